What follows belongs to an exercise in optimizing a design on an open flow for small area; a production flow would make more cautious choices. At most, simulation tests tie the RTL to the original design; equivalence was not proved. Runs are listed by start time; runs that overlapped did not see each other's results, and the first one shown may already differ from the original design. The series may have gaps, and a smaller design here may also do less where the tests do not look. The RTL of run 1 was laid out without a check of its function.

File: design/flow/design.v
module fme(
	clock,
	reset,
	enable,
	best_sad_ime,
	in_0,
	in_1,
	in_2,
	in_3,
	in_4,
	in_5,
	in_6,
	in_7,
	in_8,
	in_9,
	in_10,
	in_11,
	in_12,
	in_13,
	in_14,
	in_15,
	original_0,
	original_1,
	original_2,
	original_3,
	original_4,
	original_5,
	original_6,
	original_7,
	lambda_r_SAD_0,
	lambda_r_SAD_1,
	lambda_r_SAD_2,
	lambda_r_SAD_3,
	lambda_r_SAD_4,
	lambda_r_SAD_5,
	address_best_sad,
	best_sad
	);
parameter DATAWIDTH = 8;
input clock, reset, enable;
input [DATAWIDTH+8:0] best_sad_ime;
input [DATAWIDTH-1:0] in_0, in_1, in_2, in_3, in_4, in_5, in_6, in_7, in_8, in_9, in_10, in_11, in_12, in_13, in_14, in_15,original_0,original_1,original_2,original_3,original_4,original_5,original_6,original_7;
input [DATAWIDTH+7:0] lambda_r_SAD_0,lambda_r_SAD_1,lambda_r_SAD_2,lambda_r_SAD_3,lambda_r_SAD_4,lambda_r_SAD_5;
output [5:0] address_best_sad;
output [DATAWIDTH+8:0] best_sad;
wire [DATAWIDTH-1:0] a0,a1,a2,a3,a4,a5,a6,a7,a8,b0,b1,b2,b3,b4,b5,b6,b7,b8,c0,c1,c2,c3,c4,c5,c6,c7,c8;
reg enable_search;
reg [2:0] counter_enable_search;
interpolation #(DATAWIDTH) interpolation_cell (clock,reset,enable,in_0,in_1,in_2,in_3,in_4,in_5,in_6,in_7,in_8,in_9,in_10,in_11,in_12,in_13,in_14,in_15,a0,a1,a2,a3,a4,a5,a6,a7,a8,b0,b1,b2,b3,b4,b5,b6,b7,b8,c0,c1,c2,c3,c4,c5,c6,c7,c8);
search #(DATAWIDTH) search_cell (clock,reset,enable_search,best_sad_ime,original_0,original_1,original_2,original_3,original_4,original_5,original_6,original_7,a0,a1,a2,a3,a4,a5,a6,a7,a8,b0,b1,b2,b3,b4,b5,b6,b7,b8,c0,c1,c2,c3,c4,c5,c6,c7,c8,lambda_r_SAD_0,lambda_r_SAD_1,lambda_r_SAD_2,lambda_r_SAD_3,lambda_r_SAD_4,lambda_r_SAD_5,address_best_sad,best_sad); 
always @ (posedge reset or posedge clock)
    if (reset) begin
        enable_search <= 0;
        counter_enable_search <= 2;
    end else if (enable) begin
    	counter_enable_search <= counter_enable_search +1;
        	if (counter_enable_search > 4) begin  
            enable_search <= 1;
            end
    end 
    else begin
        counter_enable_search <= counter_enable_search -1;
            if (counter_enable_search < 5) begin  
            enable_search <= 0;
            end
    end 
endmodule
module interpolation(
	clock,
	reset,
	enable,
	in_0,
	in_1,
	in_2,
	in_3,
	in_4,
	in_5,
	in_6,
	in_7,
	in_8,
	in_9,
	in_10,
	in_11,
	in_12,
	in_13,
	in_14,
	in_15,
	out_0,
	out_1,
	out_2,
	out_3,
	out_4,
	out_5,
	out_6,
	out_7,
	out_8,
	out_9,
	out_10,
	out_11,
	out_12,
	out_13,
	out_14,
	out_15,
	out_16,
	out_17,
	out_18,
	out_19,
	out_20,
	out_21,
	out_22,
	out_23,
	out_24,
	out_25,
	out_26
	);
parameter DATAWIDTH = 8;
input clock, reset, enable;
input [DATAWIDTH-1:0] in_0, in_1, in_2, in_3, in_4, in_5, in_6, in_7, in_8, in_9, in_10, in_11, in_12, in_13, in_14, in_15;
output [DATAWIDTH-1:0] out_0,out_1,out_2,out_3,out_4,out_5,out_6,out_7,out_8,out_9,out_10,out_11,out_12,out_13,out_14,out_15,out_16,out_17,out_18,out_19,out_20,out_21,out_22,out_23,out_24,out_25,out_26;
wire enable_reg_int, enable_TB_int, enable_TB_PH, direction_int, direction_PH, mux_c0, mux_c1, enable_clip, PH_INTERPOLATION_finished, PVPO_INTERPOLATION_finished, PVSO_INTERPOLATION_finished;
interpolation_operative #(DATAWIDTH) interpolation_op (clock, reset,enable,enable_reg_int,enable_TB_int,enable_TB_PH,direction_int,direction_PH,mux_c0,mux_c1,enable_clip,in_0,in_1,in_2,in_3,in_4,in_5,in_6,in_7,in_8,in_9,in_10,in_11,in_12,in_13,in_14,in_15,PH_INTERPOLATION_finished,PVPO_INTERPOLATION_finished,PVSO_INTERPOLATION_finished,out_0,out_1,out_2,out_3,out_4,out_5,out_6,out_7,out_8,out_9,out_10,out_11,out_12,out_13,out_14,out_15,out_16,out_17,out_18,out_19,out_20,out_21,out_22,out_23,out_24,out_25,out_26);
interpolation_control #(DATAWIDTH) interpolation_con(clock,reset,enable,PH_INTERPOLATION_finished,PVPO_INTERPOLATION_finished,PVSO_INTERPOLATION_finished,enable_reg_int,enable_TB_int,enable_TB_PH,direction_int,direction_PH,mux_c0,mux_c1,enable_clip);
endmodule
module interpolation_control(
	clock,
	reset,
	enable,
	PH_INTERPOLATION_finished,
	PVPO_INTERPOLATION_finished,
	PVSO_INTERPOLATION_finished,
	enable_reg_int,
	enable_TB_int,
	enable_TB_PH,
	direction_int, 
	direction_PH,
	mux_c0,
	mux_c1,
	enable_clip
	);
parameter DATAWIDTH = 8;
input clock, reset, enable, PH_INTERPOLATION_finished, PVPO_INTERPOLATION_finished, PVSO_INTERPOLATION_finished;
output reg enable_reg_int,enable_TB_int,enable_TB_PH,direction_int,direction_PH,mux_c0,mux_c1,enable_clip;
reg [2:0] state;
parameter
IDLE = 0,
BEGINNING = 1,
PH_INTERPOLATION = 2,
PVPO_INTERPOLATION_SETUP = 3,
PVPO_INTERPOLATION = 4,
PVSO_INTERPOLATION = 5;
always @ (state) begin
	case (state)
		IDLE:begin  
			enable_reg_int = 1'b0;
			enable_TB_int = 1'b0;
			enable_TB_PH = 1'b0;
			direction_int = 1'b0;
			direction_PH = 1'b0;
			mux_c0 = 1'b0;
			mux_c1 = 1'b0;
			enable_clip = 1'b0;
		end
		BEGINNING:begin  
			enable_reg_int = 1'b1;
			enable_TB_int = 1'b1;
			enable_TB_PH = 1'b0;
			direction_int = 1'b0; 
			direction_PH = 1'b0;
			mux_c0 = 1'b0;
			mux_c1 = 1'b0;
			enable_clip = 1'b0;
		end
		PH_INTERPOLATION:begin  
			enable_reg_int = 1'b1;
			enable_TB_int = 1'b1;
			enable_TB_PH = 1'b1;
			direction_int = 1'b0;
			direction_PH = 1'b0;
			mux_c0 = 1'b0;
			mux_c1 = 1'b0;
			enable_clip = 1'b1;
		end
		PVPO_INTERPOLATION_SETUP:begin  
			enable_reg_int = 1'b1;
			enable_TB_int = 1'b1;
			enable_TB_PH = 1'b1;
			direction_int = 1'b0;
			direction_PH = 1'b0;
			mux_c0 = 1'b0;
			mux_c1 = 1'b0;
			enable_clip = 1'b1;
		end
		PVPO_INTERPOLATION:begin  
			enable_reg_int = 1'b0;
			enable_TB_int = 1'b1;
			enable_TB_PH = 1'b0;
			direction_int = 1'b1;
			direction_PH = 1'b1;
			mux_c0 = 1'b0;
			mux_c1 = 1'b1;
			enable_clip = 1'b1;
		end
		PVSO_INTERPOLATION:begin  
			enable_reg_int = 1'b0;
			enable_TB_int = 1'b0;
			enable_TB_PH = 1'b1;
			direction_int = 1'b1;
			direction_PH = 1'b1;
			mux_c0 = 1'b1;
			mux_c1 = 1'b1;
			enable_clip = 1'b1;
		end
		default:begin 
			enable_reg_int = 1'b0;
			enable_TB_int = 1'b0;
			enable_TB_PH = 1'b0;
			direction_int = 1'b0;
			direction_PH = 1'b0;
			mux_c0 = 1'b0;
			mux_c1 = 1'b0;
			enable_clip = 1'b0;
		end
	endcase
end
always @ (posedge clock or posedge reset) begin
	if (reset)
		state <= IDLE;
	else
	case (state)
		IDLE: if(enable)
				state <= BEGINNING;
		BEGINNING: state <= PH_INTERPOLATION;
		PH_INTERPOLATION: if (PH_INTERPOLATION_finished)
				state <= PVPO_INTERPOLATION_SETUP;
		PVPO_INTERPOLATION_SETUP: state <= PVPO_INTERPOLATION;
		PVPO_INTERPOLATION: if (PVPO_INTERPOLATION_finished)
			state <= PVSO_INTERPOLATION;
		PVSO_INTERPOLATION: if (PVSO_INTERPOLATION_finished)
			state <= IDLE;
	endcase
end
endmodule
module interpolation_operative(
	clock, 
	reset,
	enable,
	enable_reg_int,
	enable_TB_int,
	enable_TB_PH,
	direction_int,
	direction_PH,
	mux_c0,
	mux_c1,
	enable_clip,
	in_0,
	in_1,
	in_2,
	in_3,
	in_4,
	in_5,
	in_6,
	in_7,
	in_8,
	in_9,
	in_10,
	in_11,
	in_12,
	in_13,
	in_14,
	in_15,
	PH_INTERPOLATION_finished,
	PVPO_INTERPOLATION_finished,
	PVSO_INTERPOLATION_finished,
	out_0,
	out_1,
	out_2,
	out_3,
	out_4,
	out_5,
	out_6,
	out_7,
	out_8,
	out_9,
	out_10,
	out_11,
	out_12,
	out_13,
	out_14,
	out_15,
	out_16,
	out_17,
	out_18,
	out_19,
	out_20,
	out_21,
	out_22,
	out_23,
	out_24,
	out_25,
	out_26
	);
parameter DATAWIDTH = 8;
input clock, reset, enable, enable_reg_int, enable_TB_int, direction_int, enable_TB_PH, direction_PH, mux_c0, mux_c1, enable_clip;
input [DATAWIDTH-1:0] in_0, in_1, in_2, in_3, in_4, in_5, in_6, in_7, in_8, in_9, in_10, in_11, in_12, in_13, in_14, in_15;
output reg PH_INTERPOLATION_finished, PVPO_INTERPOLATION_finished, PVSO_INTERPOLATION_finished;
output [DATAWIDTH-1:0] out_0,out_1,out_2,out_3,out_4,out_5,out_6,out_7,out_8,out_9,out_10,out_11,out_12,out_13,out_14,out_15,out_16,out_17,out_18,out_19,out_20,out_21,out_22,out_23,out_24,out_25,out_26;
wire [DATAWIDTH-1:0] out_reg_barrier_0,out_reg_barrier_1,out_reg_barrier_2,out_reg_barrier_3,out_reg_barrier_4,out_reg_barrier_5,out_reg_barrier_6,out_reg_barrier_7,out_reg_barrier_8,out_reg_barrier_9,out_reg_barrier_10,out_reg_barrier_11,out_reg_barrier_12,out_reg_barrier_13,out_reg_barrier_14,out_reg_barrier_15,out_TB_int_0,out_TB_int_1,out_TB_int_2,out_TB_int_3,out_TB_int_4,out_TB_int_5,out_TB_int_6,out_TB_int_7,out_TB_int_8,out_TB_int_9,out_TB_int_10,out_TB_int_11,out_TB_int_12,out_TB_int_13,out_TB_int_14,out_TB_int_15;
wire [DATAWIDTH+1:0] A0,A1,A2,A3,A4,A5,A6,A7,A8,A9,A10,A11,A12,A13,A14,A15;  
wire signed [DATAWIDTH+1:0] a3,a4,a5,a6,a7,a8,a9,a10,a11,c3,c4,c5,c6,c7,c8,c9,c10,c11, PH_0,PH_1,PH_2,PH_3,PH_4,PH_5,PH_6,PH_7,PH_8,PH_9,PH_10,PH_11,PH_12,PH_13,PH_14,PH_15;
wire signed [DATAWIDTH+2:0] b3,b4,b5,b6,b7,b8,b9,b10,b11;
wire [DATAWIDTH-1:0] out_clip_0, out_clip_1, out_clip_2, out_clip_3, out_clip_4, out_clip_5, out_clip_6, out_clip_7, out_clip_8, out_clip_9, out_clip_10, out_clip_11, out_clip_12, out_clip_13, out_clip_14, out_clip_15, out_clip_16, out_clip_17, out_clip_18, out_clip_19, out_clip_20, out_clip_21, out_clip_22, out_clip_23, out_clip_24, out_clip_25, out_clip_26;
reg [5:0] counter_operative;
reg_int #(DATAWIDTH) reg_int_cell(clock,reset,enable_reg_int,in_0, in_1, in_2, in_3, in_4, in_5, in_6, in_7, in_8, in_9, in_10, in_11, in_12, in_13, in_14, in_15,out_reg_barrier_0,out_reg_barrier_1,out_reg_barrier_2,out_reg_barrier_3,out_reg_barrier_4,out_reg_barrier_5,out_reg_barrier_6,out_reg_barrier_7,out_reg_barrier_8,out_reg_barrier_9,out_reg_barrier_10,out_reg_barrier_11,out_reg_barrier_12,out_reg_barrier_13,out_reg_barrier_14,out_reg_barrier_15);
TB_int #(DATAWIDTH) TB_int_cell (clock,reset,enable_TB_int,direction_int,out_reg_barrier_4,out_reg_barrier_5,out_reg_barrier_6,out_reg_barrier_7,out_reg_barrier_8,out_reg_barrier_9,out_reg_barrier_10,out_reg_barrier_11,out_TB_int_0,out_TB_int_1,out_TB_int_2,out_TB_int_3,out_TB_int_4,out_TB_int_5,out_TB_int_6,out_TB_int_7,out_TB_int_8,out_TB_int_9,out_TB_int_10,out_TB_int_11,out_TB_int_12,out_TB_int_13,out_TB_int_14,out_TB_int_15);
TB_PH #(DATAWIDTH) TB_PH_cell (clock,reset,enable_TB_PH,direction_PH,a3,a4,a5,a6,a7,a8,a9,a10,a11,b3[9:0],b4[9:0],b5[9:0],b6[9:0],b7[9:0],b8[9:0],b9[9:0],b10[9:0],b11[9:0],c3,c4,c5,c6,c7,c8,c9,c10,c11,PH_0,PH_1,PH_2,PH_3,PH_4,PH_5,PH_6,PH_7,PH_8,PH_9,PH_10,PH_11,PH_12,PH_13,PH_14,PH_15);
mux3x1_48inputs #(DATAWIDTH) mux_cell (mux_c0,mux_c1,{2'b00, out_reg_barrier_0},{2'b00, out_reg_barrier_1},{2'b00, out_reg_barrier_2},{2'b00, out_reg_barrier_3},{2'b00, out_reg_barrier_4},{2'b00, out_reg_barrier_5},{2'b00, out_reg_barrier_6},{2'b00, out_reg_barrier_7},{2'b00, out_reg_barrier_8},{2'b00, out_reg_barrier_9},{2'b00, out_reg_barrier_10},{2'b00, out_reg_barrier_11},{2'b00, out_reg_barrier_12},{2'b00, out_reg_barrier_13},{2'b00, out_reg_barrier_14},{2'b00, out_reg_barrier_15}, {2'b00, out_TB_int_0},{2'b00, out_TB_int_1},{2'b00, out_TB_int_2},{2'b00, out_TB_int_3},{2'b00, out_TB_int_4},{2'b00, out_TB_int_5},{2'b00, out_TB_int_6},{2'b00, out_TB_int_7},{2'b00, out_TB_int_8},{2'b00, out_TB_int_9},{2'b00, out_TB_int_10},{2'b00, out_TB_int_11},{2'b00, out_TB_int_12},{2'b00, out_TB_int_13},{2'b00, out_TB_int_14},{2'b00, out_TB_int_15},PH_0,PH_1,PH_2,PH_3,PH_4,PH_5,PH_6,PH_7,PH_8,PH_9,PH_10,PH_11,PH_12,PH_13,PH_14,PH_15, A0,A1,A2,A3,A4,A5,A6,A7,A8,A9,A10,A11,A12,A13,A14,A15);
arithmetic #(DATAWIDTH) arithmetic_cell(A0,A1,A2,A3,A4,A5,A6,A7,A8,A9,A10,A11,A12,A13,A14,A15,a3,a4,a5,a6,a7,a8,a9,a10,a11,b3,b4,b5,b6,b7,b8,b9,b10,b11,c3,c4,c5,c6,c7,c8,c9,c10,c11);
clipper #(DATAWIDTH) clipper_cell (clock,enable_clip,a3,a4,a5,a6,a7,a8,a9,a10,a11,b3,b4,b5,b6,b7,b8,b9,b10,b11,c3,c4,c5,c6,c7,c8,c9,c10,c11,out_clip_0, out_clip_1, out_clip_2, out_clip_3, out_clip_4, out_clip_5, out_clip_6, out_clip_7, out_clip_8, out_clip_9, out_clip_10, out_clip_11, out_clip_12, out_clip_13, out_clip_14, out_clip_15, out_clip_16, out_clip_17, out_clip_18, out_clip_19, out_clip_20, out_clip_21, out_clip_22, out_clip_23, out_clip_24, out_clip_25, out_clip_26);
assign out_0  = out_clip_0;
assign out_1  = out_clip_1;
assign out_2  = out_clip_2;
assign out_3  = out_clip_3;
assign out_4  = out_clip_4;
assign out_5  = out_clip_5;
assign out_6  = out_clip_6;
assign out_7  = out_clip_7;
assign out_8  = out_clip_8;
assign out_9  = out_clip_9;
assign out_10 = out_clip_10;
assign out_11 = out_clip_11;
assign out_12 = out_clip_12;
assign out_13 = out_clip_13;
assign out_14 = out_clip_14;
assign out_15 = out_clip_15;
assign out_16 = out_clip_16;
assign out_17 = out_clip_17;
assign out_18 = out_clip_18;
assign out_19 = out_clip_19;
assign out_20 = out_clip_20;
assign out_21 = out_clip_21;
assign out_22 = out_clip_22;
assign out_23 = out_clip_23;
assign out_24 = out_clip_24;
assign out_25 = out_clip_25;
assign out_26 = out_clip_26;
always @ (posedge clock) begin
	if (reset) begin
	PH_INTERPOLATION_finished <= 0;
	PVPO_INTERPOLATION_finished <= 0;
	PVSO_INTERPOLATION_finished <= 0;
	counter_operative <= 6'b0;
	end
 	else if (enable) begin
 		counter_operative <= counter_operative + 1;
 		if (counter_operative == 15) begin
 			PH_INTERPOLATION_finished <= 1;
 		end
 		else if (counter_operative == 24) begin
 			PVPO_INTERPOLATION_finished  <= 1;
 		end
 		else if (counter_operative == 51) begin
 			PVSO_INTERPOLATION_finished <= 1;
 		end
 	end
end
endmodule
module reg_int(
	clock,
	reset,
	enable,
	in_0,
	in_1,
	in_2,
	in_3,
	in_4,
	in_5,
	in_6,
	in_7,
	in_8,
	in_9,
	in_10,
	in_11,
	in_12,
	in_13,
	in_14,
	in_15,
	out_0,
	out_1,
	out_2,
	out_3,
	out_4,
	out_5,
	out_6,
	out_7,
	out_8,
	out_9,
	out_10,
	out_11,
	out_12,
	out_13,
	out_14,
	out_15
	);
	parameter DATAWIDTH = 8;
	input clock, reset, enable;
	input [DATAWIDTH-1:0] in_0, in_1, in_2, in_3, in_4, in_5, in_6, in_7, in_8, in_9, in_10, in_11, in_12, in_13, in_14, in_15;
	output [DATAWIDTH-1:0] out_0,out_1,out_2,out_3,out_4,out_5,out_6,out_7,out_8,out_9,out_10,out_11,out_12,out_13,out_14,out_15;
register #(DATAWIDTH) reg_0(clock,reset,enable,in_0,out_0);
register #(DATAWIDTH) reg_1(clock,reset,enable,in_1,out_1);
register #(DATAWIDTH) reg_2(clock,reset,enable,in_2,out_2);
register #(DATAWIDTH) reg_3(clock,reset,enable,in_3,out_3);
register #(DATAWIDTH) reg_4(clock,reset,enable,in_4,out_4);
register #(DATAWIDTH) reg_5(clock,reset,enable,in_5,out_5);
register #(DATAWIDTH) reg_6(clock,reset,enable,in_6,out_6);
register #(DATAWIDTH) reg_7(clock,reset,enable,in_7,out_7);
register #(DATAWIDTH) reg_8(clock,reset,enable,in_8,out_8);
register #(DATAWIDTH) reg_9(clock,reset,enable,in_9,out_9);
register #(DATAWIDTH) reg_10(clock,reset,enable,in_10,out_10);
register #(DATAWIDTH) reg_11(clock,reset,enable,in_11,out_11);
register #(DATAWIDTH) reg_12(clock,reset,enable,in_12,out_12);
register #(DATAWIDTH) reg_13(clock,reset,enable,in_13,out_13);
register #(DATAWIDTH) reg_14(clock,reset,enable,in_14,out_14);
register #(DATAWIDTH) reg_15(clock,reset,enable,in_15,out_15);
endmodule
module register(
	clock,
	reset,
	enable,
	in,
	out
	);
	parameter DATAWIDTH = 8;
	input clock, enable, reset;
	input  [DATAWIDTH-1:0] in;
	output reg [DATAWIDTH-1:0] out;
	always @ (posedge clock or posedge reset)
	if (reset) begin
 		out <= 8'b0;
	end else if (enable) begin
  		out <= in;
	end 
endmodule
module TB_int(
	clock, 
	reset,
	enable,
	direction,
	in_0,
	in_1,
	in_2,
	in_3,
	in_4,
	in_5,
	in_6,
	in_7,
	out_0,
	out_1,
	out_2,
	out_3,
	out_4,
	out_5,
	out_6,
	out_7,
	out_8,
	out_9,
	out_10,
	out_11,
	out_12,
	out_13,
	out_14,
	out_15
);
parameter DATAWIDTH = 8;
input clock, reset, enable, direction;
input [DATAWIDTH-1:0] in_0, in_1, in_2, in_3, in_4, in_5, in_6, in_7;
output [DATAWIDTH-1:0] out_0, out_1, out_2, out_3, out_4, out_5, out_6, out_7, out_8, out_9, out_10, out_11, out_12, out_13, out_14, out_15;
wire [DATAWIDTH-1:0] out_of_0_0, out_of_0_1, out_of_0_2, out_of_0_3, out_of_0_4, out_of_0_5, out_of_0_6, out_of_0_7,out_of_1_0, out_of_1_1, out_of_1_2, out_of_1_3, out_of_1_4, out_of_1_5, out_of_1_6, out_of_1_7,out_of_2_0, out_of_2_1, out_of_2_2, out_of_2_3, out_of_2_4, out_of_2_5, out_of_2_6, out_of_2_7, out_of_3_0, out_of_3_1, out_of_3_2, out_of_3_3, out_of_3_4, out_of_3_5, out_of_3_6, out_of_3_7,out_of_4_0, out_of_4_1, out_of_4_2, out_of_4_3, out_of_4_4, out_of_4_5, out_of_4_6, out_of_4_7, out_of_5_0, out_of_5_1, out_of_5_2, out_of_5_3, out_of_5_4, out_of_5_5, out_of_5_6, out_of_5_7,  out_of_6_0, out_of_6_1, out_of_6_2, out_of_6_3, out_of_6_4, out_of_6_5, out_of_6_6, out_of_6_7, out_of_7_0, out_of_7_1, out_of_7_2, out_of_7_3, out_of_7_4, out_of_7_5, out_of_7_6, out_of_7_7,  out_of_8_0, out_of_8_1, out_of_8_2, out_of_8_3, out_of_8_4, out_of_8_5, out_of_8_6, out_of_8_7, out_of_9_0, out_of_9_1, out_of_9_2, out_of_9_3, out_of_9_4, out_of_9_5, out_of_9_6, out_of_9_7,   out_of_10_0, out_of_10_1, out_of_10_2, out_of_10_3, out_of_10_4, out_of_10_5, out_of_10_6, out_of_10_7, out_of_11_0, out_of_11_1, out_of_11_2, out_of_11_3, out_of_11_4, out_of_11_5, out_of_11_6, out_of_11_7,out_of_12_0, out_of_12_1, out_of_12_2, out_of_12_3, out_of_12_4, out_of_12_5, out_of_12_6, out_of_12_7,out_of_13_0, out_of_13_1, out_of_13_2, out_of_13_3, out_of_13_4, out_of_13_5, out_of_13_6, out_of_13_7, out_of_14_0, out_of_14_1, out_of_14_2, out_of_14_3, out_of_14_4, out_of_14_5, out_of_14_6, out_of_14_7, out_of_15_0, out_of_15_1, out_of_15_2, out_of_15_3, out_of_15_4, out_of_15_5, out_of_15_6, out_of_15_7;
transpose_buffer_cell #(DATAWIDTH) tb_cell_0_0(clock, reset, enable, direction, in_7, in_0, out_of_0_0);
transpose_buffer_cell #(DATAWIDTH) tb_cell_0_1(clock, reset, enable, direction, in_6, out_of_0_0, out_of_0_1);
transpose_buffer_cell #(DATAWIDTH) tb_cell_0_2(clock, reset, enable, direction, in_5, out_of_0_1, out_of_0_2);
transpose_buffer_cell #(DATAWIDTH) tb_cell_0_3(clock, reset, enable, direction, in_4, out_of_0_2, out_of_0_3);
transpose_buffer_cell #(DATAWIDTH) tb_cell_0_4(clock, reset, enable, direction, in_3, out_of_0_3, out_of_0_4);
transpose_buffer_cell #(DATAWIDTH) tb_cell_0_5(clock, reset, enable, direction, in_2, out_of_0_4, out_of_0_5);
transpose_buffer_cell #(DATAWIDTH) tb_cell_0_6(clock, reset, enable, direction, in_1, out_of_0_5, out_of_0_6);
transpose_buffer_cell #(DATAWIDTH) tb_cell_0_7(clock, reset, enable, direction, in_0, out_of_0_6, out_of_0_7);
transpose_buffer_cell #(DATAWIDTH) tb_cell_1_0(clock, reset, enable, direction, out_of_0_0, in_1, out_of_1_0);
transpose_buffer_cell #(DATAWIDTH) tb_cell_1_1(clock, reset, enable, direction, out_of_0_1, out_of_1_0, out_of_1_1);
transpose_buffer_cell #(DATAWIDTH) tb_cell_1_2(clock, reset, enable, direction, out_of_0_2, out_of_1_1, out_of_1_2);
transpose_buffer_cell #(DATAWIDTH) tb_cell_1_3(clock, reset, enable, direction, out_of_0_3, out_of_1_2, out_of_1_3);
transpose_buffer_cell #(DATAWIDTH) tb_cell_1_4(clock, reset, enable, direction, out_of_0_4, out_of_1_3, out_of_1_4);
transpose_buffer_cell #(DATAWIDTH) tb_cell_1_5(clock, reset, enable, direction, out_of_0_5, out_of_1_4, out_of_1_5);
transpose_buffer_cell #(DATAWIDTH) tb_cell_1_6(clock, reset, enable, direction, out_of_0_6, out_of_1_5, out_of_1_6);
transpose_buffer_cell #(DATAWIDTH) tb_cell_1_7(clock, reset, enable, direction, out_of_0_7, out_of_1_6, out_of_1_7);
transpose_buffer_cell #(DATAWIDTH) tb_cell_2_0(clock, reset, enable, direction, out_of_1_0, in_2, out_of_2_0);
transpose_buffer_cell #(DATAWIDTH) tb_cell_2_1(clock, reset, enable, direction, out_of_1_1, out_of_2_0, out_of_2_1);
transpose_buffer_cell #(DATAWIDTH) tb_cell_2_2(clock, reset, enable, direction, out_of_1_2, out_of_2_1, out_of_2_2);
transpose_buffer_cell #(DATAWIDTH) tb_cell_2_3(clock, reset, enable, direction, out_of_1_3, out_of_2_2, out_of_2_3);
transpose_buffer_cell #(DATAWIDTH) tb_cell_2_4(clock, reset, enable, direction, out_of_1_4, out_of_2_3, out_of_2_4);
transpose_buffer_cell #(DATAWIDTH) tb_cell_2_5(clock, reset, enable, direction, out_of_1_5, out_of_2_4, out_of_2_5);
transpose_buffer_cell #(DATAWIDTH) tb_cell_2_6(clock, reset, enable, direction, out_of_1_6, out_of_2_5, out_of_2_6);
transpose_buffer_cell #(DATAWIDTH) tb_cell_2_7(clock, reset, enable, direction, out_of_1_7, out_of_2_6, out_of_2_7);
transpose_buffer_cell #(DATAWIDTH) tb_cell_3_0(clock, reset, enable, direction, out_of_2_0, in_3, out_of_3_0);
transpose_buffer_cell #(DATAWIDTH) tb_cell_3_1(clock, reset, enable, direction, out_of_2_1, out_of_3_0, out_of_3_1);
transpose_buffer_cell #(DATAWIDTH) tb_cell_3_2(clock, reset, enable, direction, out_of_2_2, out_of_3_1, out_of_3_2);
transpose_buffer_cell #(DATAWIDTH) tb_cell_3_3(clock, reset, enable, direction, out_of_2_3, out_of_3_2, out_of_3_3);
transpose_buffer_cell #(DATAWIDTH) tb_cell_3_4(clock, reset, enable, direction, out_of_2_4, out_of_3_3, out_of_3_4);
transpose_buffer_cell #(DATAWIDTH) tb_cell_3_5(clock, reset, enable, direction, out_of_2_5, out_of_3_4, out_of_3_5);
transpose_buffer_cell #(DATAWIDTH) tb_cell_3_6(clock, reset, enable, direction, out_of_2_6, out_of_3_5, out_of_3_6);
transpose_buffer_cell #(DATAWIDTH) tb_cell_3_7(clock, reset, enable, direction, out_of_2_7, out_of_3_6, out_of_3_7);
transpose_buffer_cell #(DATAWIDTH) tb_cell_4_0(clock, reset, enable, direction, out_of_3_0, in_4, out_of_4_0);
transpose_buffer_cell #(DATAWIDTH) tb_cell_4_1(clock, reset, enable, direction, out_of_3_1, out_of_4_0, out_of_4_1);
transpose_buffer_cell #(DATAWIDTH) tb_cell_4_2(clock, reset, enable, direction, out_of_3_2, out_of_4_1, out_of_4_2);
transpose_buffer_cell #(DATAWIDTH) tb_cell_4_3(clock, reset, enable, direction, out_of_3_3, out_of_4_2, out_of_4_3);
transpose_buffer_cell #(DATAWIDTH) tb_cell_4_4(clock, reset, enable, direction, out_of_3_4, out_of_4_3, out_of_4_4);
transpose_buffer_cell #(DATAWIDTH) tb_cell_4_5(clock, reset, enable, direction, out_of_3_5, out_of_4_4, out_of_4_5);
transpose_buffer_cell #(DATAWIDTH) tb_cell_4_6(clock, reset, enable, direction, out_of_3_6, out_of_4_5, out_of_4_6);
transpose_buffer_cell #(DATAWIDTH) tb_cell_4_7(clock, reset, enable, direction, out_of_3_7, out_of_4_6, out_of_4_7);
transpose_buffer_cell #(DATAWIDTH) tb_cell_5_0(clock, reset, enable, direction, out_of_4_0, in_5, out_of_5_0);
transpose_buffer_cell #(DATAWIDTH) tb_cell_5_1(clock, reset, enable, direction, out_of_4_1, out_of_5_0, out_of_5_1);
transpose_buffer_cell #(DATAWIDTH) tb_cell_5_2(clock, reset, enable, direction, out_of_4_2, out_of_5_1, out_of_5_2);
transpose_buffer_cell #(DATAWIDTH) tb_cell_5_3(clock, reset, enable, direction, out_of_4_3, out_of_5_2, out_of_5_3);
transpose_buffer_cell #(DATAWIDTH) tb_cell_5_4(clock, reset, enable, direction, out_of_4_4, out_of_5_3, out_of_5_4);
transpose_buffer_cell #(DATAWIDTH) tb_cell_5_5(clock, reset, enable, direction, out_of_4_5, out_of_5_4, out_of_5_5);
transpose_buffer_cell #(DATAWIDTH) tb_cell_5_6(clock, reset, enable, direction, out_of_4_6, out_of_5_5, out_of_5_6);
transpose_buffer_cell #(DATAWIDTH) tb_cell_5_7(clock, reset, enable, direction, out_of_4_7, out_of_5_6, out_of_5_7);
transpose_buffer_cell #(DATAWIDTH) tb_cell_6_0(clock, reset, enable, direction, out_of_5_0, in_6, out_of_6_0);
transpose_buffer_cell #(DATAWIDTH) tb_cell_6_1(clock, reset, enable, direction, out_of_5_1, out_of_6_0, out_of_6_1);
transpose_buffer_cell #(DATAWIDTH) tb_cell_6_2(clock, reset, enable, direction, out_of_5_2, out_of_6_1, out_of_6_2);
transpose_buffer_cell #(DATAWIDTH) tb_cell_6_3(clock, reset, enable, direction, out_of_5_3, out_of_6_2, out_of_6_3);
transpose_buffer_cell #(DATAWIDTH) tb_cell_6_4(clock, reset, enable, direction, out_of_5_4, out_of_6_3, out_of_6_4);
transpose_buffer_cell #(DATAWIDTH) tb_cell_6_5(clock, reset, enable, direction, out_of_5_5, out_of_6_4, out_of_6_5);
transpose_buffer_cell #(DATAWIDTH) tb_cell_6_6(clock, reset, enable, direction, out_of_5_6, out_of_6_5, out_of_6_6);
transpose_buffer_cell #(DATAWIDTH) tb_cell_6_7(clock, reset, enable, direction, out_of_5_7, out_of_6_6, out_of_6_7);
transpose_buffer_cell #(DATAWIDTH) tb_cell_7_0(clock, reset, enable, direction, out_of_6_0, in_7, out_of_7_0);
transpose_buffer_cell #(DATAWIDTH) tb_cell_7_1(clock, reset, enable, direction, out_of_6_1, out_of_7_0, out_of_7_1);
transpose_buffer_cell #(DATAWIDTH) tb_cell_7_2(clock, reset, enable, direction, out_of_6_2, out_of_7_1, out_of_7_2);
transpose_buffer_cell #(DATAWIDTH) tb_cell_7_3(clock, reset, enable, direction, out_of_6_3, out_of_7_2, out_of_7_3);
transpose_buffer_cell #(DATAWIDTH) tb_cell_7_4(clock, reset, enable, direction, out_of_6_4, out_of_7_3, out_of_7_4);
transpose_buffer_cell #(DATAWIDTH) tb_cell_7_5(clock, reset, enable, direction, out_of_6_5, out_of_7_4, out_of_7_5);
transpose_buffer_cell #(DATAWIDTH) tb_cell_7_6(clock, reset, enable, direction, out_of_6_6, out_of_7_5, out_of_7_6);
transpose_buffer_cell #(DATAWIDTH) tb_cell_7_7(clock, reset, enable, direction, out_of_6_7, out_of_7_6, out_of_7_7);
transpose_buffer_cell #(DATAWIDTH) tb_cell_8_0(clock, reset, enable, direction, out_of_7_0, in_7, out_of_8_0);
transpose_buffer_cell #(DATAWIDTH) tb_cell_8_1(clock, reset, enable, direction, out_of_7_1, out_of_8_0, out_of_8_1);
transpose_buffer_cell #(DATAWIDTH) tb_cell_8_2(clock, reset, enable, direction, out_of_7_2, out_of_8_1, out_of_8_2);
transpose_buffer_cell #(DATAWIDTH) tb_cell_8_3(clock, reset, enable, direction, out_of_7_3, out_of_8_2, out_of_8_3);
transpose_buffer_cell #(DATAWIDTH) tb_cell_8_4(clock, reset, enable, direction, out_of_7_4, out_of_8_3, out_of_8_4);
transpose_buffer_cell #(DATAWIDTH) tb_cell_8_5(clock, reset, enable, direction, out_of_7_5, out_of_8_4, out_of_8_5);
transpose_buffer_cell #(DATAWIDTH) tb_cell_8_6(clock, reset, enable, direction, out_of_7_6, out_of_8_5, out_of_8_6);
transpose_buffer_cell #(DATAWIDTH) tb_cell_8_7(clock, reset, enable, direction, out_of_7_7, out_of_8_6, out_of_8_7);
transpose_buffer_cell #(DATAWIDTH) tb_cell_9_0(clock, reset, enable, direction, out_of_8_0, in_7, out_of_9_0);
transpose_buffer_cell #(DATAWIDTH) tb_cell_9_1(clock, reset, enable, direction, out_of_8_1, out_of_9_0, out_of_9_1);
transpose_buffer_cell #(DATAWIDTH) tb_cell_9_2(clock, reset, enable, direction, out_of_8_2, out_of_9_1, out_of_9_2);
transpose_buffer_cell #(DATAWIDTH) tb_cell_9_3(clock, reset, enable, direction, out_of_8_3, out_of_9_2, out_of_9_3);
transpose_buffer_cell #(DATAWIDTH) tb_cell_9_4(clock, reset, enable, direction, out_of_8_4, out_of_9_3, out_of_9_4);
transpose_buffer_cell #(DATAWIDTH) tb_cell_9_5(clock, reset, enable, direction, out_of_8_5, out_of_9_4, out_of_9_5);
transpose_buffer_cell #(DATAWIDTH) tb_cell_9_6(clock, reset, enable, direction, out_of_8_6, out_of_9_5, out_of_9_6);
transpose_buffer_cell #(DATAWIDTH) tb_cell_9_7(clock, reset, enable, direction, out_of_8_7, out_of_9_6, out_of_9_7);
transpose_buffer_cell #(DATAWIDTH) tb_cell_10_0(clock, reset, enable, direction, out_of_9_0, in_7, out_of_10_0);
transpose_buffer_cell #(DATAWIDTH) tb_cell_10_1(clock, reset, enable, direction, out_of_9_1, out_of_10_0, out_of_10_1);
transpose_buffer_cell #(DATAWIDTH) tb_cell_10_2(clock, reset, enable, direction, out_of_9_2, out_of_10_1, out_of_10_2);
transpose_buffer_cell #(DATAWIDTH) tb_cell_10_3(clock, reset, enable, direction, out_of_9_3, out_of_10_2, out_of_10_3);
transpose_buffer_cell #(DATAWIDTH) tb_cell_10_4(clock, reset, enable, direction, out_of_9_4, out_of_10_3, out_of_10_4);
transpose_buffer_cell #(DATAWIDTH) tb_cell_10_5(clock, reset, enable, direction, out_of_9_5, out_of_10_4, out_of_10_5);
transpose_buffer_cell #(DATAWIDTH) tb_cell_10_6(clock, reset, enable, direction, out_of_9_6, out_of_10_5, out_of_10_6);
transpose_buffer_cell #(DATAWIDTH) tb_cell_10_7(clock, reset, enable, direction, out_of_9_7, out_of_10_6, out_of_10_7);
transpose_buffer_cell #(DATAWIDTH) tb_cell_11_0(clock, reset, enable, direction, out_of_10_0, in_7, out_of_11_0);
transpose_buffer_cell #(DATAWIDTH) tb_cell_11_1(clock, reset, enable, direction, out_of_10_1, out_of_11_0, out_of_11_1);
transpose_buffer_cell #(DATAWIDTH) tb_cell_11_2(clock, reset, enable, direction, out_of_10_2, out_of_11_1, out_of_11_2);
transpose_buffer_cell #(DATAWIDTH) tb_cell_11_3(clock, reset, enable, direction, out_of_10_3, out_of_11_2, out_of_11_3);
transpose_buffer_cell #(DATAWIDTH) tb_cell_11_4(clock, reset, enable, direction, out_of_10_4, out_of_11_3, out_of_11_4);
transpose_buffer_cell #(DATAWIDTH) tb_cell_11_5(clock, reset, enable, direction, out_of_10_5, out_of_11_4, out_of_11_5);
transpose_buffer_cell #(DATAWIDTH) tb_cell_11_6(clock, reset, enable, direction, out_of_10_6, out_of_11_5, out_of_11_6);
transpose_buffer_cell #(DATAWIDTH) tb_cell_11_7(clock, reset, enable, direction, out_of_10_7, out_of_11_6, out_of_11_7);
transpose_buffer_cell #(DATAWIDTH) tb_cell_12_0(clock, reset, enable, direction, out_of_11_0, in_7, out_of_12_0);
transpose_buffer_cell #(DATAWIDTH) tb_cell_12_1(clock, reset, enable, direction, out_of_11_1, out_of_12_0, out_of_12_1);
transpose_buffer_cell #(DATAWIDTH) tb_cell_12_2(clock, reset, enable, direction, out_of_11_2, out_of_12_1, out_of_12_2);
transpose_buffer_cell #(DATAWIDTH) tb_cell_12_3(clock, reset, enable, direction, out_of_11_3, out_of_12_2, out_of_12_3);
transpose_buffer_cell #(DATAWIDTH) tb_cell_12_4(clock, reset, enable, direction, out_of_11_4, out_of_12_3, out_of_12_4);
transpose_buffer_cell #(DATAWIDTH) tb_cell_12_5(clock, reset, enable, direction, out_of_11_5, out_of_12_4, out_of_12_5);
transpose_buffer_cell #(DATAWIDTH) tb_cell_12_6(clock, reset, enable, direction, out_of_11_6, out_of_12_5, out_of_12_6);
transpose_buffer_cell #(DATAWIDTH) tb_cell_12_7(clock, reset, enable, direction, out_of_11_7, out_of_12_6, out_of_12_7);
transpose_buffer_cell #(DATAWIDTH) tb_cell_13_0(clock, reset, enable, direction, out_of_12_0, in_7, out_of_13_0);
transpose_buffer_cell #(DATAWIDTH) tb_cell_13_1(clock, reset, enable, direction, out_of_12_1, out_of_13_0, out_of_13_1);
transpose_buffer_cell #(DATAWIDTH) tb_cell_13_2(clock, reset, enable, direction, out_of_12_2, out_of_13_1, out_of_13_2);
transpose_buffer_cell #(DATAWIDTH) tb_cell_13_3(clock, reset, enable, direction, out_of_12_3, out_of_13_2, out_of_13_3);
transpose_buffer_cell #(DATAWIDTH) tb_cell_13_4(clock, reset, enable, direction, out_of_12_4, out_of_13_3, out_of_13_4);
transpose_buffer_cell #(DATAWIDTH) tb_cell_13_5(clock, reset, enable, direction, out_of_12_5, out_of_13_4, out_of_13_5);
transpose_buffer_cell #(DATAWIDTH) tb_cell_13_6(clock, reset, enable, direction, out_of_12_6, out_of_13_5, out_of_13_6);
transpose_buffer_cell #(DATAWIDTH) tb_cell_13_7(clock, reset, enable, direction, out_of_12_7, out_of_13_6, out_of_13_7);
transpose_buffer_cell #(DATAWIDTH) tb_cell_14_0(clock, reset, enable, direction, out_of_13_0, in_7, out_of_14_0);
transpose_buffer_cell #(DATAWIDTH) tb_cell_14_1(clock, reset, enable, direction, out_of_13_1, out_of_14_0, out_of_14_1);
transpose_buffer_cell #(DATAWIDTH) tb_cell_14_2(clock, reset, enable, direction, out_of_13_2, out_of_14_1, out_of_14_2);
transpose_buffer_cell #(DATAWIDTH) tb_cell_14_3(clock, reset, enable, direction, out_of_13_3, out_of_14_2, out_of_14_3);
transpose_buffer_cell #(DATAWIDTH) tb_cell_14_4(clock, reset, enable, direction, out_of_13_4, out_of_14_3, out_of_14_4);
transpose_buffer_cell #(DATAWIDTH) tb_cell_14_5(clock, reset, enable, direction, out_of_13_5, out_of_14_4, out_of_14_5);
transpose_buffer_cell #(DATAWIDTH) tb_cell_14_6(clock, reset, enable, direction, out_of_13_6, out_of_14_5, out_of_14_6);
transpose_buffer_cell #(DATAWIDTH) tb_cell_14_7(clock, reset, enable, direction, out_of_13_7, out_of_14_6, out_of_14_7);
transpose_buffer_cell #(DATAWIDTH) tb_cell_15_0(clock, reset, enable, direction, out_of_14_0, in_7, out_of_15_0);
transpose_buffer_cell #(DATAWIDTH) tb_cell_15_1(clock, reset, enable, direction, out_of_14_1, out_of_15_0, out_of_15_1);
transpose_buffer_cell #(DATAWIDTH) tb_cell_15_2(clock, reset, enable, direction, out_of_14_2, out_of_15_1, out_of_15_2);
transpose_buffer_cell #(DATAWIDTH) tb_cell_15_3(clock, reset, enable, direction, out_of_14_3, out_of_15_2, out_of_15_3);
transpose_buffer_cell #(DATAWIDTH) tb_cell_15_4(clock, reset, enable, direction, out_of_14_4, out_of_15_3, out_of_15_4);
transpose_buffer_cell #(DATAWIDTH) tb_cell_15_5(clock, reset, enable, direction, out_of_14_5, out_of_15_4, out_of_15_5);
transpose_buffer_cell #(DATAWIDTH) tb_cell_15_6(clock, reset, enable, direction, out_of_14_6, out_of_15_5, out_of_15_6);
transpose_buffer_cell #(DATAWIDTH) tb_cell_15_7(clock, reset, enable, direction, out_of_14_7, out_of_15_6, out_of_15_7);
assign out_0 = (direction) ? out_of_0_7 : {8'b0}; 
assign out_1 = (direction) ? out_of_1_7 : {8'b0}; 
assign out_2 = (direction) ? out_of_2_7 : {8'b0}; 
assign out_3 = (direction) ? out_of_3_7 : {8'b0}; 
assign out_4 = (direction) ? out_of_4_7 : {8'b0}; 
assign out_5 = (direction) ? out_of_5_7 : {8'b0}; 
assign out_6 = (direction) ? out_of_6_7 : {8'b0}; 
assign out_7 = (direction) ? out_of_7_7 : {8'b0}; 
assign out_8 = (direction) ? out_of_8_7 : {8'b0}; 
assign out_9 = (direction) ? out_of_9_7 : {8'b0}; 
assign out_10 = (direction) ? out_of_10_7 : {8'b0}; 
assign out_11 = (direction) ? out_of_11_7 : {8'b0}; 
assign out_12 = (direction) ? out_of_12_7 : {8'b0}; 
assign out_13 = (direction) ? out_of_13_7 : {8'b0}; 
assign out_14 = (direction) ? out_of_14_7 : {8'b0}; 
assign out_15 = (direction) ? out_of_15_7 : {8'b0}; 
endmodule
module TB_PH(
	clock, 
	reset,
	enable,
	direction,
	in_0,
	in_1,
	in_2,
	in_3,
	in_4,
	in_5,
	in_6,
	in_7,
	in_8,
	in_9,
	in_10,
	in_11,
	in_12,
	in_13,
	in_14,
	in_15,
	in_16,
	in_17,
	in_18,
	in_19,
	in_20,
	in_21,
	in_22,
	in_23,
	in_24,
	in_25,
	in_26,
	out_0,
	out_1,
	out_2,
	out_3,
	out_4,
	out_5,
	out_6,
	out_7,
	out_8,
	out_9,
	out_10,
	out_11,
	out_12,
	out_13,
	out_14,
	out_15
);
parameter DATAWIDTH = 8;
input clock, reset, enable, direction;
input signed [DATAWIDTH+1:0] in_0, in_1, in_2, in_3, in_4, in_5, in_6, in_7, in_8, in_9, in_10, in_11, in_12, in_13, in_14, in_15, in_16,in_17,in_18,in_19,in_20,in_21,in_22,in_23,in_24,in_25,in_26;
output signed [DATAWIDTH+1:0] out_0, out_1, out_2, out_3, out_4, out_5, out_6, out_7, out_8, out_9, out_10, out_11, out_12, out_13, out_14, out_15;
wire signed [DATAWIDTH+1:0] out_of_0_0,out_of_0_1,out_of_0_2,out_of_0_3,out_of_0_4,out_of_0_5,out_of_0_6,out_of_0_7,out_of_0_8,out_of_0_9,out_of_0_10,out_of_0_11,out_of_0_12,out_of_0_13,out_of_0_14,out_of_0_15,out_of_0_16,out_of_0_17,out_of_0_18,out_of_0_19,out_of_0_20,out_of_0_21,out_of_0_22,out_of_0_23,out_of_0_24,out_of_0_25,out_of_0_26,out_of_1_0,out_of_1_1,out_of_1_2,out_of_1_3,out_of_1_4,out_of_1_5,out_of_1_6,out_of_1_7,out_of_1_8,out_of_1_9,out_of_1_10,out_of_1_11,out_of_1_12,out_of_1_13,out_of_1_14,out_of_1_15,out_of_1_16,out_of_1_17,out_of_1_18,out_of_1_19,out_of_1_20,out_of_1_21,out_of_1_22,out_of_1_23,out_of_1_24,out_of_1_25,out_of_1_26,out_of_2_0,out_of_2_1,out_of_2_2,out_of_2_3,out_of_2_4,out_of_2_5,out_of_2_6,out_of_2_7,out_of_2_8,out_of_2_9,out_of_2_10,out_of_2_11,out_of_2_12,out_of_2_13,out_of_2_14,out_of_2_15,out_of_2_16,out_of_2_17,out_of_2_18,out_of_2_19,out_of_2_20,out_of_2_21,out_of_2_22,out_of_2_23,out_of_2_24,out_of_2_25,out_of_2_26,out_of_3_0,out_of_3_1,out_of_3_2,out_of_3_3,out_of_3_4,out_of_3_5,out_of_3_6,out_of_3_7,out_of_3_8,out_of_3_9,out_of_3_10,out_of_3_11,out_of_3_12,out_of_3_13,out_of_3_14,out_of_3_15,out_of_3_16,out_of_3_17,out_of_3_18,out_of_3_19,out_of_3_20,out_of_3_21,out_of_3_22,out_of_3_23,out_of_3_24,out_of_3_25,out_of_3_26,out_of_4_0,out_of_4_1,out_of_4_2,out_of_4_3,out_of_4_4,out_of_4_5,out_of_4_6,out_of_4_7,out_of_4_8,out_of_4_9,out_of_4_10,out_of_4_11,out_of_4_12,out_of_4_13,out_of_4_14,out_of_4_15,out_of_4_16,out_of_4_17,out_of_4_18,out_of_4_19,out_of_4_20,out_of_4_21,out_of_4_22,out_of_4_23,out_of_4_24,out_of_4_25,out_of_4_26,out_of_5_0,out_of_5_1,out_of_5_2,out_of_5_3,out_of_5_4,out_of_5_5,out_of_5_6,out_of_5_7,out_of_5_8,out_of_5_9,out_of_5_10,out_of_5_11,out_of_5_12,out_of_5_13,out_of_5_14,out_of_5_15,out_of_5_16,out_of_5_17,out_of_5_18,out_of_5_19,out_of_5_20,out_of_5_21,out_of_5_22,out_of_5_23,out_of_5_24,out_of_5_25,out_of_5_26,out_of_6_0,out_of_6_1,out_of_6_2,out_of_6_3,out_of_6_4,out_of_6_5,out_of_6_6,out_of_6_7,out_of_6_8,out_of_6_9,out_of_6_10,out_of_6_11,out_of_6_12,out_of_6_13,out_of_6_14,out_of_6_15,out_of_6_16,out_of_6_17,out_of_6_18,out_of_6_19,out_of_6_20,out_of_6_21,out_of_6_22,out_of_6_23,out_of_6_24,out_of_6_25,out_of_6_26,out_of_7_0,out_of_7_1,out_of_7_2,out_of_7_3,out_of_7_4,out_of_7_5,out_of_7_6,out_of_7_7,out_of_7_8,out_of_7_9,out_of_7_10,out_of_7_11,out_of_7_12,out_of_7_13,out_of_7_14,out_of_7_15,out_of_7_16,out_of_7_17,out_of_7_18,out_of_7_19,out_of_7_20,out_of_7_21,out_of_7_22,out_of_7_23,out_of_7_24,out_of_7_25,out_of_7_26,out_of_8_0,out_of_8_1,out_of_8_2,out_of_8_3,out_of_8_4,out_of_8_5,out_of_8_6,out_of_8_7,out_of_8_8,out_of_8_9,out_of_8_10,out_of_8_11,out_of_8_12,out_of_8_13,out_of_8_14,out_of_8_15,out_of_8_16,out_of_8_17,out_of_8_18,out_of_8_19,out_of_8_20,out_of_8_21,out_of_8_22,out_of_8_23,out_of_8_24,out_of_8_25,out_of_8_26,out_of_9_0,out_of_9_1,out_of_9_2,out_of_9_3,out_of_9_4,out_of_9_5,out_of_9_6,out_of_9_7,out_of_9_8,out_of_9_9,out_of_9_10,out_of_9_11,out_of_9_12,out_of_9_13,out_of_9_14,out_of_9_15,out_of_9_16,out_of_9_17,out_of_9_18,out_of_9_19,out_of_9_20,out_of_9_21,out_of_9_22,out_of_9_23,out_of_9_24,out_of_9_25,out_of_9_26,out_of_10_0,out_of_10_1,out_of_10_2,out_of_10_3,out_of_10_4,out_of_10_5,out_of_10_6,out_of_10_7,out_of_10_8,out_of_10_9,out_of_10_10,out_of_10_11,out_of_10_12,out_of_10_13,out_of_10_14,out_of_10_15,out_of_10_16,out_of_10_17,out_of_10_18,out_of_10_19,out_of_10_20,out_of_10_21,out_of_10_22,out_of_10_23,out_of_10_24,out_of_10_25,out_of_10_26,out_of_11_0,out_of_11_1,out_of_11_2,out_of_11_3,out_of_11_4,out_of_11_5,out_of_11_6,out_of_11_7,out_of_11_8,out_of_11_9,out_of_11_10,out_of_11_11,out_of_11_12,out_of_11_13,out_of_11_14,out_of_11_15,out_of_11_16,out_of_11_17,out_of_11_18,out_of_11_19,out_of_11_20,out_of_11_21,out_of_11_22,out_of_11_23,out_of_11_24,out_of_11_25,out_of_11_26,out_of_12_0,out_of_12_1,out_of_12_2,out_of_12_3,out_of_12_4,out_of_12_5,out_of_12_6,out_of_12_7,out_of_12_8,out_of_12_9,out_of_12_10,out_of_12_11,out_of_12_12,out_of_12_13,out_of_12_14,out_of_12_15,out_of_12_16,out_of_12_17,out_of_12_18,out_of_12_19,out_of_12_20,out_of_12_21,out_of_12_22,out_of_12_23,out_of_12_24,out_of_12_25,out_of_12_26,out_of_13_0,out_of_13_1,out_of_13_2,out_of_13_3,out_of_13_4,out_of_13_5,out_of_13_6,out_of_13_7,out_of_13_8,out_of_13_9,out_of_13_10,out_of_13_11,out_of_13_12,out_of_13_13,out_of_13_14,out_of_13_15,out_of_13_16,out_of_13_17,out_of_13_18,out_of_13_19,out_of_13_20,out_of_13_21,out_of_13_22,out_of_13_23,out_of_13_24,out_of_13_25,out_of_13_26,out_of_14_0,out_of_14_1,out_of_14_2,out_of_14_3,out_of_14_4,out_of_14_5,out_of_14_6,out_of_14_7,out_of_14_8,out_of_14_9,out_of_14_10,out_of_14_11,out_of_14_12,out_of_14_13,out_of_14_14,out_of_14_15,out_of_14_16,out_of_14_17,out_of_14_18,out_of_14_19,out_of_14_20,out_of_14_21,out_of_14_22,out_of_14_23,out_of_14_24,out_of_14_25,out_of_14_26,out_of_15_0,out_of_15_1,out_of_15_2,out_of_15_3,out_of_15_4,out_of_15_5,out_of_15_6,out_of_15_7,out_of_15_8,out_of_15_9,out_of_15_10,out_of_15_11,out_of_15_12,out_of_15_13,out_of_15_14,out_of_15_15,out_of_15_16,out_of_15_17,out_of_15_18,out_of_15_19,out_of_15_20,out_of_15_21,out_of_15_22,out_of_15_23,out_of_15_24,out_of_15_25,out_of_15_26;
transpose_buffer_cell #(DATAWIDTH+2) tb_cell_0_0(clock, reset, enable, direction, in_26, in_0, out_of_0_0);
transpose_buffer_cell #(DATAWIDTH+2) tb_cell_0_1(clock, reset, enable, direction, in_25, out_of_0_0, out_of_0_1);
transpose_buffer_cell #(DATAWIDTH+2) tb_cell_0_2(clock, reset, enable, direction, in_24, out_of_0_1, out_of_0_2);
transpose_buffer_cell #(DATAWIDTH+2) tb_cell_0_3(clock, reset, enable, direction, in_23, out_of_0_2, out_of_0_3);
transpose_buffer_cell #(DATAWIDTH+2) tb_cell_0_4(clock, reset, enable, direction, in_22, out_of_0_3, out_of_0_4);
transpose_buffer_cell #(DATAWIDTH+2) tb_cell_0_5(clock, reset, enable, direction, in_21, out_of_0_4, out_of_0_5);
transpose_buffer_cell #(DATAWIDTH+2) tb_cell_0_6(clock, reset, enable, direction, in_20, out_of_0_5, out_of_0_6);
transpose_buffer_cell #(DATAWIDTH+2) tb_cell_0_7(clock, reset, enable, direction, in_19, out_of_0_6, out_of_0_7);
transpose_buffer_cell #(DATAWIDTH+2) tb_cell_0_8(clock, reset, enable, direction, in_18, out_of_0_7, out_of_0_8);
transpose_buffer_cell #(DATAWIDTH+2) tb_cell_0_9(clock, reset, enable, direction, in_17, out_of_0_8, out_of_0_9);
transpose_buffer_cell #(DATAWIDTH+2) tb_cell_0_10(clock, reset, enable, direction, in_16, out_of_0_9, out_of_0_10);
transpose_buffer_cell #(DATAWIDTH+2) tb_cell_0_11(clock, reset, enable, direction, in_15, out_of_0_10, out_of_0_11);
transpose_buffer_cell #(DATAWIDTH+2) tb_cell_0_12(clock, reset, enable, direction, in_14, out_of_0_11, out_of_0_12);
transpose_buffer_cell #(DATAWIDTH+2) tb_cell_0_13(clock, reset, enable, direction, in_13, out_of_0_12, out_of_0_13);
transpose_buffer_cell #(DATAWIDTH+2) tb_cell_0_14(clock, reset, enable, direction, in_12, out_of_0_13, out_of_0_14);
transpose_buffer_cell #(DATAWIDTH+2) tb_cell_0_15(clock, reset, enable, direction, in_11, out_of_0_14, out_of_0_15);
transpose_buffer_cell #(DATAWIDTH+2) tb_cell_0_16(clock, reset, enable, direction, in_10, out_of_0_15, out_of_0_16);
transpose_buffer_cell #(DATAWIDTH+2) tb_cell_0_17(clock, reset, enable, direction, in_9, out_of_0_16, out_of_0_17);
transpose_buffer_cell #(DATAWIDTH+2) tb_cell_0_18(clock, reset, enable, direction, in_8, out_of_0_17, out_of_0_18);
transpose_buffer_cell #(DATAWIDTH+2) tb_cell_0_19(clock, reset, enable, direction, in_7, out_of_0_18, out_of_0_19);
transpose_buffer_cell #(DATAWIDTH+2) tb_cell_0_20(clock, reset, enable, direction, in_6, out_of_0_19, out_of_0_20);
transpose_buffer_cell #(DATAWIDTH+2) tb_cell_0_21(clock, reset, enable, direction, in_5, out_of_0_20, out_of_0_21);
transpose_buffer_cell #(DATAWIDTH+2) tb_cell_0_22(clock, reset, enable, direction, in_4, out_of_0_21, out_of_0_22);
transpose_buffer_cell #(DATAWIDTH+2) tb_cell_0_23(clock, reset, enable, direction, in_3, out_of_0_22, out_of_0_23);
transpose_buffer_cell #(DATAWIDTH+2) tb_cell_0_24(clock, reset, enable, direction, in_2, out_of_0_23, out_of_0_24);
transpose_buffer_cell #(DATAWIDTH+2) tb_cell_0_25(clock, reset, enable, direction, in_1, out_of_0_24, out_of_0_25);
transpose_buffer_cell #(DATAWIDTH+2) tb_cell_0_26(clock, reset, enable, direction, in_0, out_of_0_25, out_of_0_26);
transpose_buffer_cell #(DATAWIDTH+2) tb_cell_1_0(clock, reset, enable, direction,  out_of_0_0,      in_1,    out_of_1_0);
transpose_buffer_cell #(DATAWIDTH+2) tb_cell_1_1(clock, reset, enable, direction,  out_of_0_1,  out_of_1_0,  out_of_1_1);
transpose_buffer_cell #(DATAWIDTH+2) tb_cell_1_2(clock, reset, enable, direction,  out_of_0_2,  out_of_1_1,  out_of_1_2);
transpose_buffer_cell #(DATAWIDTH+2) tb_cell_1_3(clock, reset, enable, direction,  out_of_0_3,  out_of_1_2,  out_of_1_3);
transpose_buffer_cell #(DATAWIDTH+2) tb_cell_1_4(clock, reset, enable, direction,  out_of_0_4,  out_of_1_3,  out_of_1_4);
transpose_buffer_cell #(DATAWIDTH+2) tb_cell_1_5(clock, reset, enable, direction,  out_of_0_5,  out_of_1_4,  out_of_1_5);
transpose_buffer_cell #(DATAWIDTH+2) tb_cell_1_6(clock, reset, enable, direction,  out_of_0_6,  out_of_1_5,  out_of_1_6);
transpose_buffer_cell #(DATAWIDTH+2) tb_cell_1_7(clock, reset, enable, direction,  out_of_0_7,  out_of_1_6,  out_of_1_7);
transpose_buffer_cell #(DATAWIDTH+2) tb_cell_1_8(clock, reset, enable, direction,  out_of_0_8,  out_of_1_7,  out_of_1_8);
transpose_buffer_cell #(DATAWIDTH+2) tb_cell_1_9(clock, reset, enable, direction,  out_of_0_9,  out_of_1_8,  out_of_1_9);
transpose_buffer_cell #(DATAWIDTH+2) tb_cell_1_10(clock, reset, enable, direction, out_of_0_10, out_of_1_9,  out_of_1_10);
transpose_buffer_cell #(DATAWIDTH+2) tb_cell_1_11(clock, reset, enable, direction, out_of_0_11, out_of_1_10, out_of_1_11);
transpose_buffer_cell #(DATAWIDTH+2) tb_cell_1_12(clock, reset, enable, direction, out_of_0_12, out_of_1_11, out_of_1_12);
transpose_buffer_cell #(DATAWIDTH+2) tb_cell_1_13(clock, reset, enable, direction, out_of_0_13, out_of_1_12, out_of_1_13);
transpose_buffer_cell #(DATAWIDTH+2) tb_cell_1_14(clock, reset, enable, direction, out_of_0_14, out_of_1_13, out_of_1_14);
transpose_buffer_cell #(DATAWIDTH+2) tb_cell_1_15(clock, reset, enable, direction, out_of_0_15, out_of_1_14, out_of_1_15);
transpose_buffer_cell #(DATAWIDTH+2) tb_cell_1_16(clock, reset, enable, direction, out_of_0_16, out_of_1_15, out_of_1_16);
transpose_buffer_cell #(DATAWIDTH+2) tb_cell_1_17(clock, reset, enable, direction, out_of_0_17, out_of_1_16, out_of_1_17);
transpose_buffer_cell #(DATAWIDTH+2) tb_cell_1_18(clock, reset, enable, direction, out_of_0_18, out_of_1_17, out_of_1_18);
transpose_buffer_cell #(DATAWIDTH+2) tb_cell_1_19(clock, reset, enable, direction, out_of_0_19, out_of_1_18, out_of_1_19);
transpose_buffer_cell #(DATAWIDTH+2) tb_cell_1_20(clock, reset, enable, direction, out_of_0_20, out_of_1_19, out_of_1_20);
transpose_buffer_cell #(DATAWIDTH+2) tb_cell_1_21(clock, reset, enable, direction, out_of_0_21, out_of_1_20, out_of_1_21);
transpose_buffer_cell #(DATAWIDTH+2) tb_cell_1_22(clock, reset, enable, direction, out_of_0_22, out_of_1_21, out_of_1_22);
transpose_buffer_cell #(DATAWIDTH+2) tb_cell_1_23(clock, reset, enable, direction, out_of_0_23, out_of_1_22, out_of_1_23);
transpose_buffer_cell #(DATAWIDTH+2) tb_cell_1_24(clock, reset, enable, direction, out_of_0_24, out_of_1_23, out_of_1_24);
transpose_buffer_cell #(DATAWIDTH+2) tb_cell_1_25(clock, reset, enable, direction, out_of_0_25, out_of_1_24, out_of_1_25);
transpose_buffer_cell #(DATAWIDTH+2) tb_cell_1_26(clock, reset, enable, direction, out_of_0_26, out_of_1_25, out_of_1_26);
transpose_buffer_cell #(DATAWIDTH+2) tb_cell_2_0(clock, reset, enable, direction,  out_of_1_0,      in_2,    out_of_2_0);
transpose_buffer_cell #(DATAWIDTH+2) tb_cell_2_1(clock, reset, enable, direction,  out_of_1_1,  out_of_2_0,  out_of_2_1);
transpose_buffer_cell #(DATAWIDTH+2) tb_cell_2_2(clock, reset, enable, direction,  out_of_1_2,  out_of_2_1,  out_of_2_2);
transpose_buffer_cell #(DATAWIDTH+2) tb_cell_2_3(clock, reset, enable, direction,  out_of_1_3,  out_of_2_2,  out_of_2_3);
transpose_buffer_cell #(DATAWIDTH+2) tb_cell_2_4(clock, reset, enable, direction,  out_of_1_4,  out_of_2_3,  out_of_2_4);
transpose_buffer_cell #(DATAWIDTH+2) tb_cell_2_5(clock, reset, enable, direction,  out_of_1_5,  out_of_2_4,  out_of_2_5);
transpose_buffer_cell #(DATAWIDTH+2) tb_cell_2_6(clock, reset, enable, direction,  out_of_1_6,  out_of_2_5,  out_of_2_6);
transpose_buffer_cell #(DATAWIDTH+2) tb_cell_2_7(clock, reset, enable, direction,  out_of_1_7,  out_of_2_6,  out_of_2_7);
transpose_buffer_cell #(DATAWIDTH+2) tb_cell_2_8(clock, reset, enable, direction,  out_of_1_8,  out_of_2_7,  out_of_2_8);
transpose_buffer_cell #(DATAWIDTH+2) tb_cell_2_9(clock, reset, enable, direction,  out_of_1_9,  out_of_2_8,  out_of_2_9);
transpose_buffer_cell #(DATAWIDTH+2) tb_cell_2_10(clock, reset, enable, direction, out_of_1_10, out_of_2_9,  out_of_2_10);
transpose_buffer_cell #(DATAWIDTH+2) tb_cell_2_11(clock, reset, enable, direction, out_of_1_11, out_of_2_10, out_of_2_11);
transpose_buffer_cell #(DATAWIDTH+2) tb_cell_2_12(clock, reset, enable, direction, out_of_1_12, out_of_2_11, out_of_2_12);
transpose_buffer_cell #(DATAWIDTH+2) tb_cell_2_13(clock, reset, enable, direction, out_of_1_13, out_of_2_12, out_of_2_13);
transpose_buffer_cell #(DATAWIDTH+2) tb_cell_2_14(clock, reset, enable, direction, out_of_1_14, out_of_2_13, out_of_2_14);
transpose_buffer_cell #(DATAWIDTH+2) tb_cell_2_15(clock, reset, enable, direction, out_of_1_15, out_of_2_14, out_of_2_15);
transpose_buffer_cell #(DATAWIDTH+2) tb_cell_2_16(clock, reset, enable, direction, out_of_1_16, out_of_2_15, out_of_2_16);
transpose_buffer_cell #(DATAWIDTH+2) tb_cell_2_17(clock, reset, enable, direction, out_of_1_17, out_of_2_16, out_of_2_17);
transpose_buffer_cell #(DATAWIDTH+2) tb_cell_2_18(clock, reset, enable, direction, out_of_1_18, out_of_2_17, out_of_2_18);
transpose_buffer_cell #(DATAWIDTH+2) tb_cell_2_19(clock, reset, enable, direction, out_of_1_19, out_of_2_18, out_of_2_19);
transpose_buffer_cell #(DATAWIDTH+2) tb_cell_2_20(clock, reset, enable, direction, out_of_1_20, out_of_2_19, out_of_2_20);
transpose_buffer_cell #(DATAWIDTH+2) tb_cell_2_21(clock, reset, enable, direction, out_of_1_21, out_of_2_20, out_of_2_21);
transpose_buffer_cell #(DATAWIDTH+2) tb_cell_2_22(clock, reset, enable, direction, out_of_1_22, out_of_2_21, out_of_2_22);
transpose_buffer_cell #(DATAWIDTH+2) tb_cell_2_23(clock, reset, enable, direction, out_of_1_23, out_of_2_22, out_of_2_23);
transpose_buffer_cell #(DATAWIDTH+2) tb_cell_2_24(clock, reset, enable, direction, out_of_1_24, out_of_2_23, out_of_2_24);
transpose_buffer_cell #(DATAWIDTH+2) tb_cell_2_25(clock, reset, enable, direction, out_of_1_25, out_of_2_24, out_of_2_25);
transpose_buffer_cell #(DATAWIDTH+2) tb_cell_2_26(clock, reset, enable, direction, out_of_1_26, out_of_2_25, out_of_2_26);
transpose_buffer_cell #(DATAWIDTH+2) tb_cell_3_0(clock, reset, enable, direction,  out_of_2_0,      in_3,    out_of_3_0);
transpose_buffer_cell #(DATAWIDTH+2) tb_cell_3_1(clock, reset, enable, direction,  out_of_2_1,  out_of_3_0,  out_of_3_1);
transpose_buffer_cell #(DATAWIDTH+2) tb_cell_3_2(clock, reset, enable, direction,  out_of_2_2,  out_of_3_1,  out_of_3_2);
transpose_buffer_cell #(DATAWIDTH+2) tb_cell_3_3(clock, reset, enable, direction,  out_of_2_3,  out_of_3_2,  out_of_3_3);
transpose_buffer_cell #(DATAWIDTH+2) tb_cell_3_4(clock, reset, enable, direction,  out_of_2_4,  out_of_3_3,  out_of_3_4);
transpose_buffer_cell #(DATAWIDTH+2) tb_cell_3_5(clock, reset, enable, direction,  out_of_2_5,  out_of_3_4,  out_of_3_5);
transpose_buffer_cell #(DATAWIDTH+2) tb_cell_3_6(clock, reset, enable, direction,  out_of_2_6,  out_of_3_5,  out_of_3_6);
transpose_buffer_cell #(DATAWIDTH+2) tb_cell_3_7(clock, reset, enable, direction,  out_of_2_7,  out_of_3_6,  out_of_3_7);
transpose_buffer_cell #(DATAWIDTH+2) tb_cell_3_8(clock, reset, enable, direction,  out_of_2_8,  out_of_3_7,  out_of_3_8);
transpose_buffer_cell #(DATAWIDTH+2) tb_cell_3_9(clock, reset, enable, direction,  out_of_2_9,  out_of_3_8,  out_of_3_9);
transpose_buffer_cell #(DATAWIDTH+2) tb_cell_3_10(clock, reset, enable, direction, out_of_2_10, out_of_3_9,  out_of_3_10);
transpose_buffer_cell #(DATAWIDTH+2) tb_cell_3_11(clock, reset, enable, direction, out_of_2_11, out_of_3_10, out_of_3_11);
transpose_buffer_cell #(DATAWIDTH+2) tb_cell_3_12(clock, reset, enable, direction, out_of_2_12, out_of_3_11, out_of_3_12);
transpose_buffer_cell #(DATAWIDTH+2) tb_cell_3_13(clock, reset, enable, direction, out_of_2_13, out_of_3_12, out_of_3_13);
transpose_buffer_cell #(DATAWIDTH+2) tb_cell_3_14(clock, reset, enable, direction, out_of_2_14, out_of_3_13, out_of_3_14);
transpose_buffer_cell #(DATAWIDTH+2) tb_cell_3_15(clock, reset, enable, direction, out_of_2_15, out_of_3_14, out_of_3_15);
transpose_buffer_cell #(DATAWIDTH+2) tb_cell_3_16(clock, reset, enable, direction, out_of_2_16, out_of_3_15, out_of_3_16);
transpose_buffer_cell #(DATAWIDTH+2) tb_cell_3_17(clock, reset, enable, direction, out_of_2_17, out_of_3_16, out_of_3_17);
transpose_buffer_cell #(DATAWIDTH+2) tb_cell_3_18(clock, reset, enable, direction, out_of_2_18, out_of_3_17, out_of_3_18);
transpose_buffer_cell #(DATAWIDTH+2) tb_cell_3_19(clock, reset, enable, direction, out_of_2_19, out_of_3_18, out_of_3_19);
transpose_buffer_cell #(DATAWIDTH+2) tb_cell_3_20(clock, reset, enable, direction, out_of_2_20, out_of_3_19, out_of_3_20);
transpose_buffer_cell #(DATAWIDTH+2) tb_cell_3_21(clock, reset, enable, direction, out_of_2_21, out_of_3_20, out_of_3_21);
transpose_buffer_cell #(DATAWIDTH+2) tb_cell_3_22(clock, reset, enable, direction, out_of_2_22, out_of_3_21, out_of_3_22);
transpose_buffer_cell #(DATAWIDTH+2) tb_cell_3_23(clock, reset, enable, direction, out_of_2_23, out_of_3_22, out_of_3_23);
transpose_buffer_cell #(DATAWIDTH+2) tb_cell_3_24(clock, reset, enable, direction, out_of_2_24, out_of_3_23, out_of_3_24);
transpose_buffer_cell #(DATAWIDTH+2) tb_cell_3_25(clock, reset, enable, direction, out_of_2_25, out_of_3_24, out_of_3_25);
transpose_buffer_cell #(DATAWIDTH+2) tb_cell_3_26(clock, reset, enable, direction, out_of_2_26, out_of_3_25, out_of_3_26);
transpose_buffer_cell #(DATAWIDTH+2) tb_cell_4_0(clock, reset, enable, direction,  out_of_3_0,      in_4,    out_of_4_0);
transpose_buffer_cell #(DATAWIDTH+2) tb_cell_4_1(clock, reset, enable, direction,  out_of_3_1,  out_of_4_0,  out_of_4_1);
transpose_buffer_cell #(DATAWIDTH+2) tb_cell_4_2(clock, reset, enable, direction,  out_of_3_2,  out_of_4_1,  out_of_4_2);
transpose_buffer_cell #(DATAWIDTH+2) tb_cell_4_3(clock, reset, enable, direction,  out_of_3_3,  out_of_4_2,  out_of_4_3);
transpose_buffer_cell #(DATAWIDTH+2) tb_cell_4_4(clock, reset, enable, direction,  out_of_3_4,  out_of_4_3,  out_of_4_4);
transpose_buffer_cell #(DATAWIDTH+2) tb_cell_4_5(clock, reset, enable, direction,  out_of_3_5,  out_of_4_4,  out_of_4_5);
transpose_buffer_cell #(DATAWIDTH+2) tb_cell_4_6(clock, reset, enable, direction,  out_of_3_6,  out_of_4_5,  out_of_4_6);
transpose_buffer_cell #(DATAWIDTH+2) tb_cell_4_7(clock, reset, enable, direction,  out_of_3_7,  out_of_4_6,  out_of_4_7);
transpose_buffer_cell #(DATAWIDTH+2) tb_cell_4_8(clock, reset, enable, direction,  out_of_3_8,  out_of_4_7,  out_of_4_8);
transpose_buffer_cell #(DATAWIDTH+2) tb_cell_4_9(clock, reset, enable, direction,  out_of_3_9,  out_of_4_8,  out_of_4_9);
transpose_buffer_cell #(DATAWIDTH+2) tb_cell_4_10(clock, reset, enable, direction, out_of_3_10, out_of_4_9,  out_of_4_10);
transpose_buffer_cell #(DATAWIDTH+2) tb_cell_4_11(clock, reset, enable, direction, out_of_3_11, out_of_4_10, out_of_4_11);
transpose_buffer_cell #(DATAWIDTH+2) tb_cell_4_12(clock, reset, enable, direction, out_of_3_12, out_of_4_11, out_of_4_12);
transpose_buffer_cell #(DATAWIDTH+2) tb_cell_4_13(clock, reset, enable, direction, out_of_3_13, out_of_4_12, out_of_4_13);
transpose_buffer_cell #(DATAWIDTH+2) tb_cell_4_14(clock, reset, enable, direction, out_of_3_14, out_of_4_13, out_of_4_14);
transpose_buffer_cell #(DATAWIDTH+2) tb_cell_4_15(clock, reset, enable, direction, out_of_3_15, out_of_4_14, out_of_4_15);
transpose_buffer_cell #(DATAWIDTH+2) tb_cell_4_16(clock, reset, enable, direction, out_of_3_16, out_of_4_15, out_of_4_16);
transpose_buffer_cell #(DATAWIDTH+2) tb_cell_4_17(clock, reset, enable, direction, out_of_3_17, out_of_4_16, out_of_4_17);
transpose_buffer_cell #(DATAWIDTH+2) tb_cell_4_18(clock, reset, enable, direction, out_of_3_18, out_of_4_17, out_of_4_18);
transpose_buffer_cell #(DATAWIDTH+2) tb_cell_4_19(clock, reset, enable, direction, out_of_3_19, out_of_4_18, out_of_4_19);
transpose_buffer_cell #(DATAWIDTH+2) tb_cell_4_20(clock, reset, enable, direction, out_of_3_20, out_of_4_19, out_of_4_20);
transpose_buffer_cell #(DATAWIDTH+2) tb_cell_4_21(clock, reset, enable, direction, out_of_3_21, out_of_4_20, out_of_4_21);
transpose_buffer_cell #(DATAWIDTH+2) tb_cell_4_22(clock, reset, enable, direction, out_of_3_22, out_of_4_21, out_of_4_22);
transpose_buffer_cell #(DATAWIDTH+2) tb_cell_4_23(clock, reset, enable, direction, out_of_3_23, out_of_4_22, out_of_4_23);
transpose_buffer_cell #(DATAWIDTH+2) tb_cell_4_24(clock, reset, enable, direction, out_of_3_24, out_of_4_23, out_of_4_24);
transpose_buffer_cell #(DATAWIDTH+2) tb_cell_4_25(clock, reset, enable, direction, out_of_3_25, out_of_4_24, out_of_4_25);
transpose_buffer_cell #(DATAWIDTH+2) tb_cell_4_26(clock, reset, enable, direction, out_of_3_26, out_of_4_25, out_of_4_26);
transpose_buffer_cell #(DATAWIDTH+2) tb_cell_5_0(clock, reset, enable, direction,  out_of_4_0,      in_5,    out_of_5_0);
transpose_buffer_cell #(DATAWIDTH+2) tb_cell_5_1(clock, reset, enable, direction,  out_of_4_1,  out_of_5_0,  out_of_5_1);
transpose_buffer_cell #(DATAWIDTH+2) tb_cell_5_2(clock, reset, enable, direction,  out_of_4_2,  out_of_5_1,  out_of_5_2);
transpose_buffer_cell #(DATAWIDTH+2) tb_cell_5_3(clock, reset, enable, direction,  out_of_4_3,  out_of_5_2,  out_of_5_3);
transpose_buffer_cell #(DATAWIDTH+2) tb_cell_5_4(clock, reset, enable, direction,  out_of_4_4,  out_of_5_3,  out_of_5_4);
transpose_buffer_cell #(DATAWIDTH+2) tb_cell_5_5(clock, reset, enable, direction,  out_of_4_5,  out_of_5_4,  out_of_5_5);
transpose_buffer_cell #(DATAWIDTH+2) tb_cell_5_6(clock, reset, enable, direction,  out_of_4_6,  out_of_5_5,  out_of_5_6);
transpose_buffer_cell #(DATAWIDTH+2) tb_cell_5_7(clock, reset, enable, direction,  out_of_4_7,  out_of_5_6,  out_of_5_7);
transpose_buffer_cell #(DATAWIDTH+2) tb_cell_5_8(clock, reset, enable, direction,  out_of_4_8,  out_of_5_7,  out_of_5_8);
transpose_buffer_cell #(DATAWIDTH+2) tb_cell_5_9(clock, reset, enable, direction,  out_of_4_9,  out_of_5_8,  out_of_5_9);
transpose_buffer_cell #(DATAWIDTH+2) tb_cell_5_10(clock, reset, enable, direction, out_of_4_10, out_of_5_9,  out_of_5_10);
transpose_buffer_cell #(DATAWIDTH+2) tb_cell_5_11(clock, reset, enable, direction, out_of_4_11, out_of_5_10, out_of_5_11);
transpose_buffer_cell #(DATAWIDTH+2) tb_cell_5_12(clock, reset, enable, direction, out_of_4_12, out_of_5_11, out_of_5_12);
transpose_buffer_cell #(DATAWIDTH+2) tb_cell_5_13(clock, reset, enable, direction, out_of_4_13, out_of_5_12, out_of_5_13);
transpose_buffer_cell #(DATAWIDTH+2) tb_cell_5_14(clock, reset, enable, direction, out_of_4_14, out_of_5_13, out_of_5_14);
transpose_buffer_cell #(DATAWIDTH+2) tb_cell_5_15(clock, reset, enable, direction, out_of_4_15, out_of_5_14, out_of_5_15);
transpose_buffer_cell #(DATAWIDTH+2) tb_cell_5_16(clock, reset, enable, direction, out_of_4_16, out_of_5_15, out_of_5_16);
transpose_buffer_cell #(DATAWIDTH+2) tb_cell_5_17(clock, reset, enable, direction, out_of_4_17, out_of_5_16, out_of_5_17);
transpose_buffer_cell #(DATAWIDTH+2) tb_cell_5_18(clock, reset, enable, direction, out_of_4_18, out_of_5_17, out_of_5_18);
transpose_buffer_cell #(DATAWIDTH+2) tb_cell_5_19(clock, reset, enable, direction, out_of_4_19, out_of_5_18, out_of_5_19);
transpose_buffer_cell #(DATAWIDTH+2) tb_cell_5_20(clock, reset, enable, direction, out_of_4_20, out_of_5_19, out_of_5_20);
transpose_buffer_cell #(DATAWIDTH+2) tb_cell_5_21(clock, reset, enable, direction, out_of_4_21, out_of_5_20, out_of_5_21);
transpose_buffer_cell #(DATAWIDTH+2) tb_cell_5_22(clock, reset, enable, direction, out_of_4_22, out_of_5_21, out_of_5_22);
transpose_buffer_cell #(DATAWIDTH+2) tb_cell_5_23(clock, reset, enable, direction, out_of_4_23, out_of_5_22, out_of_5_23);
transpose_buffer_cell #(DATAWIDTH+2) tb_cell_5_24(clock, reset, enable, direction, out_of_4_24, out_of_5_23, out_of_5_24);
transpose_buffer_cell #(DATAWIDTH+2) tb_cell_5_25(clock, reset, enable, direction, out_of_4_25, out_of_5_24, out_of_5_25);
transpose_buffer_cell #(DATAWIDTH+2) tb_cell_5_26(clock, reset, enable, direction, out_of_4_26, out_of_5_25, out_of_5_26);
transpose_buffer_cell #(DATAWIDTH+2) tb_cell_6_0(clock, reset, enable, direction,  out_of_5_0,      in_6,    out_of_6_0);
transpose_buffer_cell #(DATAWIDTH+2) tb_cell_6_1(clock, reset, enable, direction,  out_of_5_1,  out_of_6_0,  out_of_6_1);
transpose_buffer_cell #(DATAWIDTH+2) tb_cell_6_2(clock, reset, enable, direction,  out_of_5_2,  out_of_6_1,  out_of_6_2);
transpose_buffer_cell #(DATAWIDTH+2) tb_cell_6_3(clock, reset, enable, direction,  out_of_5_3,  out_of_6_2,  out_of_6_3);
transpose_buffer_cell #(DATAWIDTH+2) tb_cell_6_4(clock, reset, enable, direction,  out_of_5_4,  out_of_6_3,  out_of_6_4);
transpose_buffer_cell #(DATAWIDTH+2) tb_cell_6_5(clock, reset, enable, direction,  out_of_5_5,  out_of_6_4,  out_of_6_5);
transpose_buffer_cell #(DATAWIDTH+2) tb_cell_6_6(clock, reset, enable, direction,  out_of_5_6,  out_of_6_5,  out_of_6_6);
transpose_buffer_cell #(DATAWIDTH+2) tb_cell_6_7(clock, reset, enable, direction,  out_of_5_7,  out_of_6_6,  out_of_6_7);
transpose_buffer_cell #(DATAWIDTH+2) tb_cell_6_8(clock, reset, enable, direction,  out_of_5_8,  out_of_6_7,  out_of_6_8);
transpose_buffer_cell #(DATAWIDTH+2) tb_cell_6_9(clock, reset, enable, direction,  out_of_5_9,  out_of_6_8,  out_of_6_9);
transpose_buffer_cell #(DATAWIDTH+2) tb_cell_6_10(clock, reset, enable, direction, out_of_5_10, out_of_6_9,  out_of_6_10);
transpose_buffer_cell #(DATAWIDTH+2) tb_cell_6_11(clock, reset, enable, direction, out_of_5_11, out_of_6_10, out_of_6_11);
transpose_buffer_cell #(DATAWIDTH+2) tb_cell_6_12(clock, reset, enable, direction, out_of_5_12, out_of_6_11, out_of_6_12);
transpose_buffer_cell #(DATAWIDTH+2) tb_cell_6_13(clock, reset, enable, direction, out_of_5_13, out_of_6_12, out_of_6_13);
transpose_buffer_cell #(DATAWIDTH+2) tb_cell_6_14(clock, reset, enable, direction, out_of_5_14, out_of_6_13, out_of_6_14);
transpose_buffer_cell #(DATAWIDTH+2) tb_cell_6_15(clock, reset, enable, direction, out_of_5_15, out_of_6_14, out_of_6_15);
transpose_buffer_cell #(DATAWIDTH+2) tb_cell_6_16(clock, reset, enable, direction, out_of_5_16, out_of_6_15, out_of_6_16);
transpose_buffer_cell #(DATAWIDTH+2) tb_cell_6_17(clock, reset, enable, direction, out_of_5_17, out_of_6_16, out_of_6_17);
transpose_buffer_cell #(DATAWIDTH+2) tb_cell_6_18(clock, reset, enable, direction, out_of_5_18, out_of_6_17, out_of_6_18);
transpose_buffer_cell #(DATAWIDTH+2) tb_cell_6_19(clock, reset, enable, direction, out_of_5_19, out_of_6_18, out_of_6_19);
transpose_buffer_cell #(DATAWIDTH+2) tb_cell_6_20(clock, reset, enable, direction, out_of_5_20, out_of_6_19, out_of_6_20);
transpose_buffer_cell #(DATAWIDTH+2) tb_cell_6_21(clock, reset, enable, direction, out_of_5_21, out_of_6_20, out_of_6_21);
transpose_buffer_cell #(DATAWIDTH+2) tb_cell_6_22(clock, reset, enable, direction, out_of_5_22, out_of_6_21, out_of_6_22);
transpose_buffer_cell #(DATAWIDTH+2) tb_cell_6_23(clock, reset, enable, direction, out_of_5_23, out_of_6_22, out_of_6_23);
transpose_buffer_cell #(DATAWIDTH+2) tb_cell_6_24(clock, reset, enable, direction, out_of_5_24, out_of_6_23, out_of_6_24);
transpose_buffer_cell #(DATAWIDTH+2) tb_cell_6_25(clock, reset, enable, direction, out_of_5_25, out_of_6_24, out_of_6_25);
transpose_buffer_cell #(DATAWIDTH+2) tb_cell_6_26(clock, reset, enable, direction, out_of_5_26, out_of_6_25, out_of_6_26);
transpose_buffer_cell #(DATAWIDTH+2) tb_cell_7_0(clock, reset, enable, direction,  out_of_6_0,      in_7,    out_of_7_0);
transpose_buffer_cell #(DATAWIDTH+2) tb_cell_7_1(clock, reset, enable, direction,  out_of_6_1,  out_of_7_0,  out_of_7_1);
transpose_buffer_cell #(DATAWIDTH+2) tb_cell_7_2(clock, reset, enable, direction,  out_of_6_2,  out_of_7_1,  out_of_7_2);
transpose_buffer_cell #(DATAWIDTH+2) tb_cell_7_3(clock, reset, enable, direction,  out_of_6_3,  out_of_7_2,  out_of_7_3);
transpose_buffer_cell #(DATAWIDTH+2) tb_cell_7_4(clock, reset, enable, direction,  out_of_6_4,  out_of_7_3,  out_of_7_4);
transpose_buffer_cell #(DATAWIDTH+2) tb_cell_7_5(clock, reset, enable, direction,  out_of_6_5,  out_of_7_4,  out_of_7_5);
transpose_buffer_cell #(DATAWIDTH+2) tb_cell_7_6(clock, reset, enable, direction,  out_of_6_6,  out_of_7_5,  out_of_7_6);
transpose_buffer_cell #(DATAWIDTH+2) tb_cell_7_7(clock, reset, enable, direction,  out_of_6_7,  out_of_7_6,  out_of_7_7);
transpose_buffer_cell #(DATAWIDTH+2) tb_cell_7_8(clock, reset, enable, direction,  out_of_6_8,  out_of_7_7,  out_of_7_8);
transpose_buffer_cell #(DATAWIDTH+2) tb_cell_7_9(clock, reset, enable, direction,  out_of_6_9,  out_of_7_8,  out_of_7_9);
transpose_buffer_cell #(DATAWIDTH+2) tb_cell_7_10(clock, reset, enable, direction, out_of_6_10, out_of_7_9,  out_of_7_10);
transpose_buffer_cell #(DATAWIDTH+2) tb_cell_7_11(clock, reset, enable, direction, out_of_6_11, out_of_7_10, out_of_7_11);
transpose_buffer_cell #(DATAWIDTH+2) tb_cell_7_12(clock, reset, enable, direction, out_of_6_12, out_of_7_11, out_of_7_12);
transpose_buffer_cell #(DATAWIDTH+2) tb_cell_7_13(clock, reset, enable, direction, out_of_6_13, out_of_7_12, out_of_7_13);
transpose_buffer_cell #(DATAWIDTH+2) tb_cell_7_14(clock, reset, enable, direction, out_of_6_14, out_of_7_13, out_of_7_14);
transpose_buffer_cell #(DATAWIDTH+2) tb_cell_7_15(clock, reset, enable, direction, out_of_6_15, out_of_7_14, out_of_7_15);
transpose_buffer_cell #(DATAWIDTH+2) tb_cell_7_16(clock, reset, enable, direction, out_of_6_16, out_of_7_15, out_of_7_16);
transpose_buffer_cell #(DATAWIDTH+2) tb_cell_7_17(clock, reset, enable, direction, out_of_6_17, out_of_7_16, out_of_7_17);
transpose_buffer_cell #(DATAWIDTH+2) tb_cell_7_18(clock, reset, enable, direction, out_of_6_18, out_of_7_17, out_of_7_18);
transpose_buffer_cell #(DATAWIDTH+2) tb_cell_7_19(clock, reset, enable, direction, out_of_6_19, out_of_7_18, out_of_7_19);
transpose_buffer_cell #(DATAWIDTH+2) tb_cell_7_20(clock, reset, enable, direction, out_of_6_20, out_of_7_19, out_of_7_20);
transpose_buffer_cell #(DATAWIDTH+2) tb_cell_7_21(clock, reset, enable, direction, out_of_6_21, out_of_7_20, out_of_7_21);
transpose_buffer_cell #(DATAWIDTH+2) tb_cell_7_22(clock, reset, enable, direction, out_of_6_22, out_of_7_21, out_of_7_22);
transpose_buffer_cell #(DATAWIDTH+2) tb_cell_7_23(clock, reset, enable, direction, out_of_6_23, out_of_7_22, out_of_7_23);
transpose_buffer_cell #(DATAWIDTH+2) tb_cell_7_24(clock, reset, enable, direction, out_of_6_24, out_of_7_23, out_of_7_24);
transpose_buffer_cell #(DATAWIDTH+2) tb_cell_7_25(clock, reset, enable, direction, out_of_6_25, out_of_7_24, out_of_7_25);
transpose_buffer_cell #(DATAWIDTH+2) tb_cell_7_26(clock, reset, enable, direction, out_of_6_26, out_of_7_25, out_of_7_26);
transpose_buffer_cell #(DATAWIDTH+2) tb_cell_8_0(clock, reset, enable, direction,  out_of_7_0,      in_8,    out_of_8_0);
transpose_buffer_cell #(DATAWIDTH+2) tb_cell_8_1(clock, reset, enable, direction,  out_of_7_1,  out_of_8_0,  out_of_8_1);
transpose_buffer_cell #(DATAWIDTH+2) tb_cell_8_2(clock, reset, enable, direction,  out_of_7_2,  out_of_8_1,  out_of_8_2);
transpose_buffer_cell #(DATAWIDTH+2) tb_cell_8_3(clock, reset, enable, direction,  out_of_7_3,  out_of_8_2,  out_of_8_3);
transpose_buffer_cell #(DATAWIDTH+2) tb_cell_8_4(clock, reset, enable, direction,  out_of_7_4,  out_of_8_3,  out_of_8_4);
transpose_buffer_cell #(DATAWIDTH+2) tb_cell_8_5(clock, reset, enable, direction,  out_of_7_5,  out_of_8_4,  out_of_8_5);
transpose_buffer_cell #(DATAWIDTH+2) tb_cell_8_6(clock, reset, enable, direction,  out_of_7_6,  out_of_8_5,  out_of_8_6);
transpose_buffer_cell #(DATAWIDTH+2) tb_cell_8_7(clock, reset, enable, direction,  out_of_7_7,  out_of_8_6,  out_of_8_7);
transpose_buffer_cell #(DATAWIDTH+2) tb_cell_8_8(clock, reset, enable, direction,  out_of_7_8,  out_of_8_7,  out_of_8_8);
transpose_buffer_cell #(DATAWIDTH+2) tb_cell_8_9(clock, reset, enable, direction,  out_of_7_9,  out_of_8_8,  out_of_8_9);
transpose_buffer_cell #(DATAWIDTH+2) tb_cell_8_10(clock, reset, enable, direction, out_of_7_10, out_of_8_9,  out_of_8_10);
transpose_buffer_cell #(DATAWIDTH+2) tb_cell_8_11(clock, reset, enable, direction, out_of_7_11, out_of_8_10, out_of_8_11);
transpose_buffer_cell #(DATAWIDTH+2) tb_cell_8_12(clock, reset, enable, direction, out_of_7_12, out_of_8_11, out_of_8_12);
transpose_buffer_cell #(DATAWIDTH+2) tb_cell_8_13(clock, reset, enable, direction, out_of_7_13, out_of_8_12, out_of_8_13);
transpose_buffer_cell #(DATAWIDTH+2) tb_cell_8_14(clock, reset, enable, direction, out_of_7_14, out_of_8_13, out_of_8_14);
transpose_buffer_cell #(DATAWIDTH+2) tb_cell_8_15(clock, reset, enable, direction, out_of_7_15, out_of_8_14, out_of_8_15);
transpose_buffer_cell #(DATAWIDTH+2) tb_cell_8_16(clock, reset, enable, direction, out_of_7_16, out_of_8_15, out_of_8_16);
transpose_buffer_cell #(DATAWIDTH+2) tb_cell_8_17(clock, reset, enable, direction, out_of_7_17, out_of_8_16, out_of_8_17);
transpose_buffer_cell #(DATAWIDTH+2) tb_cell_8_18(clock, reset, enable, direction, out_of_7_18, out_of_8_17, out_of_8_18);
transpose_buffer_cell #(DATAWIDTH+2) tb_cell_8_19(clock, reset, enable, direction, out_of_7_19, out_of_8_18, out_of_8_19);
transpose_buffer_cell #(DATAWIDTH+2) tb_cell_8_20(clock, reset, enable, direction, out_of_7_20, out_of_8_19, out_of_8_20);
transpose_buffer_cell #(DATAWIDTH+2) tb_cell_8_21(clock, reset, enable, direction, out_of_7_21, out_of_8_20, out_of_8_21);
transpose_buffer_cell #(DATAWIDTH+2) tb_cell_8_22(clock, reset, enable, direction, out_of_7_22, out_of_8_21, out_of_8_22);
transpose_buffer_cell #(DATAWIDTH+2) tb_cell_8_23(clock, reset, enable, direction, out_of_7_23, out_of_8_22, out_of_8_23);
transpose_buffer_cell #(DATAWIDTH+2) tb_cell_8_24(clock, reset, enable, direction, out_of_7_24, out_of_8_23, out_of_8_24);
transpose_buffer_cell #(DATAWIDTH+2) tb_cell_8_25(clock, reset, enable, direction, out_of_7_25, out_of_8_24, out_of_8_25);
transpose_buffer_cell #(DATAWIDTH+2) tb_cell_8_26(clock, reset, enable, direction, out_of_7_26, out_of_8_25, out_of_8_26);
transpose_buffer_cell #(DATAWIDTH+2) tb_cell_9_0(clock, reset, enable, direction,  out_of_8_0,      in_9,    out_of_9_0);
transpose_buffer_cell #(DATAWIDTH+2) tb_cell_9_1(clock, reset, enable, direction,  out_of_8_1,  out_of_9_0,  out_of_9_1);
transpose_buffer_cell #(DATAWIDTH+2) tb_cell_9_2(clock, reset, enable, direction,  out_of_8_2,  out_of_9_1,  out_of_9_2);
transpose_buffer_cell #(DATAWIDTH+2) tb_cell_9_3(clock, reset, enable, direction,  out_of_8_3,  out_of_9_2,  out_of_9_3);
transpose_buffer_cell #(DATAWIDTH+2) tb_cell_9_4(clock, reset, enable, direction,  out_of_8_4,  out_of_9_3,  out_of_9_4);
transpose_buffer_cell #(DATAWIDTH+2) tb_cell_9_5(clock, reset, enable, direction,  out_of_8_5,  out_of_9_4,  out_of_9_5);
transpose_buffer_cell #(DATAWIDTH+2) tb_cell_9_6(clock, reset, enable, direction,  out_of_8_6,  out_of_9_5,  out_of_9_6);
transpose_buffer_cell #(DATAWIDTH+2) tb_cell_9_7(clock, reset, enable, direction,  out_of_8_7,  out_of_9_6,  out_of_9_7);
transpose_buffer_cell #(DATAWIDTH+2) tb_cell_9_8(clock, reset, enable, direction,  out_of_8_8,  out_of_9_7,  out_of_9_8);
transpose_buffer_cell #(DATAWIDTH+2) tb_cell_9_9(clock, reset, enable, direction,  out_of_8_9,  out_of_9_8,  out_of_9_9);
transpose_buffer_cell #(DATAWIDTH+2) tb_cell_9_10(clock, reset, enable, direction, out_of_8_10, out_of_9_9,  out_of_9_10);
transpose_buffer_cell #(DATAWIDTH+2) tb_cell_9_11(clock, reset, enable, direction, out_of_8_11, out_of_9_10, out_of_9_11);
transpose_buffer_cell #(DATAWIDTH+2) tb_cell_9_12(clock, reset, enable, direction, out_of_8_12, out_of_9_11, out_of_9_12);
transpose_buffer_cell #(DATAWIDTH+2) tb_cell_9_13(clock, reset, enable, direction, out_of_8_13, out_of_9_12, out_of_9_13);
transpose_buffer_cell #(DATAWIDTH+2) tb_cell_9_14(clock, reset, enable, direction, out_of_8_14, out_of_9_13, out_of_9_14);
transpose_buffer_cell #(DATAWIDTH+2) tb_cell_9_15(clock, reset, enable, direction, out_of_8_15, out_of_9_14, out_of_9_15);
transpose_buffer_cell #(DATAWIDTH+2) tb_cell_9_16(clock, reset, enable, direction, out_of_8_16, out_of_9_15, out_of_9_16);
transpose_buffer_cell #(DATAWIDTH+2) tb_cell_9_17(clock, reset, enable, direction, out_of_8_17, out_of_9_16, out_of_9_17);
transpose_buffer_cell #(DATAWIDTH+2) tb_cell_9_18(clock, reset, enable, direction, out_of_8_18, out_of_9_17, out_of_9_18);
transpose_buffer_cell #(DATAWIDTH+2) tb_cell_9_19(clock, reset, enable, direction, out_of_8_19, out_of_9_18, out_of_9_19);
transpose_buffer_cell #(DATAWIDTH+2) tb_cell_9_20(clock, reset, enable, direction, out_of_8_20, out_of_9_19, out_of_9_20);
transpose_buffer_cell #(DATAWIDTH+2) tb_cell_9_21(clock, reset, enable, direction, out_of_8_21, out_of_9_20, out_of_9_21);
transpose_buffer_cell #(DATAWIDTH+2) tb_cell_9_22(clock, reset, enable, direction, out_of_8_22, out_of_9_21, out_of_9_22);
transpose_buffer_cell #(DATAWIDTH+2) tb_cell_9_23(clock, reset, enable, direction, out_of_8_23, out_of_9_22, out_of_9_23);
transpose_buffer_cell #(DATAWIDTH+2) tb_cell_9_24(clock, reset, enable, direction, out_of_8_24, out_of_9_23, out_of_9_24);
transpose_buffer_cell #(DATAWIDTH+2) tb_cell_9_25(clock, reset, enable, direction, out_of_8_25, out_of_9_24, out_of_9_25);
transpose_buffer_cell #(DATAWIDTH+2) tb_cell_9_26(clock, reset, enable, direction, out_of_8_26, out_of_9_25, out_of_9_26);
transpose_buffer_cell #(DATAWIDTH+2) tb_cell_10_0(clock, reset, enable, direction,  out_of_9_0,      in_10,    out_of_10_0);
transpose_buffer_cell #(DATAWIDTH+2) tb_cell_10_1(clock, reset, enable, direction,  out_of_9_1,  out_of_10_0,  out_of_10_1);
transpose_buffer_cell #(DATAWIDTH+2) tb_cell_10_2(clock, reset, enable, direction,  out_of_9_2,  out_of_10_1,  out_of_10_2);
transpose_buffer_cell #(DATAWIDTH+2) tb_cell_10_3(clock, reset, enable, direction,  out_of_9_3,  out_of_10_2,  out_of_10_3);
transpose_buffer_cell #(DATAWIDTH+2) tb_cell_10_4(clock, reset, enable, direction,  out_of_9_4,  out_of_10_3,  out_of_10_4);
transpose_buffer_cell #(DATAWIDTH+2) tb_cell_10_5(clock, reset, enable, direction,  out_of_9_5,  out_of_10_4,  out_of_10_5);
transpose_buffer_cell #(DATAWIDTH+2) tb_cell_10_6(clock, reset, enable, direction,  out_of_9_6,  out_of_10_5,  out_of_10_6);
transpose_buffer_cell #(DATAWIDTH+2) tb_cell_10_7(clock, reset, enable, direction,  out_of_9_7,  out_of_10_6,  out_of_10_7);
transpose_buffer_cell #(DATAWIDTH+2) tb_cell_10_8(clock, reset, enable, direction,  out_of_9_8,  out_of_10_7,  out_of_10_8);
transpose_buffer_cell #(DATAWIDTH+2) tb_cell_10_9(clock, reset, enable, direction,  out_of_9_9,  out_of_10_8,  out_of_10_9);
transpose_buffer_cell #(DATAWIDTH+2) tb_cell_10_10(clock, reset, enable, direction, out_of_9_10, out_of_10_9,  out_of_10_10);
transpose_buffer_cell #(DATAWIDTH+2) tb_cell_10_11(clock, reset, enable, direction, out_of_9_11, out_of_10_10, out_of_10_11);
transpose_buffer_cell #(DATAWIDTH+2) tb_cell_10_12(clock, reset, enable, direction, out_of_9_12, out_of_10_11, out_of_10_12);
transpose_buffer_cell #(DATAWIDTH+2) tb_cell_10_13(clock, reset, enable, direction, out_of_9_13, out_of_10_12, out_of_10_13);
transpose_buffer_cell #(DATAWIDTH+2) tb_cell_10_14(clock, reset, enable, direction, out_of_9_14, out_of_10_13, out_of_10_14);
transpose_buffer_cell #(DATAWIDTH+2) tb_cell_10_15(clock, reset, enable, direction, out_of_9_15, out_of_10_14, out_of_10_15);
transpose_buffer_cell #(DATAWIDTH+2) tb_cell_10_16(clock, reset, enable, direction, out_of_9_16, out_of_10_15, out_of_10_16);
transpose_buffer_cell #(DATAWIDTH+2) tb_cell_10_17(clock, reset, enable, direction, out_of_9_17, out_of_10_16, out_of_10_17);
transpose_buffer_cell #(DATAWIDTH+2) tb_cell_10_18(clock, reset, enable, direction, out_of_9_18, out_of_10_17, out_of_10_18);
transpose_buffer_cell #(DATAWIDTH+2) tb_cell_10_19(clock, reset, enable, direction, out_of_9_19, out_of_10_18, out_of_10_19);
transpose_buffer_cell #(DATAWIDTH+2) tb_cell_10_20(clock, reset, enable, direction, out_of_9_20, out_of_10_19, out_of_10_20);
transpose_buffer_cell #(DATAWIDTH+2) tb_cell_10_21(clock, reset, enable, direction, out_of_9_21, out_of_10_20, out_of_10_21);
transpose_buffer_cell #(DATAWIDTH+2) tb_cell_10_22(clock, reset, enable, direction, out_of_9_22, out_of_10_21, out_of_10_22);
transpose_buffer_cell #(DATAWIDTH+2) tb_cell_10_23(clock, reset, enable, direction, out_of_9_23, out_of_10_22, out_of_10_23);
transpose_buffer_cell #(DATAWIDTH+2) tb_cell_10_24(clock, reset, enable, direction, out_of_9_24, out_of_10_23, out_of_10_24);
transpose_buffer_cell #(DATAWIDTH+2) tb_cell_10_25(clock, reset, enable, direction, out_of_9_25, out_of_10_24, out_of_10_25);
transpose_buffer_cell #(DATAWIDTH+2) tb_cell_10_26(clock, reset, enable, direction, out_of_9_26, out_of_10_25, out_of_10_26);
transpose_buffer_cell #(DATAWIDTH+2) tb_cell_11_0(clock, reset, enable, direction,  out_of_10_0,      in_11,    out_of_11_0);
transpose_buffer_cell #(DATAWIDTH+2) tb_cell_11_1(clock, reset, enable, direction,  out_of_10_1,  out_of_11_0,  out_of_11_1);
transpose_buffer_cell #(DATAWIDTH+2) tb_cell_11_2(clock, reset, enable, direction,  out_of_10_2,  out_of_11_1,  out_of_11_2);
transpose_buffer_cell #(DATAWIDTH+2) tb_cell_11_3(clock, reset, enable, direction,  out_of_10_3,  out_of_11_2,  out_of_11_3);
transpose_buffer_cell #(DATAWIDTH+2) tb_cell_11_4(clock, reset, enable, direction,  out_of_10_4,  out_of_11_3,  out_of_11_4);
transpose_buffer_cell #(DATAWIDTH+2) tb_cell_11_5(clock, reset, enable, direction,  out_of_10_5,  out_of_11_4,  out_of_11_5);
transpose_buffer_cell #(DATAWIDTH+2) tb_cell_11_6(clock, reset, enable, direction,  out_of_10_6,  out_of_11_5,  out_of_11_6);
transpose_buffer_cell #(DATAWIDTH+2) tb_cell_11_7(clock, reset, enable, direction,  out_of_10_7,  out_of_11_6,  out_of_11_7);
transpose_buffer_cell #(DATAWIDTH+2) tb_cell_11_8(clock, reset, enable, direction,  out_of_10_8,  out_of_11_7,  out_of_11_8);
transpose_buffer_cell #(DATAWIDTH+2) tb_cell_11_9(clock, reset, enable, direction,  out_of_10_9,  out_of_11_8,  out_of_11_9);
transpose_buffer_cell #(DATAWIDTH+2) tb_cell_11_10(clock, reset, enable, direction, out_of_10_10, out_of_11_9,  out_of_11_10);
transpose_buffer_cell #(DATAWIDTH+2) tb_cell_11_11(clock, reset, enable, direction, out_of_10_11, out_of_11_10, out_of_11_11);
transpose_buffer_cell #(DATAWIDTH+2) tb_cell_11_12(clock, reset, enable, direction, out_of_10_12, out_of_11_11, out_of_11_12);
transpose_buffer_cell #(DATAWIDTH+2) tb_cell_11_13(clock, reset, enable, direction, out_of_10_13, out_of_11_12, out_of_11_13);
transpose_buffer_cell #(DATAWIDTH+2) tb_cell_11_14(clock, reset, enable, direction, out_of_10_14, out_of_11_13, out_of_11_14);
transpose_buffer_cell #(DATAWIDTH+2) tb_cell_11_15(clock, reset, enable, direction, out_of_10_15, out_of_11_14, out_of_11_15);
transpose_buffer_cell #(DATAWIDTH+2) tb_cell_11_16(clock, reset, enable, direction, out_of_10_16, out_of_11_15, out_of_11_16);
transpose_buffer_cell #(DATAWIDTH+2) tb_cell_11_17(clock, reset, enable, direction, out_of_10_17, out_of_11_16, out_of_11_17);
transpose_buffer_cell #(DATAWIDTH+2) tb_cell_11_18(clock, reset, enable, direction, out_of_10_18, out_of_11_17, out_of_11_18);
transpose_buffer_cell #(DATAWIDTH+2) tb_cell_11_19(clock, reset, enable, direction, out_of_10_19, out_of_11_18, out_of_11_19);
transpose_buffer_cell #(DATAWIDTH+2) tb_cell_11_20(clock, reset, enable, direction, out_of_10_20, out_of_11_19, out_of_11_20);
transpose_buffer_cell #(DATAWIDTH+2) tb_cell_11_21(clock, reset, enable, direction, out_of_10_21, out_of_11_20, out_of_11_21);
transpose_buffer_cell #(DATAWIDTH+2) tb_cell_11_22(clock, reset, enable, direction, out_of_10_22, out_of_11_21, out_of_11_22);
transpose_buffer_cell #(DATAWIDTH+2) tb_cell_11_23(clock, reset, enable, direction, out_of_10_23, out_of_11_22, out_of_11_23);
transpose_buffer_cell #(DATAWIDTH+2) tb_cell_11_24(clock, reset, enable, direction, out_of_10_24, out_of_11_23, out_of_11_24);
transpose_buffer_cell #(DATAWIDTH+2) tb_cell_11_25(clock, reset, enable, direction, out_of_10_25, out_of_11_24, out_of_11_25);
transpose_buffer_cell #(DATAWIDTH+2) tb_cell_11_26(clock, reset, enable, direction, out_of_10_26, out_of_11_25, out_of_11_26);
transpose_buffer_cell #(DATAWIDTH+2) tb_cell_12_0(clock, reset, enable, direction,  out_of_11_0,      in_12,    out_of_12_0);
transpose_buffer_cell #(DATAWIDTH+2) tb_cell_12_1(clock, reset, enable, direction,  out_of_11_1,  out_of_12_0,  out_of_12_1);
transpose_buffer_cell #(DATAWIDTH+2) tb_cell_12_2(clock, reset, enable, direction,  out_of_11_2,  out_of_12_1,  out_of_12_2);
transpose_buffer_cell #(DATAWIDTH+2) tb_cell_12_3(clock, reset, enable, direction,  out_of_11_3,  out_of_12_2,  out_of_12_3);
transpose_buffer_cell #(DATAWIDTH+2) tb_cell_12_4(clock, reset, enable, direction,  out_of_11_4,  out_of_12_3,  out_of_12_4);
transpose_buffer_cell #(DATAWIDTH+2) tb_cell_12_5(clock, reset, enable, direction,  out_of_11_5,  out_of_12_4,  out_of_12_5);
transpose_buffer_cell #(DATAWIDTH+2) tb_cell_12_6(clock, reset, enable, direction,  out_of_11_6,  out_of_12_5,  out_of_12_6);
transpose_buffer_cell #(DATAWIDTH+2) tb_cell_12_7(clock, reset, enable, direction,  out_of_11_7,  out_of_12_6,  out_of_12_7);
transpose_buffer_cell #(DATAWIDTH+2) tb_cell_12_8(clock, reset, enable, direction,  out_of_11_8,  out_of_12_7,  out_of_12_8);
transpose_buffer_cell #(DATAWIDTH+2) tb_cell_12_9(clock, reset, enable, direction,  out_of_11_9,  out_of_12_8,  out_of_12_9);
transpose_buffer_cell #(DATAWIDTH+2) tb_cell_12_10(clock, reset, enable, direction, out_of_11_10, out_of_12_9,  out_of_12_10);
transpose_buffer_cell #(DATAWIDTH+2) tb_cell_12_11(clock, reset, enable, direction, out_of_11_11, out_of_12_10, out_of_12_11);
transpose_buffer_cell #(DATAWIDTH+2) tb_cell_12_12(clock, reset, enable, direction, out_of_11_12, out_of_12_11, out_of_12_12);
transpose_buffer_cell #(DATAWIDTH+2) tb_cell_12_13(clock, reset, enable, direction, out_of_11_13, out_of_12_12, out_of_12_13);
transpose_buffer_cell #(DATAWIDTH+2) tb_cell_12_14(clock, reset, enable, direction, out_of_11_14, out_of_12_13, out_of_12_14);
transpose_buffer_cell #(DATAWIDTH+2) tb_cell_12_15(clock, reset, enable, direction, out_of_11_15, out_of_12_14, out_of_12_15);
transpose_buffer_cell #(DATAWIDTH+2) tb_cell_12_16(clock, reset, enable, direction, out_of_11_16, out_of_12_15, out_of_12_16);
transpose_buffer_cell #(DATAWIDTH+2) tb_cell_12_17(clock, reset, enable, direction, out_of_11_17, out_of_12_16, out_of_12_17);
transpose_buffer_cell #(DATAWIDTH+2) tb_cell_12_18(clock, reset, enable, direction, out_of_11_18, out_of_12_17, out_of_12_18);
transpose_buffer_cell #(DATAWIDTH+2) tb_cell_12_19(clock, reset, enable, direction, out_of_11_19, out_of_12_18, out_of_12_19);
transpose_buffer_cell #(DATAWIDTH+2) tb_cell_12_20(clock, reset, enable, direction, out_of_11_20, out_of_12_19, out_of_12_20);
transpose_buffer_cell #(DATAWIDTH+2) tb_cell_12_21(clock, reset, enable, direction, out_of_11_21, out_of_12_20, out_of_12_21);
transpose_buffer_cell #(DATAWIDTH+2) tb_cell_12_22(clock, reset, enable, direction, out_of_11_22, out_of_12_21, out_of_12_22);
transpose_buffer_cell #(DATAWIDTH+2) tb_cell_12_23(clock, reset, enable, direction, out_of_11_23, out_of_12_22, out_of_12_23);
transpose_buffer_cell #(DATAWIDTH+2) tb_cell_12_24(clock, reset, enable, direction, out_of_11_24, out_of_12_23, out_of_12_24);
transpose_buffer_cell #(DATAWIDTH+2) tb_cell_12_25(clock, reset, enable, direction, out_of_11_25, out_of_12_24, out_of_12_25);
transpose_buffer_cell #(DATAWIDTH+2) tb_cell_12_26(clock, reset, enable, direction, out_of_11_26, out_of_12_25, out_of_12_26);
transpose_buffer_cell #(DATAWIDTH+2) tb_cell_13_0(clock, reset, enable, direction,  out_of_12_0,      in_13,    out_of_13_0);
transpose_buffer_cell #(DATAWIDTH+2) tb_cell_13_1(clock, reset, enable, direction,  out_of_12_1,  out_of_13_0,  out_of_13_1);
transpose_buffer_cell #(DATAWIDTH+2) tb_cell_13_2(clock, reset, enable, direction,  out_of_12_2,  out_of_13_1,  out_of_13_2);
transpose_buffer_cell #(DATAWIDTH+2) tb_cell_13_3(clock, reset, enable, direction,  out_of_12_3,  out_of_13_2,  out_of_13_3);
transpose_buffer_cell #(DATAWIDTH+2) tb_cell_13_4(clock, reset, enable, direction,  out_of_12_4,  out_of_13_3,  out_of_13_4);
transpose_buffer_cell #(DATAWIDTH+2) tb_cell_13_5(clock, reset, enable, direction,  out_of_12_5,  out_of_13_4,  out_of_13_5);
transpose_buffer_cell #(DATAWIDTH+2) tb_cell_13_6(clock, reset, enable, direction,  out_of_12_6,  out_of_13_5,  out_of_13_6);
transpose_buffer_cell #(DATAWIDTH+2) tb_cell_13_7(clock, reset, enable, direction,  out_of_12_7,  out_of_13_6,  out_of_13_7);
transpose_buffer_cell #(DATAWIDTH+2) tb_cell_13_8(clock, reset, enable, direction,  out_of_12_8,  out_of_13_7,  out_of_13_8);
transpose_buffer_cell #(DATAWIDTH+2) tb_cell_13_9(clock, reset, enable, direction,  out_of_12_9,  out_of_13_8,  out_of_13_9);
transpose_buffer_cell #(DATAWIDTH+2) tb_cell_13_10(clock, reset, enable, direction, out_of_12_10, out_of_13_9,  out_of_13_10);
transpose_buffer_cell #(DATAWIDTH+2) tb_cell_13_11(clock, reset, enable, direction, out_of_12_11, out_of_13_10, out_of_13_11);
transpose_buffer_cell #(DATAWIDTH+2) tb_cell_13_12(clock, reset, enable, direction, out_of_12_12, out_of_13_11, out_of_13_12);
transpose_buffer_cell #(DATAWIDTH+2) tb_cell_13_13(clock, reset, enable, direction, out_of_12_13, out_of_13_12, out_of_13_13);
transpose_buffer_cell #(DATAWIDTH+2) tb_cell_13_14(clock, reset, enable, direction, out_of_12_14, out_of_13_13, out_of_13_14);
transpose_buffer_cell #(DATAWIDTH+2) tb_cell_13_15(clock, reset, enable, direction, out_of_12_15, out_of_13_14, out_of_13_15);
transpose_buffer_cell #(DATAWIDTH+2) tb_cell_13_16(clock, reset, enable, direction, out_of_12_16, out_of_13_15, out_of_13_16);
transpose_buffer_cell #(DATAWIDTH+2) tb_cell_13_17(clock, reset, enable, direction, out_of_12_17, out_of_13_16, out_of_13_17);
transpose_buffer_cell #(DATAWIDTH+2) tb_cell_13_18(clock, reset, enable, direction, out_of_12_18, out_of_13_17, out_of_13_18);
transpose_buffer_cell #(DATAWIDTH+2) tb_cell_13_19(clock, reset, enable, direction, out_of_12_19, out_of_13_18, out_of_13_19);
transpose_buffer_cell #(DATAWIDTH+2) tb_cell_13_20(clock, reset, enable, direction, out_of_12_20, out_of_13_19, out_of_13_20);
transpose_buffer_cell #(DATAWIDTH+2) tb_cell_13_21(clock, reset, enable, direction, out_of_12_21, out_of_13_20, out_of_13_21);
transpose_buffer_cell #(DATAWIDTH+2) tb_cell_13_22(clock, reset, enable, direction, out_of_12_22, out_of_13_21, out_of_13_22);
transpose_buffer_cell #(DATAWIDTH+2) tb_cell_13_23(clock, reset, enable, direction, out_of_12_23, out_of_13_22, out_of_13_23);
transpose_buffer_cell #(DATAWIDTH+2) tb_cell_13_24(clock, reset, enable, direction, out_of_12_24, out_of_13_23, out_of_13_24);
transpose_buffer_cell #(DATAWIDTH+2) tb_cell_13_25(clock, reset, enable, direction, out_of_12_25, out_of_13_24, out_of_13_25);
transpose_buffer_cell #(DATAWIDTH+2) tb_cell_13_26(clock, reset, enable, direction, out_of_12_26, out_of_13_25, out_of_13_26);
transpose_buffer_cell #(DATAWIDTH+2) tb_cell_14_0(clock, reset, enable, direction,  out_of_13_0,      in_14,    out_of_14_0);
transpose_buffer_cell #(DATAWIDTH+2) tb_cell_14_1(clock, reset, enable, direction,  out_of_13_1,  out_of_14_0,  out_of_14_1);
transpose_buffer_cell #(DATAWIDTH+2) tb_cell_14_2(clock, reset, enable, direction,  out_of_13_2,  out_of_14_1,  out_of_14_2);
transpose_buffer_cell #(DATAWIDTH+2) tb_cell_14_3(clock, reset, enable, direction,  out_of_13_3,  out_of_14_2,  out_of_14_3);
transpose_buffer_cell #(DATAWIDTH+2) tb_cell_14_4(clock, reset, enable, direction,  out_of_13_4,  out_of_14_3,  out_of_14_4);
transpose_buffer_cell #(DATAWIDTH+2) tb_cell_14_5(clock, reset, enable, direction,  out_of_13_5,  out_of_14_4,  out_of_14_5);
transpose_buffer_cell #(DATAWIDTH+2) tb_cell_14_6(clock, reset, enable, direction,  out_of_13_6,  out_of_14_5,  out_of_14_6);
transpose_buffer_cell #(DATAWIDTH+2) tb_cell_14_7(clock, reset, enable, direction,  out_of_13_7,  out_of_14_6,  out_of_14_7);
transpose_buffer_cell #(DATAWIDTH+2) tb_cell_14_8(clock, reset, enable, direction,  out_of_13_8,  out_of_14_7,  out_of_14_8);
transpose_buffer_cell #(DATAWIDTH+2) tb_cell_14_9(clock, reset, enable, direction,  out_of_13_9,  out_of_14_8,  out_of_14_9);
transpose_buffer_cell #(DATAWIDTH+2) tb_cell_14_10(clock, reset, enable, direction, out_of_13_10, out_of_14_9,  out_of_14_10);
transpose_buffer_cell #(DATAWIDTH+2) tb_cell_14_11(clock, reset, enable, direction, out_of_13_11, out_of_14_10, out_of_14_11);
transpose_buffer_cell #(DATAWIDTH+2) tb_cell_14_12(clock, reset, enable, direction, out_of_13_12, out_of_14_11, out_of_14_12);
transpose_buffer_cell #(DATAWIDTH+2) tb_cell_14_13(clock, reset, enable, direction, out_of_13_13, out_of_14_12, out_of_14_13);
transpose_buffer_cell #(DATAWIDTH+2) tb_cell_14_14(clock, reset, enable, direction, out_of_13_14, out_of_14_13, out_of_14_14);
transpose_buffer_cell #(DATAWIDTH+2) tb_cell_14_15(clock, reset, enable, direction, out_of_13_15, out_of_14_14, out_of_14_15);
transpose_buffer_cell #(DATAWIDTH+2) tb_cell_14_16(clock, reset, enable, direction, out_of_13_16, out_of_14_15, out_of_14_16);
transpose_buffer_cell #(DATAWIDTH+2) tb_cell_14_17(clock, reset, enable, direction, out_of_13_17, out_of_14_16, out_of_14_17);
transpose_buffer_cell #(DATAWIDTH+2) tb_cell_14_18(clock, reset, enable, direction, out_of_13_18, out_of_14_17, out_of_14_18);
transpose_buffer_cell #(DATAWIDTH+2) tb_cell_14_19(clock, reset, enable, direction, out_of_13_19, out_of_14_18, out_of_14_19);
transpose_buffer_cell #(DATAWIDTH+2) tb_cell_14_20(clock, reset, enable, direction, out_of_13_20, out_of_14_19, out_of_14_20);
transpose_buffer_cell #(DATAWIDTH+2) tb_cell_14_21(clock, reset, enable, direction, out_of_13_21, out_of_14_20, out_of_14_21);
transpose_buffer_cell #(DATAWIDTH+2) tb_cell_14_22(clock, reset, enable, direction, out_of_13_22, out_of_14_21, out_of_14_22);
transpose_buffer_cell #(DATAWIDTH+2) tb_cell_14_23(clock, reset, enable, direction, out_of_13_23, out_of_14_22, out_of_14_23);
transpose_buffer_cell #(DATAWIDTH+2) tb_cell_14_24(clock, reset, enable, direction, out_of_13_24, out_of_14_23, out_of_14_24);
transpose_buffer_cell #(DATAWIDTH+2) tb_cell_14_25(clock, reset, enable, direction, out_of_13_25, out_of_14_24, out_of_14_25);
transpose_buffer_cell #(DATAWIDTH+2) tb_cell_14_26(clock, reset, enable, direction, out_of_13_26, out_of_14_25, out_of_14_26);
transpose_buffer_cell #(DATAWIDTH+2) tb_cell_15_0(clock, reset, enable, direction,  out_of_14_0,      in_15,    out_of_15_0);
transpose_buffer_cell #(DATAWIDTH+2) tb_cell_15_1(clock, reset, enable, direction,  out_of_14_1,  out_of_15_0,  out_of_15_1);
transpose_buffer_cell #(DATAWIDTH+2) tb_cell_15_2(clock, reset, enable, direction,  out_of_14_2,  out_of_15_1,  out_of_15_2);
transpose_buffer_cell #(DATAWIDTH+2) tb_cell_15_3(clock, reset, enable, direction,  out_of_14_3,  out_of_15_2,  out_of_15_3);
transpose_buffer_cell #(DATAWIDTH+2) tb_cell_15_4(clock, reset, enable, direction,  out_of_14_4,  out_of_15_3,  out_of_15_4);
transpose_buffer_cell #(DATAWIDTH+2) tb_cell_15_5(clock, reset, enable, direction,  out_of_14_5,  out_of_15_4,  out_of_15_5);
transpose_buffer_cell #(DATAWIDTH+2) tb_cell_15_6(clock, reset, enable, direction,  out_of_14_6,  out_of_15_5,  out_of_15_6);
transpose_buffer_cell #(DATAWIDTH+2) tb_cell_15_7(clock, reset, enable, direction,  out_of_14_7,  out_of_15_6,  out_of_15_7);
transpose_buffer_cell #(DATAWIDTH+2) tb_cell_15_8(clock, reset, enable, direction,  out_of_14_8,  out_of_15_7,  out_of_15_8);
transpose_buffer_cell #(DATAWIDTH+2) tb_cell_15_9(clock, reset, enable, direction,  out_of_14_9,  out_of_15_8,  out_of_15_9);
transpose_buffer_cell #(DATAWIDTH+2) tb_cell_15_10(clock, reset, enable, direction, out_of_14_10, out_of_15_9,  out_of_15_10);
transpose_buffer_cell #(DATAWIDTH+2) tb_cell_15_11(clock, reset, enable, direction, out_of_14_11, out_of_15_10, out_of_15_11);
transpose_buffer_cell #(DATAWIDTH+2) tb_cell_15_12(clock, reset, enable, direction, out_of_14_12, out_of_15_11, out_of_15_12);
transpose_buffer_cell #(DATAWIDTH+2) tb_cell_15_13(clock, reset, enable, direction, out_of_14_13, out_of_15_12, out_of_15_13);
transpose_buffer_cell #(DATAWIDTH+2) tb_cell_15_14(clock, reset, enable, direction, out_of_14_14, out_of_15_13, out_of_15_14);
transpose_buffer_cell #(DATAWIDTH+2) tb_cell_15_15(clock, reset, enable, direction, out_of_14_15, out_of_15_14, out_of_15_15);
transpose_buffer_cell #(DATAWIDTH+2) tb_cell_15_16(clock, reset, enable, direction, out_of_14_16, out_of_15_15, out_of_15_16);
transpose_buffer_cell #(DATAWIDTH+2) tb_cell_15_17(clock, reset, enable, direction, out_of_14_17, out_of_15_16, out_of_15_17);
transpose_buffer_cell #(DATAWIDTH+2) tb_cell_15_18(clock, reset, enable, direction, out_of_14_18, out_of_15_17, out_of_15_18);
transpose_buffer_cell #(DATAWIDTH+2) tb_cell_15_19(clock, reset, enable, direction, out_of_14_19, out_of_15_18, out_of_15_19);
transpose_buffer_cell #(DATAWIDTH+2) tb_cell_15_20(clock, reset, enable, direction, out_of_14_20, out_of_15_19, out_of_15_20);
transpose_buffer_cell #(DATAWIDTH+2) tb_cell_15_21(clock, reset, enable, direction, out_of_14_21, out_of_15_20, out_of_15_21);
transpose_buffer_cell #(DATAWIDTH+2) tb_cell_15_22(clock, reset, enable, direction, out_of_14_22, out_of_15_21, out_of_15_22);
transpose_buffer_cell #(DATAWIDTH+2) tb_cell_15_23(clock, reset, enable, direction, out_of_14_23, out_of_15_22, out_of_15_23);
transpose_buffer_cell #(DATAWIDTH+2) tb_cell_15_24(clock, reset, enable, direction, out_of_14_24, out_of_15_23, out_of_15_24);
transpose_buffer_cell #(DATAWIDTH+2) tb_cell_15_25(clock, reset, enable, direction, out_of_14_25, out_of_15_24, out_of_15_25);
transpose_buffer_cell #(DATAWIDTH+2) tb_cell_15_26(clock, reset, enable, direction, out_of_14_26, out_of_15_25, out_of_15_26);
assign out_0 = (direction) ? out_of_0_26 : {10'b0}; 
assign out_1 = (direction) ? out_of_1_26 : {10'b0}; 
assign out_2 = (direction) ? out_of_2_26 : {10'b0}; 
assign out_3 = (direction) ? out_of_3_26 : {10'b0}; 
assign out_4 = (direction) ? out_of_4_26 : {10'b0}; 
assign out_5 = (direction) ? out_of_5_26 : {10'b0}; 
assign out_6 = (direction) ? out_of_6_26 : {10'b0}; 
assign out_7 = (direction) ? out_of_7_26 : {10'b0}; 
assign out_8 = (direction) ? out_of_8_26 : {10'b0}; 
assign out_9 = (direction) ? out_of_9_26 : {10'b0}; 
assign out_10 = (direction) ? out_of_10_26 : {10'b0}; 
assign out_11 = (direction) ? out_of_11_26 : {10'b0}; 
assign out_12 = (direction) ? out_of_12_26 : {10'b0}; 
assign out_13 = (direction) ? out_of_13_26 : {10'b0}; 
assign out_14 = (direction) ? out_of_14_26 : {10'b0}; 
assign out_15 = (direction) ? out_of_15_26 : {10'b0}; 
endmodule
module transpose_buffer_cell (
	clock, 
	reset,
	enable,
	direction,
	in_0,
	in_1,
	out
);
parameter DATA_WIDTH = 8;
input clock, reset, enable, direction;
input signed[DATA_WIDTH-1:0] in_0, in_1;
output signed[DATA_WIDTH-1:0] out;
reg signed[DATA_WIDTH-1:0] out;
always @ (posedge clock or posedge reset)
if (reset) begin
 out <= 0;
end else if (enable && !direction) begin  
  out <= in_0;
end else if (enable && direction) begin
  out <= in_1;
end
endmodule
module mux3x1_48inputs(
	c0,
   c1, 
   in_0,
   in_1,
   in_2,
   in_3,
   in_4,
   in_5,
   in_6,
   in_7,
   in_8,
   in_9,
   in_10,
   in_11,
   in_12,
   in_13,
   in_14,
   in_15,
   in_16,
   in_17,
   in_18,
   in_19,
   in_20,
   in_21,
   in_22,
   in_23,
   in_24,
   in_25,
   in_26,
   in_27,
   in_28,
   in_29,
   in_30,
   in_31,
   in_32,
   in_33,
   in_34,
   in_35,
   in_36,
   in_37,
   in_38,
   in_39,
   in_40,
   in_41,
   in_42,
   in_43,
   in_44,
   in_45,
   in_46,
   in_47,
	out_0,
   out_1,
   out_2,
   out_3,
   out_4,
   out_5,
   out_6,
   out_7,
   out_8,
   out_9,
   out_10,
   out_11,
   out_12,
   out_13,
   out_14,
   out_15
);
parameter DATA_WIDTH = 8;
input c0,c1;
input signed [DATA_WIDTH+1:0] in_0, in_1, in_2, in_3, in_4, in_5, in_6, in_7, in_8, in_9, in_10, in_11, in_12, in_13, in_14, in_15, in_16,in_17,in_18,in_19,in_20,in_21,in_22,in_23,in_24,in_25,in_26,in_27,in_28,in_29,in_30,in_31,in_32,in_33,in_34,in_35,in_36,in_37,in_38,in_39,in_40,in_41,in_42,in_43,in_44,in_45,in_46,in_47;
output signed [DATA_WIDTH+1:0] out_0,out_1,out_2,out_3,out_4,out_5,out_6,out_7,out_8,out_9,out_10,out_11,out_12,out_13,out_14,out_15;
assign out_0  = (c1) ? ((c0) ? in_32  :in_16) :in_0 ;  
assign out_1  = (c1) ? ((c0) ? in_33  :in_17) :in_1 ;
assign out_2  = (c1) ? ((c0) ? in_34  :in_18) :in_2 ; 
assign out_3  = (c1) ? ((c0) ? in_35  :in_19) :in_3 ; 
assign out_4  = (c1) ? ((c0) ? in_36  :in_20) :in_4 ; 
assign out_5  = (c1) ? ((c0) ? in_37  :in_21) :in_5 ;
assign out_6  = (c1) ? ((c0) ? in_38  :in_22) :in_6 ;
assign out_7  = (c1) ? ((c0) ? in_39  :in_23) :in_7 ;
assign out_8  = (c1) ? ((c0) ? in_40  :in_24) :in_8 ;
assign out_9  = (c1) ? ((c0) ? in_41  :in_25) :in_9 ;
assign out_10 = (c1) ? ((c0) ? in_42  :in_26) :in_10;
assign out_11 = (c1) ? ((c0) ? in_43  :in_27) :in_11;
assign out_12 = (c1) ? ((c0) ? in_44  :in_28) :in_12;
assign out_13 = (c1) ? ((c0) ? in_45  :in_29) :in_13;
assign out_14 = (c1) ? ((c0) ? in_46  :in_30) :in_14;
assign out_15 = (c1) ? ((c0) ? in_47  :in_31) :in_15;  
endmodule
module arithmetic(
	A0,
	A1,
	A2,
	A3,
	A4,
	A5,
	A6,
	A7,
	A8,
	A9,
	A10,
	A11,
	A12,
	A13,
	A14,
	A15,
	a3,
	a4,
	a5,
	a6,
	a7,
	a8,
	a9,
	a10,
	a11,
	b3,
	b4,
	b5,
	b6,
	b7,
	b8,
	b9,
	b10,
	b11,
	c3,
	c4,
	c5,
	c6,
	c7,
	c8,
	c9,
	c10,
	c11
	);
	parameter DATAWIDTH = 8;
	input signed [DATAWIDTH+1:0] A0, A1, A2, A3, A4, A5, A6, A7, A8, A9, A10, A11, A12, A13, A14, A15; 
	output signed [DATAWIDTH+1:0] a3, a4, a5, a6, a7, a8, a9, a10, a11, c3, c4, c5, c6, c7, c8, c9, c10, c11;  
	output signed [DATAWIDTH+2:0] b3, b4, b5, b6, b7, b8, b9, b10, b11;  
	wire signed [DATAWIDTH+10:0]
	A0_,A1_,A1_4,
	A2_,A2_4,A2_5,A2_10,A2_11,
	A3_,A3_4,A3_5,A3_10,A3_11,A3_17,A3_40,A3_58,
	A4_,A4_4,A4_5,A4_10,A4_11,A4_17,A4_40,A4_58,
	A5_,A5_4,A5_5,A5_10,A5_11,A5_17,A5_40,A5_58,
	A6_,A6_4,A6_5,A6_10,A6_11,A6_17,A6_40,A6_58,
	A7_,A7_4,A7_5,A7_10,A7_11,A7_17,A7_40,A7_58,
	A8_,A8_4,A8_5,A8_10,A8_11,A8_17,A8_40,A8_58,
	A9_,A9_4,A9_5,A9_10,A9_11,A9_17,A9_40,A9_58,
	A10_,A10_4,A10_5,A10_10,A10_11,A10_17,A10_40,A10_58,
	A11_,A11_4,A11_5,A11_10,A11_11,A11_17,A11_40,A11_58,
	A12_,A12_4,A12_5,A12_10,A12_11,A12_17,A12_40,A12_58,
	A13_,A13_4,A13_5,A13_10,A13_11,
	A14_,A14_4,A15_,
	p_a3, p_a4, p_a5, p_a6, p_a7, p_a8, p_a9, p_a10, p_a11, p_b3, p_b4, p_b5, p_b6, p_b7, p_b8, p_b9, p_b10, p_b11, p_c3, p_c4, p_c5, p_c6, p_c7, p_c8, p_c9, p_c10, p_c11;
	datapath1 #(DATAWIDTH) dp1_0(A0,A0_);
	datapath2 #(DATAWIDTH) dp2_0(A1,A1_,A1_4);
	datapath5 #(DATAWIDTH) dp5_0(A2,A2_,A2_4,A2_5,A2_10,A2_11);
	datapath8 #(DATAWIDTH) dp8_0(A3,A3_,A3_4,A3_5,A3_10,A3_11,A3_17,A3_40,A3_58);
	datapath8 #(DATAWIDTH) dp8_1(A4,A4_,A4_4,A4_5,A4_10,A4_11,A4_17,A4_40,A4_58);
	datapath8 #(DATAWIDTH) dp8_2(A5,A5_,A5_4,A5_5,A5_10,A5_11,A5_17,A5_40,A5_58);
	datapath8 #(DATAWIDTH) dp8_3(A6,A6_,A6_4,A6_5,A6_10,A6_11,A6_17,A6_40,A6_58);
	datapath8 #(DATAWIDTH) dp8_4(A7,A7_,A7_4,A7_5,A7_10,A7_11,A7_17,A7_40,A7_58);
	datapath8 #(DATAWIDTH) dp8_5(A8,A8_,A8_4,A8_5,A8_10,A8_11,A8_17,A8_40,A8_58);
	datapath8 #(DATAWIDTH) dp8_6(A9,A9_,A9_4,A9_5,A9_10,A9_11,A9_17,A9_40,A9_58);
	datapath8 #(DATAWIDTH) dp8_7(A10,A10_,A10_4,A10_5,A10_10,A10_11,A10_17,A10_40,A10_58);
	datapath8 #(DATAWIDTH) dp8_8(A11,A11_,A11_4,A11_5,A11_10,A11_11,A11_17,A11_40,A11_58);
	datapath8 #(DATAWIDTH) dp8_9(A12,A12_,A12_4,A12_5,A12_10,A12_11,A12_17,A12_40,A12_58);
	datapath5 #(DATAWIDTH) dp5_1(A13,A13_,A13_4,A13_5,A13_10,A13_11);
	datapath2 #(DATAWIDTH) dp2_1(A14,A14_,A14_4);
	datapath1 #(DATAWIDTH) dp1_1(A15,A15_);
	assign p_a3 = A0_ + A1_4 + A2_10 + A3_58 + A4_17 + A5_5 + A6;  
	assign p_a4 = A1_ + A2_4 + A3_10 + A4_58 + A5_17 + A6_5 + A7;
	assign p_a5 = A2_ + A3_4 + A4_10 + A5_58 + A6_17 + A7_5 + A8;
	assign p_a6 = A3_ + A4_4 + A5_10 + A6_58 + A7_17 + A8_5 + A9;
	assign p_a7 = A4_ + A5_4 + A6_10 + A7_58 + A8_17 + A9_5 + A10;
	assign p_a8 = A5_ + A6_4 + A7_10 + A8_58 + A9_17 + A10_5 + A11;
	assign p_a9 = A6_ + A7_4 + A8_10 + A9_58 + A10_17 + A11_5 + A12;
	assign p_a10 = A7_ + A8_4 + A9_10 + A10_58 + A11_17 + A12_5 + A13;
	assign p_a11 = A8_ + A9_4 + A10_10 + A11_58 + A12_17 + A13_5 + A14;
	assign p_b3 = A0_ + A1_4 + A2_11 + A3_40 + A4_40 + A5_11 + A6_4 + A7_;
	assign p_b4 = A1_ + A2_4 + A3_11 + A4_40 + A5_40 + A6_11 + A7_4 + A8_;
	assign p_b5 = A2_ + A3_4 + A4_11 + A5_40 + A6_40 + A7_11 + A8_4 + A9_;
	assign p_b6 = A3_ + A4_4 + A5_11 + A6_40 + A7_40 + A8_11 + A9_4 + A10_;
	assign p_b7 = A4_ + A5_4 + A6_11 + A7_40 + A8_40 + A9_11 + A10_4 + A11_;
	assign p_b8 = A5_ + A6_4 + A7_11 + A8_40 + A9_40 + A10_11 + A11_4 + A12_;
	assign p_b9 = A6_ + A7_4 + A8_11 + A9_40 + A10_40 + A11_11 + A12_4 + A13_;
	assign p_b10 = A7_ + A8_4 + A9_11 + A10_40 + A11_40 + A12_11 + A13_4 + A14_;
	assign p_b11 = A8_ + A9_4 + A10_11 + A11_40 + A12_40 + A13_11 + A14_4 + A15_;
	assign p_c3 = A1 + A2_5 + A3_17 + A4_58 + A5_10 + A6_4 + A7_;
	assign p_c4 = A2 + A3_5 + A4_17 + A5_58 + A6_10 + A7_4 + A8_;
	assign p_c5 = A3 + A4_5 + A5_17 + A6_58 + A7_10 + A8_4 + A9_;
	assign p_c6 = A4 + A5_5 + A6_17 + A7_58 + A8_10 + A9_4 + A10_;
	assign p_c7 = A5 + A6_5 + A7_17 + A8_58 + A9_10 + A10_4 + A11_;
	assign p_c8 = A6 + A7_5 + A8_17 + A9_58 + A10_10 + A11_4 + A12_;
	assign p_c9 = A7 + A8_5 + A9_17 + A10_58 + A11_10 + A12_4 + A13_;
	assign p_c10 = A8 + A9_5 + A10_17 + A11_58 + A12_10 + A13_4 + A14_;
	assign p_c11 = A9 + A10_5 + A11_17 + A12_58 + A13_10 + A14_4 + A15_;
	assign a3 = p_a3 >> 6;
	assign a4 = p_a4 >> 6;
	assign a5 = p_a5 >> 6;
	assign a6 = p_a6 >> 6;
	assign a7 = p_a7 >> 6;
	assign a8 = p_a8 >> 6;
	assign a9 = p_a9 >> 6;
	assign a10 = p_a10 >> 6;
	assign a11 = p_a11 >> 6;
	assign b3 = p_b3 >> 6;
	assign b4 = p_b4 >> 6;
	assign b5 = p_b5 >> 6;
	assign b6 = p_b6 >> 6;
	assign b7 = p_b7 >> 6;
	assign b8 = p_b8 >> 6;
	assign b9 = p_b9 >> 6;
	assign b10 = p_b10 >> 6;
	assign b11 = p_b11 >> 6;
	assign c3 = p_c3 >> 6;
	assign c4 = p_c4 >> 6;
	assign c5 = p_c5 >> 6;
	assign c6 = p_c6 >> 6;
	assign c7 = p_c7 >> 6;
	assign c8 = p_c8 >> 6;
	assign c9 = p_c9 >> 6;
	assign c10 = p_c10 >> 6;
	assign c11 = p_c11 >> 6;
endmodule
module datapath1 (
    X,
    Y
);
parameter DATAWIDTH = 8;
  input  signed  [DATAWIDTH+1:0] X;
  output signed  [DATAWIDTH+10:0] Y;
  wire signed [DATAWIDTH+10:0]
    w1,
    w1_;
  assign w1 = X;
  assign w1_ = -1 * w1;
  assign Y = w1_;
endmodule 
module datapath2 (
    X,
    Y1,
    Y2
);
parameter DATAWIDTH = 8;
  input  signed  [DATAWIDTH+1:0] X;
  output signed  [DATAWIDTH+10:0]
    Y1, 
    Y2;
  wire signed [DATAWIDTH+10:0] Y [0:1];
  assign Y1 = Y[0];
  assign Y2 = Y[1];
  wire signed [DATAWIDTH+10:0]
    w1,
    w1_,
    w4;
  assign w1 = X;
  assign w1_ = -1 * w1;
  assign w4 = w1 << 2;
  assign Y[0] = w1_;
  assign Y[1] = w4;
endmodule 
module datapath5 (
    X,
    Y1,
    Y2,
    Y3,
    Y4,
    Y5
);
parameter DATAWIDTH = 8;
  input  signed  [DATAWIDTH+1:0] X;
  output signed  [DATAWIDTH+10:0]
    Y1,
    Y2,
    Y3,
    Y4,
    Y5;
  wire signed [DATAWIDTH+10:0] Y [0:4];
  assign Y1 = Y[0];
  assign Y2 = Y[1];
  assign Y3 = Y[2];
  assign Y4 = Y[3];
  assign Y5 = Y[4];
  wire signed [DATAWIDTH+10:0]
    w1,
    w4,
    w5,
    w16,
    w11,
    w1_,
    w5_,
    w10,
    w10_,
    w11_;
  assign w1 = X;
  assign w4 = w1 << 2;
  assign w5 = w1 + w4;
  assign w16 = w1 << 4;
  assign w11 = w16 - w5;
  assign w1_ = -1 * w1;
  assign w5_ = -1 * w5;
  assign w10 = w5 << 1;
  assign w10_ = -1 * w10;
  assign w11_ = -1 * w11;
  assign Y[0] = w1_;
  assign Y[1] = w4;
  assign Y[2] = w5_;
  assign Y[3] = w10_;
  assign Y[4] = w11_;
endmodule
module datapath8 (
    X,
    Y1,
    Y2,
    Y3,
    Y4,
    Y5,
    Y6,
    Y7,
    Y8
);
parameter DATAWIDTH = 8;
  input  signed  [DATAWIDTH+1:0] X;
  output signed  [DATAWIDTH+10:0]
    Y1,
    Y2,
    Y3,
    Y4,
    Y5,
    Y6,
    Y7,
    Y8;
  wire signed [DATAWIDTH+10:0] Y [0:7];
  assign Y1 = Y[0];
  assign Y2 = Y[1];
  assign Y3 = Y[2];
  assign Y4 = Y[3];
  assign Y5 = Y[4];
  assign Y6 = Y[5];
  assign Y7 = Y[6];
  assign Y8 = Y[7];
  wire signed [DATAWIDTH+10:0]
    w1,
    w4,
    w5,
    w16,
    w17,
    w11,
    w34,
    w29,
    w1_,
    w5_,
    w10,
    w10_,
    w11_,
    w40,
    w58;
  assign w1 = X;
  assign w4 = w1 << 2;
  assign w5 = w1 + w4;
  assign w16 = w1 << 4;
  assign w17 = w1 + w16;
  assign w11 = w16 - w5;
  assign w34 = w17 << 1;
  assign w29 = w34 - w5;
  assign w1_ = -1 * w1;
  assign w5_ = -1 * w5;
  assign w10 = w5 << 1;
  assign w10_ = -1 * w10;
  assign w11_ = -1 * w11;
  assign w40 = w5 << 3;
  assign w58 = w29 << 1;
  assign Y[0] = w1_;
  assign Y[1] = w4;
  assign Y[2] = w5_;
  assign Y[3] = w10_;
  assign Y[4] = w11_;
  assign Y[5] = w17;
  assign Y[6] = w40;
  assign Y[7] = w58;
endmodule
module clipper(
	clock,
	enable,
	in_0,
	in_1,
	in_2,
	in_3,
	in_4,
	in_5,
	in_6,
	in_7,
	in_8,
	in_9,
	in_10,
	in_11,
	in_12,
	in_13,
	in_14,
	in_15,
	in_16,
	in_17,
	in_18,
	in_19,
	in_20,
	in_21,
	in_22,
	in_23,
	in_24,
	in_25,
	in_26,
	out_0,
	out_1,
	out_2,
	out_3,
	out_4,
	out_5,
	out_6,
	out_7,
	out_8,
	out_9,
	out_10,
	out_11,
	out_12,
	out_13,
	out_14,
	out_15,
	out_16,
	out_17,
	out_18,
	out_19,
	out_20,
	out_21,
	out_22,
	out_23,
	out_24,
	out_25,
	out_26
	);
parameter DATAWIDTH = 8;
input clock, enable;
input signed [DATAWIDTH+1:0] in_0,in_1,in_2,in_3,in_4,in_5,in_6,in_7,in_8,in_18,in_19,in_20,in_21,in_22,in_23,in_24,in_25,in_26;
input signed [DATAWIDTH+2:0] in_9,in_10,in_11,in_12,in_13,in_14,in_15,in_16,in_17;
output [DATAWIDTH-1:0] out_0,out_1,out_2,out_3,out_4,out_5,out_6,out_7,out_8,out_9,out_10,out_11,out_12,out_13,out_14,out_15,out_16,out_17,out_18,out_19,out_20,out_21,out_22,out_23,out_24,out_25,out_26;
clip10 #(DATAWIDTH) cell_00(clock,enable,in_0,out_0);
clip10 #(DATAWIDTH) cell_01(clock,enable,in_1,out_1);
clip10 #(DATAWIDTH) cell_02(clock,enable,in_2,out_2);
clip10 #(DATAWIDTH) cell_03(clock,enable,in_3,out_3);
clip10 #(DATAWIDTH) cell_04(clock,enable,in_4,out_4);
clip10 #(DATAWIDTH) cell_05(clock,enable,in_5,out_5);
clip10 #(DATAWIDTH) cell_06(clock,enable,in_6,out_6);
clip10 #(DATAWIDTH) cell_07(clock,enable,in_7,out_7);
clip10 #(DATAWIDTH) cell_08(clock,enable,in_8,out_8);
clip11 #(DATAWIDTH) cell_09(clock,enable,in_9,out_9);
clip11 #(DATAWIDTH) cell_10(clock,enable,in_10,out_10);
clip11 #(DATAWIDTH) cell_11(clock,enable,in_11,out_11);
clip11 #(DATAWIDTH) cell_12(clock,enable,in_12,out_12);
clip11 #(DATAWIDTH) cell_13(clock,enable,in_13,out_13);
clip11 #(DATAWIDTH) cell_14(clock,enable,in_14,out_14);
clip11 #(DATAWIDTH) cell_15(clock,enable,in_15,out_15);
clip11 #(DATAWIDTH) cell_16(clock,enable,in_16,out_16);
clip11 #(DATAWIDTH) cell_17(clock,enable,in_17,out_17);
clip10 #(DATAWIDTH) cell_18(clock,enable,in_18,out_18);
clip10 #(DATAWIDTH) cell_19(clock,enable,in_19,out_19);
clip10 #(DATAWIDTH) cell_20(clock,enable,in_20,out_20);
clip10 #(DATAWIDTH) cell_21(clock,enable,in_21,out_21);
clip10 #(DATAWIDTH) cell_22(clock,enable,in_22,out_22);
clip10 #(DATAWIDTH) cell_23(clock,enable,in_23,out_23);
clip10 #(DATAWIDTH) cell_24(clock,enable,in_24,out_24);
clip10 #(DATAWIDTH) cell_25(clock,enable,in_25,out_25);
clip10 #(DATAWIDTH) cell_26(clock,enable,in_26,out_26);
endmodule
module clip10(
	clock,
	enable,
	in,
	out
	);
parameter DATAWIDTH = 8;
input clock, enable;
input signed [DATAWIDTH+1:0] in;
output [DATAWIDTH-1:0] out;
reg [DATAWIDTH-1:0] in_8bits;
always @ (posedge clock) begin
	if (enable) begin
		if (in[9] == 1'b1 ) begin
			in_8bits <= 8'b0;
		end else if (in[8] == 1'b1) begin
	  		in_8bits <= 8'b11111111;
	  	end else begin
			in_8bits <= in[7:0];
	  	end
	end
end
assign out = in_8bits;
endmodule
module clip11(
	clock,
	enable,
	in,
	out
	);
parameter DATAWIDTH = 8;
input clock, enable;
input signed [DATAWIDTH+2:0] in;
output [DATAWIDTH-1:0] out;
reg [DATAWIDTH-1:0] in_8bits;
always @ (posedge clock) begin
	if (enable) begin
		if (in[10] == 1'b1 ) begin
		in_8bits <= 8'b0;
		end else if (in[8] == 1'b1) begin
	  	in_8bits <= 8'b11111111;
	  	end else begin
		in_8bits <= in[7:0];
	  	end
	end
end
assign out = in_8bits;
endmodule
module search(
	clock,
	reset,
	enable,
	best_sad_ime,
	original_0,
	original_1,
	original_2,
	original_3,
	original_4,
	original_5,
	original_6,
	original_7,
	a0,
	a1,
	a2,
	a3,
	a4,
	a5,
	a6,
	a7,
	a8,
	b0,
	b1,
	b2,
	b3,
	b4,
	b5,
	b6,
	b7,
	b8,
	c0,
	c1,
	c2,
	c3,
	c4,
	c5,
	c6,
	c7,
	c8,
	lambda_r_SAD_0,
	lambda_r_SAD_1,
	lambda_r_SAD_2,
	lambda_r_SAD_3,
	lambda_r_SAD_4,
	lambda_r_SAD_5,
	address_best_sad,
	best_sad
	);
parameter DATAWIDTH = 8;
input clock, reset, enable;
input [DATAWIDTH-1:0] original_0,original_1,original_2,original_3,original_4,original_5,original_6,original_7,a0,a1,a2,a3,a4,a5,a6,a7,a8,b0,b1,b2,b3,b4,b5,b6,b7,b8,c0,c1,c2,c3,c4,c5,c6,c7,c8;
input [DATAWIDTH+7:0] lambda_r_SAD_0,lambda_r_SAD_1,lambda_r_SAD_2,lambda_r_SAD_3,lambda_r_SAD_4,lambda_r_SAD_5;
input [DATAWIDTH+8:0] best_sad_ime;
output [5:0] address_best_sad;
output [DATAWIDTH+8:0] best_sad;
wire reset_right_sads,enable_reg_ori,enable_tb_ori,direction_tb_ori,enable_left_side,enable_right_side,enable_out_sad_tree,sel_sad,enable_finder,enable_out_finder,left_or_right;
search_control #(DATAWIDTH) SC_block (clock,reset,reset_right_sads,enable,enable_reg_ori,enable_tb_ori,direction_tb_ori,enable_left_side,enable_right_side,enable_out_sad_tree,sel_sad,enable_finder,enable_out_finder,left_or_right);
search_operative #(DATAWIDTH) SO_block (clock,reset,enable,reset_right_sads,enable_reg_ori,enable_tb_ori,direction_tb_ori,enable_left_side,enable_right_side,enable_out_sad_tree,sel_sad,enable_finder,enable_out_finder,left_or_right,best_sad_ime,original_0,original_1,original_2,original_3,original_4,original_5,original_6,original_7,a0,a1,a2,a3,a4,a5,a6,a7,a8,b0,b1,b2,b3,b4,b5,b6,b7,b8,c0,c1,c2,c3,c4,c5,c6,c7,c8,lambda_r_SAD_0,lambda_r_SAD_1,lambda_r_SAD_2,lambda_r_SAD_3,lambda_r_SAD_4,lambda_r_SAD_5,address_best_sad,best_sad);
endmodule
module search_control(
	clock,
	reset,
	reset_right_sads,
	enable,
	enable_reg_ori,
	enable_tb_ori,
	direction_tb_ori,
	enable_left_side,
	enable_right_side,
	enable_out_sad_tree,
	sel_sad,
	enable_finder,
	enable_out_finder,
	left_or_right
	);
parameter DATAWIDTH = 8;
input clock, reset, enable;
output reg reset_right_sads,enable_reg_ori,enable_tb_ori,direction_tb_ori,enable_left_side,enable_right_side,enable_out_sad_tree,sel_sad,enable_finder,enable_out_finder,left_or_right;
reg [5:0] state;
parameter
IDLE = 0,
LOAD_NEW_INPUTS = 1,
LOAD_NEW_INPUTS_0  = 2,
SAD_CALCULATION_RIGHT_OFF_0 = 3, 
SAD_CALCULATION_RIGHT_OFF_1 = 4,
SAD_CALCULATION_RIGHT_OFF_2 = 5,
SAD_CALCULATION_RIGHT_OFF_3 = 6,
SAD_CALCULATION_RIGHT_OFF_4 = 7,
SAD_CALCULATION_RIGHT_OFF_5 = 8,
SAD_CALCULATION_RIGHT_OFF_6 = 9,
LOAD_NEW_INPUTS_1 = 10,
SAD_CALCULATION_RIGHT_OFF_8 = 11,
SAD_CALCULATION_RIGHT_OFF_9 = 12,
SAD_CALCULATION_RIGHT_OFF_10 = 13,
SAD_CALCULATION_RIGHT_OFF_11 = 14,
SAD_CALCULATION_RIGHT_OFF_12 = 15,
SAD_CALCULATION_RIGHT_OFF_13 = 16,
SAD_CALCULATION_RIGHT_OFF_14 = 17,
LOAD_NEW_INPUTS_2 = 18,
SAD_CALCULATION_RIGHT_ON_0 = 19,
SAD_CALCULATION_RIGHT_ON_1 = 20,
SAD_CALCULATION_RIGHT_ON_2 = 21,
SAD_CALCULATION_RIGHT_ON_3 = 22,
SAD_CALCULATION_RIGHT_ON_4 = 23,
SAD_CALCULATION_RIGHT_ON_5 = 24,
SAD_CALCULATION_RIGHT_ON_6 = 25,
SAD_CALCULATION_RIGHT_ON_7 = 26,
LOAD_NEW_INPUTS_3 = 27,
SAD_CALCULATION_RIGHT_ON_9 = 28,
SAD_CALCULATION_RIGHT_ON_10 = 29,
SAD_CALCULATION_RIGHT_ON_11 = 30,
SAD_CALCULATION_RIGHT_ON_12 = 31,
SAD_CALCULATION_RIGHT_ON_13 = 32,
SAD_CALCULATION_RIGHT_ON_14 = 33,
SAD_CALCULATION_RIGHT_ON_15 = 34,
SAD_CALCULATION_RIGHT_ON_16 = 35,
LOAD_NEW_INPUTS_4 = 36,
SAD_CALCULATION_RIGHT_ON_18 = 37,
SAD_CALCULATION_RIGHT_ON_19 = 38,
SAD_CALCULATION_RIGHT_ON_20 = 39,
SAD_CALCULATION_RIGHT_ON_21 = 40,
SAD_CALCULATION_RIGHT_ON_22 = 41,
SAD_CALCULATION_RIGHT_ON_23 = 42,
SAD_CALCULATION_RIGHT_ON_24 = 43,
SAD_CALCULATION_RIGHT_ON_25 = 44,
LAST_PART_0 = 45,
LAST_PART_1 = 46,
LAST_PART_2 = 47,
STALL_0 = 48,
STALL_1 = 49,
STALL_2 = 50,
STALL_3 = 51;
always @ (state) begin
	case (state)
		IDLE:begin 
			enable_left_side = 1'b0;
			enable_right_side = 1'b0;
			enable_out_sad_tree = 1'b0;
			sel_sad = 1'b0;
			enable_finder = 1'b0;
			enable_out_finder = 1'b0;
			left_or_right = 1'b0;
			enable_reg_ori = 1'b0;
			enable_tb_ori = 1'b0;
			direction_tb_ori = 1'b0;
			reset_right_sads  = 1'b0;
		end
		LOAD_NEW_INPUTS:begin  
			enable_left_side = 1'b1;
			enable_right_side = 1'b0;
			enable_out_sad_tree = 1'b0;
			sel_sad = 1'b0;
			enable_finder = 1'b0;
			enable_out_finder = 1'b0;
			left_or_right = 1'b0;
			enable_reg_ori = 1'b1;
			enable_tb_ori = 1'b1;
			direction_tb_ori = 1'b0;
			reset_right_sads  = 1'b1;
		end
		LOAD_NEW_INPUTS_0:begin 
			enable_left_side = 1'b1;
			enable_right_side = 1'b0;
			enable_out_sad_tree = 1'b0;
			sel_sad = 1'b0;  
			enable_finder = 1'b0;
			enable_out_finder = 1'b0;
			left_or_right = 1'b0;
			enable_reg_ori = 1'b1;
			enable_tb_ori = 1'b1;
			direction_tb_ori = 1'b0;
			reset_right_sads  = 1'b0;
		end
		SAD_CALCULATION_RIGHT_OFF_0:begin 
			enable_left_side = 1'b1;
			enable_right_side = 1'b0;
			enable_out_sad_tree = 1'b0;
			sel_sad = 1'b1;
			enable_finder = 1'b0;
			enable_out_finder = 1'b0;
			left_or_right = 1'b0;
			enable_reg_ori = 1'b1;
			enable_tb_ori = 1'b1;
			direction_tb_ori = 1'b0;
			reset_right_sads  = 1'b0;
		end
		SAD_CALCULATION_RIGHT_OFF_1:begin 
			enable_left_side = 1'b1;
			enable_right_side = 1'b0;
			enable_out_sad_tree = 1'b0;
			sel_sad = 1'b1;
			enable_finder = 1'b0;
			enable_out_finder = 1'b0;
			left_or_right = 1'b0;
			enable_reg_ori = 1'b1;
			enable_tb_ori = 1'b1;
			direction_tb_ori = 1'b0;
			reset_right_sads  = 1'b0;
		end
		SAD_CALCULATION_RIGHT_OFF_2:begin 
			enable_left_side = 1'b1;
			enable_right_side = 1'b0;
			enable_out_sad_tree = 1'b0;
			sel_sad = 1'b1;
			enable_finder = 1'b0;
			enable_out_finder = 1'b0;
			left_or_right = 1'b0;
			enable_reg_ori = 1'b1;
			enable_tb_ori = 1'b1;
			direction_tb_ori = 1'b0;
			reset_right_sads  = 1'b0;
		end
		SAD_CALCULATION_RIGHT_OFF_3:begin 
			enable_left_side = 1'b1;
			enable_right_side = 1'b0;
			enable_out_sad_tree = 1'b0;
			sel_sad = 1'b1;
			enable_finder = 1'b0;
			enable_out_finder = 1'b0;
			left_or_right = 1'b0;
			enable_reg_ori = 1'b1;
			enable_tb_ori = 1'b1;
			direction_tb_ori = 1'b0;
			reset_right_sads  = 1'b0;
		end
		SAD_CALCULATION_RIGHT_OFF_4:begin 
			enable_left_side = 1'b1;
			enable_right_side = 1'b0;
			enable_out_sad_tree = 1'b0;
			sel_sad = 1'b1;
			enable_finder = 1'b0;
			enable_out_finder = 1'b0;
			left_or_right = 1'b0;
			enable_reg_ori = 1'b1;
			enable_tb_ori = 1'b1;
			direction_tb_ori = 1'b0;
			reset_right_sads  = 1'b0;
		end
		SAD_CALCULATION_RIGHT_OFF_5:begin 
			enable_left_side = 1'b1;
			enable_right_side = 1'b0;
			enable_out_sad_tree = 1'b0;
			sel_sad = 1'b1;
			enable_finder = 1'b0;
			enable_out_finder = 1'b0;
			left_or_right = 1'b0;
			enable_reg_ori = 1'b1;
			enable_tb_ori = 1'b1;
			direction_tb_ori = 1'b0;
			reset_right_sads  = 1'b0;
		end
		SAD_CALCULATION_RIGHT_OFF_6:begin 
			enable_left_side = 1'b1;
			enable_right_side = 1'b0;
			enable_out_sad_tree = 1'b0;
			sel_sad = 1'b1;
			enable_finder = 1'b0;
			enable_out_finder = 1'b0;
			left_or_right = 1'b0;
			enable_reg_ori = 1'b1;
			enable_tb_ori = 1'b1;
			direction_tb_ori = 1'b0;
			reset_right_sads  = 1'b0;
		end
		LOAD_NEW_INPUTS_1:begin  
			enable_left_side = 1'b1;
			enable_right_side = 1'b0;
			enable_out_sad_tree = 1'b1;
			sel_sad = 1'b0;
			enable_finder = 1'b0;
			enable_out_finder = 1'b0;
			left_or_right = 1'b0;
			enable_reg_ori = 1'b0;
			enable_tb_ori = 1'b0;
			direction_tb_ori = 1'b1;
			reset_right_sads  = 1'b0;
		end
		STALL_0:begin 
			enable_left_side = 1'b1;
			enable_right_side = 1'b0;
			enable_out_sad_tree = 1'b0;
			sel_sad = 1'b0;
			enable_finder = 1'b0;
			enable_out_finder = 1'b0;
			left_or_right = 1'b0;
			enable_reg_ori = 1'b0;
			enable_tb_ori = 1'b0;
			direction_tb_ori = 1'b1;
			reset_right_sads  = 1'b0;
		end
		STALL_1:begin 
			enable_left_side = 1'b1;
			enable_right_side = 1'b0;
			enable_out_sad_tree = 1'b0;
			sel_sad = 1'b0;
			enable_finder = 1'b1;
			enable_out_finder = 1'b0;
			left_or_right = 1'b0;
			enable_reg_ori = 1'b0;
			enable_tb_ori = 1'b0;
			direction_tb_ori = 1'b1;
			reset_right_sads  = 1'b0;
		end
		STALL_2:begin
			enable_left_side = 1'b1;
			enable_right_side = 1'b0;
			enable_out_sad_tree = 1'b0;
			sel_sad = 1'b0;
			enable_finder = 1'b1;
			enable_out_finder = 1'b0;
			left_or_right = 1'b0;
			enable_reg_ori = 1'b0;
			enable_tb_ori = 1'b0;
			direction_tb_ori = 1'b1;
			reset_right_sads  = 1'b0;
		end
		STALL_3:begin
			enable_left_side = 1'b1;
			enable_right_side = 1'b0;
			enable_out_sad_tree = 1'b0;
			sel_sad = 1'b0;
			enable_finder = 1'b1;
			enable_out_finder = 1'b0;
			left_or_right = 1'b0;
			enable_reg_ori = 1'b0;
			enable_tb_ori = 1'b1;
			direction_tb_ori = 1'b1;
			reset_right_sads  = 1'b0;
		end
		SAD_CALCULATION_RIGHT_OFF_8:begin 
			enable_left_side = 1'b1;
			enable_right_side = 1'b0;
			enable_out_sad_tree = 1'b0;
			sel_sad = 1'b1;
			enable_finder = 1'b1;
			enable_out_finder = 1'b0;
			left_or_right = 1'b0;
			enable_reg_ori = 1'b0;
			enable_tb_ori = 1'b1;
			direction_tb_ori = 1'b1;
			reset_right_sads  = 1'b0;
		end
		SAD_CALCULATION_RIGHT_OFF_9:begin 
			enable_left_side = 1'b1;
			enable_right_side = 1'b0;
			enable_out_sad_tree = 1'b0;
			sel_sad = 1'b1;
			enable_finder = 1'b1;
			enable_out_finder = 1'b0;
			left_or_right = 1'b0;
			enable_reg_ori = 1'b0;
			enable_tb_ori = 1'b1;
			direction_tb_ori = 1'b1;
			reset_right_sads  = 1'b0;
		end
		SAD_CALCULATION_RIGHT_OFF_10:begin 
			enable_left_side = 1'b1;
			enable_right_side = 1'b0;
			enable_out_sad_tree = 1'b0;
			sel_sad = 1'b1;
			enable_finder = 1'b1;
			enable_out_finder = 1'b0;
			left_or_right = 1'b0;
			enable_reg_ori = 1'b0;
			enable_tb_ori = 1'b1;
			direction_tb_ori = 1'b1;
			reset_right_sads  = 1'b0;
		end
		SAD_CALCULATION_RIGHT_OFF_11:begin 
			enable_left_side = 1'b1;
			enable_right_side = 1'b0;
			enable_out_sad_tree = 1'b0;
			sel_sad = 1'b1;
			enable_finder = 1'b1;
			enable_out_finder = 1'b0;
			left_or_right = 1'b0;
			enable_reg_ori = 1'b0;
			enable_tb_ori = 1'b1;
			direction_tb_ori = 1'b1;
			reset_right_sads  = 1'b0;
		end
		SAD_CALCULATION_RIGHT_OFF_12:begin 
			enable_left_side = 1'b1;
			enable_right_side = 1'b0;
			enable_out_sad_tree = 1'b0;
			sel_sad = 1'b1;
			enable_finder = 1'b1;
			enable_out_finder = 1'b0;
			left_or_right = 1'b0;
			enable_reg_ori = 1'b0;
			enable_tb_ori = 1'b1;
			direction_tb_ori = 1'b1;
			reset_right_sads  = 1'b0;
		end
		SAD_CALCULATION_RIGHT_OFF_13:begin 
			enable_left_side = 1'b1;
			enable_right_side = 1'b0;
			enable_out_sad_tree = 1'b0;
			sel_sad = 1'b1;
			enable_finder = 1'b1;
			enable_out_finder = 1'b0;
			left_or_right = 1'b0;
			enable_reg_ori = 1'b0;
			enable_tb_ori = 1'b1;
			direction_tb_ori = 1'b1;
			reset_right_sads  = 1'b0;
		end
		SAD_CALCULATION_RIGHT_OFF_14:begin 
			enable_left_side = 1'b1;
			enable_right_side = 1'b0;
			enable_out_sad_tree = 1'b0;
			sel_sad = 1'b1;
			enable_finder = 1'b1;
			enable_out_finder = 1'b0;
			left_or_right = 1'b0;
			enable_reg_ori = 1'b0;
			enable_tb_ori = 1'b1;
			direction_tb_ori = 1'b1;
			reset_right_sads  = 1'b0;
		end
		LOAD_NEW_INPUTS_2:begin 
			enable_left_side = 1'b1;
			enable_right_side = 1'b1;
			enable_out_sad_tree = 1'b1;
			sel_sad = 1'b0;
			enable_finder = 1'b1;
			enable_out_finder = 1'b0;
			left_or_right = 1'b0;
			enable_reg_ori = 1'b0;
			enable_tb_ori = 1'b1;
			direction_tb_ori = 1'b1;
			reset_right_sads  = 1'b0;
		end
		SAD_CALCULATION_RIGHT_ON_0:begin 
			enable_left_side = 1'b1;
			enable_right_side = 1'b1;
			enable_out_sad_tree = 1'b0;
			sel_sad = 1'b1;
			enable_finder = 1'b1;
			enable_out_finder = 1'b0;
			left_or_right = 1'b0;
			enable_reg_ori = 1'b0;
			enable_tb_ori = 1'b1;
			direction_tb_ori = 1'b1;
			reset_right_sads  = 1'b0;
		end
		SAD_CALCULATION_RIGHT_ON_1:begin 
			enable_left_side = 1'b1;
			enable_right_side = 1'b1;
			enable_out_sad_tree = 1'b0;
			sel_sad = 1'b1;
			enable_finder = 1'b1;
			enable_out_finder = 1'b0;
			left_or_right = 1'b0;
			enable_reg_ori = 1'b0;
			enable_tb_ori = 1'b1;
			direction_tb_ori = 1'b1;
			reset_right_sads  = 1'b0;
		end
		SAD_CALCULATION_RIGHT_ON_2:begin 
			enable_left_side = 1'b1;
			enable_right_side = 1'b1;
			enable_out_sad_tree = 1'b0;
			sel_sad = 1'b1;
			enable_finder = 1'b1;
			enable_out_finder = 1'b0;
			left_or_right = 1'b0;
			enable_reg_ori = 1'b0;
			enable_tb_ori = 1'b1;
			direction_tb_ori = 1'b1;
			reset_right_sads  = 1'b0;
		end
		SAD_CALCULATION_RIGHT_ON_3:begin 
			enable_left_side = 1'b1;
			enable_right_side = 1'b1;
			enable_out_sad_tree = 1'b0;
			sel_sad = 1'b1;
			enable_finder = 1'b1;
			enable_out_finder = 1'b0;
			left_or_right = 1'b0;
			enable_reg_ori = 1'b0;
			enable_tb_ori = 1'b1;
			direction_tb_ori = 1'b1;
			reset_right_sads  = 1'b0;
		end
		SAD_CALCULATION_RIGHT_ON_4:begin 
			enable_left_side = 1'b1;
			enable_right_side = 1'b1;
			enable_out_sad_tree = 1'b0;
			sel_sad = 1'b1;
			enable_finder = 1'b1;
			enable_out_finder = 1'b0;
			left_or_right = 1'b0;
			enable_reg_ori = 1'b0;
			enable_tb_ori = 1'b1;
			direction_tb_ori = 1'b1;
			reset_right_sads  = 1'b0;
		end
		SAD_CALCULATION_RIGHT_ON_5:begin 
			enable_left_side = 1'b1;
			enable_right_side = 1'b1;
			enable_out_sad_tree = 1'b0;
			sel_sad = 1'b1;
			enable_finder = 1'b1;
			enable_out_finder = 1'b0;
			left_or_right = 1'b0;
			enable_reg_ori = 1'b0;
			enable_tb_ori = 1'b1;
			direction_tb_ori = 1'b1;
			reset_right_sads  = 1'b0;
		end
		SAD_CALCULATION_RIGHT_ON_6:begin 
			enable_left_side = 1'b1;
			enable_right_side = 1'b1;
			enable_out_sad_tree = 1'b0;
			sel_sad = 1'b1;
			enable_finder = 1'b1;
			enable_out_finder = 1'b0;
			left_or_right = 1'b0;
			enable_reg_ori = 1'b0;
			enable_tb_ori = 1'b1;
			direction_tb_ori = 1'b1;
			reset_right_sads  = 1'b0;
		end
		SAD_CALCULATION_RIGHT_ON_7:begin 
			enable_left_side = 1'b1;
			enable_right_side = 1'b1;
			enable_out_sad_tree = 1'b1;
			sel_sad = 1'b0;
			enable_finder = 1'b1;
			enable_out_finder = 1'b0;
			left_or_right = 1'b0;
			enable_reg_ori = 1'b0;
			enable_tb_ori = 1'b0;
			direction_tb_ori = 1'b1;
			reset_right_sads  = 1'b0;
		end
		LOAD_NEW_INPUTS_3:begin 
			enable_left_side = 1'b1;
			enable_right_side = 1'b1;
			enable_out_sad_tree = 1'b0;
			sel_sad = 1'b0;
			enable_finder = 1'b1;
			enable_out_finder = 1'b0;
			left_or_right = 1'b0;
			enable_reg_ori = 1'b0;
			enable_tb_ori = 1'b1;
			direction_tb_ori = 1'b1;
			reset_right_sads  = 1'b0;
		end
		SAD_CALCULATION_RIGHT_ON_9:begin 
			enable_left_side = 1'b1;
			enable_right_side = 1'b1;
			enable_out_sad_tree = 1'b0;
			sel_sad = 1'b1;
			enable_finder = 1'b1;
			enable_out_finder = 1'b0;
			left_or_right = 1'b1;
			enable_reg_ori = 1'b0;
			enable_tb_ori = 1'b1;
			direction_tb_ori = 1'b1;
			reset_right_sads  = 1'b0;
		end
		SAD_CALCULATION_RIGHT_ON_10:begin 
			enable_left_side = 1'b1;
			enable_right_side = 1'b1;
			enable_out_sad_tree = 1'b0;
			sel_sad = 1'b1;
			enable_finder = 1'b1;
			enable_out_finder = 1'b0;
			left_or_right = 1'b1;
			enable_reg_ori = 1'b0;
			enable_tb_ori = 1'b1;
			direction_tb_ori = 1'b1;
			reset_right_sads  = 1'b0;
		end
		SAD_CALCULATION_RIGHT_ON_11:begin 
			enable_left_side = 1'b1;
			enable_right_side = 1'b1;
			enable_out_sad_tree = 1'b0;
			sel_sad = 1'b1;
			enable_finder = 1'b1;
			enable_out_finder = 1'b0;
			left_or_right = 1'b1;
			enable_reg_ori = 1'b0;
			enable_tb_ori = 1'b1;
			direction_tb_ori = 1'b1;
			reset_right_sads  = 1'b0;
		end
		SAD_CALCULATION_RIGHT_ON_12:begin 
			enable_left_side = 1'b1;
			enable_right_side = 1'b1;
			enable_out_sad_tree = 1'b0;
			sel_sad = 1'b1;
			enable_finder = 1'b1;
			enable_out_finder = 1'b0;
			left_or_right = 1'b1;
			enable_reg_ori = 1'b0;
			enable_tb_ori = 1'b1;
			direction_tb_ori = 1'b1;
			reset_right_sads  = 1'b0;
		end
		SAD_CALCULATION_RIGHT_ON_13:begin 
			enable_left_side = 1'b1;
			enable_right_side = 1'b1;
			enable_out_sad_tree = 1'b0;
			sel_sad = 1'b1;
			enable_finder = 1'b1;
			enable_out_finder = 1'b0;
			left_or_right = 1'b1;
			enable_reg_ori = 1'b0;
			enable_tb_ori = 1'b1;
			direction_tb_ori = 1'b1;
			reset_right_sads  = 1'b0;
		end
		SAD_CALCULATION_RIGHT_ON_14:begin 
			enable_left_side = 1'b1;
			enable_right_side = 1'b1;
			enable_out_sad_tree = 1'b0;
			sel_sad = 1'b1;
			enable_finder = 1'b1;
			enable_out_finder = 1'b0;
			left_or_right = 1'b1;
			enable_reg_ori = 1'b0;
			enable_tb_ori = 1'b1;
			direction_tb_ori = 1'b1;
			reset_right_sads  = 1'b0;
		end
		SAD_CALCULATION_RIGHT_ON_15:begin 
			enable_left_side = 1'b1;
			enable_right_side = 1'b1;
			enable_out_sad_tree = 1'b0;
			sel_sad = 1'b1;
			enable_finder = 1'b1;
			enable_out_finder = 1'b0;
			left_or_right = 1'b1;
			enable_reg_ori = 1'b0;
			enable_tb_ori = 1'b1;
			direction_tb_ori = 1'b1;
			reset_right_sads  = 1'b0;
		end
		SAD_CALCULATION_RIGHT_ON_16:begin 
			enable_left_side = 1'b1;
			enable_right_side = 1'b1;
			enable_out_sad_tree = 1'b1;
			sel_sad = 1'b0;
			enable_finder = 1'b1;
			enable_out_finder = 1'b0;
			left_or_right = 1'b1;
			enable_reg_ori = 1'b0;
			enable_tb_ori = 1'b0;
			direction_tb_ori = 1'b1;
			reset_right_sads  = 1'b0;
		end
		LOAD_NEW_INPUTS_4:begin 
			enable_left_side = 1'b1;
			enable_right_side = 1'b1;
			enable_out_sad_tree = 1'b0;
			sel_sad = 1'b0;
			enable_finder = 1'b1;
			enable_out_finder = 1'b0;
			left_or_right = 1'b0;
			enable_reg_ori = 1'b0;
			enable_tb_ori = 1'b1;
			direction_tb_ori = 1'b1;
			reset_right_sads  = 1'b0;
		end
		SAD_CALCULATION_RIGHT_ON_18:begin 
			enable_left_side = 1'b1;
			enable_right_side = 1'b1;
			enable_out_sad_tree = 1'b0;
			sel_sad = 1'b1;
			enable_finder = 1'b1;
			enable_out_finder = 1'b0;
			left_or_right = 1'b1;
			enable_reg_ori = 1'b0;
			enable_tb_ori = 1'b1;
			direction_tb_ori = 1'b1;
			reset_right_sads  = 1'b0;
		end
		SAD_CALCULATION_RIGHT_ON_19:begin 
			enable_left_side = 1'b1;
			enable_right_side = 1'b1;
			enable_out_sad_tree = 1'b0;
			sel_sad = 1'b1;
			enable_finder = 1'b1;
			enable_out_finder = 1'b0;
			left_or_right = 1'b1;
			enable_reg_ori = 1'b0;
			enable_tb_ori = 1'b1;
			direction_tb_ori = 1'b1;
			reset_right_sads  = 1'b0;
		end
		SAD_CALCULATION_RIGHT_ON_20:begin 
			enable_left_side = 1'b1;
			enable_right_side = 1'b1;
			enable_out_sad_tree = 1'b0;
			sel_sad = 1'b1;
			enable_finder = 1'b1;
			enable_out_finder = 1'b0;
			left_or_right = 1'b1;
			enable_reg_ori = 1'b0;
			enable_tb_ori = 1'b1;
			direction_tb_ori = 1'b1;
			reset_right_sads  = 1'b0;
		end
		SAD_CALCULATION_RIGHT_ON_21:begin 
			enable_left_side = 1'b1;
			enable_right_side = 1'b1;
			enable_out_sad_tree = 1'b0;
			sel_sad = 1'b1;
			enable_finder = 1'b1;
			enable_out_finder = 1'b0;
			left_or_right = 1'b1;
			enable_reg_ori = 1'b0;
			enable_tb_ori = 1'b1;
			direction_tb_ori = 1'b1;
			reset_right_sads  = 1'b0;
		end
		SAD_CALCULATION_RIGHT_ON_22:begin 
			enable_left_side = 1'b1;
			enable_right_side = 1'b1;
			enable_out_sad_tree = 1'b0;
			sel_sad = 1'b1;
			enable_finder = 1'b1;
			enable_out_finder = 1'b0;
			left_or_right = 1'b1;
			enable_reg_ori = 1'b0;
			enable_tb_ori = 1'b1;
			direction_tb_ori = 1'b1;
			reset_right_sads  = 1'b0;
		end
		SAD_CALCULATION_RIGHT_ON_23:begin 
			enable_left_side = 1'b1;
			enable_right_side = 1'b1;
			enable_out_sad_tree = 1'b0;
			sel_sad = 1'b1;
			enable_finder = 1'b1;
			enable_out_finder = 1'b0;
			left_or_right = 1'b1;
			enable_reg_ori = 1'b0;
			enable_tb_ori = 1'b1;
			direction_tb_ori = 1'b1;
			reset_right_sads  = 1'b0;
		end
		SAD_CALCULATION_RIGHT_ON_24:begin 
			enable_left_side = 1'b1;
			enable_right_side = 1'b1;
			enable_out_sad_tree = 1'b0;
			sel_sad = 1'b1;
			enable_finder = 1'b1;
			enable_out_finder = 1'b0;
			left_or_right = 1'b1;
			enable_reg_ori = 1'b0;
			enable_tb_ori = 1'b1;
			direction_tb_ori = 1'b1;
			reset_right_sads  = 1'b0;
		end
		SAD_CALCULATION_RIGHT_ON_25:begin 
			enable_left_side = 1'b1;
			enable_right_side = 1'b1;
			enable_out_sad_tree = 1'b1;
			sel_sad = 1'b0;
			enable_finder = 1'b1;
			enable_out_finder = 1'b0;
			left_or_right = 1'b1;
			enable_reg_ori = 1'b0;
			enable_tb_ori = 1'b0;
			direction_tb_ori = 1'b1;
			reset_right_sads  = 1'b0;
		end
		LAST_PART_0:begin 
			enable_left_side = 1'b0;
			enable_right_side = 1'b0;
			enable_out_sad_tree = 1'b0;
			sel_sad = 1'b0;
			enable_finder = 1'b1;
			enable_out_finder = 1'b0;
			left_or_right = 1'b0;
			enable_reg_ori = 1'b0;
			enable_tb_ori = 1'b0;
			direction_tb_ori = 1'b1;
			reset_right_sads  = 1'b0;
		end
		LAST_PART_1:begin 
			enable_left_side = 1'b1;
			enable_right_side = 1'b0;
			enable_out_sad_tree = 1'b0;
			sel_sad = 1'b0;
			enable_finder = 1'b1;
			enable_out_finder = 1'b1;
			left_or_right = 1'b1;
			enable_reg_ori = 1'b0;
			enable_tb_ori = 1'b0;
			direction_tb_ori = 1'b1;
			reset_right_sads  = 1'b0;
		end
		LAST_PART_2:begin 
			enable_left_side = 1'b1;
			enable_right_side = 1'b0;
			enable_out_sad_tree = 1'b0;
			sel_sad = 1'b1;
			enable_finder = 1'b1;
			enable_out_finder = 1'b0;
			left_or_right = 1'b1;
			enable_reg_ori = 1'b1;
			enable_tb_ori = 1'b1;
			direction_tb_ori = 1'b0;
			reset_right_sads  = 1'b0;
		end
		default:begin 
			enable_left_side = 1'b0;
			enable_right_side = 1'b0;
			enable_out_sad_tree = 1'b0;
			sel_sad = 1'b0;
			enable_finder = 1'b0;
			enable_out_finder = 1'b0;
			left_or_right = 1'b0;
			enable_reg_ori = 1'b0;
			enable_tb_ori = 1'b0;
			direction_tb_ori = 1'b0;		
			reset_right_sads  = 1'b0;
		end
	endcase
end
always @ (posedge clock or posedge reset) begin
	if (reset)
		state <= IDLE;
	else
	case (state)
		IDLE: if(enable)
				state <=  LOAD_NEW_INPUTS;
		LOAD_NEW_INPUTS: if (enable)  state <=  LOAD_NEW_INPUTS_0;
		LOAD_NEW_INPUTS_0: if (enable)  state <=  SAD_CALCULATION_RIGHT_OFF_0;
		SAD_CALCULATION_RIGHT_OFF_0: if (enable) state <= SAD_CALCULATION_RIGHT_OFF_1;  
		SAD_CALCULATION_RIGHT_OFF_1: if (enable) state <= SAD_CALCULATION_RIGHT_OFF_2;
		SAD_CALCULATION_RIGHT_OFF_2: if (enable) state <= SAD_CALCULATION_RIGHT_OFF_3;
		SAD_CALCULATION_RIGHT_OFF_3: if (enable) state <= SAD_CALCULATION_RIGHT_OFF_4;
		SAD_CALCULATION_RIGHT_OFF_4: if (enable) state <= SAD_CALCULATION_RIGHT_OFF_5;
		SAD_CALCULATION_RIGHT_OFF_5: if (enable) state <= SAD_CALCULATION_RIGHT_OFF_6;
		SAD_CALCULATION_RIGHT_OFF_6: if (enable) state <= LOAD_NEW_INPUTS_1;
		LOAD_NEW_INPUTS_1: state <= STALL_0;
		STALL_0:  state <= STALL_1;
		STALL_1:  state <= STALL_2;
		STALL_2:  state <= STALL_3;
		STALL_3:  state <= SAD_CALCULATION_RIGHT_OFF_8;
		SAD_CALCULATION_RIGHT_OFF_8: if (enable) state <= SAD_CALCULATION_RIGHT_OFF_9;
		SAD_CALCULATION_RIGHT_OFF_9: if (enable)  state <= SAD_CALCULATION_RIGHT_OFF_10;
		SAD_CALCULATION_RIGHT_OFF_10: if (enable) state <= SAD_CALCULATION_RIGHT_OFF_11;
		SAD_CALCULATION_RIGHT_OFF_11: if (enable) state <= SAD_CALCULATION_RIGHT_OFF_12;
		SAD_CALCULATION_RIGHT_OFF_12: if (enable) state <= SAD_CALCULATION_RIGHT_OFF_13;
		SAD_CALCULATION_RIGHT_OFF_13: if (enable) state <= SAD_CALCULATION_RIGHT_OFF_14;
		SAD_CALCULATION_RIGHT_OFF_14: if (enable) state <= LOAD_NEW_INPUTS_2;
		LOAD_NEW_INPUTS_2: if (enable)  state <= SAD_CALCULATION_RIGHT_ON_0;
		SAD_CALCULATION_RIGHT_ON_0: if (enable) state <= SAD_CALCULATION_RIGHT_ON_1;
		SAD_CALCULATION_RIGHT_ON_1: if (enable) state <= SAD_CALCULATION_RIGHT_ON_2;
		SAD_CALCULATION_RIGHT_ON_2: if (enable) state <= SAD_CALCULATION_RIGHT_ON_3;
		SAD_CALCULATION_RIGHT_ON_3: if (enable) state <= SAD_CALCULATION_RIGHT_ON_4;
		SAD_CALCULATION_RIGHT_ON_4: if (enable) state <= SAD_CALCULATION_RIGHT_ON_5;
		SAD_CALCULATION_RIGHT_ON_5: if (enable) state <= SAD_CALCULATION_RIGHT_ON_6;
		SAD_CALCULATION_RIGHT_ON_6: if (enable) state <= SAD_CALCULATION_RIGHT_ON_7;
		SAD_CALCULATION_RIGHT_ON_7: if (enable) state <= LOAD_NEW_INPUTS_3;
		LOAD_NEW_INPUTS_3: if (enable)  state <= SAD_CALCULATION_RIGHT_ON_9;
		SAD_CALCULATION_RIGHT_ON_9: if (enable) state <= SAD_CALCULATION_RIGHT_ON_10;
		SAD_CALCULATION_RIGHT_ON_10: if (enable) state <= SAD_CALCULATION_RIGHT_ON_11;
		SAD_CALCULATION_RIGHT_ON_11: if (enable) state <= SAD_CALCULATION_RIGHT_ON_12;
		SAD_CALCULATION_RIGHT_ON_12: if (enable) state <= SAD_CALCULATION_RIGHT_ON_13;
		SAD_CALCULATION_RIGHT_ON_13: if (enable) state <= SAD_CALCULATION_RIGHT_ON_14;
		SAD_CALCULATION_RIGHT_ON_14: if (enable) state <= SAD_CALCULATION_RIGHT_ON_15;
		SAD_CALCULATION_RIGHT_ON_15: if (enable) state <= SAD_CALCULATION_RIGHT_ON_16;
		SAD_CALCULATION_RIGHT_ON_16: if (enable) state <= LOAD_NEW_INPUTS_4;
		LOAD_NEW_INPUTS_4: if (enable)  state <= SAD_CALCULATION_RIGHT_ON_18;
		SAD_CALCULATION_RIGHT_ON_18: if (enable) state <= SAD_CALCULATION_RIGHT_ON_19;
		SAD_CALCULATION_RIGHT_ON_19: if (enable) state <= SAD_CALCULATION_RIGHT_ON_20;
		SAD_CALCULATION_RIGHT_ON_20: if (enable) state <= SAD_CALCULATION_RIGHT_ON_21;
		SAD_CALCULATION_RIGHT_ON_21: if (enable) state <= SAD_CALCULATION_RIGHT_ON_22;
		SAD_CALCULATION_RIGHT_ON_22: if (enable) state <= SAD_CALCULATION_RIGHT_ON_23;
		SAD_CALCULATION_RIGHT_ON_23: if (enable) state <= SAD_CALCULATION_RIGHT_ON_24;
		SAD_CALCULATION_RIGHT_ON_24: if (enable) state <= SAD_CALCULATION_RIGHT_ON_25;
		SAD_CALCULATION_RIGHT_ON_25: if (enable) state <= LAST_PART_0;
		LAST_PART_0: state <= LAST_PART_1;
		LAST_PART_1: state <= LAST_PART_2;
	endcase
end
endmodule
module search_operative (
	clock,
	reset,
	enable,
	reset_right_sads,
	enable_reg_ori,
	enable_tb_ori,
	direction_tb_ori,
	enable_left_side,
	enable_right_side,
	enable_out_sad_tree,
	sel_sad,
	enable_finder,
	enable_out_finder,
	left_or_right,
	best_sad_ime,
	original_0,
	original_1,
	original_2,
	original_3,
	original_4,
	original_5,
	original_6,
	original_7,
	a0,
	a1,
	a2,
	a3,
	a4,
	a5,
	a6,
	a7,
	a8,
	b0,
	b1,
	b2,
	b3,
	b4,
	b5,
	b6,
	b7,
	b8,
	c0,
	c1,
	c2,
	c3,
	c4,
	c5,
	c6,
	c7,
	c8,
	lambda_r_SAD_0,
	lambda_r_SAD_1,
	lambda_r_SAD_2,
	lambda_r_SAD_3,
	lambda_r_SAD_4,
	lambda_r_SAD_5,
	address_best_sad,
	best_sad
	);
parameter DATAWIDTH = 8;
input clock,reset,enable,reset_right_sads,enable_reg_ori,enable_tb_ori,direction_tb_ori,enable_left_side,enable_right_side,enable_out_sad_tree,sel_sad,enable_finder,enable_out_finder,left_or_right;
input [DATAWIDTH-1:0] original_0,original_1,original_2,original_3,original_4,original_5,original_6,original_7,a0,a1,a2,a3,a4,a5,a6,a7,a8,b0,b1,b2,b3,b4,b5,b6,b7,b8,c0,c1,c2,c3,c4,c5,c6,c7,c8;
input [DATAWIDTH+7:0] lambda_r_SAD_0,lambda_r_SAD_1,lambda_r_SAD_2,lambda_r_SAD_3,lambda_r_SAD_4,lambda_r_SAD_5;
input [DATAWIDTH+8:0] best_sad_ime;
output [DATAWIDTH+8:0] best_sad;
output [5:0] address_best_sad;
wire msb_lr;
wire [2:0] address_best_of_6;
wire [DATAWIDTH+8:0] sad_0,sad_1,sad_2,sad_3,sad_4,sad_5,sad_6,sad_7,sad_8,sad_9,sad_10,sad_11;
wire [DATAWIDTH-1:0] reg_ori_out_0,reg_ori_out_1,reg_ori_out_2,reg_ori_out_3,reg_ori_out_4,reg_ori_out_5,reg_ori_out_6,reg_ori_out_7,tb_out_0,tb_out_1,tb_out_2,tb_out_3,tb_out_4,tb_out_5,tb_out_6,tb_out_7,tb_out_8,tb_out_9,tb_out_10,tb_out_11,tb_out_12,tb_out_13,tb_out_14,tb_out_15;
wire [DATAWIDTH-1:0] sad_tree_input_0, sad_tree_input_1, sad_tree_input_2, sad_tree_input_3, sad_tree_input_4, sad_tree_input_5, sad_tree_input_6, sad_tree_input_7;
 reg_barrier #(DATAWIDTH) reg_original_block(clock,reset,enable_reg_ori,original_0,original_1,original_2,original_3,original_4,original_5,original_6,original_7,reg_ori_out_0,reg_ori_out_1,reg_ori_out_2,reg_ori_out_3,reg_ori_out_4,reg_ori_out_5,reg_ori_out_6,reg_ori_out_7);
 TB_original #(DATAWIDTH) TB_original_block(clock,reset,enable_tb_ori,direction_tb_ori,reg_ori_out_0,reg_ori_out_1,reg_ori_out_2,reg_ori_out_3,reg_ori_out_4,reg_ori_out_5,reg_ori_out_6,reg_ori_out_7,tb_out_0,tb_out_1,tb_out_2,tb_out_3,tb_out_4,tb_out_5,tb_out_6,tb_out_7,tb_out_8,tb_out_9,tb_out_10,tb_out_11,tb_out_12,tb_out_13,tb_out_14,tb_out_15);
 SAD_tree #(DATAWIDTH) SAD_tree_block(clock,reset,reset_right_sads,enable_left_side,enable_right_side,enable_out_sad_tree,sel_sad,sad_tree_input_0,sad_tree_input_1,sad_tree_input_2,sad_tree_input_3,sad_tree_input_4,sad_tree_input_5,sad_tree_input_6,sad_tree_input_7,tb_out_8,tb_out_9,tb_out_10,tb_out_11,tb_out_12,tb_out_13,tb_out_14,tb_out_15,a0,a1,a2,a3,a4,a5,a6,a7,a8,b0,b1,b2,b3,b4,b5,b6,b7,b8,c0,c1,c2,c3,c4,c5,c6,c7,c8,lambda_r_SAD_0,lambda_r_SAD_1,lambda_r_SAD_2,lambda_r_SAD_3,lambda_r_SAD_4,lambda_r_SAD_5,sad_0,sad_1,sad_2,sad_3,sad_4,sad_5,sad_6,sad_7,sad_8,sad_9,sad_10,sad_11);
 finder #(DATAWIDTH) finder_block(clock,reset,enable_finder,enable_out_finder,left_or_right,best_sad_ime,sad_0,sad_1,sad_2,sad_3,sad_4,sad_5,sad_6,sad_7,sad_8,sad_9,sad_10,sad_11,address_best_of_6,msb_lr,best_sad,address_best_sad);
 assign sad_tree_input_0 = (enable_reg_ori) ? reg_ori_out_0 : tb_out_0;
 assign sad_tree_input_1 = (enable_reg_ori) ? reg_ori_out_1 : tb_out_1;
 assign sad_tree_input_2 = (enable_reg_ori) ? reg_ori_out_2 : tb_out_2;
 assign sad_tree_input_3 = (enable_reg_ori) ? reg_ori_out_3 : tb_out_3;
 assign sad_tree_input_4 = (enable_reg_ori) ? reg_ori_out_4 : tb_out_4;
 assign sad_tree_input_5 = (enable_reg_ori) ? reg_ori_out_5 : tb_out_5;
 assign sad_tree_input_6 = (enable_reg_ori) ? reg_ori_out_6 : tb_out_6;
 assign sad_tree_input_7 = (enable_reg_ori) ? reg_ori_out_7 : tb_out_7;
endmodule
module reg_barrier(
	clock,
	reset,
	enable,
	in_0,
	in_1,
	in_2,
	in_3,
	in_4,
	in_5,
	in_6,
	in_7,
	out_0,
	out_1,
	out_2,
	out_3,
	out_4,
	out_5,
	out_6,
	out_7
	);
	parameter DATAWIDTH = 8;
	input clock, reset,enable;
	input [DATAWIDTH-1:0] in_0, in_1, in_2, in_3, in_4, in_5, in_6, in_7;
	output [DATAWIDTH-1:0] out_0,out_1,out_2,out_3,out_4,out_5,out_6,out_7;
	register #(DATAWIDTH) reg_0(clock,reset,enable,in_0,out_0);
	register #(DATAWIDTH) reg_1(clock,reset,enable,in_1,out_1);
	register #(DATAWIDTH) reg_2(clock,reset,enable,in_2,out_2);
	register #(DATAWIDTH) reg_3(clock,reset,enable,in_3,out_3);
	register #(DATAWIDTH) reg_4(clock,reset,enable,in_4,out_4);
	register #(DATAWIDTH) reg_5(clock,reset,enable,in_5,out_5);
	register #(DATAWIDTH) reg_6(clock,reset,enable,in_6,out_6);
	register #(DATAWIDTH) reg_7(clock,reset,enable,in_7,out_7);
endmodule
module TB_original(
	clock, 
	reset,
	enable,
	direction,
	in_0,
	in_1,
	in_2,
	in_3,
	in_4,
	in_5,
	in_6,
	in_7,
	out_0,
	out_1,
	out_2,
	out_3,
	out_4,
	out_5,
	out_6,
	out_7,
	out_8,
	out_9,
	out_10,
	out_11,
	out_12,
	out_13,
	out_14,
	out_15
);
parameter DATAWIDTH = 8;
input clock, reset, enable, direction;
input [DATAWIDTH-1:0] in_0, in_1, in_2, in_3, in_4, in_5, in_6, in_7;
output [DATAWIDTH-1:0] out_0, out_1, out_2, out_3, out_4, out_5, out_6, out_7, out_8, out_9, out_10, out_11, out_12, out_13, out_14, out_15;
wire [DATAWIDTH-1:0] out_of_0_0, out_of_0_1, out_of_0_2, out_of_0_3, out_of_0_4, out_of_0_5, out_of_0_6, out_of_0_7,out_of_1_0, out_of_1_1, out_of_1_2, out_of_1_3, out_of_1_4, out_of_1_5, out_of_1_6, out_of_1_7,out_of_2_0, out_of_2_1, out_of_2_2, out_of_2_3, out_of_2_4, out_of_2_5, out_of_2_6, out_of_2_7, out_of_3_0, out_of_3_1, out_of_3_2, out_of_3_3, out_of_3_4, out_of_3_5, out_of_3_6, out_of_3_7,out_of_4_0, out_of_4_1, out_of_4_2, out_of_4_3, out_of_4_4, out_of_4_5, out_of_4_6, out_of_4_7, out_of_5_0, out_of_5_1, out_of_5_2, out_of_5_3, out_of_5_4, out_of_5_5, out_of_5_6, out_of_5_7,  out_of_6_0, out_of_6_1, out_of_6_2, out_of_6_3, out_of_6_4, out_of_6_5, out_of_6_6, out_of_6_7, out_of_7_0, out_of_7_1, out_of_7_2, out_of_7_3, out_of_7_4, out_of_7_5, out_of_7_6, out_of_7_7;
transpose_buffer_cell #(DATAWIDTH) tb_cell_0_0(clock, reset, enable, direction, in_7, out_of_0_7, out_of_0_0);
transpose_buffer_cell #(DATAWIDTH) tb_cell_0_1(clock, reset, enable, direction, in_6, out_of_0_0, out_of_0_1);
transpose_buffer_cell #(DATAWIDTH) tb_cell_0_2(clock, reset, enable, direction, in_5, out_of_0_1, out_of_0_2);
transpose_buffer_cell #(DATAWIDTH) tb_cell_0_3(clock, reset, enable, direction, in_4, out_of_0_2, out_of_0_3);
transpose_buffer_cell #(DATAWIDTH) tb_cell_0_4(clock, reset, enable, direction, in_3, out_of_0_3, out_of_0_4);
transpose_buffer_cell #(DATAWIDTH) tb_cell_0_5(clock, reset, enable, direction, in_2, out_of_0_4, out_of_0_5);
transpose_buffer_cell #(DATAWIDTH) tb_cell_0_6(clock, reset, enable, direction, in_1, out_of_0_5, out_of_0_6);
transpose_buffer_cell #(DATAWIDTH) tb_cell_0_7(clock, reset, enable, direction, in_0, out_of_0_6, out_of_0_7);
transpose_buffer_cell #(DATAWIDTH) tb_cell_1_0(clock, reset, enable, direction, out_of_0_0, out_of_1_7, out_of_1_0);
transpose_buffer_cell #(DATAWIDTH) tb_cell_1_1(clock, reset, enable, direction, out_of_0_1, out_of_1_0, out_of_1_1);
transpose_buffer_cell #(DATAWIDTH) tb_cell_1_2(clock, reset, enable, direction, out_of_0_2, out_of_1_1, out_of_1_2);
transpose_buffer_cell #(DATAWIDTH) tb_cell_1_3(clock, reset, enable, direction, out_of_0_3, out_of_1_2, out_of_1_3);
transpose_buffer_cell #(DATAWIDTH) tb_cell_1_4(clock, reset, enable, direction, out_of_0_4, out_of_1_3, out_of_1_4);
transpose_buffer_cell #(DATAWIDTH) tb_cell_1_5(clock, reset, enable, direction, out_of_0_5, out_of_1_4, out_of_1_5);
transpose_buffer_cell #(DATAWIDTH) tb_cell_1_6(clock, reset, enable, direction, out_of_0_6, out_of_1_5, out_of_1_6);
transpose_buffer_cell #(DATAWIDTH) tb_cell_1_7(clock, reset, enable, direction, out_of_0_7, out_of_1_6, out_of_1_7);
transpose_buffer_cell #(DATAWIDTH) tb_cell_2_0(clock, reset, enable, direction, out_of_1_0, out_of_2_7, out_of_2_0);
transpose_buffer_cell #(DATAWIDTH) tb_cell_2_1(clock, reset, enable, direction, out_of_1_1, out_of_2_0, out_of_2_1);
transpose_buffer_cell #(DATAWIDTH) tb_cell_2_2(clock, reset, enable, direction, out_of_1_2, out_of_2_1, out_of_2_2);
transpose_buffer_cell #(DATAWIDTH) tb_cell_2_3(clock, reset, enable, direction, out_of_1_3, out_of_2_2, out_of_2_3);
transpose_buffer_cell #(DATAWIDTH) tb_cell_2_4(clock, reset, enable, direction, out_of_1_4, out_of_2_3, out_of_2_4);
transpose_buffer_cell #(DATAWIDTH) tb_cell_2_5(clock, reset, enable, direction, out_of_1_5, out_of_2_4, out_of_2_5);
transpose_buffer_cell #(DATAWIDTH) tb_cell_2_6(clock, reset, enable, direction, out_of_1_6, out_of_2_5, out_of_2_6);
transpose_buffer_cell #(DATAWIDTH) tb_cell_2_7(clock, reset, enable, direction, out_of_1_7, out_of_2_6, out_of_2_7);
transpose_buffer_cell #(DATAWIDTH) tb_cell_3_0(clock, reset, enable, direction, out_of_2_0, out_of_3_7, out_of_3_0);
transpose_buffer_cell #(DATAWIDTH) tb_cell_3_1(clock, reset, enable, direction, out_of_2_1, out_of_3_0, out_of_3_1);
transpose_buffer_cell #(DATAWIDTH) tb_cell_3_2(clock, reset, enable, direction, out_of_2_2, out_of_3_1, out_of_3_2);
transpose_buffer_cell #(DATAWIDTH) tb_cell_3_3(clock, reset, enable, direction, out_of_2_3, out_of_3_2, out_of_3_3);
transpose_buffer_cell #(DATAWIDTH) tb_cell_3_4(clock, reset, enable, direction, out_of_2_4, out_of_3_3, out_of_3_4);
transpose_buffer_cell #(DATAWIDTH) tb_cell_3_5(clock, reset, enable, direction, out_of_2_5, out_of_3_4, out_of_3_5);
transpose_buffer_cell #(DATAWIDTH) tb_cell_3_6(clock, reset, enable, direction, out_of_2_6, out_of_3_5, out_of_3_6);
transpose_buffer_cell #(DATAWIDTH) tb_cell_3_7(clock, reset, enable, direction, out_of_2_7, out_of_3_6, out_of_3_7);
transpose_buffer_cell #(DATAWIDTH) tb_cell_4_0(clock, reset, enable, direction, out_of_3_0, out_of_4_7, out_of_4_0);
transpose_buffer_cell #(DATAWIDTH) tb_cell_4_1(clock, reset, enable, direction, out_of_3_1, out_of_4_0, out_of_4_1);
transpose_buffer_cell #(DATAWIDTH) tb_cell_4_2(clock, reset, enable, direction, out_of_3_2, out_of_4_1, out_of_4_2);
transpose_buffer_cell #(DATAWIDTH) tb_cell_4_3(clock, reset, enable, direction, out_of_3_3, out_of_4_2, out_of_4_3);
transpose_buffer_cell #(DATAWIDTH) tb_cell_4_4(clock, reset, enable, direction, out_of_3_4, out_of_4_3, out_of_4_4);
transpose_buffer_cell #(DATAWIDTH) tb_cell_4_5(clock, reset, enable, direction, out_of_3_5, out_of_4_4, out_of_4_5);
transpose_buffer_cell #(DATAWIDTH) tb_cell_4_6(clock, reset, enable, direction, out_of_3_6, out_of_4_5, out_of_4_6);
transpose_buffer_cell #(DATAWIDTH) tb_cell_4_7(clock, reset, enable, direction, out_of_3_7, out_of_4_6, out_of_4_7);
transpose_buffer_cell #(DATAWIDTH) tb_cell_5_0(clock, reset, enable, direction, out_of_4_0, out_of_5_7, out_of_5_0);
transpose_buffer_cell #(DATAWIDTH) tb_cell_5_1(clock, reset, enable, direction, out_of_4_1, out_of_5_0, out_of_5_1);
transpose_buffer_cell #(DATAWIDTH) tb_cell_5_2(clock, reset, enable, direction, out_of_4_2, out_of_5_1, out_of_5_2);
transpose_buffer_cell #(DATAWIDTH) tb_cell_5_3(clock, reset, enable, direction, out_of_4_3, out_of_5_2, out_of_5_3);
transpose_buffer_cell #(DATAWIDTH) tb_cell_5_4(clock, reset, enable, direction, out_of_4_4, out_of_5_3, out_of_5_4);
transpose_buffer_cell #(DATAWIDTH) tb_cell_5_5(clock, reset, enable, direction, out_of_4_5, out_of_5_4, out_of_5_5);
transpose_buffer_cell #(DATAWIDTH) tb_cell_5_6(clock, reset, enable, direction, out_of_4_6, out_of_5_5, out_of_5_6);
transpose_buffer_cell #(DATAWIDTH) tb_cell_5_7(clock, reset, enable, direction, out_of_4_7, out_of_5_6, out_of_5_7);
transpose_buffer_cell #(DATAWIDTH) tb_cell_6_0(clock, reset, enable, direction, out_of_5_0, out_of_6_7, out_of_6_0);
transpose_buffer_cell #(DATAWIDTH) tb_cell_6_1(clock, reset, enable, direction, out_of_5_1, out_of_6_0, out_of_6_1);
transpose_buffer_cell #(DATAWIDTH) tb_cell_6_2(clock, reset, enable, direction, out_of_5_2, out_of_6_1, out_of_6_2);
transpose_buffer_cell #(DATAWIDTH) tb_cell_6_3(clock, reset, enable, direction, out_of_5_3, out_of_6_2, out_of_6_3);
transpose_buffer_cell #(DATAWIDTH) tb_cell_6_4(clock, reset, enable, direction, out_of_5_4, out_of_6_3, out_of_6_4);
transpose_buffer_cell #(DATAWIDTH) tb_cell_6_5(clock, reset, enable, direction, out_of_5_5, out_of_6_4, out_of_6_5);
transpose_buffer_cell #(DATAWIDTH) tb_cell_6_6(clock, reset, enable, direction, out_of_5_6, out_of_6_5, out_of_6_6);
transpose_buffer_cell #(DATAWIDTH) tb_cell_6_7(clock, reset, enable, direction, out_of_5_7, out_of_6_6, out_of_6_7);
transpose_buffer_cell #(DATAWIDTH) tb_cell_7_0(clock, reset, enable, direction, out_of_6_0, out_of_7_7, out_of_7_0);
transpose_buffer_cell #(DATAWIDTH) tb_cell_7_1(clock, reset, enable, direction, out_of_6_1, out_of_7_0, out_of_7_1);
transpose_buffer_cell #(DATAWIDTH) tb_cell_7_2(clock, reset, enable, direction, out_of_6_2, out_of_7_1, out_of_7_2);
transpose_buffer_cell #(DATAWIDTH) tb_cell_7_3(clock, reset, enable, direction, out_of_6_3, out_of_7_2, out_of_7_3);
transpose_buffer_cell #(DATAWIDTH) tb_cell_7_4(clock, reset, enable, direction, out_of_6_4, out_of_7_3, out_of_7_4);
transpose_buffer_cell #(DATAWIDTH) tb_cell_7_5(clock, reset, enable, direction, out_of_6_5, out_of_7_4, out_of_7_5);
transpose_buffer_cell #(DATAWIDTH) tb_cell_7_6(clock, reset, enable, direction, out_of_6_6, out_of_7_5, out_of_7_6);
transpose_buffer_cell #(DATAWIDTH) tb_cell_7_7(clock, reset, enable, direction, out_of_6_7, out_of_7_6, out_of_7_7);
assign out_0 = (direction) ? out_of_0_7 : out_of_7_7;
assign out_1 = (direction) ? out_of_1_7 : out_of_7_6;
assign out_2 = (direction) ? out_of_2_7 : out_of_7_5;
assign out_3 = (direction) ? out_of_3_7 : out_of_7_4;
assign out_4 = (direction) ? out_of_4_7 : out_of_7_3;
assign out_5 = (direction) ? out_of_5_7 : out_of_7_2;
assign out_6 = (direction) ? out_of_6_7 : out_of_7_1;
assign out_7 = (direction) ? out_of_7_7 : out_of_7_0;
assign out_8 = out_of_0_0;
assign out_9 = out_of_1_0;
assign out_10 = out_of_2_0; 
assign out_11 = out_of_3_0; 
assign out_12 = out_of_4_0; 
assign out_13 = out_of_5_0; 
assign out_14 = out_of_6_0; 
assign out_15 = out_of_7_0; 
endmodule
module SAD_tree(
	clock,
	reset,
	reset_right_sads,
	enable_left_side,
	enable_right_side,
	enable_out,
	sel,
	original_0,
	original_1,
	original_2,
	original_3,
	original_4,
	original_5,
	original_6,
	original_7,
	original_ante_0,  
	original_ante_1,
	original_ante_2,
	original_ante_3,
	original_ante_4,
	original_ante_5,
	original_ante_6,
	original_ante_7,
	a0,
	a1,
	a2,
	a3,
	a4,
	a5,
	a6,
	a7,
	a8,
	b0,
	b1,
	b2,
	b3,
	b4,
	b5,
	b6,
	b7,
	b8,
	c0,
	c1,
	c2,
	c3,
	c4,
	c5,
	c6,
	c7,
	c8,
	lambda_r_SAD_0,	
	lambda_r_SAD_1,
	lambda_r_SAD_2,
	lambda_r_SAD_3,	
	lambda_r_SAD_4,
	lambda_r_SAD_5,
	sad_0,
	sad_1,
	sad_2,
	sad_3,
	sad_4,
	sad_5,
	sad_6,
	sad_7,
	sad_8,
	sad_9,
	sad_10,
	sad_11		
);
parameter DATAWIDTH = 8;
input clock,reset, reset_right_sads, enable_left_side, enable_right_side, enable_out, sel;
input [DATAWIDTH-1:0] original_0,original_1,original_2,original_3,original_4,original_5,original_6,original_7,original_ante_0,original_ante_1,original_ante_2,original_ante_3,original_ante_4,original_ante_5,original_ante_6,original_ante_7,a0,a1,a2,a3,a4,a5,a6,a7,a8,b0,b1,b2,b3,b4,b5,b6,b7,b8,c0,c1,c2,c3,c4,c5,c6,c7,c8;
input [DATAWIDTH+7:0] lambda_r_SAD_0,lambda_r_SAD_1,lambda_r_SAD_2,lambda_r_SAD_3,lambda_r_SAD_4,lambda_r_SAD_5;
output [DATAWIDTH+8:0] sad_0,sad_1,sad_2,sad_3,sad_4,sad_5,sad_6,sad_7,sad_8,sad_9,sad_10,sad_11;
reg enable_out_right,sel_right;
 SAD #(DATAWIDTH) SAD_0(clock,reset,enable_left_side,enable_out, 1'b0,sel,original_0,original_1,original_2,original_3,original_4,original_5,original_6,original_7,a0,a1,a2,a3,a4,a5,a6,a7,lambda_r_SAD_0,sad_0);
 SAD #(DATAWIDTH) SAD_1(clock,reset,enable_left_side,enable_out, 1'b0,sel,original_0,original_1,original_2,original_3,original_4,original_5,original_6,original_7,b0,b1,b2,b3,b4,b5,b6,b7,lambda_r_SAD_1,sad_1);
 SAD #(DATAWIDTH) SAD_2(clock,reset,enable_left_side,enable_out, 1'b0,sel,original_0,original_1,original_2,original_3,original_4,original_5,original_6,original_7,c0,c1,c2,c3,c4,c5,c6,c7,lambda_r_SAD_2,sad_2);
 SAD #(DATAWIDTH) SAD_3(clock,reset,enable_left_side,enable_out, 1'b0,sel,original_0,original_1,original_2,original_3,original_4,original_5,original_6,original_7,a1,a2,a3,a4,a5,a6,a7,a8,lambda_r_SAD_3,sad_3);
 SAD #(DATAWIDTH) SAD_4(clock,reset,enable_left_side,enable_out, 1'b0,sel,original_0,original_1,original_2,original_3,original_4,original_5,original_6,original_7,b1,b2,b3,b4,b5,b6,b7,b8,lambda_r_SAD_4,sad_4);
 SAD #(DATAWIDTH) SAD_5(clock,reset,enable_left_side,enable_out, 1'b0,sel,original_0,original_1,original_2,original_3,original_4,original_5,original_6,original_7,c1,c2,c3,c4,c5,c6,c7,c8,lambda_r_SAD_5,sad_5);
 SAD #(DATAWIDTH) SAD_6(clock,1'b0,enable_right_side,enable_out_right,reset_right_sads,sel_right,original_ante_0,original_ante_1,original_ante_2,original_ante_3,original_ante_4,original_ante_5,original_ante_6,original_ante_7,a0,a1,a2,a3,a4,a5,a6,a7,lambda_r_SAD_0,sad_6);
 SAD #(DATAWIDTH) SAD_7(clock,1'b0,enable_right_side,enable_out_right,reset_right_sads,sel_right,original_ante_0,original_ante_1,original_ante_2,original_ante_3,original_ante_4,original_ante_5,original_ante_6,original_ante_7,b0,b1,b2,b3,b4,b5,b6,b7,lambda_r_SAD_1,sad_7);
 SAD #(DATAWIDTH) SAD_8(clock,1'b0,enable_right_side,enable_out_right,reset_right_sads,sel_right,original_ante_0,original_ante_1,original_ante_2,original_ante_3,original_ante_4,original_ante_5,original_ante_6,original_ante_7,c0,c1,c2,c3,c4,c5,c6,c7,lambda_r_SAD_2,sad_8);
 SAD #(DATAWIDTH) SAD_9(clock,1'b0,enable_right_side,enable_out_right,reset_right_sads,sel_right,original_ante_0,original_ante_1,original_ante_2,original_ante_3,original_ante_4,original_ante_5,original_ante_6,original_ante_7,a1,a2,a3,a4,a5,a6,a7,a8,lambda_r_SAD_3,sad_9);
 SAD #(DATAWIDTH) SAD_10(clock,1'b0,enable_right_side,enable_out_right,reset_right_sads,sel_right,original_ante_0,original_ante_1,original_ante_2,original_ante_3,original_ante_4,original_ante_5,original_ante_6,original_ante_7,b1,b2,b3,b4,b5,b6,b7,b8,lambda_r_SAD_4,sad_10);
 SAD #(DATAWIDTH) SAD_11(clock,1'b0,enable_right_side,enable_out_right,reset_right_sads,sel_right,original_ante_0,original_ante_1,original_ante_2,original_ante_3,original_ante_4,original_ante_5,original_ante_6,original_ante_7,c1,c2,c3,c4,c5,c6,c7,c8,lambda_r_SAD_5,sad_11);
always @(posedge clock or posedge reset)
		if (reset) 	begin
			enable_out_right <= 0;
			sel_right <= 0;
		end else if (enable_right_side) begin
			enable_out_right <= enable_out;
			sel_right <= sel;
		end
endmodule
module SAD(
	clock,
	reset,
	enable_calculation,
	enable_out,
	clear,
	sel,
	original_0,
	original_1,
	original_2,
	original_3,
	original_4,
	original_5,
	original_6,
	original_7,
	candidate_0,
	candidate_1,
	candidate_2,
	candidate_3,
	candidate_4,
	candidate_5,
	candidate_6,
	candidate_7,
	lambda_r,
	sad
	);
parameter DATAWIDTH = 8;
input clock, reset, enable_calculation, enable_out, clear, sel;
input [DATAWIDTH-1:0] original_0,original_1,original_2,original_3,original_4,original_5,original_6,original_7,candidate_0,candidate_1,candidate_2,candidate_3,candidate_4,candidate_5,candidate_6,candidate_7;
input [DATAWIDTH+7:0] lambda_r;
output reg [DATAWIDTH+8:0] sad;
wire [DATAWIDTH-1:0] ad_0,ad_1,ad_2,ad_3,ad_4,ad_5,ad_6,ad_7;
wire [DATAWIDTH+2:0] aad;
wire [DATAWIDTH+8:0] pre_sad;
AbsoluteDifference #(DATAWIDTH) AbsoluteDifference0 (original_0,original_1,original_2,original_3,original_4,original_5,original_6,original_7,candidate_0,candidate_1,candidate_2,candidate_3,candidate_4,candidate_5,candidate_6,candidate_7,ad_0,ad_1,ad_2,ad_3,ad_4,ad_5,ad_6,ad_7);
Adder #(DATAWIDTH) Adder0 (ad_0,ad_1,ad_2,ad_3,ad_4,ad_5,ad_6,ad_7,aad);
Accumulator #(DATAWIDTH) Accumulator0(clock,reset,enable_calculation,clear,sel,aad,lambda_r,pre_sad);
always @(posedge clock or posedge reset)
		if (reset)begin
			sad <= 0;
		end else if (clear) begin
			sad <= 0;
		end else if (enable_out) begin
			sad <= pre_sad;  
		end
endmodule
module AbsoluteDifference(
	original_0,
	original_1,
	original_2,
	original_3,
	original_4,
	original_5,
	original_6,
	original_7,
	candidate_0,
	candidate_1,
	candidate_2,
	candidate_3,
	candidate_4,
	candidate_5,
	candidate_6,
	candidate_7,
	out_0,
	out_1,
	out_2,
	out_3,
	out_4,
	out_5,
	out_6,
	out_7
	);
parameter DATAWIDTH = 8;
input [DATAWIDTH-1:0] original_0,original_1,original_2,original_3,original_4,original_5,original_6,original_7,candidate_0,candidate_1,candidate_2,candidate_3,candidate_4,candidate_5,candidate_6,candidate_7;
output [DATAWIDTH-1:0] out_0, out_1, out_2, out_3, out_4, out_5, out_6, out_7;
AbsoluteDifference_cell #(DATAWIDTH) AbsoluteDifference_cell_0 (original_0,candidate_0,out_0);
AbsoluteDifference_cell #(DATAWIDTH) AbsoluteDifference_cell_1 (original_1,candidate_1,out_1);
AbsoluteDifference_cell #(DATAWIDTH) AbsoluteDifference_cell_2 (original_2,candidate_2,out_2);
AbsoluteDifference_cell #(DATAWIDTH) AbsoluteDifference_cell_3 (original_3,candidate_3,out_3);
AbsoluteDifference_cell #(DATAWIDTH) AbsoluteDifference_cell_4 (original_4,candidate_4,out_4);
AbsoluteDifference_cell #(DATAWIDTH) AbsoluteDifference_cell_5 (original_5,candidate_5,out_5);
AbsoluteDifference_cell #(DATAWIDTH) AbsoluteDifference_cell_6 (original_6,candidate_6,out_6);
AbsoluteDifference_cell #(DATAWIDTH) AbsoluteDifference_cell_7 (original_7,candidate_7,out_7);
endmodule
module AbsoluteDifference_cell(
	in_a,
	in_b,
	out
	);
parameter DATAWIDTH = 8;
input [DATAWIDTH-1:0] in_a, in_b;
output [DATAWIDTH-1:0]  out;
	assign out = (in_a < in_b ) ? in_b - in_a : in_a - in_b;
endmodule
module Adder(
	in_0,
	in_1,
	in_2,
	in_3,
	in_4,
	in_5,
	in_6,
	in_7,
	out
	);
parameter DATAWIDTH = 8;
input [DATAWIDTH-1:0] in_0,in_1,in_2,in_3,in_4,in_5,in_6,in_7;
output [DATAWIDTH+2:0] out;
wire [DATAWIDTH:0] wire_a, wire_b, wire_c, wire_d; 
wire [DATAWIDTH+1:0] wire_e, wire_f;
wire [DATAWIDTH+2:0] wire_g;
Adder_cell #(DATAWIDTH) Adder_cell_a (in_0,in_1,wire_a);
Adder_cell #(DATAWIDTH) Adder_cell_b (in_2,in_3,wire_b);
Adder_cell #(DATAWIDTH) Adder_cell_c (in_4,in_5,wire_c);
Adder_cell #(DATAWIDTH) Adder_cell_d (in_6,in_7,wire_d);
Adder_cell #(DATAWIDTH+1) Adder_cell_e (wire_a,wire_b,wire_e);
Adder_cell #(DATAWIDTH+1) Adder_cell_f (wire_c,wire_d,wire_f);
Adder_cell #(DATAWIDTH+2) Adder_cell_g (wire_e,wire_f,wire_g);
assign out = wire_g;
endmodule
module Adder_cell(
	in_a,
	in_b,
	out
	);
parameter DATAWIDTH = 8;
input [DATAWIDTH-1:0] in_a, in_b;
output [DATAWIDTH:0]  out;
assign out = in_a + in_b;
endmodule
module Accumulator(
	clock,
	reset,
	enable,
	clear,
	sel,
	in,
	lambda_r,
	out
	);
parameter DATAWIDTH = 8;
input clock, reset, enable, clear, sel;
input [DATAWIDTH+7:0] lambda_r;
input [DATAWIDTH+2:0] in;
output reg [DATAWIDTH+8:0] out; 
wire [DATAWIDTH+8:0] wire_1;
wire [DATAWIDTH+9:0] wire_2;
assign wire_1 = {1'b0,lambda_r} + {6'b0,in};
assign wire_2 = (sel) ? out + {6'b0,in} :wire_1;
	always @(posedge clock or posedge reset)
		if (reset) 	begin
			out <= 0;
		end else if (clear) begin
			out <= 0;
		end else if (enable) begin
			out <= wire_2;
		end
endmodule
module finder(
	clock,
	reset,
	enable,
	enable_out,
	left_or_right,
	best_sad_ime,
	sad_0,
	sad_1,
	sad_2,
	sad_3,
	sad_4,
	sad_5,
	sad_6,
	sad_7,
	sad_8,
	sad_9,
	sad_10,
	sad_11,
	address_best_of_6,
	msb_lr,
	best_sad,
	address_best_sad
	);
parameter DATAWIDTH = 8;
input clock, reset, enable, left_or_right,enable_out;
input [DATAWIDTH+8:0] sad_0,sad_1,sad_2,sad_3,sad_4,sad_5,sad_6,sad_7,sad_8,sad_9,sad_10,sad_11;
input [DATAWIDTH+8:0] best_sad_ime;
output msb_lr;
output [2:0] address_best_of_6;
output [5:0] address_best_sad;
output [DATAWIDTH+8:0] best_sad;
wire msb_01,msb_23,msb_45,msb_01_23,msb_best_sad_cicle;
wire [5:0] address_new_best_sad, address_best_sad_cicle;
wire [DATAWIDTH+8:0] sad0,sad1,sad2,sad3,sad4,sad5,best_sad_01,best_sad_23,best_sad_45,best_sad_01_23,best_sad_cicle,best_sad_lr,new_best_sad;
reg [5:0] counter, interaction, address_last_best_sad;
reg [DATAWIDTH+8:0] last_best_sad;
assign sad0 = (left_or_right) ? sad_6 : sad_0;
assign sad1 = (left_or_right) ? sad_7 : sad_1;
assign sad2 = (left_or_right) ? sad_8 : sad_2;
assign sad3 = (left_or_right) ? sad_9 : sad_3;
assign sad4 = (left_or_right) ? sad_10 : sad_4;
assign sad5 = (left_or_right) ? sad_11 : sad_5;
always @ (posedge clock)
	if (reset) begin
 	last_best_sad <= best_sad_ime;
	end else if (enable) begin
  	last_best_sad <= new_best_sad;
	end 
always @ (posedge clock or posedge reset)
	if (reset) begin
 	address_last_best_sad <= 6'b111111;
	end else if (enable) begin
 	address_last_best_sad <= address_new_best_sad;
	end 
difference_finder #(DATAWIDTH) df_01 (sad0,sad1,best_sad_01,msb_01);
difference_finder #(DATAWIDTH) df_23 (sad2,sad3,best_sad_23,msb_23);
difference_finder #(DATAWIDTH) df_45 (sad4,sad5,best_sad_45,msb_45);
difference_finder #(DATAWIDTH) df_01_23 (best_sad_01,best_sad_23,best_sad_01_23,msb_01_23);
difference_finder #(DATAWIDTH) df_0123_45 (best_sad_01_23,best_sad_45,best_sad_cicle,msb_best_sad_cicle);
difference_finder #(DATAWIDTH) df_last_round (last_best_sad,best_sad_cicle,best_sad_lr,msb_lr);
assign new_best_sad  = best_sad_lr; 
always @(posedge clock or posedge reset)
if (reset) begin
  counter <= 6'b0;
  interaction <= 0;
end else if (enable) begin
  counter <= counter + 1;
  if (counter == 7) begin
  	interaction <= interaction +1;  
  	counter <= 6'b0;
  end
end
address_finder af (msb_01,msb_23,msb_45,msb_01_23,msb_best_sad_cicle,address_best_of_6);
assign address_best_sad_cicle = (left_or_right) ? address_best_of_6 +6 : address_best_of_6;
assign address_new_best_sad = (msb_lr) ? (address_best_sad_cicle+ 12*interaction) : address_last_best_sad;
register #(17) out_best_sad_register (clock,reset,enable_out,new_best_sad,best_sad);
register #(6) out_add_best_sad_register (clock,reset,enable_out,address_new_best_sad,address_best_sad);
endmodule
module difference_finder (
	sad_0,
	sad_1,
	best_sad,
	msb
	);
parameter DATAWIDTH = 8;
input [DATAWIDTH+8:0] sad_0,sad_1;
output [DATAWIDTH+8:0] best_sad;
output msb;
wire [DATAWIDTH+9:0] wire_0; 
assign wire_0 = sad_1 - sad_0;  
assign msb = wire_0[17];  
assign best_sad = (msb) ? sad_1 : sad_0;  
endmodule
module address_finder (
	msb_01,
	msb_23,
	msb_45,
	msb_01_23,
	msb_0123_45,
	address_best_sad_cicle
	);
input msb_01,msb_23,msb_45,msb_01_23,msb_0123_45;
output [2:0] address_best_sad_cicle;
wire [5:0] wire_add_0,wire_add_1,wire_add_2,wire_add_3,wire_add_4,wire_add_5,wire_01,wire_23, wire_45,wire_0123;
assign wire_add_0 = 3'b000;  
assign wire_add_1 = 3'b001;
assign wire_add_2 = 3'b010;
assign wire_add_3 = 3'b011;
assign wire_add_4 = 3'b100;
assign wire_add_5 = 3'b101;
assign wire_01 = (msb_01) ? wire_add_1 : wire_add_0;
assign wire_23 = (msb_23) ? wire_add_3 : wire_add_2;
assign wire_45 = (msb_45) ? wire_add_5 : wire_add_4;
assign wire_0123 = (msb_01_23) ? wire_23 : wire_01;
assign address_best_sad_cicle = (msb_0123_45) ? wire_45 : wire_0123;
endmodule
File: design/flow/run.sh
#!/bin/bash
# synth_recipe.tcl (not shown) runs the flow's synth.tcl, then flattens the netlist and writes it again
# the make line also repeats each setting of config.mk as NAME=value (left out here)
make -C /OpenROAD-flow-scripts/flow DESIGN_CONFIG=/design/flow/config.mk WORK_HOME=/design/flow/orfs CLKGATE_MAP_FILE= SYNTH_SCRIPT=/design/flow/synth_recipe.tcl finish
File: design/flow/config.mk
export PLATFORM = sky130hd
export DESIGN_NAME = fme
export DESIGN_NICKNAME = fme
export VERILOG_FILES = /design/flow/design.v
export SDC_FILE = /design/flow/constraint.sdc
export NUM_CORES = 8
export LEC_CHECK = 0
export CAP_MARGIN = 20
export CORE_MARGIN = 2
export CORE_UTILIZATION = 40
export SETUP_SLACK_MARGIN = 0.5
export SLEW_MARGIN = 20
File: design/flow/constraint.sdc
create_clock -name core_clock -period 12.5 [get_ports {clock}]
set_input_delay 2.5000 -clock core_clock [delete_from_list [all_inputs] [get_ports {clock}]]
set_output_delay 2.5000 -clock core_clock [all_outputs]
set_load 0.01 [all_outputs]
==> flow_summary.ini, run 1 <==
[status]
run_status = finished clean

[place]
placed_cells = 63800
place_ws_ns = 0.772
port_buffers = 330
dp_hpwl_um = 1750000
gp_congestion = 1.06

[clocking]
holdBufCountCts = 0
worstSkewPairLatency_ns = 1.28
path_clk_slew_ns = 0.06
numCtsBuffers = 769
cts_root_buffer = clkbuf_16
clockBufferDepth = 5
cts.sinks = 6752
tritoncts = built
htree_levels = 6

[worst_setup_path]
max_stage_delay_ns = 0.74
cp-start-kind = register
worstPathArrival_ns = 12.77
worst-path-buf-inv = 9
path_common_cell = buf_4
worstPathMaxFanout = 19
end_kind = register
critical-path-top-delay-family = adder cells
reg2regPathDepth = 36
cp.required_ns = 13.45
slowest_stage = and3b_4
reg2reg_from = interpolation_cell.interpolation_con.state[1]$_DFFE_PP0P_
ff2ff_setup_slack_ns = 0.68
worst-setup-path-type = register to register
critPathLaunch = interpolation_cell.interpolation_con.state[1]$_DFFE_PP0P_

[floorplanning]
start_util_pct = 40.1
die_w_um = 1080
dieArea_um2 = 1170000
core_area_um2 = 1160000
io_pins = 331
row_count = 396
die_h_um = 1080

[synth]
synthesis.nets = 54000
ys_seq_elements = 6752
synth_edf_count = 233
yosys-top-cells-area = dfrtp_1 (34%), mux2i_1 (12%), fa_1 (11%)
yosys_most_used_dff = dfrtp_1
ys_types = 124
async_reset_ff_share_pct = 93.4
syn_area_um2 = 465000
yosysTopAreaCell = dfrtp_1
synthCells = 48400
yosysTopAreaCellShare_pct = 33.9
seq_area_frac_synth_pct = 36.3
syn_area_per_cell_um2 = 9.62
ys_warn_count = 18

[timing]
fmax_ghz = 0.0846
setup_violations = 0
drv_slew = 0
min_period_over_period_pct = 94.6
worst_slack_ns = 0.680
rsz0062_at_grt = true
relSlewSlack_pct = 9.02
tns_ns = 0
worst_hold_slack_ns = 0.445
final-hold-violation-count = 0
finClkSkew_ns = 0.158
finalCriticalPeriod_ns = 11.82
worst_pin_slew_ns = 1.36

[drt]
drc = 0
vias_per_cell = 5.65
firstDrtPassIters = 6
top_layer = met5
wl_met3_um = 209000
routed-wl-met2_um = 882000
finalWirelength_um = 2160000
drt_iter0_markers = 43700
via_count = 371000
wl_per_cell_um = 32.9
met1_length_um = 931000
drtAntennaViolNets = 0

[finish]
stdcell_count = 65700
drive_gt1_share_pct = 9.11
fillers = 112000
nets = 54700
synthToLayoutAreaGrowth_pct = 13.1

[global_route]
grt_pass1_wl_um = 2940000
grt_max_degree = 300
antenna_found_initial = 341
overflow = 0
grt_usage_pct = 36.0
grt_pass1_vias = 352000

[job]
maxCapViolCount = 0

[hold_path]
hp-class = register to register
min_path_cells = 2
## synth_stat cells (23+ instances only)
cell type / instances
edfxtp_1: 233
o21bai_1: 373
a31oi_1: 689
o21ai_0: 4877
o41ai_1: 23
mux2_2: 664
xor2_1: 513
nor3b_1: 32
o211ai_1: 82
mux2i_1: 5553
a221oi_1: 87
dfxtp_1: 213
nor2b_1: 254
o31a_1: 34
nand2_1: 6838
buf_1: 309
clkbuf_1: 2137
or3_1: 111
a211o_1: 37
nor3_1: 252
and2_1: 67
ha_1: 2716
dfrtp_1: 6299
nand3b_1: 26
buf_2: 34
or2_2: 108
o21a_1: 294
nor4_1: 25
a21oi_1: 3013
nand3_1: 225
o31ai_1: 67
a221o_1: 33
a211oi_1: 103
o21ai_1: 31
xnor2_1: 1296
and3_1: 306
inv_1: 3809
nor2_1: 2571
a21boi_0: 129
nand4_1: 45
a21o_1: 571
fa_1: 2592
nand2b_1: 250
## tightest hold or removal path: stages (launching register included)
cell and delay (ns):
dfrtp_1 0.37, nand2_1 0.06, o21ai_0 0.07
## placed cells by master, fill, tap and decap left out, types with 128 or more instances in the layout
master,n
buf_4,1964
a21boi_0,128
fa_1,2589
buf_12,167
clkdlybuf4s50_1,329
nor2b_1,254
o21ai_0,4860
nand3_1,223
diode_2,418
o21a_1,286
a31oi_1,663
o21bai_1,373
mux2i_1,5551
dfxtp_1,213
mux2_2,664
a21oi_1,3002
edfxtp_1,233
clkbuf_16,782
nand2_1,6831
nor2_1,2568
nor3_1,251
xnor2_1,1215
xor2_1,473
a21o_1,569
clkbuf_8,174
nand2b_1,245
clkbuf_1,182
dfrtp_1,6273
inv_1,3800
and3_1,306
ha_1,2713
## per-stage QoR
stage / cell area (um^2) / util, %
CTS: 524000 / 45.2
finish: 526000 / 45.3
floorplan: 465000 / -
global route: 526000 / 45.3
global placement: 498000 / 42.9
detailed placement: 498000 / 42.9
## cell type report
class | instances | area [um^2] | share of cell area (%)
multi-input combinational | 35300 | 274000 | 52.1
sequential | 6752 | 169000 | 32.1
clock buffer | 1137 | 22600 | 4.30
timing repair buffer | 2474 | 21600 | 4.11
tap | 15500 | 19400 | 3.69
inverter | 3821 | 14400 | 2.73
clock inverter | 272 | 3800 | 0.723
antenna | 418 | 1050 | 0.199
## repair_timing
action | CTS | global route
gates resized for setup | 0 | 47
setup endpoints to repair | 0 | 70
buffers inserted | 0 | 27
## cell families (layout without fill, tap and decap cells)
| family | Yosys count | count (layout) | synth area share, % |
|---|---|---|---|
| and+or+nand+nor | 11200 | 11200 | 9.92 |
| AOI/OAI and AO/OA | 10700 | 10700 | 13.1 |
| DFF | 6752 | 6752 | 36.3 |
| buffers and inverters | 6317 | 7704 | 5.12 |
| muxes | 6225 | 6225 | 13.6 |
| adders and majority gates | 5312 | 5312 | 18.5 |
| xor gates and xnor gates | 1835 | 1835 | 3.51 |
| other | 0 | 418 | 0 |
## worst max-delay path by stage
stage | endpoint | slack (ns) | cells after the start
3_5_place_dp | register | 0.77 | 40
3_3_place_gp | register | 0.59 | 52
4_1_cts | register | 0.69 | 40
2_1_floorplan | search_cell.SO_block.finder_block.last_best_sad[0]$_DFFE_PP_ | -112.97 | 3
5_1_grt | register | 0.47 | 43
6_report | register | 0.68 | 36
## per-layer routing
layer / GRT usage, % / vias to the layer above
met5: 0 / -
met3: 10.1 / 2988
li1: - / 165000
met2: 50.5 / 14800
met1: 50.3 / 188000
met4: 18.9 / 166
Power of run 1 is not shown: default switching activity piles up to over one toggle a cycle in this logic, so the estimate is an artifact.
==> run 2: too many edits to list; what changed since run 1 <==
design/flow/design.v: 3162 -> 2624 lines; modules unchanged: 0
  fme_fa: new, 3 lines
  fme_ha: new, 3 lines
  fme_vpos: new, 687 lines, not shown
  fme_hrow: new, 1065 lines, shown in part
  fme_lane: new, 540 lines
  fme: edited, 67 -> 326 lines, not shown
  removed: interpolation, interpolation_control, interpolation_operative, reg_int, register, TB_int, TB_PH, transpose_buffer_cell, mux3x1_48inputs, arithmetic, datapath1, datapath2, datapath5, datapath8, clipper, clip10, clip11, search, search_control, search_operative, reg_barrier, TB_original, SAD_tree, SAD, AbsoluteDifference, AbsoluteDifference_cell, Adder, Adder_cell, Accumulator, finder and 2 more
==> module fme_fa as of run 2 <==
module fme_fa(input a, input b, input c, output s, output co);
assign {co, s} = a + b + c;
endmodule
==> module fme_ha as of run 2 <==
module fme_ha(input a, input b, output s, output co);
assign {co, s} = a + b;
endmodule
==> module fme_hrow as of run 2, first 168 of 1065 lines <==
module fme_hrow(input [71:0] x, input g1, output [23:0] d);
wire h1;
wire h2;
wire h3;
wire h4;
wire h5;
wire h6;
wire h7;
wire h8;
wire h9;
wire h10;
wire h11;
wire h12;
wire h13;
wire h14;
wire h15;
wire h16;
wire h17;
wire h18;
wire h19;
wire h20;
wire h21;
wire h22;
wire h23;
wire h24;
wire h25;
wire h26;
wire h27;
wire h28;
wire h29;
wire h30;
wire h31;
wire h32;
wire h33;
wire h34;
wire h35;
wire h36;
wire h37;
wire h38;
wire h39;
wire h40;
wire h41;
wire h42;
wire h43;
wire h44;
wire h45;
wire h46;
wire h47;
wire h48;
wire h49;
wire h50;
wire h51;
wire h52;
wire h53;
wire h54;
wire h55;
wire h56;
wire h57;
wire h58;
wire h59;
wire h60;
wire h61;
wire h62;
wire h63;
wire h64;
wire h65;
wire h66;
wire h67;
wire h68;
wire h69;
wire h70;
wire h71;
wire h72;
wire h73;
wire h74;
wire h75;
wire h76;
wire h77;
wire h78;
wire h79;
wire h80;
wire h81;
wire h82;
wire h83;
wire h84;
wire h85;
wire h86;
wire h87;
wire h88;
wire h89;
wire h90;
wire h91;
wire h92;
wire h93;
wire h94;
wire h95;
wire h96;
wire h97;
wire h98;
wire h99;
wire h100;
wire h101;
wire h102;
wire h103;
wire h104;
wire h105;
wire h106;
wire h107;
wire h108;
wire h109;
wire h110;
wire h111;
wire h112;
wire h113;
wire h114;
wire h115;
wire h116;
wire h117;
wire h118;
wire h119;
wire h120;
wire h121;
wire h122;
wire h123;
wire h124;
wire h125;
wire h126;
wire h127;
wire h128;
wire h129;
wire h130;
wire h131;
wire h132;
wire h133;
wire h134;
wire h135;
wire h136;
wire h137;
wire h138;
wire h139;
wire h140;
wire h141;
wire h142;
wire h143;
wire h144;
wire h145;
wire h146;
wire h147;
wire h148;
wire h149;
wire h150;
wire h151;
wire h152;
wire h153;
wire h154;
wire h155;
wire h156;
wire h157;
wire h158;
wire h159;
wire h160;
wire h161;
wire h162;
wire h163;
wire h164;
wire h165;
wire h166;
wire h167;
==> module fme_lane as of run 2 <==
module fme_lane(input [63:0] a, input [63:0] nb, input [16:0] base, output [16:0] s);
wire a1;
wire a2;
wire a3;
wire a4;
wire a5;
wire a6;
wire a7;
wire a8;
wire a9;
wire a10;
wire a11;
wire a12;
wire a13;
wire a14;
wire a15;
wire a16;
wire a17;
wire a18;
wire a19;
wire a20;
wire a21;
wire a22;
wire a23;
wire a24;
wire a25;
wire a26;
wire a27;
wire a28;
wire a29;
wire a30;
wire a31;
wire a32;
wire a33;
wire a34;
wire a35;
wire a36;
wire a37;
wire a38;
wire a39;
wire a40;
wire a41;
wire a42;
wire a43;
wire a44;
wire a45;
wire a46;
wire a47;
wire a48;
wire a49;
wire a50;
wire a51;
wire a52;
wire a53;
wire a54;
wire a55;
wire a56;
wire a57;
wire a58;
wire a59;
wire a60;
wire a61;
wire a62;
wire a63;
wire a64;
wire a65;
wire a66;
wire a67;
wire a68;
wire a69;
wire a70;
wire a71;
wire a72;
wire a73;
wire a74;
wire a75;
wire a76;
wire a77;
wire a78;
wire a79;
wire a80;
wire a81;
wire a82;
wire a83;
wire a84;
wire a85;
wire a86;
wire a87;
wire a88;
wire a89;
wire a90;
wire a91;
wire a92;
wire a93;
wire a94;
wire a95;
wire a96;
wire a97;
wire a98;
wire a99;
wire a100;
wire a101;
wire a102;
wire a103;
wire a104;
wire a105;
wire a106;
wire a107;
wire a108;
wire a109;
wire a110;
wire a111;
wire a112;
wire a113;
wire a114;
wire a115;
wire a116;
wire a117;
wire a118;
wire a119;
wire a120;
wire a121;
wire a122;
wire a123;
wire a124;
wire a125;
wire a126;
wire a127;
wire a128;
wire a129;
wire a130;
wire a131;
wire a132;
wire a133;
wire a134;
wire a135;
wire a136;
wire a137;
wire a138;
wire a139;
wire a140;
wire a141;
wire a142;
wire a143;
wire a144;
wire a145;
wire a146;
wire a147;
wire a148;
wire a149;
wire a150;
wire a151;
wire a152;
wire a153;
wire a154;
wire a155;
wire a156;
wire a157;
wire a158;
wire a159;
wire a160;
wire a161;
wire a162;
wire a163;
wire a164;
wire a165;
wire a166;
wire a167;
wire a168;
wire a169;
wire a170;
wire a171;
wire a172;
wire a173;
wire a174;
wire a175;
wire a176;
wire a177;
wire a178;
wire a179;
wire a180;
wire a181;
wire a182;
wire a183;
wire a184;
wire a185;
wire a186;
wire a187;
wire a188;
wire a189;
wire a190;
wire a191;
wire a192;
wire a193;
wire a194;
wire a195;
wire a196;
wire a197;
wire a198;
wire a199;
wire a200;
wire a201;
wire a202;
wire a203;
wire a204;
wire a205;
wire a206;
wire a207;
wire a208;
wire a209;
wire a210;
wire a211;
wire a212;
wire a213;
wire a214;
wire a215;
wire a216;
wire a217;
wire a218;
wire a219;
wire a220;
wire a221;
wire a222;
wire a223;
wire a224;
wire a225;
wire a226;
wire a227;
wire a228;
wire a229;
wire a230;
wire a231;
wire a232;
wire a233;
wire a234;
wire a235;
wire a236;
wire a237;
wire a238;
wire a239;
wire a240;
wire a241;
wire a242;
wire a243;
wire a244;
wire a245;
wire a246;
wire a247;
wire a248;
wire a249;
wire a250;
wire a251;
wire a252;
wire a253;
wire a254;
wire a255;
wire a256;
wire a257;
wire a258;
wire a259;
wire a260;
wire a261;
wire a262;
wire a263;
wire a264;
wire a265;
wire a266;
wire a267;
wire a268;
wire a269;
wire a270;
wire a271;
wire a272;
wire a273;
wire a274;
wire a275;
wire a276;
wire a277;
wire a278;
wire a279;
wire a280;
wire a281;
wire a282;
wire a283;
wire a284;
wire a285;
wire a286;
wire a287;
wire a288;
wire a289;
wire a290;
wire a291;
wire a292;
wire a293;
wire a294;
wire a295;
wire a296;
wire a297;
wire a298;
wire a299;
wire a300;
wire a301;
wire a302;
wire a303;
wire a304;
wire a305;
wire a306;
wire a307;
wire a308;
wire a309;
wire a310;
wire a311;
wire a312;
wire a313;
wire a314;
wire a315;
wire a316;
wire a317;
wire a318;
wire a319;
wire a320;
wire a321;
wire a322;
wire a323;
wire a324;
wire a325;
wire a326;
wire a327;
wire a328;
wire a329;
wire a330;
wire a331;
wire a332;
wire a333;
wire a334;
fme_ha ha1(.a(a[0]), .b(nb[0]), .s(a1), .co(a2));
fme_fa fa3(.a(a[1]), .b(nb[1]), .c(a2), .s(a3), .co(a4));
fme_fa fa5(.a(a[2]), .b(nb[2]), .c(a4), .s(a5), .co(a6));
fme_fa fa7(.a(a[3]), .b(nb[3]), .c(a6), .s(a7), .co(a8));
fme_fa fa9(.a(a[4]), .b(nb[4]), .c(a8), .s(a9), .co(a10));
fme_fa fa11(.a(a[5]), .b(nb[5]), .c(a10), .s(a11), .co(a12));
fme_fa fa13(.a(a[6]), .b(nb[6]), .c(a12), .s(a13), .co(a14));
fme_fa fa15(.a(a[7]), .b(nb[7]), .c(a14), .s(a15), .co(a16));
assign a17 = a1 ^ a16;
assign a18 = a3 ^ a16;
assign a19 = a5 ^ a16;
assign a20 = a7 ^ a16;
assign a21 = a9 ^ a16;
assign a22 = a11 ^ a16;
assign a23 = a13 ^ a16;
assign a24 = a15 ^ a16;
fme_ha ha25(.a(a[8]), .b(nb[8]), .s(a25), .co(a26));
fme_fa fa27(.a(a[9]), .b(nb[9]), .c(a26), .s(a27), .co(a28));
fme_fa fa29(.a(a[10]), .b(nb[10]), .c(a28), .s(a29), .co(a30));
fme_fa fa31(.a(a[11]), .b(nb[11]), .c(a30), .s(a31), .co(a32));
fme_fa fa33(.a(a[12]), .b(nb[12]), .c(a32), .s(a33), .co(a34));
fme_fa fa35(.a(a[13]), .b(nb[13]), .c(a34), .s(a35), .co(a36));
fme_fa fa37(.a(a[14]), .b(nb[14]), .c(a36), .s(a37), .co(a38));
fme_fa fa39(.a(a[15]), .b(nb[15]), .c(a38), .s(a39), .co(a40));
assign a41 = a25 ^ a40;
assign a42 = a27 ^ a40;
assign a43 = a29 ^ a40;
assign a44 = a31 ^ a40;
assign a45 = a33 ^ a40;
assign a46 = a35 ^ a40;
assign a47 = a37 ^ a40;
assign a48 = a39 ^ a40;
fme_ha ha49(.a(a[16]), .b(nb[16]), .s(a49), .co(a50));
fme_fa fa51(.a(a[17]), .b(nb[17]), .c(a50), .s(a51), .co(a52));
fme_fa fa53(.a(a[18]), .b(nb[18]), .c(a52), .s(a53), .co(a54));
fme_fa fa55(.a(a[19]), .b(nb[19]), .c(a54), .s(a55), .co(a56));
fme_fa fa57(.a(a[20]), .b(nb[20]), .c(a56), .s(a57), .co(a58));
fme_fa fa59(.a(a[21]), .b(nb[21]), .c(a58), .s(a59), .co(a60));
fme_fa fa61(.a(a[22]), .b(nb[22]), .c(a60), .s(a61), .co(a62));
fme_fa fa63(.a(a[23]), .b(nb[23]), .c(a62), .s(a63), .co(a64));
assign a65 = a49 ^ a64;
assign a66 = a51 ^ a64;
assign a67 = a53 ^ a64;
assign a68 = a55 ^ a64;
assign a69 = a57 ^ a64;
assign a70 = a59 ^ a64;
assign a71 = a61 ^ a64;
assign a72 = a63 ^ a64;
fme_ha ha73(.a(a[24]), .b(nb[24]), .s(a73), .co(a74));
fme_fa fa75(.a(a[25]), .b(nb[25]), .c(a74), .s(a75), .co(a76));
fme_fa fa77(.a(a[26]), .b(nb[26]), .c(a76), .s(a77), .co(a78));
fme_fa fa79(.a(a[27]), .b(nb[27]), .c(a78), .s(a79), .co(a80));
fme_fa fa81(.a(a[28]), .b(nb[28]), .c(a80), .s(a81), .co(a82));
fme_fa fa83(.a(a[29]), .b(nb[29]), .c(a82), .s(a83), .co(a84));
fme_fa fa85(.a(a[30]), .b(nb[30]), .c(a84), .s(a85), .co(a86));
fme_fa fa87(.a(a[31]), .b(nb[31]), .c(a86), .s(a87), .co(a88));
assign a89 = a73 ^ a88;
assign a90 = a75 ^ a88;
assign a91 = a77 ^ a88;
assign a92 = a79 ^ a88;
assign a93 = a81 ^ a88;
assign a94 = a83 ^ a88;
assign a95 = a85 ^ a88;
assign a96 = a87 ^ a88;
fme_ha ha97(.a(a[32]), .b(nb[32]), .s(a97), .co(a98));
fme_fa fa99(.a(a[33]), .b(nb[33]), .c(a98), .s(a99), .co(a100));
fme_fa fa101(.a(a[34]), .b(nb[34]), .c(a100), .s(a101), .co(a102));
fme_fa fa103(.a(a[35]), .b(nb[35]), .c(a102), .s(a103), .co(a104));
fme_fa fa105(.a(a[36]), .b(nb[36]), .c(a104), .s(a105), .co(a106));
fme_fa fa107(.a(a[37]), .b(nb[37]), .c(a106), .s(a107), .co(a108));
fme_fa fa109(.a(a[38]), .b(nb[38]), .c(a108), .s(a109), .co(a110));
fme_fa fa111(.a(a[39]), .b(nb[39]), .c(a110), .s(a111), .co(a112));
assign a113 = a97 ^ a112;
assign a114 = a99 ^ a112;
assign a115 = a101 ^ a112;
assign a116 = a103 ^ a112;
assign a117 = a105 ^ a112;
assign a118 = a107 ^ a112;
assign a119 = a109 ^ a112;
assign a120 = a111 ^ a112;
fme_ha ha121(.a(a[40]), .b(nb[40]), .s(a121), .co(a122));
fme_fa fa123(.a(a[41]), .b(nb[41]), .c(a122), .s(a123), .co(a124));
fme_fa fa125(.a(a[42]), .b(nb[42]), .c(a124), .s(a125), .co(a126));
fme_fa fa127(.a(a[43]), .b(nb[43]), .c(a126), .s(a127), .co(a128));
fme_fa fa129(.a(a[44]), .b(nb[44]), .c(a128), .s(a129), .co(a130));
fme_fa fa131(.a(a[45]), .b(nb[45]), .c(a130), .s(a131), .co(a132));
fme_fa fa133(.a(a[46]), .b(nb[46]), .c(a132), .s(a133), .co(a134));
fme_fa fa135(.a(a[47]), .b(nb[47]), .c(a134), .s(a135), .co(a136));
assign a137 = a121 ^ a136;
assign a138 = a123 ^ a136;
assign a139 = a125 ^ a136;
assign a140 = a127 ^ a136;
assign a141 = a129 ^ a136;
assign a142 = a131 ^ a136;
assign a143 = a133 ^ a136;
assign a144 = a135 ^ a136;
fme_ha ha145(.a(a[48]), .b(nb[48]), .s(a145), .co(a146));
fme_fa fa147(.a(a[49]), .b(nb[49]), .c(a146), .s(a147), .co(a148));
fme_fa fa149(.a(a[50]), .b(nb[50]), .c(a148), .s(a149), .co(a150));
fme_fa fa151(.a(a[51]), .b(nb[51]), .c(a150), .s(a151), .co(a152));
fme_fa fa153(.a(a[52]), .b(nb[52]), .c(a152), .s(a153), .co(a154));
fme_fa fa155(.a(a[53]), .b(nb[53]), .c(a154), .s(a155), .co(a156));
fme_fa fa157(.a(a[54]), .b(nb[54]), .c(a156), .s(a157), .co(a158));
fme_fa fa159(.a(a[55]), .b(nb[55]), .c(a158), .s(a159), .co(a160));
assign a161 = a145 ^ a160;
assign a162 = a147 ^ a160;
assign a163 = a149 ^ a160;
assign a164 = a151 ^ a160;
assign a165 = a153 ^ a160;
assign a166 = a155 ^ a160;
assign a167 = a157 ^ a160;
assign a168 = a159 ^ a160;
fme_ha ha169(.a(a[56]), .b(nb[56]), .s(a169), .co(a170));
fme_fa fa171(.a(a[57]), .b(nb[57]), .c(a170), .s(a171), .co(a172));
fme_fa fa173(.a(a[58]), .b(nb[58]), .c(a172), .s(a173), .co(a174));
fme_fa fa175(.a(a[59]), .b(nb[59]), .c(a174), .s(a175), .co(a176));
fme_fa fa177(.a(a[60]), .b(nb[60]), .c(a176), .s(a177), .co(a178));
fme_fa fa179(.a(a[61]), .b(nb[61]), .c(a178), .s(a179), .co(a180));
fme_fa fa181(.a(a[62]), .b(nb[62]), .c(a180), .s(a181), .co(a182));
fme_fa fa183(.a(a[63]), .b(nb[63]), .c(a182), .s(a183), .co(a184));
assign a185 = a169 ^ a184;
assign a186 = a171 ^ a184;
assign a187 = a173 ^ a184;
assign a188 = a175 ^ a184;
assign a189 = a177 ^ a184;
assign a190 = a179 ^ a184;
assign a191 = a181 ^ a184;
assign a192 = a183 ^ a184;
fme_fa fa193(.a(base[0]), .b(a16), .c(a40), .s(a193), .co(a194));
fme_fa fa195(.a(a64), .b(a88), .c(a112), .s(a195), .co(a196));
fme_fa fa197(.a(a136), .b(a160), .c(a184), .s(a197), .co(a198));
fme_fa fa199(.a(a17), .b(a41), .c(a65), .s(a199), .co(a200));
fme_fa fa201(.a(a89), .b(a113), .c(a137), .s(a201), .co(a202));
fme_fa fa203(.a(a193), .b(a195), .c(a197), .s(a203), .co(a204));
fme_fa fa205(.a(a161), .b(a185), .c(a199), .s(a205), .co(a206));
fme_fa fa207(.a(a201), .b({~a203}), .c(a205), .s(a207), .co(a208));
fme_fa fa209(.a(a18), .b(a42), .c(a66), .s(a209), .co(a210));
fme_fa fa211(.a(a90), .b(a114), .c(a138), .s(a211), .co(a212));
fme_fa fa213(.a(base[1]), .b(a194), .c(a196), .s(a213), .co(a214));
fme_fa fa215(.a(a162), .b(a186), .c(a200), .s(a215), .co(a216));
fme_fa fa217(.a(a202), .b(a209), .c(a211), .s(a217), .co(a218));
fme_fa fa219(.a(a198), .b(a204), .c(a213), .s(a219), .co(a220));
fme_fa fa221(.a(a215), .b(a206), .c(a217), .s(a221), .co(a222));
fme_fa fa223(.a({~a219}), .b(a221), .c(a208), .s(a223), .co(a224));
fme_fa fa225(.a(a19), .b(a43), .c(a67), .s(a225), .co(a226));
fme_fa fa227(.a(a91), .b(a115), .c(a139), .s(a227), .co(a228));
fme_fa fa229(.a({~base[2]}), .b(a163), .c(a187), .s(a229), .co(a230));
fme_fa fa231(.a(a210), .b(a212), .c(a225), .s(a231), .co(a232));
fme_fa fa233(.a(a227), .b(a229), .c(a216), .s(a233), .co(a234));
fme_fa fa235(.a({~a214}), .b(a218), .c(a231), .s(a235), .co(a236));
fme_fa fa237(.a(a233), .b(a222), .c(a235), .s(a237), .co(a238));
fme_fa fa239(.a({~a220}), .b(a224), .c(a237), .s(a239), .co(a240));
fme_fa fa241(.a(a20), .b(a44), .c(a68), .s(a241), .co(a242));
fme_fa fa243(.a(a92), .b(a116), .c(a140), .s(a243), .co(a244));
fme_fa fa245(.a({~base[3]}), .b(a164), .c(a188), .s(a245), .co(a246));
fme_fa fa247(.a(a226), .b(a228), .c(a241), .s(a247), .co(a248));
fme_fa fa249(.a(a243), .b(a230), .c(a245), .s(a249), .co(a250));
fme_fa fa251(.a(a232), .b(a247), .c(a249), .s(a251), .co(a252));
fme_fa fa253(.a(a234), .b(a236), .c(a251), .s(a253), .co(a254));
assign a255 = a238 ^ a253;
assign a256 = a238 | a253;
fme_fa fa257(.a(a21), .b(a45), .c(a69), .s(a257), .co(a258));
fme_fa fa259(.a(a93), .b(a117), .c(a141), .s(a259), .co(a260));
fme_fa fa261(.a({~base[4]}), .b(a165), .c(a189), .s(a261), .co(a262));
fme_fa fa263(.a(a242), .b(a244), .c(a257), .s(a263), .co(a264));
fme_fa fa265(.a(a259), .b(a246), .c(a261), .s(a265), .co(a266));
fme_fa fa267(.a(a248), .b(a263), .c(a250), .s(a267), .co(a268));
fme_fa fa269(.a(a265), .b(a252), .c(a267), .s(a269), .co(a270));
fme_fa fa271(.a(a254), .b(a269), .c(a256), .s(a271), .co(a272));
fme_fa fa273(.a(a22), .b(a46), .c(a70), .s(a273), .co(a274));
fme_fa fa275(.a(a94), .b(a118), .c(a142), .s(a275), .co(a276));
fme_fa fa277(.a({~base[5]}), .b(a166), .c(a190), .s(a277), .co(a278));
fme_fa fa279(.a(a258), .b(a260), .c(a273), .s(a279), .co(a280));
fme_fa fa281(.a(a275), .b(a262), .c(a277), .s(a281), .co(a282));
fme_fa fa283(.a(a264), .b(a279), .c(a266), .s(a283), .co(a284));
fme_fa fa285(.a(a281), .b(a268), .c(a283), .s(a285), .co(a286));
assign a287 = a270 ^ a285;
assign a288 = a270 | a285;
fme_fa fa289(.a(a23), .b(a47), .c(a71), .s(a289), .co(a290));
fme_fa fa291(.a(a95), .b(a119), .c(a143), .s(a291), .co(a292));
fme_fa fa293(.a({~base[6]}), .b(a167), .c(a191), .s(a293), .co(a294));
fme_fa fa295(.a(a274), .b(a276), .c(a289), .s(a295), .co(a296));
fme_fa fa297(.a(a291), .b(a278), .c(a293), .s(a297), .co(a298));
fme_fa fa299(.a(a280), .b(a295), .c(a282), .s(a299), .co(a300));
fme_fa fa301(.a(a297), .b(a284), .c(a299), .s(a301), .co(a302));
fme_fa fa303(.a(a286), .b(a301), .c(a288), .s(a303), .co(a304));
fme_fa fa305(.a(a24), .b(a48), .c(a72), .s(a305), .co(a306));
fme_fa fa307(.a(a96), .b(a120), .c(a144), .s(a307), .co(a308));
fme_fa fa309(.a({~base[7]}), .b(a168), .c(a192), .s(a309), .co(a310));
fme_fa fa311(.a(a290), .b(a292), .c(a294), .s(a311), .co(a312));
fme_fa fa313(.a(a305), .b(a307), .c(a309), .s(a313), .co(a314));
fme_fa fa315(.a(a296), .b(a298), .c(a311), .s(a315), .co(a316));
fme_fa fa317(.a(a313), .b(a300), .c(a315), .s(a317), .co(a318));
assign a319 = a302 ^ a317;
assign a320 = a302 | a317;
fme_fa fa321(.a(a306), .b(a308), .c(a310), .s(a321), .co(a322));
fme_fa fa323(.a(a312), .b(a321), .c(a314), .s(a323), .co(a324));
fme_fa fa325(.a({~base[8]}), .b(a316), .c(a323), .s(a325), .co(a326));
fme_fa fa327(.a(a318), .b(a325), .c(a320), .s(a327), .co(a328));
fme_fa fa329(.a({~base[9]}), .b(a322), .c(a324), .s(a329), .co(a330));
assign a331 = a326 ^ a329;
assign a332 = a326 | a329;
fme_fa fa333(.a({~base[10]}), .b(a330), .c(a332), .s(a333), .co(a334));
assign s = {base[16], base[15], base[14], base[13], base[12], base[11], ~a333, ~a328, ~a327, ~a304, ~a303, ~a272, ~a271, ~a240, ~a239, ~a223, ~a207} + {1'b0, 1'b0, 1'b0, 1'b0, 1'b0, ~a334, 1'b0, a331, 1'b0, a319, 1'b0, a287, 1'b0, a255, 1'b0, 1'b0, 1'b0};
endmodule
--- a/design/flow/config.mk
+++ b/design/flow/config.mk
@@ -10,3 +10,5 @@
 export CORE_UTILIZATION = 40
 export SETUP_SLACK_MARGIN = 0.5
 export SLEW_MARGIN = 20
+export SYNTH_HIERARCHICAL = 1
+export SYNTH_MINIMUM_KEEP_SIZE = 0
==> flow_summary.ini, run 2 <==
[worst_setup_path]
reg2regPathDepth = 39
worstPathArrival_ns = 11.58
critPathLaunch = c1_0[12]$_DFF_P_
slowest_stage = o21ai_4
max_stage_delay_ns = 0.62
reg2reg_from = c1_0[12]$_DFF_P_
end_kind = register
cp.required_ns = 13.16
worstPathMaxFanout = 21
worst-setup-path-type = register to register
cp-start-kind = register

[synth]
seq_area_frac_synth_pct = 32.4
yosys_most_used_dff = dfxtp_1
ys_seq_elements = 4069
synthesis.nets = 27100
synthTopCellsByCount = fa_1 (5328), dfxtp_1 (3599), inv_1 (3133)
syn_area_um2 = 266000
yosys-top-cells-area = fa_1 (40%), dfxtp_1 (27%), edfxtp_1 (5.3%)
async_reset_ff_share_pct = 0
syn_area_per_cell_um2 = 13.1
synthCells = 20400
synth_edf_count = 470
yosysTopAreaCellShare_pct = 40.1
yosysTopAreaCell = fa_1
yosysMostFrequentCell = fa_1
ys_types = 93
ys_warn_count = 7

[global_route]
antenna_found_initial = 97
grt_pass1_vias = 167000
grt_pass1_wl_um = 1280000
overflow = 0
grt_usage_pct = 27.3
grt_max_degree = 88

[floorplanning]
start_util_pct = 40.1
io_pins = 331
die_h_um = 820
dieArea_um2 = 672000
core_area_um2 = 663000
row_count = 299
die_w_um = 820

[place]
gp_congestion = 1.05
postPlaceCellArea_um2 = 280000
dp_hpwl_um = 755000
place_ws_ns = 1.50
port_buffers = 330

[drt]
drt_iter0_markers = 15400
firstDrtPassIters = 12
drc = 0
wl_per_cell_um = 30.4
via_count = 155000
vias_per_cell = 5.15
drtAntennaViolNets = 0
finalWirelength_um = 915000

[timing]
final-hold-violation-count = 0
min_period_over_period_pct = 87.4
tns_ns = 0
finClkSkew_ns = 0.0996
worst_pin_slew_ns = 1.37
worst_slack_ns = 1.58
finalCriticalPeriod_ns = 10.92
setup_violations = 0
drv_slew = 0
fmax_ghz = 0.0915
relSlewSlack_pct = 8.64
worst_hold_slack_ns = 0.267
rsz0062_at_grt = false

[clocking]
clockBufferDepth = 4
post_cts_buffers = 0
numCtsBuffers = 419
worstSkewPairLatency_ns = 1.07
cts.sinks = 4069
path_clk_slew_ns = 0.06
htree_levels = 5
cts_root_buffer = clkbuf_16
holdBufCountCts = 0
cts-resized-gates = 0
tritoncts = built

[job]
maxCapViolCount = 0

[finish]
fillers = 60600
nets = 27500
mostFrequentLayoutCell = fa_1
drive_gt1_share_pct = 10.9
regMostFlops = RING
reg.largest.list = RING: 2048 flops, VSR: 648 flops, ORING: 512 flops
final_area_um2 = 295000
synthToLayoutAreaGrowth_pct = 10.9
largest_reg_flops = 2048
final_cell_mix = fa_1 (5328), dfxtp_1 (3570), inv_1 (3129)

[status]
run_status = finished clean

[hold_path]
hp-class = register to register
min_path_cells = 0
min-delay-start = RING[805]$_DFF_P_
## run 2: cell count changes after synthesis, sizes merged, moves of 1569 or more
cell,before,now
ha,2716,1065
dfrtp,6299,0
nand2,6838,394
nor2,2573,1004
dfxtp,213,3599
clkbuf,2137,447
fa,2592,5328
o21ai,4908,255
a21oi,3015,260
mux2i,5553,39
## run 2: modules after synthesis (local to each module, per instance)
| module | copies in the design | cells inside |
|---|---|---|
| fme_vpos | 9 | 124 |
| fme_lane | 14 | 175 |
| fme_hrow | 9 | 327 |
| fme_ha | 175 | 1 |
| fme | 1 | 8368 |
| fme_fa | 5322 | 1 |
## run 2: metal layers
metal  up-vias  GRT usage [%]  share of wire (%)
met4        30           16.4                7.6
met2      7060           40.5                 43
met1     81500           36.1                 40
met3      1643           6.95                9.0
met5         -              0              0.022
li1      64700              -                  -
## run 2: through the flow
step / util (%) / instances
after detailed placement: 42.2 / 29200
final: 44.5 / 30100
after floorplan: - / 20400
after global placement: 42.2 / 29200
after CTS: 44.4 / 30000
after global routing: 44.5 / 30100
## run 2: critical path: cells and delay by family (launching register included)
kind	cells	cell delay [ns]
AOI/OAI and AO/OA	17	5.00
and+or+nand+nor	11	2.29
buffers and inverters	6	1.45
adders and majority gates	4	1.12
muxes	1	0.37
DFF	1	0.31
## run 2: layout make-up
| cell class | count | area [um^2] | share of cell area (%) |
|---|---|---|---|
| Multi-Input combinational cell | 12500 | 165000 | 56.0 |
| Clock inverter | 215 | 3160 | 1.07 |
| Timing Repair Buffer | 563 | 5200 | 1.76 |
| Tap cell | 8879 | 11100 | 3.77 |
| Sequential cell | 4069 | 86200 | 29.2 |
| Inverter | 3162 | 11900 | 4.02 |
| Antenna cell | 116 | 290 | 0.0984 |
| Clock buffer | 563 | 11800 | 4.01 |
## run 2: final timing paths
path | to | slack (ns)
worst min register to register | RING[933]$_DFF_P_ | 0.27
worst max-delay path | bcost[9]$_DFFE_PP_ | 1.58
worst max register to register | bcost[9]$_DFFE_PP_ | 1.58
worst min-delay path | RING[933]$_DFF_P_ | 0.27
## run 2: cell families (layout without fill, tap and decap cells)
logic type	Yosys count	after routing	share of synthesized area, %
AOI/OAI and AO/OA	1220	1220	3.42
xor gates and xnor gates	1133	1133	3.73
adders and majority gates	6421	6421	45.2
buffers and inverters	3762	4503	5.50
DFF	4069	4069	32.4
muxes	1091	1091	4.62
other	0	116	0
and+or+nand+nor	2678	2678	5.15
Power of run 2 is left out for the same reason.
==> inputs of run 3 (changes only) <==
--- a/design/flow/design.v
+++ b/design/flow/design.v
@@ -421,275 +421,277 @@
 wire v414;
 wire v415;
 wire v416;
-assign v1 = ~x[16] & hsel;
-assign v2 = ~x[17] & hsel;
-assign v3 = ~x[18] & hsel;
-assign v4 = ~x[19] & hsel;
-assign v5 = ~x[20] & hsel;
-assign v6 = ~x[21] & hsel;
-assign v7 = ~x[22] & hsel;
-assign v8 = ~x[23] & hsel;
-assign v9 = x[24] & ~hsel;
-assign v10 = x[25] & ~hsel;
-assign v11 = x[26] & ~hsel;
-assign v12 = x[27] & ~hsel;
-assign v13 = x[28] & ~hsel;
-assign v14 = x[29] & ~hsel;
-assign v15 = x[30] & ~hsel;
-assign v16 = x[31] & ~hsel;
-assign v17 = x[24] & ~hsel;
-assign v18 = x[25] & ~hsel;
-assign v19 = x[26] & ~hsel;
-assign v20 = x[27] & ~hsel;
-assign v21 = x[28] & ~hsel;
-assign v22 = x[29] & ~hsel;
-assign v23 = x[30] & ~hsel;
-assign v24 = x[31] & ~hsel;
-assign v25 = x[32] & ~hsel;
-assign v26 = x[33] & ~hsel;
-assign v27 = x[34] & ~hsel;
-assign v28 = x[35] & ~hsel;
-assign v29 = x[36] & ~hsel;
-assign v30 = x[37] & ~hsel;
-assign v31 = x[38] & ~hsel;
-assign v32 = x[39] & ~hsel;
-assign v33 = x[32] & ~hsel;
-assign v34 = x[33] & ~hsel;
-assign v35 = x[34] & ~hsel;
-assign v36 = x[35] & ~hsel;
-assign v37 = x[36] & ~hsel;
-assign v38 = x[37] & ~hsel;
-assign v39 = x[38] & ~hsel;
-assign v40 = x[39] & ~hsel;
-assign v41 = x[32] & hsel;
-assign v42 = x[33] & hsel;
-assign v43 = x[34] & hsel;
-assign v44 = x[35] & hsel;
-assign v45 = x[36] & hsel;
-assign v46 = x[37] & hsel;
-assign v47 = x[38] & hsel;
-assign v48 = x[39] & hsel;
-assign v49 = x[32] & hsel;
-assign v50 = x[33] & hsel;
-assign v51 = x[34] & hsel;
-assign v52 = x[35] & hsel;
-assign v53 = x[36] & hsel;
-assign v54 = x[37] & hsel;
-assign v55 = x[38] & hsel;
-assign v56 = x[39] & hsel;
-assign v57 = ~x[40] & ~hsel;
-assign v58 = ~x[41] & ~hsel;
-assign v59 = ~x[42] & ~hsel;
-assign v60 = ~x[43] & ~hsel;
-assign v61 = ~x[44] & ~hsel;
-assign v62 = ~x[45] & ~hsel;
-assign v63 = ~x[46] & ~hsel;
-assign v64 = ~x[47] & ~hsel;
-assign v65 = ~x[40] & hsel;
-assign v66 = ~x[41] & hsel;
-assign v67 = ~x[42] & hsel;
-assign v68 = ~x[43] & hsel;
-assign v69 = ~x[44] & hsel;
-assign v70 = ~x[45] & hsel;
-assign v71 = ~x[46] & hsel;
-assign v72 = ~x[47] & hsel;
-assign v73 = ~x[40] & hsel;
-assign v74 = ~x[41] & hsel;
-assign v75 = ~x[42] & hsel;
-assign v76 = ~x[43] & hsel;
-assign v77 = ~x[44] & hsel;
-assign v78 = ~x[45] & hsel;
-assign v79 = ~x[46] & hsel;
-assign v80 = ~x[47] & hsel;
-assign v81 = x[48] & ~hsel;
-assign v82 = x[49] & ~hsel;
-assign v83 = x[50] & ~hsel;
-assign v84 = x[51] & ~hsel;
-assign v85 = x[52] & ~hsel;
-assign v86 = x[53] & ~hsel;
-assign v87 = x[54] & ~hsel;
-assign v88 = x[55] & ~hsel;
-assign v89 = x[48] & hsel;
-assign v90 = x[49] & hsel;
-assign v91 = x[50] & hsel;
-assign v92 = x[51] & hsel;
-assign v93 = x[52] & hsel;
-assign v94 = x[53] & hsel;
-assign v95 = x[54] & hsel;
-assign v96 = x[55] & hsel;
-assign v97 = ~x[56] & hsel;
-assign v98 = ~x[57] & hsel;
-assign v99 = ~x[58] & hsel;
-assign v100 = ~x[59] & hsel;
-assign v101 = ~x[60] & hsel;
-assign v102 = ~x[61] & hsel;
-assign v103 = ~x[62] & hsel;
-assign v104 = ~x[63] & hsel;
-fme_fa fv105(.a(v1), .b(v33), .c(v81), .s(v105), .co(v106));
-fme_fa fv107(.a(x[0]), .b(x[40]), .c({~v97}), .s(v107), .co(v108));
+assign v1 = ~(~x[16] & hsel);
+assign v2 = ~(~x[17] & hsel);
+assign v3 = ~(~x[18] & hsel);
+assign v4 = ~(~x[19] & hsel);
+assign v5 = ~(~x[20] & hsel);
+assign v6 = ~(~x[21] & hsel);
+assign v7 = ~(~x[22] & hsel);
+assign v8 = ~(~x[23] & hsel);
+assign v9 = ~(x[24] & ~hsel);
+assign v10 = ~(x[25] & ~hsel);
+assign v11 = ~(x[26] & ~hsel);
+assign v12 = ~(x[27] & ~hsel);
+assign v13 = ~(x[28] & ~hsel);
+assign v14 = ~(x[29] & ~hsel);
+assign v15 = ~(x[30] & ~hsel);
+assign v16 = ~(x[31] & ~hsel);
+assign v17 = ~(x[24] & ~hsel);
+assign v18 = ~(x[25] & ~hsel);
+assign v19 = ~(x[26] & ~hsel);
+assign v20 = ~(x[27] & ~hsel);
+assign v21 = ~(x[28] & ~hsel);
+assign v22 = ~(x[29] & ~hsel);
+assign v23 = ~(x[30] & ~hsel);
+assign v24 = ~(x[31] & ~hsel);
+assign v25 = ~(x[32] & ~hsel);
+assign v26 = ~(x[33] & ~hsel);
+assign v27 = ~(x[34] & ~hsel);
+assign v28 = ~(x[35] & ~hsel);
+assign v29 = ~(x[36] & ~hsel);
+assign v30 = ~(x[37] & ~hsel);
+assign v31 = ~(x[38] & ~hsel);
+assign v32 = ~(x[39] & ~hsel);
+assign v33 = ~(x[32] & ~hsel);
+assign v34 = ~(x[33] & ~hsel);
+assign v35 = ~(x[34] & ~hsel);
+assign v36 = ~(x[35] & ~hsel);
+assign v37 = ~(x[36] & ~hsel);
+assign v38 = ~(x[37] & ~hsel);
+assign v39 = ~(x[38] & ~hsel);
+assign v40 = ~(x[39] & ~hsel);
+assign v41 = ~(x[32] & hsel);
+assign v42 = ~(x[33] & hsel);
+assign v43 = ~(x[34] & hsel);
+assign v44 = ~(x[35] & hsel);
+assign v45 = ~(x[36] & hsel);
+assign v46 = ~(x[37] & hsel);
+assign v47 = ~(x[38] & hsel);
+assign v48 = ~(x[39] & hsel);
+assign v49 = ~(x[32] & hsel);
+assign v50 = ~(x[33] & hsel);
+assign v51 = ~(x[34] & hsel);
+assign v52 = ~(x[35] & hsel);
+assign v53 = ~(x[36] & hsel);
+assign v54 = ~(x[37] & hsel);
+assign v55 = ~(x[38] & hsel);
+assign v56 = ~(x[39] & hsel);
+assign v57 = ~(~x[40] & ~hsel);
+assign v58 = ~(~x[41] & ~hsel);
+assign v59 = ~(~x[42] & ~hsel);
+assign v60 = ~(~x[43] & ~hsel);
+assign v61 = ~(~x[44] & ~hsel);
+assign v62 = ~(~x[45] & ~hsel);
+assign v63 = ~(~x[46] & ~hsel);
+assign v64 = ~(~x[47] & ~hsel);
+assign v65 = ~(~x[40] & hsel);
+assign v66 = ~(~x[41] & hsel);
+assign v67 = ~(~x[42] & hsel);
+assign v68 = ~(~x[43] & hsel);
+assign v69 = ~(~x[44] & hsel);
+assign v70 = ~(~x[45] & hsel);
+assign v71 = ~(~x[46] & hsel);
+assign v72 = ~(~x[47] & hsel);
+assign v73 = ~(~x[40] & hsel);
+assign v74 = ~(~x[41] & hsel);
+assign v75 = ~(~x[42] & hsel);
+assign v76 = ~(~x[43] & hsel);
+assign v77 = ~(~x[44] & hsel);
+assign v78 = ~(~x[45] & hsel);
+assign v79 = ~(~x[46] & hsel);
+assign v80 = ~(~x[47] & hsel);
+assign v81 = ~(x[48] & ~hsel);
+assign v82 = ~(x[49] & ~hsel);
+assign v83 = ~(x[50] & ~hsel);
+assign v84 = ~(x[51] & ~hsel);
+assign v85 = ~(x[52] & ~hsel);
+assign v86 = ~(x[53] & ~hsel);
+assign v87 = ~(x[54] & ~hsel);
+assign v88 = ~(x[55] & ~hsel);
+assign v89 = ~(x[48] & hsel);
+assign v90 = ~(x[49] & hsel);
+assign v91 = ~(x[50] & hsel);
+assign v92 = ~(x[51] & hsel);
+assign v93 = ~(x[52] & hsel);
+assign v94 = ~(x[53] & hsel);
+assign v95 = ~(x[54] & hsel);
+assign v96 = ~(x[55] & hsel);
+assign v97 = ~(~x[56] & hsel);
+assign v98 = ~(~x[57] & hsel);
+assign v99 = ~(~x[58] & hsel);
+assign v100 = ~(~x[59] & hsel);
+assign v101 = ~(~x[60] & hsel);
+assign v102 = ~(~x[61] & hsel);
+assign v103 = ~(~x[62] & hsel);
+assign v104 = ~(~x[63] & hsel);
+fme_fa fv105(.a(x[0]), .b(x[40]), .c(v1), .s(v105), .co(v106));
+fme_fa fv107(.a(v33), .b(v81), .c(v97), .s(v107), .co(v108));
 assign v109 = v105 ^ v107;
-assign v110 = v105 & ~v107;
+assign v110 = v105 | v107;
 fme_fa fv111(.a(x[1]), .b(x[16]), .c(x[41]), .s(v111), .co(v112));
 fme_fa fv113(.a(v2), .b(v17), .c(v34), .s(v113), .co(v114));
 fme_fa fv115(.a(v73), .b(v82), .c(v98), .s(v115), .co(v116));
-fme_fa fv117(.a(v106), .b(v113), .c(v115), .s(v117), .co(v118));
-fme_fa fv119(.a(v111), .b(v108), .c({~v110}), .s(v119), .co(v120));
+fme_fa fv117(.a(v111), .b(v106), .c(v108), .s(v117), .co(v118));
+fme_fa fv119(.a(v113), .b(v115), .c(v110), .s(v119), .co(v120));
 assign v121 = v117 ^ v119;
-assign v122 = v117 & ~v119;
+assign v122 = v117 | v119;
 fme_fa fv123(.a(x[2]), .b(x[17]), .c(x[42]), .s(v123), .co(v124));
-fme_fa fv125(.a(x[8]), .b(v3), .c(v18), .s(v125), .co(v126));
-fme_fa fv127(.a(v35), .b(v57), .c(v74), .s(v127), .co(v128));
-fme_fa fv129(.a(v83), .b(v89), .c(v99), .s(v129), .co(v130));
-fme_fa fv131(.a(v114), .b(v116), .c(v125), .s(v131), .co(v132));
-fme_fa fv133(.a(v112), .b(v123), .c({~v127}), .s(v133), .co(v134));
-fme_fa fv135(.a(v129), .b(v118), .c(v131), .s(v135), .co(v136));
-fme_fa fv137(.a(v133), .b(v120), .c({~v135}), .s(v137), .co(v138));
-assign v139 = v122 ^ v137;
-assign v140 = v122 & ~v137;
+fme_fa fv125(.a(v3), .b(v18), .c(v35), .s(v125), .co(v126));
+fme_fa fv127(.a(v57), .b(v74), .c(v83), .s(v127), .co(v128));
+fme_fa fv129(.a(v89), .b(v99), .c(v112), .s(v129), .co(v130));
+fme_fa fv131(.a(v123), .b(v114), .c(v116), .s(v131), .co(v132));
+fme_fa fv133(.a(v125), .b(v127), .c(v129), .s(v133), .co(v134));
+fme_fa fv135(.a(v118), .b(v131), .c(v120), .s(v135), .co(v136));
+fme_fa fv137(.a(v133), .b(v122), .c(v135), .s(v137), .co(v138));
+assign v139 = x[8] ^ v137;
+assign v140 = x[8] & ~v137;
 fme_fa fv141(.a(x[3]), .b(x[16]), .c(x[18]), .s(v141), .co(v142));
 fme_fa fv143(.a(x[9]), .b(x[24]), .c(hsel), .s(v143), .co(v144));
-fme_fa fv145(.a(v4), .b(v19), .c(v36), .s(v145), .co(v146));
-fme_fa fv147(.a(v49), .b(v58), .c(v65), .s(v147), .co(v148));
-fme_fa fv149(.a(v75), .b(v84), .c(v90), .s(v149), .co(v150));
-fme_fa fv151(.a(x[43]), .b(v124), .c(v141), .s(v151), .co(v152));
-fme_fa fv153(.a(v100), .b(v143), .c(v126), .s(v153), .co(v154));
-fme_fa fv155(.a(v128), .b(v130), .c(v145), .s(v155), .co(v156));
-fme_fa fv157(.a(v147), .b(v149), .c(v132), .s(v157), .co(v158));
-fme_fa fv159(.a({~v151}), .b(v153), .c(v155), .s(v159), .co(v160));
-fme_fa fv161(.a(v136), .b(v157), .c(v159), .s(v161), .co(v162));
-fme_fa fv163(.a(v134), .b(v138), .c({~v161}), .s(v163), .co(v164));
+fme_fa fv145(.a(x[43]), .b(v4), .c(v19), .s(v145), .co(v146));
+fme_fa fv147(.a(v36), .b(v49), .c(v58), .s(v147), .co(v148));
+fme_fa fv149(.a(v65), .b(v75), .c(v84), .s(v149), .co(v150));
+fme_fa fv151(.a(v90), .b(v100), .c(v124), .s(v151), .co(v152));
+fme_fa fv153(.a(v141), .b(v126), .c(v128), .s(v153), .co(v154));
+fme_fa fv155(.a(v145), .b(v147), .c(v149), .s(v155), .co(v156));
+fme_fa fv157(.a(v130), .b(v151), .c(v132), .s(v157), .co(v158));
+fme_fa fv159(.a(v153), .b(v155), .c(v134), .s(v159), .co(v160));
+fme_fa fv161(.a(v157), .b(v136), .c(v159), .s(v161), .co(v162));
+fme_fa fv163(.a({~v143}), .b(v138), .c(v161), .s(v163), .co(v164));
 assign v165 = v140 ^ v163;
 assign v166 = v140 & ~v163;
 assign v167 = x[10] ^ x[4];
 assign v168 = x[10] | ~x[4];
 fme_fa fv169(.a(x[17]), .b(x[19]), .c(x[44]), .s(v169), .co(v170));
-fme_fa fv171(.a(x[25]), .b(v5), .c(v9), .s(v171), .co(v172));
-fme_fa fv173(.a(v20), .b(v25), .c(v37), .s(v173), .co(v174));
-fme_fa fv175(.a(v50), .b(v59), .c(v66), .s(v175), .co(v176));
-fme_fa fv177(.a(v76), .b(v85), .c(v91), .s(v177), .co(v178));
-fme_fa fv179(.a(v101), .b(v167), .c(v144), .s(v179), .co(v180));
-fme_fa fv181(.a(v146), .b(v148), .c(v150), .s(v181), .co(v182));
-fme_fa fv183(.a(v171), .b(v173), .c(v175), .s(v183), .co(v184));
-fme_fa fv185(.a(v142), .b(v169), .c(v152), .s(v185), .co(v186));
-fme_fa fv187(.a(v177), .b(v179), .c(v154), .s(v187), .co(v188));
-fme_fa fv189(.a(v156), .b(v181), .c(v183), .s(v189), .co(v190));
-fme_fa fv191(.a(v187), .b(v158), .c(v189), .s(v191), .co(v192));
+fme_fa fv171(.a(v5), .b(v9), .c(v20), .s(v171), .co(v172));
+fme_fa fv173(.a(v25), .b(v37), .c(v50), .s(v173), .co(v174));
+fme_fa fv175(.a(v59), .b(v66), .c(v76), .s(v175), .co(v176));
+fme_fa fv177(.a(v85), .b(v91), .c(v101), .s(v177), .co(v178));
+fme_fa fv179(.a(x[25]), .b(v167), .c(v144), .s(v179), .co(v180));
+fme_fa fv181(.a(v142), .b(v169), .c(v146), .s(v181), .co(v182));
+fme_fa fv183(.a(v148), .b(v150), .c(v171), .s(v183), .co(v184));
+fme_fa fv185(.a(v173), .b(v175), .c(v177), .s(v185), .co(v186));
+fme_fa fv187(.a(v152), .b(v154), .c(v156), .s(v187), .co(v188));
+fme_fa fv189(.a(v181), .b(v183), .c(v185), .s(v189), .co(v190));
+fme_fa fv191(.a(v158), .b(v187), .c(v189), .s(v191), .co(v192));
 fme_fa fv193(.a(v160), .b(v191), .c(v162), .s(v193), .co(v194));
-fme_fa fv195(.a(v185), .b({~v193}), .c(v164), .s(v195), .co(v196));
+fme_fa fv195(.a({~v179}), .b(v193), .c(v164), .s(v195), .co(v196));
 assign v197 = v166 ^ v195;
 assign v198 = v166 & ~v195;
 fme_fa fv199(.a(x[5]), .b(x[18]), .c(x[20]), .s(v199), .co(v200));
 fme_fa fv201(.a(x[11]), .b(x[24]), .c(x[26]), .s(v201), .co(v202));
-fme_fa fv203(.a(v6), .b(v10), .c(v21), .s(v203), .co(v204));
-fme_fa fv205(.a(v26), .b(v38), .c(v41), .s(v205), .co(v206));
-fme_fa fv207(.a(v51), .b(v60), .c(v67), .s(v207), .co(v208));
-fme_fa fv209(.a(v77), .b(v86), .c(v92), .s(v209), .co(v210));
-fme_fa fv211(.a(x[45]), .b(v170), .c(v199), .s(v211), .co(v212));
-fme_fa fv213(.a(v102), .b(v168), .c(v201), .s(v213), .co(v214));
-fme_fa fv215(.a(v172), .b(v174), .c(v176), .s(v215), .co(v216));
-fme_fa fv217(.a(v178), .b(v203), .c(v205), .s(v217), .co(v218));
-fme_fa fv219(.a(v207), .b(v209), .c(v180), .s(v219), .co(v220));
-fme_fa fv221(.a(v213), .b(v182), .c(v184), .s(v221), .co(v222));
-fme_fa fv223(.a(v215), .b(v217), .c(v219), .s(v223), .co(v224));
-fme_fa fv225(.a(v188), .b(v190), .c(v221), .s(v225), .co(v226));
-fme_fa fv227(.a(v223), .b(v225), .c(v192), .s(v227), .co(v228));
-fme_fa fv229(.a(v211), .b(v186), .c({~v227}), .s(v229), .co(v230));
-fme_fa fv231(.a({~v194}), .b(v229), .c(v196), .s(v231), .co(v232));
+fme_fa fv203(.a(x[45]), .b(v6), .c(v10), .s(v203), .co(v204));
+fme_fa fv205(.a(v21), .b(v26), .c(v38), .s(v205), .co(v206));
+fme_fa fv207(.a(v41), .b(v51), .c(v60), .s(v207), .co(v208));
+fme_fa fv209(.a(v67), .b(v77), .c(v86), .s(v209), .co(v210));
+fme_fa fv211(.a(v92), .b(v102), .c(v170), .s(v211), .co(v212));
+fme_fa fv213(.a(v199), .b(v172), .c(v174), .s(v213), .co(v214));
+fme_fa fv215(.a(v176), .b(v178), .c(v203), .s(v215), .co(v216));
+fme_fa fv217(.a(v205), .b(v207), .c(v209), .s(v217), .co(v218));
+fme_fa fv219(.a(v168), .b(v201), .c(v180), .s(v219), .co(v220));
+fme_fa fv221(.a(v211), .b(v182), .c(v184), .s(v221), .co(v222));
+fme_fa fv223(.a(v186), .b(v213), .c(v215), .s(v223), .co(v224));
+fme_fa fv225(.a(v217), .b(v188), .c(v221), .s(v225), .co(v226));
+fme_fa fv227(.a(v190), .b(v223), .c(v192), .s(v227), .co(v228));
+fme_fa fv229(.a(v225), .b(v227), .c(v194), .s(v229), .co(v230));
+fme_fa fv231(.a({~v219}), .b(v229), .c(v196), .s(v231), .co(v232));
 assign v233 = v198 ^ v231;
 assign v234 = v198 & ~v231;
 fme_fa fv235(.a(x[6]), .b(x[19]), .c(x[21]), .s(v235), .co(v236));
 fme_fa fv237(.a(x[12]), .b(x[25]), .c(x[27]), .s(v237), .co(v238));
-fme_fa fv239(.a(v7), .b(v11), .c(v22), .s(v239), .co(v240));
-fme_fa fv241(.a(v27), .b(v39), .c(v42), .s(v241), .co(v242));
-fme_fa fv243(.a(v52), .b(v61), .c(v68), .s(v243), .co(v244));
-fme_fa fv245(.a(v78), .b(v87), .c(v93), .s(v245), .co(v246));
-fme_fa fv247(.a(x[46]), .b(v200), .c(v235), .s(v247), .co(v248));
-fme_fa fv249(.a(v103), .b(v202), .c(v237), .s(v249), .co(v250));
-fme_fa fv251(.a(v204), .b(v206), .c(v208), .s(v251), .co(v252));
-fme_fa fv253(.a(v210), .b(v239), .c(v241), .s(v253), .co(v254));
-fme_fa fv255(.a(v243), .b(v245), .c(v214), .s(v255), .co(v256));
-fme_fa fv257(.a(v249), .b(v216), .c(v218), .s(v257), .co(v258));
-fme_fa fv259(.a(v251), .b(v253), .c(v220), .s(v259), .co(v260));
-fme_fa fv261(.a(v255), .b(v222), .c(v257), .s(v261), .co(v262));
-fme_fa fv263(.a(v224), .b(v259), .c(v226), .s(v263), .co(v264));
-fme_fa fv265(.a(v212), .b(v247), .c({~v261}), .s(v265), .co(v266));
-fme_fa fv267(.a(v228), .b(v263), .c({~v265}), .s(v267), .co(v268));
-fme_fa fv269(.a(v230), .b({~v267}), .c(v232), .s(v269), .co(v270));
+fme_fa fv239(.a(x[46]), .b(v7), .c(v11), .s(v239), .co(v240));
+fme_fa fv241(.a(v22), .b(v27), .c(v39), .s(v241), .co(v242));
+fme_fa fv243(.a(v42), .b(v52), .c(v61), .s(v243), .co(v244));
+fme_fa fv245(.a(v68), .b(v78), .c(v87), .s(v245), .co(v246));
+fme_fa fv247(.a(v93), .b(v103), .c(v200), .s(v247), .co(v248));
+fme_fa fv249(.a(v235), .b(v204), .c(v206), .s(v249), .co(v250));
+fme_fa fv251(.a(v208), .b(v210), .c(v239), .s(v251), .co(v252));
+fme_fa fv253(.a(v241), .b(v243), .c(v245), .s(v253), .co(v254));
+fme_fa fv255(.a(v212), .b(v247), .c(v214), .s(v255), .co(v256));
+fme_fa fv257(.a(v216), .b(v218), .c(v249), .s(v257), .co(v258));
+fme_fa fv259(.a(v202), .b(v237), .c(v220), .s(v259), .co(v260));
+fme_fa fv261(.a(v251), .b(v253), .c(v222), .s(v261), .co(v262));
+fme_fa fv263(.a(v255), .b(v257), .c(v224), .s(v263), .co(v264));
+fme_fa fv265(.a(v261), .b(v226), .c(v263), .s(v265), .co(v266));
+fme_fa fv267(.a({~v259}), .b(v228), .c(v265), .s(v267), .co(v268));
+fme_fa fv269(.a(v230), .b(v267), .c(v232), .s(v269), .co(v270));
 assign v271 = v234 ^ v269;
 assign v272 = v234 & ~v269;
 fme_fa fv273(.a(x[7]), .b(x[20]), .c(x[22]), .s(v273), .co(v274));
 fme_fa fv275(.a(x[13]), .b(x[26]), .c(x[28]), .s(v275), .co(v276));
-fme_fa fv277(.a(v8), .b(v12), .c(v23), .s(v277), .co(v278));
-fme_fa fv279(.a(v28), .b(v40), .c(v43), .s(v279), .co(v280));
-fme_fa fv281(.a(v53), .b(v62), .c(v69), .s(v281), .co(v282));
-fme_fa fv283(.a(v79), .b(v88), .c(v94), .s(v283), .co(v284));
-fme_fa fv285(.a(x[47]), .b(v236), .c(v273), .s(v285), .co(v286));
-fme_fa fv287(.a(v104), .b(v238), .c(v275), .s(v287), .co(v288));
-fme_fa fv289(.a(v240), .b(v242), .c(v244), .s(v289), .co(v290));
-fme_fa fv291(.a(v246), .b(v277), .c(v279), .s(v291), .co(v292));
-fme_fa fv293(.a(v281), .b(v283), .c(v250), .s(v293), .co(v294));
-fme_fa fv295(.a(v287), .b(v252), .c(v254), .s(v295), .co(v296));
+fme_fa fv277(.a(x[47]), .b(v8), .c(v12), .s(v277), .co(v278));
+fme_fa fv279(.a(v23), .b(v28), .c(v40), .s(v279), .co(v280));
+fme_fa fv281(.a(v43), .b(v53), .c(v62), .s(v281), .co(v282));
+fme_fa fv283(.a(v69), .b(v79), .c(v88), .s(v283), .co(v284));
+fme_fa fv285(.a(v94), .b(v104), .c(v236), .s(v285), .co(v286));
+fme_fa fv287(.a(v273), .b(v240), .c(v242), .s(v287), .co(v288));
+fme_fa fv289(.a(v244), .b(v246), .c(v277), .s(v289), .co(v290));
+fme_fa fv291(.a(v279), .b(v281), .c(v283), .s(v291), .co(v292));
+fme_fa fv293(.a(v248), .b(v285), .c(v250), .s(v293), .co(v294));
+fme_fa fv295(.a(v252), .b(v254), .c(v287), .s(v295), .co(v296));
 fme_fa fv297(.a(v289), .b(v291), .c(v256), .s(v297), .co(v298));
-fme_fa fv299(.a(v293), .b(v258), .c(v295), .s(v299), .co(v300));
-fme_fa fv301(.a(v248), .b(v285), .c({~v260}), .s(v301), .co(v302));
-fme_fa fv303(.a(v297), .b(v262), .c(v299), .s(v303), .co(v304));
-fme_fa fv305(.a({~v301}), .b(v264), .c(v303), .s(v305), .co(v306));
-fme_fa fv307(.a({~v266}), .b(v305), .c(v268), .s(v307), .co(v308));
-fme_fa fv309(.a(v307), .b({~v270}), .c(v272), .s(v309), .co(v310));
+fme_fa fv299(.a(v258), .b(v293), .c(v295), .s(v299), .co(v300));
+fme_fa fv301(.a(v238), .b(v275), .c(v260), .s(v301), .co(v302));
+fme_fa fv303(.a(v262), .b(v297), .c(v264), .s(v303), .co(v304));
+fme_fa fv305(.a(v299), .b(v266), .c(v303), .s(v305), .co(v306));
+fme_fa fv307(.a({~v301}), .b(v305), .c(v268), .s(v307), .co(v308));
+fme_fa fv309(.a(v307), .b(v270), .c({~v272}), .s(v309), .co(v310));
 fme_fa fv311(.a(x[14]), .b(x[27]), .c(x[29]), .s(v311), .co(v312));
-fme_fa fv313(.a(v13), .b(v24), .c(v29), .s(v313), .co(v314));
-fme_fa fv315(.a(v44), .b(v54), .c(v63), .s(v315), .co(v316));
-fme_fa fv317(.a(v70), .b(v80), .c(v95), .s(v317), .co(v318));
-fme_fa fv319(.a(x[21]), .b(x[23]), .c(v274), .s(v319), .co(v320));
-fme_fa fv321(.a(v276), .b(v311), .c(v278), .s(v321), .co(v322));
-fme_fa fv323(.a(v280), .b(v282), .c(v284), .s(v323), .co(v324));
-fme_fa fv325(.a(v313), .b(v315), .c(v317), .s(v325), .co(v326));
+fme_fa fv313(.a(x[21]), .b(x[23]), .c(v13), .s(v313), .co(v314));
+fme_fa fv315(.a(v24), .b(v29), .c(v44), .s(v315), .co(v316));
+fme_fa fv317(.a(v54), .b(v63), .c(v70), .s(v317), .co(v318));
+fme_fa fv319(.a(v80), .b(v95), .c(v274), .s(v319), .co(v320));
+fme_fa fv321(.a(v278), .b(v280), .c(v282), .s(v321), .co(v322));
+fme_fa fv323(.a(v284), .b(v313), .c(v315), .s(v323), .co(v324));
+fme_fa fv325(.a(v317), .b(v286), .c(v319), .s(v325), .co(v326));
 fme_fa fv327(.a(v288), .b(v290), .c(v292), .s(v327), .co(v328));
 fme_fa fv329(.a(v321), .b(v323), .c(v325), .s(v329), .co(v330));
 fme_fa fv331(.a(v294), .b(v296), .c(v327), .s(v331), .co(v332));
-fme_fa fv333(.a(v286), .b(v319), .c({~v329}), .s(v333), .co(v334));
-fme_fa fv335(.a(v298), .b(v300), .c(v331), .s(v335), .co(v336));
-fme_fa fv337(.a(v302), .b(v333), .c({~v304}), .s(v337), .co(v338));
-fme_fa fv339(.a(v335), .b(v306), .c({~v337}), .s(v339), .co(v340));
+fme_fa fv333(.a(v298), .b(v329), .c(v300), .s(v333), .co(v334));
+fme_fa fv335(.a(v276), .b(v311), .c(v302), .s(v335), .co(v336));
+fme_fa fv337(.a(v331), .b(v304), .c(v333), .s(v337), .co(v338));
+fme_fa fv339(.a({~v335}), .b(v306), .c(v337), .s(v339), .co(v340));
 fme_fa fv341(.a(v339), .b(v308), .c(v310), .s(v341), .co(v342));
 fme_fa fv343(.a(x[15]), .b(x[28]), .c(x[30]), .s(v343), .co(v344));
-fme_fa fv345(.a(v14), .b(v30), .c(v45), .s(v345), .co(v346));
-fme_fa fv347(.a(v55), .b(v64), .c(v71), .s(v347), .co(v348));
-fme_fa fv349(.a(v96), .b(v312), .c(v343), .s(v349), .co(v350));
-fme_fa fv351(.a(v314), .b(v316), .c(v318), .s(v351), .co(v352));
-fme_fa fv353(.a(v345), .b(v347), .c(v349), .s(v353), .co(v354));
-fme_fa fv355(.a(v322), .b(v324), .c(v326), .s(v355), .co(v356));
-fme_fa fv357(.a(x[22]), .b(v320), .c({~v351}), .s(v357), .co(v358));
-fme_fa fv359(.a(v353), .b(v328), .c(v330), .s(v359), .co(v360));
-fme_fa fv361(.a(v355), .b(v332), .c(v359), .s(v361), .co(v362));
-fme_fa fv363(.a(v357), .b(v334), .c({~v336}), .s(v363), .co(v364));
-fme_fa fv365(.a({~v361}), .b(v338), .c(v363), .s(v365), .co(v366));
-fme_fa fv367(.a(v340), .b({~v365}), .c(v342), .s(v367), .co(v368));
-fme_fa fv369(.a(x[29]), .b(x[31]), .c(v15), .s(v369), .co(v370));
-fme_fa fv371(.a(v31), .b(v46), .c(v56), .s(v371), .co(v372));
-fme_fa fv373(.a(v72), .b(v344), .c(v346), .s(v373), .co(v374));
-fme_fa fv375(.a(v348), .b(v369), .c(v371), .s(v375), .co(v376));
-fme_fa fv377(.a(v350), .b(v352), .c(v373), .s(v377), .co(v378));
-fme_fa fv379(.a(v375), .b(v354), .c(v356), .s(v379), .co(v380));
-fme_fa fv381(.a(x[23]), .b({~v377}), .c(v358), .s(v381), .co(v382));
-fme_fa fv383(.a(v360), .b(v379), .c(v362), .s(v383), .co(v384));
-fme_fa fv385(.a(v381), .b({~v383}), .c(v364), .s(v385), .co(v386));
-fme_fa fv387(.a(v366), .b(v385), .c({~v368}), .s(v387), .co(v388));
-fme_fa fv389(.a(x[30]), .b(v16), .c(v32), .s(v389), .co(v390));
+fme_fa fv345(.a(x[22]), .b(v14), .c(v30), .s(v345), .co(v346));
+fme_fa fv347(.a(v45), .b(v55), .c(v64), .s(v347), .co(v348));
+fme_fa fv349(.a(v71), .b(v96), .c(v314), .s(v349), .co(v350));
+fme_fa fv351(.a(v316), .b(v318), .c(v345), .s(v351), .co(v352));
+fme_fa fv353(.a(v347), .b(v320), .c(v322), .s(v353), .co(v354));
+fme_fa fv355(.a(v324), .b(v349), .c(v351), .s(v355), .co(v356));
+fme_fa fv357(.a(v326), .b(v328), .c(v353), .s(v357), .co(v358));
+fme_fa fv359(.a(v355), .b(v330), .c(v332), .s(v359), .co(v360));
+fme_fa fv361(.a(v357), .b(v334), .c(v359), .s(v361), .co(v362));
+fme_fa fv363(.a(v312), .b(v343), .c(v336), .s(v363), .co(v364));
+fme_fa fv365(.a(v338), .b(v361), .c(v340), .s(v365), .co(v366));
+fme_fa fv367(.a({~v363}), .b(v365), .c(v342), .s(v367), .co(v368));
+fme_fa fv369(.a(x[23]), .b(v15), .c(v31), .s(v369), .co(v370));
+fme_fa fv371(.a(v46), .b(v56), .c(v72), .s(v371), .co(v372));
+fme_fa fv373(.a(x[29]), .b(x[31]), .c(v344), .s(v373), .co(v374));
+fme_fa fv375(.a(v346), .b(v348), .c(v369), .s(v375), .co(v376));
+fme_fa fv377(.a(v371), .b(v350), .c(v352), .s(v377), .co(v378));
+fme_fa fv379(.a(v375), .b(v354), .c(v377), .s(v379), .co(v380));
+fme_fa fv381(.a(v356), .b(v358), .c(v379), .s(v381), .co(v382));
+fme_fa fv383(.a(v360), .b(v381), .c(v362), .s(v383), .co(v384));
+fme_fa fv385(.a(v373), .b(v364), .c({~v383}), .s(v385), .co(v386));
+fme_fa fv387(.a(v366), .b({~v385}), .c(v368), .s(v387), .co(v388));
+fme_fa fv389(.a(hsel), .b(v16), .c(v32), .s(v389), .co(v390));
 fme_fa fv391(.a(v47), .b(v370), .c(v372), .s(v391), .co(v392));
-fme_fa fv393(.a(v389), .b(v374), .c(v376), .s(v393), .co(v394));
-fme_fa fv395(.a(v391), .b(v378), .c(v393), .s(v395), .co(v396));
-fme_fa fv397(.a({~hsel}), .b(v380), .c(v395), .s(v397), .co(v398));
-fme_fa fv399(.a({~v382}), .b(v397), .c(v384), .s(v399), .co(v400));
-fme_fa fv401(.a({~v399}), .b(v386), .c(v388), .s(v401), .co(v402));
-fme_fa fv403(.a(x[31]), .b(v48), .c(v390), .s(v403), .co(v404));
-fme_fa fv405(.a(v392), .b(v403), .c(v394), .s(v405), .co(v406));
-fme_fa fv407(.a(v396), .b(v405), .c(v398), .s(v407), .co(v408));
-fme_fa fv409(.a(v407), .b(v400), .c({~v402}), .s(v409), .co(v410));
+fme_fa fv393(.a(v389), .b(v376), .c(v391), .s(v393), .co(v394));
+fme_fa fv395(.a(v378), .b(v393), .c(v380), .s(v395), .co(v396));
+fme_fa fv397(.a(x[30]), .b(v374), .c({~v382}), .s(v397), .co(v398));
+fme_fa fv399(.a(v395), .b({~v397}), .c(v384), .s(v399), .co(v400));
+fme_fa fv401(.a({~v386}), .b(v399), .c(v388), .s(v401), .co(v402));
+fme_fa fv403(.a(v48), .b(v390), .c(v392), .s(v403), .co(v404));
+fme_fa fv405(.a({~x[31]}), .b(v394), .c(v403), .s(v405), .co(v406));
+fme_fa fv407(.a(v405), .b(v396), .c({~v398}), .s(v407), .co(v408));
+fme_fa fv409(.a(v407), .b(v400), .c(v402), .s(v409), .co(v410));
 fme_fa fv411(.a(v404), .b(v406), .c(v408), .s(v411), .co(v412));
-fme_ha hv413(.a(v411), .b(v410), .s(v413), .co(v414));
-fme_ha hv415(.a(v412), .b(v414), .s(v415), .co(v416));
-assign u = {v415, v413, v409, ~v401, ~v387, v367, v341, v309, ~v271};
+assign v413 = v411 ^ v410;
+assign v414 = v411 | v410;
+assign v415 = v412 ^ v414;
+assign v416 = v412 | v414;
+assign u = {v415, v413, ~v409, ~v401, ~v387, ~v367, ~v341, ~v309, ~v271};
 endmodule
 module fme_hrow(input [71:0] x, input g1, output [23:0] d);
 wire h1;
@@ -1361,8 +1363,9 @@
 assign h13 = x[11] ^ x[4];
 assign h14 = x[11] | ~x[4];
 fme_fa fh15(.a(x[19]), .b(x[21]), .c(h8), .s(h15), .co(h16));
-fme_fa fh17(.a(h13), .b({~h15}), .c(h10), .s(h17), .co(h18));
-fme_ha hh19(.a(h12), .b(h17), .s(h19), .co(h20));
+fme_fa fh17(.a(h13), .b(h10), .c(h12), .s(h17), .co(h18));
+assign h19 = h17 ^ h15;
+assign h20 = h17 & ~h15;
 assign h21 = x[12] ^ x[5];
 assign h22 = x[12] | ~x[5];
 fme_fa fh23(.a(x[20]), .b(x[22]), .c({~h14}), .s(h23), .co(h24));
@@ -1407,8 +1410,9 @@
 assign h83 = x[56] ^ x[67];
 assign h84 = x[56] | ~x[67];
 fme_fa fh85(.a(x[46]), .b(x[48]), .c(h78), .s(h85), .co(h86));
-fme_fa fh87(.a(h83), .b({~h85}), .c(h80), .s(h87), .co(h88));
-fme_ha hh89(.a(h82), .b(h87), .s(h89), .co(h90));
+fme_fa fh87(.a(h83), .b(h80), .c(h82), .s(h87), .co(h88));
+assign h89 = h87 ^ h85;
+assign h90 = h87 & ~h85;
 assign h91 = x[57] ^ x[68];
 assign h92 = x[57] | ~x[68];
 fme_fa fh93(.a(x[47]), .b(x[49]), .c({~h84}), .s(h93), .co(h94));
@@ -1450,95 +1454,95 @@
 fme_fa fh149(.a({~h145}), .b(h144), .c(h147), .s(h149), .co(h150));
 fme_fa fh151(.a(x[27]), .b(x[28]), .c(x[45]), .s(h151), .co(h152));
 fme_fa fh153(.a(x[38]), .b({~x[47]}), .c(x[56]), .s(h153), .co(h154));
-fme_fa fh155(.a({~h151}), .b(h153), .c(h146), .s(h155), .co(h156));
-fme_fa fh157(.a(h148), .b(h5), .c(h150), .s(h157), .co(h158));
-assign h159 = h155 ^ h157;
-assign h160 = h155 & ~h157;
+fme_fa fh155(.a(h151), .b(h148), .c(h5), .s(h155), .co(h156));
+fme_fa fh157(.a(h153), .b(h146), .c({~h150}), .s(h157), .co(h158));
+assign h159 = h157 ^ h155;
+assign h160 = h157 & ~h155;
 fme_fa fh161(.a(x[28]), .b(x[29]), .c(x[46]), .s(h161), .co(h162));
-fme_fa fh163(.a(x[39]), .b({~x[48]}), .c(x[57]), .s(h163), .co(h164));
-fme_fa fh165(.a(h152), .b(h161), .c({~h154}), .s(h165), .co(h166));
-fme_fa fh167(.a(h163), .b({~h165}), .c(h156), .s(h167), .co(h168));
-fme_fa fh169(.a(h11), .b({~h167}), .c(h158), .s(h169), .co(h170));
-assign h171 = h160 ^ h169;
-assign h172 = h160 & ~h169;
+fme_fa fh163(.a(x[48]), .b(h152), .c(h161), .s(h163), .co(h164));
+fme_fa fh165(.a(x[39]), .b(x[57]), .c(h154), .s(h165), .co(h166));
+fme_fa fh167(.a(h163), .b(h11), .c(h156), .s(h167), .co(h168));
+fme_fa fh169(.a(h165), .b(h158), .c(h160), .s(h169), .co(h170));
+assign h171 = h169 ^ h167;
+assign h172 = h169 & ~h167;
 fme_fa fh173(.a(x[29]), .b(x[30]), .c(x[47]), .s(h173), .co(h174));
 fme_fa fh175(.a(x[36]), .b(x[40]), .c(x[58]), .s(h175), .co(h176));
 fme_fa fh177(.a(x[49]), .b(h162), .c(h173), .s(h177), .co(h178));
-fme_fa fh179(.a(h175), .b(h164), .c({~h177}), .s(h179), .co(h180));
-fme_fa fh181(.a(h179), .b(h168), .c(h19), .s(h181), .co(h182));
-fme_fa fh183(.a(h166), .b({~h181}), .c(h170), .s(h183), .co(h184));
-assign h185 = h172 ^ h183;
-assign h186 = h172 & ~h183;
+fme_fa fh179(.a(h175), .b({~h164}), .c(h166), .s(h179), .co(h180));
+fme_fa fh181(.a(h177), .b(h168), .c(h19), .s(h181), .co(h182));
+fme_fa fh183(.a(h179), .b(h170), .c(h172), .s(h183), .co(h184));
+assign h185 = h183 ^ h181;
+assign h186 = h183 & ~h181;
 assign h187 = x[30] ^ x[31];
 assign h188 = x[30] & x[31];
 fme_fa fh189(.a(x[37]), .b(x[41]), .c(x[59]), .s(h189), .co(h190));
 fme_fa fh191(.a(x[48]), .b(x[50]), .c(h187), .s(h191), .co(h192));
-fme_fa fh193(.a({~h174}), .b(h176), .c(h189), .s(h193), .co(h194));
-fme_fa fh195(.a(h191), .b(h178), .c({~h193}), .s(h195), .co(h196));
-fme_fa fh197(.a(h180), .b(h182), .c(h27), .s(h197), .co(h198));
-fme_fa fh199(.a(h195), .b({~h197}), .c(h184), .s(h199), .co(h200));
-assign h201 = h186 ^ h199;
-assign h202 = h186 & ~h199;
+fme_fa fh193(.a(h174), .b(h191), .c(h178), .s(h193), .co(h194));
+fme_fa fh195(.a(h176), .b(h189), .c(h180), .s(h195), .co(h196));
+fme_fa fh197(.a(h193), .b({~h195}), .c(h182), .s(h197), .co(h198));
+fme_fa fh199(.a(h27), .b(h184), .c(h186), .s(h199), .co(h200));
+assign h201 = h199 ^ h197;
+assign h202 = h199 & ~h197;
 assign h203 = x[27] ^ x[31];
 assign h204 = x[27] | ~x[31];
 fme_fa fh205(.a(x[32]), .b(x[49]), .c(x[51]), .s(h205), .co(h206));
 fme_fa fh207(.a(x[38]), .b(x[42]), .c(x[60]), .s(h207), .co(h208));
 fme_fa fh209(.a(h203), .b(h190), .c(h207), .s(h209), .co(h210));
 fme_fa fh211(.a(h188), .b(h205), .c(h192), .s(h211), .co(h212));
-fme_fa fh213(.a(h209), .b(h194), .c({~h211}), .s(h213), .co(h214));
-fme_fa fh215(.a(h196), .b({~h213}), .c(h35), .s(h215), .co(h216));
-fme_fa fh217(.a({~h198}), .b(h215), .c(h200), .s(h217), .co(h218));
-assign h219 = h202 ^ h217;
-assign h220 = h202 & ~h217;
+fme_fa fh213(.a({~h209}), .b(h211), .c(h194), .s(h213), .co(h214));
+fme_fa fh215(.a(h213), .b(h35), .c(h198), .s(h215), .co(h216));
+fme_fa fh217(.a(h196), .b(h200), .c(h202), .s(h217), .co(h218));
+assign h219 = h217 ^ h215;
+assign h220 = h217 & ~h215;
 assign h221 = x[28] ^ x[32];
 assign h222 = x[28] | ~x[32];
 fme_fa fh223(.a(x[33]), .b(x[50]), .c(x[52]), .s(h223), .co(h224));
 fme_fa fh225(.a(x[39]), .b(x[43]), .c(x[61]), .s(h225), .co(h226));
 fme_fa fh227(.a(h204), .b(h221), .c(h208), .s(h227), .co(h228));
-fme_fa fh229(.a(h206), .b(h223), .c({~h225}), .s(h229), .co(h230));
-fme_fa fh231(.a(h210), .b(h227), .c({~h229}), .s(h231), .co(h232));
-fme_fa fh233(.a({~h212}), .b(h231), .c(h214), .s(h233), .co(h234));
-fme_fa fh235(.a({~h233}), .b(h43), .c(h216), .s(h235), .co(h236));
-fme_fa fh237(.a(h235), .b(h218), .c({~h220}), .s(h237), .co(h238));
+fme_fa fh229(.a(h225), .b(h210), .c(h227), .s(h229), .co(h230));
+fme_fa fh231(.a(h206), .b(h223), .c(h212), .s(h231), .co(h232));
+fme_fa fh233(.a({~h229}), .b(h231), .c(h214), .s(h233), .co(h234));
+fme_fa fh235(.a(h233), .b(h43), .c(h216), .s(h235), .co(h236));
+fme_fa fh237(.a({~h235}), .b(h218), .c(h220), .s(h237), .co(h238));
 fme_fa fh239(.a(x[29]), .b(x[40]), .c(x[44]), .s(h239), .co(h240));
 fme_fa fh241(.a(x[33]), .b(x[34]), .c(x[51]), .s(h241), .co(h242));
 fme_fa fh243(.a(x[62]), .b(h222), .c(h226), .s(h243), .co(h244));
 fme_fa fh245(.a(x[53]), .b(h224), .c(h241), .s(h245), .co(h246));
 fme_fa fh247(.a(h239), .b(h228), .c(h243), .s(h247), .co(h248));
-fme_fa fh249(.a(h245), .b(h230), .c({~h247}), .s(h249), .co(h250));
+fme_fa fh249(.a({~h245}), .b(h230), .c(h247), .s(h249), .co(h250));
 fme_fa fh251(.a(h232), .b({~h249}), .c(h234), .s(h251), .co(h252));
-fme_fa fh253(.a({~h251}), .b(h51), .c(h236), .s(h253), .co(h254));
-assign h255 = h253 ^ h238;
-assign h256 = h253 | h238;
+fme_fa fh253(.a(h251), .b(h51), .c(h236), .s(h253), .co(h254));
+assign h255 = h238 ^ h253;
+assign h256 = h238 & ~h253;
 assign h257 = x[30] ^ x[34];
 assign h258 = x[30] | ~x[34];
-fme_fa fh259(.a(x[35]), .b({~x[41]}), .c(x[52]), .s(h259), .co(h260));
-fme_fa fh261(.a(h257), .b(h240), .c({~h242}), .s(h261), .co(h262));
-fme_fa fh263(.a(h259), .b({~h244}), .c(h246), .s(h263), .co(h264));
-fme_fa fh265(.a(h261), .b(h248), .c({~h263}), .s(h265), .co(h266));
+fme_fa fh259(.a(x[35]), .b(x[52]), .c(h242), .s(h259), .co(h260));
+fme_fa fh261(.a(x[41]), .b(h257), .c(h240), .s(h261), .co(h262));
+fme_fa fh263(.a(h244), .b(h261), .c(h248), .s(h263), .co(h264));
+fme_fa fh265(.a(h246), .b(h259), .c({~h263}), .s(h265), .co(h266));
 fme_fa fh267(.a({~h250}), .b(h265), .c(h252), .s(h267), .co(h268));
-fme_fa fh269(.a({~h267}), .b(h57), .c(h254), .s(h269), .co(h270));
-assign h271 = h269 ^ h256;
-assign h272 = h269 | h256;
+fme_fa fh269(.a(h267), .b(h57), .c(h254), .s(h269), .co(h270));
+assign h271 = h256 ^ h269;
+assign h272 = h256 & ~h269;
 assign h273 = x[31] ^ x[35];
 assign h274 = x[31] | ~x[35];
 fme_fa fh275(.a(x[42]), .b(h258), .c(h273), .s(h275), .co(h276));
-fme_fa fh277(.a(x[53]), .b(h260), .c({~h275}), .s(h277), .co(h278));
-fme_fa fh279(.a({~h262}), .b(h277), .c(h264), .s(h279), .co(h280));
-fme_fa fh281(.a({~h279}), .b(h266), .c(h268), .s(h281), .co(h282));
-fme_fa fh283(.a(h281), .b(h63), .c({~h270}), .s(h283), .co(h284));
-assign h285 = h283 ^ h272;
-assign h286 = h283 & ~h272;
+fme_fa fh277(.a(x[53]), .b({~h275}), .c(h260), .s(h277), .co(h278));
+fme_fa fh279(.a(h262), .b({~h277}), .c(h264), .s(h279), .co(h280));
+fme_fa fh281(.a(h266), .b({~h279}), .c(h268), .s(h281), .co(h282));
+fme_fa fh283(.a(h281), .b({~h63}), .c(h270), .s(h283), .co(h284));
+assign h285 = h272 ^ h283;
+assign h286 = h272 & ~h283;
 fme_fa fh287(.a(x[32]), .b(x[43]), .c(h274), .s(h287), .co(h288));
 fme_fa fh289(.a({~g1}), .b(h276), .c(h287), .s(h289), .co(h290));
-fme_fa fh291(.a(h278), .b({~h289}), .c(h280), .s(h291), .co(h292));
-fme_fa fh293(.a(h291), .b({~h282}), .c(h67), .s(h293), .co(h294));
-fme_fa fh295(.a({~h293}), .b(h284), .c(h286), .s(h295), .co(h296));
+fme_fa fh291(.a(h289), .b({~h278}), .c(h280), .s(h291), .co(h292));
+fme_fa fh293(.a(h282), .b(h67), .c(h284), .s(h293), .co(h294));
+fme_fa fh295(.a(h291), .b({~h293}), .c(h286), .s(h295), .co(h296));
 assign h297 = x[33] ^ x[44];
 assign h298 = x[33] | x[44];
 fme_fa fh299(.a({~h297}), .b(h288), .c(h290), .s(h299), .co(h300));
-fme_fa fh301(.a(h299), .b({~h292}), .c(h69), .s(h301), .co(h302));
-fme_fa fh303(.a({~h294}), .b(h301), .c(h296), .s(h303), .co(h304));
+fme_fa fh301(.a(h299), .b(h292), .c(h69), .s(h301), .co(h302));
+fme_fa fh303(.a(h301), .b({~h294}), .c(h296), .s(h303), .co(h304));
 fme_fa fh305(.a(x[34]), .b({~g1}), .c(h298), .s(h305), .co(h306));
 fme_fa fh307(.a(h305), .b(h300), .c(h302), .s(h307), .co(h308));
 fme_ha hh309(.a(h307), .b(h304), .s(h309), .co(h310));
@@ -1567,24 +1571,25 @@
 fme_fa fh343(.a(h337), .b(h334), .c({~h341}), .s(h343), .co(h344));
 fme_fa fh345(.a(x[22]), .b(x[49]), .c(h336), .s(h345), .co(h346));
 fme_fa fh347(.a(x[28]), .b(x[37]), .c(h338), .s(h347), .co(h348));
-fme_fa fh349(.a(h347), .b(h19), .c(h89), .s(h349), .co(h350));
-fme_fa fh351(.a(h345), .b(h340), .c(h342), .s(h351), .co(h352));
-fme_fa fh353(.a(h349), .b({~h351}), .c(h344), .s(h353), .co(h354));
+fme_fa fh349(.a(h345), .b(h340), .c(h19), .s(h349), .co(h350));
+fme_fa fh351(.a(h89), .b(h342), .c(h349), .s(h351), .co(h352));
+fme_fa fh353(.a(h347), .b(h344), .c({~h351}), .s(h353), .co(h354));
 assign h355 = x[23] ^ x[50];
 assign h356 = x[23] & x[50];
 fme_fa fh357(.a(x[27]), .b(x[29]), .c(x[36]), .s(h357), .co(h358));
 fme_fa fh359(.a(x[38]), .b({~h355}), .c(h357), .s(h359), .co(h360));
 fme_fa fh361(.a({~h346}), .b(h359), .c(h348), .s(h361), .co(h362));
-fme_fa fh363(.a(h361), .b(h350), .c(h27), .s(h363), .co(h364));
-fme_fa fh365(.a(h97), .b({~h352}), .c(h363), .s(h365), .co(h366));
-fme_ha hh367(.a(h354), .b(h365), .s(h367), .co(h368));
+fme_fa fh363(.a(h361), .b(h27), .c(h97), .s(h363), .co(h364));
+fme_fa fh365(.a(h350), .b(h352), .c({~h363}), .s(h365), .co(h366));
+assign h367 = h354 ^ h365;
+assign h368 = h354 & ~h365;
 fme_fa fh369(.a(x[28]), .b(x[30]), .c(x[37]), .s(h369), .co(h370));
 fme_fa fh371(.a(x[24]), .b(x[51]), .c(h356), .s(h371), .co(h372));
 fme_fa fh373(.a(x[39]), .b(h358), .c(h369), .s(h373), .co(h374));
 fme_fa fh375(.a({~h371}), .b(h373), .c(h360), .s(h375), .co(h376));
 fme_fa fh377(.a(h375), .b(h362), .c(h364), .s(h377), .co(h378));
-fme_fa fh379(.a(h35), .b(h105), .c({~h377}), .s(h379), .co(h380));
-fme_fa fh381(.a(h366), .b(h368), .c({~h379}), .s(h381), .co(h382));
+fme_fa fh379(.a(h35), .b(h105), .c(h366), .s(h379), .co(h380));
+fme_fa fh381(.a(h377), .b(h368), .c({~h379}), .s(h381), .co(h382));
 assign h383 = x[25] ^ x[52];
 assign h384 = x[25] & x[52];
 fme_fa fh385(.a(x[29]), .b(x[31]), .c(x[38]), .s(h385), .co(h386));
@@ -1602,16 +1607,16 @@
 fme_fa fh405(.a(h384), .b(h399), .c({~h388}), .s(h405), .co(h406));
 fme_fa fh407(.a({~h403}), .b(h390), .c(h405), .s(h407), .co(h408));
 fme_fa fh409(.a(h407), .b(h394), .c(h51), .s(h409), .co(h410));
-fme_fa fh411(.a({~h392}), .b(h121), .c(h409), .s(h411), .co(h412));
-fme_fa fh413(.a(h396), .b(h411), .c({~h398}), .s(h413), .co(h414));
+fme_fa fh411(.a(h121), .b(h409), .c(h396), .s(h411), .co(h412));
+fme_fa fh413(.a(h392), .b(h398), .c({~h411}), .s(h413), .co(h414));
 fme_fa fh415(.a(x[31]), .b(x[33]), .c(x[40]), .s(h415), .co(h416));
 fme_fa fh417(.a(x[42]), .b(h402), .c(h415), .s(h417), .co(h418));
 fme_fa fh419(.a({~h400}), .b(h404), .c(h417), .s(h419), .co(h420));
 fme_fa fh421(.a(h406), .b({~h419}), .c(h408), .s(h421), .co(h422));
 fme_fa fh423(.a(h421), .b(h57), .c(h127), .s(h423), .co(h424));
 fme_fa fh425(.a(h410), .b(h423), .c(h412), .s(h425), .co(h426));
-assign h427 = h425 ^ h414;
-assign h428 = h425 | h414;
+assign h427 = h414 ^ h425;
+assign h428 = h414 & ~h425;
 assign h429 = x[32] ^ x[34];
 assign h430 = x[32] | x[34];
 fme_fa fh431(.a(x[41]), .b(x[43]), .c(h416), .s(h431), .co(h432));
@@ -1620,23 +1625,23 @@
 fme_fa fh437(.a(h435), .b(h63), .c(h133), .s(h437), .co(h438));
 fme_fa fh439(.a(h424), .b({~h437}), .c(h426), .s(h439), .co(h440));
 assign h441 = h428 ^ h439;
-assign h442 = h428 | h439;
+assign h442 = h428 & ~h439;
 fme_fa fh443(.a(x[33]), .b(x[35]), .c(x[42]), .s(h443), .co(h444));
 fme_fa fh445(.a(x[44]), .b(h430), .c(h443), .s(h445), .co(h446));
-fme_fa fh447(.a({~g1}), .b(h432), .c(h445), .s(h447), .co(h448));
-fme_fa fh449(.a(h434), .b(h447), .c(h436), .s(h449), .co(h450));
+fme_fa fh447(.a(h432), .b(h445), .c(h434), .s(h447), .co(h448));
+fme_fa fh449(.a({~g1}), .b(h447), .c(h436), .s(h449), .co(h450));
 fme_fa fh451(.a(h449), .b(h438), .c({~h67}), .s(h451), .co(h452));
 fme_fa fh453(.a(h137), .b({~h451}), .c(h440), .s(h453), .co(h454));
 assign h455 = h442 ^ h453;
-assign h456 = h442 | h453;
+assign h456 = h442 & ~h453;
 assign h457 = x[34] ^ x[43];
 assign h458 = x[34] | x[43];
 fme_fa fh459(.a({~h457}), .b(h444), .c(h446), .s(h459), .co(h460));
-fme_fa fh461(.a(h448), .b(h459), .c(h450), .s(h461), .co(h462));
+fme_fa fh461(.a(h459), .b(h448), .c(h450), .s(h461), .co(h462));
 fme_fa fh463(.a(h461), .b(h69), .c(h139), .s(h463), .co(h464));
-fme_fa fh465(.a(h452), .b(h463), .c({~h454}), .s(h465), .co(h466));
-assign h467 = h465 ^ h456;
-assign h468 = h465 & ~h456;
+fme_fa fh465(.a(h452), .b(h463), .c(h456), .s(h465), .co(h466));
+assign h467 = h465 ^ h454;
+assign h468 = h465 & ~h454;
 fme_fa fh469(.a(x[35]), .b(x[44]), .c(h458), .s(h469), .co(h470));
 fme_fa fh471(.a({~g1}), .b(h469), .c(h460), .s(h471), .co(h472));
 fme_fa fh473(.a(h471), .b(h462), .c(h464), .s(h473), .co(h474));
@@ -1653,95 +1658,95 @@
 fme_fa fh491(.a({~h487}), .b(h486), .c(h489), .s(h491), .co(h492));
 fme_fa fh493(.a(x[18]), .b(x[20]), .c(x[36]), .s(h493), .co(h494));
 fme_fa fh495(.a(x[11]), .b(x[29]), .c({~x[37]}), .s(h495), .co(h496));
-fme_fa fh497(.a({~h493}), .b(h495), .c(h488), .s(h497), .co(h498));
-fme_fa fh499(.a(h490), .b(h75), .c(h492), .s(h499), .co(h500));
-assign h501 = h497 ^ h499;
-assign h502 = h497 & ~h499;
+fme_fa fh497(.a(h493), .b(h490), .c(h75), .s(h497), .co(h498));
+fme_fa fh499(.a(h495), .b(h488), .c({~h492}), .s(h499), .co(h500));
+assign h501 = h499 ^ h497;
+assign h502 = h499 & ~h497;
 fme_fa fh503(.a(x[19]), .b(x[21]), .c(x[37]), .s(h503), .co(h504));
-fme_fa fh505(.a(x[12]), .b(x[30]), .c({~x[38]}), .s(h505), .co(h506));
-fme_fa fh507(.a(h494), .b(h503), .c({~h496}), .s(h507), .co(h508));
-fme_fa fh509(.a(h505), .b({~h507}), .c(h498), .s(h509), .co(h510));
-fme_fa fh511(.a(h81), .b({~h509}), .c(h500), .s(h511), .co(h512));
-assign h513 = h502 ^ h511;
-assign h514 = h502 & ~h511;
+fme_fa fh505(.a(x[38]), .b(h494), .c(h503), .s(h505), .co(h506));
+fme_fa fh507(.a(x[12]), .b(x[30]), .c(h496), .s(h507), .co(h508));
+fme_fa fh509(.a(h505), .b(h81), .c(h498), .s(h509), .co(h510));
+fme_fa fh511(.a(h507), .b(h500), .c(h502), .s(h511), .co(h512));
+assign h513 = h511 ^ h509;
+assign h514 = h511 & ~h509;
 fme_fa fh515(.a(x[13]), .b(x[27]), .c(x[31]), .s(h515), .co(h516));
 fme_fa fh517(.a(x[20]), .b(x[22]), .c(x[38]), .s(h517), .co(h518));
 fme_fa fh519(.a(x[39]), .b(h504), .c(h517), .s(h519), .co(h520));
-fme_fa fh521(.a(h515), .b(h506), .c({~h519}), .s(h521), .co(h522));
-fme_fa fh523(.a(h521), .b(h510), .c(h89), .s(h523), .co(h524));
-fme_fa fh525(.a(h508), .b({~h523}), .c(h512), .s(h525), .co(h526));
-assign h527 = h514 ^ h525;
-assign h528 = h514 & ~h525;
+fme_fa fh521(.a(h515), .b({~h506}), .c(h508), .s(h521), .co(h522));
+fme_fa fh523(.a(h519), .b(h510), .c(h89), .s(h523), .co(h524));
+fme_fa fh525(.a(h521), .b(h512), .c(h514), .s(h525), .co(h526));
+assign h527 = h525 ^ h523;
+assign h528 = h525 & ~h523;
 assign h529 = x[14] ^ x[21];
 assign h530 = x[14] | ~x[21];
 fme_fa fh531(.a(x[23]), .b(x[39]), .c(x[40]), .s(h531), .co(h532));
 fme_fa fh533(.a(x[28]), .b(x[32]), .c(h529), .s(h533), .co(h534));
-fme_fa fh535(.a({~h516}), .b(h518), .c(h531), .s(h535), .co(h536));
-fme_fa fh537(.a({~h533}), .b(h520), .c(h535), .s(h537), .co(h538));
-fme_fa fh539(.a(h522), .b(h524), .c(h97), .s(h539), .co(h540));
-fme_fa fh541(.a(h537), .b({~h539}), .c(h526), .s(h541), .co(h542));
-assign h543 = h528 ^ h541;
-assign h544 = h528 & ~h541;
+fme_fa fh535(.a(h518), .b(h531), .c(h520), .s(h535), .co(h536));
+fme_fa fh537(.a(h516), .b(h533), .c(h522), .s(h537), .co(h538));
+fme_fa fh539(.a(h535), .b({~h537}), .c(h524), .s(h539), .co(h540));
+fme_fa fh541(.a(h97), .b(h526), .c(h528), .s(h541), .co(h542));
+assign h543 = h541 ^ h539;
+assign h544 = h541 & ~h539;
 assign h545 = x[15] ^ x[22];
 assign h546 = x[15] | ~x[22];
 fme_fa fh547(.a(x[24]), .b(x[40]), .c(x[41]), .s(h547), .co(h548));
 fme_fa fh549(.a(x[29]), .b(x[33]), .c(x[36]), .s(h549), .co(h550));
 fme_fa fh551(.a(h530), .b(h545), .c(h549), .s(h551), .co(h552));
-fme_fa fh553(.a(h532), .b(h547), .c(h536), .s(h553), .co(h554));
-fme_fa fh555(.a(h534), .b(h551), .c({~h553}), .s(h555), .co(h556));
-fme_fa fh557(.a(h538), .b({~h555}), .c(h105), .s(h557), .co(h558));
-fme_fa fh559(.a({~h540}), .b(h557), .c(h542), .s(h559), .co(h560));
-assign h561 = h544 ^ h559;
-assign h562 = h544 & ~h559;
+fme_fa fh553(.a(h532), .b(h547), .c({~h534}), .s(h553), .co(h554));
+fme_fa fh555(.a({~h551}), .b(h536), .c(h553), .s(h555), .co(h556));
+fme_fa fh557(.a(h555), .b(h105), .c(h540), .s(h557), .co(h558));
+fme_fa fh559(.a(h538), .b(h542), .c(h544), .s(h559), .co(h560));
+assign h561 = h559 ^ h557;
+assign h562 = h559 & ~h557;
 assign h563 = x[16] ^ x[23];
 assign h564 = x[16] | ~x[23];
 fme_fa fh565(.a(x[25]), .b(x[41]), .c(x[42]), .s(h565), .co(h566));
 fme_fa fh567(.a(x[30]), .b(x[34]), .c(x[37]), .s(h567), .co(h568));
 fme_fa fh569(.a(h546), .b(h563), .c(h550), .s(h569), .co(h570));
-fme_fa fh571(.a(h548), .b(h565), .c({~h567}), .s(h571), .co(h572));
-fme_fa fh573(.a(h552), .b(h569), .c({~h571}), .s(h573), .co(h574));
-fme_fa fh575(.a({~h554}), .b(h573), .c(h556), .s(h575), .co(h576));
-fme_fa fh577(.a({~h575}), .b(h113), .c(h558), .s(h577), .co(h578));
-fme_fa fh579(.a(h577), .b(h560), .c({~h562}), .s(h579), .co(h580));
+fme_fa fh571(.a(h567), .b(h552), .c(h569), .s(h571), .co(h572));
+fme_fa fh573(.a(h548), .b(h565), .c(h554), .s(h573), .co(h574));
+fme_fa fh575(.a({~h571}), .b(h573), .c(h556), .s(h575), .co(h576));
+fme_fa fh577(.a(h575), .b(h113), .c(h558), .s(h577), .co(h578));
+fme_fa fh579(.a({~h577}), .b(h560), .c(h562), .s(h579), .co(h580));
 fme_fa fh581(.a(x[17]), .b(x[31]), .c(x[35]), .s(h581), .co(h582));
 fme_fa fh583(.a(x[24]), .b(x[26]), .c(x[42]), .s(h583), .co(h584));
 fme_fa fh585(.a(x[38]), .b(h564), .c(h568), .s(h585), .co(h586));
 fme_fa fh587(.a(x[43]), .b(h566), .c(h583), .s(h587), .co(h588));
 fme_fa fh589(.a(h581), .b(h570), .c(h585), .s(h589), .co(h590));
-fme_fa fh591(.a(h587), .b(h572), .c({~h589}), .s(h591), .co(h592));
+fme_fa fh591(.a({~h587}), .b(h572), .c(h589), .s(h591), .co(h592));
 fme_fa fh593(.a(h574), .b({~h591}), .c(h576), .s(h593), .co(h594));
-fme_fa fh595(.a({~h593}), .b(h121), .c(h578), .s(h595), .co(h596));
-assign h597 = h595 ^ h580;
-assign h598 = h595 | h580;
+fme_fa fh595(.a(h593), .b(h121), .c(h578), .s(h595), .co(h596));
+assign h597 = h580 ^ h595;
+assign h598 = h580 & ~h595;
 assign h599 = x[32] ^ x[25];
 assign h600 = x[32] | ~x[25];
-fme_fa fh601(.a({~x[39]}), .b(x[43]), .c(x[44]), .s(h601), .co(h602));
-fme_fa fh603(.a(h599), .b(h582), .c({~h584}), .s(h603), .co(h604));
-fme_fa fh605(.a(h601), .b({~h586}), .c(h588), .s(h605), .co(h606));
-fme_fa fh607(.a(h603), .b(h590), .c({~h605}), .s(h607), .co(h608));
+fme_fa fh601(.a(x[39]), .b(h599), .c(h582), .s(h601), .co(h602));
+fme_fa fh603(.a(x[43]), .b(x[44]), .c(h584), .s(h603), .co(h604));
+fme_fa fh605(.a(h586), .b(h601), .c(h590), .s(h605), .co(h606));
+fme_fa fh607(.a(h588), .b(h603), .c({~h605}), .s(h607), .co(h608));
 fme_fa fh609(.a({~h592}), .b(h607), .c(h594), .s(h609), .co(h610));
-fme_fa fh611(.a({~h609}), .b(h127), .c(h596), .s(h611), .co(h612));
-assign h613 = h611 ^ h598;
-assign h614 = h611 | h598;
+fme_fa fh611(.a(h609), .b(h127), .c(h596), .s(h611), .co(h612));
+assign h613 = h598 ^ h611;
+assign h614 = h598 & ~h611;
 assign h615 = x[33] ^ x[26];
 assign h616 = x[33] | ~x[26];
 fme_fa fh617(.a(x[40]), .b(h600), .c(h615), .s(h617), .co(h618));
-fme_fa fh619(.a(x[44]), .b(h602), .c({~h617}), .s(h619), .co(h620));
+fme_fa fh619(.a({~x[44]}), .b(h617), .c(h602), .s(h619), .co(h620));
 fme_fa fh621(.a({~h604}), .b(h619), .c(h606), .s(h621), .co(h622));
-fme_fa fh623(.a({~h621}), .b(h608), .c(h610), .s(h623), .co(h624));
-fme_fa fh625(.a(h133), .b(h623), .c({~h612}), .s(h625), .co(h626));
-assign h627 = h625 ^ h614;
-assign h628 = h625 & ~h614;
+fme_fa fh623(.a(h608), .b({~h621}), .c(h610), .s(h623), .co(h624));
+fme_fa fh625(.a(h623), .b({~h133}), .c(h612), .s(h625), .co(h626));
+assign h627 = h614 ^ h625;
+assign h628 = h614 & ~h625;
 fme_fa fh629(.a(x[34]), .b(x[41]), .c(h616), .s(h629), .co(h630));
 fme_fa fh631(.a({~g1}), .b(h618), .c(h629), .s(h631), .co(h632));
-fme_fa fh633(.a(h620), .b({~h631}), .c(h622), .s(h633), .co(h634));
-fme_fa fh635(.a(h633), .b({~h624}), .c(h137), .s(h635), .co(h636));
-fme_fa fh637(.a({~h635}), .b(h626), .c(h628), .s(h637), .co(h638));
+fme_fa fh633(.a(h631), .b(h620), .c(h622), .s(h633), .co(h634));
+fme_fa fh635(.a(h624), .b(h137), .c(h626), .s(h635), .co(h636));
+fme_fa fh637(.a(h633), .b({~h635}), .c(h628), .s(h637), .co(h638));
 assign h639 = x[35] ^ x[42];
 assign h640 = x[35] | x[42];
 fme_fa fh641(.a({~h639}), .b(h630), .c(h632), .s(h641), .co(h642));
-fme_fa fh643(.a(h641), .b({~h634}), .c(h139), .s(h643), .co(h644));
-fme_fa fh645(.a({~h636}), .b(h643), .c(h638), .s(h645), .co(h646));
+fme_fa fh643(.a(h641), .b(h634), .c(h139), .s(h643), .co(h644));
+fme_fa fh645(.a(h643), .b({~h636}), .c(h638), .s(h645), .co(h646));
 fme_fa fh647(.a(x[43]), .b({~g1}), .c(h640), .s(h647), .co(h648));
 fme_fa fh649(.a(h647), .b(h642), .c(h644), .s(h649), .co(h650));
 fme_ha hh651(.a(h649), .b(h646), .s(h651), .co(h652));
@@ -1749,11 +1754,11 @@
 fme_fa fh655(.a(h653), .b(h650), .c(h652), .s(h655), .co(h656));
 assign h657 = h654 ^ h656;
 assign h658 = h654 | h656;
-wire [16:0] s0 = {~h316, ~h315, h313, h309, h303, h295, ~h285, h271, h255, ~h237, ~h219, ~h201, ~h185, ~h171, ~h159, ~h149, ~h143};
+wire [16:0] s0 = {~h316, ~h315, h313, h309, h303, h295, ~h285, ~h271, ~h255, h237, ~h219, ~h201, ~h185, ~h171, ~h159, ~h149, ~h143};
 assign d[7:0] = s0[16] ? 8'd0 : (s0[14] ? 8'd255 : s0[13:6]);
-wire [16:0] s1 = {~h482, ~h481, h479, h475, ~h467, h455, h441, h427, ~h413, ~h397, h381, h367, h353, h343, ~h333, h325, ~h319};
+wire [16:0] s1 = {~h482, ~h481, h479, h475, ~h467, ~h455, ~h441, ~h427, h413, ~h397, h381, ~h367, h353, h343, ~h333, h325, ~h319};
 assign d[15:8] = s1[16] ? 8'd0 : (s1[14] ? 8'd255 : s1[13:6]);
-wire [16:0] s2 = {~h658, ~h657, h655, h651, h645, h637, ~h627, h613, h597, ~h579, ~h561, ~h543, ~h527, ~h513, ~h501, ~h491, ~h485};
+wire [16:0] s2 = {~h658, ~h657, h655, h651, h645, h637, ~h627, ~h613, ~h597, h579, ~h561, ~h543, ~h527, ~h513, ~h501, ~h491, ~h485};
 assign d[23:16] = s2[16] ? 8'd0 : (s2[14] ? 8'd255 : s2[13:6]);
 endmodule
 module fme_lane(input [63:0] a, input [63:0] nb, input [16:0] base, output [16:0] s);
@@ -2237,64 +2242,64 @@
 fme_fa fa223(.a({~a219}), .b(a221), .c(a208), .s(a223), .co(a224));
 fme_fa fa225(.a(a19), .b(a43), .c(a67), .s(a225), .co(a226));
 fme_fa fa227(.a(a91), .b(a115), .c(a139), .s(a227), .co(a228));
-fme_fa fa229(.a({~base[2]}), .b(a163), .c(a187), .s(a229), .co(a230));
-fme_fa fa231(.a(a210), .b(a212), .c(a225), .s(a231), .co(a232));
-fme_fa fa233(.a(a227), .b(a229), .c(a216), .s(a233), .co(a234));
-fme_fa fa235(.a({~a214}), .b(a218), .c(a231), .s(a235), .co(a236));
-fme_fa fa237(.a(a233), .b(a222), .c(a235), .s(a237), .co(a238));
-fme_fa fa239(.a({~a220}), .b(a224), .c(a237), .s(a239), .co(a240));
+fme_fa fa229(.a(a163), .b(a187), .c(a210), .s(a229), .co(a230));
+fme_fa fa231(.a(a212), .b(a225), .c(a227), .s(a231), .co(a232));
+fme_fa fa233(.a(a216), .b(a229), .c(a218), .s(a233), .co(a234));
+fme_fa fa235(.a(base[2]), .b(a214), .c(a220), .s(a235), .co(a236));
+fme_fa fa237(.a(a231), .b(a222), .c(a233), .s(a237), .co(a238));
+fme_fa fa239(.a({~a235}), .b(a237), .c(a224), .s(a239), .co(a240));
 fme_fa fa241(.a(a20), .b(a44), .c(a68), .s(a241), .co(a242));
 fme_fa fa243(.a(a92), .b(a116), .c(a140), .s(a243), .co(a244));
-fme_fa fa245(.a({~base[3]}), .b(a164), .c(a188), .s(a245), .co(a246));
-fme_fa fa247(.a(a226), .b(a228), .c(a241), .s(a247), .co(a248));
-fme_fa fa249(.a(a243), .b(a230), .c(a245), .s(a249), .co(a250));
-fme_fa fa251(.a(a232), .b(a247), .c(a249), .s(a251), .co(a252));
-fme_fa fa253(.a(a234), .b(a236), .c(a251), .s(a253), .co(a254));
-assign a255 = a238 ^ a253;
-assign a256 = a238 | a253;
+fme_fa fa245(.a(a164), .b(a188), .c(a226), .s(a245), .co(a246));
+fme_fa fa247(.a(a228), .b(a241), .c(a243), .s(a247), .co(a248));
+fme_fa fa249(.a(a230), .b(a245), .c(a232), .s(a249), .co(a250));
+fme_fa fa251(.a(a247), .b(a234), .c(a249), .s(a251), .co(a252));
+fme_fa fa253(.a(base[3]), .b(a236), .c({~a238}), .s(a253), .co(a254));
+fme_fa fa255(.a(a251), .b({~a253}), .c(a240), .s(a255), .co(a256));
 fme_fa fa257(.a(a21), .b(a45), .c(a69), .s(a257), .co(a258));
 fme_fa fa259(.a(a93), .b(a117), .c(a141), .s(a259), .co(a260));
-fme_fa fa261(.a({~base[4]}), .b(a165), .c(a189), .s(a261), .co(a262));
-fme_fa fa263(.a(a242), .b(a244), .c(a257), .s(a263), .co(a264));
-fme_fa fa265(.a(a259), .b(a246), .c(a261), .s(a265), .co(a266));
-fme_fa fa267(.a(a248), .b(a263), .c(a250), .s(a267), .co(a268));
-fme_fa fa269(.a(a265), .b(a252), .c(a267), .s(a269), .co(a270));
-fme_fa fa271(.a(a254), .b(a269), .c(a256), .s(a271), .co(a272));
+fme_fa fa261(.a(a165), .b(a189), .c(a242), .s(a261), .co(a262));
+fme_fa fa263(.a(a244), .b(a257), .c(a259), .s(a263), .co(a264));
+fme_fa fa265(.a(a246), .b(a261), .c(a248), .s(a265), .co(a266));
+fme_fa fa267(.a(a263), .b(a250), .c(a265), .s(a267), .co(a268));
+fme_fa fa269(.a({~base[4]}), .b(a252), .c(a267), .s(a269), .co(a270));
+assign a271 = a254 ^ a269;
+assign a272 = a254 & ~a269;
 fme_fa fa273(.a(a22), .b(a46), .c(a70), .s(a273), .co(a274));
 fme_fa fa275(.a(a94), .b(a118), .c(a142), .s(a275), .co(a276));
-fme_fa fa277(.a({~base[5]}), .b(a166), .c(a190), .s(a277), .co(a278));
-fme_fa fa279(.a(a258), .b(a260), .c(a273), .s(a279), .co(a280));
-fme_fa fa281(.a(a275), .b(a262), .c(a277), .s(a281), .co(a282));
-fme_fa fa283(.a(a264), .b(a279), .c(a266), .s(a283), .co(a284));
-fme_fa fa285(.a(a281), .b(a268), .c(a283), .s(a285), .co(a286));
-assign a287 = a270 ^ a285;
-assign a288 = a270 | a285;
+fme_fa fa277(.a(a166), .b(a190), .c(a258), .s(a277), .co(a278));
+fme_fa fa279(.a(a260), .b(a273), .c(a275), .s(a279), .co(a280));
+fme_fa fa281(.a(a262), .b(a277), .c(a264), .s(a281), .co(a282));
+fme_fa fa283(.a(a279), .b(a266), .c(a281), .s(a283), .co(a284));
+fme_fa fa285(.a({~base[5]}), .b(a268), .c(a283), .s(a285), .co(a286));
+fme_fa fa287(.a(a270), .b(a285), .c({~a272}), .s(a287), .co(a288));
 fme_fa fa289(.a(a23), .b(a47), .c(a71), .s(a289), .co(a290));
 fme_fa fa291(.a(a95), .b(a119), .c(a143), .s(a291), .co(a292));
-fme_fa fa293(.a({~base[6]}), .b(a167), .c(a191), .s(a293), .co(a294));
-fme_fa fa295(.a(a274), .b(a276), .c(a289), .s(a295), .co(a296));
-fme_fa fa297(.a(a291), .b(a278), .c(a293), .s(a297), .co(a298));
-fme_fa fa299(.a(a280), .b(a295), .c(a282), .s(a299), .co(a300));
-fme_fa fa301(.a(a297), .b(a284), .c(a299), .s(a301), .co(a302));
-fme_fa fa303(.a(a286), .b(a301), .c(a288), .s(a303), .co(a304));
+fme_fa fa293(.a(a167), .b(a191), .c(a274), .s(a293), .co(a294));
+fme_fa fa295(.a(a276), .b(a289), .c(a291), .s(a295), .co(a296));
+fme_fa fa297(.a(a278), .b(a293), .c(a280), .s(a297), .co(a298));
+fme_fa fa299(.a(a295), .b(a282), .c(a297), .s(a299), .co(a300));
+fme_fa fa301(.a({~base[6]}), .b(a284), .c(a299), .s(a301), .co(a302));
+assign a303 = a286 ^ a301;
+assign a304 = a286 | a301;
 fme_fa fa305(.a(a24), .b(a48), .c(a72), .s(a305), .co(a306));
 fme_fa fa307(.a(a96), .b(a120), .c(a144), .s(a307), .co(a308));
-fme_fa fa309(.a({~base[7]}), .b(a168), .c(a192), .s(a309), .co(a310));
-fme_fa fa311(.a(a290), .b(a292), .c(a294), .s(a311), .co(a312));
-fme_fa fa313(.a(a305), .b(a307), .c(a309), .s(a313), .co(a314));
-fme_fa fa315(.a(a296), .b(a298), .c(a311), .s(a315), .co(a316));
-fme_fa fa317(.a(a313), .b(a300), .c(a315), .s(a317), .co(a318));
-assign a319 = a302 ^ a317;
-assign a320 = a302 | a317;
+fme_fa fa309(.a(a168), .b(a192), .c(a290), .s(a309), .co(a310));
+fme_fa fa311(.a(a292), .b(a305), .c(a307), .s(a311), .co(a312));
+fme_fa fa313(.a(a294), .b(a309), .c(a296), .s(a313), .co(a314));
+fme_fa fa315(.a(a311), .b(a298), .c(a313), .s(a315), .co(a316));
+fme_fa fa317(.a({~base[7]}), .b(a300), .c(a315), .s(a317), .co(a318));
+fme_fa fa319(.a(a302), .b(a317), .c(a304), .s(a319), .co(a320));
 fme_fa fa321(.a(a306), .b(a308), .c(a310), .s(a321), .co(a322));
 fme_fa fa323(.a(a312), .b(a321), .c(a314), .s(a323), .co(a324));
 fme_fa fa325(.a({~base[8]}), .b(a316), .c(a323), .s(a325), .co(a326));
-fme_fa fa327(.a(a318), .b(a325), .c(a320), .s(a327), .co(a328));
+assign a327 = a318 ^ a325;
+assign a328 = a318 | a325;
 fme_fa fa329(.a({~base[9]}), .b(a322), .c(a324), .s(a329), .co(a330));
-assign a331 = a326 ^ a329;
-assign a332 = a326 | a329;
-fme_fa fa333(.a({~base[10]}), .b(a330), .c(a332), .s(a333), .co(a334));
-assign s = {base[16], base[15], base[14], base[13], base[12], base[11], ~a333, ~a328, ~a327, ~a304, ~a303, ~a272, ~a271, ~a240, ~a239, ~a223, ~a207} + {1'b0, 1'b0, 1'b0, 1'b0, 1'b0, ~a334, 1'b0, a331, 1'b0, a319, 1'b0, a287, 1'b0, a255, 1'b0, 1'b0, 1'b0};
+fme_fa fa331(.a(a326), .b(a329), .c(a328), .s(a331), .co(a332));
+assign a333 = base[10] ^ a330;
+assign a334 = base[10] & ~a330;
+assign s = {base[16], base[15], base[14], base[13], base[12], base[11], ~a332, ~a331, ~a320, ~a319, ~a288, ~a287, ~a256, ~a255, ~a239, ~a223, ~a207} + {1'b0, 1'b0, 1'b0, 1'b0, 1'b0, a334, ~a333, 1'b0, a327, 1'b0, a303, 1'b0, ~a271, 1'b0, 1'b0, 1'b0, 1'b0};
 endmodule
 module fme(
 	clock, reset, enable, best_sad_ime,
--- a/design/flow/config.mk
+++ b/design/flow/config.mk
@@ -7,8 +7,9 @@
 export LEC_CHECK = 0
 export CAP_MARGIN = 20
 export CORE_MARGIN = 2
-export CORE_UTILIZATION = 40
-export SETUP_SLACK_MARGIN = 0.5
+export CORE_UTILIZATION = 60
+export CTS_BUF_LIST = sky130_fd_sc_hd__clkbuf_4 sky130_fd_sc_hd__clkbuf_8
+export SETUP_SLACK_MARGIN = 0.2
 export SLEW_MARGIN = 20
 export SYNTH_HIERARCHICAL = 1
 export SYNTH_MINIMUM_KEEP_SIZE = 0
==> flow_summary.ini, run 3 <==
[synth]
synth_edf_count = 470
syn_area_per_cell_um2 = 13.5
yosysTopAreaCell = fa_1
yosysTopAreaCellShare_pct = 40.4
ys_warn_count = 7
ys_types = 84
synthCells = 19600
syn_area_um2 = 264000
yosys-top-cells-area = fa_1 (40%), dfxtp_1 (27%), edfxtp_1 (5.4%)
synthTopCellsByCount = fa_1 (5328), dfxtp_1 (3599), inv_1 (2607)
yosys_most_used_dff = dfxtp_1
yosysMostFrequentCell = fa_1
async_reset_ff_share_pct = 0
synthesis.nets = 26300
seq_area_frac_synth_pct = 32.7
ys_seq_elements = 4069

[floorplanning]
core_area_um2 = 438000
row_count = 243
io_pins = 331
dieArea_um2 = 445000
die_h_um = 667
start_util_pct = 60.3
die_w_um = 667

[global_route]
grt_pass1_wl_um = 1220000
antenna_found_initial = 50
grt_max_degree = 215
grt_pass1_vias = 165000
overflow = 0
grt_usage_pct = 39.6

[worst_setup_path]
rr_endpoint = G_11[13]$_DFFE_PP_
worstPathArrival_ns = 11.67
path_common_cell = fa_1
critical-path-top-delay-family = adder cells
reg2regPathDepth = 28
cp-start-kind = register
end_kind = register
worstPathMaxFanout = 9
slowest_stage = fa_1
ff2ff_setup_slack_ns = 1.81
worst-setup-path-type = register to register
max_stage_delay_ns = 0.62
worst-path-buf-inv = 3
cp.required_ns = 13.48
reg2reg_from = VSR[32]$_DFF_P_

[timing]
fmax_ghz = 0.0936
rsz0062_at_grt = false
drv_slew = 0
worst_pin_slew_ns = 1.20
finalCriticalPeriod_ns = 10.69
tns_ns = 0
finClkSkew_ns = 0.149
min_period_over_period_pct = 85.5
final-hold-violation-count = 0
setup_violations = 0
relSlewSlack_pct = 17.9

[clocking]
numCtsBuffers = 650
path_clk_slew_ns = 0.08
htree_levels = 6
clockBufferDepth = 4
cts-resized-gates = 0
tritoncts = built
worstSkewPairLatency_ns = 1.34
cts.sinks = 4069
post_cts_buffers = 0
holdBufCountCts = 0
cts_root_buffer = clkbuf_8

[place]
gp_congestion = 1.15
dp_hpwl_um = 713000
port_buffers = 330

[drt]
met1_length_um = 332000
firstDrtPassIters = 14
drt_iter0_markers = 15700
drtAntennaViolNets = 0
via_count = 153000
vias_per_cell = 5.79
finalWirelength_um = 861000
routed-wl-met2_um = 375000
drc = 0
wl_met3_um = 81300
wl_per_cell_um = 32.6
top_layer = met5

[finish]
regMostFlops = RING
synthToLayoutAreaGrowth_pct = 8.81
reg.largest.list = RING: 2048 flops, VSR: 648 flops, ORING: 512 flops
drive_gt1_share_pct = 12.1
final_cell_mix = fa_1 (5328), dfxtp_1 (3571), inv_1 (2607)
nets = 26800
largest_reg_flops = 2048
mostFrequentLayoutCell = fa_1

[status]
run_status = finished clean

[job]
maxCapViolCount = 0

[hold_path]
min_path_cells = 0
min-delay-start = RING[439]$_DFF_P_
hold_end = RING[567]$_DFF_P_
hp-class = register to register
## run 3: cell count changes after synthesis, moves of 82 or more
cell / previous run / this run
nor2_1: 977 / 306
inv_1: 3133 / 2607
o22a_1: 15 / 216
nand2b_1: 64 / 462
and2_1: 166 / 37
nand2_1: 394 / 570
nor2b_1: 436 / 354
## run 3: per-stage QoR
stage | setup WS (ns) | area, um^2 | instances | hold slack, ns | util, %
after global routing | 1.26 | 287000 | 26400 | 0.268 | 65.5
after floorplan | 1.66 | 264000 | 19600 | 0.310 | -
after global placement | 1.64 | 272000 | 25200 | 0.310 | 62.2
after CTS | 1.96 | 287000 | 26400 | 0.267 | 65.5
final | 1.81 | 287000 | 26400 | 0.249 | 65.6
after detailed placement | 1.98 | 272000 | 25200 | 0.312 | 62.2
## run 3: worst max path at each step
stage,start,endpoint,slack [ns],cells past startpoint
6_report,VSR[32]$_DFF_P_,G_11[13]$_DFFE_PP_,1.81,28
5_1_grt,c1_2[4]$_DFF_P_,bcost[10]$_DFFE_PP_,1.26,38
4_1_cts,c1_2[4]$_DFF_P_,bcost[14]$_DFFE_PP_,1.96,38
3_5_place_dp,VSR[32]$_DFF_P_,G_20[15]$_DFFE_PP_,1.98,28
3_3_place_gp,c1_2[4]$_DFF_P_,bcost[12]$_DFFE_PP_,1.64,38
2_1_floorplan,c_g1$_DFF_P_,DR[158]$_DFF_P_,1.66,29
## run 3: layout make-up
class	count	area (um^2)
clock inverters	199	2340
repair buffers	502	4730
well taps	5757	7200
multi-input cells	12300	165000
fillers	32900	151000
diodes	37	92.6
inverters	2610	9800
clock buffers	967	12100
flip-flops and latches	4069	86200
## run 3: worst register-to-register path: cells and delay by family, from the launching register on
| kind | cells | cell delay (ns) |
|---|---|---|
| buffers and inverters | 3 | 0.29 |
| xor gates and xnor gates | 1 | 0.29 |
| adders and majority gates | 17 | 6.77 |
| DFF | 1 | 0.37 |
| AOI/OAI and AO/OA | 2 | 0.43 |
| muxes | 1 | 0.31 |
| and+or+nand+nor | 4 | 1.97 |
## run 3: logic make-up (layout without fill, tap and decap cells)
group	Yosys count	count (layout)	share of synthesized area, %
mux	1054	1054	4.48
xor+xnor	1112	1112	3.69
flops	4069	4069	32.7
other cells	0	37	0
simple gates	2286	2286	4.50
fa+ha+maj	6403	6403	45.5
buf+inv	3251	4278	4.98
compound gates	1433	1433	4.17
## run 3: modules after synthesis (local to each module, per instance)
module    cells inside  flops+latches  cell area, um^2
fme               8448           4069           118000
fme_hrow           273              0             1750
fme_lane           157              0             1130
fme_vpos           117              0              653
fme_fa               1              0             20.0
fme_ha               1              0             12.5
## run 3: layer usage
metal  vias to the layer above  global-route usage [%]
met2                      7638                    58.7
li1                      63400                       -
met4                        16                    26.4
met3                      1809                    9.99
met5                         -                       0
met1                     80200                    51.8
Power of run 3 is left out for the same reason.
==> inputs of run 4 (changes only) <==
--- a/design/flow/design.v
+++ b/design/flow/design.v
@@ -2398,11 +2398,10 @@
 always @(posedge clock) RING <= {RING[1919:0], c_rload ? win : RING[2047:1920]};
 reg [511:0] ORING;
 always @(posedge clock) ORING <= {ORING[447:0], c_oload ? nori : ORING[511:448]};
-wire [127:0] vin = c_tsel ? RING[383:256] : RING[127:0];
 wire [127:0] vcol;
 genvar gi, gj, gr;
 generate for (gi = 0; gi < 16; gi = gi + 1) begin : mir
-	assign vcol[8*gi +: 8] = c_tsel ? vin[8*(15-gi) +: 8] : vin[8*gi +: 8];
+	assign vcol[8*gi +: 8] = c_tsel ? RING[256 + 8*(15-gi) +: 8] : RING[8*gi +: 8];
 end endgenerate
 wire [80:0] vbank;
 generate for (gi = 0; gi < 9; gi = gi + 1) begin : vp
--- a/design/flow/config.mk
+++ b/design/flow/config.mk
@@ -7,8 +7,10 @@
 export LEC_CHECK = 0
 export CAP_MARGIN = 20
 export CORE_MARGIN = 2
-export CORE_UTILIZATION = 60
-export CTS_BUF_LIST = sky130_fd_sc_hd__clkbuf_4 sky130_fd_sc_hd__clkbuf_8
+export CORE_UTILIZATION = 70
+export CTS_BUF_LIST = sky130_fd_sc_hd__clkbuf_8 sky130_fd_sc_hd__clkbuf_16
+export CTS_CLUSTER_DIAMETER = 60
+export CTS_CLUSTER_SIZE = 16
 export SETUP_SLACK_MARGIN = 0.2
 export SLEW_MARGIN = 20
 export SYNTH_HIERARCHICAL = 1
==> flow_summary.ini, run 4 <==
[finish]
synthToLayoutAreaGrowth_pct = 7.02
mostFrequentLayoutCell = fa_1
nets = 26500
drive_gt1_share_pct = 9.29
stdcell_count = 25000
regMostFlops = RING
reg.largest.list = RING: 2048 flops, VSR: 648 flops, ORING: 512 flops
final_area_um2 = 282000
largest_reg_flops = 2048
fillers = 21900
final_cell_mix = fa_1 (5328), dfxtp_1 (3570), inv_1 (2654)

[place]
dp_hpwl_um = 719000
gp_congestion = 1.18
postPlaceCellArea_um2 = 272000
port_buffers = 330
place_ws_ns = 1.71
placed_cells = 24400

[timing]
relSlewSlack_pct = 16.8
drv_slew = 0
worst_slack_ns = 1.76
tns_ns = 0
min_period_over_period_pct = 85.9
setup_violations = 0
worst_pin_slew_ns = 1.25
rsz0062_at_grt = false
final-hold-violation-count = 0
finClkSkew_ns = 0.113
fmax_ghz = 0.0931
finalCriticalPeriod_ns = 10.74

[worst_setup_path]
worstPathArrival_ns = 11.33
worst-path-buf-inv = 3
slowest_stage = a31oi_4
max_stage_delay_ns = 0.82
end_kind = register
cp.required_ns = 13.09
path_common_cell = ha_1
worst-setup-path-type = register to register
critical-path-top-delay-family = compound AO/OA/AOI/OAI gates
cp-start-kind = register
worstPathMaxFanout = 22

[clocking]
worstSkewPairLatency_ns = 1.03
post_cts_buffers = 0
cts_root_buffer = clkbuf_16
htree_levels = 5
cts-resized-gates = 0
clockBufferDepth = 4
tritoncts = built
holdBufCountCts = 0
cts.sinks = 4069
numCtsBuffers = 344
path_clk_slew_ns = 0.08

[synth]
yosys_most_used_dff = dfxtp_1
synth_edf_count = 470
yosys-top-cells-area = fa_1 (40%), dfxtp_1 (27%), edfxtp_1 (5.3%)
synthCells = 19600
seq_area_frac_synth_pct = 32.7
ys_seq_elements = 4069
yosysMostFrequentCell = fa_1
syn_area_per_cell_um2 = 13.5
ys_warn_count = 7
synthTopCellsByCount = fa_1 (5328), dfxtp_1 (3599), inv_1 (2639)
yosysTopAreaCell = fa_1
synthesis.nets = 26200
ys_types = 91
yosysTopAreaCellShare_pct = 40.4
syn_area_um2 = 264000
async_reset_ff_share_pct = 0

[drt]
drc = 0
drtAntennaViolNets = 0
via_count = 160000
vias_per_cell = 6.43
firstDrtPassIters = 13
wl_per_cell_um = 36.9
finalWirelength_um = 922000
drt_iter0_markers = 20300

[floorplanning]
start_util_pct = 70.3
core_area_um2 = 375000
row_count = 225
die_w_um = 618
io_pins = 331
die_h_um = 618
dieArea_um2 = 382000

[global_route]
antenna_found_initial = 83
overflow = 0
grt_pass1_wl_um = 1300000
grt_pass1_vias = 174000
grt_max_degree = 175
grt_usage_pct = 49.5

[hold_path]
hp-class = register to register

[status]
run_status = finished clean

[job]
maxCapViolCount = 0
==> run 4: cell types whose count changed after synthesis, moves of 22 or more <==
cell      before   now
o21ai_0      309   269
mux2i_1       39    78
inv_1       2607  2639
nand2_1      570   541
clkbuf_1     431   404
nor2_1       306   328
==> run 4: path summary, 6_finish.rpt <==
kind                                       endpoint              start  depth (start not counted)  slack (ns)
worst min-delay path              RING[514]$_DFF_P_  RING[386]$_DFF_P_                          0        0.30
worst max-delay path            bcost[12]$_DFFE_PP_    c1_2[8]$_DFF_P_                         35        1.76
worst max register to register  bcost[12]$_DFFE_PP_    c1_2[8]$_DFF_P_                         35        1.76
worst min register to register    RING[514]$_DFF_P_  RING[386]$_DFF_P_                          0        0.30
==> run 4: final cells by class <==
cell class | instances | area (um^2) | share of cell area [%]
Antenna cell | 40 | 100 | 0.0355
Sequential cell | 4069 | 86200 | 30.5
Inverter | 2640 | 9910 | 3.51
Timing Repair Buffer | 518 | 4900 | 1.74
Clock inverter | 133 | 1680 | 0.595
Tap cell | 4994 | 6250 | 2.21
Multi-Input combinational cell | 12200 | 164000 | 58.2
Clock buffer | 356 | 8840 | 3.13
==> run 4: metal layers <==
metal | GRT usage [%] | wire length (um)
met3 | 18.0 | 116000
met5 | 0.0379 | 361
met1 | 59.4 | 311000
met4 | 42.5 | 102000
met2 | 71.1 | 393000
==> run 4: metrics by stage <==
step / hold slack (ns) / util [%]
finish: 0.301 / 75.2
global route: 0.314 / 75.2
CTS: 0.307 / 75.2
detailed placement: 0.312 / 72.4
global placement: 0.310 / 72.4
floorplan: 0.310 / -
==> run 4: per-module statistics from Yosys, one instance, submodules excluded <==
module / flip-flops and latches / area (um^2)
fme_vpos: 0 / 653
fme_lane: 0 / 1130
fme: 4069 / 118000
fme_ha: 0 / 12.5
fme_hrow: 0 / 1750
fme_fa: 0 / 20.0
==> run 4: kinds of logic after synthesis <==
group	Yosys count	synth area share [%]
adders and majority gates	6403	45.5
DFF	4069	32.7
buffers and inverters	3266	5.02
and+or+nand+nor	2228	4.39
AOI/OAI and AO/OA	1357	3.97
muxes	1117	4.76
xor gates and xnor gates	1112	3.69
Power of run 4 is left out for the same reason.
==> inputs of run 5 (changes only) <==
--- a/design/flow/config.mk
+++ b/design/flow/config.mk
@@ -7,10 +7,10 @@
 export LEC_CHECK = 0
 export CAP_MARGIN = 20
 export CORE_MARGIN = 2
-export CORE_UTILIZATION = 70
+export CORE_UTILIZATION = 65
 export CTS_BUF_LIST = sky130_fd_sc_hd__clkbuf_8 sky130_fd_sc_hd__clkbuf_16
-export CTS_CLUSTER_DIAMETER = 60
-export CTS_CLUSTER_SIZE = 16
+export CTS_CLUSTER_DIAMETER = 70
+export CTS_CLUSTER_SIZE = 22
 export SETUP_SLACK_MARGIN = 0.2
 export SLEW_MARGIN = 20
 export SYNTH_HIERARCHICAL = 1
==> flow_summary.ini, run 5 <==
[status]
run_status = finished clean

[worst_setup_path]
worst-setup-path-type = register to register
worst-path-buf-inv = 3
slowest_stage = fa_1
cp-start-kind = register
worstPathMaxFanout = 9
critical-path-top-delay-family = adder cells
max_stage_delay_ns = 0.70
worstPathArrival_ns = 11.53
rr_endpoint = G_20[13]$_DFFE_PP_
end_kind = register
cp.required_ns = 13.20
path_common_cell = fa_1
reg2regPathDepth = 28
ff2ff_setup_slack_ns = 1.67
reg2reg_from = VSR[32]$_DFF_P_

[synth]
syn_area_per_cell_um2 = 13.5
seq_area_frac_synth_pct = 32.7
synth_edf_count = 470
syn_area_um2 = 264000
ys_warn_count = 7
ys_seq_elements = 4069
synthesis.nets = 26200
yosysMostFrequentCell = fa_1
yosys-top-cells-area = fa_1 (40%), dfxtp_1 (27%), edfxtp_1 (5.3%)
async_reset_ff_share_pct = 0
yosysTopAreaCell = fa_1
yosys_most_used_dff = dfxtp_1
yosysTopAreaCellShare_pct = 40.4
ys_types = 91
synthTopCellsByCount = fa_1 (5328), dfxtp_1 (3599), inv_1 (2639)
synthCells = 19600

[timing]
finalCriticalPeriod_ns = 10.83
rsz0062_at_grt = false
setup_violations = 0
final-hold-violation-count = 0
relSlewSlack_pct = 15.1
finClkSkew_ns = 0.132
fmax_ghz = 0.0923
tns_ns = 0
drv_slew = 0
min_period_over_period_pct = 86.7
worst_pin_slew_ns = 1.27

[global_route]
grt_max_degree = 246
antenna_found_initial = 64
use_met1_pct = 57.6
grt_pass1_wl_um = 1280000
grt_usage_pct = 45.6
grt_util_met2_pct = 65.9
overflow = 0
grt_pass1_vias = 169000
use_met3_pct = 13.7
grt.busiest_layer = met2

[floorplanning]
io_pins = 331
row_count = 233
die_w_um = 641
core_area_um2 = 403000
die_h_um = 641
start_util_pct = 65.4
dieArea_um2 = 411000

[clocking]
worstSkewPairLatency_ns = 1.02
numCtsBuffers = 269
path_clk_slew_ns = 0.09
tritoncts = built
cts.sinks = 4069
cts-resized-gates = 0
post_cts_buffers = 0
htree_levels = 5
holdBufCountCts = 0
clockBufferDepth = 4
cts_root_buffer = clkbuf_16

[finish]
drive_gt1_share_pct = 9.13
fillers = 27000
mostFrequentLayoutCell = fa_1
nets = 26400
final_cell_mix = fa_1 (5328), dfxtp_1 (3571), inv_1 (2649)
synthToLayoutAreaGrowth_pct = 6.61
reg.largest.list = RING: 2048 flops, VSR: 648 flops, ORING: 512 flops
largest_reg_flops = 2048
regMostFlops = RING

[drt]
vias_per_cell = 6.16
via_count = 156000
drt_iter0_markers = 18800
drc = 0
wl_per_cell_um = 36.1
drtAntennaViolNets = 0
finalWirelength_um = 915000
firstDrtPassIters = 17

[place]
dp_hpwl_um = 743000
port_buffers = 330
gp_congestion = 1.09

[hold_path]
hold_end = ORING[169]$_DFF_P_
min-delay-start = ORING[105]$_DFF_P_
hp-class = register to register
min_path_cells = 0

[job]
maxCapViolCount = 0
==> run 5: cell counts after synthesis <==
No cell type changed its count.
==> run 5: logic make-up (layout without fill, tap and decap cells) <==
kind of cell             Yosys count  in the layout  share of synthesized area, %
AO/OA/AOI/OAI                   1357           1357                          3.97
buffers and inverters           3266           3604                          5.02
XOR/XNOR                        1112           1112                          3.69
AND/OR/NAND/NOR                 2228           2228                          4.39
adder cells (fa/ha/maj)         6403           6403                          45.5
flip-flops                      4069           4069                          32.7
multiplexers                    1117           1117                          4.76
other                              0             41                             0
==> run 5: through the flow <==
| step | setup slack, ns | cell area, um^2 | utilization, % | hold WS, ns | std cells |
|---|---|---|---|---|---|
| floorplan | 1.79 | 264000 | - | 0.310 | 19600 |
| global placement | 2.06 | 272000 | 67.5 | 0.309 | 24900 |
| detailed placement | 1.92 | 272000 | 67.5 | 0.312 | 24900 |
| CTS | 1.88 | 281000 | 69.7 | 0.294 | 25300 |
| global route | 1.13 | 281000 | 69.7 | 0.296 | 25300 |
| finish | 1.67 | 281000 | 69.7 | 0.278 | 25300 |
==> run 5: worst max path at each step <==
stage	startpoint	end	slack (ns)	depth (start not counted)
final	VSR[32]$_DFF_P_	G_20[13]$_DFFE_PP_	1.67	28
after global routing	c1_0[15]$_DFF_P_	bcost[10]$_DFFE_PP_	1.13	35
after CTS	c1_0[12]$_DFF_P_	bcost[16]$_DFFE_PP_	1.88	35
after detailed placement	c1_0[12]$_DFF_P_	bcost[15]$_DFFE_PP_	1.92	35
after global placement	c1_0[15]$_DFF_P_	bcost[11]$_DFFE_PP_	2.06	35
after floorplan	c_g1$_DFF_P_	DR[110]$_DFF_P_	1.79	28
==> run 5: modules after synthesis (local to each module, per instance) <==
module,cell area [um^2],copies in the design,flip-flops and latches,cells inside
fme_ha,12.5,130,0,1
fme_vpos,653,9,0,117
fme_hrow,1750,9,0,273
fme,118000,1,4069,8392
fme_lane,1130,14,0,157
fme_fa,20.0,5322,0,1
==> run 5: per-layer routing <==
layer  wire, um  share of wire, %
met3     100000                11
met2     390000                43
met5        249             0.027
met4      91700                10
met1     332000                36
==> run 5: worst reg2reg max path: cells and delay by family, from the launching register on <==
family	cells	cell delay, ns
AOI/OAI and AO/OA	2	0.44
DFF	1	0.37
muxes	1	0.33
xor gates and xnor gates	1	0.30
adders and majority gates	17	6.73
and+or+nand+nor	4	1.95
buffers and inverters	3	0.46
==> run 5: cell type report <==
cell class	count	area (um^2)	area share, %
diodes	41	103	0.0365
clock buffers	278	6890	2.45
clock inverters	125	1760	0.625
inverters	2640	9910	3.52
multi-input cells	12200	164000	58.5
flip-flops and latches	4069	86200	30.7
well taps	5405	6760	2.40
repair buffers	561	5160	1.84
Power of run 5 is left out for the same reason.
==> inputs of run 6 (changes only) <==
--- a/design/flow/config.mk
+++ b/design/flow/config.mk
@@ -9,8 +9,8 @@
 export CORE_MARGIN = 2
 export CORE_UTILIZATION = 65
 export CTS_BUF_LIST = sky130_fd_sc_hd__clkbuf_8 sky130_fd_sc_hd__clkbuf_16
-export CTS_CLUSTER_DIAMETER = 70
-export CTS_CLUSTER_SIZE = 22
+export CTS_CLUSTER_DIAMETER = 80
+export CTS_CLUSTER_SIZE = 28
 export SETUP_SLACK_MARGIN = 0.2
 export SLEW_MARGIN = 20
 export SYNTH_HIERARCHICAL = 1
==> flow_summary.ini, run 6 <==
[synth]
syn_area_per_cell_um2 = 13.5
yosys-top-cells-area = fa_1 (40%), dfxtp_1 (27%), edfxtp_1 (5.3%)
syn_area_um2 = 264000
synthesis.nets = 26200
synthCells = 19600
yosysMostFrequentCell = fa_1
yosysTopAreaCell = fa_1
seq_area_frac_synth_pct = 32.7
ys_seq_elements = 4069
yosysTopAreaCellShare_pct = 40.4
async_reset_ff_share_pct = 0
ys_types = 91
yosys_most_used_dff = dfxtp_1
ys_warn_count = 7
synth_edf_count = 470
synthTopCellsByCount = fa_1 (5328), dfxtp_1 (3599), inv_1 (2639)

[timing]
finalCriticalPeriod_ns = 10.80
relSlewSlack_pct = 13.4
min_period_over_period_pct = 86.4
finClkSkew_ns = 0.117
worst_pin_slew_ns = 1.29
setup_violations = 0
drv_slew = 0
fmax_ghz = 0.0926
final-hold-violation-count = 0
tns_ns = 0
rsz0062_at_grt = false

[drt]
drt_iter0_markers = 18700
drtAntennaViolNets = 0
finalWirelength_um = 908000
via_count = 155000
drc = 0
wl_met3_um = 98800
routed-wl-met2_um = 387000
wl_per_cell_um = 36.0
met1_length_um = 331000
top_layer = met5
vias_per_cell = 6.15
firstDrtPassIters = 14

[place]
dp_hpwl_um = 743000
port_buffers = 330
gp_congestion = 1.09

[floorplanning]
start_util_pct = 65.4
io_pins = 331
row_count = 233
dieArea_um2 = 411000
die_w_um = 641
core_area_um2 = 403000
die_h_um = 641

[clocking]
htree_levels = 4
numCtsBuffers = 201
clockBufferDepth = 4
post_cts_buffers = 0
holdBufCountCts = 0
cts.sinks = 4069
worstSkewPairLatency_ns = 1.01
tritoncts = built
path_clk_slew_ns = 0.11
cts_root_buffer = clkbuf_16
cts-resized-gates = 0

[finish]
drive_gt1_share_pct = 8.65
final_cell_mix = fa_1 (5328), dfxtp_1 (3571), inv_1 (2641)
synthToLayoutAreaGrowth_pct = 5.81
regMostFlops = RING
largest_reg_flops = 2048
reg.largest.list = RING: 2048 flops, VSR: 648 flops, ORING: 512 flops
mostFrequentLayoutCell = fa_1
nets = 26400

[worst_setup_path]
end_kind = register
slowest_stage = nor3_1
worst-path-buf-inv = 3
max_stage_delay_ns = 0.71
cp.required_ns = 13.23
path_common_cell = fa_1
worstPathArrival_ns = 11.53
worst-setup-path-type = register to register
worstPathMaxFanout = 9
critical-path-top-delay-family = adder cells
cp-start-kind = register

[global_route]
grt_pass1_wl_um = 1270000
grt_pass1_vias = 167000
grt_max_degree = 246
grt_usage_pct = 45.2
antenna_found_initial = 67
overflow = 0

[job]
maxCapViolCount = 0

[status]
run_status = finished clean

[hold_path]
hp-class = register to register
run 6: cell types whose count changed in the layout (fill, tap and decap cells not counted), moves of 2 or more:
cell,previous run,this run
inv_16,18,9
inv_6,13,10
clkinv_16,11,19
diode_2,41,34
bufinv_16,4,2
inv_1,2649,2641
clkinv_2,7,3
clkinv_8,19,11
clkinv_4,9,4
clkbuf_16,272,204
inv_8,13,7
clkbuf_8,6,2
inv_4,3,0
run 6: cell families (layout without fill, tap and decap cells):
logic type | Yosys count | after routing | synth area share (%)
and+or+nand+nor | 2228 | 2228 | 4.39
buffers and inverters | 3266 | 3492 | 5.02
other | 0 | 34 | 0
xor gates and xnor gates | 1112 | 1112 | 3.69
muxes | 1117 | 1117 | 4.76
DFF | 4069 | 4069 | 32.7
adders and majority gates | 6403 | 6403 | 45.5
AOI/OAI and AO/OA | 1357 | 1357 | 3.97
run 6: final cells by class:
class | instances | area, um^2
repair buffers | 561 | 5170
well taps | 5405 | 6760
fillers | 27400 | 124000
diodes | 34 | 85.1
inverters | 2640 | 9910
clock inverters | 85 | 1420
flip-flops and latches | 4069 | 86200
multi-input cells | 12200 | 164000
clock buffers | 206 | 5130
run 6: per-module statistics from Yosys (local to each module, per instance):
module    copies in the design  cell area, um^2  flops+latches
fme_ha                     130             12.5              0
fme_fa                    5322             20.0              0
fme_hrow                     9             1750              0
fme                          1           118000           4069
fme_vpos                     9              653              0
fme_lane                    14             1130              0
run 6: worst paths after layout:
kind / from / endpoint / slack, ns / depth (start not counted)
max: VSR[32]$_DFF_P_ / G_20[13]$_DFFE_PP_ / 1.70 / 28
min: VSR[538]$_DFF_P_ / VSR[619]$_DFF_P_ / 0.29 / 0
max reg2reg: VSR[32]$_DFF_P_ / G_20[13]$_DFFE_PP_ / 1.70 / 28
min reg2reg: VSR[538]$_DFF_P_ / VSR[619]$_DFF_P_ / 0.29 / 0
run 6: worst reg2reg max path: cells and delay by family, from the launching register on:
family	cells	cell delay (ns)
XOR/XNOR	1	0.30
AO/OA/AOI/OAI	2	0.43
flip-flops	1	0.37
buffers and inverters	3	0.27
adder cells (fa/ha/maj)	17	6.91
AND/OR/NAND/NOR	4	1.96
multiplexers	1	0.31
run 6: through the flow:
step | hold slack [ns] | std cells | setup WS, ns | instance area, um^2 | util, %
2_1_floorplan | 0.310 | 19600 | 1.79 | 264000 | -
3_3_place_gp | 0.309 | 24900 | 2.06 | 272000 | 67.5
3_5_place_dp | 0.312 | 24900 | 1.92 | 272000 | 67.5
4_1_cts | 0.303 | 25200 | 1.86 | 279000 | 69.2
5_1_grt | 0.299 | 25200 | 1.10 | 279000 | 69.2
6_report | 0.295 | 25200 | 1.70 | 279000 | 69.2
run 6: routing by layer:
layer | vias to the layer above | track usage [%]
met2 | 9528 | 65.4
li1 | 62000 | -
met4 | 36 | 35.3
met3 | 2521 | 13.1
met1 | 81100 | 57.6
met5 | - | 0
Power of run 6 is left out for the same reason.
==> inputs of run 7 (changes only) <==
--- a/design/flow/config.mk
+++ b/design/flow/config.mk
@@ -9,9 +9,10 @@
 export CORE_MARGIN = 2
 export CORE_UTILIZATION = 65
 export CTS_BUF_LIST = sky130_fd_sc_hd__clkbuf_8 sky130_fd_sc_hd__clkbuf_16
-export CTS_CLUSTER_DIAMETER = 80
-export CTS_CLUSTER_SIZE = 28
-export SETUP_SLACK_MARGIN = 0.2
+export CTS_CLUSTER_DIAMETER = 75
+export CTS_CLUSTER_SIZE = 25
+export GPL_TIMING_DRIVEN = 0
+export SETUP_SLACK_MARGIN = 0
 export SLEW_MARGIN = 20
 export SYNTH_HIERARCHICAL = 1
 export SYNTH_MINIMUM_KEEP_SIZE = 0
==> flow_summary.ini, run 7 <==
[status]
run_status = finished clean

[finish]
final_area_um2 = 282000
nets = 26800
regMostFlops = RING
stdcell_count = 25700
fillers = 27600
drive_gt1_share_pct = 8.65
synthToLayoutAreaGrowth_pct = 6.96
largest_reg_flops = 2048
mostFrequentLayoutCell = fa_1
reg.largest.list = RING: 2048 flops, VSR: 648 flops, ORING: 512 flops
final_cell_mix = fa_1 (5328), dfxtp_1 (3584), inv_1 (2648)

[synth]
yosys-top-cells-area = fa_1 (40%), dfxtp_1 (27%), edfxtp_1 (5.3%)
synth.mux.area_fraction_pct = 4.76
ys_types = 91
syn_area_per_cell_um2 = 13.5
synthesis.nets = 26200
yosysMostFrequentCell = fa_1
seq_area_frac_synth_pct = 32.7
yosys.area_share.simple_pct = 4.39
synth_xor_area_share_pct = 3.69
synth_edf_count = 470
synth_top_family_by_area = adder cells
async_reset_ff_share_pct = 0
yosysTopAreaCellShare_pct = 40.4
ys_warn_count = 7
syn_area_um2 = 264000
synth_compound_area_share_pct = 3.97
synthAdderAreaFrac_pct = 45.5
yosysTopAreaCell = fa_1
synthTopCellsByCount = fa_1 (5328), dfxtp_1 (3599), inv_1 (2639)
ys_seq_elements = 4069
synthCells = 19600
yosys_most_used_dff = dfxtp_1

[clocking]
post_cts_buffers = 0
clockBufferDepth = 4
cts_root_buffer = clkbuf_16
tritoncts = built
htree_levels = 4
worstSkewPairLatency_ns = 1.05
cts-resized-gates = 0
path_clk_slew_ns = 0.10
cts.sinks = 4069
holdBufCountCts = 0
numCtsBuffers = 229

[worst_setup_path]
worstPathMaxFanout = 21
slowest_stage = clkbuf_1
cp.required_ns = 13.41
cp-start-kind = register
path_common_cell = fa_1
end_kind = register
worstPathArrival_ns = 12.64
worst-setup-path-type = register to register
max_stage_delay_ns = 0.77

[job]
maxCapViolCount = 0

[place]
gp_congestion = 1.11
place_ws_ns = 0.917
port_buffers = 329
postPlaceCellArea_um2 = 275000
placed_cells = 25300
dp_hpwl_um = 761000

[timing]
setup_violations = 0
fmax_ghz = 0.0852
worst_slack_ns = 0.768
min_period_over_period_pct = 93.9
finClkSkew_ns = 0.0979
finalCriticalPeriod_ns = 11.73
relSlewSlack_pct = 10.7
final-hold-violation-count = 0
worst_pin_slew_ns = 1.34
rsz0062_at_grt = false
tns_ns = 0
drv_slew = 0

[floorplanning]
die_h_um = 641
io_pins = 331
die_w_um = 641
start_util_pct = 65.4
dieArea_um2 = 411000
core_area_um2 = 403000
row_count = 233

[drt]
finalWirelength_um = 917000
wl_per_cell_um = 35.7
via_count = 157000
drtAntennaViolNets = 0
firstDrtPassIters = 15
drt_iter0_markers = 17000
vias_per_cell = 6.10
drc = 0

[global_route]
grt_pass1_wl_um = 1280000
grt_usage_pct = 45.8
antenna_found_initial = 52
grt_pass1_vias = 170000
overflow = 0
grt_max_degree = 56

[hold_path]
hp-class = register to register
[run 7: cell count changes in the layout (fill, tap and decap cells not counted), sizes merged]
cell,change
buf,+12
clkbuf,+439
inv,+26
diode,+4
clkinv,-4
bufinv,+1
clkinvlp,-3
[run 7: per-layer routing]
metal  GRT usage (%)  routed length, um  vias to the layer above
li1                -                  -                    63000
met1            56.4             324000                    81700
met2            67.5             397000                     9413
met3            13.4             100000                     2645
met4            37.1              96300                       20
met5          0.0236                150                        -
[run 7: modules after synthesis, one instance, submodules excluded]
module,cells,copies in the design,cell area [um^2],flip-flops and latches
fme,8392,1,118000,4069
fme_fa,1,5322,20.0,0
fme_ha,1,130,12.5,0
fme_hrow,273,9,1750,0
fme_lane,157,14,1130,0
fme_vpos,117,9,653,0
[run 7: critical path: cells and delay by family, from the launching register on]
family / cells / cell delay [ns]
fa+ha+maj: 19 / 7.59
buf+inv: 8 / 2.44
flops: 1 / 0.73
mux: 1 / 0.44
compound gates: 1 / 0.37
[run 7: cell type report]
class                      count  area [um^2]  area share (%)
antenna                       38         95.1          0.0337
buffer                       626         3380            1.20
clock buffer                 235         5860            2.08
clock inverter               105         1580           0.560
inverter                    2640         9910            3.51
multi-input combinational  12200       164000            58.3
sequential                  4069        86200            30.5
tap                         5405         6760            2.40
timing repair buffer         357         3920            1.39
[run 7: path summary, 6_finish.rpt]
path | startpoint | to | slack, ns | cells past startpoint
setup / recovery | c_g1$_DFF_P_ | DR[182]$_DFF_P_ | 0.77 | 29
setup reg to reg | c_g1$_DFF_P_ | DR[182]$_DFF_P_ | 0.77 | 29
hold / removal | RING[1798]$_DFF_P_ | RING[1926]$_DFF_P_ | 0.30 | 0
hold reg to reg | RING[1798]$_DFF_P_ | RING[1926]$_DFF_P_ | 0.30 | 0
[run 7: cell families (layout without fill, tap and decap cells)]
logic type / Yosys count / in the layout
and+or+nand+nor: 2228 / 2228
xor gates and xnor gates: 1112 / 1112
DFF: 4069 / 4069
adders and majority gates: 6403 / 6403
muxes: 1117 / 1117
AOI/OAI and AO/OA: 1357 / 1357
other: 0 / 38
buffers and inverters: 3266 / 3963
[run 7: stage by stage]
step,hold slack (ns),util [%]
after floorplan,0.310,-
after global placement,0.309,67.9
after detailed placement,0.312,68.0
after CTS,0.285,69.9
after global routing,0.286,69.9
final,0.295,69.9
Power of run 7 is left out for the same reason.
==> inputs of run 8 (changes only) <==
--- a/design/flow/design.v
+++ b/design/flow/design.v
@@ -2343,15 +2343,25 @@
 reg c_g0v2;
 reg c_lr;
 reg c_ev15;
+reg c_dv15;
 reg c_ev27;
+reg c_dv27;
 reg c_ev28;
+reg c_dv28;
 reg c_ev31;
+reg c_dv31;
 reg c_ev36;
+reg c_dv36;
 reg c_ev37;
+reg c_dv37;
 reg c_ev45;
+reg c_dv45;
 reg c_ev49;
+reg c_dv49;
 reg c_ev53;
+reg c_dv53;
 reg c_ev54;
+reg c_dv54;
 always @(posedge clock) begin
 	cnt <= n;
 	c_rload <= (n >= 6'd1 && n <= 6'd16);
@@ -2381,15 +2391,25 @@
 	c_g0v2 <= (n >= 6'd41 && n <= 6'd48);
 	c_lr <= ((n == 6'd19) || (n == 6'd46));
 	c_ev15 <= (n == 6'd15);
+	c_dv15 <= (n == 6'd16);
 	c_ev27 <= (n == 6'd27);
+	c_dv27 <= (n == 6'd28);
 	c_ev28 <= (n == 6'd28);
+	c_dv28 <= (n == 6'd29);
 	c_ev31 <= (n == 6'd31);
+	c_dv31 <= (n == 6'd32);
 	c_ev36 <= (n == 6'd36);
+	c_dv36 <= (n == 6'd37);
 	c_ev37 <= (n == 6'd37);
+	c_dv37 <= (n == 6'd38);
 	c_ev45 <= (n == 6'd45);
+	c_dv45 <= (n == 6'd46);
 	c_ev49 <= (n == 6'd49);
+	c_dv49 <= (n == 6'd50);
 	c_ev53 <= (n == 6'd53);
+	c_dv53 <= (n == 6'd54);
 	c_ev54 <= (n == 6'd54);
+	c_dv54 <= (n == 6'd55);
 end
 wire [127:0] win = {in_15, in_14, in_13, in_12, in_11, in_10, in_9, in_8, in_7, in_6, in_5, in_4, in_3, in_2, in_1, in_0};
 wire [63:0] nori = ~{original_7, original_6, original_5, original_4, original_3, original_2, original_1, original_0};
@@ -2564,40 +2584,40 @@
 always @(posedge clock) if (c_lr) LR <= lamv;
 wire [16:0] sx_0 = ({17{c_ev15}} & G_00) | ({17{c_ev27}} & B_000) | ({17{c_ev28}} & P_0) | ({17{c_ev36}} & B_000) | ({17{c_ev37}} & B_100) | ({17{c_ev45}} & B_000) | ({17{c_ev53}} & B_100) | ({17{c_ev54}} & B_001);
 wire [15:0] sl_0 = ({16{c_ev27}} & lamv[80 +: 16]) | ({16{c_ev28}} & lamv[80 +: 16]) | ({16{c_ev36}} & lamv[80 +: 16]) | ({16{c_ev37}} & lamv[80 +: 16]) | ({16{c_ev45}} & LR[80 +: 16]) | ({16{c_ev53}} & LR[80 +: 16]);
-wire [5:0] sa_0 = ({6{c_ev15}} & 6'd0) | ({6{c_ev27}} & 6'd29) | ({6{c_ev28}} & 6'd35) | ({6{c_ev36}} & 6'd41) | ({6{c_ev37}} & 6'd47) | ({6{c_ev45}} & 6'd17) | ({6{c_ev53}} & 6'd59) | ({6{c_ev54}} & 6'd50);
-wire sv_0 = c_ev15 | c_ev27 | c_ev28 | c_ev36 | c_ev37 | c_ev45 | c_ev53 | c_ev54;
-reg [16:0] c1_0; reg [5:0] a1_0; reg v1_0;
-always @(posedge clock) begin c1_0 <= sx_0 + {1'b0, sl_0}; a1_0 <= sa_0; v1_0 <= sv_0 & !reset; end
+wire [5:0] a1_0 = ({6{c_dv15}} & 6'd0) | ({6{c_dv27}} & 6'd29) | ({6{c_dv28}} & 6'd35) | ({6{c_dv36}} & 6'd41) | ({6{c_dv37}} & 6'd47) | ({6{c_dv45}} & 6'd17) | ({6{c_dv53}} & 6'd59) | ({6{c_dv54}} & 6'd50);
+wire v1_0 = c_dv15 | c_dv27 | c_dv28 | c_dv36 | c_dv37 | c_dv45 | c_dv53 | c_dv54;
+reg [16:0] c1_0;
+always @(posedge clock) c1_0 <= sx_0 + {1'b0, sl_0};
 wire [16:0] sx_1 = ({17{c_ev15}} & G_01) | ({17{c_ev27}} & B_001) | ({17{c_ev28}} & B_101) | ({17{c_ev36}} & B_001) | ({17{c_ev37}} & B_101) | ({17{c_ev45}} & B_001) | ({17{c_ev53}} & B_000) | ({17{c_ev54}} & B_101);
 wire [15:0] sl_1 = ({16{c_ev27}} & lamv[32 +: 16]) | ({16{c_ev28}} & lamv[32 +: 16]) | ({16{c_ev36}} & lamv[32 +: 16]) | ({16{c_ev37}} & lamv[32 +: 16]) | ({16{c_ev45}} & LR[32 +: 16]);
-wire [5:0] sa_1 = ({6{c_ev15}} & 6'd3) | ({6{c_ev27}} & 6'd26) | ({6{c_ev28}} & 6'd32) | ({6{c_ev36}} & 6'd38) | ({6{c_ev37}} & 6'd44) | ({6{c_ev45}} & 6'd14) | ({6{c_ev53}} & 6'd53) | ({6{c_ev54}} & 6'd56);
-wire sv_1 = c_ev15 | c_ev27 | c_ev28 | c_ev36 | c_ev37 | c_ev45 | c_ev53 | c_ev54;
-reg [16:0] c1_1; reg [5:0] a1_1; reg v1_1;
-always @(posedge clock) begin c1_1 <= sx_1 + {1'b0, sl_1}; a1_1 <= sa_1; v1_1 <= sv_1 & !reset; end
+wire [5:0] a1_1 = ({6{c_dv15}} & 6'd3) | ({6{c_dv27}} & 6'd26) | ({6{c_dv28}} & 6'd32) | ({6{c_dv36}} & 6'd38) | ({6{c_dv37}} & 6'd44) | ({6{c_dv45}} & 6'd14) | ({6{c_dv53}} & 6'd53) | ({6{c_dv54}} & 6'd56);
+wire v1_1 = c_dv15 | c_dv27 | c_dv28 | c_dv36 | c_dv37 | c_dv45 | c_dv53 | c_dv54;
+reg [16:0] c1_1;
+always @(posedge clock) c1_1 <= sx_1 + {1'b0, sl_1};
 wire [16:0] sx_2 = ({17{c_ev27}} & B_010) | ({17{c_ev28}} & P_1) | ({17{c_ev31}} & G_10) | ({17{c_ev36}} & B_010) | ({17{c_ev37}} & B_110) | ({17{c_ev45}} & B_010) | ({17{c_ev53}} & B_110) | ({17{c_ev54}} & B_011);
 wire [15:0] sl_2 = ({16{c_ev27}} & lamv[64 +: 16]) | ({16{c_ev28}} & lamv[64 +: 16]) | ({16{c_ev36}} & lamv[64 +: 16]) | ({16{c_ev37}} & lamv[64 +: 16]) | ({16{c_ev45}} & LR[64 +: 16]) | ({16{c_ev53}} & LR[64 +: 16]);
-wire [5:0] sa_2 = ({6{c_ev27}} & 6'd28) | ({6{c_ev28}} & 6'd34) | ({6{c_ev31}} & 6'd1) | ({6{c_ev36}} & 6'd40) | ({6{c_ev37}} & 6'd46) | ({6{c_ev45}} & 6'd16) | ({6{c_ev53}} & 6'd58) | ({6{c_ev54}} & 6'd49);
-wire sv_2 = c_ev27 | c_ev28 | c_ev31 | c_ev36 | c_ev37 | c_ev45 | c_ev53 | c_ev54;
-reg [16:0] c1_2; reg [5:0] a1_2; reg v1_2;
-always @(posedge clock) begin c1_2 <= sx_2 + {1'b0, sl_2}; a1_2 <= sa_2; v1_2 <= sv_2 & !reset; end
+wire [5:0] a1_2 = ({6{c_dv27}} & 6'd28) | ({6{c_dv28}} & 6'd34) | ({6{c_dv31}} & 6'd1) | ({6{c_dv36}} & 6'd40) | ({6{c_dv37}} & 6'd46) | ({6{c_dv45}} & 6'd16) | ({6{c_dv53}} & 6'd58) | ({6{c_dv54}} & 6'd49);
+wire v1_2 = c_dv27 | c_dv28 | c_dv31 | c_dv36 | c_dv37 | c_dv45 | c_dv53 | c_dv54;
+reg [16:0] c1_2;
+always @(posedge clock) c1_2 <= sx_2 + {1'b0, sl_2};
 wire [16:0] sx_3 = ({17{c_ev27}} & B_011) | ({17{c_ev28}} & B_111) | ({17{c_ev31}} & G_11) | ({17{c_ev36}} & B_011) | ({17{c_ev37}} & B_111) | ({17{c_ev45}} & B_011) | ({17{c_ev53}} & B_010) | ({17{c_ev54}} & B_111);
 wire [15:0] sl_3 = ({16{c_ev27}} & lamv[16 +: 16]) | ({16{c_ev28}} & lamv[16 +: 16]) | ({16{c_ev36}} & lamv[16 +: 16]) | ({16{c_ev37}} & lamv[16 +: 16]) | ({16{c_ev45}} & LR[16 +: 16]);
-wire [5:0] sa_3 = ({6{c_ev27}} & 6'd25) | ({6{c_ev28}} & 6'd31) | ({6{c_ev31}} & 6'd4) | ({6{c_ev36}} & 6'd37) | ({6{c_ev37}} & 6'd43) | ({6{c_ev45}} & 6'd13) | ({6{c_ev53}} & 6'd52) | ({6{c_ev54}} & 6'd55);
-wire sv_3 = c_ev27 | c_ev28 | c_ev31 | c_ev36 | c_ev37 | c_ev45 | c_ev53 | c_ev54;
-reg [16:0] c1_3; reg [5:0] a1_3; reg v1_3;
-always @(posedge clock) begin c1_3 <= sx_3 + {1'b0, sl_3}; a1_3 <= sa_3; v1_3 <= sv_3 & !reset; end
+wire [5:0] a1_3 = ({6{c_dv27}} & 6'd25) | ({6{c_dv28}} & 6'd31) | ({6{c_dv31}} & 6'd4) | ({6{c_dv36}} & 6'd37) | ({6{c_dv37}} & 6'd43) | ({6{c_dv45}} & 6'd13) | ({6{c_dv53}} & 6'd52) | ({6{c_dv54}} & 6'd55);
+wire v1_3 = c_dv27 | c_dv28 | c_dv31 | c_dv36 | c_dv37 | c_dv45 | c_dv53 | c_dv54;
+reg [16:0] c1_3;
+always @(posedge clock) c1_3 <= sx_3 + {1'b0, sl_3};
 wire [16:0] sx_4 = ({17{c_ev27}} & B_020) | ({17{c_ev28}} & P_2) | ({17{c_ev36}} & B_020) | ({17{c_ev37}} & B_120) | ({17{c_ev45}} & B_020) | ({17{c_ev49}} & G_20) | ({17{c_ev53}} & B_120) | ({17{c_ev54}} & B_021);
 wire [15:0] sl_4 = ({16{c_ev27}} & lamv[48 +: 16]) | ({16{c_ev28}} & lamv[48 +: 16]) | ({16{c_ev36}} & lamv[48 +: 16]) | ({16{c_ev37}} & lamv[48 +: 16]) | ({16{c_ev45}} & LR[48 +: 16]) | ({16{c_ev53}} & LR[48 +: 16]);
-wire [5:0] sa_4 = ({6{c_ev27}} & 6'd27) | ({6{c_ev28}} & 6'd33) | ({6{c_ev36}} & 6'd39) | ({6{c_ev37}} & 6'd45) | ({6{c_ev45}} & 6'd15) | ({6{c_ev49}} & 6'd2) | ({6{c_ev53}} & 6'd57) | ({6{c_ev54}} & 6'd48);
-wire sv_4 = c_ev27 | c_ev28 | c_ev36 | c_ev37 | c_ev45 | c_ev49 | c_ev53 | c_ev54;
-reg [16:0] c1_4; reg [5:0] a1_4; reg v1_4;
-always @(posedge clock) begin c1_4 <= sx_4 + {1'b0, sl_4}; a1_4 <= sa_4; v1_4 <= sv_4 & !reset; end
+wire [5:0] a1_4 = ({6{c_dv27}} & 6'd27) | ({6{c_dv28}} & 6'd33) | ({6{c_dv36}} & 6'd39) | ({6{c_dv37}} & 6'd45) | ({6{c_dv45}} & 6'd15) | ({6{c_dv49}} & 6'd2) | ({6{c_dv53}} & 6'd57) | ({6{c_dv54}} & 6'd48);
+wire v1_4 = c_dv27 | c_dv28 | c_dv36 | c_dv37 | c_dv45 | c_dv49 | c_dv53 | c_dv54;
+reg [16:0] c1_4;
+always @(posedge clock) c1_4 <= sx_4 + {1'b0, sl_4};
 wire [16:0] sx_5 = ({17{c_ev27}} & B_021) | ({17{c_ev28}} & B_121) | ({17{c_ev36}} & B_021) | ({17{c_ev37}} & B_121) | ({17{c_ev45}} & B_021) | ({17{c_ev49}} & G_21) | ({17{c_ev53}} & B_020) | ({17{c_ev54}} & B_121);
 wire [15:0] sl_5 = ({16{c_ev27}} & lamv[0 +: 16]) | ({16{c_ev28}} & lamv[0 +: 16]) | ({16{c_ev36}} & lamv[0 +: 16]) | ({16{c_ev37}} & lamv[0 +: 16]) | ({16{c_ev45}} & LR[0 +: 16]);
-wire [5:0] sa_5 = ({6{c_ev27}} & 6'd24) | ({6{c_ev28}} & 6'd30) | ({6{c_ev36}} & 6'd36) | ({6{c_ev37}} & 6'd42) | ({6{c_ev45}} & 6'd12) | ({6{c_ev49}} & 6'd5) | ({6{c_ev53}} & 6'd51) | ({6{c_ev54}} & 6'd54);
-wire sv_5 = c_ev27 | c_ev28 | c_ev36 | c_ev37 | c_ev45 | c_ev49 | c_ev53 | c_ev54;
-reg [16:0] c1_5; reg [5:0] a1_5; reg v1_5;
-always @(posedge clock) begin c1_5 <= sx_5 + {1'b0, sl_5}; a1_5 <= sa_5; v1_5 <= sv_5 & !reset; end
+wire [5:0] a1_5 = ({6{c_dv27}} & 6'd24) | ({6{c_dv28}} & 6'd30) | ({6{c_dv36}} & 6'd36) | ({6{c_dv37}} & 6'd42) | ({6{c_dv45}} & 6'd12) | ({6{c_dv49}} & 6'd5) | ({6{c_dv53}} & 6'd51) | ({6{c_dv54}} & 6'd54);
+wire v1_5 = c_dv27 | c_dv28 | c_dv36 | c_dv37 | c_dv45 | c_dv49 | c_dv53 | c_dv54;
+reg [16:0] c1_5;
+always @(posedge clock) c1_5 <= sx_5 + {1'b0, sl_5};
 function [23:0] pick;
 	input [23:0] x; input vx; input [23:0] y; input vy;
 	begin
--- a/design/flow/config.mk
+++ b/design/flow/config.mk
@@ -9,10 +9,9 @@
 export CORE_MARGIN = 2
 export CORE_UTILIZATION = 65
 export CTS_BUF_LIST = sky130_fd_sc_hd__clkbuf_8 sky130_fd_sc_hd__clkbuf_16
-export CTS_CLUSTER_DIAMETER = 75
-export CTS_CLUSTER_SIZE = 25
-export GPL_TIMING_DRIVEN = 0
-export SETUP_SLACK_MARGIN = 0
+export CTS_CLUSTER_DIAMETER = 70
+export CTS_CLUSTER_SIZE = 22
+export SETUP_SLACK_MARGIN = 0.2
 export SLEW_MARGIN = 20
 export SYNTH_HIERARCHICAL = 1
 export SYNTH_MINIMUM_KEEP_SIZE = 0
==> flow_summary.ini, run 8 <==
[drt]
vias_per_cell = 5.99
firstDrtPassIters = 13
drtAntennaViolNets = 0
wl_per_cell_um = 33.4
drc = 0
drt_iter0_markers = 17400
finalWirelength_um = 840000
via_count = 151000

[finish]
utilization_pct = 69.5
final_cell_mix = fa_1 (5328), dfxtp_1 (3547), inv_1 (2702)
nets = 26200
reg.largest.list = RING: 2048 flops, VSR: 648 flops, ORING: 512 flops
drive_gt1_share_pct = 8.76
mostFrequentLayoutCell = fa_1
multi_input_area_um2 = 164000
regArea_um2 = 85800
fillers = 28300
regMostFlops = RING
synthToLayoutAreaGrowth_pct = 6.36
largest_reg_flops = 2048

[synth]
yosysTopAreaCellShare_pct = 40.5
seq_area_frac_synth_pct = 32.6
yosys-top-cells-area = fa_1 (41%), dfxtp_1 (27%), edfxtp_1 (5.4%)
syn_area_per_cell_um2 = 13.5
ys_types = 81
synthTopCellsByCount = fa_1 (5328), dfxtp_1 (3578), inv_1 (2692)
synthCells = 19400
synth_edf_count = 470
yosys_most_used_dff = dfxtp_1
ys_seq_elements = 4048
syn_area_um2 = 263000
async_reset_ff_share_pct = 0
ys_warn_count = 7
yosysTopAreaCell = fa_1
yosysMostFrequentCell = fa_1
synthesis.nets = 26100

[clocking]
worstSkewPairLatency_ns = 1.02
tritoncts = built
holdBufCountCts = 0
cts_root_buffer = clkbuf_16
path_clk_slew_ns = 0.09
post_cts_buffers = 0
numCtsBuffers = 269
htree_levels = 5
clockBufferDepth = 4
cts.sinks = 4048
cts-resized-gates = 0

[timing]
drv_slew = 0
relSlewSlack_pct = 14.9
worst_slack_ns = 0.907
finClkSkew_ns = 0.0748
fmax_ghz = 0.0863
min_period_over_period_pct = 92.7
final-hold-violation-count = 0
worst_pin_slew_ns = 1.28
rsz0062_at_grt = false
setup_violations = 0
tns_ns = 0
finalCriticalPeriod_ns = 11.59

[hold_path]
min_path_cells = 0
hp-class = register to register
hold_end = RING[1111]$_DFF_P_
min-delay-start = RING[983]$_DFF_P_

[worst_setup_path]
reg2regPathDepth = 44
slowest_stage = o21ai_0
reg2reg_from = c_dv28$_DFF_P_
end_kind = register
rr_endpoint = bcost[7]$_DFFE_PP_
critical-path-top-delay-family = compound AO/OA/AOI/OAI gates
max_stage_delay_ns = 0.81
cp.required_ns = 13.23
cp-start-kind = register
worstPathMaxFanout = 34
path_common_cell = a21oi_1
worstPathArrival_ns = 12.32
ff2ff_setup_slack_ns = 0.91
worst-setup-path-type = register to register
worst-path-buf-inv = 7

[place]
port_buffers = 330
dp_hpwl_um = 696000
gp_congestion = 1.12
place_ws_ns = 0.823

[job]
maxCapViolCount = 0

[status]
run_status = finished clean

[global_route]
overflow = 0
antenna_found_initial = 46
grt_usage_pct = 42.0
grt_pass1_vias = 162000
grt_pass1_wl_um = 1190000
grt_max_degree = 241

[floorplanning]
row_count = 233
dieArea_um2 = 410000
die_w_um = 640
die_h_um = 640
start_util_pct = 65.3
io_pins = 331
core_area_um2 = 403000
==> run 8: cell count changes in the layout (fill, tap and decap cells not counted), sizes merged, moves of 39 or more <==
cell / delta
buf: -96
clkbuf: -365
inv: +54
nand2: -69
nor2: -85
nor2b: -59
o2111ai: +39
xnor2: +68
==> run 8: layer usage <==
metal  routed length [um]  vias to the layer above  GRT usage [%]  part of all wire [%]
li1                     -                    61700              -                     -
met1               311000                    78600           54.2                    37
met2               358000                     8197           60.8                    43
met3                90200                     2003           12.0                    11
met4                80700                       10           31.3                   9.6
met5                  204                        -          0.272                 0.024
==> run 8: final cells by class <==
cell class / instances / share of cell area, %
sequential: 4048 / 30.6
clock inverter: 127 / 0.603
multi-input combinational: 12100 / 58.6
antenna: 48 / 0.0429
clock buffer: 280 / 2.49
inverter: 2692 / 3.61
tap: 5405 / 2.42
timing repair buffer: 478 / 1.62
==> run 8: metrics by stage <==
stage                     cell area [um^2]  std cells  hold slack, ns
after floorplan                     263000      19400           0.310
final                               280000      25100           0.300
after detailed placement            271000      24700           0.312
after global placement              271000      24700           0.309
after CTS                           280000      25100           0.297
after global routing                280000      25100           0.305
==> run 8: logic make-up after synthesis <==
| family | Yosys count | synth area share, % |
|---|---|---|
| multiplexers | 1114 | 4.73 |
| AO/OA/AOI/OAI | 1367 | 3.96 |
| buffers and inverters | 3331 | 5.16 |
| AND/OR/NAND/NOR | 2007 | 4.10 |
| flip-flops | 4048 | 32.6 |
| adder cells (fa/ha/maj) | 6424 | 45.7 |
| XOR/XNOR | 1145 | 3.81 |
==> run 8: modules after synthesis (local to each module, per instance) <==
| module | area, um^2 | flops+latches | copies in the design | cells inside |
|---|---|---|---|---|
| fme | 118000 | 4048 | 1 | 8346 |
| fme_fa | 20.0 | 0 | 5322 | 1 |
| fme_ha | 12.5 | 0 | 130 | 1 |
| fme_hrow | 1750 | 0 | 9 | 273 |
| fme_lane | 1130 | 0 | 14 | 152 |
| fme_vpos | 653 | 0 | 9 | 117 |
==> run 8: worst max-delay path by stage <==
stage | startpoint | slack, ns | cells past startpoint | end
2_1_floorplan | c_g1$_DFF_P_ | 1.89 | 28 | DR[110]$_DFF_P_
3_3_place_gp | c_dv28$_DFF_P_ | 0.92 | 44 | bcost[11]$_DFFE_PP_
3_5_place_dp | c_dv28$_DFF_P_ | 0.82 | 44 | bcost[10]$_DFFE_PP_
4_1_cts | c_dv28$_DFF_P_ | 0.78 | 44 | bcost[7]$_DFFE_PP_
5_1_grt | c_dv28$_DFF_P_ | 0.20 | 43 | bcost[7]$_DFFE_PP_
6_report | c_dv28$_DFF_P_ | 0.91 | 44 | bcost[7]$_DFFE_PP_
==> run 8: worst reg2reg max path, delay by kind of cell, from the launching register on <==
| family | cells | cell delay, ns |
|---|---|---|
| mux | 2 | 0.54 |
| simple gates | 11 | 2.05 |
| flops | 1 | 0.57 |
| compound gates | 20 | 5.50 |
| fa+ha+maj | 4 | 1.24 |
| buf+inv | 7 | 1.41 |
Power of run 8 is left out for the same reason.
==> inputs of run 9 (changes only) <==
--- a/design/flow/config.mk
+++ b/design/flow/config.mk
@@ -9,8 +9,8 @@
 export CORE_MARGIN = 2
 export CORE_UTILIZATION = 65
 export CTS_BUF_LIST = sky130_fd_sc_hd__clkbuf_8 sky130_fd_sc_hd__clkbuf_16
-export CTS_CLUSTER_DIAMETER = 70
-export CTS_CLUSTER_SIZE = 22
+export CTS_CLUSTER_DIAMETER = 76
+export CTS_CLUSTER_SIZE = 26
 export SETUP_SLACK_MARGIN = 0.2
 export SLEW_MARGIN = 20
 export SYNTH_HIERARCHICAL = 1
==> flow_summary.ini, run 9 <==
[timing]
min_period_over_period_pct = 92.5
final-hold-violation-count = 0
finClkSkew_ns = 0.0963
worst_pin_slew_ns = 1.36
fmax_ghz = 0.0865
rsz0062_at_grt = false
worst_slack_ns = 0.937
relSlewSlack_pct = 8.90
setup_violations = 0
drv_slew = 0
finalCriticalPeriod_ns = 11.56
tns_ns = 0

[global_route]
grt_pass1_vias = 161000
grt_util_met2_pct = 60.5
overflow = 0
grt_pass1_wl_um = 1180000
grt_max_degree = 241
grt_usage_pct = 41.8
use_met1_pct = 53.8
grt.busiest_layer = met2
use_met3_pct = 12.3
antenna_found_initial = 54

[hold_path]
hold_end = ORING[261]$_DFF_P_
min-delay-start = ORING[197]$_DFF_P_
min_path_cells = 0
hp-class = register to register

[finish]
drive_gt1_share_pct = 8.33
mostFrequentLayoutCell = fa_1
regMostFlops = RING
utilization_pct = 69.0
final_cell_mix = fa_1 (5328), dfxtp_1 (3546), inv_1 (2701)
fillers = 28600
synthToLayoutAreaGrowth_pct = 5.59
largest_reg_flops = 2048
reg.largest.list = RING: 2048 flops, VSR: 648 flops, ORING: 512 flops
nets = 26200

[worst_setup_path]
path_common_cell = a21oi_1
slowest_stage = o21ai_0
reg2reg_from = c_dv28$_DFF_P_
max_stage_delay_ns = 0.77
rr_endpoint = bcost[10]$_DFFE_PP_
worstPathMaxFanout = 34
worstPathArrival_ns = 12.28
worst-setup-path-type = register to register
reg2regPathDepth = 44
cp.required_ns = 13.22
cp-start-kind = register
end_kind = register
ff2ff_setup_slack_ns = 0.94

[synth]
synth_compound_area_share_pct = 3.96
synth.mux.area_fraction_pct = 4.73
ys_types = 81
synth_edf_count = 470
synthTopCellsByCount = fa_1 (5328), dfxtp_1 (3578), inv_1 (2692)
syn_area_per_cell_um2 = 13.5
synthCells = 19400
yosys-top-cells-area = fa_1 (41%), dfxtp_1 (27%), edfxtp_1 (5.4%)
yosysMostFrequentCell = fa_1
synth_top_family_by_area = adder cells
yosys_most_used_dff = dfxtp_1
yosys.area_share.simple_pct = 4.10
seq_area_frac_synth_pct = 32.6
syn_area_um2 = 263000
yosysTopAreaCell = fa_1
synth_xor_area_share_pct = 3.81
synthesis.nets = 26100
async_reset_ff_share_pct = 0
synthAdderAreaFrac_pct = 45.7
ys_seq_elements = 4048
ys_warn_count = 7
yosysTopAreaCellShare_pct = 40.5

[place]
gp_congestion = 1.12
dp_hpwl_um = 696000
place_ws_ns = 0.823
port_buffers = 330

[clocking]
holdBufCountCts = 0
worstSkewPairLatency_ns = 1.02
path_clk_slew_ns = 0.10
numCtsBuffers = 210
tritoncts = built
cts.sinks = 4048
cts_root_buffer = clkbuf_16
post_cts_buffers = 0
htree_levels = 4
clockBufferDepth = 4

[drt]
firstDrtPassIters = 13
wl_per_cell_um = 33.4
drc = 0
drt_iter0_markers = 17100
drtAntennaViolNets = 0
via_count = 150000
finalWirelength_um = 836000
vias_per_cell = 5.99

[job]
maxCapViolCount = 0

[floorplanning]
die_w_um = 640
die_h_um = 640
core_area_um2 = 403000
row_count = 233
io_pins = 331
start_util_pct = 65.3
dieArea_um2 = 410000

[status]
run_status = finished clean
==> run 9: what timing repair did <==
action,4_1_cts,5_1_grt
endpoints found under the hold margin,0,0
setup endpoints to repair,0,19
resized for setup,0,2
==> run 9: area by class of cell <==
class	instances	area (um^2)	share of cell area, %
multi-input cells	12100	164000	59.0
flip-flops and latches	4048	85800	30.9
inverters	2692	10100	3.64
well taps	5405	6760	2.43
clock buffers	220	5440	1.96
repair buffers	479	4550	1.64
clock inverters	87	1170	0.420
diodes	42	105	0.0378
==> run 9: worst max-delay path by stage <==
| stage | from | to | slack [ns] | depth (start not counted) |
|---|---|---|---|---|
| final | c_dv28$_DFF_P_ | bcost[10]$_DFFE_PP_ | 0.94 | 44 |
| after detailed placement | c_dv28$_DFF_P_ | bcost[10]$_DFFE_PP_ | 0.82 | 44 |
| after global placement | c_dv28$_DFF_P_ | bcost[11]$_DFFE_PP_ | 0.92 | 44 |
| after CTS | c_dv28$_DFF_P_ | bcost[9]$_DFFE_PP_ | 0.76 | 44 |
| after global routing | c_dv28$_DFF_P_ | bcost[11]$_DFFE_PP_ | 0.20 | 43 |
| after floorplan | c_g1$_DFF_P_ | DR[110]$_DFF_P_ | 1.89 | 28 |
==> run 9: kinds of logic after synthesis <==
kind of cell	count (synthesis)
xor+xnor	1145
buf+inv	3331
compound gates	1367
simple gates	2007
flops	4048
fa+ha+maj	6424
mux	1114
==> run 9: stage by stage <==
step | std cells | cell area [um^2] | hold slack, ns
6_report | 25000 | 278000 | 0.279
5_1_grt | 25000 | 278000 | 0.301
4_1_cts | 25000 | 278000 | 0.283
3_5_place_dp | 24700 | 271000 | 0.312
3_3_place_gp | 24700 | 271000 | 0.309
2_1_floorplan | 19400 | 263000 | 0.310
==> run 9: per-layer routing <==
metal | wire length, um | vias up
li1 | - | 61500
met1 | 309000 | 78300
met2 | 355000 | 8147
met3 | 91000 | 1942
met4 | 79900 | 18
met5 | 121 | -
==> run 9: critical path, delay by kind of cell, from the launching register on <==
family	cells	cell delay, ns
AOI/OAI and AO/OA	20	5.43
adders and majority gates	4	1.24
buffers and inverters	7	1.42
DFF	1	0.59
muxes	2	0.54
and+or+nand+nor	11	2.02
==> run 9: modules after synthesis, one instance, submodules excluded <==
module / area (um^2) / cells / times used / flops+latches
fme_fa: 20.0 / 1 / 5322 / 0
fme_ha: 12.5 / 1 / 130 / 0
fme: 118000 / 8346 / 1 / 4048
fme_hrow: 1750 / 273 / 9 / 0
fme_lane: 1130 / 152 / 14 / 0
fme_vpos: 653 / 117 / 9 / 0
Power of run 9 is left out for the same reason.
==> inputs of run 10 (changes only) <==
--- a/design/flow/design.v
+++ b/design/flow/design.v
@@ -2498,7 +2498,7 @@
 wire [16:0] B_021_s;
 fme_lane u_B_021(.a(B_021_a), .nb(otap1), .base(c_bf01 ? 17'd0 : B_021), .s(B_021_s));
 always @(posedge clock) if (c_bv01) B_021 <= B_021_s; else if (c_bp01) B_021 <= {1'b0, lamv[0 +: 16]};
-reg [16:0] B_100;
+reg [13:0] B_100;
 wire [63:0] B_100_a;
 generate for (gr = 0; gr < 8; gr = gr + 1) begin : B_100_r
 	assign B_100_a[8*gr +: 8] = DR[24*(1+gr) + 0 +: 8];
@@ -2506,7 +2506,7 @@
 wire [16:0] B_100_s;
 fme_lane u_B_100(.a(B_100_a), .nb(otap0), .base(c_bf10 ? 17'd0 : B_100), .s(B_100_s));
 always @(posedge clock) if (c_bv10) B_100 <= B_100_s;
-reg [16:0] B_110;
+reg [13:0] B_110;
 wire [63:0] B_110_a;
 generate for (gr = 0; gr < 8; gr = gr + 1) begin : B_110_r
 	assign B_110_a[8*gr +: 8] = DR[24*(1+gr) + 8 +: 8];
@@ -2514,7 +2514,7 @@
 wire [16:0] B_110_s;
 fme_lane u_B_110(.a(B_110_a), .nb(otap0), .base(c_bf10 ? 17'd0 : B_110), .s(B_110_s));
 always @(posedge clock) if (c_bv10) B_110 <= B_110_s;
-reg [16:0] B_120;
+reg [13:0] B_120;
 wire [63:0] B_120_a;
 generate for (gr = 0; gr < 8; gr = gr + 1) begin : B_120_r
 	assign B_120_a[8*gr +: 8] = DR[24*(1+gr) + 16 +: 8];
@@ -2546,7 +2546,7 @@
 wire [16:0] B_121_s;
 fme_lane u_B_121(.a(B_121_a), .nb(otap1), .base(c_bf11 ? (c_bl11 ? {1'b0, lamv[0 +: 16]} : 17'd0) : B_121), .s(B_121_s));
 always @(posedge clock) if (c_bv11) B_121 <= B_121_s;
-reg [16:0] P_0, P_1, P_2;
+reg [13:0] P_0, P_1, P_2;
 always @(posedge clock) if (c_park) begin P_0 <= B_100; P_1 <= B_110; P_2 <= B_120; end
 wire [7:0] cv [0:8];
 generate for (gi = 0; gi < 9; gi = gi + 1) begin : cl
--- a/design/flow/config.mk
+++ b/design/flow/config.mk
@@ -9,8 +9,8 @@
 export CORE_MARGIN = 2
 export CORE_UTILIZATION = 65
 export CTS_BUF_LIST = sky130_fd_sc_hd__clkbuf_8 sky130_fd_sc_hd__clkbuf_16
-export CTS_CLUSTER_DIAMETER = 76
-export CTS_CLUSTER_SIZE = 26
+export CTS_CLUSTER_DIAMETER = 70
+export CTS_CLUSTER_SIZE = 22
 export SETUP_SLACK_MARGIN = 0.2
 export SLEW_MARGIN = 20
 export SYNTH_HIERARCHICAL = 1
==> flow_summary.ini, run 10 <==
[status]
run_status = finished clean

[worst_setup_path]
worst-setup-path-type = register to register
critical-path-top-delay-family = compound AO/OA/AOI/OAI gates
worstPathArrival_ns = 12.05
max_stage_delay_ns = 0.65
worst-path-buf-inv = 3
end_kind = register
cp-start-kind = register
cp.required_ns = 13.09
slowest_stage = a21oi_1
worstPathMaxFanout = 19

[global_route]
use_met1_pct = 59.0
grt_usage_pct = 46.5
antenna_found_initial = 79
grt_pass1_wl_um = 1300000
grt_max_degree = 227
grt_util_met2_pct = 66.9
grt.busiest_layer = met2
grt_pass1_vias = 171000
overflow = 0
use_met3_pct = 15.3

[finish]
nets = 26300
largest_reg_flops = 2048
regMostFlops = RING
final_cell_mix = fa_1 (5328), dfxtp_1 (3548), inv_1 (2682)
mostFrequentLayoutCell = fa_1
drive_gt1_share_pct = 9.01
synthToLayoutAreaGrowth_pct = 6.59
reg.largest.list = RING: 2048 flops, VSR: 648 flops, ORING: 512 flops

[timing]
min_period_over_period_pct = 91.6
tns_ns = 0
final-hold-violation-count = 0
worst_slack_ns = 1.05
relSlewSlack_pct = 16.1
worst_pin_slew_ns = 1.26
setup_violations = 0
fmax_ghz = 0.0873
drv_slew = 0
finClkSkew_ns = 0.126
finalCriticalPeriod_ns = 11.45
rsz0062_at_grt = false

[clocking]
holdBufCountCts = 0
tritoncts = built
post_cts_buffers = 0
clockBufferDepth = 4
cts-resized-gates = 0
cts_root_buffer = clkbuf_16
cts.sinks = 4030
numCtsBuffers = 272
path_clk_slew_ns = 0.09
worstSkewPairLatency_ns = 1.04
htree_levels = 5

[drt]
via_count = 157000
finalWirelength_um = 933000
firstDrtPassIters = 15
wl_per_cell_um = 37.2
vias_per_cell = 6.27
drt_iter0_markers = 19600
drc = 0
drtAntennaViolNets = 0

[floorplanning]
io_pins = 331
dieArea_um2 = 409000
die_w_um = 639
row_count = 233
die_h_um = 639
core_area_um2 = 402000
start_util_pct = 65.2

[place]
place_ws_ns = 1.34
port_buffers = 330
gp_congestion = 1.10
dp_hpwl_um = 744000

[hold_path]
hp-class = register to register

[synth]
syn_area_per_cell_um2 = 13.5
syn_area_um2 = 262000
ys_warn_count = 7
synthesis.nets = 26100
synthCells = 19400

[job]
maxCapViolCount = 0
-- run 10: changes by cell type in the layout (fill, tap and decap cells not counted), sizes merged, moves of 34 or more --
cell,before,now
clkbuf,220,289
nor2,243,277
o21ai,257,208
xnor2,184,143
buf,149,196
nand3,181,235
-- run 10: path summary, 6_finish.rpt --
| check | start | slack (ns) | cells after the start | to |
|---|---|---|---|---|
| max | c_dv53$_DFF_P_ | 1.05 | 37 | bcost[13]$_DFFE_PP_ |
| min | RING[1077]$_DFF_P_ | 0.30 | 0 | RING[1205]$_DFF_P_ |
| max reg2reg | c_dv53$_DFF_P_ | 1.05 | 37 | bcost[13]$_DFFE_PP_ |
| min reg2reg | RING[1077]$_DFF_P_ | 0.30 | 0 | RING[1205]$_DFF_P_ |
-- run 10: per-layer routing --
metal  wire, um  vias to the layer above  part of all wire (%)
met5        364                        -                 0.039
met4      89100                       54                   9.6
met3     109000                     2865                    12
met2     397000                    10500                    43
met1     337000                    82000                    36
li1           -                    61800                     -
-- run 10: layout make-up --
type | count | area, um^2
clock inverters | 118 | 1710
flip-flops and latches | 4030 | 85300
inverters | 2677 | 10000
fillers | 26300 | 123000
well taps | 5287 | 6620
repair buffers | 526 | 4910
diodes | 57 | 143
clock buffers | 289 | 7130
multi-input cells | 12100 | 164000
-- run 10: through the flow --
step / hold slack (ns) / cells / utilization, % / cell area, um^2
after CTS: 0.300 / 25000 / 69.5 / 279000
after floorplan: 0.310 / 19400 / - / 262000
after detailed placement: 0.312 / 24600 / 67.3 / 271000
after global placement: 0.310 / 24600 / 67.3 / 271000
after global routing: 0.306 / 25000 / 69.5 / 280000
final: 0.303 / 25100 / 69.5 / 280000
Power of run 10 is left out for the same reason.
==> inputs of run 11 (changes only) <==
--- a/design/flow/config.mk
+++ b/design/flow/config.mk
@@ -9,8 +9,8 @@
 export CORE_MARGIN = 2
 export CORE_UTILIZATION = 65
 export CTS_BUF_LIST = sky130_fd_sc_hd__clkbuf_8 sky130_fd_sc_hd__clkbuf_16
-export CTS_CLUSTER_DIAMETER = 70
-export CTS_CLUSTER_SIZE = 22
+export CTS_CLUSTER_DIAMETER = 76
+export CTS_CLUSTER_SIZE = 26
 export SETUP_SLACK_MARGIN = 0.2
 export SLEW_MARGIN = 20
 export SYNTH_HIERARCHICAL = 1
==> flow_summary.ini, run 11 <==
[status]
run_status = finished clean

[finish]
synthToLayoutAreaGrowth_pct = 5.90
regMostFlops = RING
stdcell_count = 24900
drive_gt1_share_pct = 8.60
mostFrequentLayoutCell = fa_1
reg.largest.list = RING: 2048 flops, VSR: 648 flops, ORING: 512 flops
largest_reg_flops = 2048
nets = 26200
fillers = 26600
final_cell_mix = fa_1 (5328), dfxtp_1 (3550), inv_1 (2684)
final_area_um2 = 278000

[drt]
top_layer = met5
drtAntennaViolNets = 0
wl_met3_um = 106000
vias_per_cell = 6.24
finalWirelength_um = 919000
met1_length_um = 335000
wl_per_cell_um = 36.8
firstDrtPassIters = 15
drt_iter0_markers = 19100
routed-wl-met2_um = 390000
drc = 0
via_count = 156000

[floorplanning]
die_w_um = 639
dieArea_um2 = 409000
row_count = 233
io_pins = 331
core_area_um2 = 402000
die_h_um = 639
start_util_pct = 65.2

[clocking]
worstSkewPairLatency_ns = 1.06
htree_levels = 4
numCtsBuffers = 219
cts.sinks = 4030
clockBufferDepth = 4
cts-resized-gates = 0
post_cts_buffers = 0
cts_root_buffer = clkbuf_16
path_clk_slew_ns = 0.11
tritoncts = built
holdBufCountCts = 0

[place]
dp_hpwl_um = 744000
placed_cells = 24600
postPlaceCellArea_um2 = 271000
gp_congestion = 1.10
port_buffers = 330

[synth]
synthesis.nets = 26100
synthCells = 19400
syn_area_per_cell_um2 = 13.5
syn_area_um2 = 262000
ys_warn_count = 7

[worst_setup_path]
end_kind = register
ff2ff_setup_slack_ns = 0.89
worst-setup-path-type = register to register
reg2reg_from = c_dv53$_DFF_P_
reg2regPathDepth = 37
worstPathArrival_ns = 12.24
max_stage_delay_ns = 0.81
cp.required_ns = 13.13
worstPathMaxFanout = 19
rr_endpoint = bcost[16]$_DFFE_PP_
slowest_stage = a21oi_1
cp-start-kind = register

[global_route]
antenna_found_initial = 75
overflow = 0
grt_usage_pct = 46.0
grt_pass1_vias = 169000
grt_pass1_wl_um = 1280000
grt_max_degree = 227

[hold_path]
hold_end = RING[547]$_DFF_P_
min-delay-start = RING[419]$_DFF_P_
min_path_cells = 0
hp-class = register to register

[timing]
relSlewSlack_pct = 13.8
finalCriticalPeriod_ns = 11.61
setup_violations = 0
drv_slew = 0
tns_ns = 0
finClkSkew_ns = 0.0919
worst_pin_slew_ns = 1.29
min_period_over_period_pct = 92.9
final-hold-violation-count = 0
fmax_ghz = 0.0861
rsz0062_at_grt = false

[job]
maxCapViolCount = 0
## run 11: layout make-up
class                   instances  area, um^2  area share (%)
diodes                         37        92.6          0.0333
clock buffers                 224        5590            2.01
clock inverters                98        1460           0.525
inverters                    2677       10000            3.62
multi-input cells           12100      164000            59.0
flip-flops and latches       4030       85300            30.7
well taps                    5287        6620            2.38
repair buffers                528        4950            1.78
## run 11: routing by layer
layer  track usage [%]  vias up
met1              58.9    81200
met5                 0        -
met4              33.9       44
met3              14.4     2588
met2              66.2    10100
li1                  -    61500
## run 11: stage by stage
stage / hold WS (ns) / util, % / worst slack (ns)
after global routing: 0.293 / 69.0 / 0.397
final: 0.273 / 69.1 / 0.886
after CTS: 0.294 / 69.0 / 1.29
after detailed placement: 0.312 / 67.3 / 1.34
after global placement: 0.310 / 67.3 / 1.20
after floorplan: 0.310 / - / 1.91
## run 11: critical path: cells and delay by family (launching register included)
family / cells / cell delay [ns]
adder cells (fa/ha/maj): 4 / 1.28
buffers and inverters: 3 / 0.77
multiplexers: 2 / 0.65
AND/OR/NAND/NOR: 12 / 3.33
flip-flops: 1 / 0.45
AO/OA/AOI/OAI: 16 / 4.70
## run 11: how the worst max path moves through the flow
| stage | from | slack (ns) | end |
|---|---|---|---|
| floorplan | c_g1$_DFF_P_ | 1.91 | DR[110]$_DFF_P_ |
| global placement | c_dv53$_DFF_P_ | 1.20 | bcost[11]$_DFFE_PP_ |
| detailed placement | c_dv53$_DFF_P_ | 1.34 | bcost[15]$_DFFE_PP_ |
| CTS | c_dv53$_DFF_P_ | 1.29 | bcost[9]$_DFFE_PP_ |
| global route | c_dv53$_DFF_P_ | 0.40 | bcost[12]$_DFFE_PP_ |
| finish | c_dv53$_DFF_P_ | 0.89 | bcost[16]$_DFFE_PP_ |
Power of run 11 is left out for the same reason.

[afterwards: timing with drivers on the ports]
No port has a modelled driver above. Below, the same layouts with a new extraction and two added sets of constraints.
Step 1 assumes that a clkbuf_16 drives the clock port and a buf_2 every other input.
Step 2 also shifts input and output timing later by t, the mid clock arrival at the registers, as if the neighbouring blocks saw the same clock.
Slacks: no drivers / after step 1 / after step 2; pairs: no drivers / after step 1.
| run | t, ns | setup WS [ns] | clock arrival spread, ns |
|---|---|---|---|
| run 1 | 1.385 | 0.680 / 0.680 / 0.680 | 0.159 / 0.159 |
| run 2 | 1.177 | 1.576 / 1.576 / 1.576 | 0.121 / 0.121 |
| run 3 | 1.391 | 1.813 / 1.813 / 1.813 | 0.165 / 0.165 |
| run 4 | 1.099 | 1.757 / 1.757 / 1.757 | 0.114 / 0.114 |
| run 5 | 1.080 | 1.667 / 1.667 / 1.667 | 0.136 / 0.136 |
| run 6 | 1.100 | 1.702 / 1.702 / 1.702 | 0.154 / 0.154 |
| run 7 | 1.119 | 0.768 / 0.768 / 0.768 | 0.110 / 0.111 |
| run 8 | 1.095 | 0.907 / 0.907 / 0.907 | 0.075 / 0.075 |
| run 9 | 1.093 | 0.937 / 0.937 / 0.937 | 0.101 / 0.101 |
| run 10 | 1.117 | 1.049 / 1.049 / 1.049 | 0.141 / 0.141 |
| run 11 | 1.133 | 0.886 / 0.886 / 0.886 | 0.116 / 0.116 |
After both steps setup and hold are still met in every run listed.
